From an optimization exercise on the open Yosys and OpenROAD flow, aimed at small area; shortcuts taken in it are not production practice.
RTL that was checked went through simulation tests only; none was proved equivalent to the original.
Runs are listed by start time; runs that overlapped did not see each other's results, and the first one shown may already differ from the original design.
The series may have gaps, and a smaller design here may also do less where the tests do not look.
The RTL of runs 17 to 19 was laid out without a check of its function.
No activity file was given, so power comes from the tool's default toggle rates.

$ cat flow/run.sh
#!/bin/bash
# synth_recipe.tcl (not shown) runs the flow's synth.tcl, then flattens the netlist and writes it again
# the make line also repeats each setting of config.mk as NAME=value (left out here)
make -C /OpenROAD-flow-scripts/flow DESIGN_CONFIG=/design/flow/config.mk WORK_HOME=/design/flow/orfs CLKGATE_MAP_FILE= SYNTH_SCRIPT=/design/flow/synth_recipe.tcl finish
$ cat flow/config.mk
export PLATFORM = sky130hd
export DESIGN_NAME = router_top
export DESIGN_NICKNAME = router_top
export VERILOG_FILES = /design/flow/design.v
export SDC_FILE = /design/flow/constraint.sdc
export NUM_CORES = 4
export LEC_CHECK = 0
export CAP_MARGIN = 20
export CORE_MARGIN = 2
export CORE_UTILIZATION = 40
export SLEW_MARGIN = 20
$ cat flow/constraint.sdc
create_clock -name core_clock -period 5.0 [get_ports {clk}]
set_input_delay 1.0000 -clock core_clock [delete_from_list [all_inputs] [get_ports {clk}]]
set_output_delay 1.0000 -clock core_clock [all_outputs]
set_load 0.01 [all_outputs]
$ cat flow/design.v
module fifo (
    input clk,
    resetn,
    soft_reset,
    input read_en,
    write_en,
    input lfd_state,
    input [7:0] data_in,
    output reg [7:0] data_out,
    output empty,
    full
);
  reg [8:0] mem[15:0];
  reg [4:0] read_ptr, write_ptr;
  reg delay_lfd;
  reg [6:0] count;
  always @(posedge clk) begin
    if (~resetn || soft_reset) delay_lfd <= 1'b0;
    else delay_lfd <= lfd_state;
  end
  always @(posedge clk) begin
    if (~resetn || soft_reset) begin
      read_ptr  <= 5'b0;
      write_ptr <= 5'b0;
    end else begin
      if (read_en && ~empty) read_ptr <= read_ptr + 5'b1;
      else read_ptr <= read_ptr;
      if (write_en && ~full) write_ptr <= write_ptr + 5'b1;
      else write_ptr <= write_ptr;
    end
  end
  integer i;
  always @(posedge clk) begin
    if (~resetn || soft_reset) begin
      for (i = 0; i < 16; i = i + 1) begin
        mem[i] <= 0;
      end
    end else if (write_en && ~full) begin
      mem[write_ptr[3:0]] <= {delay_lfd, data_in};
    end
  end
  wire flag1;
  assign flag1 = ((count == 0) && (data_out != 0)) ? 1'b1 : 1'b0;
  always @(posedge clk) begin
    if (~resetn) data_out <= 8'b0;
    else if (soft_reset) data_out <= 8'b0;
    else if (flag1) data_out <= 8'b0;
    else if (read_en && ~empty) data_out <= mem[read_ptr[3:0]][7:0];
  end
  wire flag0;
  assign flag0 = (mem[read_ptr[3:0]][8] == 1'b1);
  always @(posedge clk) begin
    if (~resetn || soft_reset) count <= 7'b0;
    else if (read_en && ~empty) begin
      if (flag0) begin
        count <= mem[read_ptr[3:0]][7:2] + 7'b1;   
      end else if (count != 0) begin
        count <= count - 1'b1;
      end
    end else begin
      count <= count;
    end
  end
  assign empty = (read_ptr == write_ptr);
  assign full  = (read_ptr == {~write_ptr[4], write_ptr[3:0]});
endmodule
module synchronizer (
    input clk,
    resetn,
    read_en_0,
    read_en_1,
    read_en_2,
    full_0,
    full_1,
    full_2,
    empty_0,
    empty_1,
    empty_2,
    detect_add,
    write_en_reg,
    input [1:0] data_in,
    output valid_out_0,
    valid_out_1,
    valid_out_2,
    output reg soft_reset_0,
    output reg soft_reset_1,
    output reg soft_reset_2,
    output reg fifo_full,
    output reg [2:0] write_en
);
  reg [1:0] fifo_add;
  reg [4:0] count_fifo_0, count_fifo_1, count_fifo_2;
  reg [1:0] add;
  always @(posedge clk) begin
    if (~resetn) fifo_add <= 0;
    else if (detect_add) fifo_add <= data_in;
  end
  always @(posedge clk) begin
    if (~resetn) add <= 2'b00;
    else if (detect_add) add <= data_in;
    else add <= add;
  end
  always @(*) begin
    if (write_en_reg) begin
      case (add)
        2'b00:   write_en = 3'b001;
        2'b01:   write_en = 3'b010;
        2'b10:   write_en = 3'b100;
        default: write_en = 3'b000;
      endcase
    end else write_en = 3'b0;
  end
  always @(*) begin
    case (fifo_add)
      2'b00:   fifo_full = full_0;
      2'b01:   fifo_full = full_1;
      2'b10:   fifo_full = full_2;
      default: fifo_full = 0;
    endcase
  end
  assign valid_out_0 = ~empty_0;
  assign valid_out_1 = ~empty_1;
  assign valid_out_2 = ~empty_2;
  always @(posedge clk) begin
    if (~resetn) begin
      soft_reset_0 <= 1'b0;
      count_fifo_0 <= 5'b1;
    end else if (~valid_out_0) begin
      count_fifo_0 <= 5'b1;
    end else if (read_en_0) begin
      count_fifo_0 <= 5'b1;
    end else begin
      if (count_fifo_0 < 5'd30) begin
        soft_reset_0 <= 1'b0;
        count_fifo_0 <= count_fifo_0 + 1;
      end else begin
        soft_reset_0 <= 1'b1;
        count_fifo_0 <= 5'b1;
      end
    end
  end
  always @(posedge clk) begin
    if (~resetn) begin
      soft_reset_1 <= 1'b0;
      count_fifo_1 <= 5'b1;
    end else if (~valid_out_1) begin
      count_fifo_1 <= 5'b1;
    end else if (read_en_1) begin
      count_fifo_1 <= 5'b1;
    end else begin
      if (count_fifo_1 < 5'd30) begin
        soft_reset_1 <= 1'b0;
        count_fifo_1 <= count_fifo_1 + 1;
      end else begin
        soft_reset_1 <= 1'b1;
        count_fifo_1 <= 5'b1;
      end
    end
  end
  always @(posedge clk) begin
    if (~resetn) begin
      soft_reset_2 <= 1'b0;
      count_fifo_2 <= 5'b1;
    end else if (~valid_out_2) begin
      count_fifo_2 <= 5'b1;
    end else if (read_en_2) begin
      count_fifo_2 <= 5'b1;
    end else begin
      if (count_fifo_2 < 5'd30) begin
        soft_reset_2 <= 1'b0;
        count_fifo_2 <= count_fifo_2 + 1;
      end else begin
        soft_reset_2 <= 1'b1;
        count_fifo_2 <= 5'b1;
      end
    end
  end
endmodule
module fsm(
        input clk,resetn,
        input pkt_valid,
        input parity_done,
        input soft_reset_0,soft_reset_1,soft_reset_2,
        input fifo_empty_0,fifo_empty_1,fifo_empty_2,
        input fifo_full,
        input low_pkt_valid,
        input [1:0]data_in,
        output busy,
        output detect_add,
        output ld_state,lfd_state,laf_state,full_state,
        output write_en_reg,rst_int_reg
    );
    reg [2:0]present_state,next_state;
    reg [1:0]add;
    parameter DECODE_ADDRESS = 3'b000,
              LOAD_FIRST_DATA = 3'b001,
              LOAD_DATA = 3'b010,
              WAIT_TILL_EMPTY = 3'b011,
              FIFO_FULL_STATE = 3'b100,
              LOAD_AFTER_FULL = 3'b101,
              LOAD_PARITY = 3'b110,
              CHECK_PARITY_ERROR = 3'b111;
    always @ (posedge clk)
    begin
        if (~resetn)
            add <= 2'b0;
        else if (data_in == 1)
            add <= data_in;
        else
            add <= add;
    end
    always @ (posedge clk)
    begin
        if (~resetn)
            present_state <= DECODE_ADDRESS;
        else if (((soft_reset_0 == 1) && (data_in[1:0] == 2'b00 ))
                || ((soft_reset_1 == 1) && (data_in[1:0] == 2'b01 ))
                || ((soft_reset_2 == 1) && (data_in[1:0] == 2'b10 )) )
            present_state <= DECODE_ADDRESS;
        else
            present_state <= next_state;
    end
    always @ (*)
    begin
        case (present_state)
            DECODE_ADDRESS: begin
                                if ((pkt_valid & (data_in[1:0] == 2'b00) & fifo_empty_0) || 
                                    (pkt_valid & (data_in[1:0] == 2'b01) & fifo_empty_1) || 
                                    (pkt_valid & (data_in[1:0] == 2'b10) & fifo_empty_2) )
                                    next_state = LOAD_FIRST_DATA;
                                else if ((pkt_valid & (data_in[1:0] == 2'b00) & ~fifo_empty_0) || 
                                    (pkt_valid & (data_in[1:0] == 2'b01) & ~fifo_empty_1) || 
                                    (pkt_valid & (data_in[1:0] == 2'b10) & ~fifo_empty_2) )
                                    next_state = WAIT_TILL_EMPTY;
                                else
                                    next_state = DECODE_ADDRESS;
                            end
            LOAD_FIRST_DATA:  begin
                                next_state = LOAD_DATA;
                              end
            LOAD_DATA:        begin
                                if (fifo_full)
                                    next_state = FIFO_FULL_STATE;
                                else if(~fifo_full && ~pkt_valid)
                                    next_state = LOAD_PARITY;
                                else
                                    next_state = LOAD_DATA;
                              end
            WAIT_TILL_EMPTY:  begin
                                if ((fifo_empty_0 && (add == 0)) || 
                                    (fifo_empty_1 && (add == 1)) || 
                                    (fifo_empty_2 && (add == 2)))
                                    next_state = LOAD_FIRST_DATA;
                                else
                                    next_state = WAIT_TILL_EMPTY;
                              end
            FIFO_FULL_STATE:  begin
                                if (~fifo_full)
                                    next_state = LOAD_AFTER_FULL;
                                else
                                    next_state = FIFO_FULL_STATE;
                              end
            LOAD_AFTER_FULL:  begin
                                if (~parity_done && low_pkt_valid)
                                    next_state = LOAD_PARITY;
                                else if (~parity_done && ~low_pkt_valid )
                                    next_state = LOAD_DATA;
                                else if (parity_done)
                                    next_state = DECODE_ADDRESS;
                                else
                                    next_state = LOAD_AFTER_FULL;
                              end
            LOAD_PARITY:      begin
                                next_state = CHECK_PARITY_ERROR;
                              end
            CHECK_PARITY_ERROR:   begin
                                    if (fifo_full)
                                        next_state = FIFO_FULL_STATE;
                                    else if (~fifo_full)
                                        next_state = DECODE_ADDRESS;
                                    else
                                        next_state = CHECK_PARITY_ERROR;
                                  end
        endcase
    end
    assign busy = ((present_state == LOAD_DATA) | (present_state == DECODE_ADDRESS)) ? 1'b0 : 1'b1;
    assign detect_add = (present_state == DECODE_ADDRESS);
    assign lfd_state = (present_state == LOAD_FIRST_DATA);
    assign ld_state = (present_state == LOAD_DATA);
    assign laf_state = (present_state == LOAD_AFTER_FULL);
    assign full_state = (present_state == FIFO_FULL_STATE);
    assign write_en_reg = ((present_state == LOAD_DATA) || (present_state == LOAD_PARITY) || (present_state == LOAD_AFTER_FULL));
    assign rst_int_reg = (present_state == CHECK_PARITY_ERROR);
endmodule
module register (
    input clk,
    resetn,
    input pkt_valid,
    input fifo_full,
    input ld_state,
    full_state,
    laf_state,
    lfd_state,
    detect_add,
    rst_int_reg,
    input [7:0] data_in,
    output reg parity_done,
    output reg low_pkt_valid,
    output reg err,
    output reg [7:0] data_out
);
  reg [7:0] fifo_full_state_byte, header_byte, internal_parity, packet_parity;
  always @(posedge clk) begin
    if (~resetn || detect_add) parity_done <= 1'b0;
    else if ((ld_state && ~fifo_full && ~pkt_valid) || (laf_state && low_pkt_valid && ~parity_done))
      parity_done <= 1'b1;
    else parity_done <= parity_done;
  end
  always @(posedge clk) begin
    if (~resetn || rst_int_reg) low_pkt_valid <= 1'b0;
    else if (ld_state && ~pkt_valid) low_pkt_valid <= 1'b1;
    else low_pkt_valid <= low_pkt_valid;
  end
  always @(posedge clk) begin
    if (~resetn) begin
      data_out <= 8'b0;
      header_byte <= 8'b0;
      fifo_full_state_byte <= 8'b0;
    end else if (detect_add && pkt_valid) header_byte <= data_in;
    else if (lfd_state) data_out <= header_byte;
    else if (ld_state && ~fifo_full) data_out <= data_in;
    else if (fifo_full && ld_state) fifo_full_state_byte <= data_in;
    else if (laf_state) data_out <= fifo_full_state_byte;
    else data_out <= data_out;
  end
  always @(posedge clk) begin
    if (~resetn || detect_add) internal_parity <= 8'b0;
    else if (lfd_state && pkt_valid) internal_parity <= internal_parity ^ header_byte;
    else if (pkt_valid && ld_state && ~full_state) internal_parity <= internal_parity ^ data_in;
    else internal_parity <= internal_parity;
  end
  always @(posedge clk) begin
    if (~resetn || detect_add) packet_parity <= 8'b0;
    else if ((ld_state && ~fifo_full && ~pkt_valid) || (laf_state && low_pkt_valid && ~parity_done))
      packet_parity <= data_in;
    else packet_parity <= packet_parity;
  end
  always @(posedge clk) begin
    if (~resetn) err <= 1'b0;
    else if (parity_done) begin
      if (internal_parity == packet_parity) err <= 1'b0;
      else err <= 1'b1;
    end else err <= err;
  end
endmodule
module router_top(
    input clk,resetn,
    input read_en_0,read_en_1,read_en_2,
    input pkt_valid,
    input [7:0]data_in,
    output [7:0]data_out_0,data_out_1,data_out_2,
    output valid_out_0,valid_out_1,valid_out_2,
    output err,busy
    );
    wire wire_soft_reset_0, wire_soft_reset_1, wire_soft_reset_2;
    wire [2:0]wire_write_en;
    wire [7:0]wire_register_data_out;
    wire wire_lfd_state;
    wire wire_empty_0,wire_empty_1,wire_empty_2;
    wire wire_full_0,wire_full_1,wire_full_2;
    wire wire_fifo_full;
    wire wire_parity_done;
    wire wire_detect_add;
    wire wire_write_en_reg;
    wire wire_low_pkt_valid;
    wire wire_ld_state,wire_full_state,wire_laf_state;
    wire wire_rst_int_reg;
    fifo fifo_0 (
        .clk(clk),
        .resetn(resetn),
        .soft_reset(wire_soft_reset_0),
        .read_en(read_en_0),
        .write_en(wire_write_en[0]),
        .lfd_state(wire_lfd_state),
        .data_in(wire_register_data_out),
        .data_out(data_out_0),
        .empty(wire_empty_0),
        .full(wire_full_0)
    );
    fifo fifo_1 (
        .clk(clk),
        .resetn(resetn),
        .soft_reset(wire_soft_reset_1),
        .read_en(read_en_1),
        .write_en(wire_write_en[1]),
        .lfd_state(wire_lfd_state),
        .data_in(wire_register_data_out),
        .data_out(data_out_1),
        .empty(wire_empty_1),
        .full(wire_full_1)
    );
    fifo fifo_2 (
        .clk(clk),
        .resetn(resetn),
        .soft_reset(wire_soft_reset_2),
        .read_en(read_en_2),
        .write_en(wire_write_en[2]),
        .lfd_state(wire_lfd_state),
        .data_in(wire_register_data_out),
        .data_out(data_out_2),
        .empty(wire_empty_2),
        .full(wire_full_2)
    );
    synchronizer sync (
        .clk(clk),
        .resetn(resetn),
        .read_en_0(read_en_0),
        .read_en_1(read_en_1),
        .read_en_2(read_en_2),
        .full_0(wire_full_0),
        .full_1(wire_full_1),
        .full_2(wire_full_2),
        .empty_0(wire_empty_0),
        .empty_1(wire_empty_1),
        .empty_2(wire_empty_2),
        .detect_add(wire_detect_add),
        .write_en_reg(wire_write_en_reg),
        .data_in(data_in[1:0]),
        .valid_out_0(valid_out_0),
        .valid_out_1(valid_out_1),
        .valid_out_2(valid_out_2),
        .soft_reset_0(wire_soft_reset_0),
        .soft_reset_1(wire_soft_reset_1),
        .soft_reset_2(wire_soft_reset_2),
        .fifo_full(wire_fifo_full),
        .write_en(wire_write_en)
    ); 
        fsm fsm_ (
            .clk(clk),
            .resetn(resetn),
            .pkt_valid(pkt_valid),
            .parity_done(wire_parity_done),
            .soft_reset_0(wire_soft_reset_0),
            .soft_reset_1(wire_soft_reset_1),
            .soft_reset_2(wire_soft_reset_2),
            .fifo_empty_0(wire_empty_0),
            .fifo_empty_1(wire_empty_1),
            .fifo_empty_2(wire_empty_2),
            .fifo_full(wire_fifo_full),
            .low_pkt_valid(wire_low_pkt_valid),
            .data_in(data_in[1:0]),
            .busy(busy),
            .detect_add(wire_detect_add),
            .lfd_state(wire_lfd_state),
            .ld_state(wire_ld_state),
            .laf_state(wire_laf_state),
            .full_state(wire_full_state),
            .write_en_reg(wire_write_en_reg),
            .rst_int_reg(wire_rst_int_reg)
        );
    register regi (
        .clk(clk),
        .resetn(resetn),
        .pkt_valid(pkt_valid),
        .fifo_full(wire_fifo_full),
        .ld_state(wire_ld_state),
        .full_state(wire_full_state),
        .laf_state(wire_laf_state),
        .lfd_state(wire_lfd_state),
        .detect_add(wire_detect_add),
        .rst_int_reg(wire_rst_int_reg),
        .data_in(data_in),
        .parity_done(wire_parity_done),
        .low_pkt_valid(wire_low_pkt_valid),
        .err(err),
        .data_out(wire_register_data_out)
    );
endmodule
==> flow_metrics.tcl, run 1 <==
set metrics [dict create \
    rsz0062_at_grt "false" \
    fmax_mhz 245 \
    cp-start-kind "register" \
    drt_iter0_markers 2050 \
    ys_warn_count 4 \
    async_flop_share_pct 0 \
    worst-path-buf-inv 2 \
    r2r_slack_ps 1140 \
    coreArea_um2 67200 \
    totalWireLength_um 69900 \
    min_from "fsm_.add[1]" \
    wl_met1_um 29900 \
    crit_start "fifo_2.write_ptr[2]" \
    worstMarginPinSlew_ps 1050 \
    hpwl_um 44300 \
    portBuffers 42 \
    required_ps 4000 \
    clock-root-buffer "clkbuf_16" \
    synth-main-ff-cell "edfxtp_1" \
    cts-resized-gates 0 \
    ys_seq_area_share_pct 59.5 \
    synth_area_leaders "edfxtp_1 (48%), dfxtp_1 (12%), mux4_2 (9.8%)" \
    clk_path_buf_depth 3 \
    fin_nets 2198 \
    cp_top_family "simple AND/OR/NAND/NOR gates" \
    critical_path_arrival_ps 3080 \
    antenna_found_initial 1 \
    synthTopCellsByCount "edfxtp_1 (432), nor3_1 (226), dfxtp_1 (158), nand2_1 (158), clkbuf_1 (155)" \
    layout-drive-gt1-share_pct 14.2 \
    syn_area_per_cell_um2 12.5 \
    area_growth_pct 12.4 \
    yosysTopAreaCell "edfxtp_1" \
    ys_seq_elements 590 \
    ff_latch_area_um2 16100 \
    cts_buffers 66 \
    via_per_inst 5.85 \
    reg2reg_from "fsm_.present_state[0]" \
    top_layer_used "met4" \
    gp_congestion 0.866 \
    h-tree-depth 3 \
    synth.most_common_cell "edfxtp_1" \
    start_util_pct 40.4 \
    reg2reg_to "fifo_0.mem[0][1]" \
    clkLatencyLatePin_ps 610 \
    status "no timing/DRC/antenna violations" \
    syn-num-nets 2219 \
    wl_met3_um 4710 \
    path_max_fanout 7 \
    synth_top_area_share_pct 47.8 \
    path_clk_slew_ps 60 \
    crit_end "valid_out_2" \
    dr_wl_met2_um 33700 \
    die_w_um 264 \
    yosysUniqueCellTypes 68 \
    synth_edf_count 432 \
    path_cells "xor2_1 > nor4_1 > and2_1 > inv_1 > clkdlybuf4s50_1" \
    wl_per_cell_um 22.7 \
    drcViolationCount 0 \
    power_mw 11.7 \
    die_h_um 264 \
    cts.sinks 590 \
    grt-ovfl-total 0 \
    cts_setup_buffers 0 \
    grtUsageTotal_pct 19.9 \
    multi_input_comb_area_um2 9980 \
    rows 95 \
    grt_pass1_vias 17500 \
    drv_cap 0 \
    ant_nets 0 \
    finalSetupViolations 0 \
    syn_area_um2 27100 \
    drv_slew 0 \
    critPathMaxStageDelay_ps 700 \
    syn_inst 2178 \
    num_vias 18100 \
    p_per_area_nw_per_um2 383 \
    critical_path_class "register to primary output" \
    maxSlewHeadroom_pct 29.8 \
    grt_max_degree 46 \
    die_area_um2 69900 \
    ir_drop_mv 0.273 \
    grt_pass1_wl_um 107000 \
    fin_skew_ps 26.0 \
    cts_tree "built" \
    period_share_pct 81.6 \
    hold_violations 0 \
    power.leakage_nw 10.7 \
    tns_ps 0 \
    fin_crit_ps 4080 \
    drt-pass1-iter-count 5 \
    cts_hold_buf 0 \
    hold_depth 2 \
    cpMaxStageDelayCell "nor4_1" \
    ios 43 \
    fill_cells 5936 \
    crit_cells 5 \
    min_path_type "register to register" \
    reg2reg_depth 7 \
    end_kind "primary output" \
]
-- kinds of logic after synthesis --
group,synth area share (%)
buffers and inverters,3.78
AOI/OAI and AO/OA,5.30
DFF,59.5
muxes,11.6
xor gates and xnor gates,2.19
and+or+nand+nor,16.4
adders and majority gates,1.25
-- area by class of cell --
cell class / count / share of cell area (%)
clock buffer: 91 / 5.93
antenna: 2 / 0.0164
clock inverter: 30 / 0.961
multi-input combinational: 1342 / 32.8
tap: 873 / 3.58
sequential: 590 / 53.0
inverter: 39 / 0.480
timing repair buffer: 118 / 3.28
-- flip-flops by register name (all words and copies together), names as in the netlist, 7 cells and up, named ones only --
register                   count
fifo_2.mem                   144
fifo_0.mem                   144
fifo_1.count                   7
fifo_0.count                   7
regi.fifo_full_state_byte      8
regi.header_byte               8
fifo_1.mem                   144
fifo_1.data_out                8
fifo_2.count                   7
regi.data_out                  8
fifo_0.data_out                8
regi.internal_parity           8
fifo_2.data_out                8
regi.packet_parity             8
-- per-stage QoR --
step / hold WS [ps] / cell area, um2 / setup slack, ps / instances / utilization [%]
2_1_floorplan: 388 / 27100 / 2110 / 2178 / -
3_3_place_gp: 404 / 28300 / 1000 / 2961 / 42.2
3_5_place_dp: 419 / 28300 / 932 / 2961 / 42.2
4_1_cts: 428 / 30400 / 898 / 3082 / 45.3
5_1_grt: 438 / 30500 / 889 / 3084 / 45.4
6_report: 425 / 30500 / 921 / 3085 / 45.4
-- worst reg2reg max path: stages, from the launching register on --
cell	delay [ps]
dfxtp_1	500
nor2b_1	640
a21oi_2	270
a2111oi_4	380
buf_4	230
nand3_1	660
o31ai_1	630
buf_4	250
-- worst min path at each step --
stage / endpoint / slack [ps]
after floorplan: sync.count_fifo_0[0] / 390
after global placement: sync.count_fifo_0[0] / 400
after detailed placement: fsm_.add[1] / 420
after CTS: fsm_.add[1] / 430
after global routing: fsm_.add[1] / 440
final: fsm_.add[1] / 430
-- routing by layer --
metal	up-vias	global-route usage, %
met2	699	32.3
met3	114	3.16
met4	0	5.59
met5	-	0
met1	9045	27.8
li1	8197	-
-- power by group --
part / leakage (nW) / switching [mW] / total (mW) / internal [mW]
clock: 1.01 / 1.98 / 4.74 / 2.76
combinational: 3.96 / 0.786 / 1.26 / 0.475
sequential: 5.74 / 0.236 / 5.67 / 5.43
-- layout by cell type (no fill, tap or decap), types with 68 or more instances in the layout --
| master | instances |
|---|---|
| dfxtp_1 | 154 |
| edfxtp_1 | 432 |
| mux4_2 | 118 |
| nor2_1 | 114 |
| nor4_1 | 75 |
| and3_1 | 138 |
| nor3_1 | 225 |
| nand2_1 | 158 |
| buf_4 | 75 |
| clkbuf_16 | 68 |
==> run 2, diff against run 1 <==
==> flow/design.v (replaced) <==
module fifo (
    input clk,
    resetn,
    soft_reset,
    input read_en,
    write_en,
    input lfd_state,
    input [7:0] data_in,
    output reg [7:0] data_out,
    output empty,
    full
);
  reg [143:0] mem;
  reg [4:0] occ;
  reg delay_lfd;
  reg [6:0] count;
  wire rst = ~resetn | soft_reset;
  assign empty = occ[4];
  assign full  = ~occ[4] & (&occ[3:0]);
  wire wr = write_en & ~full;
  wire rd = read_en & ~empty;
  wire [8:0] head = mem[occ[3:0]*9 +: 9];
  always @(posedge clk) begin
    if (rst) delay_lfd <= 1'b0;
    else delay_lfd <= lfd_state;
  end
  always @(posedge clk) begin
    if (rst) occ <= 5'b11111;
    else if (wr & ~rd) occ <= occ + 5'd1;
    else if (rd & ~wr) occ <= occ - 5'd1;
  end
  always @(posedge clk) begin
    if (wr) mem <= {mem[134:0], delay_lfd, data_in};
  end
  wire flag1 = (count == 0) && (data_out != 0);
  always @(posedge clk) begin
    if (rst) data_out <= 8'b0;
    else if (flag1) data_out <= 8'b0;
    else if (rd) data_out <= head[7:0];
  end
  always @(posedge clk) begin
    if (rst) count <= 7'b0;
    else if (rd) begin
      if (head[8]) count <= head[7:2] + 7'b1;
      else if (count != 0) count <= count - 1'b1;
    end
  end
endmodule
module synchronizer (
    input clk,
    resetn,
    read_en_0,
    read_en_1,
    read_en_2,
    full_0,
    full_1,
    full_2,
    empty_0,
    empty_1,
    empty_2,
    detect_add,
    write_en_reg,
    input [1:0] data_in,
    output valid_out_0,
    valid_out_1,
    valid_out_2,
    output reg soft_reset_0,
    output reg soft_reset_1,
    output reg soft_reset_2,
    output reg fifo_full,
    output reg [2:0] write_en
);
  reg [1:0] add;
  reg [4:0] count_fifo_0, count_fifo_1, count_fifo_2;
  always @(posedge clk) begin
    if (~resetn) add <= 2'b00;
    else if (detect_add) add <= data_in;
  end
  always @(*) begin
    case (add)
      2'b00:   write_en = {2'b00, write_en_reg};
      2'b01:   write_en = {1'b0, write_en_reg, 1'b0};
      2'b10:   write_en = {write_en_reg, 2'b00};
      default: write_en = 3'b000;
    endcase
  end
  always @(*) begin
    case (add)
      2'b00:   fifo_full = full_0;
      2'b01:   fifo_full = full_1;
      2'b10:   fifo_full = full_2;
      default: fifo_full = 1'b0;
    endcase
  end
  assign valid_out_0 = ~empty_0;
  assign valid_out_1 = ~empty_1;
  assign valid_out_2 = ~empty_2;
  always @(posedge clk) begin
    if (~resetn) begin
      soft_reset_0 <= 1'b0;
      count_fifo_0 <= 5'd1;
    end else if (~valid_out_0 | read_en_0) count_fifo_0 <= 5'd1;
    else if (count_fifo_0 < 5'd30) begin
      soft_reset_0 <= 1'b0;
      count_fifo_0 <= count_fifo_0 + 5'd1;
    end else begin
      soft_reset_0 <= 1'b1;
      count_fifo_0 <= 5'd1;
    end
  end
  always @(posedge clk) begin
    if (~resetn) begin
      soft_reset_1 <= 1'b0;
      count_fifo_1 <= 5'd1;
    end else if (~valid_out_1 | read_en_1) count_fifo_1 <= 5'd1;
    else if (count_fifo_1 < 5'd30) begin
      soft_reset_1 <= 1'b0;
      count_fifo_1 <= count_fifo_1 + 5'd1;
    end else begin
      soft_reset_1 <= 1'b1;
      count_fifo_1 <= 5'd1;
    end
  end
  always @(posedge clk) begin
    if (~resetn) begin
      soft_reset_2 <= 1'b0;
      count_fifo_2 <= 5'd1;
    end else if (~valid_out_2 | read_en_2) count_fifo_2 <= 5'd1;
    else if (count_fifo_2 < 5'd30) begin
      soft_reset_2 <= 1'b0;
      count_fifo_2 <= count_fifo_2 + 5'd1;
    end else begin
      soft_reset_2 <= 1'b1;
      count_fifo_2 <= 5'd1;
    end
  end
endmodule
module fsm (
    input clk,
    resetn,
    input pkt_valid,
    input parity_done,
    input soft_reset_0,
    soft_reset_1,
    soft_reset_2,
    input fifo_empty_0,
    fifo_empty_1,
    fifo_empty_2,
    input fifo_full,
    input low_pkt_valid,
    input [1:0] data_in,
    output busy,
    output detect_add,
    output ld_state,
    lfd_state,
    laf_state,
    full_state,
    output write_en_reg,
    rst_int_reg
);
  reg [2:0] present_state, next_state;
  reg seen1;   
  localparam DECODE_ADDRESS = 3'b000,
             LOAD_FIRST_DATA = 3'b001,
             LOAD_DATA = 3'b010,
             WAIT_TILL_EMPTY = 3'b011,
             FIFO_FULL_STATE = 3'b100,
             LOAD_AFTER_FULL = 3'b101,
             LOAD_PARITY = 3'b110,
             CHECK_PARITY_ERROR = 3'b111;
  always @(posedge clk) begin
    if (~resetn) seen1 <= 1'b0;
    else if (data_in == 2'b01) seen1 <= 1'b1;
  end
  wire sr_hit = (soft_reset_0 & (data_in == 2'b00)) |
                (soft_reset_1 & (data_in == 2'b01)) |
                (soft_reset_2 & (data_in == 2'b10));
  always @(posedge clk) begin
    if (~resetn | sr_hit) present_state <= DECODE_ADDRESS;
    else present_state <= next_state;
  end
  wire sel_empty = (data_in == 2'b00) ? fifo_empty_0 :
                   (data_in == 2'b01) ? fifo_empty_1 : fifo_empty_2;
  always @(*) begin
    case (present_state)
      DECODE_ADDRESS:
        if (pkt_valid & (data_in != 2'b11))
          next_state = sel_empty ? LOAD_FIRST_DATA : WAIT_TILL_EMPTY;
        else next_state = DECODE_ADDRESS;
      LOAD_FIRST_DATA: next_state = LOAD_DATA;
      LOAD_DATA:
        if (fifo_full) next_state = FIFO_FULL_STATE;
        else if (~pkt_valid) next_state = LOAD_PARITY;
        else next_state = LOAD_DATA;
      WAIT_TILL_EMPTY:
        if (seen1 ? fifo_empty_1 : fifo_empty_0) next_state = LOAD_FIRST_DATA;
        else next_state = WAIT_TILL_EMPTY;
      FIFO_FULL_STATE:
        if (~fifo_full) next_state = LOAD_AFTER_FULL;
        else next_state = FIFO_FULL_STATE;
      LOAD_AFTER_FULL:
        if (parity_done) next_state = DECODE_ADDRESS;
        else if (low_pkt_valid) next_state = LOAD_PARITY;
        else next_state = LOAD_DATA;
      LOAD_PARITY: next_state = CHECK_PARITY_ERROR;
      default:
        if (fifo_full) next_state = FIFO_FULL_STATE;
        else next_state = DECODE_ADDRESS;
    endcase
  end
  assign busy = ~((present_state == LOAD_DATA) | (present_state == DECODE_ADDRESS));
  assign detect_add = (present_state == DECODE_ADDRESS);
  assign lfd_state = (present_state == LOAD_FIRST_DATA);
  assign ld_state = (present_state == LOAD_DATA);
  assign laf_state = (present_state == LOAD_AFTER_FULL);
  assign full_state = (present_state == FIFO_FULL_STATE);
  assign write_en_reg = (present_state == LOAD_DATA) | (present_state == LOAD_PARITY) |
                        (present_state == LOAD_AFTER_FULL);
  assign rst_int_reg = (present_state == CHECK_PARITY_ERROR);
endmodule
module register (
    input clk,
    resetn,
    input pkt_valid,
    input fifo_full,
    input ld_state,
    full_state,
    laf_state,
    lfd_state,
    detect_add,
    rst_int_reg,
    input [7:0] data_in,
    output reg parity_done,
    output reg low_pkt_valid,
    output reg err,
    output reg [7:0] data_out
);
  reg [7:0] fifo_full_state_byte, parity_diff;
  wire parity_load = (ld_state & ~fifo_full & ~pkt_valid) |
                     (laf_state & low_pkt_valid & ~parity_done);
  always @(posedge clk) begin
    if (~resetn | detect_add) parity_done <= 1'b0;
    else if (parity_load) parity_done <= 1'b1;
  end
  always @(posedge clk) begin
    if (~resetn | rst_int_reg) low_pkt_valid <= 1'b0;
    else if (ld_state & ~pkt_valid) low_pkt_valid <= 1'b1;
  end
  always @(posedge clk) begin
    if (detect_add & pkt_valid) data_out <= data_in;
    else if (ld_state & ~fifo_full) data_out <= data_in;
    else if (laf_state) data_out <= fifo_full_state_byte;
  end
  always @(posedge clk) begin
    if (ld_state & fifo_full) fifo_full_state_byte <= data_in;
  end
  always @(posedge clk) begin
    if (~resetn | detect_add) parity_diff <= 8'b0;
    else if (lfd_state & pkt_valid) parity_diff <= parity_diff ^ data_out;
    else if ((ld_state & (pkt_valid | ~fifo_full)) | (laf_state & low_pkt_valid & ~parity_done))
      parity_diff <= parity_diff ^ data_in;
  end
  always @(posedge clk) begin
    if (~resetn) err <= 1'b0;
    else if (parity_done) err <= |parity_diff;
  end
endmodule
module router_top(
    input clk,resetn,
    input read_en_0,read_en_1,read_en_2,
    input pkt_valid,
    input [7:0]data_in,
    output [7:0]data_out_0,data_out_1,data_out_2,
    output valid_out_0,valid_out_1,valid_out_2,
    output err,busy
    );
    wire wire_soft_reset_0, wire_soft_reset_1, wire_soft_reset_2;
    wire [2:0]wire_write_en;
    wire [7:0]wire_register_data_out;
    wire wire_lfd_state;
    wire wire_empty_0,wire_empty_1,wire_empty_2;
    wire wire_full_0,wire_full_1,wire_full_2;
    wire wire_fifo_full;
    wire wire_parity_done;
    wire wire_detect_add;
    wire wire_write_en_reg;
    wire wire_low_pkt_valid;
    wire wire_ld_state,wire_full_state,wire_laf_state;
    wire wire_rst_int_reg;
    fifo fifo_0 (
        .clk(clk),
        .resetn(resetn),
        .soft_reset(wire_soft_reset_0),
        .read_en(read_en_0),
        .write_en(wire_write_en[0]),
        .lfd_state(wire_lfd_state),
        .data_in(wire_register_data_out),
        .data_out(data_out_0),
        .empty(wire_empty_0),
        .full(wire_full_0)
    );
    fifo fifo_1 (
        .clk(clk),
        .resetn(resetn),
        .soft_reset(wire_soft_reset_1),
        .read_en(read_en_1),
        .write_en(wire_write_en[1]),
        .lfd_state(wire_lfd_state),
        .data_in(wire_register_data_out),
        .data_out(data_out_1),
        .empty(wire_empty_1),
        .full(wire_full_1)
    );
    fifo fifo_2 (
        .clk(clk),
        .resetn(resetn),
        .soft_reset(wire_soft_reset_2),
        .read_en(read_en_2),
        .write_en(wire_write_en[2]),
        .lfd_state(wire_lfd_state),
        .data_in(wire_register_data_out),
        .data_out(data_out_2),
        .empty(wire_empty_2),
        .full(wire_full_2)
    );
    synchronizer sync (
        .clk(clk),
        .resetn(resetn),
        .read_en_0(read_en_0),
        .read_en_1(read_en_1),
        .read_en_2(read_en_2),
        .full_0(wire_full_0),
        .full_1(wire_full_1),
        .full_2(wire_full_2),
        .empty_0(wire_empty_0),
        .empty_1(wire_empty_1),
        .empty_2(wire_empty_2),
        .detect_add(wire_detect_add),
        .write_en_reg(wire_write_en_reg),
        .data_in(data_in[1:0]),
        .valid_out_0(valid_out_0),
        .valid_out_1(valid_out_1),
        .valid_out_2(valid_out_2),
        .soft_reset_0(wire_soft_reset_0),
        .soft_reset_1(wire_soft_reset_1),
        .soft_reset_2(wire_soft_reset_2),
        .fifo_full(wire_fifo_full),
        .write_en(wire_write_en)
    ); 
        fsm fsm_ (
            .clk(clk),
            .resetn(resetn),
            .pkt_valid(pkt_valid),
            .parity_done(wire_parity_done),
            .soft_reset_0(wire_soft_reset_0),
            .soft_reset_1(wire_soft_reset_1),
            .soft_reset_2(wire_soft_reset_2),
            .fifo_empty_0(wire_empty_0),
            .fifo_empty_1(wire_empty_1),
            .fifo_empty_2(wire_empty_2),
            .fifo_full(wire_fifo_full),
            .low_pkt_valid(wire_low_pkt_valid),
            .data_in(data_in[1:0]),
            .busy(busy),
            .detect_add(wire_detect_add),
            .lfd_state(wire_lfd_state),
            .ld_state(wire_ld_state),
            .laf_state(wire_laf_state),
            .full_state(wire_full_state),
            .write_en_reg(wire_write_en_reg),
            .rst_int_reg(wire_rst_int_reg)
        );
    register regi (
        .clk(clk),
        .resetn(resetn),
        .pkt_valid(pkt_valid),
        .fifo_full(wire_fifo_full),
        .ld_state(wire_ld_state),
        .full_state(wire_full_state),
        .laf_state(wire_laf_state),
        .lfd_state(wire_lfd_state),
        .detect_add(wire_detect_add),
        .rst_int_reg(wire_rst_int_reg),
        .data_in(data_in),
        .parity_done(wire_parity_done),
        .low_pkt_valid(wire_low_pkt_valid),
        .err(err),
        .data_out(wire_register_data_out)
    );
endmodule
==> run 2 against run 1 <==
Sequential power shrank 3%. Global-route usage shrank 5.1 points. Register-to-register slack gained 500 ps. Worst hold slack lost 20 ps. Non-clock buffer count shrank 54. Area after synthesis shrank 18%. Routed wire length shrank 40%. Largest cell class unchanged. Largest power group unchanged.
==> flow_metrics.tcl, run 2 <==
set metrics [dict create \
    min_from "fifo_0.delay_lfd" \
    reg2reg_from "fsm_.present_state[0]" \
    crit_cells 5 \
    synthTopCellsByCount "edfxtp_1 (448), mux4_2 (117), nand2_1 (109), dfxtp_1 (98), nor2_1 (65)" \
    fill_cells 4676 \
    ios 43 \
    period_share_pct 67.3 \
    power_mw 11.0 \
    worst-path-buf-inv 2 \
    critPathMaxStageDelay_ps 890 \
    num_vias 11500 \
    cp_common_cell "buf_4" \
    power.leakage_nw 8.44 \
    synth_top_area_share_pct 60.8 \
    path_max_fanout 81 \
    critical_path_arrival_ps 3590 \
    synth_area_leaders "edfxtp_1 (61%), mux4_2 (12%), dfxtp_1 (8.9%)" \
    grt_max_degree 145 \
    layout-drive-gt1-share_pct 19.9 \
    gp_congestion 0.815 \
    layout_setup_ws_ps 1640 \
    wl_per_cell_um 19.7 \
    die_area_um2 57200 \
    ant_nets 0 \
    synth.most_common_cell "edfxtp_1" \
    drt_iter0_markers 1026 \
    finalSetupViolations 0 \
    fin_skew_ps 44.3 \
    required_ps 5230 \
    cpMaxStageDelayCell "buf_4" \
    yosysUniqueCellTypes 67 \
    fin_hold_ws_ps 405 \
    die_h_um 239 \
    ir_drop_mv 0.317 \
    drv_cap 0 \
    hpwl_um 26000 \
    final_design_area_no_fill_um2 25400 \
    ys_seq_elements 546 \
    ys_seq_area_share_pct 69.7 \
    antenna_found_initial 1 \
    coreArea_um2 54900 \
    cp_top_family "buffers and inverters" \
    min_path_type "register to register" \
    final_cell_mix "edfxtp_1 (448), mux4_2 (117), nand2_1 (108), dfxtp_1 (92), nor2_1 (65)" \
    worstMarginPinSlew_ps 984 \
    min_to "fifo_0.mem[8]" \
    totalWireLength_um 41800 \
    path_clk_slew_ps 60 \
    synth_edf_count 448 \
    path_cells "nor2b_4 > a21oi_4 > nor4b_4 > buf_4 > buf_4" \
    drcViolationCount 0 \
    portBuffers 42 \
    clkLatencyLatePin_ps 630 \
    syn-num-nets 1347 \
    diodes 0 \
    dpl-instance-area_um2 23400 \
    rows 86 \
    reg_top3 "fifo_0.mem (144), fifo_1.mem (144), fifo_2.mem (144)" \
    dp_cells 2018 \
    hold_violations 0 \
    fin_crit_ps 3360 \
    cts_buffers 57 \
    fmax_mhz 297 \
    maxSlewHeadroom_pct 34.4 \
    cp-start-kind "register" \
    hold_depth 0 \
    async_flop_share_pct 0 \
    die_w_um 239 \
    p_per_area_nw_per_um2 434 \
    synth-main-ff-cell "edfxtp_1" \
    cts_hold_buf 0 \
    r2r_slack_ps 1640 \
    reg2reg_to "fifo_1.mem[41]" \
    cts_tree "built" \
    h-tree-depth 2 \
    status "no timing/DRC/antenna violations" \
    end_kind "register" \
    mostFrequentLayoutCell "edfxtp_1" \
    multi_input_comb_area_um2 6380 \
    ff_latch_area_um2 15400 \
    syn_area_um2 22100 \
    reg2reg_depth 5 \
    cts.sinks 546 \
    grtUsageTotal_pct 14.8 \
    drt-pass1-iter-count 5 \
    syn_area_per_cell_um2 17.0 \
    cts-resized-gates 0 \
    crit_start "fsm_.present_state[0]" \
    syn_inst 1305 \
    post-place-ws_ps 1230 \
    via_per_inst 5.43 \
    start_util_pct 40.3 \
    rsz0062_at_grt "false" \
    clk_path_buf_depth 3 \
    drv_slew 0 \
    ys_warn_count 4 \
    critical_path_class "register to register" \
    area_growth_pct 14.7 \
    yosysTopAreaCell "edfxtp_1" \
    fin_nets 1415 \
    clock-root-buffer "clkbuf_16" \
    grt-ovfl-total 0 \
    grt_pass1_vias 11500 \
    grt_pass1_wl_um 66000 \
    cts_setup_buffers 0 \
    instances_no_fill 2126 \
]
[run 2: changes by cell type in the layout (fill, tap and decap cells not counted), sizes merged, moves of 16 or more]
cell,before,now
o21ai,60,31
xor2,48,21
mux2i,50,19
nand2,158,110
and3,138,3
buf,76,22
nor3,226,7
edfxtp,432,448
nand2b,21,5
nor4,79,9
dfxtp,158,98
nor2,114,66
a22oi,33,11
[run 2: worst reg2reg max path, cell delays in order (launching register included)]
cell and delay, ps:
dfxtp_1 530, nor2b_4 300, a21oi_4 120, nor4b_4 380
buf_4 700, buf_4 910
[run 2: cell families after synthesis]
kind of cell             synth area share (%)
buffers and inverters                    2.13
AND/OR/NAND/NOR                          6.03
flip-flops                               69.7
XOR/XNOR                                 1.70
adder cells (fa/ha/maj)                  1.69
multiplexers                             14.5
AO/OA/AOI/OAI                            4.32
[run 2: layer usage]
layer	global-route usage [%]	vias up	share of wire, %
met5	0	-	0.038
met4	4.36	2	2.2
met3	2.97	69	5.0
met2	21.5	282	43
met1	22.6	5924	49
li1	-	5269	-
[run 2: metrics by stage]
stage | setup TNS, ps | util [%]
3_5_place_dp | 0 | 42.7
5_1_grt | 0 | 46.3
4_1_cts | 0 | 46.2
2_1_floorplan | -278200 | -
6_report | 0 | 46.3
3_3_place_gp | 0 | 42.7
[run 2: power breakdown]
| part | internal [mW] | switching [mW] |
|---|---|---|
| Sequential | 5.29 | 0.218 |
| Clock | 2.55 | 1.79 |
| Combinational | 0.518 | 0.642 |
[run 2: cell type report]
class,count,share of cell area (%)
Multi-Input combinational cell,668,25.1
Timing Repair Buffer,64,2.37
Inverter,36,0.532
Clock inverter,31,1.34
Tap cell,704,3.47
Clock buffer,77,6.39
Sequential cell,546,60.8
[run 2: worst max-delay path by stage]
stage               slack, ps        endpoint
floorplan               -2180   fifo_1.occ[4]
global placement         1220   fifo_1.occ[4]
detailed placement       1230   fifo_1.occ[4]
CTS                      1610  fifo_1.mem[41]
global route             1420   fifo_1.mem[0]
finish                   1640  fifo_1.mem[41]
==> run 3, diff against run 2 <==
--- a/flow/design.v
+++ b/flow/design.v
@@ -13,7 +13,8 @@
   reg [143:0] mem;
   reg [4:0] occ;
   reg delay_lfd;
-  reg [6:0] count;
+  reg count_zero;
+  reg [5:0] count_m1;
   wire rst = ~resetn | soft_reset;
   assign empty = occ[4];
   assign full  = ~occ[4] & (&occ[3:0]);
@@ -32,17 +33,22 @@
   always @(posedge clk) begin
     if (wr) mem <= {mem[134:0], delay_lfd, data_in};
   end
-  wire flag1 = (count == 0) && (data_out != 0);
+  wire flag1 = count_zero & (|data_out);
   always @(posedge clk) begin
     if (rst) data_out <= 8'b0;
     else if (flag1) data_out <= 8'b0;
     else if (rd) data_out <= head[7:0];
   end
   always @(posedge clk) begin
-    if (rst) count <= 7'b0;
+    if (rst) count_zero <= 1'b1;
     else if (rd) begin
-      if (head[8]) count <= head[7:2] + 7'b1;
-      else if (count != 0) count <= count - 1'b1;
+      if (head[8]) begin
+        count_zero <= 1'b0;
+        count_m1 <= head[7:2];
+      end else if (~count_zero) begin
+        if (count_m1 == 6'd0) count_zero <= 1'b1;
+        else count_m1 <= count_m1 - 6'd1;
+      end
     end
   end
 endmodule
@@ -71,7 +77,8 @@
     output reg [2:0] write_en
 );
   reg [1:0] add;
-  reg [4:0] count_fifo_0, count_fifo_1, count_fifo_2;
+  reg [4:0] timer_0, timer_1, timer_2;
+  localparam [4:0] T_START = 5'd1, T_END = 5'd8;
   always @(posedge clk) begin
     if (~resetn) add <= 2'b00;
     else if (detect_add) add <= data_in;
@@ -98,40 +105,40 @@
   always @(posedge clk) begin
     if (~resetn) begin
       soft_reset_0 <= 1'b0;
-      count_fifo_0 <= 5'd1;
-    end else if (~valid_out_0 | read_en_0) count_fifo_0 <= 5'd1;
-    else if (count_fifo_0 < 5'd30) begin
+      timer_0 <= T_START;
+    end else if (~valid_out_0 | read_en_0) timer_0 <= T_START;
+    else if (timer_0 != T_END) begin
       soft_reset_0 <= 1'b0;
-      count_fifo_0 <= count_fifo_0 + 5'd1;
+      timer_0 <= {timer_0[3:0], timer_0[4] ^ timer_0[2]};
     end else begin
       soft_reset_0 <= 1'b1;
-      count_fifo_0 <= 5'd1;
+      timer_0 <= T_START;
     end
   end
   always @(posedge clk) begin
     if (~resetn) begin
       soft_reset_1 <= 1'b0;
-      count_fifo_1 <= 5'd1;
-    end else if (~valid_out_1 | read_en_1) count_fifo_1 <= 5'd1;
-    else if (count_fifo_1 < 5'd30) begin
+      timer_1 <= T_START;
+    end else if (~valid_out_1 | read_en_1) timer_1 <= T_START;
+    else if (timer_1 != T_END) begin
       soft_reset_1 <= 1'b0;
-      count_fifo_1 <= count_fifo_1 + 5'd1;
+      timer_1 <= {timer_1[3:0], timer_1[4] ^ timer_1[2]};
     end else begin
       soft_reset_1 <= 1'b1;
-      count_fifo_1 <= 5'd1;
+      timer_1 <= T_START;
     end
   end
   always @(posedge clk) begin
     if (~resetn) begin
       soft_reset_2 <= 1'b0;
-      count_fifo_2 <= 5'd1;
-    end else if (~valid_out_2 | read_en_2) count_fifo_2 <= 5'd1;
-    else if (count_fifo_2 < 5'd30) begin
+      timer_2 <= T_START;
+    end else if (~valid_out_2 | read_en_2) timer_2 <= T_START;
+    else if (timer_2 != T_END) begin
       soft_reset_2 <= 1'b0;
-      count_fifo_2 <= count_fifo_2 + 5'd1;
+      timer_2 <= {timer_2[3:0], timer_2[4] ^ timer_2[2]};
     end else begin
       soft_reset_2 <= 1'b1;
-      count_fifo_2 <= 5'd1;
+      timer_2 <= T_START;
     end
   end
 endmodule
@@ -247,16 +254,15 @@
     else if (ld_state & ~pkt_valid) low_pkt_valid <= 1'b1;
   end
   always @(posedge clk) begin
-    if (detect_add & pkt_valid) data_out <= data_in;
-    else if (ld_state & ~fifo_full) data_out <= data_in;
+    if (detect_add | (ld_state & ~fifo_full)) data_out <= data_in;
     else if (laf_state) data_out <= fifo_full_state_byte;
   end
   always @(posedge clk) begin
-    if (ld_state & fifo_full) fifo_full_state_byte <= data_in;
+    if (ld_state) fifo_full_state_byte <= data_in;
   end
   always @(posedge clk) begin
-    if (~resetn | detect_add) parity_diff <= 8'b0;
-    else if (lfd_state & pkt_valid) parity_diff <= parity_diff ^ data_out;
+    if (detect_add) parity_diff <= data_in;
+    else if (lfd_state & ~pkt_valid) parity_diff <= 8'b0;
     else if ((ld_state & (pkt_valid | ~fifo_full)) | (laf_state & low_pkt_valid & ~parity_done))
       parity_diff <= parity_diff ^ data_in;
   end
--- a/flow/config.mk
+++ b/flow/config.mk
@@ -8,4 +8,5 @@
 export CAP_MARGIN = 20
 export CORE_MARGIN = 2
 export CORE_UTILIZATION = 40
+export CTS_BUF_LIST = sky130_fd_sc_hd__clkbuf_4
 export SLEW_MARGIN = 20
==> run 3 against run 2 <==
Fmax is 0.86% higher. Setup slack gained 29 ps. Clock skew is 2.5 ps lower. Combinational power is 19% lower. Critical path depth shrank 2. Worst hold slack worse by 2.4 ps. Area after synthesis decreased by 1.7%. Flip-flop and latch count did not move. Final cell count is 1.1% higher. Critical path type is now register to primary output.
==> flow_metrics.tcl, run 3 <==
set metrics [dict create \
    crit_cells 3 \
    critical_path_class "register to primary output" \
    min_path_type "register to register" \
    cpMaxStageDelayCell "clkdlybuf4s50_1" \
    period_share_pct 66.7 \
    fin_crit_ps 3330 \
    ios 43 \
    die_h_um 237 \
    syn_inst 1182 \
    wl_per_cell_um 18.9 \
    synth_area_leaders "edfxtp_1 (65%), mux4_2 (8.7%), dfxtp_1 (6.6%)" \
    worst-path-buf-inv 2 \
    totalWireLength_um 40600 \
    clkLatencyLatePin_ps 920 \
    fin_skew_ps 41.8 \
    syn_area_um2 21800 \
    path_cells "nor2_1 > inv_1 > clkdlybuf4s50_1" \
    maxSlewHeadroom_pct 27.1 \
    die_area_um2 56300 \
    coreArea_um2 53800 \
    cts_hold_buf 0 \
    grt_pass1_wl_um 64800 \
    synthTopCellsByCount "edfxtp_1 (474), mux4_2 (84), nand2_1 (82), dfxtp_1 (72), nor2_1 (67)" \
    drv_cap 0 \
    ys_seq_area_share_pct 72.1 \
    area_growth_pct 14.9 \
    cts_buffers 145 \
    syn_area_per_cell_um2 18.4 \
    cts_tree "built" \
    gp_congestion 0.789 \
    synth_top_area_share_pct 65.4 \
    ys_seq_elements 546 \
    required_ps 4000 \
    cts.sinks 546 \
    status "no timing/DRC/antenna violations" \
    fmax_mhz 300 \
    grt_max_degree 145 \
    path_clk_slew_ps 60 \
    power.leakage_nw 8.58 \
    synth_edf_count 474 \
    synth.most_common_cell "edfxtp_1" \
    reg2reg_depth 6 \
    cts_setup_buffers 0 \
    hpwl_um 24400 \
    drv_slew 0 \
    num_vias 11200 \
    start_util_pct 40.4 \
    critPathMaxStageDelay_ps 560 \
    cp-start-kind "register" \
    fin_nets 1380 \
    mostFrequentLayoutCell "edfxtp_1" \
    p_per_area_nw_per_um2 420 \
    finalSetupViolations 0 \
    grt_pass1_vias 11600 \
    fill_cells 4661 \
    layout-drive-gt1-share_pct 28.8 \
    critical_path_arrival_ps 2330 \
    utilization_pct 46.4 \
    hold_violations 0 \
    cp_top_family "buffers and inverters" \
    rows 85 \
    worstMarginPinSlew_ps 1090 \
    grt-ovfl-total 0 \
    grtUsageTotal_pct 14.9 \
    end_kind "primary output" \
    final_cell_mix "edfxtp_1 (474), clkbuf_4 (231), mux4_2 (84), nand2_1 (82), dfxtp_1 (66)" \
    clock-root-buffer "clkbuf_4" \
    cts-resized-gates 0 \
    antenna_found_initial 1 \
    via_per_inst 5.22 \
    portBuffers 42 \
    drt_iter0_markers 985 \
    ys_warn_count 4 \
    hold_depth 0 \
    ir_drop_mv 0.176 \
    die_w_um 237 \
    drt-pass1-iter-count 5 \
    fin_hold_ws_ps 403 \
    clk_path_buf_depth 3 \
    yosysUniqueCellTypes 61 \
    synth-main-ff-cell "edfxtp_1" \
    rsz0062_at_grt "false" \
    async_flop_share_pct 0 \
    h-tree-depth 4 \
    ant_nets 0 \
    drcViolationCount 0 \
    reg_top3 "fifo_0.mem (144), fifo_1.mem (144), fifo_2.mem (144)" \
    syn-num-nets 1218 \
    path_max_fanout 11 \
    yosysTopAreaCell "edfxtp_1" \
]
==> run 3: cell types whose count changed in the layout (fill, tap and decap cells not counted), moves of 14 or more <==
cell       delta
clkbuf_4    +231
clkbuf_16    -57
a21oi_1      -43
mux4_2       -33
dfxtp_1      -26
edfxtp_1     +26
nand2_1      -26
nand3_1      -26
a22o_1       +24
o31ai_1      +18
a221oi_2     +16
mux4_1       +15
inv_1        -14
==> run 3: cell type report <==
type / count / area (um2) / area share [%]
clock buffers: 231 / 1730 / 6.94
well taps: 696 / 871 / 3.48
flip-flops and latches: 546 / 15700 / 62.8
clock inverters: 24 / 175 / 0.701
repair buffers: 67 / 624 / 2.50
multi-input cells: 563 / 5820 / 23.3
inverters: 21 / 83.8 / 0.335
diodes: 1 / 2.50 / 0.0100
==> run 3: layer usage <==
metal	vias up	global-route usage, %	wire [um]	share of wire, %
met3	60	4.92	2190	5.4
li1	5180	-	-	-
met2	288	21.2	18400	45
met4	0	6.25	728	1.8
met5	-	0	0	0
met1	5698	21.2	19300	47
==> run 3: kinds of logic (layout without fill, tap and decap cells) <==
kind of cell             count (synthesis)  count (layout)  share of synthesized area, %
flip-flops                             546             546                          72.1
AND/OR/NAND/NOR                        225             225                          4.85
AO/OA/AOI/OAI                          152             152                          5.74
multiplexers                           130             130                          12.8
buffers and inverters                   73             343                          1.81
XOR/XNOR                                34              34                          1.37
adder cells (fa/ha/maj)                 22              22                          1.37
other                                    0               1                             0
==> run 3: worst paths after layout <==
kind / slack [ps] / end / startpoint
setup reg to reg: 1890 / fifo_2.mem[118] / fsm_.present_state[1]
hold reg to reg: 400 / fifo_1.mem[8] / fifo_1.delay_lfd
hold / removal: 400 / fifo_1.mem[8] / fifo_1.delay_lfd
setup / recovery: 1670 / busy / fsm_.present_state[0]
==> run 3: power by group <==
| part | total, mW | switching (mW) | internal, mW |
|---|---|---|---|
| logic | 0.940 | 0.530 | 0.410 |
| registers | 5.53 | 0.197 | 5.33 |
| clock network | 4.03 | 1.79 | 2.24 |
| total | 10.5 | 2.52 | 7.98 |
==> run 3: stage by stage <==
stage / power, mW / area [um2] / cells / TNS [ps] / setup slack, ps
floorplan: 6.31 / 21900 / 1182 / -134950 / -2220
global placement: 6.56 / 23100 / 1893 / 0 / 1330
detailed placement: 6.58 / 23100 / 1893 / 0 / 1270
CTS: 10.7 / 25000 / 2148 / 0 / 1540
global route: 11.0 / 25000 / 2149 / 0 / 1450
finish: 10.5 / 25000 / 2149 / 0 / 1670
==> run 3: worst reg2reg max path, cell delays in order (launching register included) <==
cell and delay (ps):
dfxtp_1 550, inv_6 80, nor2_2 180, nor2_4 100, nor3_4 150, buf_4 680
buf_4 880
==> run 4, diff against run 3 <==
--- a/flow/config.mk
+++ b/flow/config.mk
@@ -8,5 +8,6 @@
 export CAP_MARGIN = 20
 export CORE_MARGIN = 2
 export CORE_UTILIZATION = 40
-export CTS_BUF_LIST = sky130_fd_sc_hd__clkbuf_4
+export CTS_BUF_LIST = sky130_fd_sc_hd__clkbuf_8
+export CTS_CLUSTER_SIZE = 24
 export SLEW_MARGIN = 20
==> run 4 against run 3 <==
Clock power shrank 12%. Register-to-register slack gained 40 ps. Design area down 1.0%. Core utilization shrank 0.47 points. First-iteration DRC count increased by 1.7%. Worst hold slack gained 1.8 ps. Highest routed layer unchanged.
==> flow_metrics.tcl, run 4 <==
set metrics [dict create \
    status "no timing/DRC/antenna violations" \
    cts.sinks 546 \
    synth_area_leaders "edfxtp_1 (65%), mux4_2 (8.7%), dfxtp_1 (6.6%)" \
    cts_buffers 90 \
    required_ps 5570 \
    power.leakage_nw 8.39 \
    end_kind "register" \
    clock-root-buffer "clkbuf_8" \
    fin_hold_ws_ps 405 \
    post-place-ws_ps 1270 \
    fmax_mhz 317 \
    period_share_pct 63.2 \
    cp_common_cell "nor2b_1" \
    hpwl_um 24400 \
    fin_crit_ps 3160 \
    grt-ovfl-total 0 \
    ys_warn_count 4 \
    hold_depth 0 \
    synth_edf_count 474 \
    seqPwrFrac_pct 55.1 \
    rows 85 \
    drt_iter0_markers 1002 \
    die_w_um 237 \
    mostFrequentLayoutCell "edfxtp_1" \
    clkLatencyLatePin_ps 640 \
    min_path_type "register to register" \
    cp_top_family "simple AND/OR/NAND/NOR gates" \
    totalWireLength_um 40000 \
    gp_congestion 0.789 \
    final_cell_mix "edfxtp_1 (474), clkbuf_8 (101), mux4_2 (84), nand2_1 (82), dfxtp_1 (66)" \
    critical_path_arrival_ps 3730 \
    clk_path_buf_depth 3 \
    cts_tree "built" \
    grt_pass1_wl_um 63400 \
    cpMaxStageDelayCell "clkdlybuf4s50_1" \
    yosysTopAreaCell "edfxtp_1" \
    layout-drive-gt1-share_pct 21.2 \
    drv_cap 0 \
    drt-pass1-iter-count 8 \
    grtUsageTotal_pct 14.5 \
    syn_inst 1182 \
    reg2reg_from "fsm_.present_state[1]" \
    power.net_switching_mw 2.45 \
    synth_top_area_share_pct 65.4 \
    synth.most_common_cell "edfxtp_1" \
    start_util_pct 40.4 \
    power_mw 10.0 \
    ant_nets 0 \
    hold_violations 0 \
    path_cells "clkdlybuf4s50_1 > nor2b_1 > inv_1 > ha_1 > inv_2 > ha_4 > nor2b_1 > o21a_1 > or3_1 > a21oi_2 > mux2i_1" \
    portBuffers 42 \
    reg_top3 "fifo_0.mem (144), fifo_1.mem (144), fifo_2.mem (144)" \
    min_to "fifo_0.mem[8]" \
    h-tree-depth 3 \
    synthTopCellsByCount "edfxtp_1 (474), mux4_2 (84), nand2_1 (82), dfxtp_1 (72), nor2_1 (67)" \
    fin_skew_ps 24.0 \
    wl_per_cell_um 19.4 \
    switching_share_pct 24.4 \
    ir_drop_mv 0.204 \
    syn-num-nets 1218 \
    num_vias 10900 \
    reg2reg_to "fifo_2.mem[133]" \
    cts_setup_buffers 0 \
    path_clk_slew_ps 60 \
    critPathMaxStageDelay_ps 560 \
    cts-resized-gates 0 \
    drcViolationCount 0 \
    yosysUniqueCellTypes 61 \
    syn_area_per_cell_um2 18.4 \
    drv_slew 0 \
    ys_seq_elements 546 \
    min_from "fifo_0.delay_lfd" \
    ios 43 \
    synth-main-ff-cell "edfxtp_1" \
    grt_max_degree 145 \
    p_per_area_nw_per_um2 406 \
    combPwrFrac_pct 9.4 \
    layout_setup_ws_ps 1840 \
    die_h_um 237 \
    maxSlewHeadroom_pct 32.1 \
    antenna_found_initial 1 \
    grt_pass1_vias 11100 \
    p_int_mw 7.59 \
    die_area_um2 56300 \
    cp-start-kind "input pin" \
    r2r_slack_ps 1930 \
    worst-path-buf-inv 3 \
    finalSetupViolations 0 \
    reg2reg_depth 6 \
    worstMarginPinSlew_ps 1020 \
    rsz0062_at_grt "false" \
    fin_nets 1325 \
    area_growth_pct 13.7 \
    coreArea_um2 53800 \
    clkPwrFrac_pct 35.5 \
    async_flop_share_pct 0 \
    critical_path_class "input pin to register" \
    syn_area_um2 21800 \
    via_per_inst 5.30 \
    path_max_fanout 5 \
    cts_hold_buf 0 \
    ys_seq_area_share_pct 72.1 \
]
## run 4: layout make-up
class / instances / area (um2)
Inverter: 21 / 83.8
Antenna cell: 1 / 2.50
Clock buffer: 101 / 1390
Clock inverter: 63 / 260
Tap cell: 696 / 871
Fill cell: 4633 / 29100
Multi-Input combinational cell: 563 / 5820
Timing Repair Buffer: 67 / 624
Sequential cell: 546 / 15700
## run 4: through the flow
stage | cells | TNS (ps) | utilization, % | cell area (um2)
final | 2058 | 0 | 46.0 | 24700
after global routing | 2058 | 0 | 46.0 | 24700
after CTS | 2057 | 0 | 45.9 | 24700
after detailed placement | 1893 | 0 | 42.9 | 23100
after global placement | 1893 | 0 | 42.9 | 23100
after floorplan | 1182 | -134950 | - | 21900
## run 4: power by group through the flow
stage / Combinational, mW / Sequential [mW] / Clock (mW)
finish: 0.940 / 5.53 / 3.56
global placement: 0.940 / 5.62 / 0
global route: 1.03 / 5.57 / 3.90
CTS: 0.957 / 5.54 / 3.71
floorplan: 0.768 / 5.54 / 0
detailed placement: 0.954 / 5.63 / 0
## run 4: worst max path at each step
| stage | cells past startpoint | to | slack [ps] | startpoint |
|---|---|---|---|---|
| 2_1_floorplan | 13 | fifo_0.occ[4] | -2220 | fsm_.present_state[1] |
| 3_3_place_gp | 11 | fifo_2.occ[4] | 1330 | read_en_2 |
| 3_5_place_dp | 11 | fifo_2.occ[4] | 1270 | read_en_2 |
| 4_1_cts | 6 | fifo_1.mem[64] | 1830 | fsm_.present_state[1] |
| 5_1_grt | 6 | fifo_2.mem[115] | 1670 | fsm_.present_state[1] |
| 6_report | 11 | fifo_2.occ[4] | 1840 | read_en_2 |
## run 4: worst register-to-register path, delay by kind of cell, from the launching register on
kind	cells	cell delay, ps
DFF	1	550
buffers and inverters	3	1650
and+or+nand+nor	3	430
## run 4: metal layers
layer  global-route usage (%)  part of all wire [%]  wire, um  vias up
met5                        0                     0         0        -
met4                     5.74                   2.6      1030        0
met3                     3.36                   5.8      2340       74
met2                     20.8                    44     17800      307
met1                     21.3                    47     18800     5531
li1                         -                     -         -     4992
## run 4: cells by family after synthesis
| group | count (synthesis) | share of synthesized area, % |
|---|---|---|
| AND/OR/NAND/NOR | 225 | 4.85 |
| adder cells (fa/ha/maj) | 22 | 1.37 |
| AO/OA/AOI/OAI | 152 | 5.74 |
| flip-flops | 546 | 72.1 |
| multiplexers | 130 | 12.8 |
| XOR/XNOR | 34 | 1.37 |
| buffers and inverters | 73 | 1.81 |
==> run 5, diff against run 4 <==
--- a/flow/config.mk
+++ b/flow/config.mk
@@ -8,6 +8,7 @@
 export CAP_MARGIN = 20
 export CORE_MARGIN = 2
 export CORE_UTILIZATION = 40
-export CTS_BUF_LIST = sky130_fd_sc_hd__clkbuf_8
-export CTS_CLUSTER_SIZE = 24
+export CTS_BUF_LIST = sky130_fd_sc_hd__clkbuf_16
+export CTS_CLUSTER_DIAMETER = 70
+export CTS_CLUSTER_SIZE = 30
 export SLEW_MARGIN = 20
==> run 5 against run 4 <==
Global-route usage is 0.64 points lower. Clock power down 15%. Fmax grew 0.84%. Non-clock buffer count stayed put. First-iteration DRC count increased by 3.0%. Critical path depth shrank 5. Critical path type is now register to register. Highest routed layer unchanged.
==> flow_metrics.tcl, run 5 <==
set metrics [dict create \
    status "no timing/DRC/antenna violations" \
    gp_congestion 0.789 \
    cp_common_cell "buf_4" \
    end_kind "register" \
    clock-root-buffer "clkbuf_16" \
    synth-main-ff-cell "edfxtp_1" \
    layout_setup_ws_ps 1870 \
    ys_warn_count 4 \
    required_ps 5230 \
    fill_cells 4601 \
    switching_share_pct 25.2 \
    synthTopCellsByCount "edfxtp_1 (474), mux4_2 (84), nand2_1 (82), dfxtp_1 (72), nor2_1 (67)" \
    clkPwrFrac_pct 31.9 \
    cts-resized-gates 0 \
    p_int_mw 7.09 \
    cts_setup_buffers 0 \
    via_per_inst 5.38 \
    syn_area_per_cell_um2 18.4 \
    yosysUniqueCellTypes 61 \
    reg2reg_to "fifo_2.mem[77]" \
    synth_top_area_share_pct 65.4 \
    critical_path_class "register to register" \
    rsz0062_at_grt "false" \
    tns_ps 0 \
    crit_cells 6 \
    portBuffers 42 \
    min_path_type "register to register" \
    yosysTopAreaCell "edfxtp_1" \
    cts_tree "built" \
    fin_nets 1266 \
    post-place-ws_ps 1270 \
    grtUsageMet1_pct 21.2 \
    cpMaxStageDelayCell "buf_4" \
    hpwl_um 24400 \
    antenna_found_initial 0 \
    power.leakage_nw 7.97 \
    fin_crit_ps 3130 \
    r2r_slack_ps 1870 \
    reg_top3 "fifo_0.mem (144), fifo_1.mem (144), fifo_2.mem (144)" \
    drv_cap 0 \
    path_clk_slew_ps 100 \
    drt_iter0_markers 1032 \
    drcViolationCount 0 \
    ant_nets 0 \
    critical_path_arrival_ps 3360 \
    h-tree-depth 1 \
    fin_hold_ws_ps 409 \
    clkLatencyLatePin_ps 610 \
    start_util_pct 40.4 \
    cts.sinks 546 \
    cts_hold_buf 0 \
    coreArea_um2 53800 \
    mostFrequentLayoutCell "edfxtp_1" \
    synth_edf_count 474 \
    use_met3_pct 1.99 \
    totalWireLength_um 38800 \
    die_area_um2 56300 \
    top_usage_layer "met1" \
    reg2reg_depth 6 \
    finalSetupViolations 0 \
    reg2reg_from "fsm_.present_state[1]" \
    ys_seq_area_share_pct 72.1 \
    cp_top_family "buffers and inverters" \
    worstMarginPinSlew_ps 1160 \
    path_cells "inv_6 > nor2_2 > nor2_4 > nor3_4 > buf_4 > buf_4" \
    hold_violations 0 \
    syn_inst 1182 \
    grt-ovfl-total 0 \
    min_to "fifo_1.mem[8]" \
    synth_area_leaders "edfxtp_1 (65%), mux4_2 (8.7%), dfxtp_1 (6.6%)" \
    die_h_um 237 \
    async_flop_share_pct 0 \
    hold_depth 0 \
    worst-path-buf-inv 3 \
    ir_drop_mv 0.222 \
    wl_per_cell_um 19.9 \
    cp-start-kind "register" \
    ys_seq_elements 546 \
    grt_pass1_wl_um 61700 \
    seqPwrFrac_pct 58.2 \
    min_from "fifo_1.delay_lfd" \
    grtUsageTotal_pct 13.8 \
    maxSlewHeadroom_pct 22.3 \
    drt-pass1-iter-count 4 \
    power.net_switching_mw 2.39 \
    diodes 0 \
    num_vias 10500 \
    period_share_pct 62.6 \
    rows 85 \
    grt_pass1_vias 10600 \
    p_per_area_nw_per_um2 391 \
    fmax_mhz 319 \
    die_w_um 237 \
    area_growth_pct 11.4 \
    grt_max_degree 145 \
    grtUsageMet2_pct 20.8 \
    power_mw 9.48 \
    synth.most_common_cell "edfxtp_1" \
    fin_skew_ps 31.2 \
    syn_area_um2 21800 \
    layout-drive-gt1-share_pct 18.3 \
    final_cell_mix "edfxtp_1 (474), mux4_2 (84), nand2_1 (82), dfxtp_1 (66), nor2_1 (65)" \
    combPwrFrac_pct 9.9 \
    critPathMaxStageDelay_ps 880 \
    syn-num-nets 1218 \
    clk_path_buf_depth 3 \
    cts_buffers 31 \
    path_max_fanout 81 \
    ios 43 \
    drv_slew 0 \
]
[run 5: cell counts after synthesis]
Identical to the previous run, type by type.
[run 5: area by class of cell]
cell class	instances	area, um2	area share, %
multi-input combinational	563	5820	24.0
clock buffer	31	776	3.20
sequential	546	15700	64.7
inverter	21	83.8	0.346
clock inverter	26	383	1.58
timing repair buffer	67	624	2.58
tap	696	871	3.59
[run 5: cells by family after synthesis]
family,Yosys count,synth area share (%)
fa+ha+maj,22,1.37
flops,546,72.1
buf+inv,73,1.81
xor+xnor,34,1.37
compound gates,152,5.74
mux,130,12.8
simple gates,225,4.85
[run 5: power by group through the flow]
stage / Combinational (mW) / Clock (mW) / Sequential (mW)
4_1_cts: 0.958 / 3.12 / 5.53
3_3_place_gp: 0.940 / 0 / 5.62
5_1_grt: 1.03 / 3.28 / 5.56
2_1_floorplan: 0.768 / 0 / 5.54
3_5_place_dp: 0.954 / 0 / 5.63
6_report: 0.939 / 3.02 / 5.52
[run 5: metal layers]
layer	routed length [um]	part of all wire (%)
met5	0	0
met4	786	2.0
met3	1620	4.2
met2	17600	45
met1	18800	48
[run 5: per-stage QoR]
step | utilization, % | std cells | area, um2
global route | 45.0 | 1950 | 24200
finish | 45.0 | 1950 | 24200
floorplan | - | 1182 | 21900
CTS | 45.0 | 1950 | 24200
detailed placement | 42.9 | 1893 | 23100
global placement | 42.9 | 1893 | 23100
[run 5: worst max path at each step]
stage | end | slack, ps | start
after detailed placement | fifo_2.occ[4] | 1270 | read_en_2
final | fifo_2.mem[77] | 1870 | fsm_.present_state[1]
after floorplan | fifo_0.occ[4] | -2220 | fsm_.present_state[1]
after global placement | fifo_2.occ[4] | 1330 | read_en_2
after global routing | fifo_2.mem[118] | 1610 | fsm_.present_state[1]
after CTS | fifo_1.mem[36] | 1780 | fsm_.present_state[1]
==> run 6, diff against run 5 <==
--- a/flow/config.mk
+++ b/flow/config.mk
@@ -9,6 +9,6 @@
 export CORE_MARGIN = 2
 export CORE_UTILIZATION = 40
 export CTS_BUF_LIST = sky130_fd_sc_hd__clkbuf_16
-export CTS_CLUSTER_DIAMETER = 70
-export CTS_CLUSTER_SIZE = 30
+export CTS_CLUSTER_DIAMETER = 100
+export CTS_CLUSTER_SIZE = 25
 export SLEW_MARGIN = 20
==> run 6 against run 5 <==
Still clean. Critical path depth increased by 5. Global-route usage decreased by 0.14 points. Final cell count down 0.46%. Synthesized cell count unchanged. Clock-buffer cell count decreased by 2. Clock skew down 11 ps. Sequential share of layout area up 0.94 points. Register-to-register slack improved by 70 ps. Highest routed layer unchanged.
==> flow_metrics.tcl, run 6 <==
set metrics [dict create \
    final_design_area_no_fill_um2 23900 \
    reg_top3 "fifo_0.mem (144), fifo_1.mem (144), fifo_2.mem (144)" \
    ir_drop_mv 0.249 \
    utilization_pct 44.4 \
    antenna_found_initial 0 \
    required_ps 5500 \
    fin_hold_ws_ps 415 \
    syn_area_um2 21800 \
    drt_iter0_markers 924 \
    path_max_fanout 5 \
    reg2reg_from "fsm_.present_state[1]" \
    synth_top_area_share_pct 65.4 \
    area_growth_pct 9.82 \
    p_per_area_nw_per_um2 372 \
    syn_area_per_cell_um2 18.4 \
    drv_slew 0 \
    drcViolationCount 0 \
    gp_congestion 0.789 \
    layout_setup_ws_ps 1820 \
    critical_path_arrival_ps 3680 \
    grt_pass1_vias 10500 \
    power.leakage_nw 7.87 \
    fin_nets 1261 \
    coreArea_um2 53800 \
    grt_pass1_wl_um 61200 \
    worstMarginPinSlew_ps 1090 \
    reg2reg_depth 6 \
    die_area_um2 56300 \
    cts-resized-gates 0 \
    r2r_slack_ps 1940 \
    synth_area_leaders "edfxtp_1 (65%), mux4_2 (8.7%), dfxtp_1 (6.6%)" \
    grt-ovfl-total 0 \
    cts_hold_buf 0 \
    maxSlewHeadroom_pct 27.0 \
    ios 43 \
    rows 85 \
    mostFrequentLayoutCell "edfxtp_1" \
    h-tree-depth 1 \
    ys_seq_elements 546 \
    period_share_pct 63.5 \
    wl_per_cell_um 19.9 \
    drt-pass1-iter-count 4 \
    ys_seq_area_share_pct 72.1 \
    ys_warn_count 4 \
    syn_inst 1182 \
    die_h_um 237 \
    critical_path_class "input pin to register" \
    fin_crit_ps 3180 \
    status "no timing/DRC/antenna violations" \
    clkLatencyLatePin_ps 580 \
    grtUsageTotal_pct 13.7 \
    diodes 0 \
    end_kind "register" \
    dpl-instance-area_um2 23100 \
    cts_tree "built" \
    cp-start-kind "input pin" \
    hold_violations 0 \
    syn-num-nets 1218 \
    die_w_um 237 \
    final_cell_mix "edfxtp_1 (474), mux4_2 (84), nand2_1 (82), dfxtp_1 (66), nor2_1 (65)" \
    num_vias 10400 \
    cts.sinks 546 \
    finalSetupViolations 0 \
    fin_skew_ps 20.1 \
    clock-root-buffer "clkbuf_16" \
    cts_setup_buffers 0 \
    min_from "fifo_0.delay_lfd" \
    synth.most_common_cell "edfxtp_1" \
    min_path_type "register to register" \
    post-place-ws_ps 1270 \
    via_per_inst 5.36 \
    synthTopCellsByCount "edfxtp_1 (474), mux4_2 (84), nand2_1 (82), dfxtp_1 (72), nor2_1 (67)" \
    hold_depth 0 \
    fmax_mhz 315 \
    drv_cap 0 \
    rsz0062_at_grt "false" \
    synth-main-ff-cell "edfxtp_1" \
    cts_buffers 26 \
    synth_edf_count 474 \
    hpwl_um 24400 \
    reg2reg_to "fifo_2.mem[118]" \
    ant_nets 0 \
    totalWireLength_um 38600 \
    yosysTopAreaCell "edfxtp_1" \
    path_clk_slew_ps 100 \
    clk_path_buf_depth 3 \
    portBuffers 42 \
    start_util_pct 40.4 \
    grt_max_degree 145 \
    min_to "fifo_0.mem[8]" \
    async_flop_share_pct 0 \
    layout-drive-gt1-share_pct 16.5 \
    yosysUniqueCellTypes 61 \
]
run 6: through the flow:
stage / TNS (ps) / cells / total power [mW]
2_1_floorplan: -134950 / 1182 / 6.31
3_3_place_gp: 0 / 1893 / 6.56
3_5_place_dp: 0 / 1893 / 6.58
4_1_cts: 0 / 1941 / 9.01
5_1_grt: 0 / 1941 / 9.28
6_report: 0 / 1941 / 8.89
run 6: how the worst max path moves through the flow:
stage                                     start         endpoint  cells past startpoint
after detailed placement              read_en_2    fifo_2.occ[4]                     11
after floorplan           fsm_.present_state[1]    fifo_0.occ[4]                     13
after CTS                 fsm_.present_state[1]  fifo_1.mem[100]                      6
final                                 read_en_2    fifo_2.occ[4]                     11
after global placement                read_en_2    fifo_2.occ[4]                     11
after global routing      fsm_.present_state[1]  fifo_2.mem[118]                      6
run 6: area by class of cell:
cell class,count,area (um2)
tap,696,871
timing repair buffer,67,624
sequential,546,15700
inverter,21,83.8
clock inverter,19,85.1
fill,4634,29900
clock buffer,29,726
multi-input combinational,563,5820
run 6: critical path, cell delays in order:
cell	delay (ps)
clkdlybuf4s50_1	580
nor2b_1	390
inv_1	90
ha_1	250
inv_2	150
ha_4	220
nor2b_1	120
o21a_1	170
or3_1	380
a21oi_2	140
mux2i_1	180
run 6: routing by layer:
metal	vias to the layer above	routed length (um)	track usage, %
li1	4811	-	-
met1	5378	19100	21.4
met2	180	17500	20.7
met3	29	1600	1.79
met4	0	417	2.61
met5	-	0	0
run 6: kinds of logic after synthesis:
| kind of cell | count (synthesis) | share of synthesized area [%] |
|---|---|---|
| flops | 546 | 72.1 |
| mux | 130 | 12.8 |
| simple gates | 225 | 4.85 |
| buf+inv | 73 | 1.81 |
| compound gates | 152 | 5.74 |
| fa+ha+maj | 22 | 1.37 |
| xor+xnor | 34 | 1.37 |
run 6: report_power, final:
group	leakage, nW	switching [mW]	internal [mW]
logic	2.52	0.529	0.410
registers	4.89	0.198	5.32
clock network	0.455	1.37	1.06
==> run 7, diff against run 6 <==
--- a/flow/config.mk
+++ b/flow/config.mk
@@ -7,8 +7,9 @@
 export LEC_CHECK = 0
 export CAP_MARGIN = 20
 export CORE_MARGIN = 2
-export CORE_UTILIZATION = 40
+export CORE_UTILIZATION = 65
 export CTS_BUF_LIST = sky130_fd_sc_hd__clkbuf_16
 export CTS_CLUSTER_DIAMETER = 100
 export CTS_CLUSTER_SIZE = 25
+export PLACE_DENSITY = 0.75
 export SLEW_MARGIN = 20
==> run 7 against run 6 <==
Worst hold slack improved by 0.62 ps. Die area down 38%. Critical endpoint is now fifo_2.mem[124]. Total power shrank 2.3%. Routed wire length down 4.4%. Sequential share of layout area up 1.2 points. Largest power group unchanged. Non-clock buffer count down 3. Area after synthesis is the same. Clock-buffer cell count fell by 3. Fmax is 1.4% lower.
==> flow_metrics.tcl, run 7 <==
set metrics [dict create \
    drt-pass1-iter-count 7 \
    h-tree-depth 1 \
    cts_tree "built" \
    min_to "fifo_1.mem[8]" \
    combPwrFrac_pct 10.5 \
    clock-root-buffer "clkbuf_16" \
    critical_path_arrival_ps 3400 \
    ys_seq_area_share_pct 72.1 \
    yosysUniqueCellTypes 61 \
    power_mw 8.69 \
    drv_cap 0 \
    syn_area_um2 21800 \
    totalWireLength_um 36900 \
    synth.most_common_cell "edfxtp_1" \
    diodes 0 \
    wl_met1_um 17600 \
    grt_max_degree 145 \
    fin_nets 1257 \
    reg2reg_from "fsm_.present_state[1]" \
    reg_top3 "fifo_0.mem (144), fifo_1.mem (144), fifo_2.mem (144)" \
    dr_wl_met2_um 17200 \
    rsz0062_at_grt "false" \
    min_from "fifo_1.delay_lfd" \
    synth-main-ff-cell "edfxtp_1" \
    synthTopCellsByCount "edfxtp_1 (474), mux4_2 (84), nand2_1 (82), dfxtp_1 (72), nor2_1 (67)" \
    reg2reg_depth 6 \
    drv_slew 0 \
    synthAdderAreaFrac_pct 1.37 \
    start_util_pct 66.3 \
    seqPwrFrac_pct 63.7 \
    hold_depth 0 \
    p_int_mw 6.67 \
    hpwl_um 23600 \
    wl_met3_um 1650 \
    fin_crit_ps 3220 \
    portBuffers 42 \
    ios 43 \
    maxSlewHeadroom_pct 30.4 \
    dpl-instance-area_um2 22700 \
    cts.sinks 546 \
    final_cell_mix "edfxtp_1 (474), mux4_2 (84), nand2_1 (82), dfxtp_1 (66), nor2_1 (65)" \
    power.net_switching_mw 2.01 \
    async_flop_share_pct 0 \
    synth_xor_area_share_pct 1.37 \
    syn_area_per_cell_um2 18.4 \
    ir_drop_mv 0.272 \
    p_per_area_nw_per_um2 370 \
    layout-drive-gt1-share_pct 15.9 \
    ys_warn_count 4 \
    worstMarginPinSlew_ps 1040 \
    antenna_found_initial 1 \
    r2r_slack_ps 1780 \
    cts_setup_buffers 0 \
    clkPwrFrac_pct 25.8 \
    via_per_inst 6.23 \
    mostFrequentLayoutCell "edfxtp_1" \
    cp-start-kind "register" \
    synth_edf_count 474 \
    top_layer_used "met4" \
    power.leakage_nw 7.82 \
    syn_inst 1182 \
    synth_area_leaders "edfxtp_1 (65%), mux4_2 (8.7%), dfxtp_1 (6.6%)" \
    drt_iter0_markers 1025 \
    clk_path_buf_depth 3 \
    required_ps 5180 \
    cts_buffers 25 \
    final_design_area_no_fill_um2 23500 \
    die_w_um 187 \
    muxShareOfSynthArea_pct 12.8 \
    die_area_um2 34900 \
    grt_pass1_wl_um 58700 \
    rows 66 \
    path_clk_slew_ps 100 \
    synthSimpleGateAreaFrac_pct 4.85 \
    grt_pass1_vias 10300 \
    cts-resized-gates 0 \
    path_max_fanout 83 \
    ys_seq_elements 546 \
    synth_top_area_share_pct 65.4 \
    synth_compound_area_share_pct 5.74 \
    area_growth_pct 7.83 \
    critical_path_class "register to register" \
    syn-num-nets 1218 \
    period_share_pct 64.4 \
    reg2reg_to "fifo_2.mem[124]" \
    num_vias 10500 \
    end_kind "register" \
    min_path_type "register to register" \
    grt-ovfl-total 0 \
    yosysTopAreaCell "edfxtp_1" \
    cts_hold_buf 0 \
    hold_violations 0 \
    die_h_um 187 \
    coreArea_um2 32800 \
    grtUsageTotal_pct 21.3 \
    clkLatencyLatePin_ps 560 \
    finalSetupViolations 0 \
    fin_skew_ps 16.9 \
    wl_per_cell_um 21.9 \
    status "no timing/DRC/antenna violations" \
    fin_hold_ws_ps 416 \
    gp_congestion 0.841 \
    fmax_mhz 310 \
    switching_share_pct 23.2 \
    ant_nets 0 \
    drcViolationCount 0 \
    synth_top_family_by_area "multiplexers" \
]
## run 7: cell counts after synthesis
No cell type changed its count.
## run 7: per-stage QoR
stage	util (%)	setup slack, ps	TNS, ps	cells
final	71.5	1780	0	1681
after global routing	71.5	1560	0	1681
after CTS	71.5	1790	0	1681
after detailed placement	69.3	1380	0	1636
after global placement	69.3	1450	0	1636
after floorplan	-	-2220	-134950	1182
## run 7: cell type report
cell class              count  area [um2]
flip-flops and latches    546       15700
fillers                  2027        9330
multi-input cells         563        5820
clock buffers              26         651
repair buffers             64         598
well taps                 442         553
inverters                  21        83.8
clock inverters            19        71.3
## run 7: power by group through the flow
| stage | Sequential [mW] | Clock [mW] | Combinational [mW] |
|---|---|---|---|
| global placement | 5.62 | 0 | 0.902 |
| global route | 5.57 | 2.46 | 0.995 |
| detailed placement | 5.64 | 0 | 0.918 |
| finish | 5.53 | 2.25 | 0.912 |
| CTS | 5.54 | 2.32 | 0.920 |
| floorplan | 5.54 | 0 | 0.768 |
## run 7: worst max-delay path: stages (launching register included)
cell and delay [ps]:
dfxtp_1 570, inv_6 80, nor2_2 190, nor2_4 100, nor3_4 230, buf_4 660
buf_4 900
## run 7: how the worst max path moves through the flow
stage	startpoint	end
global placement	read_en_2	fifo_2.occ[4]
finish	fsm_.present_state[1]	fifo_2.mem[124]
floorplan	fsm_.present_state[1]	fifo_0.occ[4]
detailed placement	read_en_2	fifo_2.occ[4]
CTS	fsm_.present_state[1]	fifo_2.mem[25]
global route	fsm_.present_state[1]	fifo_2.mem[119]
## run 7: kinds of logic (layout without fill, tap and decap cells)
logic type / count (synthesis) / in the layout
flops: 546 / 546
simple gates: 225 / 225
compound gates: 152 / 152
mux: 130 / 130
buf+inv: 73 / 130
xor+xnor: 34 / 34
fa+ha+maj: 22 / 22
## run 7: per-layer routing
metal | up-vias | global-route usage [%]
li1 | 4812 | -
met1 | 5399 | 34.7
met2 | 228 | 32.2
met3 | 37 | 2.46
met4 | 0 | 3.36
met5 | - | 0
==> run 8, diff against run 7 <==
==> flow/flow/run.sh (new file) <==
#!/bin/bash
# Standard ORFS layout, with two changes:
#  - clock tree: clkbuf_16 leaf buffers in clusters of up to 25 flip-flops,
#    and no dummy loads;
#  - port buffers: buf_1 instead of the default choice.
set -o pipefail
cp standard.sh standard_sh.txt
export CTS_ARGS="-sink_clustering_enable -repair_clock_nets -dont_use_dummy_load -sink_clustering_size 25 -sink_clustering_max_diameter 100 -buf_list sky130_fd_sc_hd__clkbuf_16"
export BUFFER_PORTS_ARGS="-buffer_cell sky130_fd_sc_hd__buf_1"
bash standard.sh > standard.log 2>&1
==> flow/standard.sh (new file) <==
#!/bin/bash
# synth_recipe.tcl (not shown) runs the flow's synth.tcl, then flattens the netlist and writes it again
# the make line also repeats each setting of config.mk as NAME=value (left out here)
make -C /OpenROAD-flow-scripts/flow DESIGN_CONFIG=/design/flow/config.mk WORK_HOME=/design/flow/orfs CLKGATE_MAP_FILE= SYNTH_SCRIPT=/design/flow/synth_recipe.tcl "${@:-finish}"
==> flow/config.mk (replaced) <==
export PLATFORM = sky130hd
export DESIGN_NAME = router_top
export DESIGN_NICKNAME = router_top
export VERILOG_FILES = /design/flow/design.v
export SDC_FILE = /design/flow/constraint.sdc
export NUM_CORES = 4
export LEC_CHECK = 0
export CAP_MARGIN = 20
export CORE_MARGIN = 2
export CORE_UTILIZATION = 40
export SLEW_MARGIN = 20
removed: flow/run.sh
==> run 8 against run 7 <==
Setup slack better by 6.7 ps. Design area hardly changed. Area after synthesis stayed put. Register-to-register slack hardly changed. Sequential power hardly changed. Fmax is 0.21% higher. Critical path depth stayed put. Sequential share of layout area hardly changed.
==> flow_metrics.tcl, run 8 <==
set metrics [dict create \
    cts.sinks 546 \
    cts_tree "built" \
    ys_warn_count 4 \
    die_area_um2 56300 \
    grt_pass1_wl_um 61700 \
    gp_congestion 0.760 \
    ant_nets 0 \
    syn_inst 1182 \
    final_cell_mix "edfxtp_1 (474), mux4_2 (84), nand2_1 (82), dfxtp_1 (66), nor2_1 (65)" \
    fin_nets 1261 \
    hpwl_um 24900 \
    async_flop_share_pct 0 \
    mostFrequentLayoutCell "edfxtp_1" \
    fin_crit_ps 3210 \
    path_clk_slew_ps 100 \
    synthTopCellsByCount "edfxtp_1 (474), mux4_2 (84), nand2_1 (82), dfxtp_1 (72), nor2_1 (67)" \
    p_per_area_nw_per_um2 370 \
    drt-pass1-iter-count 5 \
    synth_edf_count 474 \
    fin_skew_ps 38.0 \
    syn_area_per_cell_um2 18.4 \
    clkLatencyLatePin_ps 580 \
    cpMaxStageDelayCell "buf_4" \
    synth_area_leaders "edfxtp_1 (65%), mux4_2 (8.7%), dfxtp_1 (6.6%)" \
    drv_cap 0 \
    ys_seq_area_share_pct 72.1 \
    critical_path_class "register to register" \
    worstMarginPinSlew_ps 1050 \
    cts_buffers 26 \
    area_growth_pct 7.81 \
    via_per_inst 5.42 \
    rows 85 \
    layout-drive-gt1-share_pct 16.4 \
    yosysUniqueCellTypes 61 \
    min_path_type "register to register" \
    fill_cells 4648 \
    syn_area_um2 21800 \
    cts-resized-gates 0 \
    wl_per_cell_um 20.3 \
    power_mw 8.67 \
    ios 43 \
    critPathMaxStageDelay_ps 790 \
    grt-ovfl-total 0 \
    finalSetupViolations 0 \
    required_ps 5180 \
    critical_path_arrival_ps 3390 \
    status "no timing/DRC/antenna violations" \
    hold_violations 0 \
    cp-start-kind "register" \
    num_vias 10400 \
    drcViolationCount 0 \
    power.leakage_nw 7.63 \
    coreArea_um2 53800 \
    grtUsageTotal_pct 13.8 \
    instances_no_fill 1919 \
    synth.most_common_cell "edfxtp_1" \
    portBuffers 42 \
    end_kind "register" \
    cp_common_cell "buf_4" \
    maxSlewHeadroom_pct 30.1 \
    grt_pass1_vias 10400 \
    totalWireLength_um 38900 \
    diodes 0 \
    start_util_pct 40.4 \
    synth_top_area_share_pct 65.4 \
    drt_iter0_markers 998 \
    cts_hold_buf 0 \
    ir_drop_mv 0.243 \
    clock-root-buffer "clkbuf_16" \
    path_cells "inv_6 > nor2_2 > nor2_4 > nor3_4 > buf_4 > buf_4" \
    h-tree-depth 1 \
    fin_hold_ws_ps 410 \
    drv_slew 0 \
    die_w_um 237 \
    period_share_pct 64.3 \
    reg_top3 "fifo_0.mem (144), fifo_1.mem (144), fifo_2.mem (144)" \
    die_h_um 237 \
    ys_seq_elements 546 \
    dp_cells 1893 \
    syn-num-nets 1218 \
    path_max_fanout 79 \
    rsz0062_at_grt "false" \
    yosysTopAreaCell "edfxtp_1" \
    clk_path_buf_depth 3 \
    synth-main-ff-cell "edfxtp_1" \
    grt_max_degree 82 \
    cts_setup_buffers 0 \
    fmax_mhz 311 \
    antenna_found_initial 0 \
]
==> run 8: power by group <==
part           switching, mW  internal [mW]  total [mW]
Clock                   1.31          0.930        2.24
Combinational          0.533          0.391       0.924
Sequential             0.183           5.32        5.51
Total                   2.02           6.64        8.67
==> run 8: layout make-up <==
| cell class | instances | area, um2 | share of cell area (%) |
|---|---|---|---|
| inverter | 21 | 83.8 | 0.357 |
| multi-input combinational | 563 | 5820 | 24.8 |
| clock buffer | 26 | 651 | 2.77 |
| sequential | 546 | 15700 | 66.9 |
| timing repair buffer | 67 | 345 | 1.47 |
| tap | 696 | 871 | 3.71 |
==> run 8: metal layers <==
layer	wire [um]	track usage [%]	vias to the layer above
met5	0	0	-
li1	-	-	4784
met2	17800	21.1	163
met3	1640	1.60	35
met1	18800	21.4	5426
met4	656	3.28	0
==> run 8: worst paths after layout <==
kind / startpoint / endpoint / slack (ps) / cells past startpoint
worst min-delay path: fifo_1.delay_lfd / fifo_1.mem[8] / 410 / 0
worst max-delay path: fsm_.present_state[1] / fifo_1.mem[109] / 1790 / 6
worst min register to register: fifo_1.delay_lfd / fifo_1.mem[8] / 410 / 0
worst max register to register: fsm_.present_state[1] / fifo_1.mem[109] / 1790 / 6
==> run 8: metrics by stage <==
| step | TNS [ps] | area (um2) | worst slack (ps) | util, % |
|---|---|---|---|---|
| floorplan | -134950 | 21900 | -2220 | - |
| global placement | 0 | 22800 | 1710 | 42.4 |
| detailed placement | 0 | 22800 | 1630 | 42.4 |
| CTS | 0 | 23500 | 1760 | 43.6 |
| global route | 0 | 23500 | 1520 | 43.6 |
| finish | 0 | 23500 | 1790 | 43.6 |
==> run 8: cells by family after synthesis <==
group | after synthesis | synth area share, %
flip-flops | 546 | 72.1
AND/OR/NAND/NOR | 225 | 4.85
AO/OA/AOI/OAI | 152 | 5.74
multiplexers | 130 | 12.8
buffers and inverters | 73 | 1.81
XOR/XNOR | 34 | 1.37
adder cells (fa/ha/maj) | 22 | 1.37
==> run 8: worst max-delay path, delay by kind of cell, from the launching register on <==
kind / cells / cell delay [ps]
buffers and inverters: 3 / 1630
DFF: 1 / 580
and+or+nand+nor: 3 / 490
==> run 9, diff against run 8 <==
==> flow/flow/run.sh (replaced) <==
#!/bin/bash
# The standard layout (standard.sh), with these changes:
#  - synthesis: the standard flow's script, but ABC maps with flow/abc_area.script
#    (area recovery in &nf); everything before and after ABC, and so every
#    register, is as in the standard synthesis;
#  - clock tree: clkbuf_16 leaf buffers in clusters of up to 25 flip-flops,
#    without dummy loads;
#  - port buffers: buf_1.
set -euo pipefail
HERE=$(pwd)
sed "s#source \$::env(SCRIPTS_DIR)/synth_preamble.tcl#source \$::env(SCRIPTS_DIR)/synth_preamble.tcl\nset abc_args [lreplace \$abc_args 1 1 $HERE/flow/abc_area.script]#" \
  "$FLOW_HOME/scripts/synth.tcl" > synth_abc.tcl
sed "s#source \$::env(SCRIPTS_DIR)/synth.tcl#source $HERE/synth_abc.tcl#" synth_recipe.tcl > synth_recipe_abc.tcl
sed "s#SYNTH_SCRIPT=[^ ]*#SYNTH_SCRIPT=$HERE/synth_recipe_abc.tcl#" standard.sh > standard_abc.sh
export CTS_ARGS="-sink_clustering_enable -repair_clock_nets -dont_use_dummy_load -sink_clustering_size 25 -sink_clustering_max_diameter 100 -buf_list sky130_fd_sc_hd__clkbuf_16"
export BUFFER_PORTS_ARGS="-buffer_cell sky130_fd_sc_hd__buf_1"
bash standard_abc.sh > standard.log 2>&1
==> flow/flow/abc_area.script (new file) <==
&get -n
&st
&dch
&nf -R 1000
&st
&syn2
&if -g -K 6
&synch2
&nf -R 1000
&st
&syn2
&if -g -K 6
&synch2
&nf -R 1000
&put
--- a/flow/config.mk
+++ b/flow/config.mk
@@ -7,5 +7,6 @@
 export LEC_CHECK = 0
 export CAP_MARGIN = 20
 export CORE_MARGIN = 2
-export CORE_UTILIZATION = 40
+export CORE_UTILIZATION = 65
+export PLACE_DENSITY = 0.75
 export SLEW_MARGIN = 20
==> run 9 against run 8 <==
Still clean. Worst hold slack gained 6.9 ps. Clock skew shrank 15 ps. Register-to-register slack lost 30 ps. Largest cell class unchanged. Largest power group unchanged.
==> flow_metrics.tcl, run 9 <==
set metrics [dict create \
    status "no timing/DRC/antenna violations" \
    p_int_mw 6.42 \
    power.net_switching_mw 1.82 \
    fin_skew_ps 23.1 \
    reg2reg_from "fifo_1.occ[0]" \
    fin_crit_ps 3250 \
    cts_hold_buf 0 \
    drcViolationCount 0 \
    cp_common_cell "buf_4" \
    reg2reg_depth 5 \
    tns_ps 0 \
    r2r_slack_ps 1750 \
    layout-drive-gt1-share_pct 15.0 \
    start_util_pct 66.5 \
    fin_nets 1248 \
    gp_congestion 0.844 \
    diodes 0 \
    area_growth_pct 7.46 \
    grt_pass1_vias 10100 \
    seqPwrFrac_pct 66.1 \
    syn_area_um2 21100 \
    worst-path-buf-inv 2 \
    clkLatencyLatePin_ps 570 \
    ios 43 \
    yosysTopAreaCell "edfxtp_1" \
    critPathMaxStageDelay_ps 810 \
    synth.most_common_cell "edfxtp_1" \
    period_share_pct 64.9 \
    clk_path_buf_depth 3 \
    cts_tree "built" \
    synth_edf_count 474 \
    reg_top3 "fifo_0.mem (144), fifo_1.mem (144), fifo_2.mem (144)" \
    dpl-instance-area_um2 22000 \
    path_clk_slew_ps 100 \
    cts.sinks 546 \
    clkPwrFrac_pct 26.1 \
    coreArea_um2 31700 \
    cts-resized-gates 0 \
    clock-root-buffer "clkbuf_16" \
    fmax_mhz 308 \
    wl_per_cell_um 22.8 \
    switching_share_pct 22.1 \
    drv_cap 0 \
    via_per_inst 6.51 \
    synthTopCellsByCount "edfxtp_1 (474), mux4_2 (108), nand2_1 (79), dfxtp_1 (72), nor2_1 (60)" \
    ys_seq_area_share_pct 74.4 \
    combPwrFrac_pct 7.8 \
    async_flop_share_pct 0 \
    reg2reg_to "fifo_1.mem[100]" \
    cp_top_family "buffers and inverters" \
    totalWireLength_um 36800 \
    critical_path_arrival_ps 3430 \
    num_vias 10500 \
    drt-pass1-iter-count 5 \
    mostFrequentLayoutCell "edfxtp_1" \
    drv_slew 0 \
    min_path_type "register to register" \
    ys_seq_elements 546 \
    p_per_area_nw_per_um2 364 \
    power_mw 8.24 \
    grt_max_degree 89 \
    crit_cells 5 \
    hpwl_um 23500 \
    synth_top_area_share_pct 67.5 \
    final_design_area_no_fill_um2 22700 \
    finalSetupViolations 0 \
    hold_depth 0 \
    synth-main-ff-cell "edfxtp_1" \
    path_cells "nand4_1 > nor2_2 > nor4b_4 > buf_4 > buf_4" \
    cts_setup_buffers 0 \
    fin_hold_ws_ps 417 \
    final_cell_mix "edfxtp_1 (474), mux4_2 (108), nand2_1 (78), dfxtp_1 (64), nor2_1 (58)" \
    die_area_um2 33900 \
    instances_no_fill 1612 \
    antenna_found_initial 1 \
    critical_path_class "register to register" \
    die_w_um 184 \
    h-tree-depth 1 \
    worstMarginPinSlew_ps 1050 \
    cpMaxStageDelayCell "buf_4" \
    maxSlewHeadroom_pct 29.8 \
    die_h_um 184 \
    syn_area_per_cell_um2 18.7 \
    cts_buffers 25 \
    rows 65 \
    grt_pass1_wl_um 58000 \
    path_max_fanout 79 \
    syn-num-nets 1162 \
    hold_violations 0 \
    rsz0062_at_grt "false" \
    power.leakage_nw 7.32 \
    synth_area_leaders "edfxtp_1 (68%), mux4_2 (12%), dfxtp_1 (6.8%)" \
    yosysUniqueCellTypes 38 \
    ir_drop_mv 0.296 \
    min_from "fifo_1.delay_lfd" \
    syn_inst 1126 \
    ant_nets 0 \
    end_kind "register" \
    dp_cells 1586 \
    cp-start-kind "register" \
    portBuffers 42 \
    min_to "fifo_1.mem[8]" \
    required_ps 5190 \
    grtUsageTotal_pct 22.4 \
    drt_iter0_markers 971 \
    ys_warn_count 4 \
    grt-ovfl-total 0 \
]
-- run 9: per-layer routing --
layer,routed length (um),track usage [%],vias to the layer above,part of all wire (%)
met5,10,0,-,0.027
met4,731,4.64,2,2.0
met3,2140,2.94,50,5.8
met2,17000,33.8,318,46
met1,16900,36.1,5410,46
li1,-,-,4713,-
-- run 9: how the worst max path moves through the flow --
stage	startpoint	slack, ps	to
6_report	fifo_1.occ[0]	1750	fifo_1.mem[100]
5_1_grt	fifo_2.occ[0]	1500	fifo_2.mem[140]
4_1_cts	fifo_1.occ[0]	1730	fifo_1.mem[127]
3_5_place_dp	fifo_1.occ[0]	1730	fifo_1.mem[28]
3_3_place_gp	fifo_1.occ[0]	1800	fifo_1.mem[116]
2_1_floorplan	fifo_1.occ[0]	-2320	fifo_1.occ[4]
-- run 9: logic make-up after synthesis --
logic type,after synthesis,share of synthesized area (%)
AOI/OAI and AO/OA,147,4.84
xor gates and xnor gates,35,1.45
adders and majority gates,22,1.41
buffers and inverters,23,0.410
DFF,546,74.4
muxes,130,12.6
and+or+nand+nor,223,4.89
-- run 9: per-stage QoR --
step	utilization, %	setup WS (ps)
after floorplan	-	-2320
after detailed placement	69.4	1730
after global placement	69.4	1800
after CTS	71.4	1730
final	71.4	1750
after global routing	71.4	1500
-- run 9: layout make-up --
cell class | count | area, um2
clock buffer | 25 | 626
inverter | 23 | 90.1
fill | 1982 | 9060
multi-input combinational | 557 | 5450
timing repair buffer | 59 | 283
tap | 402 | 503
sequential | 546 | 15700
-- run 9: power by group through the flow --
stage	sequential [mW]	combinational, mW	clock (mW)
global placement	5.54	0.624	0
CTS	5.45	0.645	2.22
global route	5.49	0.701	2.35
finish	5.45	0.641	2.15
floorplan	5.48	0.491	0
detailed placement	5.56	0.644	0
==> run 10, diff against run 9 <==
--- a/flow/flow/run.sh
+++ b/flow/flow/run.sh
@@ -12,6 +12,6 @@
   "$FLOW_HOME/scripts/synth.tcl" > synth_abc.tcl
 sed "s#source \$::env(SCRIPTS_DIR)/synth.tcl#source $HERE/synth_abc.tcl#" synth_recipe.tcl > synth_recipe_abc.tcl
 sed "s#SYNTH_SCRIPT=[^ ]*#SYNTH_SCRIPT=$HERE/synth_recipe_abc.tcl#" standard.sh > standard_abc.sh
-export CTS_ARGS="-sink_clustering_enable -repair_clock_nets -dont_use_dummy_load -sink_clustering_size 25 -sink_clustering_max_diameter 100 -buf_list sky130_fd_sc_hd__clkbuf_16"
+export CTS_ARGS="-sink_clustering_enable -repair_clock_nets -dont_use_dummy_load -sink_clustering_size 32 -sink_clustering_max_diameter 70 -buf_list sky130_fd_sc_hd__clkbuf_16"
 export BUFFER_PORTS_ARGS="-buffer_cell sky130_fd_sc_hd__buf_1"
 bash standard_abc.sh > standard.log 2>&1
==> run 10 against run 9 <==
Still clean on timing, DRC and antenna. Core utilization rose by 0.24 points. Setup slack improved by 18 ps. Final cell count rose by 0.25%. Register-to-register slack improved by 20 ps. Clock skew rose by 26 ps. Non-clock buffer count did not move. Global-route usage rose by 0.31 points. First-iteration DRC count did not move. Clock-buffer cell count rose by 3. Design area rose by 0.34%. Largest power group unchanged.
==> flow_metrics.tcl, run 10 <==
set metrics [dict create \
    drv_slew 0 \
    rows 65 \
    switching_share_pct 22.1 \
    num_vias 10500 \
    die_area_um2 33900 \
    status "no timing/DRC/antenna violations" \
    period_share_pct 64.6 \
    cp_top_family "buffers and inverters" \
    cpMaxStageDelayCell "buf_4" \
    area_growth_pct 7.83 \
    cp-start-kind "register" \
    fin_skew_ps 48.9 \
    crit_start "fifo_2.occ[0]" \
    final_cell_mix "edfxtp_1 (474), mux4_2 (108), nand2_1 (78), dfxtp_1 (64), nor2_1 (58)" \
    gp_congestion 0.844 \
    cts_setup_buffers 0 \
    reg_top3 "fifo_0.mem (144), fifo_1.mem (144), fifo_2.mem (144)" \
    ios 43 \
    mostFrequentLayoutCell "edfxtp_1" \
    start_util_pct 66.5 \
    synth_top_area_share_pct 67.5 \
    syn-num-nets 1162 \
    path_clk_slew_ps 110 \
    ant_nets 0 \
    die_w_um 184 \
    fin_nets 1251 \
    ys_warn_count 4 \
    worstMarginPinSlew_ps 1050 \
    path_cells "nand4_1 > nor2_2 > nor4b_4 > buf_4 > buf_4" \
    reg2reg_from "fifo_2.occ[0]" \
    rsz0062_at_grt "false" \
    portBuffers 42 \
    post-place-ws_ps 1730 \
    clock-root-buffer "clkbuf_16" \
    via_per_inst 6.49 \
    drcViolationCount 0 \
    cts.sinks 546 \
    clkLatencyLatePin_ps 590 \
    min_path_type "register to register" \
    min_from "fifo_2.delay_lfd" \
    syn_area_per_cell_um2 18.7 \
    maxSlewHeadroom_pct 30.1 \
    required_ps 5170 \
    combPwrFrac_pct 7.7 \
    fmax_mhz 310 \
    critPathMaxStageDelay_ps 870 \
    async_flop_share_pct 0 \
    finalSetupViolations 0 \
    grtUsageTotal_pct 22.7 \
    syn_inst 1126 \
    totalWireLength_um 37300 \
    drv_cap 0 \
    layout_setup_ws_ps 1770 \
    clkPwrFrac_pct 27.2 \
    syn_area_um2 21100 \
    antenna_found_initial 0 \
    synth-main-ff-cell "edfxtp_1" \
    cts_tree "built" \
    tns_ps 0 \
    cts-resized-gates 0 \
    dp_cells 1586 \
    critical_path_class "register to register" \
    drt-pass1-iter-count 5 \
    wl_per_cell_um 23.1 \
    synth_area_leaders "edfxtp_1 (68%), mux4_2 (12%), dfxtp_1 (6.8%)" \
    power.net_switching_mw 1.85 \
    p_int_mw 6.52 \
    path_max_fanout 79 \
    cp_common_cell "buf_4" \
    ir_drop_mv 0.302 \
    grt_pass1_vias 10300 \
    cts_buffers 28 \
    critical_path_arrival_ps 3400 \
    fin_crit_ps 3230 \
    power_mw 8.37 \
    grt-ovfl-total 0 \
    yosysUniqueCellTypes 38 \
    coreArea_um2 31700 \
    h-tree-depth 1 \
    layout-drive-gt1-share_pct 15.2 \
    yosysTopAreaCell "edfxtp_1" \
    fin_hold_ws_ps 409 \
    clk_path_buf_depth 3 \
    hpwl_um 23500 \
    grt_max_degree 89 \
    synthTopCellsByCount "edfxtp_1 (474), mux4_2 (108), nand2_1 (79), dfxtp_1 (72), nor2_1 (60)" \
    worst-path-buf-inv 2 \
    p_per_area_nw_per_um2 368 \
    grt_pass1_wl_um 58900 \
    synth_edf_count 474 \
    ys_seq_area_share_pct 74.4 \
    ys_seq_elements 546 \
    seqPwrFrac_pct 65.1 \
    instances_no_fill 1616 \
    power.leakage_nw 7.36 \
    drt_iter0_markers 971 \
    synth.most_common_cell "edfxtp_1" \
    die_h_um 184 \
    cts_hold_buf 0 \
    hold_violations 0 \
    end_kind "register" \
]
[run 10: cells by family after synthesis]
group                    share of synthesized area, %
flip-flops                                       74.4
AND/OR/NAND/NOR                                  4.89
AO/OA/AOI/OAI                                    4.84
multiplexers                                     12.6
XOR/XNOR                                         1.45
buffers and inverters                           0.410
adder cells (fa/ha/maj)                          1.41
[run 10: stage by stage]
step | utilization, % | instance area (um2)
floorplan | - | 21200
global placement | 69.4 | 22000
detailed placement | 69.4 | 22000
CTS | 71.6 | 22700
global route | 71.7 | 22700
finish | 71.7 | 22700
[run 10: final cells by class]
class / instances / area, um2
flip-flops and latches: 546 / 15700
clock buffers: 28 / 701
inverters: 23 / 90.1
fillers: 1953 / 8990
repair buffers: 59 / 283
multi-input cells: 557 / 5450
diodes: 1 / 2.50
well taps: 402 / 503
[run 10: worst paths after layout]
kind	to	slack [ps]	cells past startpoint
setup / recovery	fifo_2.mem[130]	1770	5
hold / removal	fifo_2.mem[8]	410	0
setup reg to reg	fifo_2.mem[130]	1770	5
hold reg to reg	fifo_2.mem[8]	410	0
[run 10: power by group through the flow]
| stage | clock network [mW] | registers (mW) | logic [mW] |
|---|---|---|---|
| 6_report | 2.28 | 5.45 | 0.643 |
| 5_1_grt | 2.46 | 5.49 | 0.704 |
| 4_1_cts | 2.34 | 5.46 | 0.647 |
| 3_5_place_dp | 0 | 5.56 | 0.644 |
| 3_3_place_gp | 0 | 5.54 | 0.624 |
| 2_1_floorplan | 0 | 5.48 | 0.491 |
[run 10: layer usage]
layer | part of all wire [%] | GRT usage (%) | up-vias
met5 | 0 | 0 | -
met4 | 2.0 | 4.86 | 0
met3 | 4.8 | 2.75 | 56
met2 | 46 | 34.1 | 292
met1 | 47 | 36.9 | 5430
li1 | - | - | 4717
==> run 11, diff against run 10 <==
--- a/flow/flow/run.sh
+++ b/flow/flow/run.sh
@@ -12,6 +12,6 @@
   "$FLOW_HOME/scripts/synth.tcl" > synth_abc.tcl
 sed "s#source \$::env(SCRIPTS_DIR)/synth.tcl#source $HERE/synth_abc.tcl#" synth_recipe.tcl > synth_recipe_abc.tcl
 sed "s#SYNTH_SCRIPT=[^ ]*#SYNTH_SCRIPT=$HERE/synth_recipe_abc.tcl#" standard.sh > standard_abc.sh
-export CTS_ARGS="-sink_clustering_enable -repair_clock_nets -dont_use_dummy_load -sink_clustering_size 32 -sink_clustering_max_diameter 70 -buf_list sky130_fd_sc_hd__clkbuf_16"
+export CTS_ARGS="-sink_clustering_enable -repair_clock_nets -dont_use_dummy_load -sink_clustering_size 16 -sink_clustering_max_diameter 60 -buf_list sky130_fd_sc_hd__clkbuf_8"
 export BUFFER_PORTS_ARGS="-buffer_cell sky130_fd_sc_hd__buf_1"
 bash standard_abc.sh > standard.log 2>&1
==> run 11 against run 10 <==
Still clean. Routed wire length shrank 0.32%. First-iteration DRC count shrank 1.0%. Sequential power is essentially flat. Die area is the same. Clock-buffer cell count grew 13. Register-to-register slack is essentially flat. Combinational power shrank 0.6%. Core utilization shrank 0.43 points. Fmax is essentially flat. Sequential share of layout area grew 0.42 points. Largest cell class unchanged.
==> flow_metrics.tcl, run 11 <==
set metrics [dict create \
    status "no timing/DRC/antenna violations" \
    syn_area_per_cell_um2 18.7 \
    die_h_um 184 \
    cts-resized-gates 0 \
    wl_per_cell_um 22.8 \
    synth_area_leaders "edfxtp_1 (68%), mux4_2 (12%), dfxtp_1 (6.8%)" \
    syn_area_um2 21100 \
    clkLatencyLatePin_ps 580 \
    drv_slew 0 \
    mostFrequentLayoutCell "edfxtp_1" \
    portBuffers 42 \
    fin_hold_ws_ps 420 \
    yosysTopAreaCell "edfxtp_1" \
    die_w_um 184 \
    muxShareOfSynthArea_pct 12.6 \
    cp-start-kind "register" \
    cp_common_cell "buf_4" \
    cts_tree "built" \
    drcViolationCount 0 \
    fin_skew_ps 39.2 \
    antenna_found_initial 0 \
    final_cell_mix "edfxtp_1 (474), mux4_2 (108), nand2_1 (78), dfxtp_1 (64), nor2_1 (58)" \
    synthTopCellsByCount "edfxtp_1 (474), mux4_2 (108), nand2_1 (79), dfxtp_1 (72), nor2_1 (60)" \
    reg_top3 "fifo_0.mem (144), fifo_1.mem (144), fifo_2.mem (144)" \
    totalWireLength_um 37100 \
    via_per_inst 6.42 \
    fill_cells 2006 \
    coreArea_um2 31700 \
    fmax_mhz 310 \
    yosysUniqueCellTypes 38 \
    syn-num-nets 1162 \
    power.leakage_nw 7.31 \
    num_vias 10500 \
    start_util_pct 66.5 \
    drv_cap 0 \
    ios 43 \
    synthAdderAreaFrac_pct 1.41 \
    async_flop_share_pct 0 \
    clock-root-buffer "clkbuf_8" \
    synth_edf_count 474 \
    synth_top_area_share_pct 67.5 \
    grt_pass1_wl_um 58400 \
    fin_nets 1264 \
    grtUsageTotal_pct 22.7 \
    grt_max_degree 89 \
    synth_xor_area_share_pct 1.45 \
    synth_top_family_by_area "multiplexers" \
    ir_drop_mv 0.274 \
    ys_seq_area_share_pct 74.4 \
    path_clk_slew_ps 100 \
    h-tree-depth 2 \
    hold_violations 0 \
    ant_nets 0 \
    critPathMaxStageDelay_ps 820 \
    grt-ovfl-total 0 \
    rows 65 \
    drt-pass1-iter-count 5 \
    layout_setup_ws_ps 1770 \
    hpwl_um 23500 \
    grt_pass1_vias 10200 \
    cpMaxStageDelayCell "buf_4" \
    syn_inst 1126 \
    critical_path_class "register to register" \
    cts_setup_buffers 0 \
    rsz0062_at_grt "false" \
    post-place-ws_ps 1730 \
    cts_buffers 41 \
    fin_crit_ps 3230 \
    period_share_pct 64.6 \
    worst-path-buf-inv 2 \
    clk_path_buf_depth 3 \
    gp_congestion 0.844 \
    finalSetupViolations 0 \
    critical_path_arrival_ps 3420 \
    drt_iter0_markers 961 \
    synth-main-ff-cell "edfxtp_1" \
    cts_hold_buf 0 \
    area_growth_pct 7.18 \
    path_cells "nand4_1 > nor2_2 > nor4b_4 > buf_4 > buf_4" \
    p_per_area_nw_per_um2 359 \
    synth.most_common_cell "edfxtp_1" \
    required_ps 5190 \
    cp_top_family "buffers and inverters" \
    tns_ps 0 \
    cts.sinks 546 \
    synth_compound_area_share_pct 4.84 \
    worstMarginPinSlew_ps 1050 \
    layout-drive-gt1-share_pct 16.1 \
    ys_seq_elements 546 \
    min_path_type "register to register" \
    die_area_um2 33900 \
    end_kind "register" \
    synthSimpleGateAreaFrac_pct 4.89 \
    maxSlewHeadroom_pct 30.1 \
    ys_warn_count 4 \
    path_max_fanout 79 \
]
-- run 11: cell count changes in the layout (fill, tap and decap cells not counted) --
cell       before  now
clkbuf_16      28    0
clkbuf_8        0   41
-- run 11: routing by layer --
metal  vias up  track usage, %  wire [um]  part of all wire, %
met5         -               0          0                    0
met1      5401            36.7      17500                   47
met4         0            5.28        680                  1.8
met2       275            33.7      17100                   46
li1       4735               -          -                    -
met3        53            3.26       1860                  5.0
-- run 11: path summary, 6_finish.rpt --
| path | endpoint | cells after the start | slack (ps) | from |
|---|---|---|---|---|
| min reg2reg | fifo_0.mem[8] | 0 | 420 | fifo_0.delay_lfd |
| min | fifo_0.mem[8] | 0 | 420 | fifo_0.delay_lfd |
| max reg2reg | fifo_1.mem[100] | 5 | 1770 | fifo_1.occ[0] |
| max | fifo_1.mem[100] | 5 | 1770 | fifo_1.occ[0] |
-- run 11: cells by family (layout without fill, tap and decap cells) --
group                      Yosys count  in the layout
DFF                                546            546
and+or+nand+nor                    223            223
AOI/OAI and AO/OA                  147            147
muxes                              130            130
xor gates and xnor gates            35             35
buffers and inverters               23            123
adders and majority gates           22             22
other                                0              1
-- run 11: cell type report --
type                            instances  area [um2]  area share [%]
Tap cell                              402         503            2.23
Multi-Input combinational cell        557        5450            24.1
Clock buffer                           41         564            2.50
Inverter                               23        90.1           0.399
Sequential cell                       546       15700            69.5
Timing Repair Buffer                   59         283            1.25
Antenna cell                            1        2.50          0.0111
-- run 11: where the power goes --
group / total [mW] / switching, mW / internal, mW / leakage [nW]
sequential: 5.45 / 0.217 / 5.23 / 4.89
clock: 2.02 / 1.28 / 0.739 / 0.295
combinational: 0.639 / 0.345 / 0.294 / 2.12
-- run 11: per-stage QoR --
step                      power [mW]  cell area [um2]  instances  util [%]
after global routing            8.42            22600       1628      71.2
after detailed placement        6.20            22000       1586      69.4
after CTS                       8.19            22600       1627      71.2
after global placement          6.17            22000       1586      69.4
after floorplan                 5.97            21200       1126         -
final                           8.11            22600       1629      71.2
==> run 12, diff against run 11 <==
--- a/flow/flow/run.sh
+++ b/flow/flow/run.sh
@@ -12,6 +12,6 @@
   "$FLOW_HOME/scripts/synth.tcl" > synth_abc.tcl
 sed "s#source \$::env(SCRIPTS_DIR)/synth.tcl#source $HERE/synth_abc.tcl#" synth_recipe.tcl > synth_recipe_abc.tcl
 sed "s#SYNTH_SCRIPT=[^ ]*#SYNTH_SCRIPT=$HERE/synth_recipe_abc.tcl#" standard.sh > standard_abc.sh
-export CTS_ARGS="-sink_clustering_enable -repair_clock_nets -dont_use_dummy_load -sink_clustering_size 16 -sink_clustering_max_diameter 60 -buf_list sky130_fd_sc_hd__clkbuf_8"
+export CTS_ARGS="-sink_clustering_enable -repair_clock_nets -dont_use_dummy_load -sink_clustering_size 25 -sink_clustering_max_diameter 100 -buf_list sky130_fd_sc_hd__clkbuf_16"
 export BUFFER_PORTS_ARGS="-buffer_cell sky130_fd_sc_hd__buf_1"
 bash standard_abc.sh > standard.log 2>&1
--- a/flow/config.mk
+++ b/flow/config.mk
@@ -7,6 +7,6 @@
 export LEC_CHECK = 0
 export CAP_MARGIN = 20
 export CORE_MARGIN = 2
-export CORE_UTILIZATION = 65
-export PLACE_DENSITY = 0.75
+export CORE_UTILIZATION = 80
+export PLACE_DENSITY = 0.88
 export SLEW_MARGIN = 20
==> run 12 against run 11 <==
Die area shrank 18%. Still clean on timing, DRC and antenna. Highest routed layer unchanged. First-iteration DRC count rose by 100%. Final cell count is 5.3% lower. Largest cell class unchanged. Critical path depth is the same.
==> flow_metrics.tcl, run 12 <==
set metrics [dict create \
    status "no timing/DRC/antenna violations" \
    required_ps 5190 \
    synth.most_common_cell "edfxtp_1" \
    end_kind "register" \
    power_mw 8.31 \
    totalWireLength_um 43500 \
    mostFrequentLayoutCell "edfxtp_1" \
    ant_nets 0 \
    clk_path_buf_depth 3 \
    drv_cap 0 \
    die_w_um 166 \
    die_h_um 166 \
    syn-num-nets 1162 \
    synth-main-ff-cell "edfxtp_1" \
    gp_congestion 0.893 \
    grt_max_degree 89 \
    maxSlewHeadroom_pct 27.0 \
    cts_hold_buf 0 \
    power.leakage_nw 7.30 \
    drv_slew 0 \
    rsz0062_at_grt "false" \
    ys_warn_count 4 \
    grt-ovfl-total 0 \
    ys_seq_elements 546 \
    ys_seq_area_share_pct 74.4 \
    grt_pass1_vias 11200 \
    h-tree-depth 1 \
    critical_path_class "register to register" \
    async_flop_share_pct 0 \
    layout-drive-gt1-share_pct 14.6 \
    synth_edf_count 474 \
    yosysUniqueCellTypes 38 \
    drt_iter0_markers 1967 \
    syn_area_per_cell_um2 18.7 \
    synth_area_leaders "edfxtp_1 (68%), mux4_2 (12%), dfxtp_1 (6.8%)" \
    via_per_inst 7.26 \
    coreArea_um2 26000 \
    cts_buffers 25 \
    syn_inst 1126 \
    fin_skew_ps 30.2 \
    grt_pass1_wl_um 67000 \
    area_growth_pct 6.93 \
    drt-pass1-iter-count 5 \
    cp-start-kind "register" \
    path_max_fanout 88 \
    finalSetupViolations 0 \
    critical_path_arrival_ps 3470 \
    portBuffers 42 \
    drcViolationCount 0 \
    grtUsageTotal_pct 32.2 \
    rows 59 \
    clock-root-buffer "clkbuf_16" \
    synthTopCellsByCount "edfxtp_1 (474), mux4_2 (108), nand2_1 (79), dfxtp_1 (72), nor2_1 (60)" \
    period_share_pct 65.6 \
    final_cell_mix "edfxtp_1 (474), mux4_2 (108), nand2_1 (78), dfxtp_1 (64), nor2_1 (58)" \
    ir_drop_mv 0.532 \
    yosysTopAreaCell "edfxtp_1" \
    wl_per_cell_um 28.2 \
    min_path_type "register to register" \
    fill_cells 1003 \
    worstMarginPinSlew_ps 1090 \
    tns_ps 0 \
    cts_setup_buffers 0 \
    num_vias 11200 \
    die_area_um2 27700 \
    cts-resized-gates 0 \
    cts.sinks 546 \
    synth_top_area_share_pct 67.5 \
    start_util_pct 81.1 \
    reg_top3 "fifo_0.mem (144), fifo_1.mem (144), fifo_2.mem (144)" \
    fmax_mhz 305 \
    path_clk_slew_ps 100 \
    hold_violations 0 \
    ios 43 \
    antenna_found_initial 3 \
    fin_crit_ps 3280 \
    fin_nets 1243 \
    clkLatencyLatePin_ps 570 \
    syn_area_um2 21100 \
    hpwl_um 26600 \
    p_per_area_nw_per_um2 369 \
    cts_tree "built" \
]
run 12: changes by cell type in the layout (fill, tap and decap cells not counted), sizes merged:
| cell | before | now |
|---|---|---|
| buf | 58 | 54 |
| clkbuf | 42 | 25 |
| diode | 1 | 3 |
run 12: final timing paths:
| path | from | end | slack (ps) | depth (start not counted) |
|---|---|---|---|---|
| max | fifo_1.occ[0] | fifo_1.mem[116] | 1720 | 5 |
| min | fifo_1.delay_lfd | fifo_1.mem[8] | 430 | 0 |
| max reg2reg | fifo_1.occ[0] | fifo_1.mem[116] | 1720 | 5 |
| min reg2reg | fifo_1.delay_lfd | fifo_1.mem[8] | 430 | 0 |
run 12: area by class of cell:
type | instances | area, um2 | area share (%)
multi-input cells | 557 | 5450 | 24.2
flip-flops and latches | 546 | 15700 | 69.6
well taps | 335 | 419 | 1.86
inverters | 23 | 90.1 | 0.400
diodes | 3 | 7.51 | 0.0333
clock buffers | 25 | 626 | 2.78
repair buffers | 54 | 248 | 1.10
run 12: power by group:
part,switching [mW],internal (mW)
clock network,1.27,0.896
registers,0.231,5.23
logic,0.390,0.293
total,1.89,6.42
run 12: kinds of logic (layout without fill, tap and decap cells):
kind of cell    count (synthesis)  in the layout  synth area share [%]
compound gates                147            147                  4.84
fa+ha+maj                      22             22                  1.41
xor+xnor                       35             35                  1.45
simple gates                  223            223                  4.89
mux                           130            130                  12.6
flops                         546            546                  74.4
buf+inv                        23            102                 0.410
other cells                     0              3                     0
run 12: per-layer routing:
metal	track usage, %	share of wire, %	vias up
li1	-	-	4704
met1	46.2	37	5676
met2	53.0	50	701
met3	4.50	8.7	122
met4	10.8	3.8	0
met5	0	0	-
run 12: through the flow:
stage	cell area, um2	util [%]	hold WS, ps	setup slack, ps	std cells
2_1_floorplan	21200	-	386	-2320	1126
5_1_grt	22500	86.7	435	1430	1542
4_1_cts	22500	86.7	425	1730	1540
3_3_place_gp	21900	84.3	390	1850	1515
3_5_place_dp	21900	84.3	393	1740	1515
6_report	22500	86.8	427	1720	1543
run 12: critical path: stages (launching register included):
cell and delay (ps):
dfxtp_4 590, nand4_1 220, nor2_2 70, nor4b_4 320
buf_4 880, buf_4 740
==> run 13, diff against run 12 <==
--- a/flow/flow/run.sh
+++ b/flow/flow/run.sh
@@ -12,6 +12,6 @@
   "$FLOW_HOME/scripts/synth.tcl" > synth_abc.tcl
 sed "s#source \$::env(SCRIPTS_DIR)/synth.tcl#source $HERE/synth_abc.tcl#" synth_recipe.tcl > synth_recipe_abc.tcl
 sed "s#SYNTH_SCRIPT=[^ ]*#SYNTH_SCRIPT=$HERE/synth_recipe_abc.tcl#" standard.sh > standard_abc.sh
-export CTS_ARGS="-sink_clustering_enable -repair_clock_nets -dont_use_dummy_load -sink_clustering_size 25 -sink_clustering_max_diameter 100 -buf_list sky130_fd_sc_hd__clkbuf_16"
+export CTS_ARGS="-sink_clustering_enable -repair_clock_nets -dont_use_dummy_load -sink_clustering_size 16 -sink_clustering_max_diameter 60 -buf_list sky130_fd_sc_hd__clkbuf_8"
 export BUFFER_PORTS_ARGS="-buffer_cell sky130_fd_sc_hd__buf_1"
 bash standard_abc.sh > standard.log 2>&1
--- a/flow/config.mk
+++ b/flow/config.mk
@@ -5,8 +5,8 @@
 export SDC_FILE = /design/flow/constraint.sdc
 export NUM_CORES = 4
 export LEC_CHECK = 0
-export CAP_MARGIN = 20
+export CAP_MARGIN = 0
 export CORE_MARGIN = 2
 export CORE_UTILIZATION = 80
 export PLACE_DENSITY = 0.88
-export SLEW_MARGIN = 20
+export SLEW_MARGIN = 0
==> run 13 against run 12 <==
Fmax increased by 1.9%. Worst hold slack got worse by 23 ps. Register-to-register slack improved by 60 ps. Sequential share of layout area increased by 0.22 points. Design area decreased by 0.31%. Routed wire length decreased by 7.2%. Global-route usage decreased by 2.4 points. First-iteration DRC count decreased by 21%. Clock skew increased by 15 ps. Flip-flop and latch count unchanged. Critical path type unchanged. Highest routed layer is now met5.
==> flow_metrics.tcl, run 13 <==
set metrics [dict create \
    synth_xor_area_share_pct 1.45 \
    hold_violations 0 \
    min_path_type "register to register" \
    die_w_um 166 \
    layout-drive-gt1-share_pct 15.7 \
    h-tree-depth 2 \
    fin_skew_ps 44.9 \
    cp-start-kind "register" \
    synth_compound_area_share_pct 4.84 \
    ir_drop_mv 0.316 \
    grt_pass1_vias 11000 \
    cts-resized-gates 0 \
    synthTopCellsByCount "edfxtp_1 (474), mux4_2 (108), nand2_1 (79), dfxtp_1 (72), nor2_1 (60)" \
    dp_cells 1515 \
    synthAdderAreaFrac_pct 1.41 \
    cts_hold_buf 0 \
    synth_edf_count 474 \
    ys_seq_elements 546 \
    totalWireLength_um 40300 \
    synth-main-ff-cell "edfxtp_1" \
    grt-ovfl-total 0 \
    maxSlewHeadroom_pct 23.2 \
    reg_top3 "fifo_0.mem (144), fifo_1.mem (144), fifo_2.mem (144)" \
    mostFrequentLayoutCell "edfxtp_1" \
    grt_max_degree 89 \
    path_cells "nand4_1 > nor2_2 > nor4b_4 > buf_4 > buf_4" \
    worstMarginPinSlew_ps 1150 \
    syn-num-nets 1162 \
    drv_cap 0 \
    muxShareOfSynthArea_pct 12.6 \
    fin_nets 1258 \
    rows 59 \
    syn_area_um2 21100 \
    coreArea_um2 26000 \
    area_growth_pct 6.60 \
    drcViolationCount 0 \
    grt_pass1_wl_um 62600 \
    cts_buffers 40 \
    critPathMaxStageDelay_ps 860 \
    required_ps 5200 \
    critical_path_arrival_ps 3420 \
    fin_crit_ps 3220 \
    drt_iter0_markers 1563 \
    ios 43 \
    synthSimpleGateAreaFrac_pct 4.89 \
    synth_top_family_by_area "multiplexers" \
    cpMaxStageDelayCell "buf_4" \
    tns_ps 0 \
    wl_per_cell_um 25.9 \
    clkLatencyLatePin_ps 580 \
    path_clk_slew_ps 100 \
    ys_warn_count 4 \
    final_design_area_no_fill_um2 22500 \
    period_share_pct 64.3 \
    synth_area_leaders "edfxtp_1 (68%), mux4_2 (12%), dfxtp_1 (6.8%)" \
    async_flop_share_pct 0 \
    finalSetupViolations 0 \
    power.leakage_nw 7.28 \
    clock-root-buffer "clkbuf_8" \
    antenna_found_initial 4 \
    die_h_um 166 \
    dpl-instance-area_um2 21900 \
    portBuffers 42 \
    p_per_area_nw_per_um2 360 \
    cts.sinks 546 \
    yosysTopAreaCell "edfxtp_1" \
    cts_tree "built" \
    gp_congestion 0.893 \
    fill_cells 1039 \
    synth_top_area_share_pct 67.5 \
    end_kind "register" \
    status "no timing/DRC/antenna violations" \
    syn_inst 1126 \
    cts_setup_buffers 0 \
    grtUsageTotal_pct 29.8 \
    drv_slew 0 \
    ys_seq_area_share_pct 74.4 \
    fin_hold_ws_ps 404 \
    synth.most_common_cell "edfxtp_1" \
    ant_nets 0 \
    instances_no_fill 1560 \
    hpwl_um 26600 \
    clk_path_buf_depth 3 \
    start_util_pct 81.1 \
    drt-pass1-iter-count 5 \
    via_per_inst 7.04 \
    rsz0062_at_grt "false" \
    yosysUniqueCellTypes 38 \
    cp_common_cell "buf_4" \
    final_cell_mix "edfxtp_1 (474), mux4_2 (108), nand2_1 (78), dfxtp_1 (64), nor2_1 (58)" \
    num_vias 11000 \
    critical_path_class "register to register" \
    die_area_um2 27700 \
    syn_area_per_cell_um2 18.7 \
    path_max_fanout 88 \
    fmax_mhz 311 \
]
-- run 13: cell counts after synthesis --
Identical to the previous run, type by type.
-- run 13: final cells by class --
class / instances / area, um2 / share of cell area, %
diodes: 5 / 12.5 / 0.0557
flip-flops and latches: 546 / 15700 / 69.9
well taps: 335 / 419 / 1.87
repair buffers: 54 / 248 / 1.10
multi-input cells: 557 / 5450 / 24.3
inverters: 23 / 90.1 / 0.401
clock buffers: 40 / 551 / 2.45
-- run 13: per-layer routing --
metal  share of wire [%]  GRT usage [%]  wire, um
met4                 3.7           11.0      1480
met5               0.072              0        29
met1                  40           44.3     16200
met2                  48           46.5     19600
met3                 7.7           4.98      3100
-- run 13: path summary, 6_finish.rpt --
kind                                  startpoint              end  slack, ps  cells past startpoint
worst min register to register  fifo_0.delay_lfd    fifo_0.mem[8]        400                      0
worst max register to register     fifo_1.occ[0]  fifo_1.mem[116]       1780                      5
worst max-delay path               fifo_1.occ[0]  fifo_1.mem[116]       1780                      5
worst min-delay path            fifo_0.delay_lfd    fifo_0.mem[8]        400                      0
-- run 13: worst max-delay path, delay by kind of cell, from the launching register on --
| family | cells | cell delay, ps |
|---|---|---|
| buffers and inverters | 2 | 1600 |
| and+or+nand+nor | 3 | 610 |
| DFF | 1 | 580 |
-- run 13: metrics by stage --
step           power [mW]  setup WS (ps)  util, %
2_1_floorplan        5.97          -2320        -
3_3_place_gp         6.15           1850     84.3
3_5_place_dp         6.21           1740     84.3
4_1_cts              8.12           1770     86.4
5_1_grt              8.35           1530     86.5
6_report             8.10           1780     86.5
-- run 13: kinds of logic (layout without fill, tap and decap cells) --
logic type               Yosys count  in the layout
multiplexers                     130            130
other                              0              5
AO/OA/AOI/OAI                    147            147
buffers and inverters             23            117
flip-flops                       546            546
XOR/XNOR                          35             35
AND/OR/NAND/NOR                  223            223
adder cells (fa/ha/maj)           22             22
-- run 13: power by group --
group          leakage (nW)  internal [mW]  switching (mW)
combinational          2.10          0.291           0.368
clock                 0.288          0.722            1.26
sequential             4.89           5.23           0.221
total                  7.28           6.25            1.85
==> run 14, diff against run 13 <==
--- a/flow/design.v
+++ b/flow/design.v
@@ -4,7 +4,7 @@
     soft_reset,
     input read_en,
     write_en,
-    input lfd_state,
+    input header_flag,
     input [7:0] data_in,
     output reg [7:0] data_out,
     output empty,
@@ -12,7 +12,6 @@
 );
   reg [143:0] mem;
   reg [4:0] occ;
-  reg delay_lfd;
   reg count_zero;
   reg [5:0] count_m1;
   wire rst = ~resetn | soft_reset;
@@ -22,16 +21,12 @@
   wire rd = read_en & ~empty;
   wire [8:0] head = mem[occ[3:0]*9 +: 9];
   always @(posedge clk) begin
-    if (rst) delay_lfd <= 1'b0;
-    else delay_lfd <= lfd_state;
-  end
-  always @(posedge clk) begin
     if (rst) occ <= 5'b11111;
     else if (wr & ~rd) occ <= occ + 5'd1;
     else if (rd & ~wr) occ <= occ - 5'd1;
   end
   always @(posedge clk) begin
-    if (wr) mem <= {mem[134:0], delay_lfd, data_in};
+    if (wr) mem <= {mem[134:0], header_flag, data_in};
   end
   wire flag1 = count_zero & (|data_out);
   always @(posedge clk) begin
@@ -66,6 +61,7 @@
     empty_2,
     detect_add,
     write_en_reg,
+    lfd_state,
     input [1:0] data_in,
     output valid_out_0,
     valid_out_1,
@@ -74,6 +70,7 @@
     output reg soft_reset_1,
     output reg soft_reset_2,
     output reg fifo_full,
+    output reg header_flag,
     output reg [2:0] write_en
 );
   reg [1:0] add;
@@ -99,6 +96,18 @@
       default: fifo_full = 1'b0;
     endcase
   end
+  reg soft_reset_sel;
+  always @(*) begin
+    case (add)
+      2'b00:   soft_reset_sel = soft_reset_0;
+      2'b01:   soft_reset_sel = soft_reset_1;
+      default: soft_reset_sel = soft_reset_2;
+    endcase
+  end
+  always @(posedge clk) begin
+    if (~resetn) header_flag <= 1'b0;
+    else header_flag <= lfd_state & ~soft_reset_sel;
+  end
   assign valid_out_0 = ~empty_0;
   assign valid_out_1 = ~empty_1;
   assign valid_out_2 = ~empty_2;
@@ -284,6 +293,7 @@
     wire [2:0]wire_write_en;
     wire [7:0]wire_register_data_out;
     wire wire_lfd_state;
+    wire wire_header_flag;
     wire wire_empty_0,wire_empty_1,wire_empty_2;
     wire wire_full_0,wire_full_1,wire_full_2;
     wire wire_fifo_full;
@@ -299,7 +309,7 @@
         .soft_reset(wire_soft_reset_0),
         .read_en(read_en_0),
         .write_en(wire_write_en[0]),
-        .lfd_state(wire_lfd_state),
+        .header_flag(wire_header_flag),
         .data_in(wire_register_data_out),
         .data_out(data_out_0),
         .empty(wire_empty_0),
@@ -311,7 +321,7 @@
         .soft_reset(wire_soft_reset_1),
         .read_en(read_en_1),
         .write_en(wire_write_en[1]),
-        .lfd_state(wire_lfd_state),
+        .header_flag(wire_header_flag),
         .data_in(wire_register_data_out),
         .data_out(data_out_1),
         .empty(wire_empty_1),
@@ -323,7 +333,7 @@
         .soft_reset(wire_soft_reset_2),
         .read_en(read_en_2),
         .write_en(wire_write_en[2]),
-        .lfd_state(wire_lfd_state),
+        .header_flag(wire_header_flag),
         .data_in(wire_register_data_out),
         .data_out(data_out_2),
         .empty(wire_empty_2),
@@ -343,6 +353,7 @@
         .empty_2(wire_empty_2),
         .detect_add(wire_detect_add),
         .write_en_reg(wire_write_en_reg),
+        .lfd_state(wire_lfd_state),
         .data_in(data_in[1:0]),
         .valid_out_0(valid_out_0),
         .valid_out_1(valid_out_1),
@@ -351,6 +362,7 @@
         .soft_reset_1(wire_soft_reset_1),
         .soft_reset_2(wire_soft_reset_2),
         .fifo_full(wire_fifo_full),
+        .header_flag(wire_header_flag),
         .write_en(wire_write_en)
     ); 
         fsm fsm_ (
==> flow/flow/abc_area.script (replaced) <==
&get -n
&st
&dch
&nf -R 1000 -p -F 8 -A 4 -C 32
&st
&syn2
&if -g -K 6
&synch2
&nf -R 1000 -p -F 8 -A 4 -C 32
&st
&syn2
&if -g -K 6
&synch2
&nf -R 1000 -p -F 8 -A 4 -C 32
&put
--- a/flow/config.mk
+++ b/flow/config.mk
@@ -5,8 +5,8 @@
 export SDC_FILE = /design/flow/constraint.sdc
 export NUM_CORES = 4
 export LEC_CHECK = 0
-export CAP_MARGIN = 0
+export CAP_MARGIN = 20
 export CORE_MARGIN = 2
 export CORE_UTILIZATION = 80
 export PLACE_DENSITY = 0.88
-export SLEW_MARGIN = 0
+export SLEW_MARGIN = 20
==> run 14 against run 13 <==
Still clean. Combinational power grew to 2.6 times the previous value. Total power grew 22%. Clock power about the same. Setup slack got worse by 120 ps. Core utilization about the same. Largest power group unchanged.
==> flow_metrics.tcl, run 14 <==
set metrics [dict create \
    p_per_area_nw_per_um2 442 \
    worstMarginPinSlew_ps 1060 \
    die_area_um2 27600 \
    cts-resized-gates 0 \
    fill_cells 1007 \
    cp-start-kind "register" \
    async_flop_share_pct 0 \
    yosysTopAreaCell "edfxtp_1" \
    status "no timing/DRC/antenna violations" \
    grtUsageTotal_pct 30.9 \
    critical_path_arrival_ps 3520 \
    min_from "fifo_0.mem[61]" \
    hpwl_um 26700 \
    reg2reg_from "fifo_1.occ[0]" \
    cts_setup_buffers 0 \
    synth_top_area_share_pct 67.7 \
    grt_max_degree 86 \
    min_to "fifo_0.mem[70]" \
    required_ps 5180 \
    path_cells "nand4_1 > nor2_2 > a21oi_1 > o21ai_0 > nand2_1 > nand2_1 > o221ai_1" \
    fin_crit_ps 3340 \
    ys_seq_elements 544 \
    ir_drop_mv 0.459 \
    num_vias 11000 \
    period_share_pct 66.8 \
    cp_common_cell "nand2_1" \
    ff_latch_area_um2 15700 \
    power.leakage_nw 7.33 \
    maxSlewHeadroom_pct 29.4 \
    clkLatencyLatePin_ps 600 \
    end_kind "register" \
    synth_edf_count 474 \
    h-tree-depth 2 \
    synth-main-ff-cell "edfxtp_1" \
    ys_seq_area_share_pct 74.3 \
    syn-num-nets 1148 \
    gp_congestion 0.856 \
    grt_pass1_wl_um 64300 \
    via_per_inst 7.12 \
    fmax_mhz 299 \
    ys_warn_count 4 \
    drv_cap 0 \
    antenna_found_initial 4 \
    wl_met1_um 15800 \
    ios 43 \
    min_path_type "register to register" \
    crit_start "fifo_1.occ[0]" \
    area_growth_pct 6.59 \
    clkPwrFrac_pct 20.0 \
    finalSetupViolations 0 \
    die_h_um 166 \
    instances_no_fill 1546 \
    r2r_slack_ps 1660 \
    yosysUniqueCellTypes 37 \
    hold_depth 0 \
    start_util_pct 81.2 \
    cts_hold_buf 0 \
    dr_wl_met2_um 20700 \
    fin_skew_ps 74.1 \
    path_max_fanout 40 \
    final_cell_mix "edfxtp_1 (474), mux4_2 (108), nand2_1 (78), dfxtp_1 (61), o21ai_0 (52)" \
    cts_buffers 40 \
    critPathMaxStageDelay_ps 850 \
    syn_area_per_cell_um2 18.9 \
    drv_slew 0 \
    totalWireLength_um 41700 \
    clk_path_buf_depth 3 \
    coreArea_um2 25900 \
    drt_iter0_markers 1378 \
    cpMaxStageDelayCell "dfxtp_4" \
    multi_input_comb_area_um2 5420 \
    clock-root-buffer "clkbuf_8" \
    wl_met3_um 3540 \
    synth_area_leaders "edfxtp_1 (68%), mux4_2 (12%), dfxtp_1 (6.7%)" \
    drt-pass1-iter-count 5 \
    path_clk_slew_ps 100 \
    fin_nets 1247 \
    hold_violations 0 \
    cts_tree "built" \
    synthTopCellsByCount "edfxtp_1 (474), mux4_2 (108), nand2_1 (78), dfxtp_1 (70), o21ai_0 (54)" \
    reg2reg_to "regi.parity_diff[3]" \
    combPwrFrac_pct 17.2 \
    critical_path_class "register to register" \
    syn_area_um2 21000 \
    layout-drive-gt1-share_pct 15.9 \
    synth.most_common_cell "edfxtp_1" \
    cts.sinks 544 \
    grt_pass1_vias 11100 \
    rsz0062_at_grt "false" \
    switching_share_pct 27.4 \
    reg_top3 "fifo_0.mem (144), fifo_1.mem (144), fifo_2.mem (144)" \
    drcViolationCount 0 \
    dp_cells 1505 \
    reg2reg_depth 7 \
    wl_per_cell_um 27.0 \
    mostFrequentLayoutCell "edfxtp_1" \
    syn_inst 1113 \
    grt-ovfl-total 0 \
    ant_nets 0 \
    seqPwrFrac_pct 62.8 \
    portBuffers 42 \
    rows 59 \
    die_w_um 166 \
    fin_hold_ws_ps 408 \
    power.net_switching_mw 2.71 \
    top_layer_used "met4" \
    utilization_pct 86.5 \
    p_int_mw 7.19 \
]
## run 14: changes by cell type in the layout (fill, tap and decap cells not counted), sizes merged, moves of 4 or more
| cell | delta |
|---|---|
| and3 | +9 |
| nor2 | -18 |
| and2 | -9 |
| a21oi | -7 |
| o21ai | +24 |
| diode | -4 |
| a221oi | +9 |
| a22oi | -16 |
| nor3 | -5 |
## run 14: critical path, delay by kind of cell, from the launching register on
family | cells | cell delay (ps)
DFF | 1 | 850
AOI/OAI and AO/OA | 3 | 1130
and+or+nand+nor | 4 | 970
## run 14: kinds of logic after synthesis
kind of cell             count (synthesis)  share of synthesized area (%)
multiplexers                           134                           12.9
AO/OA/AOI/OAI                          150                           4.82
XOR/XNOR                                35                           1.46
flip-flops                             544                           74.3
AND/OR/NAND/NOR                        206                           4.76
adder cells (fa/ha/maj)                 21                           1.36
buffers and inverters                   23                          0.410
## run 14: worst max path at each step
stage	to	slack, ps	cells past startpoint
6_report	regi.parity_diff[3]	1660	7
5_1_grt	regi.parity_diff[0]	1320	7
4_1_cts	regi.data_out[6]	1630	7
3_5_place_dp	regi.data_out[5]	1680	7
3_3_place_gp	fifo_1.mem[103]	1880	5
2_1_floorplan	fifo_0.occ[4]	-2270	11
## run 14: power groups by stage
stage	clock (mW)	combinational (mW)	sequential, mW
2_1_floorplan	0	1.22	6.16
4_1_cts	2.02	1.69	6.21
6_report	1.98	1.70	6.22
5_1_grt	2.16	1.82	6.27
3_3_place_gp	0	1.60	6.24
3_5_place_dp	0	1.67	6.29
## run 14: through the flow
| step | cell area (um2) | setup slack [ps] | power [mW] | TNS (ps) |
|---|---|---|---|---|
| after floorplan | 21200 | -2270 | 7.37 | -281930 |
| after global placement | 21900 | 1880 | 7.84 | 0 |
| after detailed placement | 21900 | 1680 | 7.96 | 0 |
| after CTS | 22400 | 1630 | 9.92 | 0 |
| after global routing | 22400 | 1320 | 10.3 | 0 |
| final | 22400 | 1660 | 9.90 | 0 |
## run 14: layout make-up
class,count,share of cell area [%]
clock buffer,40,2.46
timing repair buffer,57,1.21
inverter,23,0.402
multi-input combinational,546,24.2
sequential,544,69.9
antenna,1,0.0112
tap,335,1.87
## run 14: per-layer routing
layer,global-route usage (%),up-vias
met1,45.3,5529
met5,0,-
met3,4.50,104
met4,11.9,0
met2,49.3,673
li1,-,4708
==> run 15, diff against run 14 <==
--- a/flow/config.mk
+++ b/flow/config.mk
@@ -5,8 +5,8 @@
 export SDC_FILE = /design/flow/constraint.sdc
 export NUM_CORES = 4
 export LEC_CHECK = 0
-export CAP_MARGIN = 20
+export CAP_MARGIN = 0
 export CORE_MARGIN = 2
 export CORE_UTILIZATION = 80
 export PLACE_DENSITY = 0.88
-export SLEW_MARGIN = 20
+export SLEW_MARGIN = 0
==> run 15 against run 14 <==
Fmax is 0.23% lower. Global-route usage stayed put. Critical path type unchanged. Flip-flop and latch count stayed put. Critical endpoint is now regi.data_out[6]. Die area stayed put. Critical path depth stayed put. Core utilization stayed put. Sequential power hardly changed. First-iteration DRC count is 3.0% higher. Worst hold slack worse by 0.50 ps. Clock-buffer cell count stayed put. Routed wire length hardly changed. Via count is 0.33% lower.
==> flow_metrics.tcl, run 15 <==
set metrics [dict create \
    gp_congestion 0.856 \
    drv_cap 0 \
    hold_depth 0 \
    mostFrequentLayoutCell "edfxtp_1" \
    rsz0062_at_grt "false" \
    die_h_um 166 \
    cts_setup_buffers 0 \
    cts_tree "built" \
    p_per_area_nw_per_um2 442 \
    utilization_pct 86.5 \
    syn_area_per_cell_um2 18.9 \
    yosysUniqueCellTypes 37 \
    syn-num-nets 1148 \
    wl_per_cell_um 26.9 \
    r2r_slack_ps 1650 \
    drt_iter0_markers 1419 \
    cpMaxStageDelayCell "dfxtp_4" \
    path_max_fanout 40 \
    fin_skew_ps 72.6 \
    hold_violations 0 \
    cts_buffers 40 \
    drcViolationCount 0 \
    critical_path_arrival_ps 3520 \
    drv_slew 0 \
    worstMarginPinSlew_ps 1150 \
    clkLatencyLatePin_ps 600 \
    syn_inst 1113 \
    ios 43 \
    synth_edf_count 474 \
    drt-pass1-iter-count 5 \
    worst-path-buf-inv 0 \
    layout-drive-gt1-share_pct 15.8 \
    status "no timing/DRC/antenna violations" \
    h-tree-depth 2 \
    ir_drop_mv 0.462 \
    cts_hold_buf 0 \
    grtUsageTotal_pct 30.9 \
    cts.sinks 544 \
    area_growth_pct 6.59 \
    cp-start-kind "register" \
    required_ps 5170 \
    cts-resized-gates 0 \
    period_share_pct 67.0 \
    cp_top_family "compound AO/OA/AOI/OAI gates" \
    num_vias 11000 \
    async_flop_share_pct 0 \
    power_mw 9.90 \
    clk_path_buf_depth 3 \
    finalSetupViolations 0 \
    via_per_inst 7.10 \
    end_kind "register" \
    power.leakage_nw 7.33 \
    ys_seq_area_share_pct 74.3 \
    die_area_um2 27600 \
    syn_area_um2 21000 \
    final_design_area_no_fill_um2 22400 \
    synth.most_common_cell "edfxtp_1" \
    grt_max_degree 86 \
    fill_cells 1005 \
    min_path_type "register to register" \
    totalWireLength_um 41600 \
    yosysTopAreaCell "edfxtp_1" \
    clock-root-buffer "clkbuf_8" \
    ys_warn_count 4 \
    maxSlewHeadroom_pct 23.5 \
    rows 59 \
    ys_seq_elements 544 \
    fmax_mhz 299 \
    synth-main-ff-cell "edfxtp_1" \
    reg2reg_depth 7 \
    synthTopCellsByCount "edfxtp_1 (474), mux4_2 (108), nand2_1 (78), dfxtp_1 (70), o21ai_0 (54)" \
    die_w_um 166 \
    fin_nets 1247 \
    grt_pass1_vias 11100 \
    fin_crit_ps 3350 \
    post-place-ws_ps 1680 \
    portBuffers 42 \
    layout_setup_ws_ps 1650 \
    coreArea_um2 25900 \
    path_clk_slew_ps 100 \
    synth_top_area_share_pct 67.7 \
    critical_path_class "register to register" \
    antenna_found_initial 4 \
    synth_area_leaders "edfxtp_1 (68%), mux4_2 (12%), dfxtp_1 (6.7%)" \
    crit_cells 7 \
    grt_pass1_wl_um 64300 \
    path_cells "nand4_1 > nor2_2 > a21oi_1 > o21ai_0 > nand2_1 > nand2_1 > o21ai_0" \
    hpwl_um 26700 \
    reg_top3 "fifo_0.mem (144), fifo_1.mem (144), fifo_2.mem (144)" \
    ant_nets 0 \
    final_cell_mix "edfxtp_1 (474), mux4_2 (108), nand2_1 (78), dfxtp_1 (61), o21ai_0 (53)" \
    start_util_pct 81.2 \
    critPathMaxStageDelay_ps 850 \
    fin_hold_ws_ps 407 \
    dpl-instance-area_um2 21900 \
    grt-ovfl-total 0 \
]
-- run 15: metrics by stage --
stage / std cells / setup TNS (ps)
after floorplan: 1113 / -281930
after global placement: 1505 / 0
after detailed placement: 1505 / 0
after CTS: 1545 / 0
after global routing: 1546 / 0
final: 1547 / 0
-- run 15: path summary, 6_finish.rpt --
kind	startpoint	endpoint
max	fifo_1.occ[0]	regi.data_out[6]
min	fifo_0.mem[61]	fifo_0.mem[70]
min reg2reg	fifo_0.mem[61]	fifo_0.mem[70]
max reg2reg	fifo_1.occ[0]	regi.data_out[6]
-- run 15: layer usage --
layer  share of wire, %  track usage, %
met5                  0               0
met4                4.0            11.9
met3                8.4            4.50
met2                 49            49.3
met1                 38            45.3
-- run 15: final cells by class --
cell class                 instances  area [um2]  area share [%]
sequential                       544       15700            69.9
multi-input combinational        546        5420            24.2
clock buffer                      40         551            2.46
tap                              335         419            1.87
timing repair buffer              57         270            1.21
inverter                          23        90.1           0.402
antenna                            2        5.00          0.0223
-- run 15: logic make-up (layout without fill, tap and decap cells) --
logic type	Yosys count	in the layout	share of synthesized area [%]
simple gates	206	206	4.76
buf+inv	23	120	0.410
flops	544	544	74.3
xor+xnor	35	35	1.46
fa+ha+maj	21	21	1.36
compound gates	150	150	4.82
mux	134	134	12.9
other cells	0	2	0
-- run 15: report_power, final --
part / internal [mW] / switching [mW] / leakage [nW]
registers: 5.71 / 0.507 / 4.88
logic: 0.758 / 0.943 / 2.16
clock network: 0.722 / 1.26 / 0.288
total: 7.19 / 2.71 / 7.33
==> run 16, diff against run 15 <==
--- a/flow/flow/run.sh
+++ b/flow/flow/run.sh
@@ -12,6 +12,6 @@
   "$FLOW_HOME/scripts/synth.tcl" > synth_abc.tcl
 sed "s#source \$::env(SCRIPTS_DIR)/synth.tcl#source $HERE/synth_abc.tcl#" synth_recipe.tcl > synth_recipe_abc.tcl
 sed "s#SYNTH_SCRIPT=[^ ]*#SYNTH_SCRIPT=$HERE/synth_recipe_abc.tcl#" standard.sh > standard_abc.sh
-export CTS_ARGS="-sink_clustering_enable -repair_clock_nets -dont_use_dummy_load -sink_clustering_size 16 -sink_clustering_max_diameter 60 -buf_list sky130_fd_sc_hd__clkbuf_8"
+export CTS_ARGS="-sink_clustering_enable -repair_clock_nets -dont_use_dummy_load -sink_clustering_size 19 -sink_clustering_max_diameter 50 -buf_list sky130_fd_sc_hd__clkbuf_8"
 export BUFFER_PORTS_ARGS="-buffer_cell sky130_fd_sc_hd__buf_1"
 bash standard_abc.sh > standard.log 2>&1
==> run 16 against run 15 <==
Register-to-register slack worse by 80 ps. Flip-flop and latch count stayed put. Core utilization is 0.063 points lower. Global-route usage is 0.80 points higher. Setup slack worse by 75 ps. Sequential power hardly changed. Critical endpoint is now regi.parity_diff[0]. Largest power group unchanged.
==> flow_metrics.tcl, run 16 <==
set metrics [dict create \
    ant_nets 0 \
    drcViolationCount 0 \
    hpwl_um 26700 \
    yosysUniqueCellTypes 37 \
    totalWireLength_um 42800 \
    drt_iter0_markers 1475 \
    p_per_area_nw_per_um2 443 \
    fin_nets 1246 \
    clock-root-buffer "clkbuf_8" \
    finalSetupViolations 0 \
    path_clk_slew_ps 110 \
    via_per_inst 7.18 \
    syn_area_per_cell_um2 18.9 \
    power.leakage_nw 7.32 \
    grt_max_degree 86 \
    cts-resized-gates 0 \
    drv_cap 0 \
    ios 43 \
    grt_pass1_wl_um 65600 \
    cts_buffers 39 \
    synth_top_area_share_pct 67.7 \
    cts_hold_buf 0 \
    hold_violations 0 \
    mostFrequentLayoutCell "edfxtp_1" \
    min_path_type "register to register" \
    h-tree-depth 2 \
    combPwrFrac_pct 17.4 \
    die_area_um2 27600 \
    start_util_pct 81.2 \
    end_kind "register" \
    synth_edf_count 474 \
    switching_share_pct 27.6 \
    synth_area_leaders "edfxtp_1 (68%), mux4_2 (12%), dfxtp_1 (6.7%)" \
    critPathMaxStageDelay_ps 860 \
    ys_seq_area_share_pct 74.3 \
    path_cells "nand4_1 > nor2_2 > a21oi_1 > o21ai_0 > nand2_1 > nand2_1 > o221ai_1" \
    power.net_switching_mw 2.74 \
    final_cell_mix "edfxtp_1 (474), mux4_2 (108), nand2_1 (78), dfxtp_1 (61), o21ai_0 (53)" \
    instances_no_fill 1545 \
    synth-main-ff-cell "edfxtp_1" \
    ys_warn_count 4 \
    critical_path_class "register to register" \
    reg_top3 "fifo_0.mem (144), fifo_1.mem (144), fifo_2.mem (144)" \
    grt_pass1_vias 11200 \
    cpMaxStageDelayCell "dfxtp_4" \
    syn_inst 1113 \
    maxSlewHeadroom_pct 26.5 \
    ir_drop_mv 0.462 \
    seqPwrFrac_pct 62.8 \
    fmax_mhz 292 \
    cp_common_cell "nand2_1" \
    period_share_pct 68.5 \
    status "no timing/DRC/antenna violations" \
    p_int_mw 7.18 \
    dpl-instance-area_um2 21900 \
    cts_setup_buffers 0 \
    gp_congestion 0.856 \
    clkPwrFrac_pct 19.8 \
    grtUsageTotal_pct 31.7 \
    rsz0062_at_grt "false" \
    cts.sinks 544 \
    async_flop_share_pct 0 \
    critical_path_arrival_ps 3570 \
    syn-num-nets 1148 \
    yosysTopAreaCell "edfxtp_1" \
    clk_path_buf_depth 3 \
    fin_hold_ws_ps 424 \
    cp-start-kind "register" \
    synth.most_common_cell "edfxtp_1" \
    area_growth_pct 6.51 \
    layout-drive-gt1-share_pct 15.7 \
    coreArea_um2 25900 \
    num_vias 11100 \
    post-place-ws_ps 1680 \
    layout_setup_ws_ps 1580 \
    multi_input_comb_area_um2 5420 \
    rows 59 \
    final_design_area_no_fill_um2 22400 \
    antenna_found_initial 2 \
    syn_area_um2 21000 \
    die_h_um 166 \
    fin_skew_ps 56.0 \
    clkLatencyLatePin_ps 580 \
    cts_tree "built" \
    path_max_fanout 40 \
    drt-pass1-iter-count 5 \
    portBuffers 42 \
    dp_cells 1505 \
    drv_slew 0 \
    worstMarginPinSlew_ps 1090 \
    die_w_um 166 \
    ys_seq_elements 544 \
    wl_per_cell_um 27.7 \
    r2r_slack_ps 1580 \
    fin_crit_ps 3420 \
    tns_ps 0 \
    synthTopCellsByCount "edfxtp_1 (474), mux4_2 (108), nand2_1 (78), dfxtp_1 (70), o21ai_0 (54)" \
    required_ps 5140 \
    grt-ovfl-total 0 \
    fill_cells 998 \
    ff_latch_area_um2 15700 \
]
[run 16: cell counts after synthesis]
No cell type changed its count.
[run 16: worst paths after layout]
check,endpoint,start,depth (start not counted)
max reg2reg,regi.parity_diff[0],fifo_1.occ[0],7
min reg2reg,fifo_0.mem[31],fifo_0.mem[22],0
min,fifo_0.mem[31],fifo_0.mem[22],0
max,regi.parity_diff[0],fifo_1.occ[0],7
[run 16: per-layer routing]
metal | part of all wire [%] | global-route usage (%) | vias to the layer above
li1 | - | - | 4712
met5 | 0.061 | 0 | -
met4 | 3.8 | 12.3 | 4
met3 | 7.8 | 5.03 | 114
met2 | 50 | 51.0 | 683
met1 | 38 | 45.6 | 5586
[run 16: critical path, delay by kind of cell (launching register included)]
family           cells  cell delay [ps]
flip-flops           1              860
AO/OA/AOI/OAI        3             1140
AND/OR/NAND/NOR      4              990
[run 16: power by group through the flow]
stage	clock network [mW]	logic [mW]	registers, mW
after floorplan	0	1.22	6.16
after global placement	0	1.60	6.24
after detailed placement	0	1.67	6.29
after CTS	1.98	1.71	6.21
after global routing	2.13	1.84	6.28
final	1.97	1.73	6.22
[run 16: final cells by class]
cell class | count | share of cell area, %
sequential | 544 | 69.9
multi-input combinational | 546 | 24.2
clock buffer | 39 | 2.40
tap | 335 | 1.87
timing repair buffer | 57 | 1.21
inverter | 23 | 0.402
antenna | 1 | 0.0112
[run 16: cells by family (layout without fill, tap and decap cells)]
| kind of cell | after synthesis | count (layout) | share of synthesized area, % |
|---|---|---|---|
| compound gates | 150 | 150 | 4.82 |
| buf+inv | 23 | 119 | 0.410 |
| xor+xnor | 35 | 35 | 1.46 |
| flops | 544 | 544 | 74.3 |
| fa+ha+maj | 21 | 21 | 1.36 |
| simple gates | 206 | 206 | 4.76 |
| other cells | 0 | 1 | 0 |
| mux | 134 | 134 | 12.9 |
[run 16: metrics by stage]
| step | util [%] | power [mW] |
|---|---|---|
| 2_1_floorplan | - | 7.37 |
| 3_3_place_gp | 84.4 | 7.84 |
| 3_5_place_dp | 84.4 | 7.96 |
| 6_report | 86.5 | 9.92 |
| 4_1_cts | 86.4 | 9.91 |
| 5_1_grt | 86.5 | 10.3 |
==> run 17, diff against run 16 <==
--- a/flow/design.v
+++ b/flow/design.v
@@ -19,7 +19,14 @@
   assign full  = ~occ[4] & (&occ[3:0]);
   wire wr = write_en & ~full;
   wire rd = read_en & ~empty;
-  wire [8:0] head = mem[occ[3:0]*9 +: 9];
+  wire [15:0] sel = 16'b1 << occ[3:0];
+  reg [8:0] head;
+  integer k;
+  always @(*) begin
+    head = 9'b0;
+    for (k = 0; k < 16; k = k + 1)
+      head = head | (mem[k*9 +: 9] & {9{sel[k]}});
+  end
   always @(posedge clk) begin
     if (rst) occ <= 5'b11111;
     else if (wr & ~rd) occ <= occ + 5'd1;
--- a/flow/flow/run.sh
+++ b/flow/flow/run.sh
@@ -12,6 +12,6 @@
   "$FLOW_HOME/scripts/synth.tcl" > synth_abc.tcl
 sed "s#source \$::env(SCRIPTS_DIR)/synth.tcl#source $HERE/synth_abc.tcl#" synth_recipe.tcl > synth_recipe_abc.tcl
 sed "s#SYNTH_SCRIPT=[^ ]*#SYNTH_SCRIPT=$HERE/synth_recipe_abc.tcl#" standard.sh > standard_abc.sh
-export CTS_ARGS="-sink_clustering_enable -repair_clock_nets -dont_use_dummy_load -sink_clustering_size 19 -sink_clustering_max_diameter 50 -buf_list sky130_fd_sc_hd__clkbuf_8"
+export CTS_ARGS="-sink_clustering_enable -repair_clock_nets -dont_use_dummy_load -sink_clustering_size 16 -sink_clustering_max_diameter 60 -buf_list sky130_fd_sc_hd__clkbuf_8"
 export BUFFER_PORTS_ARGS="-buffer_cell sky130_fd_sc_hd__buf_1"
 bash standard_abc.sh > standard.log 2>&1
==> flow/flow/abc_area.script (replaced) <==
&get -n
&st
&dch
&nf -R 1000 -p -F 8 -A 4 -C 32
&put
==> run 17 against run 16 <==
Critical path depth fell by 2. Via count is 15% higher. Core utilization grew 1.0 points. Worst hold slack improved by 5.4 ps. Sequential share of layout area is 1.5 points higher. Die area shrank 3.6%. Clock-buffer cell count grew 1. Non-clock buffer count increased by 35. Routed wire length up 3.8%. First-iteration DRC count is 82% higher. Flip-flop and latch count unchanged. Critical endpoint is now fifo_0.mem[105]. Largest cell class unchanged. Largest power group unchanged.
==> flow_metrics.tcl, run 17 <==
set metrics [dict create \
    rsz0062_at_grt "false" \
    hold_violations 0 \
    num_vias 12700 \
    portBuffers 42 \
    die_h_um 163 \
    die_area_um2 26600 \
    power_mw 10.6 \
    start_util_pct 80.9 \
    syn_area_um2 20300 \
    critical_path_class "register to register" \
    yosysTopAreaCell "edfxtp_1" \
    fin_skew_ps 36.4 \
    final_cell_mix "edfxtp_1 (474), a222oi_1 (94), nand2_1 (90), dfxtp_1 (64)" \
    drv_cap 0 \
    synth_edf_count 474 \
    finalSetupViolations 0 \
    critical_path_arrival_ps 3320 \
    cp_common_cell "buf_4" \
    coreArea_um2 25000 \
    drt-pass1-iter-count 10 \
    required_ps 5160 \
    fin_crit_ps 3160 \
    utilization_pct 87.5 \
    synth-main-ff-cell "edfxtp_1" \
    cts-resized-gates 0 \
    status "no timing/DRC/antenna violations" \
    gp_congestion 0.886 \
    synth_top_area_share_pct 70.2 \
    fin_nets 1399 \
    ios 43 \
    ant_nets 0 \
    grt_pass1_vias 12100 \
    cp_top_family "buffers and inverters" \
    synth_area_leaders "edfxtp_1 (70%), dfxtp_1 (6.9%), a222oi_1 (4.6%)" \
    grtUsageTotal_pct 34.0 \
    period_share_pct 63.2 \
    grt_pass1_wl_um 68200 \
    cpMaxStageDelayCell "buf_4" \
    maxSlewHeadroom_pct 32.7 \
    yosysUniqueCellTypes 43 \
    cts_setup_buffers 0 \
    mostFrequentLayoutCell "edfxtp_1" \
    syn_inst 1230 \
    cts_hold_buf 0 \
    h-tree-depth 2 \
    cp-start-kind "register" \
    rows 58 \
    async_flop_share_pct 0 \
    cts_buffers 40 \
    ys_seq_elements 544 \
    power.leakage_nw 7.11 \
    end_kind "register" \
    drt_iter0_markers 2688 \
    synth.most_common_cell "edfxtp_1" \
    ys_seq_area_share_pct 77.2 \
    drcViolationCount 0 \
    antenna_found_initial 2 \
    cts_tree "built" \
    totalWireLength_um 44400 \
    worst-path-buf-inv 2 \
    ir_drop_mv 0.397 \
    grt-ovfl-total 0 \
    clkLatencyLatePin_ps 580 \
    worstMarginPinSlew_ps 1010 \
    die_w_um 163 \
    clk_path_buf_depth 3 \
    wl_per_cell_um 26.2 \
    path_cells "nand2_1 > nor3_1 > nor4_4 > buf_4 > buf_4" \
    hpwl_um 29800 \
    synthTopCellsByCount "edfxtp_1 (474), a222oi_1 (94), nand2_1 (92), dfxtp_1 (70)" \
    grt_max_degree 86 \
    reg_top3 "fifo_0.mem (144), fifo_1.mem (144), fifo_2.mem (144)" \
    ys_warn_count 4 \
    layout-drive-gt1-share_pct 8.74 \
    via_per_inst 7.51 \
    cts.sinks 544 \
    min_path_type "register to register" \
    drv_slew 0 \
    area_growth_pct 8.11 \
    fmax_mhz 316 \
    syn_area_per_cell_um2 16.5 \
    p_per_area_nw_per_um2 483 \
    path_max_fanout 85 \
    critPathMaxStageDelay_ps 900 \
    path_clk_slew_ps 90 \
    syn-num-nets 1265 \
    clock-root-buffer "clkbuf_8" \
]
==> run 17: changes by cell type after synthesis, moves of 15 or more <==
cell | previous run | this run
mux4_2 | 108 | 0
nand4_1 | 3 | 43
a21oi_1 | 18 | 54
nor4bb_1 | 0 | 15
a22oi_1 | 0 | 51
a22o_1 | 27 | 3
a222oi_1 | 0 | 94
a221oi_1 | 27 | 1
==> run 17: cell type report <==
class | instances | area (um2)
fillers | 1013 | 3130
repair buffers | 92 | 533
multi-input cells | 667 | 4680
well taps | 330 | 413
inverters | 19 | 80.1
diodes | 1 | 2.50
flip-flops and latches | 544 | 15600
clock buffers | 40 | 551
==> run 17: cell families after synthesis <==
group,Yosys count,synth area share [%]
adders and majority gates,21,1.41
xor gates and xnor gates,26,1.12
AOI/OAI and AO/OA,285,10.6
buffers and inverters,19,0.352
DFF,544,77.2
muxes,16,0.840
and+or+nand+nor,319,8.54
==> run 17: through the flow <==
step | hold WS, ps | setup slack (ps) | cell area [um2] | std cells | setup TNS [ps]
after global placement | 426 | 2020 | 21400 | 1652 | 0
after floorplan | 421 | -2070 | 20400 | 1230 | -131100
after global routing | 439 | 1630 | 21900 | 1692 | 0
final | 429 | 1840 | 21900 | 1693 | 0
after CTS | 429 | 1860 | 21900 | 1692 | 0
after detailed placement | 435 | 1850 | 21400 | 1652 | 0
==> run 17: where the power goes <==
part	internal [mW]	total (mW)	switching (mW)
logic	0.709	2.21	1.50
clock network	0.721	1.98	1.26
registers	5.86	6.40	0.541
==> run 17: worst paths after layout <==
kind / startpoint / end / slack (ps) / cells past startpoint
worst max-delay path: fifo_0.occ[1] / fifo_0.mem[105] / 1840 / 5
worst min-delay path: fifo_0.mem[132] / fifo_0.mem[141] / 430 / 0
worst max register to register: fifo_0.occ[1] / fifo_0.mem[105] / 1840 / 5
worst min register to register: fifo_0.mem[132] / fifo_0.mem[141] / 430 / 0
==> run 17: layer usage <==
| layer | track usage (%) | wire length (um) | vias to the layer above | share of wire (%) |
|---|---|---|---|---|
| li1 | - | - | 5385 | - |
| met2 | 53.4 | 20900 | 1042 | 47 |
| met4 | 12.0 | 1720 | 4 | 3.9 |
| met1 | 49.5 | 16200 | 6146 | 37 |
| met5 | 0 | 31 | - | 0.070 |
| met3 | 6.25 | 5530 | 141 | 12 |
==> run 17: worst reg2reg max path: stages, from the launching register on <==
cell and delay (ps):
dfxtp_1 510, nand2_1 250, nor3_1 120, nor4_4 290, buf_4 650, buf_4 940
==> run 18, diff against run 17 <==
--- a/flow/flow/run.sh
+++ b/flow/flow/run.sh
@@ -13,5 +13,6 @@
 sed "s#source \$::env(SCRIPTS_DIR)/synth.tcl#source $HERE/synth_abc.tcl#" synth_recipe.tcl > synth_recipe_abc.tcl
 sed "s#SYNTH_SCRIPT=[^ ]*#SYNTH_SCRIPT=$HERE/synth_recipe_abc.tcl#" standard.sh > standard_abc.sh
 export CTS_ARGS="-sink_clustering_enable -repair_clock_nets -dont_use_dummy_load -sink_clustering_size 16 -sink_clustering_max_diameter 60 -buf_list sky130_fd_sc_hd__clkbuf_8"
+export REMOVE_ABC_BUFFERS=1
 export BUFFER_PORTS_ARGS="-buffer_cell sky130_fd_sc_hd__buf_1"
 bash standard_abc.sh > standard.log 2>&1
==> flow/flow/abc_area.script (replaced) <==
&get -n
&st
&dch
&nf -R 1000 -p -F 8 -A 4 -C 32
&put
mfs3 -ae
==> flow/config.mk (replaced) <==
export PLATFORM = sky130hd
export DESIGN_NAME = router_top
export DESIGN_NICKNAME = router_top
export VERILOG_FILES = /design/flow/design.v
export SDC_FILE = /design/flow/constraint.sdc
export NUM_CORES = 4
export LEC_CHECK = 0
export CAP_MARGIN = 20
export CORE_MARGIN = 2
export CORE_UTILIZATION = 70
export GPL_TIMING_DRIVEN = 0
export PLACE_DENSITY = 0.8
export SLEW_MARGIN = 20
==> run 18 against run 17 <==
Worst hold slack gained 19 ps. First-iteration DRC count shrank 23%. Non-clock buffer count is 14 higher. Global-route usage shrank 6.2 points. Fmax decreased by 32%. Area after synthesis down 0.28%. Routed wire length is 5.8% lower. Critical endpoint is now fifo_2.occ[4]. Largest cell class unchanged. Largest power group unchanged. Highest routed layer is now met4.
==> flow_metrics.tcl, run 18 <==
set metrics [dict create \
    use_met3_pct 4.20 \
    ys_seq_elements 544 \
    status "no timing/DRC/antenna violations" \
    yosysTopAreaCell "edfxtp_1" \
    syn_area_per_cell_um2 16.3 \
    ys_seq_area_share_pct 77.4 \
    final_cell_mix "edfxtp_1 (474), nand2_1 (107), a222oi_1 (94), dfxtp_1 (70)" \
    hpwl_um 29100 \
    reg_top3 "fifo_0.mem (144), fifo_1.mem (144), fifo_2.mem (144)" \
    fin_skew_ps 42.4 \
    cts-resized-gates 0 \
    drcViolationCount 0 \
    cts_setup_buffers 0 \
    required_ps 5440 \
    cts_hold_buf 0 \
    finalSetupViolations 0 \
    layout_setup_ws_ps 345 \
    end_kind "register" \
    hold_violations 0 \
    fin_crit_ps 4660 \
    critical_path_arrival_ps 5100 \
    die_w_um 174 \
    grt_pass1_wl_um 65400 \
    async_flop_share_pct 0 \
    worstMarginPinSlew_ps 1070 \
    drv_cap 0 \
    portBuffers 42 \
    fin_hold_ws_ps 448 \
    die_area_um2 30200 \
    period_share_pct 93.1 \
    grt_pass1_vias 11700 \
    dp_cells 1733 \
    critical_path_class "register to register" \
    drv_slew 0 \
    instances_no_fill 1774 \
    ant_nets 0 \
    fin_nets 1427 \
    path_clk_slew_ps 100 \
    top_usage_layer "met2" \
    synth_area_leaders "edfxtp_1 (70%), dfxtp_1 (6.9%), a222oi_1 (4.7%)" \
    drt-pass1-iter-count 9 \
    synth.most_common_cell "edfxtp_1" \
    syn_inst 1243 \
    antenna_found_initial 0 \
    power.leakage_nw 7.23 \
    start_util_pct 70.8 \
    drt_iter0_markers 2078 \
    fmax_mhz 215 \
    synth_top_area_share_pct 70.4 \
    diodes 0 \
    grt_max_degree 33 \
    power_mw 10.8 \
    min_path_type "register to register" \
    ir_drop_mv 0.399 \
    rows 62 \
    coreArea_um2 28500 \
    synth_edf_count 474 \
    ys_warn_count 4 \
    cts_buffers 41 \
    grtUsageTotal_pct 27.9 \
    mostFrequentLayoutCell "edfxtp_1" \
    cts_tree "built" \
    r2r_slack_ps 340 \
    synthTopCellsByCount "edfxtp_1 (474), nand2_1 (107), a222oi_1 (94), dfxtp_1 (70)" \
    grtUsageMet1_pct 42.7 \
    grt-ovfl-total 0 \
    area_growth_pct 9.59 \
    p_per_area_nw_per_um2 487 \
    utilization_pct 77.6 \
    gp_congestion 0.828 \
    clock-root-buffer "clkbuf_8" \
    yosysUniqueCellTypes 40 \
    ios 43 \
    maxSlewHeadroom_pct 28.4 \
    num_vias 12200 \
    rsz0062_at_grt "false" \
    die_h_um 174 \
    cp-start-kind "register" \
    h-tree-depth 2 \
    cts.sinks 544 \
    grtUsageMet2_pct 43.2 \
    syn_area_um2 20200 \
    totalWireLength_um 41900 \
    clkLatencyLatePin_ps 590 \
    wl_per_cell_um 23.6 \
    post-place-ws_ps 454 \
    clk_path_buf_depth 3 \
    path_max_fanout 15 \
    synth-main-ff-cell "edfxtp_1" \
    via_per_inst 6.90 \
    layout-drive-gt1-share_pct 11.1 \
]
-- run 18: cell types whose count changed after synthesis, sizes merged --
| cell | before | now |
|---|---|---|
| clkinv | 19 | 21 |
| or3b | 1 | 0 |
| nor3b | 11 | 15 |
| xnor2 | 11 | 13 |
| and4 | 4 | 1 |
| nand2 | 92 | 107 |
| and4b | 6 | 0 |
| nor4bb | 15 | 0 |
| xor2 | 15 | 13 |
| nor2 | 52 | 49 |
| nor3 | 22 | 37 |
| nor4 | 13 | 16 |
| or3 | 1 | 3 |
-- run 18: worst max-delay path, cell delays in order (launching register included) --
cell and delay, ps:
dfxtp_1 540, nand2_1 350, nor3_1 200, nor3b_2 720
buf_4 340, buf_6 180, buf_6 170, buf_4 210
buf_6 170, buf_4 210, ha_1 220, clkinv_1 170
fa_1 440, a21o_1 170, a21oi_1 210, xnor2_1 140
o211ai_1 90
-- run 18: final timing paths --
| path | end | start | cells after the start |
|---|---|---|---|
| min reg2reg | fifo_0.mem[11] | fifo_0.mem[2] | 0 |
| max | fifo_2.occ[4] | fifo_2.occ[2] | 16 |
| min | fifo_0.mem[11] | fifo_0.mem[2] | 0 |
| max reg2reg | fifo_2.occ[4] | fifo_2.occ[2] | 16 |
-- run 18: cell families after synthesis --
| group | count (synthesis) | synth area share [%] |
|---|---|---|
| AO/OA/AOI/OAI | 285 | 10.6 |
| buffers and inverters | 21 | 0.390 |
| AND/OR/NAND/NOR | 330 | 8.25 |
| multiplexers | 16 | 0.842 |
| adder cells (fa/ha/maj) | 21 | 1.41 |
| XOR/XNOR | 26 | 1.13 |
| flip-flops | 544 | 77.4 |
-- run 18: cell type report --
type,instances,area [um2]
Inverter,21,78.8
Tap cell,384,480
Timing Repair Buffer,106,636
Sequential cell,544,15600
Fill cell,1646,6400
Multi-Input combinational cell,678,4750
Clock buffer,41,564
-- run 18: power by group --
part	switching, mW	total [mW]	internal, mW
Combinational	1.57	2.34	0.771
Clock	1.27	2.01	0.739
Sequential	0.561	6.44	5.87
Total	3.40	10.8	7.38
-- run 18: metal layers --
metal / up-vias / wire length [um]
met5: - / 0
met4: 0 / 905
met3: 69 / 3630
met2: 627 / 19600
met1: 6099 / 17700
li1: 5445 / -
-- run 18: through the flow --
step	setup TNS [ps]	instance area [um2]
finish	0	22100
global route	0	22100
CTS	0	22100
detailed placement	0	21600
global placement	-5329370	20800
floorplan	-3702540	20200
==> run 19, diff against run 18 <==
--- a/flow/config.mk
+++ b/flow/config.mk
@@ -8,6 +8,5 @@
 export CAP_MARGIN = 20
 export CORE_MARGIN = 2
 export CORE_UTILIZATION = 70
-export GPL_TIMING_DRIVEN = 0
 export PLACE_DENSITY = 0.8
 export SLEW_MARGIN = 20
==> run 19 against run 18 <==
Global-route usage grew 0.56 points. Clock-buffer cell count shrank 1. Register-to-register slack gained 1300 ps. Combinational power shrank 3%. Flip-flop and latch count is the same.
==> flow_metrics.tcl, run 19 <==
set metrics [dict create \
    drt-pass1-iter-count 9 \
    fill_cells 1688 \
    ff_latch_area_um2 15600 \
    fmax_mhz 297 \
    drcViolationCount 0 \
    synth.most_common_cell "edfxtp_1" \
    synth_area_leaders "edfxtp_1 (70%), dfxtp_1 (6.9%), a222oi_1 (4.7%)" \
    min_path_type "register to register" \
    finalSetupViolations 0 \
    combPwrFrac_pct 21.4 \
    antenna_found_initial 0 \
    start_util_pct 70.8 \
    synthAdderAreaFrac_pct 1.41 \
    yosysUniqueCellTypes 40 \
    ir_drop_mv 0.361 \
    clk_path_buf_depth 3 \
    grt-ovfl-total 0 \
    muxShareOfSynthArea_pct 0.842 \
    min_from "fifo_1.mem[46]" \
    grtUsageTotal_pct 28.4 \
    syn_area_um2 20200 \
    synth_top_area_share_pct 70.4 \
    cts_hold_buf 0 \
    fin_crit_ps 3370 \
    path_max_fanout 73 \
    r2r_slack_ps 1630 \
    gp_congestion 0.818 \
    clock-root-buffer "clkbuf_8" \
    syn_area_per_cell_um2 16.3 \
    worstMarginPinSlew_ps 1060 \
    dpl-instance-area_um2 21300 \
    fin_nets 1415 \
    seqPwrFrac_pct 60.0 \
    ys_warn_count 4 \
    reg_top3 "fifo_0.mem (144), fifo_1.mem (144), fifo_2.mem (144)" \
    reg2reg_from "fsm_.present_state[0]" \
    totalWireLength_um 42800 \
    area_growth_pct 8.09 \
    mostFrequentLayoutCell "edfxtp_1" \
    grt_max_degree 87 \
    die_h_um 174 \
    path_clk_slew_ps 100 \
    grt_pass1_wl_um 66300 \
    synthTopCellsByCount "edfxtp_1 (474), nand2_1 (107), a222oi_1 (94), dfxtp_1 (70)" \
    final_design_area_no_fill_um2 21800 \
    layout-drive-gt1-share_pct 7.40 \
    yosysTopAreaCell "edfxtp_1" \
    hold_violations 0 \
    cp-start-kind "register" \
    die_w_um 174 \
    drv_cap 0 \
    min_to "fifo_1.mem[55]" \
    ant_nets 0 \
    coreArea_um2 28500 \
    cts_setup_buffers 0 \
    ys_seq_area_share_pct 77.4 \
    hold_depth 0 \
    reg2reg_depth 6 \
    power.net_switching_mw 3.34 \
    synth_edf_count 474 \
    h-tree-depth 2 \
    rsz0062_at_grt "false" \
    switching_share_pct 31.3 \
    clkLatencyLatePin_ps 570 \
    wl_per_cell_um 24.3 \
    hpwl_um 28300 \
    p_per_area_nw_per_um2 489 \
    via_per_inst 6.94 \
    rows 62 \
    clkPwrFrac_pct 18.6 \
    synth_top_family_by_area "compound AO/OA/AOI/OAI gates" \
    reg2reg_to "fifo_2.mem[78]" \
    period_share_pct 67.4 \
    p_int_mw 7.33 \
    diodes 0 \
    die_area_um2 30200 \
    drv_slew 0 \
    cts-resized-gates 0 \
    cts_tree "built" \
    num_vias 12200 \
    grt_pass1_vias 11800 \
    ys_seq_elements 544 \
    synth_compound_area_share_pct 10.6 \
    cts.sinks 544 \
    fin_skew_ps 49.1 \
    ios 43 \
    critical_path_class "register to register" \
    cts_buffers 40 \
    synth-main-ff-cell "edfxtp_1" \
    drt_iter0_markers 1892 \
    status "no timing/DRC/antenna violations" \
    final_cell_mix "edfxtp_1 (474), nand2_1 (107), a222oi_1 (94), dfxtp_1 (70)" \
    multi_input_comb_area_um2 4540 \
    portBuffers 42 \
    synthSimpleGateAreaFrac_pct 8.25 \
    power_mw 10.7 \
    syn_inst 1243 \
    required_ps 5190 \
    utilization_pct 76.5 \
    power.leakage_nw 7.10 \
    critical_path_arrival_ps 3550 \
    end_kind "register" \
    maxSlewHeadroom_pct 29.0 \
    synth_xor_area_share_pct 1.13 \
    async_flop_share_pct 0 \
]
run 19: cell counts after synthesis:
No cell type changed its count.
run 19: worst max-delay path, stage by stage (launching register included):
cell and delay [ps]:
dfxtp_1 430, clkinv_1 170, nor2_1 180, a21oi_1 190
nor3b_2 350, buf_4 760, buf_4 820
run 19: power groups by stage:
stage | registers [mW] | clock network, mW | logic [mW]
floorplan | 6.45 | 0 | 1.49
global placement | 6.44 | 0 | 2.17
detailed placement | 6.49 | 0 | 2.27
finish | 6.40 | 1.98 | 2.28
CTS | 6.39 | 2.03 | 2.27
global route | 6.48 | 2.16 | 2.50
run 19: cell families after synthesis:
logic type | after synthesis
flops | 544
simple gates | 330
compound gates | 285
xor+xnor | 26
buf+inv | 21
fa+ha+maj | 21
mux | 16
run 19: worst max path at each step:
stage | endpoint | slack [ps] | from | depth (start not counted)
floorplan | fifo_0.occ[4] | -12400 | fsm_.present_state[0] | 11
global placement | fifo_2.mem[138] | 1780 | fsm_.present_state[0] | 6
detailed placement | fifo_2.mem[114] | 1670 | fsm_.present_state[0] | 6
CTS | fifo_2.mem[130] | 1670 | fsm_.present_state[0] | 6
global route | fifo_2.mem[78] | 1410 | fsm_.present_state[0] | 6
finish | fifo_2.mem[78] | 1630 | fsm_.present_state[0] | 6
run 19: metrics by stage:
step	cells	hold WS [ps]	setup slack, ps	setup TNS [ps]
after floorplan	1243	421	-12400	-3702540
after global placement	1722	427	1780	0
after detailed placement	1722	433	1670	0
after CTS	1762	446	1670	0
after global routing	1762	449	1410	0
final	1762	446	1630	0
run 19: final cells by class:
| class | instances | share of cell area, % |
|---|---|---|
| multi-input cells | 678 | 20.8 |
| clock buffers | 40 | 2.52 |
| repair buffers | 95 | 2.54 |
| well taps | 384 | 2.20 |
| inverters | 21 | 0.361 |
| flip-flops and latches | 544 | 71.6 |
run 19: per-layer routing:
metal | global-route usage [%] | vias to the layer above | wire [um]
met4 | 9.91 | 0 | 1330
met1 | 40.8 | 6027 | 16900
met2 | 45.0 | 711 | 20300
met3 | 5.18 | 96 | 4270
met5 | 0 | - | 0
li1 | - | 5402 | -
==> run 20, diff against run 19 <==
--- a/flow/design.v
+++ b/flow/design.v
@@ -32,8 +32,10 @@
     else if (wr & ~rd) occ <= occ + 5'd1;
     else if (rd & ~wr) occ <= occ - 5'd1;
   end
+  wire load = wr & ~rst;
+  wire hold = ~wr & ~rst;
   always @(posedge clk) begin
-    if (wr) mem <= {mem[134:0], header_flag, data_in};
+    mem <= ({144{load}} & {mem[134:0], header_flag, data_in}) | ({144{hold}} & mem);
   end
   wire flag1 = count_zero & (|data_out);
   always @(posedge clk) begin
--- a/flow/flow/run.sh
+++ b/flow/flow/run.sh
@@ -13,6 +13,5 @@
 sed "s#source \$::env(SCRIPTS_DIR)/synth.tcl#source $HERE/synth_abc.tcl#" synth_recipe.tcl > synth_recipe_abc.tcl
 sed "s#SYNTH_SCRIPT=[^ ]*#SYNTH_SCRIPT=$HERE/synth_recipe_abc.tcl#" standard.sh > standard_abc.sh
 export CTS_ARGS="-sink_clustering_enable -repair_clock_nets -dont_use_dummy_load -sink_clustering_size 16 -sink_clustering_max_diameter 60 -buf_list sky130_fd_sc_hd__clkbuf_8"
-export REMOVE_ABC_BUFFERS=1
 export BUFFER_PORTS_ARGS="-buffer_cell sky130_fd_sc_hd__buf_1"
 bash standard_abc.sh > standard.log 2>&1
==> flow/config.mk (replaced) <==
export PLATFORM = sky130hd
export DESIGN_NAME = router_top
export DESIGN_NICKNAME = router_top
export VERILOG_FILES = /design/flow/design.v
export SDC_FILE = /design/flow/constraint.sdc
export NUM_CORES = 4
export LEC_CHECK = 0
export CAP_MARGIN = 10
export CORE_MARGIN = 2
export CORE_UTILIZATION = 75
export PLACE_DENSITY = 0.85
export SLEW_MARGIN = 10
==> run 20 against run 19 <==
Die area is 8.8% lower. Final cell count is 23% higher. Worst hold slack better by 21 ps. Flip-flop and latch count stayed put. Non-clock buffer count is 9 higher. Critical path type unchanged.
==> flow_metrics.tcl, run 20 <==
set metrics [dict create \
    totalWireLength_um 47200 \
    yosysUniqueCellTypes 43 \
    fill_cells 1553 \
    combPwrFrac_pct 19.1 \
    start_util_pct 76.0 \
    drv_slew 0 \
    cpMaxStageDelayCell "a2111oi_0" \
    cp_common_cell "a21oi_1" \
    path_max_fanout 7 \
    critical_path_arrival_ps 3900 \
    grtUsageTotal_pct 33.0 \
    switching_share_pct 32.3 \
    cts_buffers 40 \
    seqPwrFrac_pct 57.8 \
    path_cells "nor2b_1 > a21oi_1 > a2111oi_0 > buf_4 > ha_1 > clkinv_1 > fa_1 > a21o_1 > a21oi_1 > xnor2_1 > o211ai_1" \
    via_per_inst 7.23 \
    layout_setup_ws_ps 1540 \
    mostFrequentLayoutCell "dfxtp_1" \
    cts.sinks 544 \
    power_mw 8.65 \
    h-tree-depth 2 \
    die_area_um2 27600 \
    grt_pass1_vias 14300 \
    ys_seq_area_share_pct 57.4 \
    period_share_pct 69.2 \
    syn_inst 1683 \
    fin_crit_ps 3460 \
    ff_latch_area_um2 11300 \
    hold_violations 0 \
    rows 59 \
    grt_pass1_wl_um 75700 \
    synth.most_common_cell "dfxtp_1" \
    cp-start-kind "register" \
    r2r_slack_ps 1540 \
    cts_setup_buffers 0 \
    required_ps 5440 \
    drv_cap 0 \
    path_clk_slew_ps 100 \
    ys_warn_count 4 \
    critPathMaxStageDelay_ps 760 \
    min_path_type "register to register" \
    fin_skew_ps 31.6 \
    diodes 0 \
    drcViolationCount 0 \
    maxSlewHeadroom_pct 27.5 \
    clk_path_buf_depth 3 \
    synth_edf_count 42 \
    status "no timing/DRC/antenna violations" \
    fmax_mhz 289 \
    multi_input_comb_area_um2 8360 \
    synth-main-ff-cell "dfxtp_1" \
    hpwl_um 30500 \
    drt-pass1-iter-count 11 \
    antenna_found_initial 0 \
    clock-root-buffer "clkbuf_8" \
    num_vias 15600 \
    fin_hold_ws_ps 468 \
    area_growth_pct 8.79 \
    p_int_mw 5.86 \
    reg_top3 "fifo_0.mem (144), fifo_1.mem (144), fifo_2.mem (144)" \
    yosysTopAreaCell "dfxtp_1" \
    ir_drop_mv 0.405 \
    clkLatencyLatePin_ps 570 \
    layout-drive-gt1-share_pct 6.13 \
    cts_hold_buf 0 \
    wl_per_cell_um 21.8 \
    drt_iter0_markers 2149 \
    end_kind "register" \
    finalSetupViolations 0 \
    portBuffers 42 \
    ys_seq_elements 544 \
    syn_area_um2 19700 \
    grt_max_degree 145 \
    reg2reg_depth 11 \
    ios 43 \
    syn-num-nets 1718 \
    tns_ps 0 \
    post-place-ws_ps 1590 \
    coreArea_um2 25900 \
    synthTopCellsByCount "dfxtp_1 (502), a22o_1 (436), nand2_1 (115), a222oi_1 (93), a21oi_1 (56)" \
    fin_nets 1864 \
    worstMarginPinSlew_ps 1080 \
    p_per_area_nw_per_um2 404 \
    clkPwrFrac_pct 23.2 \
    critical_path_class "register to register" \
    grt-ovfl-total 0 \
    cts-resized-gates 0 \
    die_w_um 166 \
    power.leakage_nw 8.04 \
    die_h_um 166 \
    power.net_switching_mw 2.79 \
    cts_tree "built" \
    ant_nets 0 \
    syn_area_per_cell_um2 11.7 \
    gp_congestion 0.861 \
    hold_depth 2 \
    synth_top_area_share_pct 51.0 \
    final_cell_mix "dfxtp_1 (502), a22o_1 (436), nand2_1 (115), a222oi_1 (93)" \
    synth_area_leaders "dfxtp_1 (51%), a22o_1 (19%), edfxtp_1 (6.4%)" \
    rsz0062_at_grt "false" \
    async_flop_share_pct 0 \
]
-- run 20: layout make-up --
| cell class | count | area share, % |
|---|---|---|
| tap | 335 | 1.96 |
| clock buffer | 40 | 2.57 |
| multi-input combinational | 1117 | 39.0 |
| inverter | 22 | 0.385 |
| timing repair buffer | 104 | 3.26 |
| sequential | 544 | 52.8 |
-- run 20: worst max-delay path, delay by kind of cell, from the launching register on --
family,cells,cell delay (ps)
adder cells (fa/ha/maj),2,640
AO/OA/AOI/OAI,5,1410
buffers and inverters,2,430
flip-flops,1,430
XOR/XNOR,1,140
AND/OR/NAND/NOR,1,280
-- run 20: final timing paths --
check                              from         endpoint
setup / recovery  fsm_.present_state[0]    fifo_2.occ[4]
hold / removal          sync.timer_1[3]  sync.timer_1[4]
setup reg to reg  fsm_.present_state[0]    fifo_2.occ[4]
hold reg to reg         sync.timer_1[3]  sync.timer_1[4]
-- run 20: through the flow --
step                area (um2)  instances  util [%]
floorplan                19700       1683         -
global placement         20900       2122      80.6
detailed placement       20900       2122      80.6
CTS                      21400       2162      82.7
global route             21400       2162      82.7
finish                   21400       2162      82.7
-- run 20: kinds of logic (layout without fill, tap and decap cells) --
| kind of cell | count (synthesis) | in the layout | synth area share [%] |
|---|---|---|---|
| compound gates | 716 | 716 | 30.0 |
| xor+xnor | 29 | 29 | 1.29 |
| fa+ha+maj | 21 | 21 | 1.45 |
| buf+inv | 22 | 166 | 0.419 |
| flops | 544 | 544 | 57.4 |
| mux | 16 | 16 | 0.864 |
| simple gates | 335 | 335 | 8.52 |
-- run 20: routing by layer --
layer	global-route usage, %	vias up	wire (um)
met1	47.9	7567	20300
met5	0	-	0
met4	11.8	0	1480
met3	4.55	110	3910
met2	51.3	763	21600
li1	-	7188	-
-- run 20: power by group through the flow --
stage / sequential, mW / combinational, mW / clock, mW
after floorplan: 4.95 / 1.05 / 0
after global placement: 5.06 / 1.56 / 0
after detailed placement: 5.08 / 1.61 / 0
after CTS: 4.98 / 1.62 / 2.01
after global routing: 5.03 / 1.81 / 2.17
final: 5.00 / 1.65 / 2.00
==> run 21, diff against run 20 <==
--- a/flow/flow/run.sh
+++ b/flow/flow/run.sh
@@ -13,5 +13,6 @@
 sed "s#source \$::env(SCRIPTS_DIR)/synth.tcl#source $HERE/synth_abc.tcl#" synth_recipe.tcl > synth_recipe_abc.tcl
 sed "s#SYNTH_SCRIPT=[^ ]*#SYNTH_SCRIPT=$HERE/synth_recipe_abc.tcl#" standard.sh > standard_abc.sh
 export CTS_ARGS="-sink_clustering_enable -repair_clock_nets -dont_use_dummy_load -sink_clustering_size 16 -sink_clustering_max_diameter 60 -buf_list sky130_fd_sc_hd__clkbuf_8"
+export REMOVE_ABC_BUFFERS=1
 export BUFFER_PORTS_ARGS="-buffer_cell sky130_fd_sc_hd__buf_1"
 bash standard_abc.sh > standard.log 2>&1
==> flow/config.mk (replaced) <==
export PLATFORM = sky130hd
export DESIGN_NAME = router_top
export DESIGN_NICKNAME = router_top
export VERILOG_FILES = /design/flow/design.v
export SDC_FILE = /design/flow/constraint.sdc
export NUM_CORES = 4
export LEC_CHECK = 0
export CAP_MARGIN = 20
export CORE_MARGIN = 2
export CORE_UTILIZATION = 70
export PLACE_DENSITY = 0.8
export SLEW_MARGIN = 20
==> run 21 against run 20 <==
Still clean. Fmax decreased by 6.7%. Design area barely moved. Combinational power barely moved. Core utilization down 5.3 points. Sequential power about the same.
==> flow_metrics.tcl, run 21 <==
set metrics [dict create \
    synth-main-ff-cell "dfxtp_1" \
    grtUsageTotal_pct 30.8 \
    drt-pass1-iter-count 9 \
    utilization_pct 77.4 \
    final_cell_mix "dfxtp_1 (502), a22o_1 (436), nand2_1 (115), a222oi_1 (93), a21oi_1 (56)" \
    via_per_inst 6.98 \
    totalWireLength_um 46400 \
    die_area_um2 29500 \
    worstMarginPinSlew_ps 1160 \
    final_design_area_no_fill_um2 21400 \
    hold_depth 2 \
    path_clk_slew_ps 100 \
    fmax_mhz 270 \
    fin_skew_ps 42.3 \
    power.leakage_nw 8.01 \
    end_kind "register" \
    drcViolationCount 0 \
    dpl-instance-area_um2 20900 \
    num_vias 15400 \
    cts-resized-gates 0 \
    yosysUniqueCellTypes 43 \
    ant_nets 0 \
    ir_drop_mv 0.312 \
    r2r_slack_ps 1290 \
    cts_hold_buf 0 \
    min_from "sync.timer_2[3]" \
    clock-root-buffer "clkbuf_8" \
    fill_cells 1893 \
    ios 43 \
    mostFrequentLayoutCell "dfxtp_1" \
    diodes 0 \
    synthTopCellsByCount "dfxtp_1 (502), a22o_1 (436), nand2_1 (115), a222oi_1 (93), a21oi_1 (56)" \
    grt_max_degree 145 \
    syn_inst 1683 \
    min_to "sync.timer_2[4]" \
    synth_area_leaders "dfxtp_1 (51%), a22o_1 (19%), edfxtp_1 (6.4%)" \
    p_per_area_nw_per_um2 401 \
    clkLatencyLatePin_ps 580 \
    reg2reg_from "fifo_2.occ[0]" \
    layout-drive-gt1-share_pct 5.93 \
    cts_setup_buffers 0 \
    antenna_found_initial 0 \
    syn_area_per_cell_um2 11.7 \
    grtUsageMet1_pct 45.0 \
    die_w_um 172 \
    cts.sinks 544 \
    synth_top_area_share_pct 51.0 \
    start_util_pct 71.1 \
    die_h_um 172 \
    portBuffers 42 \
    cts_tree "built" \
    coreArea_um2 27700 \
    fin_crit_ps 3710 \
    cts_buffers 40 \
    rsz0062_at_grt "false" \
    yosysTopAreaCell "dfxtp_1" \
    synth_edf_count 42 \
    hold_violations 0 \
    reg2reg_depth 8 \
    syn_area_um2 19700 \
    async_flop_share_pct 0 \
    grt_pass1_wl_um 72900 \
    clk_path_buf_depth 3 \
    ys_warn_count 4 \
    grtUsageMet2_pct 46.9 \
    maxSlewHeadroom_pct 22.5 \
    wl_per_cell_um 21.1 \
    area_growth_pct 8.81 \
    required_ps 5250 \
    drv_slew 0 \
    drt_iter0_markers 2055 \
    ys_seq_elements 544 \
    reg_top3 "fifo_0.mem (144), fifo_1.mem (144), fifo_2.mem (144)" \
    synth.most_common_cell "dfxtp_1" \
    status "no timing/DRC/antenna violations" \
    cp-start-kind "register" \
    reg2reg_to "regi.parity_diff[3]" \
    use_met3_pct 5.48 \
    rows 61 \
    critical_path_class "register to register" \
    ys_seq_area_share_pct 57.4 \
    grt-ovfl-total 0 \
    finalSetupViolations 0 \
    min_path_type "register to register" \
    hpwl_um 30200 \
    gp_congestion 0.880 \
    path_max_fanout 16 \
    critical_path_arrival_ps 3960 \
    h-tree-depth 2 \
    top_usage_layer "met2" \
    drv_cap 0 \
    fin_nets 1859 \
    period_share_pct 74.2 \
    power_mw 8.60 \
    grt_pass1_vias 13800 \
]
[run 21: cell counts after synthesis]
Identical to the previous run, type by type.
[run 21: cells by family after synthesis]
kind of cell               after synthesis  synth area share, %
xor gates and xnor gates                29                 1.29
buffers and inverters                   22                0.419
DFF                                    544                 57.4
and+or+nand+nor                        335                 8.52
muxes                                   16                0.864
adders and majority gates               21                 1.45
AOI/OAI and AO/OA                      716                 30.0
[run 21: metrics by stage]
| stage | hold slack, ps | TNS [ps] | cells | worst slack, ps |
|---|---|---|---|---|
| 5_1_grt | 490 | 0 | 2200 | 1140 |
| 6_report | 467 | 0 | 2200 | 1290 |
| 2_1_floorplan | 441 | -1395830 | 1683 | -6980 |
| 4_1_cts | 467 | 0 | 2200 | 1270 |
| 3_5_place_dp | 454 | 0 | 2160 | 1310 |
| 3_3_place_gp | 443 | 0 | 2160 | 1500 |
[run 21: cell type report]
cell class | instances | area [um2] | area share, %
timing repair buffer | 99 | 648 | 3.02
tap | 378 | 473 | 2.21
clock buffer | 40 | 551 | 2.57
sequential | 544 | 11300 | 52.8
multi-input combinational | 1117 | 8370 | 39.0
inverter | 22 | 82.6 | 0.385
[run 21: power by group]
group,internal [mW],total (mW),switching (mW)
Clock,0.722,1.99,1.27
Sequential,4.65,4.99,0.339
Combinational,0.471,1.62,1.15
Total,5.84,8.60,2.76
[run 21: worst max path at each step]
stage	start	to	cells after the start
2_1_floorplan	resetn	fifo_1.mem[0]	3
3_3_place_gp	fifo_2.occ[1]	fifo_2.occ[4]	10
3_5_place_dp	fifo_2.occ[1]	fifo_2.occ[4]	10
4_1_cts	fifo_2.occ[1]	fifo_2.occ[4]	10
5_1_grt	fifo_2.occ[1]	regi.parity_diff[1]	8
6_report	fifo_2.occ[0]	regi.parity_diff[3]	8
[run 21: worst max-delay path: stages, from the launching register on]
cell and delay (ps):
dfxtp_1 700, nand2_1 210, nor2_1 930, nand2_1 130
nor3_1 220, a221oi_1 120, nand2_1 200, nand2_1 270
a2111o_1 610
[run 21: routing by layer]
layer	share of wire [%]	wire length [um]	up-vias
met5	0	0	-
met4	2.2	1030	0
met3	7.8	3600	85
met2	45	20700	592
met1	45	21000	7507
li1	-	-	7182
==> run 22, diff against run 21 <==
--- a/flow/flow/run.sh
+++ b/flow/flow/run.sh
@@ -3,8 +3,10 @@
 #  - synthesis: the standard flow's script, but ABC maps with flow/abc_area.script
 #    (area recovery in &nf); everything before and after ABC, and so every
 #    register, is as in the standard synthesis;
-#  - clock tree: clkbuf_16 leaf buffers in clusters of up to 25 flip-flops,
+#  - clock tree: clkbuf_8 leaf buffers in clusters of up to 16 flip-flops,
 #    without dummy loads;
+#  - floorplan: ABC's buffers removed instead of a timing repair on the
+#    unplaced, unbuffered netlist (REMOVE_ABC_BUFFERS);
 #  - port buffers: buf_1.
 set -euo pipefail
 HERE=$(pwd)
==> run 22 against run 21 <==
Total power unchanged. Fmax stayed put. Flip-flop and latch count unchanged. Worst hold slack is the same. Core utilization stayed put. Clock skew unchanged. Critical path type unchanged. Clock-buffer cell count did not move. Sequential power barely moved. Routed wire length unchanged. Final cell count unchanged. First-iteration DRC count unchanged. Via count did not move.
==> flow_metrics.tcl, run 22 <==
set metrics [dict create \
    status "no timing/DRC/antenna violations" \
    critPathMaxStageDelay_ps 930 \
    combPwrFrac_pct 18.9 \
    path_cells "nand2_1 > nor2_1 > nand2_1 > nor3_1 > a221oi_1 > nand2_1 > nand2_1 > a2111o_1" \
    die_h_um 172 \
    worst-path-buf-inv 0 \
    fmax_mhz 270 \
    layout_setup_ws_ps 1290 \
    grt_pass1_vias 13800 \
    cts_buffers 40 \
    gp_congestion 0.880 \
    final_cell_mix "dfxtp_1 (502), a22o_1 (436), nand2_1 (115), a222oi_1 (93), a21oi_1 (56)" \
    maxSlewHeadroom_pct 22.5 \
    fin_hold_ws_ps 467 \
    cts_tree "built" \
    hold_depth 2 \
    clock-root-buffer "clkbuf_8" \
    end_kind "register" \
    yosysTopAreaCell "dfxtp_1" \
    grt_pass1_wl_um 72900 \
    synth-main-ff-cell "dfxtp_1" \
    p_int_mw 5.84 \
    fin_skew_ps 42.3 \
    layout-drive-gt1-share_pct 5.93 \
    grt-ovfl-total 0 \
    synth_area_leaders "dfxtp_1 (51%), a22o_1 (19%), edfxtp_1 (6.4%)" \
    wl_per_cell_um 21.1 \
    min_path_type "register to register" \
    drv_cap 0 \
    synth.most_common_cell "dfxtp_1" \
    clkLatencyLatePin_ps 580 \
    grt_max_degree 145 \
    seqPwrFrac_pct 58.0 \
    power.net_switching_mw 2.76 \
    clk_path_buf_depth 3 \
    grtUsageTotal_pct 30.8 \
    totalWireLength_um 46400 \
    finalSetupViolations 0 \
    r2r_slack_ps 1290 \
    ys_warn_count 4 \
    reg2reg_from "fifo_2.occ[0]" \
    period_share_pct 74.2 \
    critical_path_arrival_ps 3960 \
    rows 61 \
    via_per_inst 6.98 \
    hold_violations 0 \
    reg2reg_depth 8 \
    coreArea_um2 27700 \
    cts-resized-gates 0 \
    path_max_fanout 16 \
    drt-pass1-iter-count 9 \
    cp_top_family "simple AND/OR/NAND/NOR gates" \
    mostFrequentLayoutCell "dfxtp_1" \
    cts_setup_buffers 0 \
    switching_share_pct 32.1 \
    die_area_um2 29500 \
    area_growth_pct 8.81 \
    clkPwrFrac_pct 23.1 \
    diodes 0 \
    ant_nets 0 \
    fin_crit_ps 3710 \
    crit_start "fifo_2.occ[0]" \
    post-place-ws_ps 1310 \
    power.leakage_nw 8.01 \
    cp-start-kind "register" \
    die_w_um 172 \
    rsz0062_at_grt "false" \
    h-tree-depth 2 \
    synth_edf_count 42 \
    ir_drop_mv 0.312 \
    worstMarginPinSlew_ps 1160 \
    min_from "sync.timer_2[3]" \
    cp_common_cell "nand2_1" \
    required_ps 5250 \
    ios 43 \
    fin_nets 1859 \
    critical_path_class "register to register" \
    drt_iter0_markers 2055 \
    syn_inst 1683 \
    reg2reg_to "regi.parity_diff[3]" \
    start_util_pct 71.1 \
    tns_ps 0 \
    path_clk_slew_ps 100 \
    cpMaxStageDelayCell "nor2_1" \
    yosysUniqueCellTypes 43 \
    min_to "sync.timer_2[4]" \
    antenna_found_initial 0 \
    p_per_area_nw_per_um2 401 \
    hpwl_um 30200 \
    synthTopCellsByCount "dfxtp_1 (502), a22o_1 (436), nand2_1 (115), a222oi_1 (93), a21oi_1 (56)" \
    num_vias 15400 \
    ys_seq_elements 544 \
    syn_area_per_cell_um2 11.7 \
    ys_seq_area_share_pct 57.4 \
    portBuffers 42 \
    syn_area_um2 19700 \
    power_mw 8.60 \
    async_flop_share_pct 0 \
    cts_hold_buf 0 \
    synth_top_area_share_pct 51.0 \
    drv_slew 0 \
    drcViolationCount 0 \
    reg_top3 "fifo_0.mem (144), fifo_1.mem (144), fifo_2.mem (144)" \
    cts.sinks 544 \
]
==> run 22: per-stage QoR <==
step / cells / instance area, um2 / utilization (%)
after floorplan: 1683 / 19700 / -
after global placement: 2160 / 20900 / 75.4
after detailed placement: 2160 / 20900 / 75.4
after CTS: 2200 / 21400 / 77.3
after global routing: 2200 / 21400 / 77.4
final: 2200 / 21400 / 77.4
==> run 22: worst max path at each step <==
stage	to	slack [ps]	cells past startpoint
final	regi.parity_diff[3]	1290	8
after global placement	fifo_2.occ[4]	1500	10
after detailed placement	fifo_2.occ[4]	1310	10
after floorplan	fifo_1.mem[0]	-6980	3
after global routing	regi.parity_diff[1]	1140	8
after CTS	fifo_2.occ[4]	1270	10
==> run 22: cell families after synthesis <==
kind of cell	share of synthesized area [%]
buf+inv	0.419
mux	0.864
xor+xnor	1.29
simple gates	8.52
compound gates	30.0
fa+ha+maj	1.45
flops	57.4
==> run 22: power groups by stage <==
| stage | Clock, mW | Sequential (mW) | Combinational (mW) |
|---|---|---|---|
| after floorplan | 0 | 4.95 | 1.04 |
| after CTS | 2.03 | 4.98 | 1.60 |
| final | 1.99 | 4.99 | 1.62 |
| after global placement | 0 | 5.07 | 1.54 |
| after global routing | 2.18 | 5.03 | 1.77 |
| after detailed placement | 0 | 5.08 | 1.59 |
==> run 22: per-layer routing <==
layer / vias up / part of all wire, % / track usage, % / wire length, um
met4: 0 / 2.2 / 9.21 / 1030
li1: 7182 / - / - / -
met3: 85 / 7.8 / 5.48 / 3600
met5: - / 0 / 0 / 0
met1: 7507 / 45 / 45.0 / 21000
met2: 592 / 45 / 46.9 / 20700
==> run 22: worst register-to-register path: stages (launching register included) <==
cell and delay, ps:
dfxtp_1 700, nand2_1 220, nor2_1 930, nand2_1 130
nor3_1 220, a221oi_1 120, nand2_1 200, nand2_1 270
a2111o_1 610
==> run 22: cell type report <==
cell class,count,area [um2]
Tap cell,378,473
Timing Repair Buffer,99,648
Clock buffer,40,551
Multi-Input combinational cell,1117,8370
Fill cell,1893,6270
Sequential cell,544,11300
Inverter,22,82.6
==> run 23, diff against run 22 <==
--- a/flow/flow/run.sh
+++ b/flow/flow/run.sh
@@ -1,7 +1,7 @@
 #!/bin/bash
 # The standard layout (standard.sh), with these changes:
 #  - synthesis: the standard flow's script, but ABC maps with flow/abc_area.script
-#    (area recovery in &nf); everything before and after ABC, and so every
+#    (area recovery in &nf) and without weak NOR3/NOR4 cells; everything before and after ABC, and so every
 #    register, is as in the standard synthesis;
 #  - clock tree: clkbuf_8 leaf buffers in clusters of up to 16 flip-flops,
 #    without dummy loads;
@@ -10,7 +10,10 @@
 #  - port buffers: buf_1.
 set -euo pipefail
 HERE=$(pwd)
-sed "s#source \$::env(SCRIPTS_DIR)/synth_preamble.tcl#source \$::env(SCRIPTS_DIR)/synth_preamble.tcl\nset abc_args [lreplace \$abc_args 1 1 $HERE/flow/abc_area.script]#" \
+# weak NOR3/NOR4 cells, kept out of ABC's mapping only: as drivers of the
+# read-select lines they make the placer add a buffer to each line
+ABC_DONT_USE="sky130_fd_sc_hd__nor3_1 sky130_fd_sc_hd__nor3b_1 sky130_fd_sc_hd__nor4_1 sky130_fd_sc_hd__nor4b_1 sky130_fd_sc_hd__nor4bb_1"
+sed "s#source \$::env(SCRIPTS_DIR)/synth_preamble.tcl#source \$::env(SCRIPTS_DIR)/synth_preamble.tcl\nset abc_args [lreplace \$abc_args 1 1 $HERE/flow/abc_area.script]\nforeach c {$ABC_DONT_USE} { lappend abc_args -dont_use \$c }#" \
   "$FLOW_HOME/scripts/synth.tcl" > synth_abc.tcl
 sed "s#source \$::env(SCRIPTS_DIR)/synth.tcl#source $HERE/synth_abc.tcl#" synth_recipe.tcl > synth_recipe_abc.tcl
 sed "s#SYNTH_SCRIPT=[^ ]*#SYNTH_SCRIPT=$HERE/synth_recipe_abc.tcl#" standard.sh > standard_abc.sh
==> run 23 against run 22 <==
Still clean on timing, DRC and antenna. Non-clock buffer count down 19. Core utilization fell by 0.54 points. Sequential share of layout area up 0.22 points. Sequential power decreased by 4%. Design area decreased by 0.42%. Critical path type unchanged.
==> flow_metrics.tcl, run 23 <==
set metrics [dict create \
    status "no timing/DRC/antenna violations" \
    die_w_um 172 \
    power.leakage_nw 7.92 \
    fin_skew_ps 60.7 \
    r2r_slack_ps 1320 \
    coreArea_um2 27800 \
    maxSlewHeadroom_pct 25.0 \
    async_flop_share_pct 0 \
    layout_setup_ws_ps 1320 \
    fin_nets 1877 \
    synth.most_common_cell "dfxtp_1" \
    cts_buffers 39 \
    start_util_pct 71.1 \
    critical_path_class "register to register" \
    synth_edf_count 42 \
    worstMarginPinSlew_ps 1120 \
    ys_seq_area_share_pct 57.3 \
    critPathMaxStageDelay_ps 940 \
    h-tree-depth 2 \
    cts_hold_buf 0 \
    cp-start-kind "register" \
    grt_max_degree 145 \
    path_max_fanout 18 \
    ys_warn_count 4 \
    ff_latch_area_um2 11300 \
    diodes 0 \
    synth_area_leaders "dfxtp_1 (51%), a22o_1 (19%), edfxtp_1 (6.4%)" \
    grt-ovfl-total 0 \
    cp_common_cell "nor2_1" \
    cts.sinks 544 \
    syn_area_um2 19700 \
    fin_hold_ws_ps 459 \
    synthTopCellsByCount "dfxtp_1 (502), a22o_1 (434), nand2_1 (107), nor2_1 (107), a222oi_1 (93)" \
    required_ps 5150 \
    end_kind "register" \
    antenna_found_initial 0 \
    reg_top3 "fifo_0.mem (144), fifo_1.mem (144), fifo_2.mem (144)" \
    clkLatencyLatePin_ps 590 \
    period_share_pct 73.6 \
    clk_path_buf_depth 3 \
    power_mw 7.88 \
    clock-root-buffer "clkbuf_8" \
    fmax_mhz 272 \
    post-place-ws_ps 1460 \
    mostFrequentLayoutCell "dfxtp_1" \
    area_growth_pct 8.07 \
    cts-resized-gates 0 \
    finalSetupViolations 0 \
    layout-drive-gt1-share_pct 4.51 \
    yosysTopAreaCell "dfxtp_1" \
    drv_slew 0 \
    ios 43 \
    hpwl_um 29300 \
    grtUsageTotal_pct 30.2 \
    final_cell_mix "dfxtp_1 (502), a22o_1 (434), nand2_1 (107), nor2_1 (104), a222oi_1 (93)" \
    hold_violations 0 \
    rows 61 \
    ant_nets 0 \
    syn_area_per_cell_um2 11.5 \
    path_cells "nor2b_1 > and2_0 > a32oi_1 > nand2_1 > nor2_1 > nor2_1 > nand4_1" \
    drv_cap 0 \
    gp_congestion 0.815 \
    via_per_inst 6.90 \
    critical_path_arrival_ps 3830 \
    totalWireLength_um 45800 \
    ys_seq_elements 544 \
    die_area_um2 29600 \
    rsz0062_at_grt "false" \
    ir_drop_mv 0.289 \
    tns_ps 0 \
    multi_input_comb_area_um2 8390 \
    cts_setup_buffers 0 \
    p_per_area_nw_per_um2 369 \
    drcViolationCount 0 \
    synth_top_area_share_pct 50.9 \
    drt-pass1-iter-count 8 \
    cts_tree "built" \
    portBuffers 42 \
    synth-main-ff-cell "dfxtp_1" \
    grt_pass1_vias 13700 \
    yosysUniqueCellTypes 43 \
    drt_iter0_markers 2022 \
    die_h_um 172 \
    fill_cells 1926 \
    min_path_type "register to register" \
    grt_pass1_wl_um 72400 \
    cpMaxStageDelayCell "nor2b_1" \
    fin_crit_ps 3680 \
    syn_inst 1721 \
    num_vias 15300 \
    path_clk_slew_ps 100 \
    wl_per_cell_um 20.7 \
]
-- run 23: changes by cell type after synthesis, sizes merged, moves of 10 or more --
cell,before,now
a21oi,56,66
nand3,13,23
nor2,49,107
nor2b,12,30
nor3,33,0
nor3b,12,0
nor4,16,0
nor4b,12,0
xor2,16,6
-- run 23: area by class of cell --
type	count	area share, %
multi-input cells	1154	39.3
inverters	23	0.405
clock buffers	39	2.52
well taps	378	2.22
flip-flops and latches	544	53.0
repair buffers	80	2.54
-- run 23: critical path: cells and delay by family (launching register included) --
family | cells | cell delay, ps
DFF | 1 | 620
AOI/OAI and AO/OA | 1 | 70
and+or+nand+nor | 6 | 2580
-- run 23: cells by family after synthesis --
group,synth area share (%)
buffers and inverters,0.437
adder cells (fa/ha/maj),1.44
XOR/XNOR,0.798
AND/OR/NAND/NOR,9.05
multiplexers,0.760
flip-flops,57.3
AO/OA/AOI/OAI,30.2
-- run 23: worst paths after layout --
path | cells after the start | startpoint | to
hold reg to reg | 1 | fifo_0.mem[3] | fifo_0.mem[12]
hold / removal | 1 | fifo_0.mem[3] | fifo_0.mem[12]
setup reg to reg | 7 | fifo_2.occ[3] | regi.parity_diff[2]
setup / recovery | 7 | fifo_2.occ[3] | regi.parity_diff[2]
-- run 23: power by group --
| group | total (mW) | internal, mW | switching (mW) |
|---|---|---|---|
| clock network | 1.98 | 0.705 | 1.28 |
| logic | 1.10 | 0.314 | 0.781 |
| registers | 4.80 | 4.58 | 0.217 |
-- run 23: metal layers --
layer	vias up	global-route usage (%)	routed length [um]
met3	75	4.28	3260
li1	7219	-	-
met5	-	0	0
met1	7451	44.3	20600
met4	0	8.91	1040
met2	555	46.9	20900
-- run 23: metrics by stage --
stage | instances | util (%) | cell area (um2)
6_report | 2218 | 76.8 | 21300
5_1_grt | 2218 | 76.8 | 21300
4_1_cts | 2217 | 76.7 | 21300
3_5_place_dp | 2178 | 74.8 | 20800
3_3_place_gp | 2178 | 74.8 | 20800
2_1_floorplan | 1721 | - | 19700
==> run 24, diff against run 23 <==
--- a/flow/flow/run.sh
+++ b/flow/flow/run.sh
@@ -3,7 +3,7 @@
 #  - synthesis: the standard flow's script, but ABC maps with flow/abc_area.script
 #    (area recovery in &nf) and without weak NOR3/NOR4 cells; everything before and after ABC, and so every
 #    register, is as in the standard synthesis;
-#  - clock tree: clkbuf_8 leaf buffers in clusters of up to 16 flip-flops,
+#  - clock tree: clkbuf_4 leaf buffers in clusters of up to 10 flip-flops,
 #    without dummy loads;
 #  - floorplan: ABC's buffers removed instead of a timing repair on the
 #    unplaced, unbuffered netlist (REMOVE_ABC_BUFFERS);
@@ -17,7 +17,7 @@
   "$FLOW_HOME/scripts/synth.tcl" > synth_abc.tcl
 sed "s#source \$::env(SCRIPTS_DIR)/synth.tcl#source $HERE/synth_abc.tcl#" synth_recipe.tcl > synth_recipe_abc.tcl
 sed "s#SYNTH_SCRIPT=[^ ]*#SYNTH_SCRIPT=$HERE/synth_recipe_abc.tcl#" standard.sh > standard_abc.sh
-export CTS_ARGS="-sink_clustering_enable -repair_clock_nets -dont_use_dummy_load -sink_clustering_size 16 -sink_clustering_max_diameter 60 -buf_list sky130_fd_sc_hd__clkbuf_8"
+export CTS_ARGS="-sink_clustering_enable -repair_clock_nets -dont_use_dummy_load -sink_clustering_size 10 -sink_clustering_max_diameter 40 -buf_list sky130_fd_sc_hd__clkbuf_4"
 export REMOVE_ABC_BUFFERS=1
 export BUFFER_PORTS_ARGS="-buffer_cell sky130_fd_sc_hd__buf_1"
 bash standard_abc.sh > standard.log 2>&1
==> run 24 against run 23 <==
Clock-buffer cell count grew 27. Area after synthesis unchanged. Core utilization is 0.14 points lower. Total power shrank 0.65%. Global-route usage up 0.32 points.
==> flow_metrics.tcl, run 24 <==
set metrics [dict create \
    die_area_um2 29600 \
    cp-start-kind "register" \
    num_vias 15500 \
    grt_pass1_vias 14000 \
    p_per_area_nw_per_um2 368 \
    path_cells "nand3_1 > nor2b_1 > and2_0 > a32oi_1 > nand2_1 > nor2_1 > nor2_1 > nand4_1" \
    synthAdderAreaFrac_pct 1.44 \
    muxShareOfSynthArea_pct 0.760 \
    layout_setup_ws_ps 1410 \
    tns_ps 0 \
    clk_path_buf_depth 3 \
    synth_xor_area_share_pct 0.798 \
    path_clk_slew_ps 100 \
    syn_area_per_cell_um2 11.5 \
    critPathMaxStageDelay_ps 860 \
    seqPwrFrac_pct 61.3 \
    ys_warn_count 4 \
    drt-pass1-iter-count 9 \
    required_ps 5300 \
    fmax_mhz 279 \
    clkPwrFrac_pct 24.7 \
    totalWireLength_um 46200 \
    syn_area_um2 19700 \
    synthTopCellsByCount "dfxtp_1 (502), a22o_1 (434), nand2_1 (107), nor2_1 (107), a222oi_1 (93)" \
    instances_no_fill 2246 \
    start_util_pct 71.1 \
    maxSlewHeadroom_pct 27.6 \
    critical_path_arrival_ps 3890 \
    hpwl_um 29300 \
    hold_violations 0 \
    grt_pass1_wl_um 72700 \
    cts_tree "built" \
    cp_common_cell "nor2_1" \
    layout-drive-gt1-share_pct 5.89 \
    reg2reg_from "fifo_2.occ[2]" \
    min_from "fifo_1.mem[51]" \
    power.net_switching_mw 2.32 \
    post-place-ws_ps 1460 \
    cpMaxStageDelayCell "nor2b_1" \
    synth_edf_count 42 \
    ios 43 \
    worstMarginPinSlew_ps 1080 \
    cts_setup_buffers 0 \
    grt_max_degree 145 \
    wl_per_cell_um 20.6 \
    coreArea_um2 27800 \
    drcViolationCount 0 \
    drt_iter0_markers 1976 \
    clkLatencyLatePin_ps 710 \
    yosysUniqueCellTypes 43 \
    die_h_um 172 \
    fill_cells 1938 \
    cts-resized-gates 0 \
    synth_compound_area_share_pct 30.2 \
    synth_area_leaders "dfxtp_1 (51%), a22o_1 (19%), edfxtp_1 (6.4%)" \
    power.leakage_nw 7.94 \
    cts.sinks 544 \
    fin_crit_ps 3590 \
    fin_nets 1904 \
    final_design_area_no_fill_um2 21300 \
    status "no timing/DRC/antenna violations" \
    ir_drop_mv 0.297 \
    via_per_inst 6.91 \
    combPwrFrac_pct 14.0 \
    min_path_type "register to register" \
    synth-main-ff-cell "dfxtp_1" \
    antenna_found_initial 1 \
    synth_top_family_by_area "compound AO/OA/AOI/OAI gates" \
    mostFrequentLayoutCell "dfxtp_1" \
    cts_buffers 66 \
    h-tree-depth 3 \
    path_max_fanout 13 \
    area_growth_pct 7.87 \
    ff_latch_area_um2 11300 \
    portBuffers 42 \
    rows 61 \
    ant_nets 0 \
    dpl-instance-area_um2 20800 \
    final_cell_mix "dfxtp_1 (502), a22o_1 (434), nand2_1 (107), nor2_1 (104), a222oi_1 (93)" \
    synthSimpleGateAreaFrac_pct 9.05 \
    drv_cap 0 \
    ys_seq_area_share_pct 57.3 \
    clock-root-buffer "clkbuf_4" \
    yosysTopAreaCell "dfxtp_1" \
    end_kind "register" \
    utilization_pct 76.7 \
    fin_skew_ps 65.2 \
    p_int_mw 5.51 \
    synth_top_area_share_pct 50.9 \
    die_w_um 172 \
    synth.most_common_cell "dfxtp_1" \
    period_share_pct 71.7 \
    crit_start "fifo_2.occ[2]" \
    switching_share_pct 29.6 \
    ys_seq_elements 544 \
    multi_input_comb_area_um2 8390 \
    finalSetupViolations 0 \
    drv_slew 0 \
    syn_inst 1721 \
    grt-ovfl-total 0 \
    critical_path_class "register to register" \
    reg_top3 "fifo_0.mem (144), fifo_1.mem (144), fifo_2.mem (144)" \
    async_flop_share_pct 0 \
    grtUsageTotal_pct 30.5 \
    cts_hold_buf 0 \
    gp_congestion 0.815 \
    rsz0062_at_grt "false" \
    dp_cells 2178 \
]
[run 24: per-layer routing]
metal	up-vias	wire [um]	track usage (%)
met5	-	0	0
met4	0	1440	11.8
met3	123	3490	5.31
met2	655	20700	46.6
met1	7459	20600	43.6
li1	7289	-	-
[run 24: critical path, delay by kind of cell, from the launching register on]
family | cells | cell delay [ps]
and+or+nand+nor | 7 | 2630
DFF | 1 | 530
AOI/OAI and AO/OA | 1 | 70
[run 24: metrics by stage]
stage	hold WS, ps	total power [mW]
CTS	464	7.85
global route	492	8.15
detailed placement	465	5.97
finish	470	7.83
floorplan	443	5.51
global placement	462	5.93
[run 24: cell families (layout without fill, tap and decap cells)]
kind of cell             after synthesis  count (layout)
AO/OA/AOI/OAI                        729             729
multiplexers                          14              14
buffers and inverters                 23             169
AND/OR/NAND/NOR                      372             372
XOR/XNOR                              18              18
flip-flops                           544             544
adder cells (fa/ha/maj)               21              21
other                                  0               1
[run 24: worst paths after layout]
path | endpoint | slack (ps) | depth (start not counted)
setup / recovery | regi.parity_diff[7] | 1410 | 8
hold / removal | fifo_1.mem[60] | 470 | 1
setup reg to reg | regi.parity_diff[7] | 1410 | 8
hold reg to reg | fifo_1.mem[60] | 470 | 1
[run 24: power by group through the flow]
stage | logic (mW) | registers [mW] | clock network, mW
final | 1.09 | 4.80 | 1.93
after detailed placement | 1.07 | 4.90 | 0
after global routing | 1.19 | 4.83 | 2.13
after CTS | 1.08 | 4.80 | 1.97
after global placement | 1.04 | 4.89 | 0
after floorplan | 0.708 | 4.81 | 0
[run 24: layout make-up]
type / count / share of cell area (%)
well taps: 378 / 2.22
diodes: 1 / 0.0117
multi-input cells: 1154 / 39.4
repair buffers: 80 / 2.55
clock buffers: 66 / 2.33
inverters: 23 / 0.405
flip-flops and latches: 544 / 53.1
==> run 25, diff against run 24 <==
--- a/flow/flow/run.sh
+++ b/flow/flow/run.sh
@@ -3,10 +3,12 @@
 #  - synthesis: the standard flow's script, but ABC maps with flow/abc_area.script
 #    (area recovery in &nf) and without weak NOR3/NOR4 cells; everything before and after ABC, and so every
 #    register, is as in the standard synthesis;
-#  - clock tree: clkbuf_4 leaf buffers in clusters of up to 10 flip-flops,
+#  - clock tree: clkbuf_8 leaf buffers in clusters of up to 16 flip-flops,
 #    without dummy loads;
 #  - floorplan: ABC's buffers removed instead of a timing repair on the
 #    unplaced, unbuffered netlist (REMOVE_ABC_BUFFERS);
+#  - timing-driven global placement keeps none of its trial repairs
+#    (GPL_KEEP_OVERFLOW=0); repair_design after placement does the fixing;
 #  - port buffers: buf_1.
 set -euo pipefail
 HERE=$(pwd)
@@ -17,7 +19,8 @@
   "$FLOW_HOME/scripts/synth.tcl" > synth_abc.tcl
 sed "s#source \$::env(SCRIPTS_DIR)/synth.tcl#source $HERE/synth_abc.tcl#" synth_recipe.tcl > synth_recipe_abc.tcl
 sed "s#SYNTH_SCRIPT=[^ ]*#SYNTH_SCRIPT=$HERE/synth_recipe_abc.tcl#" standard.sh > standard_abc.sh
-export CTS_ARGS="-sink_clustering_enable -repair_clock_nets -dont_use_dummy_load -sink_clustering_size 10 -sink_clustering_max_diameter 40 -buf_list sky130_fd_sc_hd__clkbuf_4"
+export CTS_ARGS="-sink_clustering_enable -repair_clock_nets -dont_use_dummy_load -sink_clustering_size 16 -sink_clustering_max_diameter 60 -buf_list sky130_fd_sc_hd__clkbuf_8"
 export REMOVE_ABC_BUFFERS=1
+export GPL_KEEP_OVERFLOW=0
 export BUFFER_PORTS_ARGS="-buffer_cell sky130_fd_sc_hd__buf_1"
 bash standard_abc.sh > standard.log 2>&1
==> run 25 against run 24 <==
Worst hold slack got worse by 29 ps. Setup slack got worse by 150 ps. Synthesized cell count unchanged. Combinational power increased by 6%. Die area unchanged. First-iteration DRC count up 3.7%. Sequential share of layout area down 0.46 points.
==> flow_metrics.tcl, run 25 <==
set metrics [dict create \
    hold_violations 0 \
    ys_seq_area_share_pct 57.3 \
    via_per_inst 7.00 \
    synth-main-ff-cell "dfxtp_1" \
    num_vias 15400 \
    drv_slew 0 \
    tns_ps 0 \
    async_flop_share_pct 0 \
    ant_nets 0 \
    ys_seq_elements 544 \
    antenna_found_initial 0 \
    min_path_type "register to register" \
    end_kind "register" \
    cts_hold_buf 0 \
    power_mw 7.96 \
    reg_top3 "fifo_0.mem (144), fifo_1.mem (144), fifo_2.mem (144)" \
    ir_drop_mv 0.344 \
    rsz0062_at_grt "false" \
    fmax_mhz 268 \
    critical_path_class "register to register" \
    yosysTopAreaCell "dfxtp_1" \
    h-tree-depth 2 \
    totalWireLength_um 46300 \
    clk_path_buf_depth 3 \
    syn_area_um2 19700 \
    synth_area_leaders "dfxtp_1 (51%), a22o_1 (19%), edfxtp_1 (6.4%)" \
    drv_cap 0 \
    drcViolationCount 0 \
    grt-ovfl-total 0 \
    synthTopCellsByCount "dfxtp_1 (502), a22o_1 (434), nand2_1 (107), nor2_1 (107), a222oi_1 (93)" \
    cp-start-kind "register" \
    fin_nets 1861 \
    drt_iter0_markers 2049 \
    grt_max_degree 79 \
    cts_setup_buffers 0 \
    syn_inst 1721 \
    die_area_um2 29600 \
    critical_path_arrival_ps 3890 \
    rows 61 \
    mostFrequentLayoutCell "dfxtp_1" \
    grt_pass1_wl_um 73800 \
    clkLatencyLatePin_ps 580 \
    status "no timing/DRC/antenna violations" \
    gp_congestion 0.835 \
    start_util_pct 71.1 \
    cts_tree "built" \
    hpwl_um 30400 \
    period_share_pct 74.8 \
    path_max_fanout 13 \
    ff_latch_area_um2 11300 \
    area_growth_pct 8.82 \
    die_w_um 172 \
    die_h_um 172 \
    finalSetupViolations 0 \
    r2r_slack_ps 1260 \
    cts.sinks 544 \
    synth_edf_count 42 \
    fin_skew_ps 53.8 \
    syn_area_per_cell_um2 11.5 \
    synth.most_common_cell "dfxtp_1" \
    ys_warn_count 4 \
    cts_buffers 40 \
    worstMarginPinSlew_ps 1070 \
    p_per_area_nw_per_um2 371 \
    min_to "fifo_0.mem[127]" \
    synth_top_area_share_pct 50.9 \
    cts-resized-gates 0 \
    reg2reg_depth 8 \
    multi_input_comb_area_um2 8400 \
    hold_depth 1 \
    power.leakage_nw 7.93 \
    reg2reg_from "fifo_2.occ[2]" \
    drt-pass1-iter-count 9 \
    coreArea_um2 27800 \
    reg2reg_to "regi.parity_diff[7]" \
    clock-root-buffer "clkbuf_8" \
    layout-drive-gt1-share_pct 3.89 \
    fin_crit_ps 3740 \
    yosysUniqueCellTypes 43 \
    ios 43 \
    required_ps 5150 \
    final_cell_mix "dfxtp_1 (502), a22o_1 (434), nand2_1 (107), nor2_1 (104), a222oi_1 (93)" \
    wl_per_cell_um 21.0 \
    grtUsageTotal_pct 30.8 \
    path_clk_slew_ps 100 \
    diodes 0 \
    grt_pass1_vias 13800 \
    fill_cells 1945 \
    maxSlewHeadroom_pct 28.4 \
    min_from "fifo_0.mem[118]" \
    portBuffers 42 \
]
[run 25: layer usage]
| metal | up-vias | global-route usage [%] | part of all wire, % |
|---|---|---|---|
| met5 | - | 0 | 0 |
| met4 | 0 | 8.81 | 2.4 |
| met3 | 77 | 3.25 | 6.4 |
| met2 | 553 | 48.6 | 46 |
| met1 | 7596 | 45.3 | 45 |
| li1 | 7194 | - | - |
[run 25: where the power goes]
part           switching (mW)  internal [mW]
registers               0.220           4.59
logic                   0.796          0.350
clock network            1.29          0.722
total                    2.31           5.66
[run 25: how the worst max path moves through the flow]
stage,startpoint,end,slack [ps],cells past startpoint
floorplan,resetn,fifo_2.mem[0],-1380,3
global route,fifo_2.occ[2],regi.parity_diff[2],960,8
detailed placement,read_en_1,fifo_1.occ[4],830,11
global placement,resetn,fifo_1.mem[137],-4570,4
finish,fifo_2.occ[2],regi.parity_diff[7],1260,8
CTS,fifo_0.occ[3],regi.parity_diff[7],1190,6
[run 25: worst max-delay path, stage by stage (launching register included)]
cell     delay [ps]
dfxtp_1         540
nand3_1         150
nor2b_1         850
and2_0          260
a32oi_1          60
nand2_1         180
nor2_1           80
nor2_1          620
nand4_1         580
[run 25: cell families after synthesis]
kind of cell    synth area share (%)
flops                           57.3
mux                            0.760
fa+ha+maj                       1.44
compound gates                  30.2
simple gates                    9.05
buf+inv                        0.437
xor+xnor                       0.798
[run 25: final cells by class]
class	instances	share of cell area (%)
Clock buffer	40	2.56
Inverter	23	0.402
Multi-Input combinational cell	1154	39.1
Sequential cell	544	52.6
Tap cell	378	2.20
Timing Repair Buffer	63	3.11
[run 25: metrics by stage]
step | area (um2) | hold slack [ps] | std cells | setup WS (ps) | utilization, %
floorplan | 19700 | 443 | 1721 | -1380 | -
global placement | 20400 | 461 | 2141 | -4570 | 73.4
detailed placement | 20900 | 467 | 2162 | 831 | 75.3
CTS | 21500 | 438 | 2202 | 1190 | 77.3
global route | 21500 | 464 | 2202 | 963 | 77.4
finish | 21500 | 441 | 2202 | 1260 | 77.4
==> run 26, diff against run 25 <==
==> flow/flow/run.sh (replaced) <==
#!/bin/bash
# The standard layout (standard.sh), with these changes:
#  - synthesis: the standard flow's script, but ABC maps with flow/abc_area.script
#    (six rounds of choice computation, area-recovering &nf mapping and mfs3) and without weak NOR3/NOR4 cells; everything before and after ABC, and so every
#    register, is as in the standard synthesis;
#  - clock tree: clkbuf_4 leaf buffers in clusters of up to 10 flip-flops,
#    without dummy loads;
#  - floorplan: ABC's buffers removed instead of a timing repair on the
#    unplaced, unbuffered netlist (REMOVE_ABC_BUFFERS);
#  - port buffers: buf_1.
set -euo pipefail
HERE=$(pwd)
# weak NOR3/NOR4 cells, kept out of ABC's mapping only: as drivers of the
# read-select lines they make the placer add a buffer to each line
ABC_DONT_USE="sky130_fd_sc_hd__nor3_1 sky130_fd_sc_hd__nor3b_1 sky130_fd_sc_hd__nor4_1 sky130_fd_sc_hd__nor4b_1 sky130_fd_sc_hd__nor4bb_1"
sed "s#source \$::env(SCRIPTS_DIR)/synth_preamble.tcl#source \$::env(SCRIPTS_DIR)/synth_preamble.tcl\nset abc_args [lreplace \$abc_args 1 1 $HERE/flow/abc_area.script]\nforeach c {$ABC_DONT_USE} { lappend abc_args -dont_use \$c }#" \
  "$FLOW_HOME/scripts/synth.tcl" > synth_abc.tcl
sed "s#source \$::env(SCRIPTS_DIR)/synth.tcl#source $HERE/synth_abc.tcl#" synth_recipe.tcl > synth_recipe_abc.tcl
sed "s#SYNTH_SCRIPT=[^ ]*#SYNTH_SCRIPT=$HERE/synth_recipe_abc.tcl#" standard.sh > standard_abc.sh
export CTS_ARGS="-sink_clustering_enable -repair_clock_nets -dont_use_dummy_load -sink_clustering_size 10 -sink_clustering_max_diameter 35 -buf_list sky130_fd_sc_hd__clkbuf_4"
export REMOVE_ABC_BUFFERS=1
export BUFFER_PORTS_ARGS="-buffer_cell sky130_fd_sc_hd__buf_1"
bash standard_abc.sh > standard.log 2>&1
==> flow/flow/abc_area.script (replaced) <==
&get -n
&st
&dch
&nf -R 1000 -p -F 8 -A 4 -C 32
&put
mfs3 -ae
&get -n
&st
&dch
&nf -R 1000 -p -F 8 -A 4 -C 32
&put
mfs3 -ae
&get -n
&st
&dch
&nf -R 1000 -p -F 8 -A 4 -C 32
&put
mfs3 -ae
&get -n
&st
&dch
&nf -R 1000 -p -F 8 -A 4 -C 32
&put
mfs3 -ae
&get -n
&st
&dch
&nf -R 1000 -p -F 8 -A 4 -C 32
&put
mfs3 -ae
&get -n
&st
&dch
&nf -R 1000 -p -F 8 -A 4 -C 32
&put
mfs3 -ae
==> run 26 against run 25 <==
Fmax is 12% higher. Synthesized cell count is 3.7% lower. Total power is 2.0% higher. Non-clock buffer count is 26 higher. Clock skew is 10 ps higher. Design area is 1.5% lower.
==> flow_metrics.tcl, run 26 <==
set metrics [dict create \
    instances_no_fill 2198 \
    reg2reg_depth 14 \
    fmax_mhz 299 \
    ys_warn_count 4 \
    drt_iter0_markers 2014 \
    ant_nets 0 \
    hpwl_um 30100 \
    cts_hold_buf 0 \
    gp_congestion 0.883 \
    async_flop_share_pct 0 \
    cts-resized-gates 0 \
    grt_pass1_wl_um 73700 \
    syn_area_per_cell_um2 11.8 \
    cts.sinks 544 \
    grt_max_degree 118 \
    rsz0062_at_grt "false" \
    path_max_fanout 6 \
    critical_path_arrival_ps 3920 \
    synthTopCellsByCount "dfxtp_1 (502), a22o_1 (432), a222oi_1 (109), nor2_1 (105), a21oi_1 (72)" \
    drcViolationCount 0 \
    min_path_type "register to register" \
    totalWireLength_um 46700 \
    grtUsageTotal_pct 31.4 \
    antenna_found_initial 1 \
    syn_area_um2 19500 \
    reg_top3 "fifo_0.mem (144), fifo_1.mem (144), fifo_2.mem (144)" \
    period_share_pct 66.9 \
    syn_inst 1657 \
    yosysUniqueCellTypes 39 \
    wl_per_cell_um 21.2 \
    ff_latch_area_um2 11300 \
    area_growth_pct 8.54 \
    drv_cap 0 \
    cts_tree "built" \
    synth_edf_count 42 \
    ys_seq_elements 544 \
    power_mw 8.12 \
    p_per_area_nw_per_um2 384 \
    clkLatencyLatePin_ps 700 \
    ys_seq_area_share_pct 58.0 \
    maxSlewHeadroom_pct 30.2 \
    fin_skew_ps 63.8 \
    synth-main-ff-cell "dfxtp_1" \
    status "no timing/DRC/antenna violations" \
    drt-pass1-iter-count 7 \
    min_from "fifo_2.mem[132]" \
    layout-drive-gt1-share_pct 6.93 \
    grt_pass1_vias 14000 \
    end_kind "register" \
    synth.most_common_cell "dfxtp_1" \
    reg2reg_from "fsm_.present_state[0]" \
    clock-root-buffer "clkbuf_4" \
    dp_cells 2124 \
    tns_ps 0 \
    dpl-instance-area_um2 20600 \
    die_area_um2 29200 \
    worstMarginPinSlew_ps 1040 \
    fin_hold_ws_ps 461 \
    finalSetupViolations 0 \
    cp-start-kind "register" \
    fin_crit_ps 3350 \
    cts_buffers 73 \
    portBuffers 42 \
    required_ps 5580 \
    start_util_pct 70.6 \
    critical_path_class "register to register" \
    final_cell_mix "dfxtp_1 (502), a22o_1 (432), a222oi_1 (109), nor2_1 (102), clkbuf_4 (73)" \
    hold_violations 0 \
    r2r_slack_ps 1650 \
    die_w_um 171 \
    yosysTopAreaCell "dfxtp_1" \
    min_to "fifo_2.mem[141]" \
    power.leakage_nw 7.95 \
    h-tree-depth 3 \
    ir_drop_mv 0.290 \
    rows 61 \
    num_vias 15300 \
    mostFrequentLayoutCell "dfxtp_1" \
    cts_setup_buffers 0 \
    final_design_area_no_fill_um2 21200 \
    synth_top_area_share_pct 51.5 \
    clk_path_buf_depth 3 \
    die_h_um 171 \
    coreArea_um2 27600 \
    hold_depth 1 \
    fin_nets 1856 \
    grt-ovfl-total 0 \
    via_per_inst 6.96 \
    drv_slew 0 \
    reg2reg_to "fifo_0.occ[4]" \
    multi_input_comb_area_um2 8150 \
    fill_cells 1944 \
    synth_area_leaders "dfxtp_1 (52%), a22o_1 (19%), edfxtp_1 (6.5%)" \
    ios 43 \
    path_clk_slew_ps 100 \
]
## run 26: cell count changes after synthesis, moves of 6 or more
cell and delta:
nand2_1 -63, nand4_1 -40, nand3_1 +31, nor2b_1 -22
a222oi_1 +16, a221oi_1 +15, a22oi_1 -10, and3_1 -8
a21oi_1 +6, o21ai_0 +6, or2_0 +6, or4_1 +6
## run 26: worst max-delay path, stage by stage (launching register included)
cell and delay [ps]:
dfxtp_1 390, clkinv_1 130, nor2_1 380, nand2_1 130, nand2_1 160, nand2_1 70, a21oi_1 370, ha_1 280
clkinv_1 160, fa_1 440, a21o_1 190, a21oi_1 180, o21ai_0 120, a21oi_1 140, o21ai_0 90
## run 26: layout make-up
type	instances	share of cell area (%)
diodes	1	0.0118
clock buffers	73	2.59
inverters	24	0.425
multi-input cells	1089	38.5
flip-flops and latches	544	53.4
well taps	378	2.23
repair buffers	89	2.82
## run 26: how the worst max path moves through the flow
stage | cells past startpoint | endpoint | start | slack, ps
final | 14 | fifo_0.occ[4] | fsm_.present_state[0] | 1650
after global routing | 14 | fifo_0.occ[4] | fsm_.present_state[0] | 1380
after CTS | 6 | fifo_1.count_m1[5] | fifo_1.occ[0] | 1660
after detailed placement | 11 | fifo_0.occ[4] | read_en_0 | 1400
after global placement | 11 | fifo_0.occ[4] | read_en_0 | 1530
after floorplan | 3 | fifo_0.mem[0] | resetn | -1390
## run 26: metal layers
metal	global-route usage (%)	vias up	routed length (um)
met1	44.9	7444	20900
met2	47.5	612	20800
met4	12.7	0	1420
met5	0	-	0
li1	-	7145	-
met3	5.67	105	3610
## run 26: kinds of logic (layout without fill, tap and decap cells)
group	Yosys count	in the layout	synth area share, %
XOR/XNOR	18	18	0.808
multiplexers	14	14	0.770
other	0	1	0
adder cells (fa/ha/maj)	21	21	1.46
flip-flops	544	544	58.0
AO/OA/AOI/OAI	760	760	31.8
AND/OR/NAND/NOR	276	276	6.74
buffers and inverters	24	186	0.462
## run 26: stage by stage
stage / setup slack (ps) / util (%)
after global placement: 1530 / 74.6
final: 1650 / 76.6
after detailed placement: 1400 / 74.6
after floorplan: -1390 / -
after CTS: 1660 / 76.6
after global routing: 1380 / 76.6
## run 26: report_power, final
part / total (mW) / internal (mW) / leakage, nW / switching, mW
logic: 1.30 / 0.374 / 3.17 / 0.930
registers: 4.81 / 4.60 / 4.44 / 0.205
clock network: 2.01 / 0.674 / 0.336 / 1.34
==> run 27, diff against run 26 <==
--- a/flow/flow/run.sh
+++ b/flow/flow/run.sh
@@ -3,7 +3,7 @@
 #  - synthesis: the standard flow's script, but ABC maps with flow/abc_area.script
 #    (six rounds of choice computation, area-recovering &nf mapping and mfs3) and without weak NOR3/NOR4 cells; everything before and after ABC, and so every
 #    register, is as in the standard synthesis;
-#  - clock tree: clkbuf_4 leaf buffers in clusters of up to 10 flip-flops,
+#  - clock tree: clkbuf_8 leaf buffers in clusters of up to 16 flip-flops,
 #    without dummy loads;
 #  - floorplan: ABC's buffers removed instead of a timing repair on the
 #    unplaced, unbuffered netlist (REMOVE_ABC_BUFFERS);
@@ -17,7 +17,7 @@
   "$FLOW_HOME/scripts/synth.tcl" > synth_abc.tcl
 sed "s#source \$::env(SCRIPTS_DIR)/synth.tcl#source $HERE/synth_abc.tcl#" synth_recipe.tcl > synth_recipe_abc.tcl
 sed "s#SYNTH_SCRIPT=[^ ]*#SYNTH_SCRIPT=$HERE/synth_recipe_abc.tcl#" standard.sh > standard_abc.sh
-export CTS_ARGS="-sink_clustering_enable -repair_clock_nets -dont_use_dummy_load -sink_clustering_size 10 -sink_clustering_max_diameter 35 -buf_list sky130_fd_sc_hd__clkbuf_4"
+export CTS_ARGS="-sink_clustering_enable -repair_clock_nets -dont_use_dummy_load -sink_clustering_size 16 -sink_clustering_max_diameter 60 -buf_list sky130_fd_sc_hd__clkbuf_8"
 export REMOVE_ABC_BUFFERS=1
 export BUFFER_PORTS_ARGS="-buffer_cell sky130_fd_sc_hd__buf_1"
 bash standard_abc.sh > standard.log 2>&1
==> run 27 against run 26 <==
Register-to-register slack got worse by 40 ps. Synthesized cell count unchanged. Clock skew increased by 4.8 ps. Worst hold slack got worse by 7.3 ps.
==> flow_metrics.tcl, run 27 <==
set metrics [dict create \
    status "no timing/DRC/antenna violations" \
    fill_cells 1916 \
    synth_top_family_by_area "compound AO/OA/AOI/OAI gates" \
    die_h_um 171 \
    dpl-instance-area_um2 20600 \
    yosysTopAreaCell "dfxtp_1" \
    die_area_um2 29200 \
    hold_depth 1 \
    min_path_type "register to register" \
    synth_edf_count 42 \
    ant_nets 0 \
    maxSlewHeadroom_pct 29.4 \
    reg2reg_depth 7 \
    ir_drop_mv 0.340 \
    start_util_pct 70.6 \
    multi_input_comb_area_um2 8150 \
    path_clk_slew_ps 100 \
    cts_hold_buf 0 \
    cts_setup_buffers 0 \
    wl_per_cell_um 21.3 \
    syn_area_um2 19500 \
    finalSetupViolations 0 \
    portBuffers 42 \
    final_cell_mix "dfxtp_1 (502), a22o_1 (432), a222oi_1 (109), nor2_1 (102), a21oi_1 (72)" \
    critical_path_class "register to register" \
    synthAdderAreaFrac_pct 1.46 \
    critical_path_arrival_ps 3520 \
    grt_pass1_vias 13800 \
    ios 43 \
    syn_inst 1657 \
    clk_path_buf_depth 3 \
    antenna_found_initial 0 \
    async_flop_share_pct 0 \
    period_share_pct 67.7 \
    rsz0062_at_grt "false" \
    ys_warn_count 4 \
    fin_nets 1823 \
    area_growth_pct 8.54 \
    hpwl_um 30100 \
    clock-root-buffer "clkbuf_8" \
    drt-pass1-iter-count 6 \
    drv_slew 0 \
    fin_crit_ps 3390 \
    coreArea_um2 27600 \
    cts_buffers 40 \
    reg_top3 "fifo_0.mem (144), fifo_1.mem (144), fifo_2.mem (144)" \
    num_vias 15100 \
    layout-drive-gt1-share_pct 5.21 \
    fin_skew_ps 68.6 \
    post-place-ws_ps 1400 \
    synthTopCellsByCount "dfxtp_1 (502), a22o_1 (432), a222oi_1 (109), nor2_1 (105), a21oi_1 (72)" \
    end_kind "register" \
    drt_iter0_markers 1979 \
    fmax_mhz 295 \
    final_design_area_no_fill_um2 21200 \
    ff_latch_area_um2 11300 \
    grt-ovfl-total 0 \
    instances_no_fill 2164 \
    via_per_inst 6.99 \
    synthSimpleGateAreaFrac_pct 6.74 \
    gp_congestion 0.883 \
    rows 61 \
    synth_xor_area_share_pct 0.808 \
    synth-main-ff-cell "dfxtp_1" \
    synth_top_area_share_pct 51.5 \
    required_ps 5140 \
    ys_seq_elements 544 \
    clkLatencyLatePin_ps 590 \
    p_per_area_nw_per_um2 383 \
    drcViolationCount 0 \
    syn_area_per_cell_um2 11.8 \
    h-tree-depth 2 \
    cts-resized-gates 0 \
    totalWireLength_um 46200 \
    synth.most_common_cell "dfxtp_1" \
    synth_area_leaders "dfxtp_1 (52%), a22o_1 (19%), edfxtp_1 (6.5%)" \
    mostFrequentLayoutCell "dfxtp_1" \
    grt_max_degree 118 \
    drv_cap 0 \
    die_w_um 171 \
    cp-start-kind "register" \
    muxShareOfSynthArea_pct 0.770 \
    layout_setup_ws_ps 1610 \
    grtUsageTotal_pct 30.9 \
    cts.sinks 544 \
    dp_cells 2124 \
    worstMarginPinSlew_ps 1050 \
    yosysUniqueCellTypes 39 \
    path_max_fanout 10 \
    power.leakage_nw 7.90 \
    cts_tree "built" \
    grt_pass1_wl_um 73000 \
    synth_compound_area_share_pct 31.8 \
    diodes 0 \
    hold_violations 0 \
    ys_seq_area_share_pct 58.0 \
]
[run 27: cell families after synthesis]
| group | Yosys count |
|---|---|
| compound gates | 760 |
| flops | 544 |
| simple gates | 276 |
| buf+inv | 24 |
| fa+ha+maj | 21 |
| xor+xnor | 18 |
| mux | 14 |
[run 27: metrics by stage]
| stage | hold WS, ps | TNS [ps] | power [mW] | utilization, % |
|---|---|---|---|---|
| after floorplan | 445 | -601040 | 5.61 | - |
| after CTS | 455 | 0 | 8.13 | 76.6 |
| final | 454 | 0 | 8.11 | 76.6 |
| after global routing | 492 | 0 | 8.44 | 76.6 |
| after detailed placement | 463 | 0 | 6.19 | 74.6 |
| after global placement | 458 | 0 | 6.14 | 74.6 |
[run 27: worst max-delay path: stages (launching register included)]
cell and delay (ps):
dfxtp_1 510, nand2_1 190, nor2_1 470, nand2_1 100
o21ai_0 400, nand2b_1 220, and2_0 560, nand4_1 530
[run 27: area by class of cell]
class / instances / area share [%]
well taps: 378 / 2.23
clock buffers: 40 / 2.60
flip-flops and latches: 544 / 53.4
repair buffers: 89 / 2.82
inverters: 24 / 0.425
multi-input cells: 1089 / 38.5
[run 27: final timing paths]
kind	endpoint	slack, ps	startpoint
max reg2reg	regi.parity_diff[5]	1610	fifo_2.occ[0]
min	fifo_0.mem[99]	450	fifo_0.mem[90]
min reg2reg	fifo_0.mem[99]	450	fifo_0.mem[90]
max	regi.parity_diff[5]	1610	fifo_2.occ[0]
[run 27: metal layers]
| layer | vias to the layer above | wire length [um] | track usage (%) |
|---|---|---|---|
| li1 | 7066 | - | - |
| met1 | 7383 | 21000 | 45.4 |
| met2 | 593 | 20600 | 47.5 |
| met3 | 86 | 3250 | 3.93 |
| met4 | 0 | 1300 | 10.7 |
| met5 | - | 0 | 0 |
[run 27: where the power goes]
part / switching (mW) / internal, mW
sequential: 0.206 / 4.60
clock: 1.28 / 0.721
combinational: 0.931 / 0.374
total: 2.41 / 5.70
==> run 28, diff against run 27 <==
--- a/flow/config.mk
+++ b/flow/config.mk
@@ -7,6 +7,6 @@
 export LEC_CHECK = 0
 export CAP_MARGIN = 20
 export CORE_MARGIN = 2
-export CORE_UTILIZATION = 70
-export PLACE_DENSITY = 0.8
+export CORE_UTILIZATION = 78
+export PLACE_DENSITY = 0.86
 export SLEW_MARGIN = 20
==> run 28 against run 27 <==
Worst hold slack better by 6.3 ps. Largest power group unchanged. Area after synthesis unchanged. Highest routed layer unchanged. Total power up 0.14%.
==> flow_metrics.tcl, run 28 <==
set metrics [dict create \
    status "no timing/DRC/antenna violations" \
    fin_skew_ps 55.0 \
    grtUsageTotal_pct 36.0 \
    clock-root-buffer "clkbuf_8" \
    power_mw 8.12 \
    hpwl_um 30600 \
    antenna_found_initial 0 \
    fin_crit_ps 3450 \
    end_kind "register" \
    synth-main-ff-cell "dfxtp_1" \
    period_share_pct 69.0 \
    ys_warn_count 4 \
    ios 43 \
    layout-drive-gt1-share_pct 4.83 \
    start_util_pct 79.7 \
    num_vias 15600 \
    final_cell_mix "dfxtp_1 (502), a22o_1 (432), a222oi_1 (109), nor2_1 (102), a21oi_1 (72)" \
    clk_path_buf_depth 3 \
    portBuffers 42 \
    fin_nets 1816 \
    drv_cap 0 \
    p_per_area_nw_per_um2 386 \
    drv_slew 0 \
    coreArea_um2 24500 \
    via_per_inst 7.40 \
    synth_top_area_share_pct 51.5 \
    reg_top3 "fifo_0.mem (144), fifo_1.mem (144), fifo_2.mem (144)" \
    dpl-instance-area_um2 20500 \
    synth_area_leaders "dfxtp_1 (52%), a22o_1 (19%), edfxtp_1 (6.5%)" \
    syn_area_um2 19500 \
    critical_path_class "register to register" \
    die_w_um 162 \
    syn_area_per_cell_um2 11.8 \
    ys_seq_elements 544 \
    min_path_type "register to register" \
    fmax_mhz 290 \
    totalWireLength_um 48000 \
    ys_seq_area_share_pct 58.0 \
    cts-resized-gates 0 \
    ir_drop_mv 0.379 \
    synthTopCellsByCount "dfxtp_1 (502), a22o_1 (432), a222oi_1 (109), nor2_1 (105), a21oi_1 (72)" \
    r2r_slack_ps 1550 \
    yosysTopAreaCell "dfxtp_1" \
    synth_edf_count 42 \
    area_growth_pct 7.99 \
    critical_path_arrival_ps 3890 \
    multi_input_comb_area_um2 8150 \
    grt_pass1_vias 14800 \
    syn_inst 1657 \
    hold_violations 0 \
    h-tree-depth 2 \
    mostFrequentLayoutCell "dfxtp_1" \
    grt_pass1_wl_um 77100 \
    rows 57 \
    cts_setup_buffers 0 \
    drt_iter0_markers 2560 \
    grt-ovfl-total 0 \
    fill_cells 1296 \
    maxSlewHeadroom_pct 31.3 \
    ant_nets 0 \
    gp_congestion 0.850 \
    wl_per_cell_um 22.8 \
    die_h_um 162 \
    diodes 0 \
    async_flop_share_pct 0 \
    synth.most_common_cell "dfxtp_1" \
    cts_hold_buf 0 \
    cts.sinks 544 \
    die_area_um2 26300 \
    power.leakage_nw 7.87 \
    drt-pass1-iter-count 7 \
    path_clk_slew_ps 100 \
    grt_max_degree 145 \
    final_design_area_no_fill_um2 21100 \
    rsz0062_at_grt "false" \
    cp-start-kind "register" \
    yosysUniqueCellTypes 39 \
    cts_tree "built" \
    ff_latch_area_um2 11300 \
    cts_buffers 40 \
    drcViolationCount 0 \
    worstMarginPinSlew_ps 1020 \
    finalSetupViolations 0 \
    clkLatencyLatePin_ps 570 \
    path_max_fanout 6 \
    required_ps 5440 \
]
run 28: changes by cell type in the layout (fill, tap and decap cells not counted):
| cell | before | now |
|---|---|---|
| buf_12 | 7 | 8 |
| buf_4 | 40 | 32 |
run 28: metrics by stage:
step / setup TNS, ps / setup slack [ps] / instances / utilization (%) / hold slack [ps]
floorplan: -601040 / -1390 / 1657 / - / 445
global placement: 0 / 1210 / 2063 / 83.9 / 458
detailed placement: 0 / 1040 / 2063 / 83.9 / 464
CTS: 0 / 1620 / 2103 / 86.1 / 450
global route: 0 / 1270 / 2103 / 86.1 / 476
finish: 0 / 1550 / 2103 / 86.1 / 460
run 28: cell families (layout without fill, tap and decap cells):
logic type	Yosys count	after routing	synth area share, %
AOI/OAI and AO/OA	760	760	31.8
xor gates and xnor gates	18	18	0.808
adders and majority gates	21	21	1.46
buffers and inverters	24	146	0.462
DFF	544	544	58.0
muxes	14	14	0.770
and+or+nand+nor	276	276	6.74
run 28: worst paths after layout:
check	startpoint	to	cells past startpoint
worst min register to register	fifo_0.mem[45]	fifo_0.mem[54]	1
worst max-delay path	fsm_.present_state[0]	fifo_1.occ[4]	14
worst max register to register	fsm_.present_state[0]	fifo_1.occ[4]	14
worst min-delay path	fifo_0.mem[45]	fifo_0.mem[54]	1
run 28: final cells by class:
type                    count  area share, %
flip-flops and latches    544           53.7
well taps                 324           1.92
clock buffers              40           2.61
repair buffers             82           2.65
inverters                  24          0.428
multi-input cells        1089           38.7
run 28: where the power goes:
part	switching (mW)	internal (mW)
Sequential	0.218	4.60
Combinational	0.939	0.353
Clock	1.29	0.722
Total	2.45	5.68
run 28: layer usage:
metal	track usage, %	wire (um)	up-vias
met5	0	0	-
met4	14.4	1680	0
met3	5.95	4450	145
met2	56.9	22400	803
met1	50.0	19500	7557
li1	-	-	7051
run 28: critical path, cell delays in order (launching register included):
cell	delay [ps]
dfxtp_1	400
clkinv_1	140
nor2_1	350
nand2_1	130
nand2_1	140
nand2_1	80
nor2_1	470
ha_1	310
clkinv_1	160
fa_1	430
a21o_1	170
a21oi_1	190
o21ai_0	130
a21oi_1	150
o21ai_0	80
==> run 29, diff against run 28 <==
--- a/flow/design.v
+++ b/flow/design.v
@@ -43,18 +43,18 @@
     else if (flag1) data_out <= 8'b0;
     else if (rd) data_out <= head[7:0];
   end
+  wire count_load = rd & head[8];
+  wire count_dec = rd & ~head[8] & ~count_zero & (count_m1 != 6'd0);
   always @(posedge clk) begin
     if (rst) count_zero <= 1'b1;
     else if (rd) begin
-      if (head[8]) begin
-        count_zero <= 1'b0;
-        count_m1 <= head[7:2];
-      end else if (~count_zero) begin
-        if (count_m1 == 6'd0) count_zero <= 1'b1;
-        else count_m1 <= count_m1 - 6'd1;
-      end
+      if (head[8]) count_zero <= 1'b0;
+      else if (count_m1 == 6'd0) count_zero <= 1'b1;
     end
   end
+  always @(posedge clk) begin
+    count_m1 <= count_load ? head[7:2] : count_m1 - {5'd0, count_dec};
+  end
 endmodule
 module synchronizer (
     input clk,
@@ -272,14 +272,16 @@
     else if (ld_state & ~pkt_valid) low_pkt_valid <= 1'b1;
   end
   always @(posedge clk) begin
-    if (detect_add | (ld_state & ~fifo_full)) data_out <= data_in;
+    if (~resetn) data_out <= 8'b0;
+    else if (detect_add | (ld_state & ~fifo_full)) data_out <= data_in;
     else if (laf_state) data_out <= fifo_full_state_byte;
   end
   always @(posedge clk) begin
     if (ld_state) fifo_full_state_byte <= data_in;
   end
   always @(posedge clk) begin
-    if (detect_add) parity_diff <= data_in;
+    if (~resetn) parity_diff <= 8'b0;
+    else if (detect_add) parity_diff <= data_in;
     else if (lfd_state & ~pkt_valid) parity_diff <= 8'b0;
     else if ((ld_state & (pkt_valid | ~fifo_full)) | (laf_state & low_pkt_valid & ~parity_done))
       parity_diff <= parity_diff ^ data_in;
==> run 29 against run 28 <==
Critical endpoint is now fifo_1.occ[4]. Still clean. Critical path type unchanged. Total power decreased by 0.23%. Sequential share of layout area decreased by 1.4 points. Combinational power increased by 9%. Synthesized cell count increased by 2.4%.
==> flow_metrics.tcl, run 29 <==
set metrics [dict create \
    portBuffers 42 \
    layout_setup_ws_ps 1430 \
    seqPwrFrac_pct 57.9 \
    cts_buffers 40 \
    synth.most_common_cell "dfxtp_1" \
    ys_seq_area_share_pct 56.7 \
    grt_pass1_wl_um 80200 \
    p_int_mw 5.59 \
    required_ps 5430 \
    grt_max_degree 145 \
    drv_slew 0 \
    mostFrequentLayoutCell "dfxtp_1" \
    drcViolationCount 0 \
    instances_no_fill 2154 \
    fill_cells 1294 \
    power_mw 8.11 \
    area_growth_pct 8.40 \
    cts.sinks 544 \
    num_vias 16000 \
    cts_tree "built" \
    path_max_fanout 6 \
    rows 57 \
    ios 43 \
    cts_setup_buffers 0 \
    reg_top3 "fifo_0.mem (144), fifo_1.mem (144), fifo_2.mem (144)" \
    critical_path_arrival_ps 4000 \
    fin_nets 1867 \
    final_cell_mix "dfxtp_1 (536), a22o_1 (432), a222oi_1 (107), nor2_1 (102), o21ai_0 (75)" \
    critical_path_class "register to register" \
    die_w_um 161 \
    reg2reg_from "fsm_.present_state[0]" \
    dp_cells 2114 \
    ys_seq_elements 544 \
    p_per_area_nw_per_um2 387 \
    gp_congestion 0.881 \
    post-place-ws_ps 1580 \
    fin_hold_ws_ps 461 \
    power.net_switching_mw 2.51 \
    drt_iter0_markers 2592 \
    clock-root-buffer "clkbuf_8" \
    path_cells "clkinv_1 > nor2_1 > nand2_1 > nand2_1 > nand2_1 > a21oi_1 > ha_1 > clkinv_1 > fa_1 > a21o_1 > a21oi_1 > o21ai_0 > a21oi_1 > o21ai_0" \
    min_to "fifo_1.mem[122]" \
    synth_area_leaders "dfxtp_1 (55%), a22o_1 (20%), a222oi_1 (5.5%)" \
    min_path_type "register to register" \
    totalWireLength_um 50100 \
    tns_ps 0 \
    via_per_inst 7.43 \
    switching_share_pct 31.0 \
    clkLatencyLatePin_ps 570 \
    syn_area_um2 19300 \
    grt-ovfl-total 0 \
    grtUsageTotal_pct 37.9 \
    path_clk_slew_ps 100 \
    drt-pass1-iter-count 9 \
    die_h_um 161 \
    status "no timing/DRC/antenna violations" \
    hpwl_um 32100 \
    clk_path_buf_depth 3 \
    dpl-instance-area_um2 20400 \
    r2r_slack_ps 1430 \
    critPathMaxStageDelay_ps 450 \
    reg2reg_to "fifo_1.occ[4]" \
    ant_nets 0 \
    cts-resized-gates 0 \
    grt_pass1_vias 15100 \
    worstMarginPinSlew_ps 1060 \
    syn_area_per_cell_um2 11.4 \
    yosysUniqueCellTypes 37 \
    maxSlewHeadroom_pct 29.1 \
    reg2reg_depth 14 \
    drv_cap 0 \
    rsz0062_at_grt "false" \
    diodes 0 \
    end_kind "register" \
    combPwrFrac_pct 17.4 \
    hold_violations 0 \
    wl_per_cell_um 23.3 \
    syn_inst 1696 \
    async_flop_share_pct 0 \
    layout-drive-gt1-share_pct 5.36 \
    power.leakage_nw 7.97 \
    die_area_um2 26100 \
    start_util_pct 79.5 \
    synth-main-ff-cell "dfxtp_1" \
    fin_crit_ps 3570 \
    coreArea_um2 24300 \
    fin_skew_ps 45.3 \
    utilization_pct 86.2 \
    finalSetupViolations 0 \
    hold_depth 1 \
    cpMaxStageDelayCell "fa_1" \
    synthTopCellsByCount "dfxtp_1 (536), a22o_1 (432), a222oi_1 (107), nor2_1 (105), o21ai_0 (76)" \
    synth_edf_count 8 \
    ys_warn_count 4 \
    cp-start-kind "register" \
    cts_hold_buf 0 \
    clkPwrFrac_pct 24.8 \
    period_share_pct 71.5 \
    antenna_found_initial 0 \
    h-tree-depth 2 \
    min_from "fifo_1.mem[113]" \
    synth_top_area_share_pct 55.5 \
    yosysTopAreaCell "dfxtp_1" \
    fmax_mhz 280 \
    final_design_area_no_fill_um2 21000 \
    ir_drop_mv 0.309 \
]
run 29: changes by cell type after synthesis, moves of 5 or more:
cell | previous run | this run
mux2_1 | 8 | 0
o21ai_0 | 66 | 76
and3_1 | 16 | 21
edfxtp_1 | 42 | 8
dfxtp_1 | 502 | 536
a21boi_0 | 0 | 5
nand3_1 | 54 | 43
xnor2_1 | 12 | 17
nand2_1 | 44 | 70
a21o_1 | 6 | 12
a221oi_1 | 17 | 27
run 29: routing by layer:
layer | vias up | routed length [um] | global-route usage (%)
li1 | 7189 | - | -
met1 | 7728 | 20000 | 52.6
met2 | 910 | 23200 | 59.2
met3 | 168 | 4870 | 6.09
met4 | 0 | 2060 | 16.6
met5 | - | 0 | 0
run 29: layout make-up:
class | count | area (um2) | area share [%]
repair buffers | 94 | 623 | 2.97
multi-input cells | 1131 | 8340 | 39.8
well taps | 324 | 405 | 1.93
clock buffers | 40 | 551 | 2.63
inverters | 21 | 78.8 | 0.376
flip-flops and latches | 544 | 11000 | 52.3
run 29: worst max-delay path, delay by kind of cell (launching register included):
kind                     cells  cell delay [ps]
AO/OA/AOI/OAI                6             1220
AND/OR/NAND/NOR              4              750
adder cells (fa/ha/maj)      2              750
flip-flops                   1              400
buffers and inverters        2              290
run 29: logic make-up after synthesis:
| kind of cell | share of synthesized area (%) |
|---|---|
| buf+inv | 0.408 |
| compound gates | 32.8 |
| flops | 56.7 |
| xor+xnor | 1.04 |
| simple gates | 7.25 |
| fa+ha+maj | 1.47 |
| mux | 0.311 |
run 29: power by group through the flow:
stage,Combinational (mW),Sequential (mW),Clock [mW]
2_1_floorplan,0.857,4.69,0
3_3_place_gp,1.28,4.77,0
3_5_place_dp,1.36,4.78,0
4_1_cts,1.37,4.68,2.01
5_1_grt,1.53,4.70,2.18
6_report,1.41,4.69,2.01
run 29: how the worst max path moves through the flow:
stage / start / end / slack (ps) / cells after the start
floorplan: fsm_.present_state[0] / fifo_0.mem[0] / -1390 / 8
CTS: fsm_.present_state[0] / fifo_2.occ[4] / 1540 / 14
global placement: fsm_.present_state[0] / fifo_2.occ[4] / 1770 / 14
detailed placement: fsm_.present_state[0] / fifo_1.occ[4] / 1580 / 14
global route: fsm_.present_state[0] / fifo_1.occ[4] / 1110 / 15
finish: fsm_.present_state[0] / fifo_1.occ[4] / 1430 / 14
==> run 30, diff against run 29 <==
--- a/flow/config.mk
+++ b/flow/config.mk
@@ -7,6 +7,6 @@
 export LEC_CHECK = 0
 export CAP_MARGIN = 20
 export CORE_MARGIN = 2
-export CORE_UTILIZATION = 78
-export PLACE_DENSITY = 0.86
+export CORE_UTILIZATION = 70
+export PLACE_DENSITY = 0.8
 export SLEW_MARGIN = 20
==> run 30 against run 29 <==
Area after synthesis did not move. Largest cell class unchanged. Routed wire length is 4.2% lower. Highest routed layer unchanged. Critical endpoint unchanged. Via count is 2.0% lower. Clock-buffer cell count is the same. Design area barely moved.
==> flow_metrics.tcl, run 30 <==
set metrics [dict create \
    maxSlewHeadroom_pct 28.3 \
    cp-start-kind "register" \
    cts_hold_buf 0 \
    h-tree-depth 2 \
    syn_area_per_cell_um2 11.4 \
    clk_path_buf_depth 3 \
    rows 60 \
    ys_warn_count 4 \
    post-place-ws_ps 1750 \
    wl_per_cell_um 22.1 \
    cts.sinks 544 \
    path_clk_slew_ps 100 \
    dpl-instance-area_um2 20400 \
    grt-ovfl-total 0 \
    clkPwrFrac_pct 24.8 \
    combPwrFrac_pct 17.0 \
    synthTopCellsByCount "dfxtp_1 (536), a22o_1 (432), a222oi_1 (107), nor2_1 (105), o21ai_0 (76)" \
    critical_path_arrival_ps 3750 \
    grt_pass1_wl_um 76200 \
    drcViolationCount 0 \
    via_per_inst 7.22 \
    fmax_mhz 302 \
    p_int_mw 5.58 \
    yosysTopAreaCell "dfxtp_1" \
    syn_inst 1696 \
    synth_edf_count 8 \
    fin_crit_ps 3310 \
    synth_area_leaders "dfxtp_1 (55%), a22o_1 (20%), a222oi_1 (5.5%)" \
    power.net_switching_mw 2.47 \
    synth.most_common_cell "dfxtp_1" \
    start_util_pct 71.6 \
    hold_violations 0 \
    cts_setup_buffers 0 \
    cts_buffers 40 \
    cts_tree "built" \
    critical_path_class "register to register" \
    required_ps 5440 \
    drv_slew 0 \
    yosysUniqueCellTypes 37 \
    totalWireLength_um 48000 \
    seqPwrFrac_pct 58.2 \
    async_flop_share_pct 0 \
    gp_congestion 0.873 \
    grtUsageTotal_pct 32.3 \
    reg_top3 "fifo_0.mem (144), fifo_1.mem (144), fifo_2.mem (144)" \
    ant_nets 0 \
    die_area_um2 29000 \
    ir_drop_mv 0.298 \
    switching_share_pct 30.6 \
    diodes 0 \
    finalSetupViolations 0 \
    die_w_um 170 \
    layout-drive-gt1-share_pct 5.25 \
    cts-resized-gates 0 \
    fin_skew_ps 38.4 \
    r2r_slack_ps 1690 \
    ys_seq_area_share_pct 56.7 \
    fin_hold_ws_ps 473 \
    fin_nets 1865 \
    drt_iter0_markers 2505 \
    drv_cap 0 \
    rsz0062_at_grt "false" \
    path_max_fanout 6 \
    worstMarginPinSlew_ps 1070 \
    grt_pass1_vias 14300 \
    end_kind "register" \
    antenna_found_initial 0 \
    drt-pass1-iter-count 9 \
    syn_area_um2 19300 \
    clkLatencyLatePin_ps 570 \
    die_h_um 170 \
    power_mw 8.04 \
    area_growth_pct 8.43 \
    num_vias 15700 \
    synth-main-ff-cell "dfxtp_1" \
    final_cell_mix "dfxtp_1 (536), a22o_1 (432), a222oi_1 (107), nor2_1 (102), o21ai_0 (75)" \
    grt_max_degree 145 \
    hpwl_um 30000 \
    final_design_area_no_fill_um2 21000 \
    ios 43 \
    layout_setup_ws_ps 1690 \
    period_share_pct 66.2 \
    coreArea_um2 27000 \
    p_per_area_nw_per_um2 384 \
    clock-root-buffer "clkbuf_8" \
    power.leakage_nw 7.96 \
    mostFrequentLayoutCell "dfxtp_1" \
    status "no timing/DRC/antenna violations" \
    min_path_type "register to register" \
    portBuffers 42 \
    ys_seq_elements 544 \
    synth_top_area_share_pct 55.5 \
]
==> run 30: changes by cell type in the layout (fill, tap and decap cells not counted), sizes merged <==
| cell | change |
|---|---|
| buf | -2 |
==> run 30: final timing paths <==
check | to | start | cells after the start
worst max-delay path | fifo_1.occ[4] | fsm_.present_state[0] | 14
worst min register to register | fifo_0.mem[27] | fifo_0.mem[18] | 1
worst max register to register | fifo_1.occ[4] | fsm_.present_state[0] | 14
worst min-delay path | fifo_0.mem[27] | fifo_0.mem[18] | 1
==> run 30: final cells by class <==
type	instances	area, um2
repair buffers	92	608
inverters	21	78.8
well taps	341	427
flip-flops and latches	544	11000
fillers	1842	6050
multi-input cells	1131	8340
clock buffers	40	551
==> run 30: metrics by stage <==
| stage | util (%) | setup TNS [ps] | std cells |
|---|---|---|---|
| 2_1_floorplan | - | -596250 | 1696 |
| 3_3_place_gp | 75.6 | 0 | 2129 |
| 3_5_place_dp | 75.6 | 0 | 2129 |
| 4_1_cts | 77.6 | 0 | 2169 |
| 5_1_grt | 77.6 | 0 | 2169 |
| 6_report | 77.6 | 0 | 2169 |
==> run 30: cell families after synthesis <==
logic type,share of synthesized area (%)
muxes,0.311
buffers and inverters,0.408
and+or+nand+nor,7.25
xor gates and xnor gates,1.04
DFF,56.7
adders and majority gates,1.47
AOI/OAI and AO/OA,32.8
==> run 30: critical path, stage by stage (launching register included) <==
cell,delay (ps)
dfxtp_1,400
clkinv_1,120
nor2_1,260
nand2_1,220
nand2_1,180
nand2_1,70
a21oi_1,330
ha_1,280
clkinv_1,170
fa_1,440
a21o_1,170
a21oi_1,180
o21ai_0,120
a21oi_1,150
o21ai_0,100
==> run 30: power by group through the flow <==
stage / registers [mW] / clock network [mW] / logic, mW
after detailed placement: 4.78 / 0 / 1.32
final: 4.68 / 2.00 / 1.37
after floorplan: 4.69 / 0 / 0.857
after global placement: 4.76 / 0 / 1.28
after global routing: 4.69 / 2.19 / 1.49
after CTS: 4.67 / 2.03 / 1.33
==> run 30: per-layer routing <==
layer,GRT usage (%),vias to the layer above,part of all wire (%)
li1,-,7172,-
met1,45.6,7702,43
met2,50.6,682,46
met3,5.30,114,8.0
met4,11.6,0,3.2
met5,0,-,0
==> run 31, diff against run 30 <==
--- a/flow/flow/run.sh
+++ b/flow/flow/run.sh
@@ -7,6 +7,8 @@
 #    without dummy loads;
 #  - floorplan: ABC's buffers removed instead of a timing repair on the
 #    unplaced, unbuffered netlist (REMOVE_ABC_BUFFERS);
+#  - after global routing, gates off the critical paths are downsized
+#    (RECOVER_POWER=100);
 #  - port buffers: buf_1.
 set -euo pipefail
 HERE=$(pwd)
@@ -19,5 +21,6 @@
 sed "s#SYNTH_SCRIPT=[^ ]*#SYNTH_SCRIPT=$HERE/synth_recipe_abc.tcl#" standard.sh > standard_abc.sh
 export CTS_ARGS="-sink_clustering_enable -repair_clock_nets -dont_use_dummy_load -sink_clustering_size 16 -sink_clustering_max_diameter 60 -buf_list sky130_fd_sc_hd__clkbuf_8"
 export REMOVE_ABC_BUFFERS=1
+export RECOVER_POWER=100
 export BUFFER_PORTS_ARGS="-buffer_cell sky130_fd_sc_hd__buf_1"
 bash standard_abc.sh > standard.log 2>&1
==> run 31 against run 30 <==
Now fails the layout checks on max-capacitance violations, max-slew violations. Routed wire length up 0.42%. Final cell count unchanged. Clock power about the same. Clock-buffer cell count did not move. Die area stayed put. Core utilization down 0.20 points. Critical path depth down 5. Combinational power is essentially flat. Fmax shrank 14%. Non-clock buffer count unchanged. Register-to-register slack got worse by 530 ps. Largest cell class unchanged.
==> flow_metrics.tcl, run 31 <==
set metrics [dict create \
    grt_max_degree 145 \
    ys_warn_count 4 \
    yosysTopAreaCell "dfxtp_1" \
    diodes 0 \
    clock-root-buffer "clkbuf_8" \
    grtUsageTotal_pct 32.3 \
    totalWireLength_um 48200 \
    syn_inst 1696 \
    rsz0062_at_grt "false" \
    antenna_found_initial 0 \
    hold_violations 0 \
    drv_cap 1 \
    synthTopCellsByCount "dfxtp_1 (536), a22o_1 (432), a222oi_1 (107), nor2_1 (105), o21ai_0 (76)" \
    ys_seq_elements 544 \
    clk_path_buf_depth 3 \
    post-place-ws_ps 1750 \
    critical_path_arrival_ps 4330 \
    finalSetupViolations 0 \
    path_max_fanout 67 \
    required_ps 5490 \
    power_mw 8.04 \
    die_w_um 170 \
    ios 43 \
    cts_setup_buffers 0 \
    ir_drop_mv 0.300 \
    syn_area_per_cell_um2 11.4 \
    wl_per_cell_um 22.2 \
    gp_congestion 0.873 \
    ys_seq_area_share_pct 56.7 \
    grt_pass1_wl_um 76200 \
    period_share_pct 76.8 \
    yosysUniqueCellTypes 37 \
    synthAdderAreaFrac_pct 1.47 \
    cts.sinks 544 \
    synth.most_common_cell "dfxtp_1" \
    tns_ps 0 \
    drt_iter0_markers 2608 \
    fin_crit_ps 3840 \
    layout_setup_ws_ps 1160 \
    cts-resized-gates 0 \
    area_growth_pct 8.15 \
    drt-pass1-iter-count 10 \
    final_cell_mix "dfxtp_1 (536), a22o_1 (432), a222oi_1 (107), nor2_1 (102), o21ai_0 (76)" \
    grt_pass1_vias 14300 \
    synth_compound_area_share_pct 32.8 \
    power.leakage_nw 7.92 \
    worstMarginPinSlew_ps 1730 \
    fill_cells 1854 \
    fin_nets 1865 \
    so.violations "max-capacitance violations, max-slew violations" \
    drcViolationCount 0 \
    cts_tree "built" \
    die_area_um2 29000 \
    cts_hold_buf 0 \
    p_per_area_nw_per_um2 384 \
    synth_edf_count 8 \
    mostFrequentLayoutCell "dfxtp_1" \
    clkLatencyLatePin_ps 570 \
    path_clk_slew_ps 100 \
    muxShareOfSynthArea_pct 0.311 \
    synth_top_area_share_pct 55.5 \
    synth_area_leaders "dfxtp_1 (55%), a22o_1 (20%), a222oi_1 (5.5%)" \
    ant_nets 0 \
    cp-start-kind "register" \
    synth_xor_area_share_pct 1.04 \
    via_per_inst 7.22 \
    grt-ovfl-total 0 \
    hpwl_um 30000 \
    fin_hold_ws_ps 466 \
    end_kind "register" \
    synthSimpleGateAreaFrac_pct 7.25 \
    maxSlewHeadroom_pct -15.4 \
    synth-main-ff-cell "dfxtp_1" \
    reg_top3 "fifo_0.mem (144), fifo_1.mem (144), fifo_2.mem (144)" \
    coreArea_um2 27000 \
    min_path_type "register to register" \
    critical_path_class "register to register" \
    layout-drive-gt1-share_pct 4.81 \
    fin_skew_ps 40.1 \
    h-tree-depth 2 \
    syn_area_um2 19300 \
    portBuffers 42 \
    die_h_um 170 \
    synth_top_family_by_area "compound AO/OA/AOI/OAI gates" \
    num_vias 15700 \
    async_flop_share_pct 0 \
    rows 60 \
    drv_slew 87 \
    start_util_pct 71.6 \
    fmax_mhz 260 \
    cts_buffers 40 \
    status "complete, but fails checks" \
]
[run 31: cell count changes in the layout (fill, tap and decap cells not counted), moves of 3 or more]
| cell | delta |
|---|---|
| buf_1 | -3 |
| buf_4 | -9 |
| clkbuf_1 | +10 |
| clkbuf_2 | +3 |
[run 31: layer usage]
| metal | track usage, % | routed length (um) |
|---|---|---|
| met3 | 5.30 | 3810 |
| met1 | 45.6 | 20800 |
| met2 | 50.6 | 22000 |
| met5 | 0 | 0 |
| met4 | 11.6 | 1670 |
[run 31: final cells by class]
cell class / instances / area [um2] / area share [%]
Multi-Input combinational cell: 1131 / 8330 / 39.8
Inverter: 21 / 78.8 / 0.377
Sequential cell: 544 / 11000 / 52.4
Clock buffer: 40 / 551 / 2.63
Tap cell: 341 / 427 / 2.04
Timing Repair Buffer: 92 / 562 / 2.69
[run 31: worst max-delay path, stage by stage (launching register included)]
cell	delay, ps
dfxtp_1	400
clkinv_1	120
nor2_1	270
nand2_1	220
nand2_1	180
nand2_1	70
nor2_1	340
nor2b_4	770
clkbuf_2	1110
a22o_1	260
[run 31: report_power, final]
| part | internal [mW] | switching, mW |
|---|---|---|
| Clock | 0.722 | 1.28 |
| Sequential | 4.49 | 0.192 |
| Combinational | 0.354 | 1.00 |
| Total | 5.56 | 2.47 |
[run 31: per-stage QoR]
step           cell area (um2)  util, %  cells
6_report                 20900     77.4   2169
4_1_cts                  21000     77.6   2169
3_3_place_gp             20400     75.6   2129
3_5_place_dp             20400     75.6   2129
5_1_grt                  20900     77.4   2169
2_1_floorplan            19300        -   1696
[run 31: kinds of logic (layout without fill, tap and decap cells)]
group,after synthesis,in the layout
muxes,6,6
and+or+nand+nor,298,298
AOI/OAI and AO/OA,783,783
DFF,544,544
buffers and inverters,21,153
xor gates and xnor gates,23,23
adders and majority gates,21,21
[run 31: final timing paths]
path	start	cells past startpoint	slack (ps)	endpoint
worst max-delay path	fsm_.present_state[0]	9	1160	fifo_2.mem[138]
worst min-delay path	fifo_0.mem[18]	1	470	fifo_0.mem[27]
worst max register to register	fsm_.present_state[0]	9	1160	fifo_2.mem[138]
worst min register to register	fifo_0.mem[18]	1	470	fifo_0.mem[27]
==> run 32, diff against run 31 <==
--- a/flow/flow/run.sh
+++ b/flow/flow/run.sh
@@ -7,8 +7,6 @@
 #    without dummy loads;
 #  - floorplan: ABC's buffers removed instead of a timing repair on the
 #    unplaced, unbuffered netlist (REMOVE_ABC_BUFFERS);
-#  - after global routing, gates off the critical paths are downsized
-#    (RECOVER_POWER=100);
 #  - port buffers: buf_1.
 set -euo pipefail
 HERE=$(pwd)
@@ -21,6 +19,5 @@
 sed "s#SYNTH_SCRIPT=[^ ]*#SYNTH_SCRIPT=$HERE/synth_recipe_abc.tcl#" standard.sh > standard_abc.sh
 export CTS_ARGS="-sink_clustering_enable -repair_clock_nets -dont_use_dummy_load -sink_clustering_size 16 -sink_clustering_max_diameter 60 -buf_list sky130_fd_sc_hd__clkbuf_8"
 export REMOVE_ABC_BUFFERS=1
-export RECOVER_POWER=100
 export BUFFER_PORTS_ARGS="-buffer_cell sky130_fd_sc_hd__buf_1"
 bash standard_abc.sh > standard.log 2>&1
--- a/flow/config.mk
+++ b/flow/config.mk
@@ -8,5 +8,5 @@
 export CAP_MARGIN = 20
 export CORE_MARGIN = 2
 export CORE_UTILIZATION = 70
-export PLACE_DENSITY = 0.8
+export PLACE_DENSITY = 0.9
 export SLEW_MARGIN = 20
==> run 32 against run 31 <==
The run now finishes clean. First-iteration DRC count is 6.4% lower. Total power is 0.25% higher. Routed wire length is 2.2% higher. Clock power hardly changed. Clock skew is 8.0 ps higher.
==> flow_metrics.tcl, run 32 <==
set metrics [dict create \
    status "no timing/DRC/antenna violations" \
    fin_crit_ps 3440 \
    clk_path_buf_depth 3 \
    rsz0062_at_grt "false" \
    drt-pass1-iter-count 9 \
    p_per_area_nw_per_um2 384 \
    ios 43 \
    synth_top_area_share_pct 55.5 \
    cts-resized-gates 0 \
    via_per_inst 7.28 \
    async_flop_share_pct 0 \
    syn_inst 1696 \
    coreArea_um2 27000 \
    grtUsageTotal_pct 33.6 \
    critPathMaxStageDelay_ps 430 \
    fin_skew_ps 48.1 \
    fill_cells 1740 \
    grt_max_degree 145 \
    totalWireLength_um 49300 \
    required_ps 5450 \
    clock-root-buffer "clkbuf_8" \
    power_mw 8.06 \
    end_kind "register" \
    yosysUniqueCellTypes 37 \
    start_util_pct 71.6 \
    critical_path_class "register to register" \
    path_cells "clkinv_1 > nor2_1 > nand2_1 > nand2_1 > nand2_1 > a21oi_1 > ha_1 > clkinv_1 > fa_1 > a21o_1 > a21oi_1 > o21ai_0 > a21oi_1 > o21ai_0" \
    period_share_pct 68.8 \
    syn_area_per_cell_um2 11.4 \
    die_h_um 170 \
    dpl-instance-area_um2 20400 \
    cts_setup_buffers 0 \
    finalSetupViolations 0 \
    yosysTopAreaCell "dfxtp_1" \
    cts_buffers 39 \
    gp_congestion 0.856 \
    critical_path_arrival_ps 3890 \
    cts.sinks 544 \
    mostFrequentLayoutCell "dfxtp_1" \
    drv_cap 0 \
    ys_seq_elements 544 \
    fin_nets 1869 \
    hold_violations 0 \
    wl_per_cell_um 22.7 \
    drcViolationCount 0 \
    rows 60 \
    final_design_area_no_fill_um2 21000 \
    syn_area_um2 19300 \
    portBuffers 42 \
    power.leakage_nw 7.97 \
    fmax_mhz 291 \
    num_vias 15800 \
    ys_warn_count 4 \
    die_w_um 170 \
    synth_area_leaders "dfxtp_1 (55%), a22o_1 (20%), a222oi_1 (5.5%)" \
    synth_edf_count 8 \
    cp-start-kind "register" \
    tns_ps 0 \
    ir_drop_mv 0.313 \
    synth.most_common_cell "dfxtp_1" \
    area_growth_pct 8.36 \
    die_area_um2 29000 \
    grt_pass1_wl_um 78800 \
    grt-ovfl-total 0 \
    layout-drive-gt1-share_pct 5.46 \
    path_max_fanout 6 \
    utilization_pct 77.5 \
    drt_iter0_markers 2441 \
    reg_top3 "fifo_0.mem (144), fifo_1.mem (144), fifo_2.mem (144)" \
    h-tree-depth 2 \
    hpwl_um 31100 \
    path_clk_slew_ps 100 \
    ant_nets 0 \
    cpMaxStageDelayCell "fa_1" \
    final_cell_mix "dfxtp_1 (536), a22o_1 (432), a222oi_1 (107), nor2_1 (102), o21ai_0 (75)" \
    cts_hold_buf 0 \
    antenna_found_initial 0 \
    drv_slew 0 \
    maxSlewHeadroom_pct 30.6 \
    min_path_type "register to register" \
    clkLatencyLatePin_ps 590 \
    diodes 0 \
    worstMarginPinSlew_ps 1040 \
    grt_pass1_vias 14900 \
    synth-main-ff-cell "dfxtp_1" \
    synthTopCellsByCount "dfxtp_1 (536), a22o_1 (432), a222oi_1 (107), nor2_1 (105), o21ai_0 (76)" \
    cts_tree "built" \
    ys_seq_area_share_pct 56.7 \
]
-- run 32: per-stage QoR --
stage          instances  setup WS [ps]  hold WS [ps]
6_report            2173           1560           479
2_1_floorplan       1696          -1390           439
5_1_grt             2173           1260           500
4_1_cts             2173           1620           488
3_3_place_gp        2134           1780           453
3_5_place_dp        2134           1700           464
-- run 32: path summary, 6_finish.rpt --
| check | start | endpoint | slack, ps | cells past startpoint |
|---|---|---|---|---|
| max reg2reg | fsm_.present_state[0] | fifo_0.occ[4] | 1560 | 14 |
| max | fsm_.present_state[0] | fifo_0.occ[4] | 1560 | 14 |
| min reg2reg | fifo_2.mem[53] | fifo_2.mem[62] | 480 | 1 |
| min | fifo_2.mem[53] | fifo_2.mem[62] | 480 | 1 |
-- run 32: layer usage --
metal	vias up	global-route usage (%)	part of all wire [%]
li1	7181	-	-
met1	7661	46.0	40
met2	809	52.4	46
met3	166	5.53	9.1
met4	0	16.0	4.7
met5	-	0	0
-- run 32: kinds of logic (layout without fill, tap and decap cells) --
kind of cell / after synthesis / in the layout / synth area share (%)
buf+inv: 21 / 157 / 0.408
xor+xnor: 23 / 23 / 1.04
simple gates: 298 / 298 / 7.25
fa+ha+maj: 21 / 21 / 1.47
compound gates: 783 / 783 / 32.8
flops: 544 / 544 / 56.7
mux: 6 / 6 / 0.311
-- run 32: final cells by class --
class,instances,area (um2),share of cell area [%]
timing repair buffer,97,608,2.90
multi-input combinational,1131,8340,39.8
inverter,21,78.8,0.376
tap,341,427,2.04
clock buffer,39,537,2.56
sequential,544,11000,52.3
-- run 32: report_power, final --
group / internal [mW] / total, mW / switching, mW
registers: 4.49 / 4.69 / 0.202
logic: 0.362 / 1.38 / 1.02
clock network: 0.704 / 1.99 / 1.28
total: 5.55 / 8.06 / 2.50
-- run 32: worst max-delay path, delay by kind of cell (launching register included) --
kind                       cells  cell delay, ps
buffers and inverters          2             280
DFF                            1             400
AOI/OAI and AO/OA              6            1150
and+or+nand+nor                4             790
adders and majority gates      2             700
==> run 33, diff against run 32 <==
--- a/flow/flow/run.sh
+++ b/flow/flow/run.sh
@@ -7,6 +7,8 @@
 #    without dummy loads;
 #  - floorplan: ABC's buffers removed instead of a timing repair on the
 #    unplaced, unbuffered netlist (REMOVE_ABC_BUFFERS);
+#  - before global placement, weak NOR2 drivers of eight or more pins are
+#    upsized (flow/pre_gp.tcl) rather than left for the placer to buffer;
 #  - port buffers: buf_1.
 set -euo pipefail
 HERE=$(pwd)
@@ -19,5 +21,6 @@
 sed "s#SYNTH_SCRIPT=[^ ]*#SYNTH_SCRIPT=$HERE/synth_recipe_abc.tcl#" standard.sh > standard_abc.sh
 export CTS_ARGS="-sink_clustering_enable -repair_clock_nets -dont_use_dummy_load -sink_clustering_size 16 -sink_clustering_max_diameter 60 -buf_list sky130_fd_sc_hd__clkbuf_8"
 export REMOVE_ABC_BUFFERS=1
+export PRE_GLOBAL_PLACE_TCL=$HERE/flow/pre_gp.tcl
 export BUFFER_PORTS_ARGS="-buffer_cell sky130_fd_sc_hd__buf_1"
 bash standard_abc.sh > standard.log 2>&1
==> flow/flow/pre_gp.tcl (new file) <==
# Before global placement: a weak NOR2 driving eight or more pins (the FIFO
# read-select lines) is replaced by its 2x version, so that the placer's
# repair does not put a buffer after it.
set n_up 0
foreach inst [[ord::get_db_block] getInsts] {
  set master [[$inst getMaster] getName]
  if { ![regexp {^sky130_fd_sc_hd__(nor2|nor2b)_1$} $master -> base] } {
    continue
  }
  foreach iterm [$inst getITerms] {
    if { [$iterm isOutputSignal] } {
      set net [$iterm getNet]
      if { $net != "NULL" && [llength [$net getITerms]] - 1 >= 8 } {
        replace_cell [$inst getName] sky130_fd_sc_hd__${base}_2
        incr n_up
      }
    }
  }
}
puts "pre_gp.tcl: upsized $n_up NOR2 drivers"
--- a/flow/config.mk
+++ b/flow/config.mk
@@ -8,5 +8,5 @@
 export CAP_MARGIN = 20
 export CORE_MARGIN = 2
 export CORE_UTILIZATION = 70
-export PLACE_DENSITY = 0.9
+export PLACE_DENSITY = 0.8
 export SLEW_MARGIN = 20
==> run 33 against run 32 <==
Still clean. Global-route usage is 1.5 points lower. Die area stayed put. Total power is 0.12% lower. Fmax is 2.5% lower. Clock power hardly changed. Routed wire length is 3.1% lower. Non-clock buffer count is 41 lower. Clock skew is 8.7 ps lower. Design area is 0.84% lower. Via count is 2.3% lower. Critical path type unchanged. Critical endpoint unchanged. Largest power group unchanged.
==> flow_metrics.tcl, run 33 <==
set metrics [dict create \
    critPathMaxStageDelay_ps 440 \
    maxSlewHeadroom_pct 29.3 \
    synth-main-ff-cell "dfxtp_1" \
    min_path_type "register to register" \
    synth_compound_area_share_pct 32.8 \
    ir_drop_mv 0.400 \
    end_kind "register" \
    clock-root-buffer "clkbuf_8" \
    syn_area_per_cell_um2 11.4 \
    power_mw 8.05 \
    async_flop_share_pct 0 \
    hold_violations 0 \
    worst-path-buf-inv 2 \
    syn_inst 1696 \
    path_clk_slew_ps 100 \
    layout-drive-gt1-share_pct 6.25 \
    post-place-ws_ps 1540 \
    yosysTopAreaCell "dfxtp_1" \
    drcViolationCount 0 \
    fin_skew_ps 39.4 \
    final_cell_mix "dfxtp_1 (536), a22o_1 (432), a222oi_1 (107), o21ai_0 (75), a21oi_1 (73)" \
    reg_top3 "fifo_0.mem (144), fifo_1.mem (144), fifo_2.mem (144)" \
    power.leakage_nw 7.74 \
    finalSetupViolations 0 \
    ys_seq_area_share_pct 56.7 \
    fin_crit_ps 3530 \
    drv_slew 0 \
    synthAdderAreaFrac_pct 1.47 \
    wl_per_cell_um 22.4 \
    die_area_um2 29000 \
    status "no timing/DRC/antenna violations" \
    mostFrequentLayoutCell "dfxtp_1" \
    portBuffers 42 \
    ys_warn_count 4 \
    ios 43 \
    critical_path_arrival_ps 3960 \
    cts-resized-gates 0 \
    path_cells "clkinv_1 > nor2_1 > nand2_1 > nand2_1 > nand2_1 > a21oi_1 > ha_1 > clkinv_1 > fa_1 > a21o_1 > a21oi_1 > o21ai_0 > a21oi_1 > o21ai_0" \
    grt_pass1_vias 14200 \
    final_design_area_no_fill_um2 20800 \
    yosysUniqueCellTypes 37 \
    die_h_um 170 \
    cpMaxStageDelayCell "fa_1" \
    grt-ovfl-total 0 \
    coreArea_um2 27000 \
    synthSimpleGateAreaFrac_pct 7.25 \
    synthTopCellsByCount "dfxtp_1 (536), a22o_1 (432), a222oi_1 (107), nor2_1 (105), o21ai_0 (76)" \
    path_max_fanout 6 \
    critical_path_class "register to register" \
    layout_setup_ws_ps 1470 \
    required_ps 5430 \
    gp_congestion 0.830 \
    cp_top_family "compound AO/OA/AOI/OAI gates" \
    die_w_um 170 \
    worstMarginPinSlew_ps 1060 \
    grt_pass1_wl_um 75200 \
    cts_tree "built" \
    drt_iter0_markers 2254 \
    area_growth_pct 7.45 \
    ant_nets 0 \
    grtUsageTotal_pct 32.1 \
    cts_buffers 40 \
    start_util_pct 71.6 \
    syn_area_um2 19300 \
    rsz0062_at_grt "false" \
    via_per_inst 7.25 \
    synth_edf_count 8 \
    p_per_area_nw_per_um2 387 \
    fin_nets 1829 \
    cts_setup_buffers 0 \
    antenna_found_initial 0 \
    synth_top_family_by_area "compound AO/OA/AOI/OAI gates" \
    cp-start-kind "register" \
    clk_path_buf_depth 3 \
    drv_cap 0 \
    muxShareOfSynthArea_pct 0.311 \
    hpwl_um 29900 \
    grt_max_degree 135 \
    synth_top_area_share_pct 55.5 \
    drt-pass1-iter-count 8 \
    synth_area_leaders "dfxtp_1 (55%), a22o_1 (20%), a222oi_1 (5.5%)" \
    rows 60 \
    fmax_mhz 283 \
    synth.most_common_cell "dfxtp_1" \
    period_share_pct 70.6 \
    synth_xor_area_share_pct 1.04 \
    clkLatencyLatePin_ps 580 \
    dpl-instance-area_um2 20200 \
    cts.sinks 544 \
    tns_ps 0 \
    diodes 0 \
    totalWireLength_um 47800 \
    num_vias 15500 \
    ys_seq_elements 544 \
    cts_hold_buf 0 \
    utilization_pct 76.9 \
    h-tree-depth 2 \
]
-- run 33: cells by family after synthesis --
| kind of cell | Yosys count |
|---|---|
| adder cells (fa/ha/maj) | 21 |
| AO/OA/AOI/OAI | 783 |
| AND/OR/NAND/NOR | 298 |
| multiplexers | 6 |
| buffers and inverters | 21 |
| flip-flops | 544 |
| XOR/XNOR | 23 |
-- run 33: power breakdown --
part	leakage [nW]	total [mW]	internal (mW)	switching, mW
logic	3.06	1.35	0.325	1.02
clock network	0.288	2.02	0.722	1.29
registers	4.40	4.68	4.49	0.194
-- run 33: final timing paths --
kind / start / end / slack, ps / cells past startpoint
setup / recovery: fsm_.present_state[0] / fifo_0.occ[4] / 1470 / 14
hold reg to reg: fifo_1.mem[86] / fifo_1.mem[95] / 470 / 1
setup reg to reg: fsm_.present_state[0] / fifo_0.occ[4] / 1470 / 14
hold / removal: fifo_1.mem[86] / fifo_1.mem[95] / 470 / 1
-- run 33: worst register-to-register path: stages (launching register included) --
cell and delay, ps:
dfxtp_1 400, clkinv_1 120, nor2_1 300, nand2_1 250
nand2_1 190, nand2_1 70, a21oi_1 380, ha_1 300
clkinv_1 180, fa_1 440, a21o_1 190, a21oi_1 190
o21ai_0 140, a21oi_1 160, o21ai_0 100
-- run 33: cell type report --
type | count | area [um2]
Clock buffer | 40 | 551
Fill cell | 1855 | 6240
Inverter | 21 | 78.8
Multi-Input combinational cell | 1131 | 8470
Sequential cell | 544 | 11000
Tap cell | 341 | 427
Timing Repair Buffer | 56 | 288
-- run 33: metal layers --
metal | part of all wire (%) | global-route usage [%] | wire length (um)
met3 | 8.2 | 5.21 | 3890
met2 | 45 | 49.5 | 21600
met1 | 44 | 45.9 | 20800
met4 | 2.9 | 11.5 | 1400
met5 | 0 | 0 | 0
-- run 33: stage by stage --
step           hold WS [ps]  instances
6_report                473       2133
5_1_grt                 494       2133
4_1_cts                 476       2133
3_5_place_dp            462       2093
3_3_place_gp            454       2093
2_1_floorplan           439       1696
==> run 34, diff against run 33 <==
--- a/flow/flow/run.sh
+++ b/flow/flow/run.sh
@@ -3,7 +3,7 @@
 #  - synthesis: the standard flow's script, but ABC maps with flow/abc_area.script
 #    (six rounds of choice computation, area-recovering &nf mapping and mfs3) and without weak NOR3/NOR4 cells; everything before and after ABC, and so every
 #    register, is as in the standard synthesis;
-#  - clock tree: clkbuf_8 leaf buffers in clusters of up to 16 flip-flops,
+#  - clock tree: clkbuf_8 leaf buffers in clusters of up to 18 flip-flops,
 #    without dummy loads;
 #  - floorplan: ABC's buffers removed instead of a timing repair on the
 #    unplaced, unbuffered netlist (REMOVE_ABC_BUFFERS);
@@ -19,7 +19,7 @@
   "$FLOW_HOME/scripts/synth.tcl" > synth_abc.tcl
 sed "s#source \$::env(SCRIPTS_DIR)/synth.tcl#source $HERE/synth_abc.tcl#" synth_recipe.tcl > synth_recipe_abc.tcl
 sed "s#SYNTH_SCRIPT=[^ ]*#SYNTH_SCRIPT=$HERE/synth_recipe_abc.tcl#" standard.sh > standard_abc.sh
-export CTS_ARGS="-sink_clustering_enable -repair_clock_nets -dont_use_dummy_load -sink_clustering_size 16 -sink_clustering_max_diameter 60 -buf_list sky130_fd_sc_hd__clkbuf_8"
+export CTS_ARGS="-sink_clustering_enable -repair_clock_nets -dont_use_dummy_load -sink_clustering_size 18 -sink_clustering_max_diameter 55 -buf_list sky130_fd_sc_hd__clkbuf_8"
 export REMOVE_ABC_BUFFERS=1
 export PRE_GLOBAL_PLACE_TCL=$HERE/flow/pre_gp.tcl
 export BUFFER_PORTS_ARGS="-buffer_cell sky130_fd_sc_hd__buf_1"
==> run 34 against run 33 <==
Still clean on timing, DRC and antenna. Area after synthesis unchanged. Register-to-register slack got worse by 20 ps. Clock skew decreased by 4.3 ps. Worst hold slack improved by 8.3 ps. Combinational power about the same. Total power decreased by 0.97%. Sequential share of layout area increased by 0.11 points.
==> flow_metrics.tcl, run 34 <==
set metrics [dict create \
    hpwl_um 29900 \
    layout_setup_ws_ps 1450 \
    ios 43 \
    grtUsageTotal_pct 32.0 \
    critical_path_class "register to register" \
    period_share_pct 71.0 \
    critical_path_arrival_ps 3970 \
    diodes 0 \
    r2r_slack_ps 1450 \
    drt_iter0_markers 2203 \
    path_clk_slew_ps 110 \
    cts_hold_buf 0 \
    reg2reg_from "fsm_.present_state[0]" \
    rsz0062_at_grt "false" \
    fmax_mhz 282 \
    grt-ovfl-total 0 \
    fin_skew_ps 35.1 \
    reg_top3 "fifo_0.mem (144), fifo_1.mem (144), fifo_2.mem (144)" \
    p_per_area_nw_per_um2 384 \
    min_from "fifo_0.mem[13]" \
    ant_nets 0 \
    clock-root-buffer "clkbuf_8" \
    reg2reg_depth 14 \
    async_flop_share_pct 0 \
    drt-pass1-iter-count 9 \
    cts_setup_buffers 0 \
    clkLatencyLatePin_ps 570 \
    cts_buffers 37 \
    start_util_pct 71.6 \
    path_cells "clkinv_1 > nor2_1 > nand2_1 > nand2_1 > nand2_1 > a21oi_1 > ha_1 > clkinv_1 > fa_1 > a21o_1 > a21oi_1 > o21ai_0 > a21oi_1 > o21ai_0" \
    antenna_found_initial 0 \
    cp-start-kind "register" \
    ys_seq_area_share_pct 56.7 \
    required_ps 5410 \
    critPathMaxStageDelay_ps 450 \
    finalSetupViolations 0 \
    synth_area_leaders "dfxtp_1 (55%), a22o_1 (20%), a222oi_1 (5.5%)" \
    synth_edf_count 8 \
    cts_tree "built" \
    layout-drive-gt1-share_pct 6.09 \
    fill_cells 1843 \
    grt_max_degree 135 \
    hold_depth 1 \
    die_w_um 170 \
    end_kind "register" \
    post-place-ws_ps 1540 \
    hold_violations 0 \
    syn_area_um2 19300 \
    drv_cap 0 \
    syn_area_per_cell_um2 11.4 \
    ys_seq_elements 544 \
    fin_crit_ps 3550 \
    rows 60 \
    totalWireLength_um 47600 \
    gp_congestion 0.830 \
    coreArea_um2 27000 \
    reg2reg_to "fifo_0.occ[4]" \
    min_path_type "register to register" \
    worstMarginPinSlew_ps 1050 \
    ys_warn_count 4 \
    area_growth_pct 7.23 \
    power.leakage_nw 7.72 \
    yosysUniqueCellTypes 37 \
    maxSlewHeadroom_pct 29.6 \
    synth-main-ff-cell "dfxtp_1" \
    yosysTopAreaCell "dfxtp_1" \
    status "no timing/DRC/antenna violations" \
    fin_hold_ws_ps 481 \
    portBuffers 42 \
    drcViolationCount 0 \
    synthTopCellsByCount "dfxtp_1 (536), a22o_1 (432), a222oi_1 (107), nor2_1 (105), o21ai_0 (76)" \
    grt_pass1_wl_um 74700 \
    power_mw 7.97 \
    final_cell_mix "dfxtp_1 (536), a22o_1 (432), a222oi_1 (107), o21ai_0 (75), a21oi_1 (73)" \
    drv_slew 0 \
    cts-resized-gates 0 \
    die_area_um2 29000 \
    grt_pass1_vias 14100 \
    ff_latch_area_um2 11000 \
    cpMaxStageDelayCell "fa_1" \
    multi_input_comb_area_um2 8470 \
    die_h_um 170 \
    cts.sinks 544 \
    syn_inst 1696 \
    mostFrequentLayoutCell "dfxtp_1" \
    path_max_fanout 6 \
    h-tree-depth 2 \
    min_to "fifo_0.mem[22]" \
    synth_top_area_share_pct 55.5 \
    num_vias 15400 \
    fin_nets 1826 \
    synth.most_common_cell "dfxtp_1" \
    ir_drop_mv 0.269 \
    wl_per_cell_um 22.4 \
    clk_path_buf_depth 3 \
    via_per_inst 7.24 \
]
run 34: cell counts after synthesis:
Identical to the previous run, type by type.
run 34: power by group:
group / internal [mW] / switching, mW / total (mW) / leakage [nW]
registers: 4.49 / 0.195 / 4.68 / 4.40
clock network: 0.671 / 1.26 / 1.93 / 0.266
logic: 0.325 / 1.03 / 1.35 / 3.06
run 34: worst max-delay path: cells and delay by family, from the launching register on:
kind,cells,cell delay [ps]
fa+ha+maj,2,750
flops,1,390
compound gates,6,1160
simple gates,4,820
buf+inv,2,310
run 34: logic make-up after synthesis:
| kind of cell | after synthesis | share of synthesized area (%) |
|---|---|---|
| mux | 6 | 0.311 |
| fa+ha+maj | 21 | 1.47 |
| compound gates | 783 | 32.8 |
| xor+xnor | 23 | 1.04 |
| flops | 544 | 56.7 |
| buf+inv | 21 | 0.408 |
| simple gates | 298 | 7.25 |
run 34: worst max path at each step:
stage	from	end	slack, ps
6_report	fsm_.present_state[0]	fifo_0.occ[4]	1450
5_1_grt	fsm_.present_state[0]	fifo_0.occ[4]	1220
4_1_cts	fsm_.present_state[0]	fifo_0.occ[4]	1540
3_5_place_dp	read_en_0	fifo_0.occ[4]	1540
3_3_place_gp	resetn	fifo_0.mem[101]	1660
2_1_floorplan	fsm_.present_state[0]	fifo_0.mem[0]	-1390
run 34: metrics by stage:
| step | utilization [%] | setup TNS, ps | std cells | cell area (um2) |
|---|---|---|---|---|
| 4_1_cts | 76.7 | 0 | 2130 | 20700 |
| 2_1_floorplan | - | -596250 | 1696 | 19300 |
| 3_5_place_dp | 74.9 | 0 | 2093 | 20200 |
| 5_1_grt | 76.7 | 0 | 2130 | 20700 |
| 3_3_place_gp | 74.9 | 0 | 2093 | 20200 |
| 6_report | 76.7 | 0 | 2130 | 20700 |
run 34: layout make-up:
class,instances,area share (%)
Sequential cell,544,52.9
Multi-Input combinational cell,1131,40.8
Tap cell,341,2.06
Timing Repair Buffer,56,1.39
Inverter,21,0.380
Clock buffer,37,2.46
run 34: layer usage:
metal	up-vias	global-route usage (%)	routed length, um
met1	7517	45.9	20600
met4	0	12.4	1510
met5	-	0	0
met3	111	4.14	3840
li1	7106	-	-
met2	688	49.4	21600
==> run 35, diff against run 34 <==
--- a/flow/flow/run.sh
+++ b/flow/flow/run.sh
@@ -3,7 +3,7 @@
 #  - synthesis: the standard flow's script, but ABC maps with flow/abc_area.script
 #    (six rounds of choice computation, area-recovering &nf mapping and mfs3) and without weak NOR3/NOR4 cells; everything before and after ABC, and so every
 #    register, is as in the standard synthesis;
-#  - clock tree: clkbuf_8 leaf buffers in clusters of up to 18 flip-flops,
+#  - clock tree: clkbuf_4 leaf buffers in clusters of up to 10 flip-flops (clkbuf_8 root),
 #    without dummy loads;
 #  - floorplan: ABC's buffers removed instead of a timing repair on the
 #    unplaced, unbuffered netlist (REMOVE_ABC_BUFFERS);
@@ -19,7 +19,7 @@
   "$FLOW_HOME/scripts/synth.tcl" > synth_abc.tcl
 sed "s#source \$::env(SCRIPTS_DIR)/synth.tcl#source $HERE/synth_abc.tcl#" synth_recipe.tcl > synth_recipe_abc.tcl
 sed "s#SYNTH_SCRIPT=[^ ]*#SYNTH_SCRIPT=$HERE/synth_recipe_abc.tcl#" standard.sh > standard_abc.sh
-export CTS_ARGS="-sink_clustering_enable -repair_clock_nets -dont_use_dummy_load -sink_clustering_size 18 -sink_clustering_max_diameter 55 -buf_list sky130_fd_sc_hd__clkbuf_8"
+export CTS_ARGS="-sink_clustering_enable -repair_clock_nets -dont_use_dummy_load -sink_clustering_size 10 -sink_clustering_max_diameter 35 -buf_list \"sky130_fd_sc_hd__clkbuf_4 sky130_fd_sc_hd__clkbuf_8\" -root_buf sky130_fd_sc_hd__clkbuf_8 -sink_clustering_buffer sky130_fd_sc_hd__clkbuf_4"
 export REMOVE_ABC_BUFFERS=1
 export PRE_GLOBAL_PLACE_TCL=$HERE/flow/pre_gp.tcl
 export BUFFER_PORTS_ARGS="-buffer_cell sky130_fd_sc_hd__buf_1"
==> run 35 against run 34 <==
Core utilization is 0.38 points higher. Combinational power hardly changed. Non-clock buffer count stayed put. Die area stayed put. Still clean. Sequential power hardly changed. Sequential share of layout area is 0.26 points lower. Setup slack better by 45 ps. Register-to-register slack better by 50 ps. Critical endpoint unchanged. Via count is 1.9% higher. Clock skew is 26 ps higher.
==> flow_metrics.tcl, run 35 <==
set metrics [dict create \
    antenna_found_initial 0 \
    p_per_area_nw_per_um2 391 \
    finalSetupViolations 0 \
    path_max_fanout 6 \
    drt_iter0_markers 2274 \
    r2r_slack_ps 1490 \
    ys_seq_elements 544 \
    grt_pass1_vias 14500 \
    cts_tree "built" \
    seqPwrFrac_pct 57.5 \
    power_mw 8.15 \
    dpl-instance-area_um2 20200 \
    synth_top_family_by_area "compound AO/OA/AOI/OAI gates" \
    fill_cells 1858 \
    totalWireLength_um 48100 \
    gp_congestion 0.830 \
    async_flop_share_pct 0 \
    p_int_mw 5.58 \
    clkPwrFrac_pct 25.9 \
    status "no timing/DRC/antenna violations" \
    hold_depth 1 \
    worstMarginPinSlew_ps 1060 \
    diodes 0 \
    period_share_pct 70.1 \
    portBuffers 42 \
    yosysUniqueCellTypes 37 \
    drv_slew 0 \
    reg2reg_depth 14 \
    wl_per_cell_um 22.2 \
    h-tree-depth 3 \
    die_h_um 170 \
    synth_area_leaders "dfxtp_1 (55%), a22o_1 (20%), a222oi_1 (5.5%)" \
    reg_top3 "fifo_0.mem (144), fifo_1.mem (144), fifo_2.mem (144)" \
    ys_warn_count 4 \
    min_from "fifo_0.mem[125]" \
    cp-start-kind "register" \
    clk_path_buf_depth 3 \
    clock-root-buffer "clkbuf_8" \
    power.net_switching_mw 2.57 \
    power.leakage_nw 7.82 \
    synthSimpleGateAreaFrac_pct 7.25 \
    final_design_area_no_fill_um2 20800 \
    fin_skew_ps 60.8 \
    path_clk_slew_ps 90 \
    fin_crit_ps 3510 \
    critical_path_arrival_ps 3940 \
    coreArea_um2 27000 \
    reg2reg_to "fifo_0.occ[4]" \
    synth_xor_area_share_pct 1.04 \
    critical_path_class "register to register" \
    fmax_mhz 285 \
    tns_ps 0 \
    grt_max_degree 135 \
    grt-ovfl-total 0 \
    die_w_um 170 \
    ys_seq_area_share_pct 56.7 \
    required_ps 5430 \
    drcViolationCount 0 \
    end_kind "register" \
    layout-drive-gt1-share_pct 8.00 \
    fin_nets 1863 \
    syn_area_um2 19300 \
    min_path_type "register to register" \
    synthAdderAreaFrac_pct 1.47 \
    drt-pass1-iter-count 8 \
    synth_compound_area_share_pct 32.8 \
    hold_violations 0 \
    synth.most_common_cell "dfxtp_1" \
    die_area_um2 29000 \
    grtUsageTotal_pct 32.5 \
    cts_buffers 74 \
    maxSlewHeadroom_pct 28.9 \
    drv_cap 0 \
    cts_hold_buf 0 \
    area_growth_pct 7.76 \
    yosysTopAreaCell "dfxtp_1" \
    final_cell_mix "dfxtp_1 (536), a22o_1 (432), a222oi_1 (107), o21ai_0 (75), a21oi_1 (73)" \
    start_util_pct 71.6 \
    grt_pass1_wl_um 75700 \
    synthTopCellsByCount "dfxtp_1 (536), a22o_1 (432), a222oi_1 (107), nor2_1 (105), o21ai_0 (76)" \
    ant_nets 0 \
    rsz0062_at_grt "false" \
    ir_drop_mv 0.293 \
    utilization_pct 77.1 \
    switching_share_pct 31.5 \
    fin_hold_ws_ps 465 \
    cts.sinks 544 \
    ios 43 \
    synth_top_area_share_pct 55.5 \
    synth-main-ff-cell "dfxtp_1" \
    num_vias 15700 \
    via_per_inst 7.25 \
    rows 60 \
    syn_inst 1696 \
    reg2reg_from "fsm_.present_state[0]" \
    cts-resized-gates 0 \
    muxShareOfSynthArea_pct 0.311 \
    syn_area_per_cell_um2 11.4 \
    combPwrFrac_pct 16.6 \
    synth_edf_count 8 \
    mostFrequentLayoutCell "dfxtp_1" \
    hpwl_um 29900 \
    clkLatencyLatePin_ps 600 \
    cts_setup_buffers 0 \
    min_to "fifo_0.mem[134]" \
]
[run 35: worst max-delay path: stages, from the launching register on]
cell and delay [ps]:
dfxtp_1 380, clkinv_1 120, nor2_1 290, nand2_1 250, nand2_1 190, nand2_1 70
a21oi_1 380, ha_1 300, clkinv_1 180, fa_1 450, a21o_1 190, a21oi_1 190
o21ai_0 140, a21oi_1 160, o21ai_0 100
[run 35: logic make-up (layout without fill, tap and decap cells)]
kind of cell             Yosys count  after routing
AND/OR/NAND/NOR                  298            298
AO/OA/AOI/OAI                    783            783
flip-flops                       544            544
adder cells (fa/ha/maj)           21             21
multiplexers                       6              6
XOR/XNOR                          23             23
buffers and inverters             21            151
[run 35: worst max-delay path by stage]
stage	start	slack, ps	end
2_1_floorplan	fsm_.present_state[0]	-1390	fifo_0.mem[0]
3_3_place_gp	resetn	1660	fifo_0.mem[101]
3_5_place_dp	read_en_0	1540	fifo_0.occ[4]
4_1_cts	fsm_.present_state[0]	1560	fifo_0.occ[4]
5_1_grt	fsm_.present_state[0]	1250	fifo_0.occ[4]
6_report	fsm_.present_state[0]	1490	fifo_0.occ[4]
[run 35: power by group through the flow]
stage               registers, mW  logic, mW  clock network (mW)
finish                       4.69       1.35                2.11
global route                 4.70       1.48                2.33
CTS                          4.68       1.32                2.15
detailed placement           4.78       1.32                   0
global placement             4.78       1.28                   0
floorplan                    4.69      0.857                   0
[run 35: metal layers]
metal / part of all wire [%] / global-route usage [%] / up-vias
met3: 8.7 / 6.40 / 132
met5: 0 / 0 / -
met1: 43 / 45.1 / 7634
li1: - / - / 7202
met2: 45 / 49.7 / 741
met4: 3.5 / 14.5 / 0
[run 35: per-stage QoR]
step,cells,setup WS (ps)
6_report,2167,1490
5_1_grt,2167,1250
4_1_cts,2167,1560
3_5_place_dp,2093,1540
3_3_place_gp,2093,1660
2_1_floorplan,1696,-1390
[run 35: area by class of cell]
type	count	area [um2]	area share (%)
repair buffers	56	288	1.38
multi-input cells	1131	8470	40.6
inverters	21	78.8	0.378
well taps	341	427	2.05
flip-flops and latches	544	11000	52.6
clock buffers	74	612	2.94

what the ideal ports hide:
No port has a modelled driver above. Below, the same layouts with a new extraction and two added sets of constraints. Step 1 assumes that a clkbuf_16 drives the clock port and a buf_2 every other input. Step 2 moves the port delays by t, midway between the first and last clock arrival at a register: inputs arrive t later, outputs are due t later. That takes back most of the time a late clock gives input paths. Slacks: ideal ports / drivers / drivers and shift; pairs: ideal ports / drivers.
run	t (ns)	setup slack, ns	hold slack, ns	worst setup path after step 2	worst slew at a driven data input, ns
run 1	0.657	0.921 / 0.859 / 0.814	0.425 / 0.425 / 0.425	input to register	0.13
run 2	0.661	1.637 / 1.637 / 1.181	0.405 / 0.405 / 0.405	input to register	0.08
run 3	0.948	1.666 / 1.618 / 1.231	0.403 / 0.403 / 0.403	input to register	0.04
run 4	0.680	1.842 / 1.860 / 1.186	0.405 / 0.405 / 0.405	input to register	0.04
run 5	0.651	1.868 / 1.868 / 1.246	0.409 / 0.409 / 0.409	input to register	0.04
run 6	0.624	1.824 / 1.852 / 1.228	0.415 / 0.415 / 0.415	input to register	0.04
run 7	0.601	1.779 / 1.779 / 1.336	0.416 / 0.416 / 0.416	input to register	0.04
run 8	0.621	1.786 / 1.786 / 1.578	0.410 / 0.410 / 0.410	input to register	0.07
run 9	0.610	1.754 / 1.754 / 1.632	0.417 / 0.417 / 0.417	input to register	0.07
run 10	0.619	1.772 / 1.772 / 1.650	0.409 / 0.409 / 0.409	input to register	0.07
run 11	0.614	1.770 / 1.770 / 1.659	0.420 / 0.420 / 0.420	input to register	0.07
run 12	0.605	1.722 / 1.722 / 1.722	0.427 / 0.427 / 0.427	register to register	0.09
run 13	0.607	1.783 / 1.783 / 1.783	0.404 / 0.404 / 0.404	register to register	0.09
run 14	0.609	1.659 / 1.659 / 1.659	0.408 / 0.408 / 0.408	register to register	0.08
run 15	0.609	1.652 / 1.652 / 1.652	0.407 / 0.407 / 0.407	register to register	0.08
run 16	0.603	1.577 / 1.577 / 1.577	0.424 / 0.424 / 0.424	register to register	0.08
run 17	0.605	1.839 / 1.839 / 1.788	0.429 / 0.429 / 0.429	input to register	0.03
run 18	0.613	0.345 / 0.345 / 0.345	0.448 / 0.448 / 0.448	register to register	0.05
run 19	0.595	1.632 / 1.632 / 1.632	0.446 / 0.446 / 0.446	register to register	0.05
run 20	0.605	1.540 / 1.540 / 1.540	0.468 / 0.468 / 0.468	register to register	0.04
run 21	0.607	1.291 / 1.291 / 1.291	0.467 / 0.467 / 0.467	register to register	0.04
run 22	0.607	1.291 / 1.291 / 1.291	0.467 / 0.467 / 0.467	register to register	0.04
run 23	0.613	1.321 / 1.321 / 1.321	0.459 / 0.459 / 0.459	register to register	0.03
run 24	0.730	1.414 / 1.414 / 1.414	0.470 / 0.470 / 0.470	register to register	0.03
run 25	0.596	1.262 / 1.262 / 1.135	0.441 / 0.441 / 0.441	input to register	0.03
run 26	0.732	1.655 / 1.655 / 1.399	0.461 / 0.461 / 0.461	input to register	0.04
run 27	0.611	1.614 / 1.614 / 1.361	0.454 / 0.454 / 0.454	input to register	0.04
run 28	0.594	1.550 / 1.550 / 0.997	0.460 / 0.460 / 0.460	input to register	0.03
run 29	0.603	1.427 / 1.427 / 1.427	0.461 / 0.461 / 0.461	register to register	0.04
run 30	0.602	1.692 / 1.692 / 1.692	0.473 / 0.473 / 0.473	register to register	0.03
run 31	0.602	1.158 / 1.158 / 1.108	0.466 / 0.466 / 0.466	input to register	0.04
run 32	0.617	1.558 / 1.558 / 1.558	0.479 / 0.479 / 0.479	register to register	0.04
run 33	0.610	1.471 / 1.471 / 1.471	0.473 / 0.473 / 0.473	register to register	0.03
run 34	0.601	1.448 / 1.448 / 1.448	0.481 / 0.481 / 0.481	register to register	0.03
run 35	0.617	1.493 / 1.493 / 1.491	0.465 / 0.465 / 0.465	input to register	0.03
For run 4, which loses most, drivers alone change the setup slack by +0.018 ns; drivers and shift together by -0.656 ns.
